This is an optimization exercise on Yosys and OpenROAD, whose aim is small area, not a production implementation.
At most, simulation tests tie the RTL to the original design; equivalence was not proved.
Runs are listed by start time; runs that overlapped did not see each other's results, and the first one shown may already differ from the original design.
Not every run is shown, and edits may drop behaviour that the tests do not exercise.
For runs 1 to 4, 11, 12, 14 and 25, only the layout was checked, not whether the RTL still works.
Power figures rest on the tool's default switching activity, not on a simulated workload.

## flow/design.v

```verilog
	module NEO (Enable, Load, clk, rst, Full, Data_out, Data_in, write_en);
		input Enable, Load, clk, Full, rst;
		output write_en;
		parameter Data_width = 16;		 
		wire start;
		input  signed [Data_width-1:0] Data_in;			 
		output signed [Data_width*2-1:0] Data_out;		 
		Controller M1 (Enable, Load, rst, clk, Full, start, write_en);
		Datapath	#(.Data_width(Data_width)) M0 (Data_out, Data_in, clk, rst, start);
	endmodule
	module Controller (Enable, Load, rst, clk, Full, start, write_en);
		input	Full, Enable, Load, clk, rst;
		output reg start, write_en;
		parameter Idle = 1'b0;	 
		parameter DSP	= 1'b1;	 
		reg state, next_state;
		always @ (posedge clk or posedge rst)
			if (rst)
				state <= Idle;
			else
				state <= next_state;
		always @ *
			begin
			start = 0;
			write_en =0;
			next_state = state;	 
				case (state)
				Idle: if (Enable)
						next_state = DSP;	 
						else
						next_state = Idle;	 
				DSP:	if (~Full) begin		 
						start = 1;				 
						if (Load)
						write_en = 1; end		 
						else if (Full)
						next_state = Idle;	 
				endcase
			end	
	endmodule
	module Datapath (Data_out, Data_in, clk, rst, start);
		parameter Data_width = 8;						 
		input signed [Data_width-1:0] Data_in;				 
		input clk, rst, start;							 
		output reg signed [Data_width*2-1:0] Data_out;	 
		reg signed [Data_width-1:0] 	Current, Prev, Ahead;	 
		always @ (posedge clk)
			begin
				if (rst) begin
					Data_out <= 0;		 
					Current <= 0;		 
					Prev <= 0;			 
					Ahead <= 0; end	 
			 else if (start) begin
					Prev <= Current;	 
					Current <= Ahead;	 
					Ahead <= Data_in;	 
					Data_out <= (Current * Current) - (Prev * Ahead); end	 
			end
	endmodule
```

## flow/run.sh

```bash
#!/bin/bash
# synth_recipe.tcl (not shown) runs the flow's synth.tcl, then flattens the netlist and writes it again
# the make line also repeats each setting of config.mk as NAME=value (left out here)
make -C /OpenROAD-flow-scripts/flow DESIGN_CONFIG=/design/flow/config.mk WORK_HOME=/design/flow/orfs CLKGATE_MAP_FILE= SYNTH_SCRIPT=/design/flow/synth_recipe.tcl finish
```

## flow/config.mk

```make
export PLATFORM = sky130hd
export DESIGN_NAME = NEO
export DESIGN_NICKNAME = NEO
export VERILOG_FILES = /design/flow/design.v
export SDC_FILE = /design/flow/constraint.sdc
export NUM_CORES = 4
export LEC_CHECK = 0
export CAP_MARGIN = 20
export CORE_MARGIN = 2
export CORE_UTILIZATION = 40
export SLEW_MARGIN = 20
```

## flow/constraint.sdc

```tcl
create_clock -name core_clock -period 9.0 [get_ports {clk}]
set_input_delay 1.8000 -clock core_clock [delete_from_list [all_inputs] [get_ports {clk}]]
set_output_delay 1.8000 -clock core_clock [all_outputs]
set_load 0.01 [all_outputs]
```

==> flow_metrics.env, run 1 <==
export IMPL_startpoint="M0.Prev[15]"
export IMPL_gp_congestion=0.920
export IMPL_synthArstFlopShare=0.0123
export IMPL_drt_wl_total_um=54600
export IMPL_grt_max_degree=93
export IMPL_fin_skew_ps=14.7
export IMPL_fin_area_sq_um=23600
export IMPL_yosys_warnings=2
export IMPL_numCtsBuffers=9
export IMPL_avgSynthCellArea_sq_um=9.16
export IMPL_place_ws_ps=1020
export IMPL_cp_required_ps=9230
export IMPL_syn2layout_area_growth_pct=6.94
export IMPL_insertedDiodeCount=0
export IMPL_synth_area_leaders="fa_1 50%, inv_1 12%, ha_1 9.5%, dfxtp_1 7.3%, nand2_1 5.7%"
export IMPL_hpwl_um=44600
export IMPL_cts_root_buf="clkbuf_16"
export IMPL_start_util=0.403
export IMPL_clk_path_buf_depth=2
export IMPL_cp_end_kind="register"
export IMPL_core_rowCount=86
export IMPL_synth_top_cell_area_share=0.496
export IMPL_cts_setup_buffers=0
export IMPL_swShare=0.449
export IMPL_cts_repair_resized=0
export IMPL_crit_arrival_ps=8190
export IMPL_vias=15300
export IMPL_finalMaxSlewViolations=0
export IMPL_drtIter0Drc=787
export IMPL_rsz0062_at_grt="false"
export IMPL_syn_area_sq_um=22100
export IMPL_core_sq_um=54800
export IMPL_die_area_sq_um=57000
export IMPL_min_from="M0.Data_out[5]"
export IMPL_drive_above_1_share=0.0225
export IMPL_seqPwrFrac=0.227
export IMPL_critPathMaxFanout=17
export IMPL_power_density_nw_per_um2=82.7
export IMPL_die_y_um=239
export IMPL_finalCritPeriodShare=0.885
export IMPL_synth_commonest_cells="691 x inv_1, 547 x fa_1, 336 x nand2_1, 167 x ha_1, 166 x and2_1"
export IMPL_hold_ws_ps=452
export IMPL_yosysMostFrequentCell="inv_1"
export IMPL_ir_worst_vdd_mv=0.0900
export IMPL_clockPowerShare=0.211
export IMPL_finalHoldViolCount=0
export IMPL_period_needed_ps=7960
export IMPL_final_cells=3106
export IMPL_grt_pass1_wl_um=90100
export IMPL_cts_htree_levels=3
export IMPL_synth_seq_cells=81
export IMPL_io_pins=54
export IMPL_synth_top_area_cell="fa_1"
export IMPL_hold_class="reg2reg"
export IMPL_die_w_um=239
export IMPL_grt_pass1_vias=17100
export IMPL_maxCapViolations=0
export IMPL_grt_ovfl_total=0
export IMPL_via_per_inst=4.94
export IMPL_synth_ff_type="dfxtp_1"
export IMPL_ctsHoldBuffers=0
export IMPL_path_clk_slew_ps=80
export IMPL_drc=0
export IMPL_worstSetupPathType="reg2reg"
export IMPL_leakage_nw=11.4
export IMPL_synthCells=2409
export IMPL_ant_nets=0
export IMPL_grt_use_total=0.205
export IMPL_dr_pass1_iters=5
export IMPL_synth_cell_types=58
export IMPL_cts_tree="yes"
export IMPL_final_nets=3132
export IMPL_clock_fmax_ghz=0.126
export IMPL_timing_rr_start="M0.Prev[15]"
export IMPL_worstMarginPinSlew_ps=1040
export IMPL_clkLatencyLatePin_ps=390
export IMPL_fin_setup_tns_ps=0
export IMPL_p_switching_mw=0.875
export IMPL_place_area_sq_um=23300
export IMPL_finalSetupViolCount=0
export IMPL_place_inst=3089
export IMPL_crit_path_start_kind="register"
export IMPL_synth_edf_count=0
export IMPL_p_int_mw=1.08
export IMPL_outcome="timing/DRC/antenna clean"
export IMPL_cts_sinks=81
export IMPL_antenna_found_initial=0
export IMPL_wl_per_cell_um=17.6
export IMPL_io_buffers=53
export IMPL_fin_ws_ps=1040
export IMPL_r2r_setup_slack_ps=1040
export IMPL_slew_headroom=0.307
export IMPL_pwr_share_comb=0.562
export IMPL_ys_seq_area_frac=0.0737
[power by group through the flow]
stage	sequential [mW]	clock [mW]	combinational, mW
after global routing	0.448	0.435	1.21
after global placement	0.449	0	1.06
after detailed placement	0.451	0	1.08
final	0.443	0.412	1.10
after floorplan	0.440	0	0.763
after CTS	0.443	0.423	1.09
[cell type report]
type                    count  area, sq um
fillers                  5370        31200
flip-flops and latches     81         1630
clock buffers              10          229
multi-input cells        1540        17500
well taps                 704          881
inverters                 691         2590
repair buffers             74          703
clock inverters             6         67.6
[placed cells by master, fill, tap and decap left out, types with 3 or more instances in the layout]
cell,netlist,routed
inv_1,691,691
fa_1,547,547
nand2_1,336,336
ha_1,167,167
and2_1,166,166
a21oi_1,83,83
dfxtp_1,80,80
clkdlybuf4s50_1,0,52
nor2_1,30,30
xnor2_1,28,28
nand3_1,21,21
buf_4,0,20
nor2b_1,18,17
a21o_1,14,14
xor2_1,12,12
nand2b_1,12,11
o21ai_0,10,10
nor3_1,10,10
clkbuf_16,0,9
and3_1,8,8
a211oi_1,6,6
a31oi_1,5,5
o31ai_1,5,5
or2_2,4,4
nand4_1,4,4
xnor3_1,4,4
o21bai_1,3,3
or4_1,3,3
[sequential cells by signal, indices dropped and copies added, names as in the netlist]
name and count:
M0.Ahead 16, M0.Prev 16, M1.state 1, M0.Data_out 32
M0.Current 16
[metal layers]
metal	GRT usage	share of wire	wire (um)
met5	0	0	0
met4	0.0867	0.041	2260
met3	0.0204	0.038	2060
met2	0.372	0.53	28900
met1	0.248	0.39	21300
[per-stage QoR]
stage          utilization  power [mW]
2_1_floorplan            -        1.20
3_3_place_gp         0.425        1.51
3_5_place_dp         0.425        1.53
4_1_cts              0.430        1.95
5_1_grt              0.431        2.10
6_report             0.431        1.95
[final timing paths]
check,depth (start not counted),end
hold / removal,2,M0.Data_out[5]
min in group asynchronous,2,M1.state
max in group asynchronous,2,M1.state
setup reg to reg,23,M0.Data_out[21]
hold reg to reg,2,M0.Data_out[5]
setup / recovery,23,M0.Data_out[21]
[worst max-delay path: stages (launching register included)]
cell and delay, ps:
dfxtp_1 680, nand2_1 320, inv_1 650, fa_1 540, inv_1 80, fa_1 410, inv_1 100, fa_1 420
inv_1 90, fa_1 460, fa_1 580, fa_1 430, fa_1 490, inv_1 50, fa_1 470, inv_1 40
ha_1 380, a21o_1 210, a21o_1 190, a2111oi_0 410, a21bo_2 300, a41oi_1 240, xor2_1 170, o31ai_1 70
[kinds of logic (layout without fill, tap and decap cells)]
group                    count (synthesis)  in the layout  share of synthesized area
adder cells (fa/ha/maj)                714            714                      0.591
AO/OA/AOI/OAI                          160            160                     0.0471
flip-flops                              81             81                     0.0737
multiplexers                             2              2                   0.000908
AND/OR/NAND/NOR                        620            620                      0.133
buffers and inverters                  788            781                      0.134
XOR/XNOR                                44             44                     0.0200
==> run 2, diff against run 1 <==
==> flow/design.v (replaced) <==
module NEO (Enable, Load, clk, rst, Full, Data_out, Data_in, write_en);
  input Enable, Load, clk, Full, rst;
  input signed [15:0] Data_in;
  output signed [31:0] Data_out;
  output write_en;
  reg state;
  wire start = state & ~Full;
  assign write_en = start & Load;
  always @(posedge clk or posedge rst)
    if (rst) state <= 1'b0;
    else if (state) state <= ~Full;
    else state <= Enable;
  reg signed [15:0] Prev, Current, Ahead;
  reg signed [31:0] Data_out;
  wire [31:0] psi;
  always @(posedge clk)
    if (rst) begin
      Data_out <= 0; Prev <= 0; Current <= 0; Ahead <= 0;
    end else if (start) begin
      Prev <= Current; Current <= Ahead; Ahead <= Data_in;
      Data_out <= psi;
    end
  wire n0 = Ahead[0] ^ 1'b0;
  wire n1 = (Ahead[1] & ~Ahead[0] & ~1'b0) | (~Ahead[1] & Ahead[0] & 1'b0);
  wire n2 = ~Ahead[1] & (Ahead[0] | 1'b0);
  wire n3 = Ahead[2] ^ Ahead[1];
  wire n4 = (Ahead[3] & ~Ahead[2] & ~Ahead[1]) | (~Ahead[3] & Ahead[2] & Ahead[1]);
  wire n5 = ~Ahead[3] & (Ahead[2] | Ahead[1]);
  wire n6 = Ahead[4] ^ Ahead[3];
  wire n7 = (Ahead[5] & ~Ahead[4] & ~Ahead[3]) | (~Ahead[5] & Ahead[4] & Ahead[3]);
  wire n8 = ~Ahead[5] & (Ahead[4] | Ahead[3]);
  wire n9 = Ahead[6] ^ Ahead[5];
  wire n10 = (Ahead[7] & ~Ahead[6] & ~Ahead[5]) | (~Ahead[7] & Ahead[6] & Ahead[5]);
  wire n11 = ~Ahead[7] & (Ahead[6] | Ahead[5]);
  wire n12 = Ahead[8] ^ Ahead[7];
  wire n13 = (Ahead[9] & ~Ahead[8] & ~Ahead[7]) | (~Ahead[9] & Ahead[8] & Ahead[7]);
  wire n14 = ~Ahead[9] & (Ahead[8] | Ahead[7]);
  wire n15 = Ahead[10] ^ Ahead[9];
  wire n16 = (Ahead[11] & ~Ahead[10] & ~Ahead[9]) | (~Ahead[11] & Ahead[10] & Ahead[9]);
  wire n17 = ~Ahead[11] & (Ahead[10] | Ahead[9]);
  wire n18 = Ahead[12] ^ Ahead[11];
  wire n19 = (Ahead[13] & ~Ahead[12] & ~Ahead[11]) | (~Ahead[13] & Ahead[12] & Ahead[11]);
  wire n20 = ~Ahead[13] & (Ahead[12] | Ahead[11]);
  wire n21 = Ahead[14] ^ Ahead[13];
  wire n22 = (Ahead[15] & ~Ahead[14] & ~Ahead[13]) | (~Ahead[15] & Ahead[14] & Ahead[13]);
  wire n23 = ~Ahead[15] & (Ahead[14] | Ahead[13]);
  wire n24 = Current[0] ^ n2 ^ (((n0 & Prev[0]) | (n1 & 1'b0)) ^ n2);
  wire n25 = (Current[0] & n2) | (Current[0] & (((n0 & Prev[0]) | (n1 & 1'b0)) ^ n2)) | (n2 & (((n0 & Prev[0]) | (n1 & 1'b0)) ^ n2));
  wire n26 = Current[1] ^ (Current[0]&Current[1]) ^ n5;
  wire n27 = (Current[1] & (Current[0]&Current[1])) | (Current[1] & n5) | ((Current[0]&Current[1]) & n5);
  wire n28 = (((n0 & Prev[2]) | (n1 & Prev[1])) ^ n2) ^ (((n3 & Prev[0]) | (n4 & 1'b0)) ^ n5) ^ n26;
  wire n29 = ((((n0 & Prev[2]) | (n1 & Prev[1])) ^ n2) & (((n3 & Prev[0]) | (n4 & 1'b0)) ^ n5)) | ((((n0 & Prev[2]) | (n1 & Prev[1])) ^ n2) & n26) | ((((n3 & Prev[0]) | (n4 & 1'b0)) ^ n5) & n26);
  wire n30 = (Current[0]&Current[2]) ^ (((n0 & Prev[3]) | (n1 & Prev[2])) ^ n2) ^ (((n3 & Prev[1]) | (n4 & Prev[0])) ^ n5);
  wire n31 = ((Current[0]&Current[2]) & (((n0 & Prev[3]) | (n1 & Prev[2])) ^ n2)) | ((Current[0]&Current[2]) & (((n3 & Prev[1]) | (n4 & Prev[0])) ^ n5)) | ((((n0 & Prev[3]) | (n1 & Prev[2])) ^ n2) & (((n3 & Prev[1]) | (n4 & Prev[0])) ^ n5));
  wire n32 = n27 ^ n30 ^ n29;
  wire n33 = (n27 & n30) | (n27 & n29) | (n30 & n29);
  wire n34 = Current[2] ^ (Current[0]&Current[3]) ^ (Current[1]&Current[2]);
  wire n35 = (Current[2] & (Current[0]&Current[3])) | (Current[2] & (Current[1]&Current[2])) | ((Current[0]&Current[3]) & (Current[1]&Current[2]));
  wire n36 = n8 ^ (((n0 & Prev[4]) | (n1 & Prev[3])) ^ n2) ^ (((n3 & Prev[2]) | (n4 & Prev[1])) ^ n5);
  wire n37 = (n8 & (((n0 & Prev[4]) | (n1 & Prev[3])) ^ n2)) | (n8 & (((n3 & Prev[2]) | (n4 & Prev[1])) ^ n5)) | ((((n0 & Prev[4]) | (n1 & Prev[3])) ^ n2) & (((n3 & Prev[2]) | (n4 & Prev[1])) ^ n5));
  wire n38 = (((n6 & Prev[0]) | (n7 & 1'b0)) ^ n8) ^ n34 ^ n31;
  wire n39 = ((((n6 & Prev[0]) | (n7 & 1'b0)) ^ n8) & n34) | ((((n6 & Prev[0]) | (n7 & 1'b0)) ^ n8) & n31) | (n34 & n31);
  wire n40 = n36 ^ n38 ^ n33;
  wire n41 = (n36 & n38) | (n36 & n33) | (n38 & n33);
  wire n42 = (Current[0]&Current[4]) ^ (Current[1]&Current[3]) ^ n35;
  wire n43 = ((Current[0]&Current[4]) & (Current[1]&Current[3])) | ((Current[0]&Current[4]) & n35) | ((Current[1]&Current[3]) & n35);
  wire n44 = (((n0 & Prev[5]) | (n1 & Prev[4])) ^ n2) ^ (((n3 & Prev[3]) | (n4 & Prev[2])) ^ n5) ^ (((n6 & Prev[1]) | (n7 & Prev[0])) ^ n8);
  wire n45 = ((((n0 & Prev[5]) | (n1 & Prev[4])) ^ n2) & (((n3 & Prev[3]) | (n4 & Prev[2])) ^ n5)) | ((((n0 & Prev[5]) | (n1 & Prev[4])) ^ n2) & (((n6 & Prev[1]) | (n7 & Prev[0])) ^ n8)) | ((((n3 & Prev[3]) | (n4 & Prev[2])) ^ n5) & (((n6 & Prev[1]) | (n7 & Prev[0])) ^ n8));
  wire n46 = n37 ^ n42 ^ n44;
  wire n47 = (n37 & n42) | (n37 & n44) | (n42 & n44);
  wire n48 = n39 ^ n46 ^ n41;
  wire n49 = (n39 & n46) | (n39 & n41) | (n46 & n41);
  wire n50 = Current[3] ^ (Current[0]&Current[5]) ^ (Current[1]&Current[4]);
  wire n51 = (Current[3] & (Current[0]&Current[5])) | (Current[3] & (Current[1]&Current[4])) | ((Current[0]&Current[5]) & (Current[1]&Current[4]));
  wire n52 = (Current[2]&Current[3]) ^ n11 ^ (((n0 & Prev[6]) | (n1 & Prev[5])) ^ n2);
  wire n53 = ((Current[2]&Current[3]) & n11) | ((Current[2]&Current[3]) & (((n0 & Prev[6]) | (n1 & Prev[5])) ^ n2)) | (n11 & (((n0 & Prev[6]) | (n1 & Prev[5])) ^ n2));
  wire n54 = (((n3 & Prev[4]) | (n4 & Prev[3])) ^ n5) ^ (((n6 & Prev[2]) | (n7 & Prev[1])) ^ n8) ^ (((n9 & Prev[0]) | (n10 & 1'b0)) ^ n11);
  wire n55 = ((((n3 & Prev[4]) | (n4 & Prev[3])) ^ n5) & (((n6 & Prev[2]) | (n7 & Prev[1])) ^ n8)) | ((((n3 & Prev[4]) | (n4 & Prev[3])) ^ n5) & (((n9 & Prev[0]) | (n10 & 1'b0)) ^ n11)) | ((((n6 & Prev[2]) | (n7 & Prev[1])) ^ n8) & (((n9 & Prev[0]) | (n10 & 1'b0)) ^ n11));
  wire n56 = n50 ^ n43 ^ n45;
  wire n57 = (n50 & n43) | (n50 & n45) | (n43 & n45);
  wire n58 = n52 ^ n54 ^ n56;
  wire n59 = (n52 & n54) | (n52 & n56) | (n54 & n56);
  wire n60 = n47 ^ n58 ^ n49;
  wire n61 = (n47 & n58) | (n47 & n49) | (n58 & n49);
  wire n62 = (Current[0]&Current[6]) ^ (Current[1]&Current[5]) ^ (Current[2]&Current[4]);
  wire n63 = ((Current[0]&Current[6]) & (Current[1]&Current[5])) | ((Current[0]&Current[6]) & (Current[2]&Current[4])) | ((Current[1]&Current[5]) & (Current[2]&Current[4]));
  wire n64 = n51 ^ (((n0 & Prev[7]) | (n1 & Prev[6])) ^ n2) ^ (((n3 & Prev[5]) | (n4 & Prev[4])) ^ n5);
  wire n65 = (n51 & (((n0 & Prev[7]) | (n1 & Prev[6])) ^ n2)) | (n51 & (((n3 & Prev[5]) | (n4 & Prev[4])) ^ n5)) | ((((n0 & Prev[7]) | (n1 & Prev[6])) ^ n2) & (((n3 & Prev[5]) | (n4 & Prev[4])) ^ n5));
  wire n66 = (((n6 & Prev[3]) | (n7 & Prev[2])) ^ n8) ^ (((n9 & Prev[1]) | (n10 & Prev[0])) ^ n11) ^ n62;
  wire n67 = ((((n6 & Prev[3]) | (n7 & Prev[2])) ^ n8) & (((n9 & Prev[1]) | (n10 & Prev[0])) ^ n11)) | ((((n6 & Prev[3]) | (n7 & Prev[2])) ^ n8) & n62) | ((((n9 & Prev[1]) | (n10 & Prev[0])) ^ n11) & n62);
  wire n68 = n53 ^ n55 ^ n64;
  wire n69 = (n53 & n55) | (n53 & n64) | (n55 & n64);
  wire n70 = n66 ^ n57 ^ n68;
  wire n71 = (n66 & n57) | (n66 & n68) | (n57 & n68);
  wire n72 = n59 ^ n70 ^ n61;
  wire n73 = (n59 & n70) | (n59 & n61) | (n70 & n61);
  wire n74 = Current[4] ^ (Current[0]&Current[7]) ^ (Current[1]&Current[6]);
  wire n75 = (Current[4] & (Current[0]&Current[7])) | (Current[4] & (Current[1]&Current[6])) | ((Current[0]&Current[7]) & (Current[1]&Current[6]));
  wire n76 = (Current[2]&Current[5]) ^ (Current[3]&Current[4]) ^ n14;
  wire n77 = ((Current[2]&Current[5]) & (Current[3]&Current[4])) | ((Current[2]&Current[5]) & n14) | ((Current[3]&Current[4]) & n14);
  wire n78 = n63 ^ (((n0 & Prev[8]) | (n1 & Prev[7])) ^ n2) ^ (((n3 & Prev[6]) | (n4 & Prev[5])) ^ n5);
  wire n79 = (n63 & (((n0 & Prev[8]) | (n1 & Prev[7])) ^ n2)) | (n63 & (((n3 & Prev[6]) | (n4 & Prev[5])) ^ n5)) | ((((n0 & Prev[8]) | (n1 & Prev[7])) ^ n2) & (((n3 & Prev[6]) | (n4 & Prev[5])) ^ n5));
  wire n80 = (((n6 & Prev[4]) | (n7 & Prev[3])) ^ n8) ^ (((n9 & Prev[2]) | (n10 & Prev[1])) ^ n11) ^ (((n12 & Prev[0]) | (n13 & 1'b0)) ^ n14);
  wire n81 = ((((n6 & Prev[4]) | (n7 & Prev[3])) ^ n8) & (((n9 & Prev[2]) | (n10 & Prev[1])) ^ n11)) | ((((n6 & Prev[4]) | (n7 & Prev[3])) ^ n8) & (((n12 & Prev[0]) | (n13 & 1'b0)) ^ n14)) | ((((n9 & Prev[2]) | (n10 & Prev[1])) ^ n11) & (((n12 & Prev[0]) | (n13 & 1'b0)) ^ n14));
  wire n82 = n74 ^ n76 ^ n65;
  wire n83 = (n74 & n76) | (n74 & n65) | (n76 & n65);
  wire n84 = n67 ^ n78 ^ n80;
  wire n85 = (n67 & n78) | (n67 & n80) | (n78 & n80);
  wire n86 = n82 ^ n69 ^ n84;
  wire n87 = (n82 & n69) | (n82 & n84) | (n69 & n84);
  wire n88 = n71 ^ n86 ^ n73;
  wire n89 = (n71 & n86) | (n71 & n73) | (n86 & n73);
  wire n90 = (Current[0]&Current[8]) ^ (Current[1]&Current[7]) ^ (Current[2]&Current[6]);
  wire n91 = ((Current[0]&Current[8]) & (Current[1]&Current[7])) | ((Current[0]&Current[8]) & (Current[2]&Current[6])) | ((Current[1]&Current[7]) & (Current[2]&Current[6]));
  wire n92 = (Current[3]&Current[5]) ^ n75 ^ (((n0 & Prev[9]) | (n1 & Prev[8])) ^ n2);
  wire n93 = ((Current[3]&Current[5]) & n75) | ((Current[3]&Current[5]) & (((n0 & Prev[9]) | (n1 & Prev[8])) ^ n2)) | (n75 & (((n0 & Prev[9]) | (n1 & Prev[8])) ^ n2));
  wire n94 = (((n3 & Prev[7]) | (n4 & Prev[6])) ^ n5) ^ (((n6 & Prev[5]) | (n7 & Prev[4])) ^ n8) ^ (((n9 & Prev[3]) | (n10 & Prev[2])) ^ n11);
  wire n95 = ((((n3 & Prev[7]) | (n4 & Prev[6])) ^ n5) & (((n6 & Prev[5]) | (n7 & Prev[4])) ^ n8)) | ((((n3 & Prev[7]) | (n4 & Prev[6])) ^ n5) & (((n9 & Prev[3]) | (n10 & Prev[2])) ^ n11)) | ((((n6 & Prev[5]) | (n7 & Prev[4])) ^ n8) & (((n9 & Prev[3]) | (n10 & Prev[2])) ^ n11));
  wire n96 = (((n12 & Prev[1]) | (n13 & Prev[0])) ^ n14) ^ n90 ^ n77;
  wire n97 = ((((n12 & Prev[1]) | (n13 & Prev[0])) ^ n14) & n90) | ((((n12 & Prev[1]) | (n13 & Prev[0])) ^ n14) & n77) | (n90 & n77);
  wire n98 = n79 ^ n81 ^ n92;
  wire n99 = (n79 & n81) | (n79 & n92) | (n81 & n92);
  wire n100 = n94 ^ n96 ^ n83;
  wire n101 = (n94 & n96) | (n94 & n83) | (n96 & n83);
  wire n102 = n85 ^ n98 ^ n100;
  wire n103 = (n85 & n98) | (n85 & n100) | (n98 & n100);
  wire n104 = n87 ^ n102 ^ n89;
  wire n105 = (n87 & n102) | (n87 & n89) | (n102 & n89);
  wire n106 = Current[5] ^ (Current[0]&Current[9]) ^ (Current[1]&Current[8]);
  wire n107 = (Current[5] & (Current[0]&Current[9])) | (Current[5] & (Current[1]&Current[8])) | ((Current[0]&Current[9]) & (Current[1]&Current[8]));
  wire n108 = (Current[2]&Current[7]) ^ (Current[3]&Current[6]) ^ (Current[4]&Current[5]);
  wire n109 = ((Current[2]&Current[7]) & (Current[3]&Current[6])) | ((Current[2]&Current[7]) & (Current[4]&Current[5])) | ((Current[3]&Current[6]) & (Current[4]&Current[5]));
  wire n110 = n17 ^ n91 ^ (((n0 & Prev[10]) | (n1 & Prev[9])) ^ n2);
  wire n111 = (n17 & n91) | (n17 & (((n0 & Prev[10]) | (n1 & Prev[9])) ^ n2)) | (n91 & (((n0 & Prev[10]) | (n1 & Prev[9])) ^ n2));
  wire n112 = (((n3 & Prev[8]) | (n4 & Prev[7])) ^ n5) ^ (((n6 & Prev[6]) | (n7 & Prev[5])) ^ n8) ^ (((n9 & Prev[4]) | (n10 & Prev[3])) ^ n11);
  wire n113 = ((((n3 & Prev[8]) | (n4 & Prev[7])) ^ n5) & (((n6 & Prev[6]) | (n7 & Prev[5])) ^ n8)) | ((((n3 & Prev[8]) | (n4 & Prev[7])) ^ n5) & (((n9 & Prev[4]) | (n10 & Prev[3])) ^ n11)) | ((((n6 & Prev[6]) | (n7 & Prev[5])) ^ n8) & (((n9 & Prev[4]) | (n10 & Prev[3])) ^ n11));
  wire n114 = (((n12 & Prev[2]) | (n13 & Prev[1])) ^ n14) ^ (((n15 & Prev[0]) | (n16 & 1'b0)) ^ n17) ^ n106;
  wire n115 = ((((n12 & Prev[2]) | (n13 & Prev[1])) ^ n14) & (((n15 & Prev[0]) | (n16 & 1'b0)) ^ n17)) | ((((n12 & Prev[2]) | (n13 & Prev[1])) ^ n14) & n106) | ((((n15 & Prev[0]) | (n16 & 1'b0)) ^ n17) & n106);
  wire n116 = n108 ^ n93 ^ n95;
  wire n117 = (n108 & n93) | (n108 & n95) | (n93 & n95);
  wire n118 = n110 ^ n112 ^ n114;
  wire n119 = (n110 & n112) | (n110 & n114) | (n112 & n114);
  wire n120 = n97 ^ n116 ^ n99;
  wire n121 = (n97 & n116) | (n97 & n99) | (n116 & n99);
  wire n122 = n118 ^ n101 ^ n120;
  wire n123 = (n118 & n101) | (n118 & n120) | (n101 & n120);
  wire n124 = n103 ^ n122 ^ n105;
  wire n125 = (n103 & n122) | (n103 & n105) | (n122 & n105);
  wire n126 = (Current[0]&Current[10]) ^ (Current[1]&Current[9]) ^ (Current[2]&Current[8]);
  wire n127 = ((Current[0]&Current[10]) & (Current[1]&Current[9])) | ((Current[0]&Current[10]) & (Current[2]&Current[8])) | ((Current[1]&Current[9]) & (Current[2]&Current[8]));
  wire n128 = (Current[3]&Current[7]) ^ (Current[4]&Current[6]) ^ n107;
  wire n129 = ((Current[3]&Current[7]) & (Current[4]&Current[6])) | ((Current[3]&Current[7]) & n107) | ((Current[4]&Current[6]) & n107);
  wire n130 = n109 ^ (((n0 & Prev[11]) | (n1 & Prev[10])) ^ n2) ^ (((n3 & Prev[9]) | (n4 & Prev[8])) ^ n5);
  wire n131 = (n109 & (((n0 & Prev[11]) | (n1 & Prev[10])) ^ n2)) | (n109 & (((n3 & Prev[9]) | (n4 & Prev[8])) ^ n5)) | ((((n0 & Prev[11]) | (n1 & Prev[10])) ^ n2) & (((n3 & Prev[9]) | (n4 & Prev[8])) ^ n5));
  wire n132 = (((n6 & Prev[7]) | (n7 & Prev[6])) ^ n8) ^ (((n9 & Prev[5]) | (n10 & Prev[4])) ^ n11) ^ (((n12 & Prev[3]) | (n13 & Prev[2])) ^ n14);
  wire n133 = ((((n6 & Prev[7]) | (n7 & Prev[6])) ^ n8) & (((n9 & Prev[5]) | (n10 & Prev[4])) ^ n11)) | ((((n6 & Prev[7]) | (n7 & Prev[6])) ^ n8) & (((n12 & Prev[3]) | (n13 & Prev[2])) ^ n14)) | ((((n9 & Prev[5]) | (n10 & Prev[4])) ^ n11) & (((n12 & Prev[3]) | (n13 & Prev[2])) ^ n14));
  wire n134 = (((n15 & Prev[1]) | (n16 & Prev[0])) ^ n17) ^ n126 ^ n111;
  wire n135 = ((((n15 & Prev[1]) | (n16 & Prev[0])) ^ n17) & n126) | ((((n15 & Prev[1]) | (n16 & Prev[0])) ^ n17) & n111) | (n126 & n111);
  wire n136 = n113 ^ n115 ^ n128;
  wire n137 = (n113 & n115) | (n113 & n128) | (n115 & n128);
  wire n138 = n130 ^ n132 ^ n117;
  wire n139 = (n130 & n132) | (n130 & n117) | (n132 & n117);
  wire n140 = n134 ^ n136 ^ n119;
  wire n141 = (n134 & n136) | (n134 & n119) | (n136 & n119);
  wire n142 = n138 ^ n121 ^ n140;
  wire n143 = (n138 & n121) | (n138 & n140) | (n121 & n140);
  wire n144 = n123 ^ n142 ^ n125;
  wire n145 = (n123 & n142) | (n123 & n125) | (n142 & n125);
  wire n146 = Current[6] ^ (Current[0]&Current[11]) ^ (Current[1]&Current[10]);
  wire n147 = (Current[6] & (Current[0]&Current[11])) | (Current[6] & (Current[1]&Current[10])) | ((Current[0]&Current[11]) & (Current[1]&Current[10]));
  wire n148 = (Current[2]&Current[9]) ^ (Current[3]&Current[8]) ^ (Current[4]&Current[7]);
  wire n149 = ((Current[2]&Current[9]) & (Current[3]&Current[8])) | ((Current[2]&Current[9]) & (Current[4]&Current[7])) | ((Current[3]&Current[8]) & (Current[4]&Current[7]));
  wire n150 = (Current[5]&Current[6]) ^ n20 ^ n127;
  wire n151 = ((Current[5]&Current[6]) & n20) | ((Current[5]&Current[6]) & n127) | (n20 & n127);
  wire n152 = (((n0 & Prev[12]) | (n1 & Prev[11])) ^ n2) ^ (((n3 & Prev[10]) | (n4 & Prev[9])) ^ n5) ^ (((n6 & Prev[8]) | (n7 & Prev[7])) ^ n8);
  wire n153 = ((((n0 & Prev[12]) | (n1 & Prev[11])) ^ n2) & (((n3 & Prev[10]) | (n4 & Prev[9])) ^ n5)) | ((((n0 & Prev[12]) | (n1 & Prev[11])) ^ n2) & (((n6 & Prev[8]) | (n7 & Prev[7])) ^ n8)) | ((((n3 & Prev[10]) | (n4 & Prev[9])) ^ n5) & (((n6 & Prev[8]) | (n7 & Prev[7])) ^ n8));
  wire n154 = (((n9 & Prev[6]) | (n10 & Prev[5])) ^ n11) ^ (((n12 & Prev[4]) | (n13 & Prev[3])) ^ n14) ^ (((n15 & Prev[2]) | (n16 & Prev[1])) ^ n17);
  wire n155 = ((((n9 & Prev[6]) | (n10 & Prev[5])) ^ n11) & (((n12 & Prev[4]) | (n13 & Prev[3])) ^ n14)) | ((((n9 & Prev[6]) | (n10 & Prev[5])) ^ n11) & (((n15 & Prev[2]) | (n16 & Prev[1])) ^ n17)) | ((((n12 & Prev[4]) | (n13 & Prev[3])) ^ n14) & (((n15 & Prev[2]) | (n16 & Prev[1])) ^ n17));
  wire n156 = (((n18 & Prev[0]) | (n19 & 1'b0)) ^ n20) ^ n146 ^ n148;
  wire n157 = ((((n18 & Prev[0]) | (n19 & 1'b0)) ^ n20) & n146) | ((((n18 & Prev[0]) | (n19 & 1'b0)) ^ n20) & n148) | (n146 & n148);
  wire n158 = n129 ^ n131 ^ n133;
  wire n159 = (n129 & n131) | (n129 & n133) | (n131 & n133);
  wire n160 = n150 ^ n152 ^ n154;
  wire n161 = (n150 & n152) | (n150 & n154) | (n152 & n154);
  wire n162 = n156 ^ n135 ^ n137;
  wire n163 = (n156 & n135) | (n156 & n137) | (n135 & n137);
  wire n164 = n158 ^ n160 ^ n139;
  wire n165 = (n158 & n160) | (n158 & n139) | (n160 & n139);
  wire n166 = n162 ^ n141 ^ n164;
  wire n167 = (n162 & n141) | (n162 & n164) | (n141 & n164);
  wire n168 = n143 ^ n166 ^ n145;
  wire n169 = (n143 & n166) | (n143 & n145) | (n166 & n145);
  wire n170 = (Current[0]&Current[12]) ^ (Current[1]&Current[11]) ^ (Current[2]&Current[10]);
  wire n171 = ((Current[0]&Current[12]) & (Current[1]&Current[11])) | ((Current[0]&Current[12]) & (Current[2]&Current[10])) | ((Current[1]&Current[11]) & (Current[2]&Current[10]));
  wire n172 = (Current[3]&Current[9]) ^ (Current[4]&Current[8]) ^ (Current[5]&Current[7]);
  wire n173 = ((Current[3]&Current[9]) & (Current[4]&Current[8])) | ((Current[3]&Current[9]) & (Current[5]&Current[7])) | ((Current[4]&Current[8]) & (Current[5]&Current[7]));
  wire n174 = n147 ^ n149 ^ (((n0 & Prev[13]) | (n1 & Prev[12])) ^ n2);
  wire n175 = (n147 & n149) | (n147 & (((n0 & Prev[13]) | (n1 & Prev[12])) ^ n2)) | (n149 & (((n0 & Prev[13]) | (n1 & Prev[12])) ^ n2));
  wire n176 = (((n3 & Prev[11]) | (n4 & Prev[10])) ^ n5) ^ (((n6 & Prev[9]) | (n7 & Prev[8])) ^ n8) ^ (((n9 & Prev[7]) | (n10 & Prev[6])) ^ n11);
  wire n177 = ((((n3 & Prev[11]) | (n4 & Prev[10])) ^ n5) & (((n6 & Prev[9]) | (n7 & Prev[8])) ^ n8)) | ((((n3 & Prev[11]) | (n4 & Prev[10])) ^ n5) & (((n9 & Prev[7]) | (n10 & Prev[6])) ^ n11)) | ((((n6 & Prev[9]) | (n7 & Prev[8])) ^ n8) & (((n9 & Prev[7]) | (n10 & Prev[6])) ^ n11));
  wire n178 = (((n12 & Prev[5]) | (n13 & Prev[4])) ^ n14) ^ (((n15 & Prev[3]) | (n16 & Prev[2])) ^ n17) ^ (((n18 & Prev[1]) | (n19 & Prev[0])) ^ n20);
  wire n179 = ((((n12 & Prev[5]) | (n13 & Prev[4])) ^ n14) & (((n15 & Prev[3]) | (n16 & Prev[2])) ^ n17)) | ((((n12 & Prev[5]) | (n13 & Prev[4])) ^ n14) & (((n18 & Prev[1]) | (n19 & Prev[0])) ^ n20)) | ((((n15 & Prev[3]) | (n16 & Prev[2])) ^ n17) & (((n18 & Prev[1]) | (n19 & Prev[0])) ^ n20));
  wire n180 = n170 ^ n172 ^ n151;
  wire n181 = (n170 & n172) | (n170 & n151) | (n172 & n151);
  wire n182 = n153 ^ n155 ^ n157;
  wire n183 = (n153 & n155) | (n153 & n157) | (n155 & n157);
  wire n184 = n174 ^ n176 ^ n178;
  wire n185 = (n174 & n176) | (n174 & n178) | (n176 & n178);
  wire n186 = n159 ^ n180 ^ n182;
  wire n187 = (n159 & n180) | (n159 & n182) | (n180 & n182);
  wire n188 = n161 ^ n184 ^ n163;
  wire n189 = (n161 & n184) | (n161 & n163) | (n184 & n163);
  wire n190 = n186 ^ n165 ^ n188;
  wire n191 = (n186 & n165) | (n186 & n188) | (n165 & n188);
  wire n192 = n167 ^ n190 ^ n169;
  wire n193 = (n167 & n190) | (n167 & n169) | (n190 & n169);
  wire n194 = Current[7] ^ (Current[0]&Current[13]) ^ (Current[1]&Current[12]);
  wire n195 = (Current[7] & (Current[0]&Current[13])) | (Current[7] & (Current[1]&Current[12])) | ((Current[0]&Current[13]) & (Current[1]&Current[12]));
  wire n196 = (Current[2]&Current[11]) ^ (Current[3]&Current[10]) ^ (Current[4]&Current[9]);
  wire n197 = ((Current[2]&Current[11]) & (Current[3]&Current[10])) | ((Current[2]&Current[11]) & (Current[4]&Current[9])) | ((Current[3]&Current[10]) & (Current[4]&Current[9]));
  wire n198 = (Current[5]&Current[8]) ^ (Current[6]&Current[7]) ^ n23;
  wire n199 = ((Current[5]&Current[8]) & (Current[6]&Current[7])) | ((Current[5]&Current[8]) & n23) | ((Current[6]&Current[7]) & n23);
  wire n200 = n171 ^ n173 ^ (((n0 & Prev[14]) | (n1 & Prev[13])) ^ n2);
  wire n201 = (n171 & n173) | (n171 & (((n0 & Prev[14]) | (n1 & Prev[13])) ^ n2)) | (n173 & (((n0 & Prev[14]) | (n1 & Prev[13])) ^ n2));
  wire n202 = (((n3 & Prev[12]) | (n4 & Prev[11])) ^ n5) ^ (((n6 & Prev[10]) | (n7 & Prev[9])) ^ n8) ^ (((n9 & Prev[8]) | (n10 & Prev[7])) ^ n11);
  wire n203 = ((((n3 & Prev[12]) | (n4 & Prev[11])) ^ n5) & (((n6 & Prev[10]) | (n7 & Prev[9])) ^ n8)) | ((((n3 & Prev[12]) | (n4 & Prev[11])) ^ n5) & (((n9 & Prev[8]) | (n10 & Prev[7])) ^ n11)) | ((((n6 & Prev[10]) | (n7 & Prev[9])) ^ n8) & (((n9 & Prev[8]) | (n10 & Prev[7])) ^ n11));
  wire n204 = (((n12 & Prev[6]) | (n13 & Prev[5])) ^ n14) ^ (((n15 & Prev[4]) | (n16 & Prev[3])) ^ n17) ^ (((n18 & Prev[2]) | (n19 & Prev[1])) ^ n20);
  wire n205 = ((((n12 & Prev[6]) | (n13 & Prev[5])) ^ n14) & (((n15 & Prev[4]) | (n16 & Prev[3])) ^ n17)) | ((((n12 & Prev[6]) | (n13 & Prev[5])) ^ n14) & (((n18 & Prev[2]) | (n19 & Prev[1])) ^ n20)) | ((((n15 & Prev[4]) | (n16 & Prev[3])) ^ n17) & (((n18 & Prev[2]) | (n19 & Prev[1])) ^ n20));
  wire n206 = (((n21 & Prev[0]) | (n22 & 1'b0)) ^ n23) ^ n194 ^ n196;
  wire n207 = ((((n21 & Prev[0]) | (n22 & 1'b0)) ^ n23) & n194) | ((((n21 & Prev[0]) | (n22 & 1'b0)) ^ n23) & n196) | (n194 & n196);
  wire n208 = n198 ^ n175 ^ n177;
  wire n209 = (n198 & n175) | (n198 & n177) | (n175 & n177);
  wire n210 = n179 ^ n200 ^ n202;
  wire n211 = (n179 & n200) | (n179 & n202) | (n200 & n202);
  wire n212 = n204 ^ n206 ^ n181;
  wire n213 = (n204 & n206) | (n204 & n181) | (n206 & n181);
  wire n214 = n183 ^ n208 ^ n185;
  wire n215 = (n183 & n208) | (n183 & n185) | (n208 & n185);
  wire n216 = n210 ^ n212 ^ n187;
  wire n217 = (n210 & n212) | (n210 & n187) | (n212 & n187);
  wire n218 = n214 ^ n189 ^ n216;
  wire n219 = (n214 & n189) | (n214 & n216) | (n189 & n216);
  wire n220 = n191 ^ n218 ^ n193;
  wire n221 = (n191 & n218) | (n191 & n193) | (n218 & n193);
  wire n222 = (Current[0]&Current[14]) ^ (Current[1]&Current[13]) ^ (Current[2]&Current[12]);
  wire n223 = ((Current[0]&Current[14]) & (Current[1]&Current[13])) | ((Current[0]&Current[14]) & (Current[2]&Current[12])) | ((Current[1]&Current[13]) & (Current[2]&Current[12]));
  wire n224 = (Current[3]&Current[11]) ^ (Current[4]&Current[10]) ^ (Current[5]&Current[9]);
  wire n225 = ((Current[3]&Current[11]) & (Current[4]&Current[10])) | ((Current[3]&Current[11]) & (Current[5]&Current[9])) | ((Current[4]&Current[10]) & (Current[5]&Current[9]));
  wire n226 = (Current[6]&Current[8]) ^ n195 ^ n197;
  wire n227 = ((Current[6]&Current[8]) & n195) | ((Current[6]&Current[8]) & n197) | (n195 & n197);
  wire n228 = (((n0 & Prev[15]) | (n1 & Prev[14])) ^ n2) ^ (((n3 & Prev[13]) | (n4 & Prev[12])) ^ n5) ^ (((n6 & Prev[11]) | (n7 & Prev[10])) ^ n8);
  wire n229 = ((((n0 & Prev[15]) | (n1 & Prev[14])) ^ n2) & (((n3 & Prev[13]) | (n4 & Prev[12])) ^ n5)) | ((((n0 & Prev[15]) | (n1 & Prev[14])) ^ n2) & (((n6 & Prev[11]) | (n7 & Prev[10])) ^ n8)) | ((((n3 & Prev[13]) | (n4 & Prev[12])) ^ n5) & (((n6 & Prev[11]) | (n7 & Prev[10])) ^ n8));
  wire n230 = (((n9 & Prev[9]) | (n10 & Prev[8])) ^ n11) ^ (((n12 & Prev[7]) | (n13 & Prev[6])) ^ n14) ^ (((n15 & Prev[5]) | (n16 & Prev[4])) ^ n17);
  wire n231 = ((((n9 & Prev[9]) | (n10 & Prev[8])) ^ n11) & (((n12 & Prev[7]) | (n13 & Prev[6])) ^ n14)) | ((((n9 & Prev[9]) | (n10 & Prev[8])) ^ n11) & (((n15 & Prev[5]) | (n16 & Prev[4])) ^ n17)) | ((((n12 & Prev[7]) | (n13 & Prev[6])) ^ n14) & (((n15 & Prev[5]) | (n16 & Prev[4])) ^ n17));
  wire n232 = (((n18 & Prev[3]) | (n19 & Prev[2])) ^ n20) ^ (((n21 & Prev[1]) | (n22 & Prev[0])) ^ n23) ^ n222;
  wire n233 = ((((n18 & Prev[3]) | (n19 & Prev[2])) ^ n20) & (((n21 & Prev[1]) | (n22 & Prev[0])) ^ n23)) | ((((n18 & Prev[3]) | (n19 & Prev[2])) ^ n20) & n222) | ((((n21 & Prev[1]) | (n22 & Prev[0])) ^ n23) & n222);
  wire n234 = n224 ^ n199 ^ n201;
  wire n235 = (n224 & n199) | (n224 & n201) | (n199 & n201);
  wire n236 = n203 ^ n205 ^ n207;
  wire n237 = (n203 & n205) | (n203 & n207) | (n205 & n207);
  wire n238 = n226 ^ n228 ^ n230;
  wire n239 = (n226 & n228) | (n226 & n230) | (n228 & n230);
  wire n240 = n232 ^ n209 ^ n234;
  wire n241 = (n232 & n209) | (n232 & n234) | (n209 & n234);
  wire n242 = n236 ^ n211 ^ n238;
  wire n243 = (n236 & n211) | (n236 & n238) | (n211 & n238);
  wire n244 = n213 ^ n215 ^ n240;
  wire n245 = (n213 & n215) | (n213 & n240) | (n215 & n240);
  wire n246 = n242 ^ n217 ^ n244;
  wire n247 = (n242 & n217) | (n242 & n244) | (n217 & n244);
  wire n248 = n219 ^ n246 ^ n221;
  wire n249 = (n219 & n246) | (n219 & n221) | (n246 & n221);
  wire n250 = Current[8] ^ ~(Current[0]&Current[15]) ^ (Current[1]&Current[14]);
  wire n251 = (Current[8] & ~(Current[0]&Current[15])) | (Current[8] & (Current[1]&Current[14])) | (~(Current[0]&Current[15]) & (Current[1]&Current[14]));
  wire n252 = (Current[2]&Current[13]) ^ (Current[3]&Current[12]) ^ (Current[4]&Current[11]);
  wire n253 = ((Current[2]&Current[13]) & (Current[3]&Current[12])) | ((Current[2]&Current[13]) & (Current[4]&Current[11])) | ((Current[3]&Current[12]) & (Current[4]&Current[11]));
  wire n254 = (Current[5]&Current[10]) ^ (Current[6]&Current[9]) ^ (Current[7]&Current[8]);
  wire n255 = ((Current[5]&Current[10]) & (Current[6]&Current[9])) | ((Current[5]&Current[10]) & (Current[7]&Current[8])) | ((Current[6]&Current[9]) & (Current[7]&Current[8]));
  wire n256 = n223 ^ n225 ^ ~(((n0 & Prev[15]) | (n1 & Prev[15])) ^ n2);
  wire n257 = (n223 & n225) | (n223 & ~(((n0 & Prev[15]) | (n1 & Prev[15])) ^ n2)) | (n225 & ~(((n0 & Prev[15]) | (n1 & Prev[15])) ^ n2));
  wire n258 = (((n3 & Prev[14]) | (n4 & Prev[13])) ^ n5) ^ (((n6 & Prev[12]) | (n7 & Prev[11])) ^ n8) ^ (((n9 & Prev[10]) | (n10 & Prev[9])) ^ n11);
  wire n259 = ((((n3 & Prev[14]) | (n4 & Prev[13])) ^ n5) & (((n6 & Prev[12]) | (n7 & Prev[11])) ^ n8)) | ((((n3 & Prev[14]) | (n4 & Prev[13])) ^ n5) & (((n9 & Prev[10]) | (n10 & Prev[9])) ^ n11)) | ((((n6 & Prev[12]) | (n7 & Prev[11])) ^ n8) & (((n9 & Prev[10]) | (n10 & Prev[9])) ^ n11));
  wire n260 = (((n12 & Prev[8]) | (n13 & Prev[7])) ^ n14) ^ (((n15 & Prev[6]) | (n16 & Prev[5])) ^ n17) ^ (((n18 & Prev[4]) | (n19 & Prev[3])) ^ n20);
  wire n261 = ((((n12 & Prev[8]) | (n13 & Prev[7])) ^ n14) & (((n15 & Prev[6]) | (n16 & Prev[5])) ^ n17)) | ((((n12 & Prev[8]) | (n13 & Prev[7])) ^ n14) & (((n18 & Prev[4]) | (n19 & Prev[3])) ^ n20)) | ((((n15 & Prev[6]) | (n16 & Prev[5])) ^ n17) & (((n18 & Prev[4]) | (n19 & Prev[3])) ^ n20));
  wire n262 = (((n21 & Prev[2]) | (n22 & Prev[1])) ^ n23) ^ n250 ^ n252;
  wire n263 = ((((n21 & Prev[2]) | (n22 & Prev[1])) ^ n23) & n250) | ((((n21 & Prev[2]) | (n22 & Prev[1])) ^ n23) & n252) | (n250 & n252);
  wire n264 = n254 ^ n227 ^ n229;
  wire n265 = (n254 & n227) | (n254 & n229) | (n227 & n229);
  wire n266 = n231 ^ n233 ^ n256;
  wire n267 = (n231 & n233) | (n231 & n256) | (n233 & n256);
  wire n268 = n258 ^ n260 ^ n262;
  wire n269 = (n258 & n260) | (n258 & n262) | (n260 & n262);
  wire n270 = n235 ^ n237 ^ n264;
  wire n271 = (n235 & n237) | (n235 & n264) | (n237 & n264);
  wire n272 = n239 ^ n266 ^ n268;
  wire n273 = (n239 & n266) | (n239 & n268) | (n266 & n268);
  wire n274 = n241 ^ n243 ^ n270;
  wire n275 = (n241 & n243) | (n241 & n270) | (n243 & n270);
  wire n276 = n272 ^ n245 ^ n274;
  wire n277 = (n272 & n245) | (n272 & n274) | (n245 & n274);
  wire n278 = n247 ^ n276 ^ n249;
  wire n279 = (n247 & n276) | (n247 & n249) | (n276 & n249);
  wire n280 = ~(Current[1]&Current[15]) ^ (Current[2]&Current[14]) ^ (Current[3]&Current[13]);
  wire n281 = (~(Current[1]&Current[15]) & (Current[2]&Current[14])) | (~(Current[1]&Current[15]) & (Current[3]&Current[13])) | ((Current[2]&Current[14]) & (Current[3]&Current[13]));
  wire n282 = (Current[4]&Current[12]) ^ (Current[5]&Current[11]) ^ (Current[6]&Current[10]);
  wire n283 = ((Current[4]&Current[12]) & (Current[5]&Current[11])) | ((Current[4]&Current[12]) & (Current[6]&Current[10])) | ((Current[5]&Current[11]) & (Current[6]&Current[10]));
  wire n284 = (Current[7]&Current[9]) ^ n251 ^ n253;
  wire n285 = ((Current[7]&Current[9]) & n251) | ((Current[7]&Current[9]) & n253) | (n251 & n253);
  wire n286 = n255 ^ (((n3 & Prev[15]) | (n4 & Prev[14])) ^ n5) ^ (((n6 & Prev[13]) | (n7 & Prev[12])) ^ n8);
  wire n287 = (n255 & (((n3 & Prev[15]) | (n4 & Prev[14])) ^ n5)) | (n255 & (((n6 & Prev[13]) | (n7 & Prev[12])) ^ n8)) | ((((n3 & Prev[15]) | (n4 & Prev[14])) ^ n5) & (((n6 & Prev[13]) | (n7 & Prev[12])) ^ n8));
  wire n288 = (((n9 & Prev[11]) | (n10 & Prev[10])) ^ n11) ^ (((n12 & Prev[9]) | (n13 & Prev[8])) ^ n14) ^ (((n15 & Prev[7]) | (n16 & Prev[6])) ^ n17);
  wire n289 = ((((n9 & Prev[11]) | (n10 & Prev[10])) ^ n11) & (((n12 & Prev[9]) | (n13 & Prev[8])) ^ n14)) | ((((n9 & Prev[11]) | (n10 & Prev[10])) ^ n11) & (((n15 & Prev[7]) | (n16 & Prev[6])) ^ n17)) | ((((n12 & Prev[9]) | (n13 & Prev[8])) ^ n14) & (((n15 & Prev[7]) | (n16 & Prev[6])) ^ n17));
  wire n290 = (((n18 & Prev[5]) | (n19 & Prev[4])) ^ n20) ^ (((n21 & Prev[3]) | (n22 & Prev[2])) ^ n23) ^ n280;
  wire n291 = ((((n18 & Prev[5]) | (n19 & Prev[4])) ^ n20) & (((n21 & Prev[3]) | (n22 & Prev[2])) ^ n23)) | ((((n18 & Prev[5]) | (n19 & Prev[4])) ^ n20) & n280) | ((((n21 & Prev[3]) | (n22 & Prev[2])) ^ n23) & n280);
  wire n292 = n282 ^ n257 ^ n259;
  wire n293 = (n282 & n257) | (n282 & n259) | (n257 & n259);
  wire n294 = n261 ^ n263 ^ n284;
  wire n295 = (n261 & n263) | (n261 & n284) | (n263 & n284);
  wire n296 = n286 ^ n288 ^ n290;
  wire n297 = (n286 & n288) | (n286 & n290) | (n288 & n290);
  wire n298 = n265 ^ n292 ^ n294;
  wire n299 = (n265 & n292) | (n265 & n294) | (n292 & n294);
  wire n300 = n267 ^ n269 ^ n296;
  wire n301 = (n267 & n269) | (n267 & n296) | (n269 & n296);
  wire n302 = n271 ^ n273 ^ n298;
  wire n303 = (n271 & n273) | (n271 & n298) | (n273 & n298);
  wire n304 = n300 ^ n275 ^ n302;
  wire n305 = (n300 & n275) | (n300 & n302) | (n275 & n302);
  wire n306 = n277 ^ n304 ^ n279;
  wire n307 = (n277 & n304) | (n277 & n279) | (n304 & n279);
  wire n308 = Current[9] ^ 1'b1 ^ ~(Current[2]&Current[15]);
  wire n309 = (Current[9] & 1'b1) | (Current[9] & ~(Current[2]&Current[15])) | (1'b1 & ~(Current[2]&Current[15]));
  wire n310 = (Current[3]&Current[14]) ^ (Current[4]&Current[13]) ^ (Current[5]&Current[12]);
  wire n311 = ((Current[3]&Current[14]) & (Current[4]&Current[13])) | ((Current[3]&Current[14]) & (Current[5]&Current[12])) | ((Current[4]&Current[13]) & (Current[5]&Current[12]));
  wire n312 = (Current[6]&Current[11]) ^ (Current[7]&Current[10]) ^ (Current[8]&Current[9]);
  wire n313 = ((Current[6]&Current[11]) & (Current[7]&Current[10])) | ((Current[6]&Current[11]) & (Current[8]&Current[9])) | ((Current[7]&Current[10]) & (Current[8]&Current[9]));
  wire n314 = n281 ^ n283 ^ ~(((n3 & Prev[15]) | (n4 & Prev[15])) ^ n5);
  wire n315 = (n281 & n283) | (n281 & ~(((n3 & Prev[15]) | (n4 & Prev[15])) ^ n5)) | (n283 & ~(((n3 & Prev[15]) | (n4 & Prev[15])) ^ n5));
  wire n316 = (((n6 & Prev[14]) | (n7 & Prev[13])) ^ n8) ^ (((n9 & Prev[12]) | (n10 & Prev[11])) ^ n11) ^ (((n12 & Prev[10]) | (n13 & Prev[9])) ^ n14);
  wire n317 = ((((n6 & Prev[14]) | (n7 & Prev[13])) ^ n8) & (((n9 & Prev[12]) | (n10 & Prev[11])) ^ n11)) | ((((n6 & Prev[14]) | (n7 & Prev[13])) ^ n8) & (((n12 & Prev[10]) | (n13 & Prev[9])) ^ n14)) | ((((n9 & Prev[12]) | (n10 & Prev[11])) ^ n11) & (((n12 & Prev[10]) | (n13 & Prev[9])) ^ n14));
  wire n318 = (((n15 & Prev[8]) | (n16 & Prev[7])) ^ n17) ^ (((n18 & Prev[6]) | (n19 & Prev[5])) ^ n20) ^ (((n21 & Prev[4]) | (n22 & Prev[3])) ^ n23);
  wire n319 = ((((n15 & Prev[8]) | (n16 & Prev[7])) ^ n17) & (((n18 & Prev[6]) | (n19 & Prev[5])) ^ n20)) | ((((n15 & Prev[8]) | (n16 & Prev[7])) ^ n17) & (((n21 & Prev[4]) | (n22 & Prev[3])) ^ n23)) | ((((n18 & Prev[6]) | (n19 & Prev[5])) ^ n20) & (((n21 & Prev[4]) | (n22 & Prev[3])) ^ n23));
  wire n320 = n308 ^ n310 ^ n312;
  wire n321 = (n308 & n310) | (n308 & n312) | (n310 & n312);
  wire n322 = n285 ^ n287 ^ n289;
  wire n323 = (n285 & n287) | (n285 & n289) | (n287 & n289);
  wire n324 = n291 ^ n314 ^ n316;
  wire n325 = (n291 & n314) | (n291 & n316) | (n314 & n316);
  wire n326 = n318 ^ n320 ^ n293;
  wire n327 = (n318 & n320) | (n318 & n293) | (n320 & n293);
  wire n328 = n295 ^ n322 ^ n297;
  wire n329 = (n295 & n322) | (n295 & n297) | (n322 & n297);
  wire n330 = n324 ^ n326 ^ n299;
  wire n331 = (n324 & n326) | (n324 & n299) | (n326 & n299);
  wire n332 = n301 ^ n328 ^ n303;
  wire n333 = (n301 & n328) | (n301 & n303) | (n328 & n303);
  wire n334 = n330 ^ n305 ^ n332;
  wire n335 = (n330 & n305) | (n330 & n332) | (n305 & n332);
  wire n336 = 1'b1 ^ ~(Current[3]&Current[15]) ^ (Current[4]&Current[14]);
  wire n337 = (1'b1 & ~(Current[3]&Current[15])) | (1'b1 & (Current[4]&Current[14])) | (~(Current[3]&Current[15]) & (Current[4]&Current[14]));
  wire n338 = (Current[5]&Current[13]) ^ (Current[6]&Current[12]) ^ (Current[7]&Current[11]);
  wire n339 = ((Current[5]&Current[13]) & (Current[6]&Current[12])) | ((Current[5]&Current[13]) & (Current[7]&Current[11])) | ((Current[6]&Current[12]) & (Current[7]&Current[11]));
  wire n340 = (Current[8]&Current[10]) ^ n309 ^ n311;
  wire n341 = ((Current[8]&Current[10]) & n309) | ((Current[8]&Current[10]) & n311) | (n309 & n311);
  wire n342 = n313 ^ (((n6 & Prev[15]) | (n7 & Prev[14])) ^ n8) ^ (((n9 & Prev[13]) | (n10 & Prev[12])) ^ n11);
  wire n343 = (n313 & (((n6 & Prev[15]) | (n7 & Prev[14])) ^ n8)) | (n313 & (((n9 & Prev[13]) | (n10 & Prev[12])) ^ n11)) | ((((n6 & Prev[15]) | (n7 & Prev[14])) ^ n8) & (((n9 & Prev[13]) | (n10 & Prev[12])) ^ n11));
  wire n344 = (((n12 & Prev[11]) | (n13 & Prev[10])) ^ n14) ^ (((n15 & Prev[9]) | (n16 & Prev[8])) ^ n17) ^ (((n18 & Prev[7]) | (n19 & Prev[6])) ^ n20);
  wire n345 = ((((n12 & Prev[11]) | (n13 & Prev[10])) ^ n14) & (((n15 & Prev[9]) | (n16 & Prev[8])) ^ n17)) | ((((n12 & Prev[11]) | (n13 & Prev[10])) ^ n14) & (((n18 & Prev[7]) | (n19 & Prev[6])) ^ n20)) | ((((n15 & Prev[9]) | (n16 & Prev[8])) ^ n17) & (((n18 & Prev[7]) | (n19 & Prev[6])) ^ n20));
  wire n346 = (((n21 & Prev[5]) | (n22 & Prev[4])) ^ n23) ^ n336 ^ n338;
  wire n347 = ((((n21 & Prev[5]) | (n22 & Prev[4])) ^ n23) & n336) | ((((n21 & Prev[5]) | (n22 & Prev[4])) ^ n23) & n338) | (n336 & n338);
  wire n348 = n315 ^ n317 ^ n319;
  wire n349 = (n315 & n317) | (n315 & n319) | (n317 & n319);
  wire n350 = n321 ^ n340 ^ n342;
  wire n351 = (n321 & n340) | (n321 & n342) | (n340 & n342);
  wire n352 = n344 ^ n346 ^ n323;
  wire n353 = (n344 & n346) | (n344 & n323) | (n346 & n323);
  wire n354 = n348 ^ n325 ^ n350;
  wire n355 = (n348 & n325) | (n348 & n350) | (n325 & n350);
  wire n356 = n327 ^ n352 ^ n329;
  wire n357 = (n327 & n352) | (n327 & n329) | (n352 & n329);
  wire n358 = n354 ^ n331 ^ n356;
  wire n359 = (n354 & n331) | (n354 & n356) | (n331 & n356);
  wire n360 = n333 ^ n358 ^ n335;
  wire n361 = (n333 & n358) | (n333 & n335) | (n358 & n335);
  wire n362 = Current[10] ^ ~(Current[4]&Current[15]) ^ (Current[5]&Current[14]);
  wire n363 = (Current[10] & ~(Current[4]&Current[15])) | (Current[10] & (Current[5]&Current[14])) | (~(Current[4]&Current[15]) & (Current[5]&Current[14]));
  wire n364 = (Current[6]&Current[13]) ^ (Current[7]&Current[12]) ^ (Current[8]&Current[11]);
  wire n365 = ((Current[6]&Current[13]) & (Current[7]&Current[12])) | ((Current[6]&Current[13]) & (Current[8]&Current[11])) | ((Current[7]&Current[12]) & (Current[8]&Current[11]));
  wire n366 = (Current[9]&Current[10]) ^ n337 ^ n339;
  wire n367 = ((Current[9]&Current[10]) & n337) | ((Current[9]&Current[10]) & n339) | (n337 & n339);
  wire n368 = ~(((n6 & Prev[15]) | (n7 & Prev[15])) ^ n8) ^ (((n9 & Prev[14]) | (n10 & Prev[13])) ^ n11) ^ (((n12 & Prev[12]) | (n13 & Prev[11])) ^ n14);
  wire n369 = (~(((n6 & Prev[15]) | (n7 & Prev[15])) ^ n8) & (((n9 & Prev[14]) | (n10 & Prev[13])) ^ n11)) | (~(((n6 & Prev[15]) | (n7 & Prev[15])) ^ n8) & (((n12 & Prev[12]) | (n13 & Prev[11])) ^ n14)) | ((((n9 & Prev[14]) | (n10 & Prev[13])) ^ n11) & (((n12 & Prev[12]) | (n13 & Prev[11])) ^ n14));
  wire n370 = (((n15 & Prev[10]) | (n16 & Prev[9])) ^ n17) ^ (((n18 & Prev[8]) | (n19 & Prev[7])) ^ n20) ^ (((n21 & Prev[6]) | (n22 & Prev[5])) ^ n23);
  wire n371 = ((((n15 & Prev[10]) | (n16 & Prev[9])) ^ n17) & (((n18 & Prev[8]) | (n19 & Prev[7])) ^ n20)) | ((((n15 & Prev[10]) | (n16 & Prev[9])) ^ n17) & (((n21 & Prev[6]) | (n22 & Prev[5])) ^ n23)) | ((((n18 & Prev[8]) | (n19 & Prev[7])) ^ n20) & (((n21 & Prev[6]) | (n22 & Prev[5])) ^ n23));
  wire n372 = n362 ^ n364 ^ n341;
  wire n373 = (n362 & n364) | (n362 & n341) | (n364 & n341);
  wire n374 = n343 ^ n345 ^ n347;
  wire n375 = (n343 & n345) | (n343 & n347) | (n345 & n347);
  wire n376 = n366 ^ n368 ^ n370;
  wire n377 = (n366 & n368) | (n366 & n370) | (n368 & n370);
  wire n378 = n349 ^ n372 ^ n374;
  wire n379 = (n349 & n372) | (n349 & n374) | (n372 & n374);
  wire n380 = n351 ^ n376 ^ n353;
  wire n381 = (n351 & n376) | (n351 & n353) | (n376 & n353);
  wire n382 = n355 ^ n378 ^ n357;
  wire n383 = (n355 & n378) | (n355 & n357) | (n378 & n357);
  wire n384 = n380 ^ n359 ^ n382;
  wire n385 = (n380 & n359) | (n380 & n382) | (n359 & n382);
  wire n386 = 1'b1 ^ ~(Current[5]&Current[15]) ^ (Current[6]&Current[14]);
  wire n387 = (1'b1 & ~(Current[5]&Current[15])) | (1'b1 & (Current[6]&Current[14])) | (~(Current[5]&Current[15]) & (Current[6]&Current[14]));
  wire n388 = (Current[7]&Current[13]) ^ (Current[8]&Current[12]) ^ (Current[9]&Current[11]);
  wire n389 = ((Current[7]&Current[13]) & (Current[8]&Current[12])) | ((Current[7]&Current[13]) & (Current[9]&Current[11])) | ((Current[8]&Current[12]) & (Current[9]&Current[11]));
  wire n390 = n363 ^ n365 ^ (((n9 & Prev[15]) | (n10 & Prev[14])) ^ n11);
  wire n391 = (n363 & n365) | (n363 & (((n9 & Prev[15]) | (n10 & Prev[14])) ^ n11)) | (n365 & (((n9 & Prev[15]) | (n10 & Prev[14])) ^ n11));
  wire n392 = (((n12 & Prev[13]) | (n13 & Prev[12])) ^ n14) ^ (((n15 & Prev[11]) | (n16 & Prev[10])) ^ n17) ^ (((n18 & Prev[9]) | (n19 & Prev[8])) ^ n20);
  wire n393 = ((((n12 & Prev[13]) | (n13 & Prev[12])) ^ n14) & (((n15 & Prev[11]) | (n16 & Prev[10])) ^ n17)) | ((((n12 & Prev[13]) | (n13 & Prev[12])) ^ n14) & (((n18 & Prev[9]) | (n19 & Prev[8])) ^ n20)) | ((((n15 & Prev[11]) | (n16 & Prev[10])) ^ n17) & (((n18 & Prev[9]) | (n19 & Prev[8])) ^ n20));
  wire n394 = (((n21 & Prev[7]) | (n22 & Prev[6])) ^ n23) ^ n386 ^ n388;
  wire n395 = ((((n21 & Prev[7]) | (n22 & Prev[6])) ^ n23) & n386) | ((((n21 & Prev[7]) | (n22 & Prev[6])) ^ n23) & n388) | (n386 & n388);
  wire n396 = n367 ^ n369 ^ n371;
  wire n397 = (n367 & n369) | (n367 & n371) | (n369 & n371);
  wire n398 = n390 ^ n392 ^ n394;
  wire n399 = (n390 & n392) | (n390 & n394) | (n392 & n394);
  wire n400 = n373 ^ n375 ^ n396;
  wire n401 = (n373 & n375) | (n373 & n396) | (n375 & n396);
  wire n402 = n377 ^ n398 ^ n379;
  wire n403 = (n377 & n398) | (n377 & n379) | (n398 & n379);
  wire n404 = n400 ^ n381 ^ n402;
  wire n405 = (n400 & n381) | (n400 & n402) | (n381 & n402);
  wire n406 = n383 ^ n404 ^ n385;
  wire n407 = (n383 & n404) | (n383 & n385) | (n404 & n385);
  wire n408 = Current[11] ^ ~(Current[6]&Current[15]) ^ (Current[7]&Current[14]);
  wire n409 = (Current[11] & ~(Current[6]&Current[15])) | (Current[11] & (Current[7]&Current[14])) | (~(Current[6]&Current[15]) & (Current[7]&Current[14]));
  wire n410 = (Current[8]&Current[13]) ^ (Current[9]&Current[12]) ^ (Current[10]&Current[11]);
  wire n411 = ((Current[8]&Current[13]) & (Current[9]&Current[12])) | ((Current[8]&Current[13]) & (Current[10]&Current[11])) | ((Current[9]&Current[12]) & (Current[10]&Current[11]));
  wire n412 = n387 ^ n389 ^ ~(((n9 & Prev[15]) | (n10 & Prev[15])) ^ n11);
  wire n413 = (n387 & n389) | (n387 & ~(((n9 & Prev[15]) | (n10 & Prev[15])) ^ n11)) | (n389 & ~(((n9 & Prev[15]) | (n10 & Prev[15])) ^ n11));
  wire n414 = (((n12 & Prev[14]) | (n13 & Prev[13])) ^ n14) ^ (((n15 & Prev[12]) | (n16 & Prev[11])) ^ n17) ^ (((n18 & Prev[10]) | (n19 & Prev[9])) ^ n20);
  wire n415 = ((((n12 & Prev[14]) | (n13 & Prev[13])) ^ n14) & (((n15 & Prev[12]) | (n16 & Prev[11])) ^ n17)) | ((((n12 & Prev[14]) | (n13 & Prev[13])) ^ n14) & (((n18 & Prev[10]) | (n19 & Prev[9])) ^ n20)) | ((((n15 & Prev[12]) | (n16 & Prev[11])) ^ n17) & (((n18 & Prev[10]) | (n19 & Prev[9])) ^ n20));
  wire n416 = (((n21 & Prev[8]) | (n22 & Prev[7])) ^ n23) ^ n408 ^ n410;
  wire n417 = ((((n21 & Prev[8]) | (n22 & Prev[7])) ^ n23) & n408) | ((((n21 & Prev[8]) | (n22 & Prev[7])) ^ n23) & n410) | (n408 & n410);
  wire n418 = n391 ^ n393 ^ n395;
  wire n419 = (n391 & n393) | (n391 & n395) | (n393 & n395);
  wire n420 = n412 ^ n414 ^ n416;
  wire n421 = (n412 & n414) | (n412 & n416) | (n414 & n416);
  wire n422 = n397 ^ n418 ^ n399;
  wire n423 = (n397 & n418) | (n397 & n399) | (n418 & n399);
  wire n424 = n420 ^ n401 ^ n422;
  wire n425 = (n420 & n401) | (n420 & n422) | (n401 & n422);
  wire n426 = n403 ^ n424 ^ n405;
  wire n427 = (n403 & n424) | (n403 & n405) | (n424 & n405);
  wire n428 = 1'b1 ^ ~(Current[7]&Current[15]) ^ (Current[8]&Current[14]);
  wire n429 = (1'b1 & ~(Current[7]&Current[15])) | (1'b1 & (Current[8]&Current[14])) | (~(Current[7]&Current[15]) & (Current[8]&Current[14]));
  wire n430 = (Current[9]&Current[13]) ^ (Current[10]&Current[12]) ^ n409;
  wire n431 = ((Current[9]&Current[13]) & (Current[10]&Current[12])) | ((Current[9]&Current[13]) & n409) | ((Current[10]&Current[12]) & n409);
  wire n432 = n411 ^ (((n12 & Prev[15]) | (n13 & Prev[14])) ^ n14) ^ (((n15 & Prev[13]) | (n16 & Prev[12])) ^ n17);
  wire n433 = (n411 & (((n12 & Prev[15]) | (n13 & Prev[14])) ^ n14)) | (n411 & (((n15 & Prev[13]) | (n16 & Prev[12])) ^ n17)) | ((((n12 & Prev[15]) | (n13 & Prev[14])) ^ n14) & (((n15 & Prev[13]) | (n16 & Prev[12])) ^ n17));
  wire n434 = (((n18 & Prev[11]) | (n19 & Prev[10])) ^ n20) ^ (((n21 & Prev[9]) | (n22 & Prev[8])) ^ n23) ^ n428;
  wire n435 = ((((n18 & Prev[11]) | (n19 & Prev[10])) ^ n20) & (((n21 & Prev[9]) | (n22 & Prev[8])) ^ n23)) | ((((n18 & Prev[11]) | (n19 & Prev[10])) ^ n20) & n428) | ((((n21 & Prev[9]) | (n22 & Prev[8])) ^ n23) & n428);
  wire n436 = n413 ^ n415 ^ n417;
  wire n437 = (n413 & n415) | (n413 & n417) | (n415 & n417);
  wire n438 = n430 ^ n432 ^ n434;
  wire n439 = (n430 & n432) | (n430 & n434) | (n432 & n434);
  wire n440 = n419 ^ n436 ^ n421;
  wire n441 = (n419 & n436) | (n419 & n421) | (n436 & n421);
  wire n442 = n438 ^ n423 ^ n440;
  wire n443 = (n438 & n423) | (n438 & n440) | (n423 & n440);
  wire n444 = n425 ^ n442 ^ n427;
  wire n445 = (n425 & n442) | (n425 & n427) | (n442 & n427);
  wire n446 = Current[12] ^ ~(Current[8]&Current[15]) ^ (Current[9]&Current[14]);
  wire n447 = (Current[12] & ~(Current[8]&Current[15])) | (Current[12] & (Current[9]&Current[14])) | (~(Current[8]&Current[15]) & (Current[9]&Current[14]));
  wire n448 = (Current[10]&Current[13]) ^ (Current[11]&Current[12]) ^ n429;
  wire n449 = ((Current[10]&Current[13]) & (Current[11]&Current[12])) | ((Current[10]&Current[13]) & n429) | ((Current[11]&Current[12]) & n429);
  wire n450 = ~(((n12 & Prev[15]) | (n13 & Prev[15])) ^ n14) ^ (((n15 & Prev[14]) | (n16 & Prev[13])) ^ n17) ^ (((n18 & Prev[12]) | (n19 & Prev[11])) ^ n20);
  wire n451 = (~(((n12 & Prev[15]) | (n13 & Prev[15])) ^ n14) & (((n15 & Prev[14]) | (n16 & Prev[13])) ^ n17)) | (~(((n12 & Prev[15]) | (n13 & Prev[15])) ^ n14) & (((n18 & Prev[12]) | (n19 & Prev[11])) ^ n20)) | ((((n15 & Prev[14]) | (n16 & Prev[13])) ^ n17) & (((n18 & Prev[12]) | (n19 & Prev[11])) ^ n20));
  wire n452 = (((n21 & Prev[10]) | (n22 & Prev[9])) ^ n23) ^ n446 ^ n431;
  wire n453 = ((((n21 & Prev[10]) | (n22 & Prev[9])) ^ n23) & n446) | ((((n21 & Prev[10]) | (n22 & Prev[9])) ^ n23) & n431) | (n446 & n431);
  wire n454 = n433 ^ n435 ^ n448;
  wire n455 = (n433 & n435) | (n433 & n448) | (n435 & n448);
  wire n456 = n450 ^ n437 ^ n452;
  wire n457 = (n450 & n437) | (n450 & n452) | (n437 & n452);
  wire n458 = n454 ^ n439 ^ n441;
  wire n459 = (n454 & n439) | (n454 & n441) | (n439 & n441);
  wire n460 = n456 ^ n443 ^ n458;
  wire n461 = (n456 & n443) | (n456 & n458) | (n443 & n458);
  wire n462 = 1'b1 ^ ~(Current[9]&Current[15]) ^ (Current[10]&Current[14]);
  wire n463 = (1'b1 & ~(Current[9]&Current[15])) | (1'b1 & (Current[10]&Current[14])) | (~(Current[9]&Current[15]) & (Current[10]&Current[14]));
  wire n464 = (Current[11]&Current[13]) ^ n447 ^ (((n15 & Prev[15]) | (n16 & Prev[14])) ^ n17);
  wire n465 = ((Current[11]&Current[13]) & n447) | ((Current[11]&Current[13]) & (((n15 & Prev[15]) | (n16 & Prev[14])) ^ n17)) | (n447 & (((n15 & Prev[15]) | (n16 & Prev[14])) ^ n17));
  wire n466 = (((n18 & Prev[13]) | (n19 & Prev[12])) ^ n20) ^ (((n21 & Prev[11]) | (n22 & Prev[10])) ^ n23) ^ n462;
  wire n467 = ((((n18 & Prev[13]) | (n19 & Prev[12])) ^ n20) & (((n21 & Prev[11]) | (n22 & Prev[10])) ^ n23)) | ((((n18 & Prev[13]) | (n19 & Prev[12])) ^ n20) & n462) | ((((n21 & Prev[11]) | (n22 & Prev[10])) ^ n23) & n462);
  wire n468 = n449 ^ n451 ^ n464;
  wire n469 = (n449 & n451) | (n449 & n464) | (n451 & n464);
  wire n470 = n466 ^ n453 ^ n455;
  wire n471 = (n466 & n453) | (n466 & n455) | (n453 & n455);
  wire n472 = n468 ^ n457 ^ n470;
  wire n473 = (n468 & n457) | (n468 & n470) | (n457 & n470);
  wire n474 = n459 ^ n472 ^ n461;
  wire n475 = (n459 & n472) | (n459 & n461) | (n472 & n461);
  wire n476 = Current[13] ^ ~(Current[10]&Current[15]) ^ (Current[11]&Current[14]);
  wire n477 = (Current[13] & ~(Current[10]&Current[15])) | (Current[13] & (Current[11]&Current[14])) | (~(Current[10]&Current[15]) & (Current[11]&Current[14]));
  wire n478 = (Current[12]&Current[13]) ^ n463 ^ ~(((n15 & Prev[15]) | (n16 & Prev[15])) ^ n17);
  wire n479 = ((Current[12]&Current[13]) & n463) | ((Current[12]&Current[13]) & ~(((n15 & Prev[15]) | (n16 & Prev[15])) ^ n17)) | (n463 & ~(((n15 & Prev[15]) | (n16 & Prev[15])) ^ n17));
  wire n480 = (((n18 & Prev[14]) | (n19 & Prev[13])) ^ n20) ^ (((n21 & Prev[12]) | (n22 & Prev[11])) ^ n23) ^ n476;
  wire n481 = ((((n18 & Prev[14]) | (n19 & Prev[13])) ^ n20) & (((n21 & Prev[12]) | (n22 & Prev[11])) ^ n23)) | ((((n18 & Prev[14]) | (n19 & Prev[13])) ^ n20) & n476) | ((((n21 & Prev[12]) | (n22 & Prev[11])) ^ n23) & n476);
  wire n482 = n465 ^ n467 ^ n478;
  wire n483 = (n465 & n467) | (n465 & n478) | (n467 & n478);
  wire n484 = n480 ^ n469 ^ n482;
  wire n485 = (n480 & n469) | (n480 & n482) | (n469 & n482);
  wire n486 = n471 ^ n484 ^ n473;
  wire n487 = (n471 & n484) | (n471 & n473) | (n484 & n473);
  wire n488 = 1'b1 ^ ~(Current[11]&Current[15]) ^ (Current[12]&Current[14]);
  wire n489 = (1'b1 & ~(Current[11]&Current[15])) | (1'b1 & (Current[12]&Current[14])) | (~(Current[11]&Current[15]) & (Current[12]&Current[14]));
  wire n490 = n477 ^ (((n18 & Prev[15]) | (n19 & Prev[14])) ^ n20) ^ (((n21 & Prev[13]) | (n22 & Prev[12])) ^ n23);
  wire n491 = (n477 & (((n18 & Prev[15]) | (n19 & Prev[14])) ^ n20)) | (n477 & (((n21 & Prev[13]) | (n22 & Prev[12])) ^ n23)) | ((((n18 & Prev[15]) | (n19 & Prev[14])) ^ n20) & (((n21 & Prev[13]) | (n22 & Prev[12])) ^ n23));
  wire n492 = n488 ^ n479 ^ n481;
  wire n493 = (n488 & n479) | (n488 & n481) | (n479 & n481);
  wire n494 = n490 ^ n492 ^ n483;
  wire n495 = (n490 & n492) | (n490 & n483) | (n492 & n483);
  wire n496 = n485 ^ n494 ^ n487;
  wire n497 = (n485 & n494) | (n485 & n487) | (n494 & n487);
  wire n498 = Current[14] ^ ~(Current[12]&Current[15]) ^ (Current[13]&Current[14]);
  wire n499 = (Current[14] & ~(Current[12]&Current[15])) | (Current[14] & (Current[13]&Current[14])) | (~(Current[12]&Current[15]) & (Current[13]&Current[14]));
  wire n500 = n489 ^ ~(((n18 & Prev[15]) | (n19 & Prev[15])) ^ n20) ^ (((n21 & Prev[14]) | (n22 & Prev[13])) ^ n23);
  wire n501 = (n489 & ~(((n18 & Prev[15]) | (n19 & Prev[15])) ^ n20)) | (n489 & (((n21 & Prev[14]) | (n22 & Prev[13])) ^ n23)) | (~(((n18 & Prev[15]) | (n19 & Prev[15])) ^ n20) & (((n21 & Prev[14]) | (n22 & Prev[13])) ^ n23));
  wire n502 = n498 ^ n491 ^ n500;
  wire n503 = (n498 & n491) | (n498 & n500) | (n491 & n500);
  wire n504 = n493 ^ n502 ^ n495;
  wire n505 = (n493 & n502) | (n493 & n495) | (n502 & n495);
  wire n506 = 1'b1 ^ ~(Current[13]&Current[15]) ^ n499;
  wire n507 = (1'b1 & ~(Current[13]&Current[15])) | (1'b1 & n499) | (~(Current[13]&Current[15]) & n499);
  wire n508 = (((n21 & Prev[15]) | (n22 & Prev[14])) ^ n23) ^ n501 ^ n506;
  wire n509 = ((((n21 & Prev[15]) | (n22 & Prev[14])) ^ n23) & n501) | ((((n21 & Prev[15]) | (n22 & Prev[14])) ^ n23) & n506) | (n501 & n506);
  wire n510 = n508 ^ n503 ^ n505;
  wire n511 = (n508 & n503) | (n508 & n505) | (n503 & n505);
  wire n512 = Current[15] ^ ~(Current[14]&Current[15]) ^ ~(((n21 & Prev[15]) | (n22 & Prev[15])) ^ n23);
  wire n513 = (Current[15] & ~(Current[14]&Current[15])) | (Current[15] & ~(((n21 & Prev[15]) | (n22 & Prev[15])) ^ n23)) | (~(Current[14]&Current[15]) & ~(((n21 & Prev[15]) | (n22 & Prev[15])) ^ n23));
  wire n514 = n507 ^ n512 ^ n509;
  wire n515 = (n507 & n512) | (n507 & n509) | (n512 & n509);
  wire n516 = (((n0 & Prev[1]) | (n1 & Prev[0])) ^ n2) ^ n25;
  wire n517 = (((n0 & Prev[1]) | (n1 & Prev[0])) ^ n2) & n25;
  wire n518 = n28 ^ n517;
  wire n519 = n28 & n517;
  wire n520 = n519 ^ n32;
  wire n521 = n519 & n32;
  wire n522 = n521 ^ n40;
  wire n523 = n521 & n40;
  wire n524 = n523 ^ n48;
  wire n525 = n523 & n48;
  wire n526 = n525 ^ n60;
  wire n527 = n525 & n60;
  wire n528 = n527 ^ n72;
  wire n529 = n527 & n72;
  wire n530 = n529 ^ n88;
  wire n531 = n529 & n88;
  wire n532 = n531 ^ n104;
  wire n533 = n531 & n104;
  wire n534 = n533 ^ n124;
  wire n535 = n533 & n124;
  wire n536 = n535 ^ n144;
  wire n537 = n535 & n144;
  wire n538 = n537 ^ n168;
  wire n539 = n537 & n168;
  wire n540 = n539 ^ n192;
  wire n541 = n539 & n192;
  wire n542 = n541 ^ n220;
  wire n543 = n541 & n220;
  wire n544 = n543 ^ n248;
  wire n545 = n543 & n248;
  wire n546 = n545 ^ n278;
  wire n547 = n545 & n278;
  wire n548 = n547 ^ n306;
  wire n549 = n547 & n306;
  wire n550 = n334 ^ n307 ^ n549;
  wire n551 = (n334 & n307) | (n334 & n549) | (n307 & n549);
  wire n552 = n360 ^ n551;
  wire n553 = n360 & n551;
  wire n554 = n384 ^ n361 ^ n553;
  wire n555 = (n384 & n361) | (n384 & n553) | (n361 & n553);
  wire n556 = n406 ^ n555;
  wire n557 = n406 & n555;
  wire n558 = n426 ^ n407 ^ n557;
  wire n559 = (n426 & n407) | (n426 & n557) | (n407 & n557);
  wire n560 = n444 ^ n559;
  wire n561 = n444 & n559;
  wire n562 = n460 ^ n445 ^ n561;
  wire n563 = (n460 & n445) | (n460 & n561) | (n445 & n561);
  wire n564 = n474 ^ n563;
  wire n565 = n474 & n563;
  wire n566 = n486 ^ n475 ^ n565;
  wire n567 = (n486 & n475) | (n486 & n565) | (n475 & n565);
  wire n568 = n496 ^ n567;
  wire n569 = n496 & n567;
  wire n570 = n504 ^ n497 ^ n569;
  wire n571 = (n504 & n497) | (n504 & n569) | (n497 & n569);
  wire n572 = n510 ^ n571;
  wire n573 = n510 & n571;
  wire n574 = n514 ^ n511 ^ n573;
  wire n575 = (n514 & n511) | (n514 & n573) | (n511 & n573);
  wire n576 = n513 ^ n515 ^ n575;
  assign psi = {n576, n574, n572, n570, n568, n566, n564, n562, n560, n558, n556, n554, n552, n550, n548, n546, n544, n542, n540, n538, n536, n534, n532, n530, n528, n526, n524, n522, n520, n518, n516, n24};
endmodule
==> flow_metrics.env, run 2 <==
export IMPL_outcome="complete, but fails checks"
export IMPL_so_violations="negative setup slack"
export IMPL_r2r_setup_slack_ps=-2650
export IMPL_worstSetupPathType="reg2reg"
export IMPL_crit_arrival_ps=11940
export IMPL_clk_path_buf_depth=2
export IMPL_ys_seq_area_frac=0.128
export IMPL_timing_rr_start="Ahead[1]"
export IMPL_drive_above_1_share=0.155
export IMPL_grt_pass1_wl_um=57400
export IMPL_hpwl_um=27100
export IMPL_min_from="Data_out[18]"
export IMPL_hold_ws_ps=455
export IMPL_final_nets=1824
export IMPL_place_area_sq_um=14500
export IMPL_synth_commonest_cells="264 x inv_1, 241 x fa_1, 216 x nand2_1, 114 x a22oi_1, 95 x xnor2_1"
export IMPL_slowest_stage="fa_1"
export IMPL_ctsHoldBuffers=0
export IMPL_clkLatencyLatePin_ps=380
export IMPL_core_sq_um=31400
export IMPL_synth_cell_types=37
export IMPL_hold_class="reg2reg"
export IMPL_leakage_nw=5.92
export IMPL_place_inst=1913
export IMPL_synth_top_area_cell="fa_1"
export IMPL_drtIter0Drc=705
export IMPL_avgSynthCellArea_sq_um=8.85
export IMPL_path_clk_slew_ps=70
export IMPL_r2r_end="Data_out[31]"
export IMPL_yosys_warnings=1
export IMPL_largest_reg_flops=32
export IMPL_numCtsBuffers=9
export IMPL_cp_required_ps=9300
export IMPL_die_w_um=182
export IMPL_synthArstFlopShare=0.0123
export IMPL_cts_root_buf="clkbuf_16"
export IMPL_top_register="Data_out"
export IMPL_rsz0062_at_grt="true"
export IMPL_grt_use_total=0.226
export IMPL_synthCells=1432
export IMPL_utilization=0.474
export IMPL_fin_setup_tns_ps=-11750
export IMPL_cts_htree_levels=3
export IMPL_worst_path_largest_cell_delay_ps=510
export IMPL_clock_fmax_ghz=0.0859
export IMPL_worstRegToRegCells=39
export IMPL_ir_worst_vdd_mv=0.181
export IMPL_start_util=0.404
export IMPL_finalMaxSlewViolations=0
export IMPL_worstMarginPinSlew_ps=994
export IMPL_synth_ff_type="dfxtp_1"
export IMPL_syn_area_sq_um=12700
export IMPL_n_fill_cell=3053
export IMPL_worst_path_most_repeated_cell="fa_2"
export IMPL_slew_headroom=0.337
export IMPL_cp_end_kind="register"
export IMPL_syn2layout_area_growth_pct=17.3
export IMPL_dr_pass1_iters=6
export IMPL_worstHoldEndpoint="Data_out[18]"
export IMPL_wl_per_cell_um=18.2
export IMPL_via_per_inst=5.05
export IMPL_grt_ovfl_total=0
export IMPL_synth_edf_count=0
export IMPL_cts_sinks=81
export IMPL_finalSetupViolCount=10
export IMPL_final_common_cell="inv_1"
export IMPL_die_area_sq_um=33100
export IMPL_grt_pass1_vias=10300
export IMPL_crit_path_start_kind="register"
export IMPL_yosysMostFrequentCell="inv_1"
export IMPL_grt_max_degree=84
export IMPL_fin_area_sq_um=14900
export IMPL_vias=9749
export IMPL_final_cell_mix="260 x inv_1, 218 x fa_1, 210 x nand2_1, 144 x buf_4, 112 x a22oi_1"
export IMPL_power_density_nw_per_um2=185
export IMPL_synth_top_cell_area_share=0.381
export IMPL_drt_wl_total_um=35000
export IMPL_finalCritPeriodShare=1.29
export IMPL_crit_family="adder cells"
export IMPL_synth_area_leaders="fa_1 38%, dfxtp_1 13%, inv_1 7.8%, a22oi_1 6.8%, xnor2_1 6.6%"
export IMPL_critPathMaxFanout=4
export IMPL_synth_seq_cells=81
export IMPL_antenna_found_initial=0
export IMPL_gp_congestion=0.931
export IMPL_maxCapViolations=0
export IMPL_die_y_um=182
export IMPL_fin_ws_ps=-2650
export IMPL_path_buf_inv=2
export IMPL_cp_depth=39
export IMPL_drc=0
export IMPL_io_buffers=53
export IMPL_finalHoldViolCount=0
export IMPL_cts_tree="yes"
export IMPL_fin_skew_ps=17.5
export IMPL_core_rowCount=65
export IMPL_ant_nets=0
export IMPL_min_delay_path_depth=2
export IMPL_io_pins=54
export IMPL_final_cells=1930
export IMPL_period_needed_ps=11650
export IMPL_insertedDiodeCount=0
==> run 2: tightest hold or removal path: stages (launching register included) <==
cell,delay (ps)
dfxtp_1,310
nand2_1,50
a21oi_1,50
==> run 2: stage by stage <==
step	power, mW	worst slack [ps]
2_1_floorplan	1.82	-2350
3_3_place_gp	2.27	-2680
3_5_place_dp	2.32	-2750
4_1_cts	2.77	-2730
5_1_grt	3.13	-3010
6_report	2.76	-2650
==> run 2: power breakdown <==
group / internal (mW) / switching, mW
registers: 0.403 / 0.0249
logic: 0.876 / 1.02
clock network: 0.230 / 0.199
total: 1.51 / 1.25
==> run 2: cell type report <==
type	instances	area [sq um]	share of cell area
clock buffers	10	239	0.0161
clock inverters	6	80.1	0.00539
inverters	267	1010	0.0678
multi-input cells	966	9780	0.658
flip-flops and latches	81	1630	0.110
well taps	402	503	0.0338
repair buffers	198	1630	0.109
==> run 2: cells by family after synthesis <==
kind of cell	after synthesis	share of synthesized area
AO/OA/AOI/OAI	222	0.117
XOR/XNOR	138	0.0954
adder cells (fa/ha/maj)	280	0.419
buffers and inverters	385	0.119
flip-flops	81	0.128
AND/OR/NAND/NOR	326	0.120
==> run 2: worst max path at each step <==
stage / start / to / slack [ps]
detailed placement: Ahead[1] / Data_out[31] / -2750
CTS: Ahead[1] / Data_out[31] / -2730
floorplan: Ahead[1] / Data_out[31] / -2350
global placement: Ahead[1] / Data_out[31] / -2680
global route: Ahead[1] / Data_out[31] / -3010
finish: Ahead[1] / Data_out[31] / -2650
==> run 2: per-layer routing <==
layer  GRT usage  wire, um
met1       0.321     16200
met2       0.355     15800
met3      0.0439      2360
met4      0.0584       686
met5           0         0
==> run 2: timing repair <==
item                       in CTS  in global routing
gates resized for setup         6                 10
setup endpoints to repair      10                 10
buffers inserted                1                  0
pin swaps                       1                  5
--- run 3: outline of the changes from run 2 ---
flow/design.v: 601 -> 600 lines; modules unchanged: 0
  NEO: edited, 601 -> 600 lines, shown in part
==> module NEO as of run 3, first 38 of 600 lines <==
module NEO (Enable, Load, clk, rst, Full, Data_out, Data_in, write_en);
  input Enable, Load, clk, Full, rst;
  input signed [15:0] Data_in;
  output signed [31:0] Data_out;
  output write_en;
  reg state;
  wire start = state & ~Full;
  assign write_en = start & Load;
  always @(posedge clk or posedge rst)
    if (rst) state <= 1'b0;
    else if (state) state <= ~Full;
    else state <= Enable;
  reg signed [15:0] PP, Prev, Current, Ahead;
  wire [31:0] psi;
  always @(posedge clk)
    if (rst) begin
      PP <= 0; Prev <= 0; Current <= 0; Ahead <= 0;
    end else if (start) begin
      PP <= Prev; Prev <= Current; Current <= Ahead; Ahead <= Data_in;
    end
  assign Data_out = psi;
  wire n0 = Current[0] ^ 1'b0;
  wire n1 = (Current[1] & ~Current[0] & ~1'b0) | (~Current[1] & Current[0] & 1'b0);
  wire n2 = ~Current[1] & (Current[0] | 1'b0);
  wire n3 = Current[2] ^ Current[1];
  wire n4 = (Current[3] & ~Current[2] & ~Current[1]) | (~Current[3] & Current[2] & Current[1]);
  wire n5 = ~Current[3] & (Current[2] | Current[1]);
  wire n6 = Current[4] ^ Current[3];
  wire n7 = (Current[5] & ~Current[4] & ~Current[3]) | (~Current[5] & Current[4] & Current[3]);
  wire n8 = ~Current[5] & (Current[4] | Current[3]);
  wire n9 = Current[6] ^ Current[5];
  wire n10 = (Current[7] & ~Current[6] & ~Current[5]) | (~Current[7] & Current[6] & Current[5]);
  wire n11 = ~Current[7] & (Current[6] | Current[5]);
  wire n12 = Current[8] ^ Current[7];
  wire n13 = (Current[9] & ~Current[8] & ~Current[7]) | (~Current[9] & Current[8] & Current[7]);
  wire n14 = ~Current[9] & (Current[8] | Current[7]);
  wire n15 = Current[10] ^ Current[9];
  wire n16 = (Current[11] & ~Current[10] & ~Current[9]) | (~Current[11] & Current[10] & Current[9]);
==> flow_metrics.env, run 3 <==
export IMPL_outcome="complete, but fails checks"
export IMPL_so_violations="negative setup slack"
export IMPL_cts_root_buf="clkbuf_16"
export IMPL_power_mw=1.56
export IMPL_hold_class="reg2reg"
export IMPL_place_area_sq_um=13900
export IMPL_final_cell_mix="261 x inv_1, 218 x fa_1, 185 x nand2_1, 153 x buf_4, 101 x a22oi_1"
export IMPL_crit_arrival_ps=11400
export IMPL_finalMaxSlewViolations=0
export IMPL_fin_area_sq_um=14300
export IMPL_grt_ovfl_total=0
export IMPL_worstMarginPinSlew_ps=667
export IMPL_cp_required_ps=7200
export IMPL_io_buffers=53
export IMPL_synth_ff_type="dfxtp_1"
export IMPL_path_buf_inv=3
export IMPL_synth_top_cell_area_share=0.384
export IMPL_die_w_um=181
export IMPL_ctsHoldBuffers=0
export IMPL_worstRegToRegCells=4
export IMPL_power_density_nw_per_um2=109
export IMPL_utilization=0.465
export IMPL_cts_tree="yes"
export IMPL_critPathMaxFanout=4
export IMPL_synth_edf_count=0
export IMPL_die_area_sq_um=32900
export IMPL_worstSetupPathType="reg2out"
export IMPL_drc=0
export IMPL_yosys_warnings=1
export IMPL_clock_fmax_ghz=0.0758
export IMPL_core_rowCount=64
export IMPL_syn2layout_area_growth_pct=13.8
export IMPL_crit_family="adder cells"
export IMPL_synth_area_leaders="fa_1 38%, dfxtp_1 10%, inv_1 7.9%, xnor2_1 6.8%, a22oi_1 6.2%"
export IMPL_cts_htree_levels=3
export IMPL_io_pins=54
export IMPL_place_inst=1847
export IMPL_gp_congestion=0.904
export IMPL_path_clk_slew_ps=50
export IMPL_worst_path_largest_cell_delay_ps=500
export IMPL_drt_wl_total_um=33400
export IMPL_vias=9307
export IMPL_slowest_stage="fa_1"
export IMPL_final_nets=1764
export IMPL_fin_ws_ps=-4200
export IMPL_slew_headroom=0.556
export IMPL_clk_path_buf_depth=2
export IMPL_yosysMostFrequentCell="inv_1"
export IMPL_clkLatencyLatePin_ps=330
export IMPL_numCtsBuffers=9
export IMPL_cp_end_kind="output port"
export IMPL_drive_above_1_share=0.173
export IMPL_grt_use_total=0.216
export IMPL_start_util=0.409
export IMPL_wl_per_cell_um=18.0
export IMPL_hold_ws_ps=448
export IMPL_synthCells=1390
export IMPL_worst_path_most_repeated_cell="fa_2"
export IMPL_syn_area_sq_um=12600
export IMPL_antenna_found_initial=0
export IMPL_crit_path_start_kind="register"
export IMPL_min_delay_path_depth=2
export IMPL_hpwl_um=26900
export IMPL_grt_pass1_vias=10000
export IMPL_via_per_inst=5.00
export IMPL_ant_nets=0
export IMPL_final_common_cell="inv_1"
export IMPL_drtIter0Drc=676
export IMPL_synth_top_area_cell="fa_1"
export IMPL_rsz0062_at_grt="true"
export IMPL_n_fill_cell=2998
export IMPL_insertedDiodeCount=0
export IMPL_finalSetupViolCount=16
export IMPL_synthArstFlopShare=0.0154
export IMPL_leakage_nw=5.78
export IMPL_maxCapViolations=0
export IMPL_die_y_um=181
export IMPL_avgSynthCellArea_sq_um=9.05
export IMPL_core_sq_um=30700
export IMPL_ir_worst_vdd_mv=0.180
export IMPL_finalHoldViolCount=0
export IMPL_place_ws_ps=-4400
export IMPL_fin_skew_ps=5.37
export IMPL_grt_max_degree=66
export IMPL_finalCritPeriodShare=1.47
export IMPL_cts_sinks=65
export IMPL_synth_commonest_cells="265 x inv_1, 241 x fa_1, 185 x nand2_1, 104 x a22oi_1, 97 x xnor2_1"
export IMPL_synth_cell_types=38
export IMPL_final_cells=1863
export IMPL_dr_pass1_iters=5
export IMPL_fin_setup_tns_ps=-36150
export IMPL_cp_depth=38
export IMPL_ys_seq_area_frac=0.104
export IMPL_synth_seq_cells=65
export IMPL_grt_pass1_wl_um=55100
export IMPL_period_needed_ps=13200
[run 3: cell count changes after synthesis, moves of 10 or more]
cell      change
buf_4        +29
a22oi_1      -10
clkbuf_1     -19
clkbuf_8     +21
nand2_1      -31
dfxtp_1      -16
a21oi_1      -14
[run 3: what timing repair did]
| item | CTS | global route |
|---|---|---|
| setup buffers | 0 | 1 |
| pin swaps | 3 | 3 |
| gates resized for setup | 92 | 6 |
| setup endpoints to repair | 18 | 18 |
[run 3: area by class of cell]
class / count / area, sq um / share of cell area
flip-flops and latches: 65 / 1310 / 0.0918
multi-input cells: 914 / 9530 / 0.666
clock buffers: 10 / 239 / 0.0167
well taps: 396 / 495 / 0.0346
clock inverters: 5 / 32.5 / 0.00227
inverters: 268 / 1010 / 0.0706
repair buffers: 205 / 1690 / 0.118
[run 3: kinds of logic (layout without fill, tap and decap cells)]
family | count (synthesis) | after routing | synth area share
buf+inv | 411 | 488 | 0.156
simple gates | 286 | 286 | 0.104
fa+ha+maj | 280 | 280 | 0.423
compound gates | 208 | 208 | 0.116
xor+xnor | 140 | 140 | 0.0975
flops | 65 | 65 | 0.104
[run 3: routing by layer]
| metal | share of wire | global-route usage | up-vias |
|---|---|---|---|
| met5 | 0 | 0 | - |
| met4 | 0.017 | 0.0433 | 0 |
| met3 | 0.067 | 0.0393 | 29 |
| met2 | 0.47 | 0.355 | 282 |
| met1 | 0.45 | 0.299 | 4698 |
| li1 | - | - | 4298 |
[run 3: worst paths after layout]
kind | startpoint | endpoint | slack (ps)
worst max-delay path | Current[1] | Data_out[31] | -4200
worst min-delay path | Ahead[1] | Current[1] | 450
worst max register to register | state | Prev[3] | 7490
worst min register to register | Ahead[1] | Current[1] | 450
max in group asynchronous | rst | state | 7290
min in group asynchronous | rst | state | 1600
[run 3: worst min-delay path: cells and delay by family, from the launching register on]
family / cells / cell delay [ps]
flip-flops: 1 / 310
AND/OR/NAND/NOR: 1 / 50
AO/OA/AOI/OAI: 1 / 50
[run 3: power by group]
| group | total (mW) | leakage [nW] | switching (mW) | internal, mW |
|---|---|---|---|---|
| Combinational | 0.945 | 5.12 | 0.445 | 0.501 |
| Sequential | 0.300 | 0.531 | 0.00517 | 0.295 |
| Clock | 0.317 | 0.126 | 0.126 | 0.191 |
| Total | 1.56 | 5.78 | 0.576 | 0.987 |
--- run 4: outline of the changes from run 3 ---
flow/design.v: 600 -> 691 lines; modules unchanged: 0
  NEO: edited, 600 -> 691 lines, shown in part
==> module NEO as of run 4, first 38 of 691 lines <==
module NEO (Enable, Load, clk, rst, Full, Data_out, Data_in, write_en);
  input Enable, Load, clk, Full, rst;
  input signed [15:0] Data_in;
  output signed [31:0] Data_out;
  output write_en;
  reg state;
  wire start = state & ~Full;
  assign write_en = start & Load;
  always @(posedge clk or posedge rst)
    if (rst) state <= 1'b0;
    else if (state) state <= ~Full;
    else state <= Enable;
  reg signed [15:0] PP, Prev, Current, Ahead;
  wire [31:0] psi;
  always @(posedge clk)
    if (rst) begin
      PP <= 0; Prev <= 0; Current <= 0; Ahead <= 0;
    end else if (start) begin
      PP <= Prev; Prev <= Current; Current <= Ahead; Ahead <= Data_in;
    end
  assign Data_out = psi;
  wire n0 = Current[0] ^ 1'b0;
  wire n1 = (Current[1] & ~Current[0] & ~1'b0) | (~Current[1] & Current[0] & 1'b0);
  wire n2 = ~Current[1] & (Current[0] | 1'b0);
  wire n3 = Current[2] ^ Current[1];
  wire n4 = (Current[3] & ~Current[2] & ~Current[1]) | (~Current[3] & Current[2] & Current[1]);
  wire n5 = ~Current[3] & (Current[2] | Current[1]);
  wire n6 = Current[4] ^ Current[3];
  wire n7 = (Current[5] & ~Current[4] & ~Current[3]) | (~Current[5] & Current[4] & Current[3]);
  wire n8 = ~Current[5] & (Current[4] | Current[3]);
  wire n9 = Current[6] ^ Current[5];
  wire n10 = (Current[7] & ~Current[6] & ~Current[5]) | (~Current[7] & Current[6] & Current[5]);
  wire n11 = ~Current[7] & (Current[6] | Current[5]);
  wire n12 = Current[8] ^ Current[7];
  wire n13 = (Current[9] & ~Current[8] & ~Current[7]) | (~Current[9] & Current[8] & Current[7]);
  wire n14 = ~Current[9] & (Current[8] | Current[7]);
  wire n15 = Current[10] ^ Current[9];
  wire n16 = (Current[11] & ~Current[10] & ~Current[9]) | (~Current[11] & Current[10] & Current[9]);
==> flow_metrics.env, run 4 <==
export IMPL_outcome="timing/DRC/antenna clean"
export IMPL_slew_headroom=0.541
export IMPL_die_y_um=183
export IMPL_die_area_sq_um=33300
export IMPL_finalCritPeriodShare=0.965
export IMPL_worstMarginPinSlew_ps=689
export IMPL_worstRegToRegCells=4
export IMPL_dr_pass1_iters=6
export IMPL_power_mw=1.58
export IMPL_cts_htree_levels=3
export IMPL_synth_seq_cells=65
export IMPL_synth_top_cell_area_share=0.364
export IMPL_place_ws_ps=249
export IMPL_drc=0
export IMPL_yosys_warnings=1
export IMPL_path_buf_inv=5
export IMPL_startpoint="Current[11]"
export IMPL_path_clk_slew_ps=60
export IMPL_grt_pass1_vias=10200
export IMPL_die_w_um=183
export IMPL_grt_ovfl_total=0
export IMPL_leakage_nw=5.95
export IMPL_core_rowCount=65
export IMPL_core_sq_um=31500
export IMPL_synth_edf_count=0
export IMPL_insertedDiodeCount=0
export IMPL_final_nets=1814
export IMPL_avgSynthCellArea_sq_um=8.54
export IMPL_finalHoldViolCount=0
export IMPL_cp_end_kind="output port"
export IMPL_hpwl_um=26300
export IMPL_period_needed_ps=8690
export IMPL_cp_depth=20
export IMPL_maxCapViolations=0
export IMPL_hold_class="reg2reg"
export IMPL_cts_sinks=65
export IMPL_drive_above_1_share=0.0898
export IMPL_final_cell_mix="288 x inv_1, 231 x fa_1, 207 x nand2_1, 111 x a22oi_1, 91 x xnor2_1"
export IMPL_r2r_end="Prev[2]"
export IMPL_synth_cell_types=44
export IMPL_grt_use_total=0.207
export IMPL_synth_area_leaders="fa_1 36%, dfxtp_1 10%, inv_1 8.5%, a22oi_1 6.6%, xnor2_1 6.4%"
export IMPL_yosysMostFrequentCell="inv_1"
export IMPL_crit_family="adder cells"
export IMPL_n_fill_cell=3085
export IMPL_vias=9717
export IMPL_cp_required_ps=7200
export IMPL_fin_ws_ps=312
export IMPL_slowest_stage="fa_1"
export IMPL_critPathMaxFanout=7
export IMPL_drt_wl_total_um=32500
export IMPL_crit_path_start_kind="register"
export IMPL_synthCells=1494
export IMPL_numCtsBuffers=9
export IMPL_finalMaxSlewViolations=0
export IMPL_timing_rr_start="state"
export IMPL_io_buffers=53
export IMPL_ant_nets=0
export IMPL_ir_worst_vdd_mv=0.113
export IMPL_synth_top_area_cell="fa_1"
export IMPL_io_pins=54
export IMPL_cts_tree="yes"
export IMPL_place_area_sq_um=13700
export IMPL_syn_area_sq_um=12800
export IMPL_synth_commonest_cells="289 x inv_1, 232 x fa_1, 207 x nand2_1, 112 x a22oi_1, 93 x xnor2_1"
export IMPL_cts_root_buf="clkbuf_16"
export IMPL_antenna_found_initial=0
export IMPL_finalSetupViolCount=0
export IMPL_worstPathCellList="inv_1 -> ha_2 -> nor2_2 -> clkinvlp_4 -> buf_12 -> xnor2_2 -> fa_1 -> fa_1 -> fa_1 -> fa_1 -> inv_1 -> fa_1 -> ha_1 -> a21oi_1 -> o22ai_1 -> or2_2 -> o31a_1 -> a31o_1 -> fa_1 -> clkdlybuf4s50_1"
export IMPL_final_common_cell="inv_1"
export IMPL_fin_skew_ps=5.08
export IMPL_wl_per_cell_um=17.1
export IMPL_clk_path_buf_depth=2
export IMPL_crit_arrival_ps=6890
export IMPL_critPathCapture="Data_out[26]"
export IMPL_fin_area_sq_um=14200
export IMPL_gp_congestion=0.914
export IMPL_worst_path_largest_cell_delay_ps=580
export IMPL_ys_seq_area_frac=0.102
export IMPL_syn2layout_area_growth_pct=11.2
export IMPL_power_density_nw_per_um2=112
export IMPL_start_util=0.405
export IMPL_worst_path_most_repeated_cell="fa_1"
export IMPL_synth_ff_type="dfxtp_1"
export IMPL_grt_pass1_wl_um=54300
export IMPL_min_delay_path_depth=2
export IMPL_grt_max_degree=66
export IMPL_worstSetupPathType="reg2out"
export IMPL_clkLatencyLatePin_ps=330
export IMPL_r2r_setup_slack_ps=7400
export IMPL_via_per_inst=5.10
export IMPL_synthArstFlopShare=0.0154
export IMPL_utilization=0.451
export IMPL_drtIter0Drc=732
export IMPL_clock_fmax_ghz=0.115
## run 4: changes by cell type in the layout (fill, tap and decap cells not counted), sizes merged, moves of 7 or more
cell           delta
a21o             +12
fa                -9
o21ai             +9
inv              +25
clkdlybuf4s50    +15
nor2             +20
xor2             +17
buf              -86
nand3             +7
nand2            +22
ha               +23
and2             -32
## run 4: worst min path at each step
stage	startpoint	endpoint	slack (ps)
floorplan	Ahead[14]	Current[14]	430
global placement	Ahead[0]	Current[0]	440
detailed placement	Ahead[7]	Ahead[7]	450
CTS	Ahead[7]	Ahead[7]	450
global route	Ahead[14]	Current[14]	460
finish	Ahead[14]	Current[14]	450
## run 4: cells by family (layout without fill, tap and decap cells)
family,Yosys count,in the layout,synth area share
DFF,65,65,0.102
buffers and inverters,433,443,0.138
AOI/OAI and AO/OA,244,244,0.127
muxes,1,1,0.000785
adders and majority gates,294,294,0.425
and+or+nand+nor,304,304,0.102
xor gates and xnor gates,153,153,0.105
## run 4: routing by layer
layer	GRT usage	share of wire
met5	0	0
met4	0.0600	0.032
met3	0.0226	0.047
met2	0.364	0.50
met1	0.271	0.42
## run 4: per-stage QoR
stage	setup TNS [ps]	hold WS (ps)	instances
after floorplan	0	432	1494
after global placement	0	442	1884
after detailed placement	0	447	1884
after CTS	0	454	1902
after global routing	-6.43	460	1906
final	0	448	1906
## run 4: worst min-delay path: cells and delay by family, from the launching register on
family	cells	cell delay (ps)
simple gates	1	50
flops	1	300
compound gates	1	50
## run 4: power breakdown
| part | total [mW] | switching, mW | internal, mW |
|---|---|---|---|
| Combinational | 0.896 | 0.453 | 0.443 |
| Sequential | 0.302 | 0.00650 | 0.295 |
| Clock | 0.384 | 0.133 | 0.251 |
## run 4: what timing repair did
| item | in CTS | in global routing |
|---|---|---|
| endpoints found under the setup margin | 1 | 13 |
| gates resized for setup | 6 | 22 |
| pin swaps | 0 | 5 |
| hold buffers | 0 | 0 |
| setup buffers | 2 | 4 |
## run 4: cell type report
class	count	area [sq um]	area share
clock buffers	10	239	0.0168
clock inverters	6	90.1	0.00635
inverters	291	1100	0.0773
multi-input cells	996	9770	0.689
flip-flops and latches	65	1310	0.0926
well taps	402	503	0.0355
repair buffers	136	1170	0.0827
==> run 5, diff against run 4 <==
==> flow/design.v (replaced) <==
module NEO (Enable, Load, clk, rst, Full, Data_out, Data_in, write_en);
  input Enable, Load, clk, Full, rst;
  input signed [15:0] Data_in;
  output signed [31:0] Data_out;
  output write_en;
  reg state;
  wire start = state & ~Full;
  assign write_en = start & Load;
  always @(posedge clk or posedge rst)
    if (rst) state <= 1'b0;
    else if (state) state <= ~Full;
    else state <= Enable;
  reg signed [15:0] PP, Prev, Current, Ahead;
  wire [31:0] psi;
  always @(posedge clk)
    if (rst) begin
      PP <= 0; Prev <= 0; Current <= 0; Ahead <= 0;
    end else if (start) begin
      PP <= Prev; Prev <= Current; Current <= Ahead; Ahead <= Data_in;
    end
  assign Data_out = psi;
  wire n0 = Current[0] ^ 1'b0;
  wire n1 = (Current[1] & ~Current[0] & ~1'b0) | (~Current[1] & Current[0] & 1'b0);
  wire n2 = ~Current[1] & (Current[0] | 1'b0);
  wire n3 = Current[2] ^ Current[1];
  wire n4 = (Current[3] & ~Current[2] & ~Current[1]) | (~Current[3] & Current[2] & Current[1]);
  wire n5 = ~Current[3] & (Current[2] | Current[1]);
  wire n6 = Current[4] ^ Current[3];
  wire n7 = (Current[5] & ~Current[4] & ~Current[3]) | (~Current[5] & Current[4] & Current[3]);
  wire n8 = ~Current[5] & (Current[4] | Current[3]);
  wire n9 = Current[6] ^ Current[5];
  wire n10 = (Current[7] & ~Current[6] & ~Current[5]) | (~Current[7] & Current[6] & Current[5]);
  wire n11 = ~Current[7] & (Current[6] | Current[5]);
  wire n12 = Current[8] ^ Current[7];
  wire n13 = (Current[9] & ~Current[8] & ~Current[7]) | (~Current[9] & Current[8] & Current[7]);
  wire n14 = ~Current[9] & (Current[8] | Current[7]);
  wire n15 = Current[10] ^ Current[9];
  wire n16 = (Current[11] & ~Current[10] & ~Current[9]) | (~Current[11] & Current[10] & Current[9]);
  wire n17 = ~Current[11] & (Current[10] | Current[9]);
  wire n18 = Current[12] ^ Current[11];
  wire n19 = (Current[13] & ~Current[12] & ~Current[11]) | (~Current[13] & Current[12] & Current[11]);
  wire n20 = ~Current[13] & (Current[12] | Current[11]);
  wire n21 = Current[14] ^ Current[13];
  wire n22 = (Current[15] & ~Current[14] & ~Current[13]) | (~Current[15] & Current[14] & Current[13]);
  wire n23 = ~Current[15] & (Current[14] | Current[13]);
  wire n24, n25;
  FA un24 (.a(Prev[6]), .b((Prev[0] & Prev[11])), .c((Prev[1] & Prev[10])), .s(n24), .co(n25));
  wire n26 = (Prev[0] & Prev[12]) ^ (Prev[1] & Prev[11]);
  wire n27 = (Prev[0] & Prev[12]) & (Prev[1] & Prev[11]);
  wire n28, n29;
  FA un28 (.a(Prev[7]), .b((Prev[0] & Prev[13])), .c((Prev[1] & Prev[12])), .s(n28), .co(n29));
  wire n30, n31;
  FA un30 (.a((Prev[2] & Prev[11])), .b((Prev[3] & Prev[10])), .c((Prev[4] & Prev[9])), .s(n30), .co(n31));
  wire n32 = (Prev[5] & Prev[8]) ^ (Prev[6] & Prev[7]);
  wire n33 = (Prev[5] & Prev[8]) & (Prev[6] & Prev[7]);
  wire n34, n35;
  FA un34 (.a((Prev[0] & Prev[14])), .b((Prev[1] & Prev[13])), .c((Prev[2] & Prev[12])), .s(n34), .co(n35));
  wire n36, n37;
  FA un36 (.a((Prev[3] & Prev[11])), .b((Prev[4] & Prev[10])), .c((Prev[5] & Prev[9])), .s(n36), .co(n37));
  wire n38 = (Prev[6] & Prev[8]) ^ (((n0 & PP[15]) | (n1 & PP[14])) ^ n2);
  wire n39 = (Prev[6] & Prev[8]) & (((n0 & PP[15]) | (n1 & PP[14])) ^ n2);
  wire n40, n41;
  FA un40 (.a(Prev[8]), .b(~(Prev[0] & Prev[15])), .c((Prev[1] & Prev[14])), .s(n40), .co(n41));
  wire n42, n43;
  FA un42 (.a((Prev[2] & Prev[13])), .b((Prev[3] & Prev[12])), .c((Prev[4] & Prev[11])), .s(n42), .co(n43));
  wire n44, n45;
  FA un44 (.a((Prev[5] & Prev[10])), .b((Prev[6] & Prev[9])), .c((Prev[7] & Prev[8])), .s(n44), .co(n45));
  wire n46 = ~(((n0 & PP[15]) | (n1 & PP[15])) ^ n2) ^ (((n3 & PP[14]) | (n4 & PP[13])) ^ n5);
  wire n47 = ~(((n0 & PP[15]) | (n1 & PP[15])) ^ n2) & (((n3 & PP[14]) | (n4 & PP[13])) ^ n5);
  wire n48, n49;
  FA un48 (.a(~(Prev[1] & Prev[15])), .b((Prev[2] & Prev[14])), .c((Prev[3] & Prev[13])), .s(n48), .co(n49));
  wire n50, n51;
  FA un50 (.a((Prev[4] & Prev[12])), .b((Prev[5] & Prev[11])), .c((Prev[6] & Prev[10])), .s(n50), .co(n51));
  wire n52 = (Prev[7] & Prev[9]) ^ (((n3 & PP[15]) | (n4 & PP[14])) ^ n5);
  wire n53 = (Prev[7] & Prev[9]) & (((n3 & PP[15]) | (n4 & PP[14])) ^ n5);
  wire n54, n55;
  FA un54 (.a(Prev[9]), .b(1'b1), .c(~(Prev[2] & Prev[15])), .s(n54), .co(n55));
  wire n56, n57;
  FA un56 (.a((Prev[3] & Prev[14])), .b((Prev[4] & Prev[13])), .c((Prev[5] & Prev[12])), .s(n56), .co(n57));
  wire n58, n59;
  FA un58 (.a((Prev[6] & Prev[11])), .b((Prev[7] & Prev[10])), .c((Prev[8] & Prev[9])), .s(n58), .co(n59));
  wire n60, n61;
  FA un60 (.a(1'b1), .b(~(Prev[3] & Prev[15])), .c((Prev[4] & Prev[14])), .s(n60), .co(n61));
  wire n62 = (Prev[5] & Prev[13]) ^ (Prev[6] & Prev[12]);
  wire n63 = (Prev[5] & Prev[13]) & (Prev[6] & Prev[12]);
  wire n64, n65;
  FA un64 (.a(Prev[10]), .b(~(Prev[4] & Prev[15])), .c((Prev[5] & Prev[14])), .s(n64), .co(n65));
  wire n66, n67;
  FA un66 (.a(Prev[4]), .b((Prev[0] & Prev[7])), .c((Prev[1] & Prev[6])), .s(n66), .co(n67));
  wire n68 = (Prev[0] & Prev[8]) ^ (Prev[1] & Prev[7]);
  wire n69 = (Prev[0] & Prev[8]) & (Prev[1] & Prev[7]);
  wire n70, n71;
  FA un70 (.a(Prev[5]), .b((Prev[0] & Prev[9])), .c((Prev[1] & Prev[8])), .s(n70), .co(n71));
  wire n72, n73;
  FA un72 (.a((Prev[2] & Prev[7])), .b((Prev[3] & Prev[6])), .c((Prev[4] & Prev[5])), .s(n72), .co(n73));
  wire n74 = n17 ^ (((n0 & PP[10]) | (n1 & PP[9])) ^ n2);
  wire n75 = n17 & (((n0 & PP[10]) | (n1 & PP[9])) ^ n2);
  wire n76, n77;
  FA un76 (.a((Prev[0] & Prev[10])), .b((Prev[1] & Prev[9])), .c((Prev[2] & Prev[8])), .s(n76), .co(n77));
  wire n78, n79;
  FA un78 (.a((Prev[3] & Prev[7])), .b((Prev[4] & Prev[6])), .c((((n0 & PP[11]) | (n1 & PP[10])) ^ n2)), .s(n78), .co(n79));
  wire n80 = (((n3 & PP[9]) | (n4 & PP[8])) ^ n5) ^ (((n6 & PP[7]) | (n7 & PP[6])) ^ n8);
  wire n81 = (((n3 & PP[9]) | (n4 & PP[8])) ^ n5) & (((n6 & PP[7]) | (n7 & PP[6])) ^ n8);
  wire n82, n83;
  FA un82 (.a((Prev[2] & Prev[9])), .b((Prev[3] & Prev[8])), .c((Prev[4] & Prev[7])), .s(n82), .co(n83));
  wire n84, n85;
  FA un84 (.a((Prev[5] & Prev[6])), .b(n20), .c((((n0 & PP[12]) | (n1 & PP[11])) ^ n2)), .s(n84), .co(n85));
  wire n86, n87;
  FA un86 (.a((((n3 & PP[10]) | (n4 & PP[9])) ^ n5)), .b((((n6 & PP[8]) | (n7 & PP[7])) ^ n8)), .c((((n9 & PP[6]) | (n10 & PP[5])) ^ n11)), .s(n86), .co(n87));
  wire n88 = (((n12 & PP[4]) | (n13 & PP[3])) ^ n14) ^ (((n15 & PP[2]) | (n16 & PP[1])) ^ n17);
  wire n89 = (((n12 & PP[4]) | (n13 & PP[3])) ^ n14) & (((n15 & PP[2]) | (n16 & PP[1])) ^ n17);
  wire n90, n91;
  FA un90 (.a((Prev[2] & Prev[10])), .b((Prev[3] & Prev[9])), .c((Prev[4] & Prev[8])), .s(n90), .co(n91));
  wire n92, n93;
  FA un92 (.a((Prev[5] & Prev[7])), .b(n26), .c((((n0 & PP[13]) | (n1 & PP[12])) ^ n2)), .s(n92), .co(n93));
  wire n94, n95;
  FA un94 (.a((((n3 & PP[11]) | (n4 & PP[10])) ^ n5)), .b((((n6 & PP[9]) | (n7 & PP[8])) ^ n8)), .c((((n9 & PP[7]) | (n10 & PP[6])) ^ n11)), .s(n94), .co(n95));
  wire n96, n97;
  FA un96 (.a((((n12 & PP[5]) | (n13 & PP[4])) ^ n14)), .b((((n15 & PP[3]) | (n16 & PP[2])) ^ n17)), .c((((n18 & PP[1]) | (n19 & PP[0])) ^ n20)), .s(n96), .co(n97));
  wire n98, n99;
  FA un98 (.a(n23), .b(n27), .c(n32), .s(n98), .co(n99));
  wire n100, n101;
  FA un100 (.a((((n0 & PP[14]) | (n1 & PP[13])) ^ n2)), .b((((n3 & PP[12]) | (n4 & PP[11])) ^ n5)), .c((((n6 & PP[10]) | (n7 & PP[9])) ^ n8)), .s(n100), .co(n101));
  wire n102, n103;
  FA un102 (.a((((n9 & PP[8]) | (n10 & PP[7])) ^ n11)), .b((((n12 & PP[6]) | (n13 & PP[5])) ^ n14)), .c((((n15 & PP[4]) | (n16 & PP[3])) ^ n17)), .s(n102), .co(n103));
  wire n104, n105;
  FA un104 (.a((((n18 & PP[2]) | (n19 & PP[1])) ^ n20)), .b((((n21 & PP[0]) | (n22 & 1'b0)) ^ n23)), .c(n28), .s(n104), .co(n105));
  wire n106, n107;
  FA un106 (.a(n33), .b((((n3 & PP[13]) | (n4 & PP[12])) ^ n5)), .c((((n6 & PP[11]) | (n7 & PP[10])) ^ n8)), .s(n106), .co(n107));
  wire n108, n109;
  FA un108 (.a((((n9 & PP[9]) | (n10 & PP[8])) ^ n11)), .b((((n12 & PP[7]) | (n13 & PP[6])) ^ n14)), .c((((n15 & PP[5]) | (n16 & PP[4])) ^ n17)), .s(n108), .co(n109));
  wire n110, n111;
  FA un110 (.a((((n18 & PP[3]) | (n19 & PP[2])) ^ n20)), .b((((n21 & PP[1]) | (n22 & PP[0])) ^ n23)), .c(n29), .s(n110), .co(n111));
  wire n112, n113;
  FA un112 (.a(n31), .b(n34), .c(n36), .s(n112), .co(n113));
  wire n114, n115;
  FA un114 (.a((((n6 & PP[12]) | (n7 & PP[11])) ^ n8)), .b((((n9 & PP[10]) | (n10 & PP[9])) ^ n11)), .c((((n12 & PP[8]) | (n13 & PP[7])) ^ n14)), .s(n114), .co(n115));
  wire n116, n117;
  FA un116 (.a((((n15 & PP[6]) | (n16 & PP[5])) ^ n17)), .b((((n18 & PP[4]) | (n19 & PP[3])) ^ n20)), .c((((n21 & PP[2]) | (n22 & PP[1])) ^ n23)), .s(n116), .co(n117));
  wire n118, n119;
  FA un118 (.a(n35), .b(n37), .c(n40), .s(n118), .co(n119));
  wire n120, n121;
  FA un120 (.a(n42), .b(n44), .c(n39), .s(n120), .co(n121));
  wire n122, n123;
  FA un122 (.a((((n6 & PP[13]) | (n7 & PP[12])) ^ n8)), .b((((n9 & PP[11]) | (n10 & PP[10])) ^ n11)), .c((((n12 & PP[9]) | (n13 & PP[8])) ^ n14)), .s(n122), .co(n123));
  wire n124, n125;
  FA un124 (.a((((n15 & PP[7]) | (n16 & PP[6])) ^ n17)), .b((((n18 & PP[5]) | (n19 & PP[4])) ^ n20)), .c((((n21 & PP[3]) | (n22 & PP[2])) ^ n23)), .s(n124), .co(n125));
  wire n126, n127;
  FA un126 (.a(n41), .b(n43), .c(n45), .s(n126), .co(n127));
  wire n128, n129;
  FA un128 (.a(n48), .b(n50), .c(n47), .s(n128), .co(n129));
  wire n130, n131;
  FA un130 (.a(~(((n3 & PP[15]) | (n4 & PP[15])) ^ n5)), .b((((n6 & PP[14]) | (n7 & PP[13])) ^ n8)), .c((((n9 & PP[12]) | (n10 & PP[11])) ^ n11)), .s(n130), .co(n131));
  wire n132, n133;
  FA un132 (.a((((n12 & PP[10]) | (n13 & PP[9])) ^ n14)), .b((((n15 & PP[8]) | (n16 & PP[7])) ^ n17)), .c((((n18 & PP[6]) | (n19 & PP[5])) ^ n20)), .s(n132), .co(n133));
  wire n134, n135;
  FA un134 (.a((((n21 & PP[4]) | (n22 & PP[3])) ^ n23)), .b(n49), .c(n51), .s(n134), .co(n135));
  wire n136, n137;
  FA un136 (.a(n54), .b(n56), .c(n58), .s(n136), .co(n137));
  wire n138, n139;
  FA un138 (.a((Prev[7] & Prev[11])), .b((Prev[8] & Prev[10])), .c(n62), .s(n138), .co(n139));
  wire n140, n141;
  FA un140 (.a((((n6 & PP[15]) | (n7 & PP[14])) ^ n8)), .b((((n9 & PP[13]) | (n10 & PP[12])) ^ n11)), .c((((n12 & PP[11]) | (n13 & PP[10])) ^ n14)), .s(n140), .co(n141));
  wire n142, n143;
  FA un142 (.a((((n15 & PP[9]) | (n16 & PP[8])) ^ n17)), .b((((n18 & PP[7]) | (n19 & PP[6])) ^ n20)), .c((((n21 & PP[5]) | (n22 & PP[4])) ^ n23)), .s(n142), .co(n143));
  wire n144, n145;
  FA un144 (.a(n55), .b(n57), .c(n59), .s(n144), .co(n145));
  wire n146, n147;
  FA un146 (.a((Prev[6] & Prev[13])), .b((Prev[7] & Prev[12])), .c((Prev[8] & Prev[11])), .s(n146), .co(n147));
  wire n148, n149;
  FA un148 (.a((Prev[9] & Prev[10])), .b(n63), .c(~(((n6 & PP[15]) | (n7 & PP[15])) ^ n8)), .s(n148), .co(n149));
  wire n150, n151;
  FA un150 (.a((((n9 & PP[14]) | (n10 & PP[13])) ^ n11)), .b((((n12 & PP[12]) | (n13 & PP[11])) ^ n14)), .c((((n15 & PP[10]) | (n16 & PP[9])) ^ n17)), .s(n150), .co(n151));
  wire n152, n153;
  FA un152 (.a((((n18 & PP[8]) | (n19 & PP[7])) ^ n20)), .b((((n21 & PP[6]) | (n22 & PP[5])) ^ n23)), .c(n61), .s(n152), .co(n153));
  wire n154, n155;
  FA un154 (.a(1'b1), .b(~(Prev[5] & Prev[15])), .c((Prev[6] & Prev[14])), .s(n154), .co(n155));
  wire n156, n157;
  FA un156 (.a((Prev[7] & Prev[13])), .b((Prev[8] & Prev[12])), .c((Prev[9] & Prev[11])), .s(n156), .co(n157));
  wire n158, n159;
  FA un158 (.a((((n9 & PP[15]) | (n10 & PP[14])) ^ n11)), .b((((n12 & PP[13]) | (n13 & PP[12])) ^ n14)), .c((((n15 & PP[11]) | (n16 & PP[10])) ^ n17)), .s(n158), .co(n159));
  wire n160 = (((n18 & PP[9]) | (n19 & PP[8])) ^ n20) ^ (((n21 & PP[7]) | (n22 & PP[6])) ^ n23);
  wire n161 = (((n18 & PP[9]) | (n19 & PP[8])) ^ n20) & (((n21 & PP[7]) | (n22 & PP[6])) ^ n23);
  wire n162, n163;
  FA un162 (.a(Prev[11]), .b(~(Prev[6] & Prev[15])), .c((Prev[7] & Prev[14])), .s(n162), .co(n163));
  wire n164, n165;
  FA un164 (.a((Prev[8] & Prev[13])), .b((Prev[9] & Prev[12])), .c((Prev[10] & Prev[11])), .s(n164), .co(n165));
  wire n166, n167;
  FA un166 (.a(~(((n9 & PP[15]) | (n10 & PP[15])) ^ n11)), .b((((n12 & PP[14]) | (n13 & PP[13])) ^ n14)), .c((((n15 & PP[12]) | (n16 & PP[11])) ^ n17)), .s(n166), .co(n167));
  wire n168, n169;
  FA un168 (.a(1'b1), .b(~(Prev[7] & Prev[15])), .c((Prev[8] & Prev[14])), .s(n168), .co(n169));
  wire n170 = (Prev[9] & Prev[13]) ^ (Prev[10] & Prev[12]);
  wire n171 = (Prev[9] & Prev[13]) & (Prev[10] & Prev[12]);
  wire n172, n173;
  FA un172 (.a(Prev[12]), .b(~(Prev[8] & Prev[15])), .c((Prev[9] & Prev[14])), .s(n172), .co(n173));
  wire n174 = Prev[2] ^ (Prev[0] & Prev[3]);
  wire n175 = Prev[2] & (Prev[0] & Prev[3]);
  wire n176, n177;
  FA un176 (.a(Prev[3]), .b((Prev[0] & Prev[5])), .c((Prev[1] & Prev[4])), .s(n176), .co(n177));
  wire n178 = (Prev[2] & Prev[3]) ^ n11;
  wire n179 = (Prev[2] & Prev[3]) & n11;
  wire n180, n181;
  FA un180 (.a((Prev[0] & Prev[6])), .b((Prev[1] & Prev[5])), .c((Prev[2] & Prev[4])), .s(n180), .co(n181));
  wire n182 = (((n0 & PP[7]) | (n1 & PP[6])) ^ n2) ^ (((n3 & PP[5]) | (n4 & PP[4])) ^ n5);
  wire n183 = (((n0 & PP[7]) | (n1 & PP[6])) ^ n2) & (((n3 & PP[5]) | (n4 & PP[4])) ^ n5);
  wire n184, n185;
  FA un184 (.a((Prev[2] & Prev[5])), .b((Prev[3] & Prev[4])), .c(n14), .s(n184), .co(n185));
  wire n186, n187;
  FA un186 (.a((((n0 & PP[8]) | (n1 & PP[7])) ^ n2)), .b((((n3 & PP[6]) | (n4 & PP[5])) ^ n5)), .c((((n6 & PP[4]) | (n7 & PP[3])) ^ n8)), .s(n186), .co(n187));
  wire n188 = (((n9 & PP[2]) | (n10 & PP[1])) ^ n11) ^ (((n12 & PP[0]) | (n13 & 1'b0)) ^ n14);
  wire n189 = (((n9 & PP[2]) | (n10 & PP[1])) ^ n11) & (((n12 & PP[0]) | (n13 & 1'b0)) ^ n14);
  wire n190, n191;
  FA un190 (.a((Prev[2] & Prev[6])), .b((Prev[3] & Prev[5])), .c(n68), .s(n190), .co(n191));
  wire n192, n193;
  FA un192 (.a((((n0 & PP[9]) | (n1 & PP[8])) ^ n2)), .b((((n3 & PP[7]) | (n4 & PP[6])) ^ n5)), .c((((n6 & PP[5]) | (n7 & PP[4])) ^ n8)), .s(n192), .co(n193));
  wire n194, n195;
  FA un194 (.a((((n9 & PP[3]) | (n10 & PP[2])) ^ n11)), .b((((n12 & PP[1]) | (n13 & PP[0])) ^ n14)), .c(n67), .s(n194), .co(n195));
  wire n196, n197;
  FA un196 (.a(n69), .b((((n3 & PP[8]) | (n4 & PP[7])) ^ n5)), .c((((n6 & PP[6]) | (n7 & PP[5])) ^ n8)), .s(n196), .co(n197));
  wire n198, n199;
  FA un198 (.a((((n9 & PP[4]) | (n10 & PP[3])) ^ n11)), .b((((n12 & PP[2]) | (n13 & PP[1])) ^ n14)), .c((((n15 & PP[0]) | (n16 & 1'b0)) ^ n17)), .s(n198), .co(n199));
  wire n200, n201;
  FA un200 (.a(n70), .b(n72), .c(n74), .s(n200), .co(n201));
  wire n202, n203;
  FA un202 (.a((((n9 & PP[5]) | (n10 & PP[4])) ^ n11)), .b((((n12 & PP[3]) | (n13 & PP[2])) ^ n14)), .c((((n15 & PP[1]) | (n16 & PP[0])) ^ n17)), .s(n202), .co(n203));
  wire n204, n205;
  FA un204 (.a(n71), .b(n73), .c(n76), .s(n204), .co(n205));
  wire n206, n207;
  FA un206 (.a(n75), .b(n80), .c(n78), .s(n206), .co(n207));
  wire n208, n209;
  FA un208 (.a((((n18 & PP[0]) | (n19 & 1'b0)) ^ n20)), .b(n77), .c(n24), .s(n208), .co(n209));
  wire n210, n211;
  FA un210 (.a(n82), .b(n81), .c(n88), .s(n210), .co(n211));
  wire n212, n213;
  FA un212 (.a(n79), .b(n84), .c(n86), .s(n212), .co(n213));
  wire n214, n215;
  FA un214 (.a(n25), .b(n83), .c(n90), .s(n214), .co(n215));
  wire n216, n217;
  FA un216 (.a(n89), .b(n85), .c(n87), .s(n216), .co(n217));
  wire n218, n219;
  FA un218 (.a(n92), .b(n94), .c(n96), .s(n218), .co(n219));
  wire n220, n221;
  FA un220 (.a(n91), .b(n30), .c(n98), .s(n220), .co(n221));
  wire n222, n223;
  FA un222 (.a(n93), .b(n95), .c(n97), .s(n222), .co(n223));
  wire n224, n225;
  FA un224 (.a(n100), .b(n102), .c(n104), .s(n224), .co(n225));
  wire n226, n227;
  FA un226 (.a(n38), .b(n99), .c(n101), .s(n226), .co(n227));
  wire n228, n229;
  FA un228 (.a(n103), .b(n106), .c(n108), .s(n228), .co(n229));
  wire n230, n231;
  FA un230 (.a(n110), .b(n105), .c(n112), .s(n230), .co(n231));
  wire n232, n233;
  FA un232 (.a(n46), .b(n107), .c(n109), .s(n232), .co(n233));
  wire n234, n235;
  FA un234 (.a(n111), .b(n114), .c(n116), .s(n234), .co(n235));
  wire n236, n237;
  FA un236 (.a(n113), .b(n118), .c(n120), .s(n236), .co(n237));
  wire n238, n239;
  FA un238 (.a(n52), .b(n115), .c(n117), .s(n238), .co(n239));
  wire n240, n241;
  FA un240 (.a(n122), .b(n124), .c(n126), .s(n240), .co(n241));
  wire n242, n243;
  FA un242 (.a(n119), .b(n121), .c(n128), .s(n242), .co(n243));
  wire n244, n245;
  FA un244 (.a(n53), .b(n123), .c(n125), .s(n244), .co(n245));
  wire n246, n247;
  FA un246 (.a(n127), .b(n130), .c(n132), .s(n246), .co(n247));
  wire n248, n249;
  FA un248 (.a(n134), .b(n136), .c(n129), .s(n248), .co(n249));
  wire n250, n251;
  FA un250 (.a(n60), .b(n138), .c(n131), .s(n250), .co(n251));
  wire n252, n253;
  FA un252 (.a(n133), .b(n135), .c(n140), .s(n252), .co(n253));
  wire n254, n255;
  FA un254 (.a(n142), .b(n144), .c(n137), .s(n254), .co(n255));
  wire n256, n257;
  FA un256 (.a(n64), .b(n146), .c(n139), .s(n256), .co(n257));
  wire n258, n259;
  FA un258 (.a(n141), .b(n143), .c(n145), .s(n258), .co(n259));
  wire n260, n261;
  FA un260 (.a(n148), .b(n150), .c(n152), .s(n260), .co(n261));
  wire n262, n263;
  FA un262 (.a(n65), .b(n147), .c(n154), .s(n262), .co(n263));
  wire n264, n265;
  FA un264 (.a(n156), .b(n160), .c(n149), .s(n264), .co(n265));
  wire n266, n267;
  FA un266 (.a(n151), .b(n153), .c(n158), .s(n266), .co(n267));
  wire n268, n269;
  FA un268 (.a((((n18 & PP[10]) | (n19 & PP[9])) ^ n20)), .b((((n21 & PP[8]) | (n22 & PP[7])) ^ n23)), .c(n155), .s(n268), .co(n269));
  wire n270, n271;
  FA un270 (.a(n157), .b(n162), .c(n164), .s(n270), .co(n271));
  wire n272, n273;
  FA un272 (.a(n161), .b(n159), .c(n166), .s(n272), .co(n273));
  wire n274, n275;
  FA un274 (.a(n170), .b((((n12 & PP[15]) | (n13 & PP[14])) ^ n14)), .c((((n15 & PP[13]) | (n16 & PP[12])) ^ n17)), .s(n274), .co(n275));
  wire n276, n277;
  FA un276 (.a((((n18 & PP[11]) | (n19 & PP[10])) ^ n20)), .b((((n21 & PP[9]) | (n22 & PP[8])) ^ n23)), .c(n163), .s(n276), .co(n277));
  wire n278, n279;
  FA un278 (.a(n165), .b(n168), .c(n167), .s(n278), .co(n279));
  wire n280, n281;
  FA un280 (.a((Prev[10] & Prev[13])), .b((Prev[11] & Prev[12])), .c(n171), .s(n280), .co(n281));
  wire n282, n283;
  FA un282 (.a(~(((n12 & PP[15]) | (n13 & PP[15])) ^ n14)), .b((((n15 & PP[14]) | (n16 & PP[13])) ^ n17)), .c((((n18 & PP[12]) | (n19 & PP[11])) ^ n20)), .s(n282), .co(n283));
  wire n284, n285;
  FA un284 (.a((((n21 & PP[10]) | (n22 & PP[9])) ^ n23)), .b(n169), .c(n172), .s(n284), .co(n285));
  wire n286, n287;
  FA un286 (.a(1'b1), .b(~(Prev[9] & Prev[15])), .c((Prev[10] & Prev[14])), .s(n286), .co(n287));
  wire n288, n289;
  FA un288 (.a((Prev[11] & Prev[13])), .b((((n15 & PP[15]) | (n16 & PP[14])) ^ n17)), .c((((n18 & PP[13]) | (n19 & PP[12])) ^ n20)), .s(n288), .co(n289));
  wire n290 = (((n21 & PP[11]) | (n22 & PP[10])) ^ n23) ^ n173;
  wire n291 = (((n21 & PP[11]) | (n22 & PP[10])) ^ n23) & n173;
  wire n292, n293;
  FA un292 (.a(Prev[13]), .b(~(Prev[10] & Prev[15])), .c((Prev[11] & Prev[14])), .s(n292), .co(n293));
  wire n294, n295;
  FA un294 (.a((Prev[12] & Prev[13])), .b(~(((n15 & PP[15]) | (n16 & PP[15])) ^ n17)), .c((((n18 & PP[14]) | (n19 & PP[13])) ^ n20)), .s(n294), .co(n295));
  wire n296 = 1'b1 ^ ~(Prev[11] & Prev[15]);
  wire n297 = 1'b1 & ~(Prev[11] & Prev[15]);
  wire n298 = Prev[1] ^ (Prev[0] & Prev[1]);
  wire n299 = Prev[1] & (Prev[0] & Prev[1]);
  wire n300, n301;
  FA un300 (.a((Prev[1] & Prev[2])), .b(n8), .c(n174), .s(n300), .co(n301));
  wire n302, n303;
  FA un302 (.a((Prev[0] & Prev[4])), .b((Prev[1] & Prev[3])), .c(n175), .s(n302), .co(n303));
  wire n304 = (((n0 & PP[5]) | (n1 & PP[4])) ^ n2) ^ (((n3 & PP[3]) | (n4 & PP[2])) ^ n5);
  wire n305 = (((n0 & PP[5]) | (n1 & PP[4])) ^ n2) & (((n3 & PP[3]) | (n4 & PP[2])) ^ n5);
  wire n306, n307;
  FA un306 (.a(n178), .b((((n0 & PP[6]) | (n1 & PP[5])) ^ n2)), .c((((n3 & PP[4]) | (n4 & PP[3])) ^ n5)), .s(n306), .co(n307));
  wire n308, n309;
  FA un308 (.a((((n6 & PP[2]) | (n7 & PP[1])) ^ n8)), .b((((n9 & PP[0]) | (n10 & 1'b0)) ^ n11)), .c(n176), .s(n308), .co(n309));
  wire n310, n311;
  FA un310 (.a(n179), .b((((n6 & PP[3]) | (n7 & PP[2])) ^ n8)), .c((((n9 & PP[1]) | (n10 & PP[0])) ^ n11)), .s(n310), .co(n311));
  wire n312, n313;
  FA un312 (.a(n177), .b(n180), .c(n182), .s(n312), .co(n313));
  wire n314, n315;
  FA un314 (.a(n181), .b(n66), .c(n184), .s(n314), .co(n315));
  wire n316, n317;
  FA un316 (.a(n183), .b(n188), .c(n186), .s(n316), .co(n317));
  wire n318, n319;
  FA un318 (.a(n185), .b(n189), .c(n190), .s(n318), .co(n319));
  wire n320, n321;
  FA un320 (.a(n187), .b(n192), .c(n194), .s(n320), .co(n321));
  wire n322, n323;
  FA un322 (.a(n191), .b(n193), .c(n195), .s(n322), .co(n323));
  wire n324, n325;
  FA un324 (.a(n196), .b(n198), .c(n200), .s(n324), .co(n325));
  wire n326, n327;
  FA un326 (.a(n197), .b(n199), .c(n202), .s(n326), .co(n327));
  wire n328, n329;
  FA un328 (.a(n204), .b(n201), .c(n206), .s(n328), .co(n329));
  wire n330, n331;
  FA un330 (.a(n203), .b(n205), .c(n208), .s(n330), .co(n331));
  wire n332, n333;
  FA un332 (.a(n210), .b(n207), .c(n212), .s(n332), .co(n333));
  wire n334, n335;
  FA un334 (.a(n209), .b(n214), .c(n211), .s(n334), .co(n335));
  wire n336, n337;
  FA un336 (.a(n213), .b(n216), .c(n218), .s(n336), .co(n337));
  wire n338, n339;
  FA un338 (.a(n215), .b(n220), .c(n217), .s(n338), .co(n339));
  wire n340, n341;
  FA un340 (.a(n219), .b(n222), .c(n224), .s(n340), .co(n341));
  wire n342, n343;
  FA un342 (.a(n221), .b(n223), .c(n226), .s(n342), .co(n343));
  wire n344, n345;
  FA un344 (.a(n228), .b(n225), .c(n230), .s(n344), .co(n345));
  wire n346, n347;
  FA un346 (.a(n227), .b(n229), .c(n232), .s(n346), .co(n347));
  wire n348, n349;
  FA un348 (.a(n234), .b(n231), .c(n236), .s(n348), .co(n349));
  wire n350, n351;
  FA un350 (.a(n233), .b(n235), .c(n238), .s(n350), .co(n351));
  wire n352, n353;
  FA un352 (.a(n240), .b(n237), .c(n242), .s(n352), .co(n353));
  wire n354, n355;
  FA un354 (.a(n239), .b(n241), .c(n244), .s(n354), .co(n355));
  wire n356, n357;
  FA un356 (.a(n246), .b(n248), .c(n243), .s(n356), .co(n357));
  wire n358, n359;
  FA un358 (.a(n245), .b(n247), .c(n250), .s(n358), .co(n359));
  wire n360, n361;
  FA un360 (.a(n252), .b(n254), .c(n249), .s(n360), .co(n361));
  wire n362, n363;
  FA un362 (.a(n256), .b(n251), .c(n253), .s(n362), .co(n363));
  wire n364, n365;
  FA un364 (.a(n255), .b(n258), .c(n260), .s(n364), .co(n365));
  wire n366, n367;
  FA un366 (.a(n262), .b(n257), .c(n259), .s(n366), .co(n367));
  wire n368, n369;
  FA un368 (.a(n261), .b(n264), .c(n266), .s(n368), .co(n369));
  wire n370, n371;
  FA un370 (.a(n268), .b(n263), .c(n270), .s(n370), .co(n371));
  wire n372, n373;
  FA un372 (.a(n265), .b(n267), .c(n272), .s(n372), .co(n373));
  wire n374, n375;
  FA un374 (.a(n269), .b(n274), .c(n276), .s(n374), .co(n375));
  wire n376, n377;
  FA un376 (.a(n271), .b(n273), .c(n278), .s(n376), .co(n377));
  wire n378, n379;
  FA un378 (.a(n280), .b(n275), .c(n277), .s(n378), .co(n379));
  wire n380, n381;
  FA un380 (.a(n282), .b(n284), .c(n279), .s(n380), .co(n381));
  wire n382, n383;
  FA un382 (.a(n286), .b(n281), .c(n290), .s(n382), .co(n383));
  wire n384, n385;
  FA un384 (.a(n283), .b(n288), .c(n285), .s(n384), .co(n385));
  wire n386, n387;
  FA un386 (.a((((n21 & PP[12]) | (n22 & PP[11])) ^ n23)), .b(n287), .c(n292), .s(n386), .co(n387));
  wire n388, n389;
  FA un388 (.a(n291), .b(n289), .c(n294), .s(n388), .co(n389));
  wire n390, n391;
  FA un390 (.a((Prev[12] & Prev[14])), .b(n296), .c((((n18 & PP[15]) | (n19 & PP[14])) ^ n20)), .s(n390), .co(n391));
  wire n392, n393;
  FA un392 (.a((((n21 & PP[13]) | (n22 & PP[12])) ^ n23)), .b(n293), .c(n295), .s(n392), .co(n393));
  wire n394, n395;
  FA un394 (.a(Prev[14]), .b(~(Prev[12] & Prev[15])), .c((Prev[13] & Prev[14])), .s(n394), .co(n395));
  wire n396, n397;
  FA un396 (.a(n297), .b(~(((n18 & PP[15]) | (n19 & PP[15])) ^ n20)), .c((((n21 & PP[14]) | (n22 & PP[13])) ^ n23)), .s(n396), .co(n397));
  wire n398 = 1'b1 ^ ~(Prev[13] & Prev[15]);
  wire n399 = 1'b1 & ~(Prev[13] & Prev[15]);
  wire n400 = n5 ^ n298;
  wire n401 = n5 & n298;
  wire n402, n403;
  FA un402 (.a((Prev[0] & Prev[2])), .b(n299), .c((((n0 & PP[3]) | (n1 & PP[2])) ^ n2)), .s(n402), .co(n403));
  wire n404, n405;
  FA un404 (.a((((n0 & PP[4]) | (n1 & PP[3])) ^ n2)), .b((((n3 & PP[2]) | (n4 & PP[1])) ^ n5)), .c((((n6 & PP[0]) | (n7 & 1'b0)) ^ n8)), .s(n404), .co(n405));
  wire n406, n407;
  FA un406 (.a((((n6 & PP[1]) | (n7 & PP[0])) ^ n8)), .b(n302), .c(n304), .s(n406), .co(n407));
  wire n408, n409;
  FA un408 (.a(n305), .b(n303), .c(n306), .s(n408), .co(n409));
  wire n410, n411;
  FA un410 (.a(n307), .b(n310), .c(n309), .s(n410), .co(n411));
  wire n412, n413;
  FA un412 (.a(n311), .b(n314), .c(n313), .s(n412), .co(n413));
  wire n414, n415;
  FA un414 (.a(n315), .b(n318), .c(n317), .s(n414), .co(n415));
  wire n416, n417;
  FA un416 (.a(n319), .b(n321), .c(n322), .s(n416), .co(n417));
  wire n418, n419;
  FA un418 (.a(n323), .b(n326), .c(n325), .s(n418), .co(n419));
  wire n420, n421;
  FA un420 (.a(n327), .b(n330), .c(n329), .s(n420), .co(n421));
  wire n422, n423;
  FA un422 (.a(n331), .b(n334), .c(n333), .s(n422), .co(n423));
  wire n424, n425;
  FA un424 (.a(n335), .b(n338), .c(n337), .s(n424), .co(n425));
  wire n426, n427;
  FA un426 (.a(n339), .b(n342), .c(n341), .s(n426), .co(n427));
  wire n428, n429;
  FA un428 (.a(n343), .b(n346), .c(n345), .s(n428), .co(n429));
  wire n430, n431;
  FA un430 (.a(n347), .b(n350), .c(n349), .s(n430), .co(n431));
  wire n432, n433;
  FA un432 (.a(n351), .b(n354), .c(n353), .s(n432), .co(n433));
  wire n434, n435;
  FA un434 (.a(n355), .b(n358), .c(n360), .s(n434), .co(n435));
  wire n436, n437;
  FA un436 (.a(n359), .b(n362), .c(n364), .s(n436), .co(n437));
  wire n438, n439;
  FA un438 (.a(n363), .b(n366), .c(n365), .s(n438), .co(n439));
  wire n440, n441;
  FA un440 (.a(n370), .b(n367), .c(n369), .s(n440), .co(n441));
  wire n442, n443;
  FA un442 (.a(n374), .b(n371), .c(n376), .s(n442), .co(n443));
  wire n444, n445;
  FA un444 (.a(n375), .b(n378), .c(n380), .s(n444), .co(n445));
  wire n446, n447;
  FA un446 (.a(n382), .b(n379), .c(n384), .s(n446), .co(n447));
  wire n448, n449;
  FA un448 (.a(n386), .b(n383), .c(n385), .s(n448), .co(n449));
  wire n450, n451;
  FA un450 (.a(n390), .b(n387), .c(n389), .s(n450), .co(n451));
  wire n452, n453;
  FA un452 (.a(n394), .b(n391), .c(n396), .s(n452), .co(n453));
  wire n454, n455;
  FA un454 (.a(n398), .b((((n21 & PP[15]) | (n22 & PP[14])) ^ n23)), .c(n395), .s(n454), .co(n455));
  wire n456, n457;
  FA un456 (.a(Prev[15]), .b(~(Prev[14] & Prev[15])), .c(n399), .s(n456), .co(n457));
  wire n458 = Prev[0] ^ n2;
  wire n459 = Prev[0] & n2;
  wire n460 = (((n0 & PP[2]) | (n1 & PP[1])) ^ n2) ^ (((n3 & PP[0]) | (n4 & 1'b0)) ^ n5);
  wire n461 = (((n0 & PP[2]) | (n1 & PP[1])) ^ n2) & (((n3 & PP[0]) | (n4 & 1'b0)) ^ n5);
  wire n462, n463;
  FA un462 (.a((((n3 & PP[1]) | (n4 & PP[0])) ^ n5)), .b(n401), .c(n402), .s(n462), .co(n463));
  wire n464, n465;
  FA un464 (.a(n300), .b(n403), .c(n404), .s(n464), .co(n465));
  wire n466, n467;
  FA un466 (.a(n301), .b(n405), .c(n406), .s(n466), .co(n467));
  wire n468, n469;
  FA un468 (.a(n308), .b(n407), .c(n408), .s(n468), .co(n469));
  wire n470, n471;
  FA un470 (.a(n312), .b(n409), .c(n410), .s(n470), .co(n471));
  wire n472, n473;
  FA un472 (.a(n411), .b(n316), .c(n412), .s(n472), .co(n473));
  wire n474, n475;
  FA un474 (.a(n320), .b(n413), .c(n414), .s(n474), .co(n475));
  wire n476, n477;
  FA un476 (.a(n324), .b(n415), .c(n416), .s(n476), .co(n477));
  wire n478, n479;
  FA un478 (.a(n417), .b(n328), .c(n418), .s(n478), .co(n479));
  wire n480, n481;
  FA un480 (.a(n332), .b(n419), .c(n420), .s(n480), .co(n481));
  wire n482, n483;
  FA un482 (.a(n336), .b(n421), .c(n422), .s(n482), .co(n483));
  wire n484, n485;
  FA un484 (.a(n340), .b(n423), .c(n424), .s(n484), .co(n485));
  wire n486, n487;
  FA un486 (.a(n344), .b(n425), .c(n426), .s(n486), .co(n487));
  wire n488, n489;
  FA un488 (.a(n348), .b(n427), .c(n428), .s(n488), .co(n489));
  wire n490, n491;
  FA un490 (.a(n352), .b(n429), .c(n430), .s(n490), .co(n491));
  wire n492, n493;
  FA un492 (.a(n356), .b(n431), .c(n432), .s(n492), .co(n493));
  wire n494, n495;
  FA un494 (.a(n357), .b(n433), .c(n434), .s(n494), .co(n495));
  wire n496, n497;
  FA un496 (.a(n361), .b(n436), .c(n435), .s(n496), .co(n497));
  wire n498, n499;
  FA un498 (.a(n368), .b(n437), .c(n438), .s(n498), .co(n499));
  wire n500, n501;
  FA un500 (.a(n372), .b(n439), .c(n440), .s(n500), .co(n501));
  wire n502, n503;
  FA un502 (.a(n373), .b(n441), .c(n442), .s(n502), .co(n503));
  wire n504, n505;
  FA un504 (.a(n377), .b(n444), .c(n443), .s(n504), .co(n505));
  wire n506, n507;
  FA un506 (.a(n381), .b(n446), .c(n445), .s(n506), .co(n507));
  wire n508, n509;
  FA un508 (.a(n388), .b(n448), .c(n447), .s(n508), .co(n509));
  wire n510, n511;
  FA un510 (.a(n392), .b(n449), .c(n450), .s(n510), .co(n511));
  wire n512, n513;
  FA un512 (.a(n393), .b(n452), .c(n451), .s(n512), .co(n513));
  wire n514, n515;
  FA un514 (.a(n397), .b(n454), .c(n453), .s(n514), .co(n515));
  wire n516, n517;
  FA un516 (.a(~(((n21 & PP[15]) | (n22 & PP[15])) ^ n23)), .b(n456), .c(n455), .s(n516), .co(n517));
  wire [31:0] fa0 = {n457, n516, n514, n512, n510, n508, n506, n504, n502, n500, n498, n496, n494, n492, n490, n488, n486, n484, n482, n480, n478, n476, n474, n472, n470, n468, n466, n464, n462, n400, (((n0 & PP[1]) | (n1 & PP[0])) ^ n2), (((n0 & PP[0]) | (n1 & 1'b0)) ^ n2)};
  wire [31:0] fa1 = {n517, n515, n513, n511, n509, n507, n505, n503, n501, n499, n497, n495, n493, n491, n489, n487, n485, n483, n481, n479, n477, n475, n473, n471, n469, n467, n465, n463, n461, n460, n459, n458};
  wire [31:0] g0 = fa0 & fa1;
  wire [31:0] p0 = fa0 ^ fa1;
  wire n518 = g0[1] | (p0[1] & g0[0]);
  wire n519 = p0[1] & p0[0];
  wire n520 = g0[3] | (p0[3] & g0[2]);
  wire n521 = p0[3] & p0[2];
  wire n522 = g0[5] | (p0[5] & g0[4]);
  wire n523 = p0[5] & p0[4];
  wire n524 = g0[7] | (p0[7] & g0[6]);
  wire n525 = p0[7] & p0[6];
  wire n526 = g0[9] | (p0[9] & g0[8]);
  wire n527 = p0[9] & p0[8];
  wire n528 = g0[11] | (p0[11] & g0[10]);
  wire n529 = p0[11] & p0[10];
  wire n530 = g0[13] | (p0[13] & g0[12]);
  wire n531 = p0[13] & p0[12];
  wire n532 = g0[15] | (p0[15] & g0[14]);
  wire n533 = p0[15] & p0[14];
  wire n534 = g0[17] | (p0[17] & g0[16]);
  wire n535 = p0[17] & p0[16];
  wire n536 = g0[19] | (p0[19] & g0[18]);
  wire n537 = p0[19] & p0[18];
  wire n538 = g0[21] | (p0[21] & g0[20]);
  wire n539 = p0[21] & p0[20];
  wire n540 = g0[23] | (p0[23] & g0[22]);
  wire n541 = p0[23] & p0[22];
  wire n542 = g0[25] | (p0[25] & g0[24]);
  wire n543 = p0[25] & p0[24];
  wire n544 = g0[27] | (p0[27] & g0[26]);
  wire n545 = p0[27] & p0[26];
  wire n546 = g0[29] | (p0[29] & g0[28]);
  wire n547 = p0[29] & p0[28];
  wire n548 = g0[31] | (p0[31] & g0[30]);
  wire n549 = p0[31] & p0[30];
  wire n550 = n520 | (n521 & n518);
  wire n551 = n521 & n519;
  wire n552 = n524 | (n525 & n522);
  wire n553 = n525 & n523;
  wire n554 = n528 | (n529 & n526);
  wire n555 = n529 & n527;
  wire n556 = n532 | (n533 & n530);
  wire n557 = n533 & n531;
  wire n558 = n536 | (n537 & n534);
  wire n559 = n537 & n535;
  wire n560 = n540 | (n541 & n538);
  wire n561 = n541 & n539;
  wire n562 = n544 | (n545 & n542);
  wire n563 = n545 & n543;
  wire n564 = n548 | (n549 & n546);
  wire n565 = n549 & n547;
  wire n566 = n552 | (n553 & n550);
  wire n567 = n553 & n551;
  wire n568 = n556 | (n557 & n554);
  wire n569 = n557 & n555;
  wire n570 = n560 | (n561 & n558);
  wire n571 = n561 & n559;
  wire n572 = n564 | (n565 & n562);
  wire n573 = n565 & n563;
  wire n574 = n568 | (n569 & n566);
  wire n575 = n569 & n567;
  wire n576 = n572 | (n573 & n570);
  wire n577 = n573 & n571;
  wire n578 = n576 | (n577 & n574);
  wire n579 = n577 & n575;
  wire n580 = n570 | (n571 & n574);
  wire n581 = n571 & n575;
  wire n582 = n554 | (n555 & n566);
  wire n583 = n555 & n567;
  wire n584 = n558 | (n559 & n574);
  wire n585 = n559 & n575;
  wire n586 = n562 | (n563 & n580);
  wire n587 = n563 & n581;
  wire n588 = n522 | (n523 & n550);
  wire n589 = n523 & n551;
  wire n590 = n526 | (n527 & n566);
  wire n591 = n527 & n567;
  wire n592 = n530 | (n531 & n582);
  wire n593 = n531 & n583;
  wire n594 = n534 | (n535 & n574);
  wire n595 = n535 & n575;
  wire n596 = n538 | (n539 & n584);
  wire n597 = n539 & n585;
  wire n598 = n542 | (n543 & n580);
  wire n599 = n543 & n581;
  wire n600 = n546 | (n547 & n586);
  wire n601 = n547 & n587;
  wire n602 = g0[2] | (p0[2] & n518);
  wire n603 = p0[2] & n519;
  wire n604 = g0[4] | (p0[4] & n550);
  wire n605 = p0[4] & n551;
  wire n606 = g0[6] | (p0[6] & n588);
  wire n607 = p0[6] & n589;
  wire n608 = g0[8] | (p0[8] & n566);
  wire n609 = p0[8] & n567;
  wire n610 = g0[10] | (p0[10] & n590);
  wire n611 = p0[10] & n591;
  wire n612 = g0[12] | (p0[12] & n582);
  wire n613 = p0[12] & n583;
  wire n614 = g0[14] | (p0[14] & n592);
  wire n615 = p0[14] & n593;
  wire n616 = g0[16] | (p0[16] & n574);
  wire n617 = p0[16] & n575;
  wire n618 = g0[18] | (p0[18] & n594);
  wire n619 = p0[18] & n595;
  wire n620 = g0[20] | (p0[20] & n584);
  wire n621 = p0[20] & n585;
  wire n622 = g0[22] | (p0[22] & n596);
  wire n623 = p0[22] & n597;
  wire n624 = g0[24] | (p0[24] & n580);
  wire n625 = p0[24] & n581;
  wire n626 = g0[26] | (p0[26] & n598);
  wire n627 = p0[26] & n599;
  wire n628 = g0[28] | (p0[28] & n586);
  wire n629 = p0[28] & n587;
  wire n630 = g0[30] | (p0[30] & n600);
  wire n631 = p0[30] & n601;
  wire n632 = p0[1] ^ g0[0];
  wire n633 = p0[2] ^ n518;
  wire n634 = p0[3] ^ n602;
  wire n635 = p0[4] ^ n550;
  wire n636 = p0[5] ^ n604;
  wire n637 = p0[6] ^ n588;
  wire n638 = p0[7] ^ n606;
  wire n639 = p0[8] ^ n566;
  wire n640 = p0[9] ^ n608;
  wire n641 = p0[10] ^ n590;
  wire n642 = p0[11] ^ n610;
  wire n643 = p0[12] ^ n582;
  wire n644 = p0[13] ^ n612;
  wire n645 = p0[14] ^ n592;
  wire n646 = p0[15] ^ n614;
  wire n647 = p0[16] ^ n574;
  wire n648 = p0[17] ^ n616;
  wire n649 = p0[18] ^ n594;
  wire n650 = p0[19] ^ n618;
  wire n651 = p0[20] ^ n584;
  wire n652 = p0[21] ^ n620;
  wire n653 = p0[22] ^ n596;
  wire n654 = p0[23] ^ n622;
  wire n655 = p0[24] ^ n580;
  wire n656 = p0[25] ^ n624;
  wire n657 = p0[26] ^ n598;
  wire n658 = p0[27] ^ n626;
  wire n659 = p0[28] ^ n586;
  wire n660 = p0[29] ^ n628;
  wire n661 = p0[30] ^ n600;
  wire n662 = p0[31] ^ n630;
  wire [31:0] fsum = {n662, n661, n660, n659, n658, n657, n656, n655, n654, n653, n652, n651, n650, n649, n648, n647, n646, n645, n644, n643, n642, n641, n640, n639, n638, n637, n636, n635, n634, n633, n632, p0[0]};
  assign psi = fsum;
endmodule
module FA (a, b, c, s, co);
  input a, b, c;
  output s, co;
  assign s = a ^ b ^ c;
  assign co = (a & b) | (a & c) | (b & c);
endmodule
--- a/flow/config.mk
+++ b/flow/config.mk
@@ -11 +11,2 @@
 export SLEW_MARGIN = 20
+export SYNTH_HIERARCHICAL = 1
==> flow_metrics.env, run 5 <==
export IMPL_leakage_nw=5.51
export IMPL_power_density_nw_per_um2=120
export IMPL_synth_top_area_cell="fa_1"
export IMPL_clockPowerShare=0.238
export IMPL_highest_layer="met4"
export IMPL_wl_met1_um=13900
export IMPL_worstMarginPinSlew_ps=748
export IMPL_grt_max_degree=66
export IMPL_die_area_sq_um=31600
export IMPL_grt_ovfl_total=0
export IMPL_crit_path_start_kind="register"
export IMPL_start_util=0.407
export IMPL_multiInputGateArea_sq_um=10000
export IMPL_fin_skew_ps=5.81
export IMPL_r2r_setup_slack_ps=7520
export IMPL_clkLatencyLatePin_ps=330
export IMPL_synth_area_leaders="fa_1 40%, dfxtp_1 11%, xnor2_1 9.9%, a22oi_1 6.5%, ha_1 5.8%"
export IMPL_synthArstFlopShare=0.0154
export IMPL_syn_area_sq_um=12100
export IMPL_grt_use_total=0.209
export IMPL_yosys_warnings=7
export IMPL_hold_class="reg2reg"
export IMPL_slew_headroom=0.501
export IMPL_seqPwrFrac=0.191
export IMPL_synth_ff_type="dfxtp_1"
export IMPL_dr_pass1_iters=6
export IMPL_critPathMaxFanout=8
export IMPL_synth_cell_types=43
export IMPL_critPathCapture="Data_out[31]"
export IMPL_cts_htree_levels=3
export IMPL_swShare=0.373
export IMPL_min_delay_path_depth=2
export IMPL_core_sq_um=29600
export IMPL_p_switching_mw=0.591
export IMPL_yosysMostFrequentCell="fa_1"
export IMPL_outcome="timing/DRC/antenna clean"
export IMPL_ir_worst_vdd_mv=0.164
export IMPL_syn2layout_area_growth_pct=9.75
export IMPL_r2r_end="PP[10]"
export IMPL_finalCritPeriodShare=0.965
export IMPL_die_w_um=178
export IMPL_cts_root_buf="clkbuf_16"
export IMPL_path_clk_slew_ps=60
export IMPL_finalHoldViolCount=0
export IMPL_final_cell_mix="239 x fa_1, 167 x nand2_1, 136 x xnor2_1, 107 x and2_1, 105 x a22oi_1"
export IMPL_avgSynthCellArea_sq_um=9.73
export IMPL_drtIter0Drc=745
export IMPL_ctsHoldBuffers=0
export IMPL_cts_setup_buffers=0
export IMPL_antenna_found_initial=0
export IMPL_rsz0062_at_grt="false"
export IMPL_worstSetupPathType="reg2out"
export IMPL_synth_edf_count=0
export IMPL_numCtsBuffers=9
export IMPL_via_per_inst=5.38
export IMPL_power_mw=1.58
export IMPL_cp_required_ps=7200
export IMPL_io_pins=54
export IMPL_io_buffers=53
export IMPL_synth_top_cell_area_share=0.397
export IMPL_cts_repair_resized=0
export IMPL_gp_congestion=0.886
export IMPL_hpwl_um=24000
export IMPL_wl_per_cell_um=19.4
export IMPL_clock_fmax_ghz=0.115
export IMPL_drive_above_1_share=0.0805
export IMPL_die_y_um=178
export IMPL_grt_pass1_vias=9349
export IMPL_startpoint="Current[13]"
export IMPL_final_nets=1541
export IMPL_cts_sinks=65
export IMPL_period_needed_ps=8680
export IMPL_final_common_cell="fa_1"
export IMPL_core_rowCount=63
export IMPL_cts_tree="yes"
export IMPL_finalSetupViolCount=0
export IMPL_n_fill_cell=2860
export IMPL_cp_end_kind="output port"
export IMPL_worstRegToRegCells=4
export IMPL_synth_commonest_cells="239 x fa_1, 167 x nand2_1, 136 x xnor2_1, 107 x and2_1, 105 x a22oi_1"
export IMPL_insertedDiodeCount=0
export IMPL_maxCapViolations=0
export IMPL_seq_area_sq_um=1310
export IMPL_fin_setup_tns_ps=0
export IMPL_drc=0
export IMPL_synthCells=1240
export IMPL_ys_seq_area_frac=0.108
export IMPL_wl_met3_um=1700
export IMPL_timing_rr_start="state"
export IMPL_clk_path_buf_depth=2
export IMPL_finalMaxSlewViolations=0
export IMPL_p_int_mw=0.992
export IMPL_vias=8712
export IMPL_crit_arrival_ps=6880
export IMPL_grt_pass1_wl_um=51000
export IMPL_route_met2_wl_um=15200
export IMPL_drt_wl_total_um=31400
export IMPL_hold_ws_ps=448
export IMPL_pwr_share_comb=0.571
export IMPL_ant_nets=0
export IMPL_synth_seq_cells=65
[run 5: cell count changes after synthesis, moves of 19 or more]
cell,delta
xor2_1,-44
xnor2_1,+43
clkbuf_1,-19
inv_1,-250
nand2_1,-40
and2_1,+68
nor2_1,-26
[run 5: how the worst min path moves through the flow]
stage                     startpoint           to  slack [ps]
after floorplan            Ahead[10]  Current[10]         430
after CTS                  Ahead[13]  Current[13]         460
after detailed placement    Ahead[9]   Current[9]         440
final                       Ahead[9]   Current[9]         450
after global routing        Ahead[9]     Ahead[9]         470
after global placement     Ahead[14]  Current[14]         440
[run 5: per-module statistics from Yosys, one instance, submodules excluded]
module / times used / flip-flops and latches
NEO: 1 / 65
FA: 223 / 0
[run 5: area by class of cell]
class,instances,share of cell area
repair buffers,112,0.0733
multi-input cells,998,0.756
inverters,39,0.0111
clock buffers,11,0.0183
clock inverters,5,0.00595
well taps,390,0.0369
flip-flops and latches,65,0.0989
[run 5: cell families (layout without fill, tap and decap cells)]
kind of cell    Yosys count  count (layout)  share of synthesized area
other cells               1               5                   0.000311
fa+ha+maj               295             295                      0.455
flops                    65              65                      0.108
buf+inv                 181             167                     0.0697
mux                       1               1                   0.000830
compound gates          241             241                      0.135
xor+xnor                152             152                      0.110
simple gates            304             304                      0.121
[run 5: stage by stage]
step	setup WS [ps]	instance area, sq um	util	std cells
global route	1.15	13200	0.447	1620
detailed placement	459	12800	0.434	1604
floorplan	1280	12100	-	1244
CTS	82.8	13200	0.444	1620
global placement	496	12800	0.434	1604
finish	317	13200	0.447	1620
[run 5: layer usage]
| metal | track usage | vias up |
|---|---|---|
| met1 | 0.284 | 4424 |
| met5 | 0 | - |
| met3 | 0.0304 | 40 |
| met4 | 0.0567 | 0 |
| li1 | - | 3976 |
| met2 | 0.349 | 272 |
[run 5: power by group through the flow]
stage	logic, mW	registers (mW)	clock network (mW)
6_report	0.905	0.302	0.377
5_1_grt	1.02	0.303	0.391
4_1_cts	0.920	0.302	0.378
3_5_place_dp	0.916	0.308	0
3_3_place_gp	0.907	0.308	0
2_1_floorplan	0.697	0.305	0
[run 5: worst max-delay path, stage by stage (launching register included)]
cell,delay [ps]
dfxtp_1,490
inv_1,110
ha_1,460
a22oi_1,270
xnor2_1,170
fa_1,480
fa_1,460
fa_1,570
fa_1,440
fa_1,410
ha_1,360
a21oi_1,190
o21ai_0,130
or3_1,360
a21o_1,240
a21boi_2,210
o21ai_1,110
fa_1,380
xnor2_1,160
clkdlybuf4s50_1,550
==> run 6, diff against run 5 <==
--- a/flow/config.mk
+++ b/flow/config.mk
@@ -7,6 +7,6 @@
 export LEC_CHECK = 0
-export CAP_MARGIN = 20
+export CAP_MARGIN = 0
 export CORE_MARGIN = 2
 export CORE_UTILIZATION = 40
-export SLEW_MARGIN = 20
+export SLEW_MARGIN = 0
 export SYNTH_HIERARCHICAL = 1
==> flow_metrics.env, run 6 <==
export IMPL_syn2layout_area_growth_pct=9.73
export IMPL_numCtsBuffers=9
export IMPL_synth_top_cell_area_share=0.397
export IMPL_yosys_area_share_simple=0.121
export IMPL_die_w_um=178
export IMPL_synth_seq_cells=65
export IMPL_io_pins=54
export IMPL_r2r_setup_slack_ps=7500
export IMPL_maxCapViolations=0
export IMPL_final_cell_mix="239 x fa_1, 167 x nand2_1, 136 x xnor2_1, 107 x and2_1, 105 x a22oi_1"
export IMPL_drive_above_1_share=0.0805
export IMPL_ir_worst_vdd_mv=0.164
export IMPL_synth_area_leaders="fa_1 40%, dfxtp_1 11%, xnor2_1 9.9%, a22oi_1 6.5%, ha_1 5.8%"
export IMPL_synth_commonest_cells="239 x fa_1, 167 x nand2_1, 136 x xnor2_1, 107 x and2_1, 105 x a22oi_1"
export IMPL_hpwl_um=24000
export IMPL_yosysMostFrequentCell="fa_1"
export IMPL_drtIter0Drc=745
export IMPL_fin_setup_tns_ps=0
export IMPL_grt_use_total=0.209
export IMPL_clock_fmax_ghz=0.115
export IMPL_place_inst=1604
export IMPL_crit_arrival_ps=6880
export IMPL_period_needed_ps=8680
export IMPL_cp_required_ps=7200
export IMPL_gp_congestion=0.886
export IMPL_worstHoldEndpoint="Current[9]"
export IMPL_hold_ws_ps=448
export IMPL_cts_repair_resized=0
export IMPL_cts_setup_buffers=0
export IMPL_grt_pass1_vias=9349
export IMPL_timing_rr_start="state"
export IMPL_min_delay_path_depth=2
export IMPL_critPathMaxFanout=8
export IMPL_antenna_found_initial=0
export IMPL_synth_top_area_cell="fa_1"
export IMPL_finalHoldViolCount=0
export IMPL_synthCells=1240
export IMPL_finalCritPeriodShare=0.965
export IMPL_fin_area_sq_um=13200
export IMPL_io_buffers=53
export IMPL_worstRegToRegCells=4
export IMPL_synthArstFlopShare=0.0154
export IMPL_yosys_warnings=7
export IMPL_outcome="timing/DRC/antenna clean"
export IMPL_rsz0062_at_grt="false"
export IMPL_finalSetupViolCount=0
export IMPL_ant_nets=0
export IMPL_synthAdderAreaFrac=0.455
export IMPL_final_cells=1620
export IMPL_synth_edf_count=0
export IMPL_hold_class="reg2reg"
export IMPL_n_fill_cell=2861
export IMPL_crit_path_start_kind="register"
export IMPL_clkLatencyLatePin_ps=330
export IMPL_synth_compound_area_frac=0.135
export IMPL_ys_seq_area_frac=0.108
export IMPL_start_util=0.407
export IMPL_cts_sinks=65
export IMPL_ctsHoldBuffers=0
export IMPL_drc=0
export IMPL_synth_top_family_by_area="adder cells"
export IMPL_die_y_um=178
export IMPL_cts_htree_levels=3
export IMPL_final_common_cell="fa_1"
export IMPL_clk_path_buf_depth=2
export IMPL_vias=8718
export IMPL_synth_ff_type="dfxtp_1"
export IMPL_slew_headroom=0.202
export IMPL_cts_tree="yes"
export IMPL_min_from="Ahead[9]"
export IMPL_core_rowCount=63
export IMPL_fin_skew_ps=5.74
export IMPL_worstMarginPinSlew_ps=1200
export IMPL_core_sq_um=29600
export IMPL_grt_max_degree=66
export IMPL_cts_root_buf="clkbuf_16"
export IMPL_leakage_nw=5.51
export IMPL_worstSetupPathType="reg2out"
export IMPL_insertedDiodeCount=0
export IMPL_r2r_end="PP[10]"
export IMPL_grt_pass1_wl_um=51000
export IMPL_cp_end_kind="output port"
export IMPL_path_clk_slew_ps=60
export IMPL_power_density_nw_per_um2=120
export IMPL_finalMaxSlewViolations=0
export IMPL_place_area_sq_um=12800
export IMPL_avgSynthCellArea_sq_um=9.73
export IMPL_synth_xor_area_share=0.110
export IMPL_syn_area_sq_um=12100
export IMPL_die_area_sq_um=31600
export IMPL_synthMuxAreaShare=0.000830
export IMPL_dr_pass1_iters=6
export IMPL_synth_cell_types=43
export IMPL_via_per_inst=5.38
export IMPL_drt_wl_total_um=31500
export IMPL_grt_ovfl_total=0
export IMPL_wl_per_cell_um=19.4
export IMPL_final_nets=1541
[run 6: cell counts after synthesis]
Identical to the previous run, type by type.
[run 6: logic make-up after synthesis]
kind of cell             count (synthesis)
XOR/XNOR                               152
adder cells (fa/ha/maj)                295
AND/OR/NAND/NOR                        304
AO/OA/AOI/OAI                          241
other                                    1
multiplexers                             1
flip-flops                              65
buffers and inverters                  181
[run 6: per-stage QoR]
| step | utilization | power, mW | setup slack, ps |
|---|---|---|---|
| after global routing | 0.447 | 1.71 | 1.15 |
| after CTS | 0.444 | 1.60 | 82.8 |
| final | 0.447 | 1.58 | 317 |
| after floorplan | - | 1.00 | 1280 |
| after global placement | 0.434 | 1.22 | 496 |
| after detailed placement | 0.434 | 1.22 | 459 |
[run 6: modules after synthesis, one instance, submodules excluded]
module,times used,flip-flops and latches,cells inside
NEO,1,65,1017
FA,223,0,1
[run 6: cell type report]
cell class | count | area [sq um] | share of cell area
Multi-Input combinational cell | 998 | 10000 | 0.756
Sequential cell | 65 | 1310 | 0.0989
Timing Repair Buffer | 112 | 968 | 0.0732
Tap cell | 390 | 488 | 0.0369
Clock buffer | 11 | 243 | 0.0183
Inverter | 39 | 146 | 0.0111
Clock inverter | 5 | 78.8 | 0.00596
[run 6: worst max-delay path, cell delays in order, from the launching register on]
cell	delay [ps]
dfxtp_1	490
inv_1	110
ha_1	460
a22oi_1	270
xnor2_1	170
fa_1	480
fa_1	460
fa_1	570
fa_1	440
fa_1	410
ha_1	360
a21oi_1	190
o21ai_0	130
or3_1	360
a21o_1	240
a21boi_2	210
o21ai_1	110
fa_1	380
xnor2_1	160
clkdlybuf4s50_1	550
[run 6: worst max-delay path by stage]
stage                start            to  slack, ps
6_report       Current[13]  Data_out[31]        320
3_3_place_gp    Current[9]  Data_out[31]        500
2_1_floorplan   Current[9]  Data_out[27]       1280
4_1_cts         Current[9]  Data_out[31]         80
3_5_place_dp    Current[7]  Data_out[31]        460
5_1_grt        Current[13]  Data_out[31]          1
[run 6: layer usage]
metal	part of all wire	global-route usage
met3	0.053	0.0304
met4	0.022	0.0567
met2	0.48	0.349
met1	0.44	0.284
met5	0	0
[run 6: power breakdown]
part	switching [mW]	internal [mW]
clock network	0.127	0.249
logic	0.457	0.447
registers	0.00703	0.295
total	0.591	0.992
==> run 7, diff against run 6 <==
==> flow/flow/run.sh (new file) <==
#!/bin/bash
# Own layout flow: the standard ORFS flow, with the port buffers made
# with the smallest buffer cell instead of the default choice.
set -euo pipefail
export BUFFER_PORTS_ARGS="-buffer_cell sky130_fd_sc_hd__buf_1"
bash standard.sh synth > synth.log 2>&1
bash standard.sh finish > layout.log 2>&1
==> flow/standard.sh (new file) <==
#!/bin/bash
# synth_recipe.tcl (not shown) runs the flow's synth.tcl, then flattens the netlist and writes it again
# the make line also repeats each setting of config.mk as NAME=value (left out here)
make -C /OpenROAD-flow-scripts/flow DESIGN_CONFIG=/design/flow/config.mk WORK_HOME=/design/flow/orfs CLKGATE_MAP_FILE= SYNTH_SCRIPT=/design/flow/synth_recipe.tcl "${@:-finish}"
--- a/flow/config.mk
+++ b/flow/config.mk
@@ -7,6 +7,6 @@
 export LEC_CHECK = 0
-export CAP_MARGIN = 0
+export CAP_MARGIN = 20
 export CORE_MARGIN = 2
 export CORE_UTILIZATION = 40
-export SLEW_MARGIN = 0
+export SLEW_MARGIN = 20
 export SYNTH_HIERARCHICAL = 1
removed: flow/run.sh
==> flow_metrics.env, run 7 <==
export IMPL_cts_tree="yes"
export IMPL_die_w_um=178
export IMPL_synthCells=1240
export IMPL_insertedDiodeCount=0
export IMPL_synth_cell_types=43
export IMPL_dr_pass1_iters=5
export IMPL_wl_per_cell_um=19.1
export IMPL_grt_use_total=0.204
export IMPL_grt_ovfl_total=0
export IMPL_worstMarginPinSlew_ps=868
export IMPL_vias=8678
export IMPL_final_cell_mix="239 x fa_1, 167 x nand2_1, 136 x xnor2_1, 107 x and2_1, 105 x a22oi_1"
export IMPL_ys_seq_area_frac=0.108
export IMPL_via_per_inst=5.40
export IMPL_syn2layout_area_growth_pct=5.49
export IMPL_cp_end_kind="output port"
export IMPL_ant_nets=0
export IMPL_power_density_nw_per_um2=109
export IMPL_drc=0
export IMPL_numCtsBuffers=9
export IMPL_cts_htree_levels=3
export IMPL_fin_area_sq_um=12700
export IMPL_slew_headroom=0.421
export IMPL_fin_skew_ps=10.6
export IMPL_worst_path_largest_cell_delay_ps=720
export IMPL_critPathMaxFanout=17
export IMPL_rsz0062_at_grt="false"
export IMPL_grt_pass1_vias=9202
export IMPL_finalSetupViolCount=0
export IMPL_drtIter0Drc=773
export IMPL_core_sq_um=29600
export IMPL_die_area_sq_um=31600
export IMPL_synth_area_leaders="fa_1 40%, dfxtp_1 11%, xnor2_1 9.9%, a22oi_1 6.5%, ha_1 5.8%"
export IMPL_synth_top_area_cell="fa_1"
export IMPL_hold_class="reg2reg"
export IMPL_crit_arrival_ps=6850
export IMPL_final_common_cell="fa_1"
export IMPL_worstPathCellList="inv_1 -> ha_1 -> a22oi_1 -> xnor2_1 -> fa_1 -> fa_1 -> fa_1 -> fa_1 -> fa_1 -> ha_1 -> a21oi_1 -> o21ai_0 -> or3_1 -> a21o_1 -> a21boi_2 -> o21ai_1 -> fa_1 -> xnor2_1 -> buf_1"
export IMPL_seqPwrFrac=0.219
export IMPL_p_int_mw=0.791
export IMPL_yosysMostFrequentCell="fa_1"
export IMPL_gp_congestion=0.920
export IMPL_finalHoldViolCount=0
export IMPL_synth_edf_count=0
export IMPL_place_inst=1591
export IMPL_fin_setup_tns_ps=0
export IMPL_synth_top_cell_area_share=0.397
export IMPL_slowest_stage="ha_1"
export IMPL_leakage_nw=5.26
export IMPL_drt_wl_total_um=30600
export IMPL_path_clk_slew_ps=50
export IMPL_outcome="timing/DRC/antenna clean"
export IMPL_grt_pass1_wl_um=50100
export IMPL_antenna_found_initial=0
export IMPL_core_rowCount=63
export IMPL_yosys_warnings=7
export IMPL_clockPowerShare=0.233
export IMPL_grt_max_degree=66
export IMPL_finalMaxSlewViolations=0
export IMPL_ir_worst_vdd_mv=0.119
export IMPL_hold_ws_ps=448
export IMPL_crit_path_start_kind="register"
export IMPL_synthArstFlopShare=0.0154
export IMPL_place_area_sq_um=12400
export IMPL_synth_seq_cells=65
export IMPL_avgSynthCellArea_sq_um=9.73
export IMPL_crit_family="adder cells"
export IMPL_cts_setup_buffers=0
export IMPL_period_needed_ps=8650
export IMPL_pwr_share_comb=0.548
export IMPL_path_buf_inv=2
export IMPL_synth_ff_type="dfxtp_1"
export IMPL_synth_commonest_cells="239 x fa_1, 167 x nand2_1, 136 x xnor2_1, 107 x and2_1, 105 x a22oi_1"
export IMPL_syn_area_sq_um=12100
export IMPL_clkLatencyLatePin_ps=330
export IMPL_start_util=0.407
export IMPL_hpwl_um=23800
export IMPL_cts_sinks=65
export IMPL_p_switching_mw=0.592
export IMPL_final_nets=1528
export IMPL_swShare=0.428
export IMPL_io_buffers=53
export IMPL_die_y_um=178
export IMPL_drive_above_1_share=0.0682
export IMPL_n_fill_cell=2938
export IMPL_clock_fmax_ghz=0.116
export IMPL_clk_path_buf_depth=2
export IMPL_maxCapViolations=0
export IMPL_cts_root_buf="clkbuf_16"
export IMPL_io_pins=54
export IMPL_utilization=0.429
export IMPL_finalCritPeriodShare=0.961
export IMPL_cp_required_ps=7200
export IMPL_worst_path_most_repeated_cell="fa_1"
export IMPL_worstSetupPathType="reg2out"
export IMPL_final_cells=1607
[run 7: cell counts after synthesis]
Identical to the previous run, type by type.
[run 7: per-stage QoR]
stage	power, mW	setup WS (ps)
6_report	1.38	352
2_1_floorplan	1.00	1280
3_5_place_dp	1.08	606
4_1_cts	1.41	223
3_3_place_gp	1.07	631
5_1_grt	1.52	36.5
[run 7: final cells by class]
cell class              instances  area (sq um)  share of cell area
inverters                      39           146              0.0115
repair buffers                 99           546              0.0429
well taps                     390           488              0.0383
clock buffers                  11           243              0.0191
flip-flops and latches         65          1310               0.103
multi-input cells             998          9960               0.782
clock inverters                 5          40.0             0.00315
[run 7: timing repair]
item | in CTS | in global routing
gates resized for setup | 0 | 5
hold buffers | 0 | 0
endpoints found under the setup margin | 0 | 3
[run 7: logic make-up (layout without fill, tap and decap cells)]
kind of cell | Yosys count | in the layout | synth area share
mux | 1 | 1 | 0.000830
compound gates | 241 | 241 | 0.135
buf+inv | 181 | 154 | 0.0697
other cells | 1 | 5 | 0.000311
xor+xnor | 152 | 152 | 0.110
fa+ha+maj | 295 | 295 | 0.455
flops | 65 | 65 | 0.108
simple gates | 304 | 304 | 0.121
[run 7: worst paths after layout]
check,slack (ps),start,cells after the start,end
min,450,Ahead[14],2,Current[14]
max,350,Current[5],19,Data_out[31]
min reg2reg,450,Ahead[14],2,Current[14]
min in group asynchronous,1660,rst,3,state
max in group asynchronous,7220,rst,3,state
max reg2reg,7530,state,4,Ahead[1]
[run 7: Yosys stat by module, one instance, submodules excluded]
module | area (sq um) | copies in the design
FA | 20.0 | 223
NEO | 7600 | 1
[run 7: power groups by stage]
stage | Sequential [mW] | Combinational (mW) | Clock [mW]
after floorplan | 0.305 | 0.697 | 0
after global placement | 0.308 | 0.763 | 0
after detailed placement | 0.308 | 0.771 | 0
after CTS | 0.302 | 0.774 | 0.329
after global routing | 0.303 | 0.871 | 0.342
final | 0.302 | 0.757 | 0.323
[run 7: layer usage]
| metal | global-route usage | wire length (um) | vias to the layer above | part of all wire |
|---|---|---|---|---|
| met5 | 0 | 0 | - | 0 |
| met4 | 0.0652 | 839 | 0 | 0.027 |
| met3 | 0.0225 | 1660 | 41 | 0.054 |
| met2 | 0.329 | 14600 | 296 | 0.48 |
| met1 | 0.289 | 13600 | 4390 | 0.44 |
| li1 | - | - | 3951 | - |
[run 7: worst min-delay path: cells and delay by family, from the launching register on]
| family | cells | cell delay, ps |
|---|---|---|
| compound gates | 1 | 50 |
| flops | 1 | 300 |
| simple gates | 1 | 50 |
==> run 8, diff against run 7 <==
--- a/flow/flow/run.sh
+++ b/flow/flow/run.sh
@@ -5,2 +5,4 @@
 export BUFFER_PORTS_ARGS="-buffer_cell sky130_fd_sc_hd__buf_1"
+export REMOVE_ABC_BUFFERS=1
+export GPL_TIMING_DRIVEN=0
 bash standard.sh synth > synth.log 2>&1
==> flow_metrics.env, run 8 <==
export IMPL_outcome="timing/DRC/antenna clean"
export IMPL_leakage_nw=5.15
export IMPL_hpwl_um=21100
export IMPL_antenna_found_initial=0
export IMPL_path_clk_slew_ps=60
export IMPL_cp_required_ps=7200
export IMPL_clock_fmax_ghz=0.115
export IMPL_wl_per_cell_um=18.3
export IMPL_synth_seq_cells=65
export IMPL_die_area_sq_um=31600
export IMPL_synthCells=1240
export IMPL_via_per_inst=5.47
export IMPL_cts_root_buf="clkbuf_16"
export IMPL_cp_end_kind="output port"
export IMPL_r2r_setup_slack_ps=7360
export IMPL_synth_compound_area_frac=0.135
export IMPL_clk_path_buf_depth=2
export IMPL_drtIter0Drc=619
export IMPL_gp_congestion=0.851
export IMPL_grt_max_degree=66
export IMPL_syn_area_sq_um=12100
export IMPL_avgSynthCellArea_sq_um=9.73
export IMPL_synth_ff_type="dfxtp_1"
export IMPL_synthArstFlopShare=0.0154
export IMPL_ir_worst_vdd_mv=0.107
export IMPL_cts_htree_levels=3
export IMPL_syn2layout_area_growth_pct=5.30
export IMPL_grt_use_total=0.189
export IMPL_synthAdderAreaFrac=0.455
export IMPL_critPathMaxFanout=18
export IMPL_worstSetupPathType="reg2out"
export IMPL_finalHoldViolCount=0
export IMPL_die_y_um=178
export IMPL_drive_above_1_share=0.0540
export IMPL_maxCapViolations=0
export IMPL_worstMarginPinSlew_ps=944
export IMPL_final_common_cell="fa_1"
export IMPL_power_density_nw_per_um2=113
export IMPL_clkLatencyLatePin_ps=330
export IMPL_period_needed_ps=8720
export IMPL_drc=0
export IMPL_io_pins=54
export IMPL_finalCritPeriodShare=0.969
export IMPL_fin_area_sq_um=12700
export IMPL_insertedDiodeCount=0
export IMPL_hold_ws_ps=445
export IMPL_grt_pass1_vias=8666
export IMPL_cts_sinks=65
export IMPL_crit_path_start_kind="register"
export IMPL_utilization=0.429
export IMPL_cts_tree="yes"
export IMPL_yosys_area_share_simple=0.121
export IMPL_fin_skew_ps=9.20
export IMPL_synth_top_cell_area_share=0.397
export IMPL_synth_top_family_by_area="adder cells"
export IMPL_hold_class="reg2reg"
export IMPL_slowest_stage="nor2_4"
export IMPL_final_cell_mix="239 x fa_1, 167 x nand2_1, 136 x xnor2_1, 107 x and2_1, 105 x a22oi_1"
export IMPL_synth_top_area_cell="fa_1"
export IMPL_core_sq_um=29600
export IMPL_synth_cell_types=43
export IMPL_synth_commonest_cells="239 x fa_1, 167 x nand2_1, 136 x xnor2_1, 107 x and2_1, 105 x a22oi_1"
export IMPL_crit_arrival_ps=6920
export IMPL_final_nets=1496
export IMPL_synth_area_leaders="fa_1 40%, dfxtp_1 11%, xnor2_1 9.9%, a22oi_1 6.5%, ha_1 5.8%"
export IMPL_start_util=0.407
export IMPL_ys_seq_area_frac=0.108
export IMPL_finalMaxSlewViolations=0
export IMPL_grt_pass1_wl_um=47000
export IMPL_rsz0062_at_grt="false"
export IMPL_io_buffers=53
export IMPL_drt_wl_total_um=28900
export IMPL_vias=8617
export IMPL_ant_nets=0
export IMPL_yosys_warnings=7
export IMPL_worst_path_largest_cell_delay_ps=590
export IMPL_grt_ovfl_total=0
export IMPL_n_fill_cell=2980
export IMPL_yosysMostFrequentCell="fa_1"
export IMPL_synthMuxAreaShare=0.000830
export IMPL_synth_edf_count=0
export IMPL_worst_path_most_repeated_cell="fa_1"
export IMPL_slew_headroom=0.370
export IMPL_ctsHoldBuffers=0
export IMPL_core_rowCount=63
export IMPL_place_area_sq_um=12200
export IMPL_numCtsBuffers=9
export IMPL_synth_xor_area_share=0.110
export IMPL_worstPathCellList="inv_1 -> ha_2 -> nor2_4 -> xnor2_1 -> fa_1 -> fa_1 -> fa_1 -> fa_1 -> fa_1 -> ha_1 -> a21oi_1 -> o21ai_0 -> or3_1 -> a21o_1 -> a21boi_2 -> o21ai_1 -> fa_1 -> xnor2_1 -> buf_1"
export IMPL_die_w_um=178
export IMPL_finalSetupViolCount=0
export IMPL_dr_pass1_iters=8
run 8: cell counts after synthesis:
Identical to the previous run, type by type.
run 8: timing repair:
| item | in CTS | in global routing |
|---|---|---|
| buffers inserted | 0 | 12 |
| hold endpoints to repair | 0 | 0 |
| endpoints found under the setup margin | 12 | 6 |
| pin swaps | 0 | 2 |
| resized for setup | 3 | 14 |
run 8: worst max-delay path, delay by kind of cell, from the launching register on:
family | cells | cell delay (ps)
fa+ha+maj | 8 | 3400
compound gates | 5 | 1000
flops | 1 | 550
xor+xnor | 2 | 360
buf+inv | 2 | 290
simple gates | 2 | 970
run 8: power breakdown:
| group | switching, mW | leakage, nW | internal, mW |
|---|---|---|---|
| Sequential | 0.00996 | 0.530 | 0.295 |
| Clock | 0.129 | 0.151 | 0.250 |
| Combinational | 0.449 | 4.47 | 0.303 |
run 8: worst paths after layout:
path,start,to,depth (start not counted)
setup / recovery,Current[7],Data_out[31],19
hold / removal,Ahead[1],Current[1],2
setup reg to reg,state,PP[13],4
hold reg to reg,Ahead[1],Current[1],2
max in group asynchronous,rst,state,3
min in group asynchronous,rst,state,3
run 8: kinds of logic (layout without fill, tap and decap cells):
group / Yosys count / after routing
multiplexers: 1 / 1
AO/OA/AOI/OAI: 241 / 241
flip-flops: 65 / 65
buffers and inverters: 181 / 122
other: 1 / 5
AND/OR/NAND/NOR: 304 / 304
XOR/XNOR: 152 / 152
adder cells (fa/ha/maj): 295 / 295
run 8: layout make-up:
cell class                 count  area, sq um  area share
sequential                    65         1310       0.103
inverter                      39          146      0.0115
timing repair buffer          67          355      0.0280
clock buffer                  10          239      0.0188
multi-input combinational    998        10100       0.793
tap                          390          488      0.0384
clock inverter                 6         91.3     0.00719
run 8: layer usage:
| layer | share of wire | track usage | vias up |
|---|---|---|---|
| met4 | 0.026 | 0.0482 | 0 |
| met2 | 0.50 | 0.314 | 255 |
| met1 | 0.43 | 0.266 | 4438 |
| met5 | 0 | 0 | - |
| li1 | - | - | 3883 |
| met3 | 0.046 | 0.0159 | 41 |
run 8: per-stage QoR:
stage	power (mW)	std cells	setup WS [ps]	setup TNS [ps]
2_1_floorplan	0.857	1102	802	0
3_3_place_gp	1.06	1545	-275	-1220
3_5_place_dp	1.08	1547	-267	-1190
4_1_cts	1.46	1563	11.7	0
5_1_grt	1.56	1575	2.37	0
6_report	1.44	1575	278	0
run 8: modules after synthesis, one instance, submodules excluded:
module | area (sq um) | copies in the design
NEO | 7600 | 1
FA | 20.0 | 223
==> run 9, diff against run 8 <==
--- a/flow/design.v
+++ b/flow/design.v
@@ -539,153 +539,131 @@
   FA un516 (.a(~(((n21 & PP[15]) | (n22 & PP[15])) ^ n23)), .b(n456), .c(n455), .s(n516), .co(n517));
-  wire [31:0] fa0 = {n457, n516, n514, n512, n510, n508, n506, n504, n502, n500, n498, n496, n494, n492, n490, n488, n486, n484, n482, n480, n478, n476, n474, n472, n470, n468, n466, n464, n462, n400, (((n0 & PP[1]) | (n1 & PP[0])) ^ n2), (((n0 & PP[0]) | (n1 & 1'b0)) ^ n2)};
-  wire [31:0] fa1 = {n517, n515, n513, n511, n509, n507, n505, n503, n501, n499, n497, n495, n493, n491, n489, n487, n485, n483, n481, n479, n477, n475, n473, n471, n469, n467, n465, n463, n461, n460, n459, n458};
-  wire [31:0] g0 = fa0 & fa1;
-  wire [31:0] p0 = fa0 ^ fa1;
-  wire n518 = g0[1] | (p0[1] & g0[0]);
-  wire n519 = p0[1] & p0[0];
-  wire n520 = g0[3] | (p0[3] & g0[2]);
-  wire n521 = p0[3] & p0[2];
-  wire n522 = g0[5] | (p0[5] & g0[4]);
-  wire n523 = p0[5] & p0[4];
-  wire n524 = g0[7] | (p0[7] & g0[6]);
-  wire n525 = p0[7] & p0[6];
-  wire n526 = g0[9] | (p0[9] & g0[8]);
-  wire n527 = p0[9] & p0[8];
-  wire n528 = g0[11] | (p0[11] & g0[10]);
-  wire n529 = p0[11] & p0[10];
-  wire n530 = g0[13] | (p0[13] & g0[12]);
-  wire n531 = p0[13] & p0[12];
-  wire n532 = g0[15] | (p0[15] & g0[14]);
-  wire n533 = p0[15] & p0[14];
-  wire n534 = g0[17] | (p0[17] & g0[16]);
-  wire n535 = p0[17] & p0[16];
-  wire n536 = g0[19] | (p0[19] & g0[18]);
-  wire n537 = p0[19] & p0[18];
-  wire n538 = g0[21] | (p0[21] & g0[20]);
-  wire n539 = p0[21] & p0[20];
-  wire n540 = g0[23] | (p0[23] & g0[22]);
-  wire n541 = p0[23] & p0[22];
-  wire n542 = g0[25] | (p0[25] & g0[24]);
-  wire n543 = p0[25] & p0[24];
-  wire n544 = g0[27] | (p0[27] & g0[26]);
-  wire n545 = p0[27] & p0[26];
-  wire n546 = g0[29] | (p0[29] & g0[28]);
-  wire n547 = p0[29] & p0[28];
-  wire n548 = g0[31] | (p0[31] & g0[30]);
-  wire n549 = p0[31] & p0[30];
-  wire n550 = n520 | (n521 & n518);
-  wire n551 = n521 & n519;
-  wire n552 = n524 | (n525 & n522);
-  wire n553 = n525 & n523;
-  wire n554 = n528 | (n529 & n526);
-  wire n555 = n529 & n527;
-  wire n556 = n532 | (n533 & n530);
-  wire n557 = n533 & n531;
-  wire n558 = n536 | (n537 & n534);
-  wire n559 = n537 & n535;
-  wire n560 = n540 | (n541 & n538);
-  wire n561 = n541 & n539;
-  wire n562 = n544 | (n545 & n542);
-  wire n563 = n545 & n543;
-  wire n564 = n548 | (n549 & n546);
-  wire n565 = n549 & n547;
-  wire n566 = n552 | (n553 & n550);
-  wire n567 = n553 & n551;
-  wire n568 = n556 | (n557 & n554);
-  wire n569 = n557 & n555;
-  wire n570 = n560 | (n561 & n558);
-  wire n571 = n561 & n559;
-  wire n572 = n564 | (n565 & n562);
-  wire n573 = n565 & n563;
-  wire n574 = n568 | (n569 & n566);
-  wire n575 = n569 & n567;
-  wire n576 = n572 | (n573 & n570);
-  wire n577 = n573 & n571;
-  wire n578 = n576 | (n577 & n574);
-  wire n579 = n577 & n575;
-  wire n580 = n570 | (n571 & n574);
-  wire n581 = n571 & n575;
-  wire n582 = n554 | (n555 & n566);
-  wire n583 = n555 & n567;
-  wire n584 = n558 | (n559 & n574);
-  wire n585 = n559 & n575;
-  wire n586 = n562 | (n563 & n580);
-  wire n587 = n563 & n581;
-  wire n588 = n522 | (n523 & n550);
-  wire n589 = n523 & n551;
-  wire n590 = n526 | (n527 & n566);
-  wire n591 = n527 & n567;
-  wire n592 = n530 | (n531 & n582);
-  wire n593 = n531 & n583;
-  wire n594 = n534 | (n535 & n574);
-  wire n595 = n535 & n575;
-  wire n596 = n538 | (n539 & n584);
-  wire n597 = n539 & n585;
-  wire n598 = n542 | (n543 & n580);
-  wire n599 = n543 & n581;
-  wire n600 = n546 | (n547 & n586);
-  wire n601 = n547 & n587;
-  wire n602 = g0[2] | (p0[2] & n518);
-  wire n603 = p0[2] & n519;
-  wire n604 = g0[4] | (p0[4] & n550);
-  wire n605 = p0[4] & n551;
-  wire n606 = g0[6] | (p0[6] & n588);
-  wire n607 = p0[6] & n589;
-  wire n608 = g0[8] | (p0[8] & n566);
-  wire n609 = p0[8] & n567;
-  wire n610 = g0[10] | (p0[10] & n590);
-  wire n611 = p0[10] & n591;
-  wire n612 = g0[12] | (p0[12] & n582);
-  wire n613 = p0[12] & n583;
-  wire n614 = g0[14] | (p0[14] & n592);
-  wire n615 = p0[14] & n593;
-  wire n616 = g0[16] | (p0[16] & n574);
-  wire n617 = p0[16] & n575;
-  wire n618 = g0[18] | (p0[18] & n594);
-  wire n619 = p0[18] & n595;
-  wire n620 = g0[20] | (p0[20] & n584);
-  wire n621 = p0[20] & n585;
-  wire n622 = g0[22] | (p0[22] & n596);
-  wire n623 = p0[22] & n597;
-  wire n624 = g0[24] | (p0[24] & n580);
-  wire n625 = p0[24] & n581;
-  wire n626 = g0[26] | (p0[26] & n598);
-  wire n627 = p0[26] & n599;
-  wire n628 = g0[28] | (p0[28] & n586);
-  wire n629 = p0[28] & n587;
-  wire n630 = g0[30] | (p0[30] & n600);
-  wire n631 = p0[30] & n601;
-  wire n632 = p0[1] ^ g0[0];
-  wire n633 = p0[2] ^ n518;
-  wire n634 = p0[3] ^ n602;
-  wire n635 = p0[4] ^ n550;
-  wire n636 = p0[5] ^ n604;
-  wire n637 = p0[6] ^ n588;
-  wire n638 = p0[7] ^ n606;
-  wire n639 = p0[8] ^ n566;
-  wire n640 = p0[9] ^ n608;
-  wire n641 = p0[10] ^ n590;
-  wire n642 = p0[11] ^ n610;
-  wire n643 = p0[12] ^ n582;
-  wire n644 = p0[13] ^ n612;
-  wire n645 = p0[14] ^ n592;
-  wire n646 = p0[15] ^ n614;
-  wire n647 = p0[16] ^ n574;
-  wire n648 = p0[17] ^ n616;
-  wire n649 = p0[18] ^ n594;
-  wire n650 = p0[19] ^ n618;
-  wire n651 = p0[20] ^ n584;
-  wire n652 = p0[21] ^ n620;
-  wire n653 = p0[22] ^ n596;
-  wire n654 = p0[23] ^ n622;
-  wire n655 = p0[24] ^ n580;
-  wire n656 = p0[25] ^ n624;
-  wire n657 = p0[26] ^ n598;
-  wire n658 = p0[27] ^ n626;
-  wire n659 = p0[28] ^ n586;
-  wire n660 = p0[29] ^ n628;
-  wire n661 = p0[30] ^ n600;
-  wire n662 = p0[31] ^ n630;
-  wire [31:0] fsum = {n662, n661, n660, n659, n658, n657, n656, n655, n654, n653, n652, n651, n650, n649, n648, n647, n646, n645, n644, n643, n642, n641, n640, n639, n638, n637, n636, n635, n634, n633, n632, p0[0]};
-  assign psi = fsum;
+  wire n518 = (((n0 & PP[0]) | (n1 & 1'b0)) ^ n2) ^ n458;
+  wire n519 = (((n0 & PP[0]) | (n1 & 1'b0)) ^ n2) & n458;
+  wire n520, n521;
+  FA un520 (.a((((n0 & PP[1]) | (n1 & PP[0])) ^ n2)), .b(n459), .c(n519), .s(n520), .co(n521));
+  wire n522, n523;
+  FA un522 (.a(n400), .b(n460), .c(n521), .s(n522), .co(n523));
+  wire n524, n525;
+  FA un524 (.a(n462), .b(n461), .c(n523), .s(n524), .co(n525));
+  wire n526, n527;
+  FA un526 (.a(n464), .b(n463), .c(n525), .s(n526), .co(n527));
+  wire n528, n529;
+  FA un528 (.a(n466), .b(n465), .c(n527), .s(n528), .co(n529));
+  wire n530, n531;
+  FA un530 (.a(n468), .b(n467), .c(n529), .s(n530), .co(n531));
+  wire n532, n533;
+  FA un532 (.a(n470), .b(n469), .c(n531), .s(n532), .co(n533));
+  wire [23:0] fa0 = {n457, n516, n514, n512, n510, n508, n506, n504, n502, n500, n498, n496, n494, n492, n490, n488, n486, n484, n482, n480, n478, n476, n474, n472};
+  wire [23:0] fa1 = {n517, n515, n513, n511, n509, n507, n505, n503, n501, n499, n497, n495, n493, n491, n489, n487, n485, n483, n481, n479, n477, n475, n473, n471};
+  wire [23:0] g0 = fa0 & fa1;
+  wire [23:0] p0 = fa0 ^ fa1;
+  wire n534 = g0[0] | (p0[0] & n533);
+  wire n535 = g0[1] | (p0[1] & n534);
+  wire n536 = p0[1] & p0[0];
+  wire n537 = g0[3] | (p0[3] & g0[2]);
+  wire n538 = p0[3] & p0[2];
+  wire n539 = g0[5] | (p0[5] & g0[4]);
+  wire n540 = p0[5] & p0[4];
+  wire n541 = g0[7] | (p0[7] & g0[6]);
+  wire n542 = p0[7] & p0[6];
+  wire n543 = g0[9] | (p0[9] & g0[8]);
+  wire n544 = p0[9] & p0[8];
+  wire n545 = g0[11] | (p0[11] & g0[10]);
+  wire n546 = p0[11] & p0[10];
+  wire n547 = g0[13] | (p0[13] & g0[12]);
+  wire n548 = p0[13] & p0[12];
+  wire n549 = g0[15] | (p0[15] & g0[14]);
+  wire n550 = p0[15] & p0[14];
+  wire n551 = g0[17] | (p0[17] & g0[16]);
+  wire n552 = p0[17] & p0[16];
+  wire n553 = g0[19] | (p0[19] & g0[18]);
+  wire n554 = p0[19] & p0[18];
+  wire n555 = g0[21] | (p0[21] & g0[20]);
+  wire n556 = p0[21] & p0[20];
+  wire n557 = g0[23] | (p0[23] & g0[22]);
+  wire n558 = p0[23] & p0[22];
+  wire n559 = n537 | (n538 & n535);
+  wire n560 = n538 & n536;
+  wire n561 = n541 | (n542 & n539);
+  wire n562 = n542 & n540;
+  wire n563 = n545 | (n546 & n543);
+  wire n564 = n546 & n544;
+  wire n565 = n549 | (n550 & n547);
+  wire n566 = n550 & n548;
+  wire n567 = n553 | (n554 & n551);
+  wire n568 = n554 & n552;
+  wire n569 = n557 | (n558 & n555);
+  wire n570 = n558 & n556;
+  wire n571 = n561 | (n562 & n559);
+  wire n572 = n562 & n560;
+  wire n573 = n565 | (n566 & n563);
+  wire n574 = n566 & n564;
+  wire n575 = n569 | (n570 & n567);
+  wire n576 = n570 & n568;
+  wire n577 = n573 | (n574 & n571);
+  wire n578 = n574 & n572;
+  wire n579 = n575 | (n576 & n577);
+  wire n580 = n576 & n578;
+  wire n581 = n563 | (n564 & n571);
+  wire n582 = n564 & n572;
+  wire n583 = n567 | (n568 & n577);
+  wire n584 = n568 & n578;
+  wire n585 = n539 | (n540 & n559);
+  wire n586 = n540 & n560;
+  wire n587 = n543 | (n544 & n571);
+  wire n588 = n544 & n572;
+  wire n589 = n547 | (n548 & n581);
+  wire n590 = n548 & n582;
+  wire n591 = n551 | (n552 & n577);
+  wire n592 = n552 & n578;
+  wire n593 = n555 | (n556 & n583);
+  wire n594 = n556 & n584;
+  wire n595 = g0[2] | (p0[2] & n535);
+  wire n596 = p0[2] & n536;
+  wire n597 = g0[4] | (p0[4] & n559);
+  wire n598 = p0[4] & n560;
+  wire n599 = g0[6] | (p0[6] & n585);
+  wire n600 = p0[6] & n586;
+  wire n601 = g0[8] | (p0[8] & n571);
+  wire n602 = p0[8] & n572;
+  wire n603 = g0[10] | (p0[10] & n587);
+  wire n604 = p0[10] & n588;
+  wire n605 = g0[12] | (p0[12] & n581);
+  wire n606 = p0[12] & n582;
+  wire n607 = g0[14] | (p0[14] & n589);
+  wire n608 = p0[14] & n590;
+  wire n609 = g0[16] | (p0[16] & n577);
+  wire n610 = p0[16] & n578;
+  wire n611 = g0[18] | (p0[18] & n591);
+  wire n612 = p0[18] & n592;
+  wire n613 = g0[20] | (p0[20] & n583);
+  wire n614 = p0[20] & n584;
+  wire n615 = g0[22] | (p0[22] & n593);
+  wire n616 = p0[22] & n594;
+  wire n617 = p0[0] ^ n533;
+  wire n618 = p0[1] ^ n534;
+  wire n619 = p0[2] ^ n535;
+  wire n620 = p0[3] ^ n595;
+  wire n621 = p0[4] ^ n559;
+  wire n622 = p0[5] ^ n597;
+  wire n623 = p0[6] ^ n585;
+  wire n624 = p0[7] ^ n599;
+  wire n625 = p0[8] ^ n571;
+  wire n626 = p0[9] ^ n601;
+  wire n627 = p0[10] ^ n587;
+  wire n628 = p0[11] ^ n603;
+  wire n629 = p0[12] ^ n581;
+  wire n630 = p0[13] ^ n605;
+  wire n631 = p0[14] ^ n589;
+  wire n632 = p0[15] ^ n607;
+  wire n633 = p0[16] ^ n577;
+  wire n634 = p0[17] ^ n609;
+  wire n635 = p0[18] ^ n591;
+  wire n636 = p0[19] ^ n611;
+  wire n637 = p0[20] ^ n583;
+  wire n638 = p0[21] ^ n613;
+  wire n639 = p0[22] ^ n593;
+  wire n640 = p0[23] ^ n615;
+  wire [23:0] fsum = {n640, n639, n638, n637, n636, n635, n634, n633, n632, n631, n630, n629, n628, n627, n626, n625, n624, n623, n622, n621, n620, n619, n618, n617};
+  assign psi = {fsum, n532, n530, n528, n526, n524, n522, n520, n518};
 endmodule
==> flow_metrics.env, run 9 <==
export IMPL_leakage_nw=5.06
export IMPL_drt_wl_total_um=28900
export IMPL_synthCells=1215
export IMPL_hpwl_um=20700
export IMPL_syn2layout_area_growth_pct=5.10
export IMPL_power_mw=1.40
export IMPL_yosys_warnings=7
export IMPL_antenna_found_initial=0
export IMPL_syn_area_sq_um=12000
export IMPL_synth_ff_type="dfxtp_1"
export IMPL_final_cells=1559
export IMPL_place_inst=1522
export IMPL_synth_edf_count=0
export IMPL_via_per_inst=5.42
export IMPL_grt_max_degree=66
export IMPL_rsz0062_at_grt="false"
export IMPL_ant_nets=0
export IMPL_cts_sinks=65
export IMPL_grt_util_met3=0.0148
export IMPL_drive_above_1_share=0.0633
export IMPL_hold_class="reg2reg"
export IMPL_n_fill_cell=2886
export IMPL_grt_pass1_vias=8782
export IMPL_crit_path_start_kind="register"
export IMPL_seq_area_sq_um=1320
export IMPL_fin_setup_tns_ps=0
export IMPL_synth_top_cell_area_share=0.406
export IMPL_drc=0
export IMPL_place_area_sq_um=12000
export IMPL_period_needed_ps=8580
export IMPL_yosysMostFrequentCell="fa_1"
export IMPL_synthArstFlopShare=0.0154
export IMPL_grt_use_met2=0.336
export IMPL_synth_area_leaders="fa_1 41%, dfxtp_1 11%, xnor2_1 9.8%, a22oi_1 6.6%, and2_1 5.6%"
export IMPL_numCtsBuffers=9
export IMPL_finalHoldViolCount=0
export IMPL_grt_use_met1=0.256
export IMPL_io_pins=54
export IMPL_power_density_nw_per_um2=111
export IMPL_core_sq_um=29600
export IMPL_core_rowCount=63
export IMPL_final_common_cell="fa_1"
export IMPL_cp_end_kind="output port"
export IMPL_cp_required_ps=7200
export IMPL_die_area_sq_um=31300
export IMPL_finalMaxSlewViolations=0
export IMPL_drtIter0Drc=542
export IMPL_multiInputGateArea_sq_um=9920
export IMPL_cts_htree_levels=3
export IMPL_clk_path_buf_depth=2
export IMPL_synth_cell_types=41
export IMPL_synth_commonest_cells="243 x fa_1, 163 x nand2_1, 134 x xnor2_1, 107 x and2_1, 105 x a22oi_1"
export IMPL_worstMarginPinSlew_ps=909
export IMPL_die_y_um=177
export IMPL_finalSetupViolCount=0
export IMPL_start_util=0.405
export IMPL_dr_pass1_iters=6
export IMPL_ys_seq_area_frac=0.109
export IMPL_fin_area_sq_um=12600
export IMPL_io_buffers=53
export IMPL_path_clk_slew_ps=60
export IMPL_finalCritPeriodShare=0.953
export IMPL_cts_root_buf="clkbuf_16"
export IMPL_avgSynthCellArea_sq_um=9.85
export IMPL_grt_pass1_wl_um=47200
export IMPL_insertedDiodeCount=0
export IMPL_wl_per_cell_um=18.6
export IMPL_final_cell_mix="243 x fa_1, 163 x nand2_1, 134 x xnor2_1, 107 x and2_1, 105 x a22oi_1"
export IMPL_critPathMaxFanout=17
export IMPL_final_nets=1477
export IMPL_outcome="timing/DRC/antenna clean"
export IMPL_synth_seq_cells=65
export IMPL_clkLatencyLatePin_ps=330
export IMPL_gp_congestion=0.838
export IMPL_slew_headroom=0.393
export IMPL_ir_worst_vdd_mv=0.104
export IMPL_fin_skew_ps=7.56
export IMPL_grt_use_total=0.192
export IMPL_maxCapViolations=0
export IMPL_cts_tree="yes"
export IMPL_grt_busiest_layer="met2"
export IMPL_clock_fmax_ghz=0.117
export IMPL_grt_ovfl_total=0
export IMPL_die_w_um=177
export IMPL_crit_arrival_ps=6780
export IMPL_synth_top_area_cell="fa_1"
export IMPL_vias=8443
export IMPL_worstSetupPathType="reg2out"
[run 9: cell types whose count changed in the layout (fill, tap and decap cells not counted), sizes merged, moves of 2 or more]
cell    before  now
nand2      167  163
ha          56   49
o21a         0    4
fa         239  243
a21o         7    0
xnor2      136  134
inv         39   37
buf         67   76
o21bai       3    0
nor2        11   15
o211ai       3    1
a21oi       80   73
xor2        16   13
[run 9: layout make-up]
type                    instances  area share
clock inverters                 5     0.00438
clock buffers                  11      0.0193
inverters                      37      0.0110
flip-flops and latches         65       0.105
repair buffers                 76      0.0329
multi-input cells             975       0.789
well taps                     390      0.0388
[run 9: layer usage]
| metal | wire (um) | share of wire | vias to the layer above |
|---|---|---|---|
| met2 | 14600 | 0.51 | 266 |
| met3 | 1290 | 0.044 | 37 |
| met5 | 0 | 0 | - |
| li1 | - | - | 3797 |
| met1 | 12500 | 0.43 | 4343 |
| met4 | 567 | 0.020 | 0 |
[run 9: what timing repair did]
| item | in CTS | in global routing |
|---|---|---|
| hold buffers | 0 | 0 |
| buffers inserted | 6 | 15 |
| gates resized for setup | 10 | 13 |
| setup endpoints to repair | 19 | 8 |
| pin swaps | 3 | 1 |
[run 9: worst paths after layout]
| kind | from | endpoint | slack [ps] | depth (start not counted) |
|---|---|---|---|---|
| worst min-delay path | Ahead[0] | Current[0] | 440 | 2 |
| min in group asynchronous | rst | state | 1520 | 2 |
| max in group asynchronous | rst | state | 7380 | 2 |
| worst min register to register | Ahead[0] | Current[0] | 440 | 2 |
| worst max register to register | state | PP[6] | 7370 | 4 |
| worst max-delay path | Current[11] | Data_out[31] | 420 | 18 |
[run 9: kinds of logic (layout without fill, tap and decap cells)]
family	count (synthesis)	count (layout)	synth area share
AO/OA/AOI/OAI	226	226	0.128
XOR/XNOR	147	147	0.108
adder cells (fa/ha/maj)	292	292	0.458
buffers and inverters	179	129	0.0708
flip-flops	65	65	0.109
multiplexers	1	1	0.000836
other	1	5	0.000313
AND/OR/NAND/NOR	304	304	0.126
[run 9: Yosys stat by module (local to each module, per instance)]
module	cells inside	copies in the design	flops+latches	area, sq um
NEO	985	1	65	7360
FA	1	230	0	20.0
[run 9: where the power goes]
| part | switching, mW | internal (mW) | total, mW | leakage [nW] |
|---|---|---|---|---|
| Combinational | 0.439 | 0.309 | 0.748 | 4.39 |
| Clock | 0.127 | 0.221 | 0.348 | 0.142 |
| Sequential | 0.00952 | 0.295 | 0.304 | 0.534 |
[run 9: worst max-delay path, cell delays in order, from the launching register on]
cell	delay, ps
dfxtp_1	530
inv_1	110
ha_1	720
a22oi_1	210
xnor2_1	200
fa_1	480
fa_1	540
fa_1	450
fa_1	510
fa_1	410
ha_1	350
a21oi_1	310
o21a_1	180
o221ai_1	180
a2111oi_2	400
nor3_1	160
fa_1	390
xnor2_1	160
buf_1	160
[run 9: per-stage QoR]
step | hold slack, ps | worst slack [ps] | util
after floorplan | 426 | 560 | -
after global placement | 437 | -674 | 0.405
after detailed placement | 442 | -752 | 0.407
after CTS | 445 | 15.3 | 0.419
after global routing | 465 | 25.2 | 0.426
final | 439 | 423 | 0.426
==> run 10, diff against run 9 <==
==> flow/flow/run.sh (replaced) <==
#!/bin/bash
# Own layout flow: the standard ORFS flow (standard.sh, unchanged
# synthesis), with these changes to the layout steps:
#  - port buffers use the smallest buffer cell (every port still gets one);
#  - ABC's buffers are removed at floorplan and global placement is not
#    timing driven (no gain-based rebuffering; timing repair still runs);
#  - clock tree built from small clock buffers, without dummy loads.
# Each step's output goes to its own log here; ORFS's own logs are under orfs/logs.
set -euo pipefail
export BUFFER_PORTS_ARGS="-buffer_cell sky130_fd_sc_hd__buf_1"
export REMOVE_ABC_BUFFERS=1
export GPL_TIMING_DRIVEN=0
export CTS_ARGS="-sink_clustering_enable -repair_clock_nets -dont_use_dummy_load -buf_list sky130_fd_sc_hd__clkbuf_4 -root_buf sky130_fd_sc_hd__clkbuf_8"
bash standard.sh synth > synth.log 2>&1
bash standard.sh finish > layout.log 2>&1
==> flow_metrics.env, run 10 <==
export IMPL_hold_class="reg2reg"
export IMPL_power_mw=1.24
export IMPL_ys_seq_area_frac=0.109
export IMPL_crit_path_start_kind="register"
export IMPL_via_per_inst=5.40
export IMPL_synth_area_leaders="fa_1 41%, dfxtp_1 11%, xnor2_1 9.8%, a22oi_1 6.6%, and2_1 5.6%"
export IMPL_synthArstFlopShare=0.0154
export IMPL_synth_ff_type="dfxtp_1"
export IMPL_ctsHoldBuffers=0
export IMPL_finalSetupViolCount=0
export IMPL_grt_pass1_wl_um=47000
export IMPL_ir_worst_vdd_mv=0.0831
export IMPL_syn_area_sq_um=12000
export IMPL_worstHoldEndpoint="Current[0]"
export IMPL_maxCapViolations=0
export IMPL_drc=0
export IMPL_io_buffers=53
export IMPL_grt_max_degree=66
export IMPL_grt_pass1_vias=8801
export IMPL_gp_congestion=0.838
export IMPL_synth_edf_count=0
export IMPL_vias=8386
export IMPL_finalMaxSlewViolations=0
export IMPL_r2r_setup_slack_ps=7380
export IMPL_worstPathCellList="a22o_1 -> fa_1 -> fa_1 -> fa_1 -> fa_1 -> fa_1 -> fa_1 -> fa_1 -> inv_1 -> fa_1 -> fa_1 -> nor2b_4 -> o31ai_4 -> a31oi_4 -> a2111oi_2 -> nor3_1 -> fa_1 -> xnor2_1 -> buf_1"
export IMPL_synthCells=1215
export IMPL_period_needed_ps=8590
export IMPL_min_delay_path_depth=2
export IMPL_die_y_um=177
export IMPL_synth_xor_area_share=0.108
export IMPL_critPathMaxFanout=17
export IMPL_worst_path_largest_cell_delay_ps=820
export IMPL_yosys_area_share_simple=0.126
export IMPL_leakage_nw=4.99
export IMPL_finalHoldViolCount=0
export IMPL_core_sq_um=29600
export IMPL_clock_fmax_ghz=0.116
export IMPL_hpwl_um=20700
export IMPL_place_area_sq_um=12000
export IMPL_synth_cell_types=41
export IMPL_cts_htree_levels=3
export IMPL_avgSynthCellArea_sq_um=9.85
export IMPL_drt_wl_total_um=28800
export IMPL_synth_commonest_cells="243 x fa_1, 163 x nand2_1, 134 x xnor2_1, 107 x and2_1, 105 x a22oi_1"
export IMPL_wl_per_cell_um=18.5
export IMPL_worstMarginPinSlew_ps=913
export IMPL_syn2layout_area_growth_pct=3.67
export IMPL_die_w_um=177
export IMPL_die_area_sq_um=31300
export IMPL_drive_above_1_share=0.0585
export IMPL_final_common_cell="fa_1"
export IMPL_slowest_stage="dfxtp_1"
export IMPL_antenna_found_initial=0
export IMPL_io_pins=54
export IMPL_drtIter0Drc=614
export IMPL_n_fill_cell=2916
export IMPL_crit_arrival_ps=6790
export IMPL_power_density_nw_per_um2=99.8
export IMPL_finalCritPeriodShare=0.954
export IMPL_final_nets=1477
export IMPL_slew_headroom=0.390
export IMPL_core_rowCount=63
export IMPL_synth_top_family_by_area="adder cells"
export IMPL_numCtsBuffers=9
export IMPL_synth_seq_cells=65
export IMPL_yosys_warnings=7
export IMPL_start_util=0.405
export IMPL_synthAdderAreaFrac=0.458
export IMPL_dr_pass1_iters=7
export IMPL_grt_use_total=0.191
export IMPL_synth_compound_area_frac=0.128
export IMPL_synth_top_area_cell="fa_1"
export IMPL_worstRegToRegCells=4
export IMPL_min_from="Ahead[0]"
export IMPL_final_cell_mix="243 x fa_1, 163 x nand2_1, 134 x xnor2_1, 107 x and2_1, 105 x a22oi_1"
export IMPL_place_inst=1522
export IMPL_fin_area_sq_um=12400
export IMPL_timing_rr_start="state"
export IMPL_synth_top_cell_area_share=0.406
export IMPL_ant_nets=0
export IMPL_worstSetupPathType="reg2out"
export IMPL_fin_ws_ps=413
export IMPL_worst_path_most_repeated_cell="fa_1"
export IMPL_cts_sinks=65
export IMPL_clkLatencyLatePin_ps=330
export IMPL_rsz0062_at_grt="false"
export IMPL_cp_required_ps=7200
export IMPL_cts_root_buf="clkbuf_8"
export IMPL_grt_ovfl_total=0
export IMPL_yosysMostFrequentCell="fa_1"
export IMPL_cp_end_kind="output port"
export IMPL_fin_skew_ps=17.0
export IMPL_r2r_end="PP[8]"
export IMPL_outcome="timing/DRC/antenna clean"
export IMPL_synthMuxAreaShare=0.000836
export IMPL_place_ws_ps=-752
export IMPL_clk_path_buf_depth=2
export IMPL_path_clk_slew_ps=70
export IMPL_cts_tree="yes"
export IMPL_final_cells=1553
-- run 10: repair_timing --
item	in CTS	in global routing
buffers inserted	6	15
endpoints found under the setup margin	19	8
gates resized for setup	10	13
pin swaps	3	1
cloned	0	0
-- run 10: cells by family after synthesis --
logic type      after synthesis
simple gates                304
fa+ha+maj                   292
compound gates              226
buf+inv                     179
xor+xnor                    147
flops                        65
other cells                   1
mux                           1
-- run 10: how the worst max path moves through the flow --
| stage | startpoint | to |
|---|---|---|
| 6_report | PP[2] | Data_out[31] |
| 5_1_grt | Current[11] | Data_out[31] |
| 4_1_cts | Current[1] | Data_out[31] |
| 3_5_place_dp | Current[1] | Data_out[31] |
| 3_3_place_gp | Current[1] | Data_out[31] |
| 2_1_floorplan | Current[1] | Data_out[31] |
-- run 10: final cells by class --
| cell class | instances | area [sq um] | area share |
|---|---|---|---|
| Antenna cell | 1 | 2.50 | 0.000202 |
| Sequential cell | 65 | 1320 | 0.106 |
| Tap cell | 390 | 488 | 0.0393 |
| Timing Repair Buffer | 76 | 414 | 0.0334 |
| Multi-Input combinational cell | 975 | 9920 | 0.800 |
| Clock buffer | 9 | 124 | 0.00998 |
| Inverter | 37 | 139 | 0.0112 |
-- run 10: routing by layer --
layer / track usage / routed length [um] / vias to the layer above
met1: 0.253 / 12200 / 4318
met5: 0 / 0 / -
met2: 0.335 / 14700 / 249
met4: 0.0475 / 501 / 0
li1: - / - / 3791
met3: 0.0180 / 1360 / 28
-- run 10: worst max-delay path: cells and delay by family, from the launching register on --
| family | cells | cell delay (ps) |
|---|---|---|
| adder cells (fa/ha/maj) | 10 | 3800 |
| AO/OA/AOI/OAI | 4 | 1170 |
| flip-flops | 1 | 820 |
| buffers and inverters | 2 | 250 |
| AND/OR/NAND/NOR | 2 | 230 |
| XOR/XNOR | 1 | 160 |
-- run 10: Yosys stat by module, one instance, submodules excluded --
module,copies in the design,area [sq um]
FA,230,20.0
NEO,1,7360
-- run 10: report_power, final --
group | switching [mW] | total (mW) | leakage [nW] | internal (mW)
Clock | 0.0970 | 0.186 | 0.0647 | 0.0891
Combinational | 0.438 | 0.748 | 4.39 | 0.309
Sequential | 0.00949 | 0.304 | 0.534 | 0.295
-- run 10: per-stage QoR --
step	utilization	hold WS, ps	setup TNS (ps)
detailed placement	0.407	442	-7910
finish	0.420	429	0
global route	0.420	462	0
global placement	0.405	437	-6600
floorplan	-	426	0
CTS	0.414	437	0
## Run 11: large edit since run 10, in outline
flow/design.v: 675 -> 811 lines; modules unchanged: 1
  NEO: edited, 669 -> 805 lines, shown in part
==> module NEO as of run 11, first 53 of 805 lines <==
module NEO (Enable, Load, clk, rst, Full, Data_out, Data_in, write_en);
  input Enable, Load, clk, Full, rst;
  input signed [15:0] Data_in;
  output signed [31:0] Data_out;
  output write_en;
  reg state;
  wire start = state & ~Full;
  assign write_en = start & Load;
  always @(posedge clk or posedge rst)
    if (rst) state <= 1'b0;
    else if (state) state <= ~Full;
    else state <= Enable;
  reg signed [15:0] PP, Prev, Current, Ahead;
  wire [31:0] psi;
  always @(posedge clk)
    if (rst) begin
      PP <= 0; Prev <= 0; Current <= 0; Ahead <= 0;
    end else if (start) begin
      PP <= Prev; Prev <= Current; Current <= Ahead; Ahead <= Data_in;
    end
  assign Data_out = psi;
  wire n0 = Current[0] ^ 1'b0;
  wire n1 = (Current[1] & ~Current[0] & ~1'b0) | (~Current[1] & Current[0] & 1'b0);
  wire n2 = ~(Current[1] & ~(Current[0] & 1'b0));
  wire n3 = ~(PP[0] ^ n2);
  wire n4 = ~(PP[1] ^ n2);
  wire n5 = ~(PP[2] ^ n2);
  wire n6 = ~(PP[3] ^ n2);
  wire n7 = ~(PP[4] ^ n2);
  wire n8 = ~(PP[5] ^ n2);
  wire n9 = ~(PP[6] ^ n2);
  wire n10 = ~(PP[7] ^ n2);
  wire n11 = ~(PP[8] ^ n2);
  wire n12 = ~(PP[9] ^ n2);
  wire n13 = ~(PP[10] ^ n2);
  wire n14 = ~(PP[11] ^ n2);
  wire n15 = ~(PP[12] ^ n2);
  wire n16 = ~(PP[13] ^ n2);
  wire n17 = ~(PP[14] ^ n2);
  wire n18 = ~(PP[15] ^ n2);
  wire n19 = ~n2;
  wire n20 = Current[2] ^ Current[1];
  wire n21 = (Current[3] & ~Current[2] & ~Current[1]) | (~Current[3] & Current[2] & Current[1]);
  wire n22 = ~(Current[3] & ~(Current[2] & Current[1]));
  wire n23 = ~(PP[0] ^ n22);
  wire n24 = ~(PP[1] ^ n22);
  wire n25 = ~(PP[2] ^ n22);
  wire n26 = ~(PP[3] ^ n22);
  wire n27 = ~(PP[4] ^ n22);
  wire n28 = ~(PP[5] ^ n22);
  wire n29 = ~(PP[6] ^ n22);
  wire n30 = ~(PP[7] ^ n22);
  wire n31 = ~(PP[8] ^ n22);
--- a/flow/flow/run.sh
+++ b/flow/flow/run.sh
@@ -12,3 +12,3 @@
 export GPL_TIMING_DRIVEN=0
-export CTS_ARGS="-sink_clustering_enable -repair_clock_nets -dont_use_dummy_load -buf_list sky130_fd_sc_hd__clkbuf_4 -root_buf sky130_fd_sc_hd__clkbuf_8"
+export CTS_ARGS="-sink_clustering_enable -repair_clock_nets -dont_use_dummy_load -buf_list sky130_fd_sc_hd__clkbuf_4 -root_buf sky130_fd_sc_hd__clkbuf_8 -sink_clustering_size 30 -sink_clustering_max_diameter 200"
 bash standard.sh synth > synth.log 2>&1
==> flow_metrics.env, run 11 <==
export IMPL_outcome="timing/DRC/antenna clean"
export IMPL_drc=0
export IMPL_synthAdderAreaFrac=0.458
export IMPL_vias=8153
export IMPL_r2r_setup_slack_ps=7340
export IMPL_finalHoldViolCount=0
export IMPL_drtIter0Drc=578
export IMPL_crit_path_start_kind="register"
export IMPL_synth_cell_types=38
export IMPL_io_pins=54
export IMPL_slew_headroom=0.376
export IMPL_final_nets=1468
export IMPL_maxCapViolations=0
export IMPL_clock_fmax_ghz=0.116
export IMPL_hold_ws_ps=439
export IMPL_synth_xor_area_share=0.102
export IMPL_finalMaxSlewViolations=0
export IMPL_yosys_area_share_simple=0.127
export IMPL_synth_ff_type="dfxtp_1"
export IMPL_ir_worst_vdd_mv=0.0737
export IMPL_worstSetupPathType="reg2out"
export IMPL_via_per_inst=5.28
export IMPL_critPathMaxFanout=19
export IMPL_cts_root_buf="clkbuf_8"
export IMPL_cp_required_ps=7200
export IMPL_clk_path_buf_depth=2
export IMPL_die_area_sq_um=31300
export IMPL_grt_pass1_vias=8710
export IMPL_synth_top_area_cell="fa_1"
export IMPL_period_needed_ps=8610
export IMPL_power_density_nw_per_um2=79.1
export IMPL_place_area_sq_um=12000
export IMPL_io_buffers=53
export IMPL_grt_use_total=0.186
export IMPL_insertedDiodeCount=0
export IMPL_drt_wl_total_um=27200
export IMPL_synthCells=1215
export IMPL_core_sq_um=29600
export IMPL_grt_pass1_wl_um=46200
export IMPL_dr_pass1_iters=5
export IMPL_hold_class="reg2reg"
export IMPL_synthMuxAreaShare=0
export IMPL_wl_per_cell_um=17.6
export IMPL_fin_skew_ps=21.3
export IMPL_worstMarginPinSlew_ps=935
export IMPL_synth_compound_area_frac=0.132
export IMPL_yosys_warnings=7
export IMPL_path_clk_slew_ps=80
export IMPL_hpwl_um=20900
export IMPL_avgSynthCellArea_sq_um=9.85
export IMPL_cts_htree_levels=3
export IMPL_final_common_cell="fa_1"
export IMPL_numCtsBuffers=9
export IMPL_die_w_um=177
export IMPL_synth_area_leaders="fa_1 41%, dfxtp_1 11%, xnor2_1 8.7%, a22oi_1 7.0%, and2_1 5.5%"
export IMPL_synth_edf_count=0
export IMPL_gp_congestion=0.875
export IMPL_synth_top_family_by_area="adder cells"
export IMPL_grt_ovfl_total=0
export IMPL_cts_tree="yes"
export IMPL_cts_sinks=65
export IMPL_rsz0062_at_grt="false"
export IMPL_ant_nets=0
export IMPL_final_cell_mix="243 x fa_1, 164 x nand2_1, 119 x xnor2_1, 112 x a22oi_1, 106 x and2_1"
export IMPL_start_util=0.405
export IMPL_leakage_nw=4.24
export IMPL_finalCritPeriodShare=0.957
export IMPL_synth_seq_cells=65
export IMPL_clkLatencyLatePin_ps=350
export IMPL_ctsHoldBuffers=0
export IMPL_yosysMostFrequentCell="fa_1"
export IMPL_fin_area_sq_um=12200
export IMPL_drive_above_1_share=0.0338
export IMPL_cp_end_kind="output port"
export IMPL_synth_top_cell_area_share=0.406
export IMPL_die_y_um=177
export IMPL_core_rowCount=63
export IMPL_syn2layout_area_growth_pct=1.90
export IMPL_antenna_found_initial=0
export IMPL_grt_max_degree=66
export IMPL_crit_arrival_ps=6810
export IMPL_n_fill_cell=2958
export IMPL_finalSetupViolCount=0
export IMPL_ys_seq_area_frac=0.109
export IMPL_synth_commonest_cells="243 x fa_1, 164 x nand2_1, 119 x xnor2_1, 112 x a22oi_1, 106 x and2_1"
export IMPL_synthArstFlopShare=0.0154
export IMPL_syn_area_sq_um=12000
## run 11: changes by cell type after synthesis, moves of 8 or more
cell | previous run | this run
a22o_1 | 15 | 0
a21oi_1 | 73 | 87
nand2b_1 | 2 | 11
nor3_1 | 1 | 10
xnor2_1 | 134 | 119
clkbuf_1 | 63 | 40
xor2_1 | 13 | 21
o21ai_0 | 14 | 5
nor2_1 | 8 | 20
buf_2 | 16 | 33
## run 11: metal layers
metal	wire length [um]	global-route usage	part of all wire	vias to the layer above
met5	0	0	0	-
met4	357	0.0320	0.013	0
met3	1020	0.0183	0.037	23
met2	14000	0.328	0.51	178
met1	11900	0.251	0.44	4129
li1	-	-	-	3823
## run 11: area by class of cell
cell class                      instances  area, sq um  share of cell area
Clock buffer                            9          124              0.0102
Timing Repair Buffer                   58          267              0.0218
Sequential cell                        65         1310               0.107
Multi-Input combinational cell        990         9890               0.811
Inverter                               31          120             0.00985
Tap cell                              390          488              0.0400
## run 11: final timing paths
| kind | depth (start not counted) | start | end |
|---|---|---|---|
| worst min register to register | 2 | Ahead[13] | Current[13] |
| worst min-delay path | 2 | Ahead[13] | Current[13] |
| min in group asynchronous | 2 | rst | state |
| max in group asynchronous | 2 | rst | state |
| worst max-delay path | 20 | Prev[0] | Data_out[31] |
| worst max register to register | 4 | state | PP[6] |
## run 11: kinds of logic after synthesis
logic type,Yosys count
xor+xnor,140
simple gates,319
other cells,1
compound gates,234
fa+ha+maj,292
flops,65
buf+inv,164
## run 11: where the power goes
group | leakage, nW | internal (mW) | switching, mW
logic | 3.64 | 0.189 | 0.286
registers | 0.531 | 0.295 | 0.00974
clock network | 0.0647 | 0.0889 | 0.0961
## run 11: worst max-delay path, stage by stage, from the launching register on
cell,delay (ps)
dfxtp_1,780
ha_1,350
ha_1,190
fa_1,390
fa_1,400
fa_1,400
fa_1,400
fa_1,430
fa_1,410
fa_1,370
inv_1,80
fa_1,200
fa_1,240
nor2b_1,100
o31ai_4,280
a31oi_4,210
a2111oi_4,380
nor3_1,140
fa_1,390
xnor2_1,160
buf_1,160
## run 11: per-module statistics from Yosys (local to each module, per instance)
module  cells inside  area (sq um)  copies in the design  flip-flops and latches
FA                 1          20.0                   230                       0
NEO              985          7370                     1                      65
## run 11: repair_timing
action                     in CTS  in global routing
gates resized for setup         5                  7
setup buffers                   0                  3
setup endpoints to repair      18                  7
## run 11: through the flow
stage	setup slack, ps	std cells	TNS [ps]	total power [mW]	utilization
2_1_floorplan	622	1086	0	0.657	-
3_3_place_gp	-318	1529	-1710	0.792	0.404
3_5_place_dp	-429	1531	-2940	0.799	0.406
4_1_cts	104	1540	0	0.986	0.410
5_1_grt	0.973	1543	0	1.06	0.413
6_report	390	1543	0	0.965	0.413
==> run 12, diff against run 11 <==
--- a/flow/flow/run.sh
+++ b/flow/flow/run.sh
@@ -12,3 +12,3 @@
 export GPL_TIMING_DRIVEN=0
-export CTS_ARGS="-sink_clustering_enable -repair_clock_nets -dont_use_dummy_load -buf_list sky130_fd_sc_hd__clkbuf_4 -root_buf sky130_fd_sc_hd__clkbuf_8 -sink_clustering_size 30 -sink_clustering_max_diameter 200"
+export CTS_ARGS="-sink_clustering_enable -repair_clock_nets -dont_use_dummy_load -buf_list sky130_fd_sc_hd__clkbuf_4 -root_buf sky130_fd_sc_hd__clkbuf_8"
 bash standard.sh synth > synth.log 2>&1
==> flow_metrics.env, run 12 <==
export IMPL_worstPathCellList="ha_1 -> ha_1 -> fa_1 -> fa_1 -> fa_1 -> fa_1 -> fa_1 -> fa_1 -> fa_1 -> inv_1 -> fa_1 -> fa_1 -> nor2b_1 -> o31ai_4 -> a31oi_4 -> a2111oi_4 -> nor3_1 -> fa_1 -> xnor2_1 -> buf_1"
export IMPL_synthCells=1215
export IMPL_slowest_stage="dfxtp_1"
export IMPL_outcome="timing/DRC/antenna clean"
export IMPL_drt_wl_total_um=27200
export IMPL_drtIter0Drc=578
export IMPL_syn2layout_area_growth_pct=1.90
export IMPL_cp_required_ps=7200
export IMPL_cts_htree_levels=3
export IMPL_via_per_inst=5.28
export IMPL_final_common_cell="fa_1"
export IMPL_fin_area_sq_um=12200
export IMPL_grt_pass1_vias=8710
export IMPL_die_y_um=177
export IMPL_worst_path_largest_cell_delay_ps=780
export IMPL_clk_path_buf_depth=2
export IMPL_ir_worst_vdd_mv=0.0737
export IMPL_slew_headroom=0.376
export IMPL_ctsHoldBuffers=0
export IMPL_core_rowCount=63
export IMPL_power_density_nw_per_um2=79.1
export IMPL_drc=0
export IMPL_grt_util_met3=0.0183
export IMPL_final_nets=1468
export IMPL_crit_family="adder cells"
export IMPL_rsz0062_at_grt="false"
export IMPL_synth_edf_count=0
export IMPL_timing_rr_start="state"
export IMPL_cts_sinks=65
export IMPL_cts_tree="yes"
export IMPL_worstSetupPathType="reg2out"
export IMPL_synth_seq_cells=65
export IMPL_critPathCapture="Data_out[31]"
export IMPL_yosys_warnings=7
export IMPL_syn_area_sq_um=12000
export IMPL_maxCapViolations=0
export IMPL_synth_ff_type="dfxtp_1"
export IMPL_hold_class="reg2reg"
export IMPL_hpwl_um=20900
export IMPL_ys_seq_area_frac=0.109
export IMPL_utilization=0.413
export IMPL_finalHoldViolCount=0
export IMPL_hold_ws_ps=439
export IMPL_grt_pass1_wl_um=46200
export IMPL_min_delay_path_depth=2
export IMPL_grt_max_degree=66
export IMPL_cts_root_buf="clkbuf_8"
export IMPL_crit_arrival_ps=6810
export IMPL_gp_congestion=0.875
export IMPL_worstMarginPinSlew_ps=935
export IMPL_grt_use_met1=0.251
export IMPL_fin_skew_ps=21.3
export IMPL_r2r_setup_slack_ps=7340
export IMPL_numCtsBuffers=9
export IMPL_synthArstFlopShare=0.0154
export IMPL_synthMuxAreaShare=0
export IMPL_dr_pass1_iters=5
export IMPL_die_area_sq_um=31300
export IMPL_place_area_sq_um=12000
export IMPL_final_cells=1543
export IMPL_clock_fmax_ghz=0.116
export IMPL_synth_top_cell_area_share=0.406
export IMPL_finalSetupViolCount=0
export IMPL_place_inst=1531
export IMPL_synth_compound_area_frac=0.132
export IMPL_drive_above_1_share=0.0338
export IMPL_io_pins=54
export IMPL_cp_end_kind="output port"
export IMPL_synthAdderAreaFrac=0.458
export IMPL_grt_use_met2=0.328
export IMPL_ant_nets=0
export IMPL_yosys_area_share_simple=0.127
export IMPL_vias=8153
export IMPL_path_buf_inv=2
export IMPL_synth_top_family_by_area="adder cells"
export IMPL_cp_depth=20
export IMPL_critPathMaxFanout=19
export IMPL_synth_xor_area_share=0.102
export IMPL_yosysMostFrequentCell="fa_1"
export IMPL_synth_area_leaders="fa_1 41%, dfxtp_1 11%, xnor2_1 8.7%, a22oi_1 7.0%, and2_1 5.5%"
export IMPL_antenna_found_initial=0
export IMPL_die_w_um=177
export IMPL_core_sq_um=29600
export IMPL_synth_cell_types=38
export IMPL_worstRegToRegCells=4
export IMPL_io_buffers=53
export IMPL_synth_top_area_cell="fa_1"
export IMPL_r2r_end="PP[6]"
export IMPL_grt_ovfl_total=0
export IMPL_startpoint="Prev[0]"
export IMPL_leakage_nw=4.24
export IMPL_clkLatencyLatePin_ps=350
export IMPL_finalMaxSlewViolations=0
export IMPL_path_clk_slew_ps=80
export IMPL_grt_busiest_layer="met2"
export IMPL_crit_path_start_kind="register"
export IMPL_period_needed_ps=8610
export IMPL_synth_commonest_cells="243 x fa_1, 164 x nand2_1, 119 x xnor2_1, 112 x a22oi_1, 106 x and2_1"
export IMPL_grt_use_total=0.186
export IMPL_insertedDiodeCount=0
export IMPL_start_util=0.405
export IMPL_avgSynthCellArea_sq_um=9.85
export IMPL_final_cell_mix="243 x fa_1, 164 x nand2_1, 119 x xnor2_1, 112 x a22oi_1, 106 x and2_1"
export IMPL_wl_per_cell_um=17.6
export IMPL_power_mw=0.965
export IMPL_worst_path_most_repeated_cell="fa_1"
export IMPL_finalCritPeriodShare=0.957
-- run 12: what timing repair did --
item                                    CTS  global route
endpoints found under the setup margin   18             7
gates resized for setup                   5             7
endpoints found under the hold margin     0             0
buffers inserted                          0             3
-- run 12: Yosys stat by module, one instance, submodules excluded --
module  cells  flops+latches  cell area [sq um]  copies in the design
FA          1              0               20.0                   230
NEO       985             65               7370                     1
-- run 12: logic make-up after synthesis --
kind of cell	Yosys count
compound gates	234
simple gates	319
buf+inv	164
fa+ha+maj	292
xor+xnor	140
flops	65
other cells	1
-- run 12: power by group --
| part | total (mW) | internal (mW) | switching, mW |
|---|---|---|---|
| logic | 0.475 | 0.189 | 0.286 |
| clock network | 0.185 | 0.0889 | 0.0961 |
| registers | 0.305 | 0.295 | 0.00974 |
-- run 12: final cells by class --
| cell class | count | area (sq um) |
|---|---|---|
| Sequential cell | 65 | 1310 |
| Fill cell | 2958 | 17400 |
| Clock buffer | 9 | 124 |
| Multi-Input combinational cell | 990 | 9890 |
| Inverter | 31 | 120 |
| Tap cell | 390 | 488 |
| Timing Repair Buffer | 58 | 267 |
-- run 12: how the worst min path moves through the flow --
stage              start          end  slack, ps
6_report       Ahead[13]  Current[13]        440
4_1_cts         Ahead[9]   Current[9]        440
5_1_grt        Ahead[13]  Current[13]        460
3_3_place_gp    Ahead[9]   Current[9]        440
2_1_floorplan   Ahead[0]   Current[0]        430
3_5_place_dp   Ahead[14]  Current[14]        450
-- run 12: metrics by stage --
step | setup WS (ps) | TNS, ps
after floorplan | 622 | 0
after global placement | -318 | -1710
after detailed placement | -429 | -2940
after CTS | 104 | 0
after global routing | 0.973 | 0
final | 390 | 0
-- run 12: worst reg2reg max path, cell delays in order, from the launching register on --
cell and delay, ps:
dfrtp_1 400, nor2b_4 650, buf_12 290, nand2_1 80
a21oi_1 170
-- run 12: layer usage --
layer / routed length [um] / share of wire
met1: 11900 / 0.44
met2: 14000 / 0.51
met3: 1020 / 0.037
met4: 357 / 0.013
met5: 0 / 0
==> run 13, diff against run 12 <==
==> flow/design.v (replaced) <==
module NEO (Enable, Load, clk, rst, Full, Data_out, Data_in, write_en);
  input Enable, Load, clk, Full, rst;
  input signed [15:0] Data_in;
  output signed [31:0] Data_out;
  output write_en;
  reg state;
  wire start = state & ~Full;
  assign write_en = start & Load;
  always @(posedge clk or posedge rst)
    if (rst) state <= 1'b0;
    else if (state) state <= ~Full;
    else state <= Enable;
  reg signed [15:0] PP, Prev, Current, Ahead;
  wire [31:0] psi;
  always @(posedge clk)
    if (rst) begin
      PP <= 0; Prev <= 0; Current <= 0; Ahead <= 0;
    end else if (start) begin
      PP <= Prev; Prev <= Current; Current <= Ahead; Ahead <= Data_in;
    end
  assign Data_out = psi;
  wire n0 = Prev[1] & ~Prev[0];
  wire n1 = Prev[2] ^ Prev[1];
  wire n2 = (Prev[3] & ~Prev[2] & ~Prev[1]) | (~Prev[3] & Prev[2] & Prev[1]);
  wire n3 = ~(~Prev[3] & (Prev[2] | Prev[1]));
  wire n4 = ~(Prev[0] ^ n3);
  wire n5 = ~(Prev[1] ^ n3);
  wire n6 = ~n3;
  wire n7 = Prev[4] ^ Prev[3];
  wire n8 = (Prev[5] & ~Prev[4] & ~Prev[3]) | (~Prev[5] & Prev[4] & Prev[3]);
  wire n9 = ~(~Prev[5] & (Prev[4] | Prev[3]));
  wire n10 = ~(Prev[0] ^ n9);
  wire n11 = ~(Prev[1] ^ n9);
  wire n12 = ~(Prev[2] ^ n9);
  wire n13 = ~(Prev[3] ^ n9);
  wire n14 = ~n9;
  wire n15 = Prev[6] ^ Prev[5];
  wire n16 = (Prev[7] & ~Prev[6] & ~Prev[5]) | (~Prev[7] & Prev[6] & Prev[5]);
  wire n17 = ~(~Prev[7] & (Prev[6] | Prev[5]));
  wire n18 = ~(Prev[0] ^ n17);
  wire n19 = ~(Prev[1] ^ n17);
  wire n20 = ~(Prev[2] ^ n17);
  wire n21 = ~(Prev[3] ^ n17);
  wire n22 = ~(Prev[4] ^ n17);
  wire n23 = ~(Prev[5] ^ n17);
  wire n24 = ~n17;
  wire n25 = Prev[8] ^ Prev[7];
  wire n26 = (Prev[9] & ~Prev[8] & ~Prev[7]) | (~Prev[9] & Prev[8] & Prev[7]);
  wire n27 = ~(~Prev[9] & (Prev[8] | Prev[7]));
  wire n28 = ~(Prev[0] ^ n27);
  wire n29 = ~(Prev[1] ^ n27);
  wire n30 = ~(Prev[2] ^ n27);
  wire n31 = ~(Prev[3] ^ n27);
  wire n32 = ~(Prev[4] ^ n27);
  wire n33 = ~(Prev[5] ^ n27);
  wire n34 = ~(Prev[6] ^ n27);
  wire n35 = ~(Prev[7] ^ n27);
  wire n36 = ~n27;
  wire n37 = Prev[10] ^ Prev[9];
  wire n38 = (Prev[11] & ~Prev[10] & ~Prev[9]) | (~Prev[11] & Prev[10] & Prev[9]);
  wire n39 = ~(~Prev[11] & (Prev[10] | Prev[9]));
  wire n40 = ~(Prev[0] ^ n39);
  wire n41 = ~(Prev[1] ^ n39);
  wire n42 = ~(Prev[2] ^ n39);
  wire n43 = ~(Prev[3] ^ n39);
  wire n44 = ~(Prev[4] ^ n39);
  wire n45 = ~(Prev[5] ^ n39);
  wire n46 = ~(Prev[6] ^ n39);
  wire n47 = ~(Prev[7] ^ n39);
  wire n48 = ~(Prev[8] ^ n39);
  wire n49 = ~(Prev[9] ^ n39);
  wire n50 = ~n39;
  wire n51 = Prev[12] ^ Prev[11];
  wire n52 = (Prev[13] & ~Prev[12] & ~Prev[11]) | (~Prev[13] & Prev[12] & Prev[11]);
  wire n53 = ~(~Prev[13] & (Prev[12] | Prev[11]));
  wire n54 = ~(Prev[0] ^ n53);
  wire n55 = ~(Prev[1] ^ n53);
  wire n56 = ~(Prev[2] ^ n53);
  wire n57 = ~(Prev[3] ^ n53);
  wire n58 = ~(Prev[4] ^ n53);
  wire n59 = ~(Prev[5] ^ n53);
  wire n60 = ~(Prev[6] ^ n53);
  wire n61 = ~(Prev[7] ^ n53);
  wire n62 = ~(Prev[8] ^ n53);
  wire n63 = ~(Prev[9] ^ n53);
  wire n64 = ~(Prev[10] ^ n53);
  wire n65 = ~(Prev[11] ^ n53);
  wire n66 = ~n53;
  wire n67 = Prev[14] ^ Prev[13];
  wire n68 = (Prev[15] & ~Prev[14] & ~Prev[13]) | (~Prev[15] & Prev[14] & Prev[13]);
  wire n69 = ~(~Prev[15] & (Prev[14] | Prev[13]));
  wire n70 = ~(Prev[0] ^ n69);
  wire n71 = ~(Prev[1] ^ n69);
  wire n72 = ~(Prev[2] ^ n69);
  wire n73 = ~(Prev[3] ^ n69);
  wire n74 = ~(Prev[4] ^ n69);
  wire n75 = ~(Prev[5] ^ n69);
  wire n76 = ~(Prev[6] ^ n69);
  wire n77 = ~(Prev[7] ^ n69);
  wire n78 = ~(Prev[8] ^ n69);
  wire n79 = ~(Prev[9] ^ n69);
  wire n80 = ~(Prev[10] ^ n69);
  wire n81 = ~(Prev[11] ^ n69);
  wire n82 = ~(Prev[12] ^ n69);
  wire n83 = ~(Prev[13] ^ n69);
  wire n84 = ~n69;
  wire n85 = Current[0] ^ 1'b0;
  wire n86 = (Current[1] & ~Current[0] & ~1'b0) | (~Current[1] & Current[0] & 1'b0);
  wire n87 = ~(Current[1] & ~(Current[0] & 1'b0));
  wire n88 = ~(PP[0] ^ n87);
  wire n89 = ~(PP[1] ^ n87);
  wire n90 = ~(PP[2] ^ n87);
  wire n91 = ~(PP[3] ^ n87);
  wire n92 = ~(PP[4] ^ n87);
  wire n93 = ~(PP[5] ^ n87);
  wire n94 = ~(PP[6] ^ n87);
  wire n95 = ~(PP[7] ^ n87);
  wire n96 = ~(PP[8] ^ n87);
  wire n97 = ~(PP[9] ^ n87);
  wire n98 = ~(PP[10] ^ n87);
  wire n99 = ~(PP[11] ^ n87);
  wire n100 = ~(PP[12] ^ n87);
  wire n101 = ~(PP[13] ^ n87);
  wire n102 = ~(PP[14] ^ n87);
  wire n103 = ~(PP[15] ^ n87);
  wire n104 = ~n87;
  wire n105 = Current[2] ^ Current[1];
  wire n106 = (Current[3] & ~Current[2] & ~Current[1]) | (~Current[3] & Current[2] & Current[1]);
  wire n107 = ~(Current[3] & ~(Current[2] & Current[1]));
  wire n108 = ~(PP[0] ^ n107);
  wire n109 = ~(PP[1] ^ n107);
  wire n110 = ~(PP[2] ^ n107);
  wire n111 = ~(PP[3] ^ n107);
  wire n112 = ~(PP[4] ^ n107);
  wire n113 = ~(PP[5] ^ n107);
  wire n114 = ~(PP[6] ^ n107);
  wire n115 = ~(PP[7] ^ n107);
  wire n116 = ~(PP[8] ^ n107);
  wire n117 = ~(PP[9] ^ n107);
  wire n118 = ~(PP[10] ^ n107);
  wire n119 = ~(PP[11] ^ n107);
  wire n120 = ~(PP[12] ^ n107);
  wire n121 = ~(PP[13] ^ n107);
  wire n122 = ~(PP[14] ^ n107);
  wire n123 = ~(PP[15] ^ n107);
  wire n124 = ~n107;
  wire n125 = Current[4] ^ Current[3];
  wire n126 = (Current[5] & ~Current[4] & ~Current[3]) | (~Current[5] & Current[4] & Current[3]);
  wire n127 = ~(Current[5] & ~(Current[4] & Current[3]));
  wire n128 = ~(PP[0] ^ n127);
  wire n129 = ~(PP[1] ^ n127);
  wire n130 = ~(PP[2] ^ n127);
  wire n131 = ~(PP[3] ^ n127);
  wire n132 = ~(PP[4] ^ n127);
  wire n133 = ~(PP[5] ^ n127);
  wire n134 = ~(PP[6] ^ n127);
  wire n135 = ~(PP[7] ^ n127);
  wire n136 = ~(PP[8] ^ n127);
  wire n137 = ~(PP[9] ^ n127);
  wire n138 = ~(PP[10] ^ n127);
  wire n139 = ~(PP[11] ^ n127);
  wire n140 = ~(PP[12] ^ n127);
  wire n141 = ~(PP[13] ^ n127);
  wire n142 = ~(PP[14] ^ n127);
  wire n143 = ~(PP[15] ^ n127);
  wire n144 = ~n127;
  wire n145 = Current[6] ^ Current[5];
  wire n146 = (Current[7] & ~Current[6] & ~Current[5]) | (~Current[7] & Current[6] & Current[5]);
  wire n147 = ~(Current[7] & ~(Current[6] & Current[5]));
  wire n148 = ~(PP[0] ^ n147);
  wire n149 = ~(PP[1] ^ n147);
  wire n150 = ~(PP[2] ^ n147);
  wire n151 = ~(PP[3] ^ n147);
  wire n152 = ~(PP[4] ^ n147);
  wire n153 = ~(PP[5] ^ n147);
  wire n154 = ~(PP[6] ^ n147);
  wire n155 = ~(PP[7] ^ n147);
  wire n156 = ~(PP[8] ^ n147);
  wire n157 = ~(PP[9] ^ n147);
  wire n158 = ~(PP[10] ^ n147);
  wire n159 = ~(PP[11] ^ n147);
  wire n160 = ~(PP[12] ^ n147);
  wire n161 = ~(PP[13] ^ n147);
  wire n162 = ~(PP[14] ^ n147);
  wire n163 = ~(PP[15] ^ n147);
  wire n164 = ~n147;
  wire n165 = Current[8] ^ Current[7];
  wire n166 = (Current[9] & ~Current[8] & ~Current[7]) | (~Current[9] & Current[8] & Current[7]);
  wire n167 = ~(Current[9] & ~(Current[8] & Current[7]));
  wire n168 = ~(PP[0] ^ n167);
  wire n169 = ~(PP[1] ^ n167);
  wire n170 = ~(PP[2] ^ n167);
  wire n171 = ~(PP[3] ^ n167);
  wire n172 = ~(PP[4] ^ n167);
  wire n173 = ~(PP[5] ^ n167);
  wire n174 = ~(PP[6] ^ n167);
  wire n175 = ~(PP[7] ^ n167);
  wire n176 = ~(PP[8] ^ n167);
  wire n177 = ~(PP[9] ^ n167);
  wire n178 = ~(PP[10] ^ n167);
  wire n179 = ~(PP[11] ^ n167);
  wire n180 = ~(PP[12] ^ n167);
  wire n181 = ~(PP[13] ^ n167);
  wire n182 = ~(PP[14] ^ n167);
  wire n183 = ~(PP[15] ^ n167);
  wire n184 = ~n167;
  wire n185 = Current[10] ^ Current[9];
  wire n186 = (Current[11] & ~Current[10] & ~Current[9]) | (~Current[11] & Current[10] & Current[9]);
  wire n187 = ~(Current[11] & ~(Current[10] & Current[9]));
  wire n188 = ~(PP[0] ^ n187);
  wire n189 = ~(PP[1] ^ n187);
  wire n190 = ~(PP[2] ^ n187);
  wire n191 = ~(PP[3] ^ n187);
  wire n192 = ~(PP[4] ^ n187);
  wire n193 = ~(PP[5] ^ n187);
  wire n194 = ~(PP[6] ^ n187);
  wire n195 = ~(PP[7] ^ n187);
  wire n196 = ~(PP[8] ^ n187);
  wire n197 = ~(PP[9] ^ n187);
  wire n198 = ~(PP[10] ^ n187);
  wire n199 = ~(PP[11] ^ n187);
  wire n200 = ~(PP[12] ^ n187);
  wire n201 = ~(PP[13] ^ n187);
  wire n202 = ~(PP[14] ^ n187);
  wire n203 = ~(PP[15] ^ n187);
  wire n204 = ~n187;
  wire n205 = Current[12] ^ Current[11];
  wire n206 = (Current[13] & ~Current[12] & ~Current[11]) | (~Current[13] & Current[12] & Current[11]);
  wire n207 = ~(Current[13] & ~(Current[12] & Current[11]));
  wire n208 = ~(PP[0] ^ n207);
  wire n209 = ~(PP[1] ^ n207);
  wire n210 = ~(PP[2] ^ n207);
  wire n211 = ~(PP[3] ^ n207);
  wire n212 = ~(PP[4] ^ n207);
  wire n213 = ~(PP[5] ^ n207);
  wire n214 = ~(PP[6] ^ n207);
  wire n215 = ~(PP[7] ^ n207);
  wire n216 = ~(PP[8] ^ n207);
  wire n217 = ~(PP[9] ^ n207);
  wire n218 = ~(PP[10] ^ n207);
  wire n219 = ~(PP[11] ^ n207);
  wire n220 = ~(PP[12] ^ n207);
  wire n221 = ~(PP[13] ^ n207);
  wire n222 = ~(PP[14] ^ n207);
  wire n223 = ~(PP[15] ^ n207);
  wire n224 = ~n207;
  wire n225 = Current[14] ^ Current[13];
  wire n226 = (Current[15] & ~Current[14] & ~Current[13]) | (~Current[15] & Current[14] & Current[13]);
  wire n227 = ~(Current[15] & ~(Current[14] & Current[13]));
  wire n228 = ~(PP[0] ^ n227);
  wire n229 = ~(PP[1] ^ n227);
  wire n230 = ~(PP[2] ^ n227);
  wire n231 = ~(PP[3] ^ n227);
  wire n232 = ~(PP[4] ^ n227);
  wire n233 = ~(PP[5] ^ n227);
  wire n234 = ~(PP[6] ^ n227);
  wire n235 = ~(PP[7] ^ n227);
  wire n236 = ~(PP[8] ^ n227);
  wire n237 = ~(PP[9] ^ n227);
  wire n238 = ~(PP[10] ^ n227);
  wire n239 = ~(PP[11] ^ n227);
  wire n240 = ~(PP[12] ^ n227);
  wire n241 = ~(PP[13] ^ n227);
  wire n242 = ~(PP[14] ^ n227);
  wire n243 = ~(PP[15] ^ n227);
  wire n244 = ~n227;
  wire n245 = 1'b1 ^ n16;
  wire n246 = 1'b1 & n16;
  wire n247, n248;
  FA un247 (.a(1'b1), .b(n69), .c(~((n25 & n34) | (n26 & n33))), .s(n247), .co(n248));
  wire n249 = n25 ^ ~((n25 & n35) | (n26 & n34));
  wire n250 = n25 & ~((n25 & n35) | (n26 & n34));
  wire n251 = 1'b1 ^ n7;
  wire n252 = 1'b1 & n7;
  wire n253 = n27 ^ ((n7 | n8) & n13);
  wire n254 = n27 & ((n7 | n8) & n13);
  wire n255, n256;
  FA un255 (.a(1'b1), .b(n8), .c(n187), .s(n255), .co(n256));
  wire n257 = ~((n15 & n21) | (n16 & n20)) ^ ~((n25 & n29) | (n26 & n28));
  wire n258 = ~((n15 & n21) | (n16 & n20)) & ~((n25 & n29) | (n26 & n28));
  wire n259, n260;
  FA un259 (.a(1'b1), .b(n39), .c(~((n15 & n22) | (n16 & n21))), .s(n259), .co(n260));
  wire n261, n262;
  FA un261 (.a(~((n25 & n30) | (n26 & n29))), .b(~((n37 & n40) | (n38 & n50))), .c(~((n85 & n99) | (n86 & n98))), .s(n261), .co(n262));
  wire n263, n264;
  FA un263 (.a(1'b1), .b(n15), .c(n207), .s(n263), .co(n264));
  wire n265, n266;
  FA un265 (.a(~((n15 & n23) | (n16 & n22))), .b(~((n25 & n31) | (n26 & n30))), .c(~((n37 & n41) | (n38 & n40))), .s(n265), .co(n266));
  wire n267, n268;
  FA un267 (.a(~((n85 & n100) | (n86 & n99))), .b(~((n105 & n118) | (n106 & n117))), .c(~((n125 & n136) | (n126 & n135))), .s(n267), .co(n268));
  wire n269, n270;
  FA un269 (.a(n53), .b(((n15 | n16) & n23)), .c(~((n25 & n32) | (n26 & n31))), .s(n269), .co(n270));
  wire n271, n272;
  FA un271 (.a(~((n37 & n42) | (n38 & n41))), .b(~((n51 & n54) | (n52 & n66))), .c(~((n85 & n101) | (n86 & n100))), .s(n271), .co(n272));
  wire n273, n274;
  FA un273 (.a(~((n105 & n119) | (n106 & n118))), .b(~((n125 & n137) | (n126 & n136))), .c(~((n145 & n155) | (n146 & n154))), .s(n273), .co(n274));
  wire n275, n276;
  FA un275 (.a(n227), .b(n245), .c(~((n25 & n33) | (n26 & n32))), .s(n275), .co(n276));
  wire n277, n278;
  FA un277 (.a(~((n37 & n43) | (n38 & n42))), .b(~((n51 & n55) | (n52 & n54))), .c(~((n85 & n102) | (n86 & n101))), .s(n277), .co(n278));
  wire n279, n280;
  FA un279 (.a(~((n105 & n120) | (n106 & n119))), .b(~((n125 & n138) | (n126 & n137))), .c(~((n145 & n156) | (n146 & n155))), .s(n279), .co(n280));
  wire n281 = ~((n165 & n174) | (n166 & n173)) ^ ~((n185 & n192) | (n186 & n191));
  wire n282 = ~((n165 & n174) | (n166 & n173)) & ~((n185 & n192) | (n186 & n191));
  wire n283, n284;
  FA un283 (.a(n246), .b(~((n37 & n44) | (n38 & n43))), .c(~((n51 & n56) | (n52 & n55))), .s(n283), .co(n284));
  wire n285, n286;
  FA un285 (.a(~((n67 & n70) | (n68 & n84))), .b(~((n85 & n103) | (n86 & n102))), .c(~((n105 & n121) | (n106 & n120))), .s(n285), .co(n286));
  wire n287, n288;
  FA un287 (.a(~((n125 & n139) | (n126 & n138))), .b(~((n145 & n157) | (n146 & n156))), .c(~((n165 & n175) | (n166 & n174))), .s(n287), .co(n288));
  wire n289, n290;
  FA un289 (.a(~((n185 & n193) | (n186 & n192))), .b(~((n205 & n211) | (n206 & n210))), .c(~((n225 & n229) | (n226 & n228))), .s(n289), .co(n290));
  wire n291, n292;
  FA un291 (.a(~((n37 & n45) | (n38 & n44))), .b(~((n51 & n57) | (n52 & n56))), .c(~((n67 & n71) | (n68 & n70))), .s(n291), .co(n292));
  wire n293, n294;
  FA un293 (.a(((n85 & n103) | (n86 & n103))), .b(~((n105 & n122) | (n106 & n121))), .c(~((n125 & n140) | (n126 & n139))), .s(n293), .co(n294));
  wire n295, n296;
  FA un295 (.a(~((n145 & n158) | (n146 & n157))), .b(~((n165 & n176) | (n166 & n175))), .c(~((n185 & n194) | (n186 & n193))), .s(n295), .co(n296));
  wire n297, n298;
  FA un297 (.a(~((n205 & n212) | (n206 & n211))), .b(~((n225 & n230) | (n226 & n229))), .c(n249), .s(n297), .co(n298));
  wire n299, n300;
  FA un299 (.a(((n25 | n26) & n35)), .b(~((n37 & n46) | (n38 & n45))), .c(~((n51 & n58) | (n52 & n57))), .s(n299), .co(n300));
  wire n301, n302;
  FA un301 (.a(~((n67 & n72) | (n68 & n71))), .b(~((n105 & n123) | (n106 & n122))), .c(~((n125 & n141) | (n126 & n140))), .s(n301), .co(n302));
  wire n303, n304;
  FA un303 (.a(~((n145 & n159) | (n146 & n158))), .b(~((n165 & n177) | (n166 & n176))), .c(~((n185 & n195) | (n186 & n194))), .s(n303), .co(n304));
  wire n305 = ~((n205 & n213) | (n206 & n212)) ^ ~((n225 & n231) | (n226 & n230));
  wire n306 = ~((n205 & n213) | (n206 & n212)) & ~((n225 & n231) | (n226 & n230));
  wire n307, n308;
  FA un307 (.a(n26), .b(~((n37 & n47) | (n38 & n46))), .c(~((n51 & n59) | (n52 & n58))), .s(n307), .co(n308));
  wire n309, n310;
  FA un309 (.a(~((n67 & n73) | (n68 & n72))), .b(((n105 & n123) | (n106 & n123))), .c(~((n125 & n142) | (n126 & n141))), .s(n309), .co(n310));
  wire n311, n312;
  FA un311 (.a(~((n145 & n160) | (n146 & n159))), .b(~((n165 & n178) | (n166 & n177))), .c(~((n185 & n196) | (n186 & n195))), .s(n311), .co(n312));
  wire n313, n314;
  FA un313 (.a(1'b1), .b(~((n37 & n48) | (n38 & n47))), .c(~((n51 & n60) | (n52 & n59))), .s(n313), .co(n314));
  wire n315, n316;
  FA un315 (.a(~((n67 & n74) | (n68 & n73))), .b(~((n125 & n143) | (n126 & n142))), .c(~((n145 & n161) | (n146 & n160))), .s(n315), .co(n316));
  wire n317, n318;
  FA un317 (.a(n37), .b(~((n37 & n49) | (n38 & n48))), .c(~((n51 & n61) | (n52 & n60))), .s(n317), .co(n318));
  wire n319 = ~((n67 & n75) | (n68 & n74)) ^ ((n125 & n143) | (n126 & n143));
  wire n320 = ~((n67 & n75) | (n68 & n74)) & ((n125 & n143) | (n126 & n143));
  wire n321 = ((n37 | n38) & n49) ^ ~((n51 & n62) | (n52 & n61));
  wire n322 = ((n37 | n38) & n49) & ~((n51 & n62) | (n52 & n61));
  wire n323 = 1'b1 ^ n9;
  wire n324 = 1'b1 & n9;
  wire n325, n326;
  FA un325 (.a(1'b1), .b(n2), .c(n147), .s(n325), .co(n326));
  wire n327 = ~((n7 & n11) | (n8 & n10)) ^ ~((n85 & n94) | (n86 & n93));
  wire n328 = ~((n7 & n11) | (n8 & n10)) & ~((n85 & n94) | (n86 & n93));
  wire n329, n330;
  FA un329 (.a(1'b1), .b(n17), .c(~((n7 & n12) | (n8 & n11))), .s(n329), .co(n330));
  wire n331, n332;
  FA un331 (.a(~((n15 & n18) | (n16 & n24))), .b(~((n85 & n95) | (n86 & n94))), .c(~((n105 & n113) | (n106 & n112))), .s(n331), .co(n332));
  wire n333, n334;
  FA un333 (.a(n167), .b(n251), .c(~((n7 & n13) | (n8 & n12))), .s(n333), .co(n334));
  wire n335, n336;
  FA un335 (.a(~((n15 & n19) | (n16 & n18))), .b(~((n85 & n96) | (n86 & n95))), .c(~((n105 & n114) | (n106 & n113))), .s(n335), .co(n336));
  wire n337 = ~((n125 & n132) | (n126 & n131)) ^ ~((n145 & n150) | (n146 & n149));
  wire n338 = ~((n125 & n132) | (n126 & n131)) & ~((n145 & n150) | (n146 & n149));
  wire n339, n340;
  FA un339 (.a(n252), .b(~((n15 & n20) | (n16 & n19))), .c(~((n25 & n28) | (n26 & n36))), .s(n339), .co(n340));
  wire n341, n342;
  FA un341 (.a(~((n85 & n97) | (n86 & n96))), .b(~((n105 & n115) | (n106 & n114))), .c(~((n125 & n133) | (n126 & n132))), .s(n341), .co(n342));
  wire n343, n344;
  FA un343 (.a(~((n145 & n151) | (n146 & n150))), .b(~((n165 & n169) | (n166 & n168))), .c(n253), .s(n343), .co(n344));
  wire n345, n346;
  FA un345 (.a(~((n85 & n98) | (n86 & n97))), .b(~((n105 & n116) | (n106 & n115))), .c(~((n125 & n134) | (n126 & n133))), .s(n345), .co(n346));
  wire n347, n348;
  FA un347 (.a(~((n145 & n152) | (n146 & n151))), .b(~((n165 & n170) | (n166 & n169))), .c(~((n185 & n188) | (n186 & n204))), .s(n347), .co(n348));
  wire n349, n350;
  FA un349 (.a(n255), .b(n254), .c(n257), .s(n349), .co(n350));
  wire n351, n352;
  FA un351 (.a(~((n105 & n117) | (n106 & n116))), .b(~((n125 & n135) | (n126 & n134))), .c(~((n145 & n153) | (n146 & n152))), .s(n351), .co(n352));
  wire n353, n354;
  FA un353 (.a(~((n165 & n171) | (n166 & n170))), .b(~((n185 & n189) | (n186 & n188))), .c(n256), .s(n353), .co(n354));
  wire n355, n356;
  FA un355 (.a(n258), .b(n259), .c(n261), .s(n355), .co(n356));
  wire n357, n358;
  FA un357 (.a(~((n145 & n154) | (n146 & n153))), .b(~((n165 & n172) | (n166 & n171))), .c(~((n185 & n190) | (n186 & n189))), .s(n357), .co(n358));
  wire n359, n360;
  FA un359 (.a(~((n205 & n208) | (n206 & n224))), .b(n263), .c(n260), .s(n359), .co(n360));
  wire n361, n362;
  FA un361 (.a(n262), .b(n265), .c(n267), .s(n361), .co(n362));
  wire n363, n364;
  FA un363 (.a(~((n165 & n173) | (n166 & n172))), .b(~((n185 & n191) | (n186 & n190))), .c(~((n205 & n209) | (n206 & n208))), .s(n363), .co(n364));
  wire n365, n366;
  FA un365 (.a(n264), .b(n266), .c(n268), .s(n365), .co(n366));
  wire n367, n368;
  FA un367 (.a(n269), .b(n271), .c(n273), .s(n367), .co(n368));
  wire n369, n370;
  FA un369 (.a(~((n205 & n210) | (n206 & n209))), .b(~((n225 & n228) | (n226 & n244))), .c(n281), .s(n369), .co(n370));
  wire n371, n372;
  FA un371 (.a(n270), .b(n272), .c(n274), .s(n371), .co(n372));
  wire n373, n374;
  FA un373 (.a(n275), .b(n277), .c(n279), .s(n373), .co(n374));
  wire n375, n376;
  FA un375 (.a(n282), .b(n276), .c(n278), .s(n375), .co(n376));
  wire n377, n378;
  FA un377 (.a(n280), .b(n247), .c(n283), .s(n377), .co(n378));
  wire n379, n380;
  FA un379 (.a(n285), .b(n287), .c(n289), .s(n379), .co(n380));
  wire n381, n382;
  FA un381 (.a(n248), .b(n284), .c(n286), .s(n381), .co(n382));
  wire n383, n384;
  FA un383 (.a(n288), .b(n290), .c(n291), .s(n383), .co(n384));
  wire n385, n386;
  FA un385 (.a(n293), .b(n295), .c(n297), .s(n385), .co(n386));
  wire n387, n388;
  FA un387 (.a(n250), .b(n305), .c(n292), .s(n387), .co(n388));
  wire n389, n390;
  FA un389 (.a(n294), .b(n296), .c(n299), .s(n389), .co(n390));
  wire n391, n392;
  FA un391 (.a(n301), .b(n303), .c(n298), .s(n391), .co(n392));
  wire n393, n394;
  FA un393 (.a(~((n205 & n214) | (n206 & n213))), .b(~((n225 & n232) | (n226 & n231))), .c(n306), .s(n393), .co(n394));
  wire n395, n396;
  FA un395 (.a(n300), .b(n302), .c(n304), .s(n395), .co(n396));
  wire n397, n398;
  FA un397 (.a(n307), .b(n309), .c(n311), .s(n397), .co(n398));
  wire n399, n400;
  FA un399 (.a(~((n165 & n179) | (n166 & n178))), .b(~((n185 & n197) | (n186 & n196))), .c(~((n205 & n215) | (n206 & n214))), .s(n399), .co(n400));
  wire n401, n402;
  FA un401 (.a(~((n225 & n233) | (n226 & n232))), .b(n308), .c(n310), .s(n401), .co(n402));
  wire n403, n404;
  FA un403 (.a(n312), .b(n313), .c(n315), .s(n403), .co(n404));
  wire n405, n406;
  FA un405 (.a(~((n145 & n162) | (n146 & n161))), .b(~((n165 & n180) | (n166 & n179))), .c(~((n185 & n198) | (n186 & n197))), .s(n405), .co(n406));
  wire n407, n408;
  FA un407 (.a(~((n205 & n216) | (n206 & n215))), .b(~((n225 & n234) | (n226 & n233))), .c(n319), .s(n407), .co(n408));
  wire n409, n410;
  FA un409 (.a(n314), .b(n316), .c(n317), .s(n409), .co(n410));
  wire n411, n412;
  FA un411 (.a(~((n67 & n76) | (n68 & n75))), .b(~((n145 & n163) | (n146 & n162))), .c(~((n165 & n181) | (n166 & n180))), .s(n411), .co(n412));
  wire n413, n414;
  FA un413 (.a(~((n185 & n199) | (n186 & n198))), .b(~((n205 & n217) | (n206 & n216))), .c(~((n225 & n235) | (n226 & n234))), .s(n413), .co(n414));
  wire n415, n416;
  FA un415 (.a(n320), .b(n321), .c(n318), .s(n415), .co(n416));
  wire n417, n418;
  FA un417 (.a(n38), .b(~((n51 & n63) | (n52 & n62))), .c(~((n67 & n77) | (n68 & n76))), .s(n417), .co(n418));
  wire n419, n420;
  FA un419 (.a(((n145 & n163) | (n146 & n163))), .b(~((n165 & n182) | (n166 & n181))), .c(~((n185 & n200) | (n186 & n199))), .s(n419), .co(n420));
  wire n421, n422;
  FA un421 (.a(~((n205 & n218) | (n206 & n217))), .b(~((n225 & n236) | (n226 & n235))), .c(n322), .s(n421), .co(n422));
  wire n423, n424;
  FA un423 (.a(1'b1), .b(~((n51 & n64) | (n52 & n63))), .c(~((n67 & n78) | (n68 & n77))), .s(n423), .co(n424));
  wire n425, n426;
  FA un425 (.a(~((n165 & n183) | (n166 & n182))), .b(~((n185 & n201) | (n186 & n200))), .c(~((n205 & n219) | (n206 & n218))), .s(n425), .co(n426));
  wire n427, n428;
  FA un427 (.a(n51), .b(~((n51 & n65) | (n52 & n64))), .c(~((n67 & n79) | (n68 & n78))), .s(n427), .co(n428));
  wire n429 = ((n165 & n183) | (n166 & n183)) ^ ~((n185 & n202) | (n186 & n201));
  wire n430 = ((n165 & n183) | (n166 & n183)) & ~((n185 & n202) | (n186 & n201));
  wire n431 = ((n51 | n52) & n65) ^ ~((n67 & n80) | (n68 & n79));
  wire n432 = ((n51 | n52) & n65) & ~((n67 & n80) | (n68 & n79));
  wire n433, n434;
  FA un433 (.a(n1), .b(n127), .c(~((n1 & n5) | (n2 & n4))), .s(n433), .co(n434));
  wire n435, n436;
  FA un435 (.a(n323), .b(((n1 | n2) & n5)), .c(~((n7 & n10) | (n8 & n14))), .s(n435), .co(n436));
  wire n437 = ~((n85 & n93) | (n86 & n92)) ^ ~((n105 & n111) | (n106 & n110));
  wire n438 = ~((n85 & n93) | (n86 & n92)) & ~((n105 & n111) | (n106 & n110));
  wire n439, n440;
  FA un439 (.a(n324), .b(~((n105 & n112) | (n106 & n111))), .c(~((n125 & n130) | (n126 & n129))), .s(n439), .co(n440));
  wire n441, n442;
  FA un441 (.a(~((n145 & n148) | (n146 & n164))), .b(n325), .c(n327), .s(n441), .co(n442));
  wire n443, n444;
  FA un443 (.a(~((n125 & n131) | (n126 & n130))), .b(~((n145 & n149) | (n146 & n148))), .c(n326), .s(n443), .co(n444));
  wire n445, n446;
  FA un445 (.a(n328), .b(n329), .c(n331), .s(n445), .co(n446));
  wire n447, n448;
  FA un447 (.a(~((n165 & n168) | (n166 & n184))), .b(n337), .c(n330), .s(n447), .co(n448));
  wire n449, n450;
  FA un449 (.a(n332), .b(n333), .c(n335), .s(n449), .co(n450));
  wire n451, n452;
  FA un451 (.a(n338), .b(n334), .c(n336), .s(n451), .co(n452));
  wire n453, n454;
  FA un453 (.a(n339), .b(n341), .c(n343), .s(n453), .co(n454));
  wire n455, n456;
  FA un455 (.a(n340), .b(n342), .c(n345), .s(n455), .co(n456));
  wire n457, n458;
  FA un457 (.a(n347), .b(n344), .c(n349), .s(n457), .co(n458));
  wire n459, n460;
  FA un459 (.a(n346), .b(n348), .c(n351), .s(n459), .co(n460));
  wire n461, n462;
  FA un461 (.a(n353), .b(n350), .c(n355), .s(n461), .co(n462));
  wire n463, n464;
  FA un463 (.a(n352), .b(n354), .c(n357), .s(n463), .co(n464));
  wire n465, n466;
  FA un465 (.a(n356), .b(n359), .c(n361), .s(n465), .co(n466));
  wire n467, n468;
  FA un467 (.a(n358), .b(n363), .c(n360), .s(n467), .co(n468));
  wire n469, n470;
  FA un469 (.a(n362), .b(n365), .c(n367), .s(n469), .co(n470));
  wire n471, n472;
  FA un471 (.a(n364), .b(n369), .c(n366), .s(n471), .co(n472));
  wire n473, n474;
  FA un473 (.a(n368), .b(n371), .c(n373), .s(n473), .co(n474));
  wire n475, n476;
  FA un475 (.a(n370), .b(n372), .c(n374), .s(n475), .co(n476));
  wire n477, n478;
  FA un477 (.a(n375), .b(n377), .c(n379), .s(n477), .co(n478));
  wire n479, n480;
  FA un479 (.a(n376), .b(n378), .c(n380), .s(n479), .co(n480));
  wire n481, n482;
  FA un481 (.a(n381), .b(n383), .c(n385), .s(n481), .co(n482));
  wire n483, n484;
  FA un483 (.a(n382), .b(n384), .c(n387), .s(n483), .co(n484));
  wire n485, n486;
  FA un485 (.a(n389), .b(n391), .c(n386), .s(n485), .co(n486));
  wire n487, n488;
  FA un487 (.a(n393), .b(n388), .c(n390), .s(n487), .co(n488));
  wire n489, n490;
  FA un489 (.a(n395), .b(n397), .c(n392), .s(n489), .co(n490));
  wire n491, n492;
  FA un491 (.a(n399), .b(n394), .c(n396), .s(n491), .co(n492));
  wire n493, n494;
  FA un493 (.a(n398), .b(n401), .c(n403), .s(n493), .co(n494));
  wire n495, n496;
  FA un495 (.a(n400), .b(n405), .c(n407), .s(n495), .co(n496));
  wire n497, n498;
  FA un497 (.a(n402), .b(n404), .c(n409), .s(n497), .co(n498));
  wire n499, n500;
  FA un499 (.a(n406), .b(n411), .c(n413), .s(n499), .co(n500));
  wire n501, n502;
  FA un501 (.a(n408), .b(n410), .c(n415), .s(n501), .co(n502));
  wire n503, n504;
  FA un503 (.a(n412), .b(n414), .c(n417), .s(n503), .co(n504));
  wire n505, n506;
  FA un505 (.a(n419), .b(n421), .c(n416), .s(n505), .co(n506));
  wire n507, n508;
  FA un507 (.a(~((n225 & n237) | (n226 & n236))), .b(n418), .c(n420), .s(n507), .co(n508));
  wire n509, n510;
  FA un509 (.a(n423), .b(n425), .c(n422), .s(n509), .co(n510));
  wire n511, n512;
  FA un511 (.a(~((n205 & n220) | (n206 & n219))), .b(~((n225 & n238) | (n226 & n237))), .c(n429), .s(n511), .co(n512));
  wire n513, n514;
  FA un513 (.a(n424), .b(n426), .c(n427), .s(n513), .co(n514));
  wire n515, n516;
  FA un515 (.a(~((n185 & n203) | (n186 & n202))), .b(~((n205 & n221) | (n206 & n220))), .c(~((n225 & n239) | (n226 & n238))), .s(n515), .co(n516));
  wire n517, n518;
  FA un517 (.a(n430), .b(n431), .c(n428), .s(n517), .co(n518));
  wire n519, n520;
  FA un519 (.a(n52), .b(~((n67 & n81) | (n68 & n80))), .c(((n185 & n203) | (n186 & n203))), .s(n519), .co(n520));
  wire n521, n522;
  FA un521 (.a(~((n205 & n222) | (n206 & n221))), .b(~((n225 & n240) | (n226 & n239))), .c(n432), .s(n521), .co(n522));
  wire n523, n524;
  FA un523 (.a(1'b1), .b(~((n67 & n82) | (n68 & n81))), .c(~((n205 & n223) | (n206 & n222))), .s(n523), .co(n524));
  wire n525 = n67 ^ ~((n67 & n83) | (n68 & n82));
  wire n526 = n67 & ~((n67 & n83) | (n68 & n82));
  wire n527 = n0 ^ n107;
  wire n528 = n0 & n107;
  wire n529, n530;
  FA un529 (.a(n3), .b(~((n1 & n4) | (n2 & n6))), .c(~((n85 & n91) | (n86 & n90))), .s(n529), .co(n530));
  wire n531, n532;
  FA un531 (.a(~((n85 & n92) | (n86 & n91))), .b(~((n105 & n110) | (n106 & n109))), .c(~((n125 & n128) | (n126 & n144))), .s(n531), .co(n532));
  wire n533, n534;
  FA un533 (.a(~((n125 & n129) | (n126 & n128))), .b(n437), .c(n434), .s(n533), .co(n534));
  wire n535, n536;
  FA un535 (.a(n438), .b(n436), .c(n439), .s(n535), .co(n536));
  wire n537, n538;
  FA un537 (.a(n440), .b(n443), .c(n442), .s(n537), .co(n538));
  wire n539, n540;
  FA un539 (.a(n444), .b(n446), .c(n447), .s(n539), .co(n540));
  wire n541, n542;
  FA un541 (.a(n448), .b(n450), .c(n451), .s(n541), .co(n542));
  wire n543, n544;
  FA un543 (.a(n452), .b(n455), .c(n454), .s(n543), .co(n544));
  wire n545, n546;
  FA un545 (.a(n456), .b(n459), .c(n458), .s(n545), .co(n546));
  wire n547, n548;
  FA un547 (.a(n460), .b(n463), .c(n462), .s(n547), .co(n548));
  wire n549, n550;
  FA un549 (.a(n464), .b(n467), .c(n466), .s(n549), .co(n550));
  wire n551, n552;
  FA un551 (.a(n468), .b(n471), .c(n470), .s(n551), .co(n552));
  wire n553, n554;
  FA un553 (.a(n472), .b(n475), .c(n474), .s(n553), .co(n554));
  wire n555, n556;
  FA un555 (.a(n476), .b(n479), .c(n478), .s(n555), .co(n556));
  wire n557, n558;
  FA un557 (.a(n480), .b(n483), .c(n482), .s(n557), .co(n558));
  wire n559, n560;
  FA un559 (.a(n484), .b(n487), .c(n489), .s(n559), .co(n560));
  wire n561, n562;
  FA un561 (.a(n488), .b(n491), .c(n493), .s(n561), .co(n562));
  wire n563, n564;
  FA un563 (.a(n495), .b(n492), .c(n494), .s(n563), .co(n564));
  wire n565, n566;
  FA un565 (.a(n499), .b(n496), .c(n501), .s(n565), .co(n566));
  wire n567, n568;
  FA un567 (.a(n500), .b(n503), .c(n505), .s(n567), .co(n568));
  wire n569, n570;
  FA un569 (.a(n504), .b(n507), .c(n509), .s(n569), .co(n570));
  wire n571, n572;
  FA un571 (.a(n511), .b(n508), .c(n513), .s(n571), .co(n572));
  wire n573, n574;
  FA un573 (.a(n515), .b(n512), .c(n514), .s(n573), .co(n574));
  wire n575, n576;
  FA un575 (.a(n516), .b(n519), .c(n521), .s(n575), .co(n576));
  wire n577, n578;
  FA un577 (.a(~((n225 & n241) | (n226 & n240))), .b(n520), .c(n523), .s(n577), .co(n578));
  wire n579, n580;
  FA un579 (.a(((n205 & n223) | (n206 & n223))), .b(~((n225 & n242) | (n226 & n241))), .c(n525), .s(n579), .co(n580));
  wire n581 = ((n67 | n68) & n83) ^ ~((n225 & n243) | (n226 & n242));
  wire n582 = ((n67 | n68) & n83) & ~((n225 & n243) | (n226 & n242));
  wire n583 = Prev[0] ^ n87;
  wire n584 = Prev[0] & n87;
  wire n585 = n527 ^ ~((n85 & n90) | (n86 & n89));
  wire n586 = n527 & ~((n85 & n90) | (n86 & n89));
  wire n587, n588;
  FA un587 (.a(n528), .b(~((n105 & n109) | (n106 & n108))), .c(n529), .s(n587), .co(n588));
  wire n589, n590;
  FA un589 (.a(n530), .b(n433), .c(n531), .s(n589), .co(n590));
  wire n591, n592;
  FA un591 (.a(n532), .b(n435), .c(n533), .s(n591), .co(n592));
  wire n593, n594;
  FA un593 (.a(n441), .b(n534), .c(n535), .s(n593), .co(n594));
  wire n595, n596;
  FA un595 (.a(n536), .b(n445), .c(n537), .s(n595), .co(n596));
  wire n597, n598;
  FA un597 (.a(n449), .b(n538), .c(n539), .s(n597), .co(n598));
  wire n599, n600;
  FA un599 (.a(n453), .b(n540), .c(n541), .s(n599), .co(n600));
  wire n601, n602;
  FA un601 (.a(n457), .b(n542), .c(n543), .s(n601), .co(n602));
  wire n603, n604;
  FA un603 (.a(n461), .b(n544), .c(n545), .s(n603), .co(n604));
  wire n605, n606;
  FA un605 (.a(n465), .b(n546), .c(n547), .s(n605), .co(n606));
  wire n607, n608;
  FA un607 (.a(n469), .b(n548), .c(n549), .s(n607), .co(n608));
  wire n609, n610;
  FA un609 (.a(n473), .b(n550), .c(n551), .s(n609), .co(n610));
  wire n611, n612;
  FA un611 (.a(n477), .b(n552), .c(n553), .s(n611), .co(n612));
  wire n613, n614;
  FA un613 (.a(n481), .b(n554), .c(n555), .s(n613), .co(n614));
  wire n615, n616;
  FA un615 (.a(n485), .b(n556), .c(n557), .s(n615), .co(n616));
  wire n617, n618;
  FA un617 (.a(n486), .b(n558), .c(n559), .s(n617), .co(n618));
  wire n619, n620;
  FA un619 (.a(n490), .b(n561), .c(n560), .s(n619), .co(n620));
  wire n621, n622;
  FA un621 (.a(n497), .b(n562), .c(n563), .s(n621), .co(n622));
  wire n623, n624;
  FA un623 (.a(n498), .b(n564), .c(n565), .s(n623), .co(n624));
  wire n625, n626;
  FA un625 (.a(n502), .b(n567), .c(n566), .s(n625), .co(n626));
  wire n627, n628;
  FA un627 (.a(n506), .b(n569), .c(n568), .s(n627), .co(n628));
  wire n629, n630;
  FA un629 (.a(n510), .b(n571), .c(n570), .s(n629), .co(n630));
  wire n631, n632;
  FA un631 (.a(n517), .b(n573), .c(n572), .s(n631), .co(n632));
  wire n633, n634;
  FA un633 (.a(n518), .b(n575), .c(n574), .s(n633), .co(n634));
  wire n635, n636;
  FA un635 (.a(n522), .b(n577), .c(n576), .s(n635), .co(n636));
  wire n637, n638;
  FA un637 (.a(n524), .b(n579), .c(n578), .s(n637), .co(n638));
  wire n639, n640;
  FA un639 (.a(n526), .b(n581), .c(n580), .s(n639), .co(n640));
  wire n641, n642;
  FA un641 (.a(n68), .b(((n225 & n243) | (n226 & n243))), .c(n582), .s(n641), .co(n642));
  wire n643 = ~((n85 & n88) | (n86 & n104)) ^ n583;
  wire n644 = ~((n85 & n88) | (n86 & n104)) & n583;
  wire n645, n646;
  FA un645 (.a(~((n85 & n89) | (n86 & n88))), .b(n584), .c(n644), .s(n645), .co(n646));
  wire n647, n648;
  FA un647 (.a(~((n105 & n108) | (n106 & n124))), .b(n585), .c(n646), .s(n647), .co(n648));
  wire n649, n650;
  FA un649 (.a(n587), .b(n586), .c(n648), .s(n649), .co(n650));
  wire n651, n652;
  FA un651 (.a(n589), .b(n588), .c(n650), .s(n651), .co(n652));
  wire n653, n654;
  FA un653 (.a(n591), .b(n590), .c(n652), .s(n653), .co(n654));
  wire n655, n656;
  FA un655 (.a(n593), .b(n592), .c(n654), .s(n655), .co(n656));
  wire n657, n658;
  FA un657 (.a(n595), .b(n594), .c(n656), .s(n657), .co(n658));
  wire [23:0] fa0 = {1'b1, n641, n639, n637, n635, n633, n631, n629, n627, n625, n623, n621, n619, n617, n615, n613, n611, n609, n607, n605, n603, n601, n599, n597};
  wire [23:0] fa1 = {n642, n640, n638, n636, n634, n632, n630, n628, n626, n624, n622, n620, n618, n616, n614, n612, n610, n608, n606, n604, n602, n600, n598, n596};
  wire [23:0] g0 = fa0 & fa1;
  wire [23:0] p0 = fa0 ^ fa1;
  wire n659 = g0[0] | (p0[0] & n658);
  wire n660 = g0[1] | (p0[1] & n659);
  wire n661 = p0[1] & p0[0];
  wire n662 = g0[3] | (p0[3] & g0[2]);
  wire n663 = p0[3] & p0[2];
  wire n664 = g0[5] | (p0[5] & g0[4]);
  wire n665 = p0[5] & p0[4];
  wire n666 = g0[7] | (p0[7] & g0[6]);
  wire n667 = p0[7] & p0[6];
  wire n668 = g0[9] | (p0[9] & g0[8]);
  wire n669 = p0[9] & p0[8];
  wire n670 = g0[11] | (p0[11] & g0[10]);
  wire n671 = p0[11] & p0[10];
  wire n672 = g0[13] | (p0[13] & g0[12]);
  wire n673 = p0[13] & p0[12];
  wire n674 = g0[15] | (p0[15] & g0[14]);
  wire n675 = p0[15] & p0[14];
  wire n676 = g0[17] | (p0[17] & g0[16]);
  wire n677 = p0[17] & p0[16];
  wire n678 = g0[19] | (p0[19] & g0[18]);
  wire n679 = p0[19] & p0[18];
  wire n680 = g0[21] | (p0[21] & g0[20]);
  wire n681 = p0[21] & p0[20];
  wire n682 = g0[23] | (p0[23] & g0[22]);
  wire n683 = p0[23] & p0[22];
  wire n684 = n662 | (n663 & n660);
  wire n685 = n663 & n661;
  wire n686 = n666 | (n667 & n664);
  wire n687 = n667 & n665;
  wire n688 = n670 | (n671 & n668);
  wire n689 = n671 & n669;
  wire n690 = n674 | (n675 & n672);
  wire n691 = n675 & n673;
  wire n692 = n678 | (n679 & n676);
  wire n693 = n679 & n677;
  wire n694 = n682 | (n683 & n680);
  wire n695 = n683 & n681;
  wire n696 = n686 | (n687 & n684);
  wire n697 = n687 & n685;
  wire n698 = n690 | (n691 & n688);
  wire n699 = n691 & n689;
  wire n700 = n694 | (n695 & n692);
  wire n701 = n695 & n693;
  wire n702 = n698 | (n699 & n696);
  wire n703 = n699 & n697;
  wire n704 = n700 | (n701 & n702);
  wire n705 = n701 & n703;
  wire n706 = n688 | (n689 & n696);
  wire n707 = n689 & n697;
  wire n708 = n692 | (n693 & n702);
  wire n709 = n693 & n703;
  wire n710 = n664 | (n665 & n684);
  wire n711 = n665 & n685;
  wire n712 = n668 | (n669 & n696);
  wire n713 = n669 & n697;
  wire n714 = n672 | (n673 & n706);
  wire n715 = n673 & n707;
  wire n716 = n676 | (n677 & n702);
  wire n717 = n677 & n703;
  wire n718 = n680 | (n681 & n708);
  wire n719 = n681 & n709;
  wire n720 = g0[2] | (p0[2] & n660);
  wire n721 = p0[2] & n661;
  wire n722 = g0[4] | (p0[4] & n684);
  wire n723 = p0[4] & n685;
  wire n724 = g0[6] | (p0[6] & n710);
  wire n725 = p0[6] & n711;
  wire n726 = g0[8] | (p0[8] & n696);
  wire n727 = p0[8] & n697;
  wire n728 = g0[10] | (p0[10] & n712);
  wire n729 = p0[10] & n713;
  wire n730 = g0[12] | (p0[12] & n706);
  wire n731 = p0[12] & n707;
  wire n732 = g0[14] | (p0[14] & n714);
  wire n733 = p0[14] & n715;
  wire n734 = g0[16] | (p0[16] & n702);
  wire n735 = p0[16] & n703;
  wire n736 = g0[18] | (p0[18] & n716);
  wire n737 = p0[18] & n717;
  wire n738 = g0[20] | (p0[20] & n708);
  wire n739 = p0[20] & n709;
  wire n740 = g0[22] | (p0[22] & n718);
  wire n741 = p0[22] & n719;
  wire n742 = p0[0] ^ n658;
  wire n743 = p0[1] ^ n659;
  wire n744 = p0[2] ^ n660;
  wire n745 = p0[3] ^ n720;
  wire n746 = p0[4] ^ n684;
  wire n747 = p0[5] ^ n722;
  wire n748 = p0[6] ^ n710;
  wire n749 = p0[7] ^ n724;
  wire n750 = p0[8] ^ n696;
  wire n751 = p0[9] ^ n726;
  wire n752 = p0[10] ^ n712;
  wire n753 = p0[11] ^ n728;
  wire n754 = p0[12] ^ n706;
  wire n755 = p0[13] ^ n730;
  wire n756 = p0[14] ^ n714;
  wire n757 = p0[15] ^ n732;
  wire n758 = p0[16] ^ n702;
  wire n759 = p0[17] ^ n734;
  wire n760 = p0[18] ^ n716;
  wire n761 = p0[19] ^ n736;
  wire n762 = p0[20] ^ n708;
  wire n763 = p0[21] ^ n738;
  wire n764 = p0[22] ^ n718;
  wire n765 = p0[23] ^ n740;
  wire [23:0] fsum = {n765, n764, n763, n762, n761, n760, n759, n758, n757, n756, n755, n754, n753, n752, n751, n750, n749, n748, n747, n746, n745, n744, n743, n742};
  assign psi = {fsum, n657, n655, n653, n651, n649, n647, n645, n643};
endmodule
module FA (a, b, c, s, co);
  input a, b, c;
  output s, co;
  assign s = a ^ b ^ c;
  assign co = (a & b) | (a & c) | (b & c);
endmodule
==> flow_metrics.env, run 13 <==
export IMPL_multiInputGateArea_sq_um=9550
export IMPL_die_w_um=175
export IMPL_maxCapViolations=0
export IMPL_syn_area_sq_um=11700
export IMPL_die_y_um=175
export IMPL_min_delay_path_depth=2
export IMPL_synth_cell_types=50
export IMPL_power_density_nw_per_um2=66.5
export IMPL_grt_busiest_layer="met2"
export IMPL_grt_pass1_vias=8731
export IMPL_period_needed_ps=8690
export IMPL_yosys_warnings=7
export IMPL_finalSetupViolCount=0
export IMPL_outcome="timing/DRC/antenna clean"
export IMPL_grt_use_met1=0.259
export IMPL_ctsHoldBuffers=0
export IMPL_via_per_inst=5.40
export IMPL_synth_top_cell_area_share=0.340
export IMPL_worstPathCellList="clkinvlp_4 -> ha_1 -> nor2_4 -> inv_1 -> and3_1 -> a21oi_1 -> fa_1 -> fa_1 -> fa_1 -> fa_1 -> inv_1 -> fa_1 -> fa_1 -> nand2b_1 -> a21o_4 -> a211oi_4 -> a211oi_2 -> buf_4 -> o211ai_2 -> fa_1 -> buf_1"
export IMPL_synthArstFlopShare=0.0154
export IMPL_worstSetupPathType="reg2out"
export IMPL_drt_wl_total_um=28500
export IMPL_path_clk_slew_ps=60
export IMPL_startpoint="Prev[5]"
export IMPL_avgSynthCellArea_sq_um=9.35
export IMPL_r2r_end="Prev[0]"
export IMPL_hold_class="reg2reg"
export IMPL_core_sq_um=28800
export IMPL_grt_use_total=0.191
export IMPL_worstHoldEndpoint="Current[1]"
export IMPL_antenna_found_initial=0
export IMPL_r2r_setup_slack_ps=7430
export IMPL_drc=0
export IMPL_crit_path_start_kind="register"
export IMPL_die_area_sq_um=30700
export IMPL_worstMarginPinSlew_ps=969
export IMPL_gp_congestion=0.921
export IMPL_final_cells=1580
export IMPL_grt_max_degree=66
export IMPL_cp_required_ps=7200
export IMPL_place_inst=1566
export IMPL_vias=8537
export IMPL_synth_ff_type="dfxtp_1"
export IMPL_finalMaxSlewViolations=0
export IMPL_grt_pass1_wl_um=46600
export IMPL_insertedDiodeCount=0
export IMPL_synthCells=1255
export IMPL_cts_htree_levels=3
export IMPL_numCtsBuffers=9
export IMPL_slowest_stage="dfxtp_1"
export IMPL_drtIter0Drc=506
export IMPL_grt_ovfl_total=0
export IMPL_grt_util_met3=0.0207
export IMPL_crit_arrival_ps=6890
export IMPL_syn2layout_area_growth_pct=2.44
export IMPL_fin_skew_ps=18.6
export IMPL_ys_seq_area_frac=0.111
export IMPL_hold_ws_ps=438
export IMPL_leakage_nw=3.38
export IMPL_io_buffers=53
export IMPL_seq_area_sq_um=1310
export IMPL_start_util=0.408
export IMPL_fin_setup_tns_ps=0
export IMPL_ir_worst_vdd_mv=0.0847
export IMPL_final_cell_mix="199 x fa_1, 172 x xnor2_1, 155 x nand2_1, 152 x a22oi_1, 87 x a21oi_1"
export IMPL_finalCritPeriodShare=0.966
export IMPL_worst_path_largest_cell_delay_ps=560
export IMPL_final_common_cell="fa_1"
export IMPL_cts_sinks=65
export IMPL_cts_tree="yes"
export IMPL_cp_end_kind="output port"
export IMPL_yosysMostFrequentCell="fa_1"
export IMPL_hpwl_um=22900
export IMPL_synth_area_leaders="fa_1 34%, xnor2_1 13%, dfxtp_1 11%, a22oi_1 9.7%, ha_1 5.5%"
export IMPL_ant_nets=0
export IMPL_clock_fmax_ghz=0.115
export IMPL_worstRegToRegCells=5
export IMPL_rsz0062_at_grt="false"
export IMPL_clk_path_buf_depth=2
export IMPL_synth_seq_cells=65
export IMPL_timing_rr_start="state"
export IMPL_n_fill_cell=2828
export IMPL_final_nets=1470
export IMPL_place_ws_ps=92.1
export IMPL_critPathMaxFanout=9
export IMPL_core_rowCount=62
export IMPL_grt_use_met2=0.325
export IMPL_synth_edf_count=0
export IMPL_min_from="Ahead[1]"
export IMPL_drive_above_1_share=0.0535
export IMPL_synth_commonest_cells="199 x fa_1, 172 x xnor2_1, 155 x nand2_1, 152 x a22oi_1, 88 x a21oi_1"
export IMPL_cts_root_buf="clkbuf_8"
export IMPL_io_pins=54
export IMPL_dr_pass1_iters=5
export IMPL_clkLatencyLatePin_ps=350
export IMPL_synth_top_area_cell="fa_1"
export IMPL_fin_ws_ps=306
export IMPL_wl_per_cell_um=18.0
export IMPL_finalHoldViolCount=0
export IMPL_slew_headroom=0.354
export IMPL_worst_path_most_repeated_cell="fa_1"
## run 13: layer usage
| metal | part of all wire | up-vias |
|---|---|---|
| li1 | - | 4070 |
| met1 | 0.46 | 4221 |
| met2 | 0.48 | 201 |
| met3 | 0.034 | 45 |
| met4 | 0.025 | 0 |
| met5 | 0 | - |
## run 13: repair_timing
item,in CTS,in global routing
cloned,0,1
endpoints found under the setup margin,7,12
gates resized for setup,6,18
setup buffers,1,3
pin swaps,1,1
## run 13: logic make-up (layout without fill, tap and decap cells)
kind of cell	count (synthesis)	in the layout	share of synthesized area
other	1	9	0.000320
adder cells (fa/ha/maj)	251	251	0.395
buffers and inverters	200	133	0.0864
AND/OR/NAND/NOR	235	235	0.0862
AO/OA/AOI/OAI	322	322	0.185
flip-flops	65	65	0.111
XOR/XNOR	180	180	0.134
multiplexers	1	1	0.000853
## run 13: per-module statistics from Yosys (local to each module, per instance)
module,cell area [sq um],copies in the design,cells
FA,20.0,186,1
NEO,8010,1,1069
## run 13: worst max-delay path: cells and delay by family (launching register included)
family                   cells  cell delay, ps
buffers and inverters        5             790
AO/OA/AOI/OAI                5            1150
flip-flops                   1             560
adder cells (fa/ha/maj)      8            3420
AND/OR/NAND/NOR              3             610
## run 13: area by class of cell
type	count	area share
well taps	384	0.0400
inverters	62	0.0201
repair buffers	61	0.0250
flip-flops and latches	65	0.109
multi-input cells	998	0.795
repair inverters	1	0.000417
clock buffers	9	0.0103
## run 13: metrics by stage
stage	instance area (sq um)	total power [mW]	utilization
2_1_floorplan	11000	0.526	-
3_3_place_gp	11700	0.610	0.405
3_5_place_dp	11800	0.620	0.409
4_1_cts	11900	0.810	0.414
5_1_grt	12000	0.866	0.417
6_report	12000	0.799	0.417
## run 13: how the worst max path moves through the flow
stage | cells past startpoint | to | slack (ps)
after global routing | 25 | Data_out[31] | 10
final | 21 | Data_out[30] | 310
after global placement | 21 | Data_out[29] | 30
after CTS | 24 | Data_out[29] | 4
after floorplan | 20 | Data_out[29] | 1000
after detailed placement | 20 | Data_out[29] | 90
## run 13: where the power goes
part	internal (mW)	switching, mW
Clock	0.0888	0.0971
Combinational	0.121	0.189
Sequential	0.295	0.00833
==> run 14, diff against run 13 <==
--- a/flow/design.v
+++ b/flow/design.v
@@ -680,35 +680,35 @@
   FA un657 (.a(n595), .b(n594), .c(n656), .s(n657), .co(n658));
-  wire [23:0] fa0 = {1'b1, n641, n639, n637, n635, n633, n631, n629, n627, n625, n623, n621, n619, n617, n615, n613, n611, n609, n607, n605, n603, n601, n599, n597};
-  wire [23:0] fa1 = {n642, n640, n638, n636, n634, n632, n630, n628, n626, n624, n622, n620, n618, n616, n614, n612, n610, n608, n606, n604, n602, n600, n598, n596};
-  wire [23:0] g0 = fa0 & fa1;
-  wire [23:0] p0 = fa0 ^ fa1;
-  wire n659 = g0[0] | (p0[0] & n658);
-  wire n660 = g0[1] | (p0[1] & n659);
-  wire n661 = p0[1] & p0[0];
-  wire n662 = g0[3] | (p0[3] & g0[2]);
-  wire n663 = p0[3] & p0[2];
-  wire n664 = g0[5] | (p0[5] & g0[4]);
-  wire n665 = p0[5] & p0[4];
-  wire n666 = g0[7] | (p0[7] & g0[6]);
-  wire n667 = p0[7] & p0[6];
-  wire n668 = g0[9] | (p0[9] & g0[8]);
-  wire n669 = p0[9] & p0[8];
-  wire n670 = g0[11] | (p0[11] & g0[10]);
-  wire n671 = p0[11] & p0[10];
-  wire n672 = g0[13] | (p0[13] & g0[12]);
-  wire n673 = p0[13] & p0[12];
-  wire n674 = g0[15] | (p0[15] & g0[14]);
-  wire n675 = p0[15] & p0[14];
-  wire n676 = g0[17] | (p0[17] & g0[16]);
-  wire n677 = p0[17] & p0[16];
-  wire n678 = g0[19] | (p0[19] & g0[18]);
-  wire n679 = p0[19] & p0[18];
-  wire n680 = g0[21] | (p0[21] & g0[20]);
-  wire n681 = p0[21] & p0[20];
-  wire n682 = g0[23] | (p0[23] & g0[22]);
-  wire n683 = p0[23] & p0[22];
-  wire n684 = n662 | (n663 & n660);
-  wire n685 = n663 & n661;
-  wire n686 = n666 | (n667 & n664);
-  wire n687 = n667 & n665;
+  wire n659, n660;
+  FA un659 (.a(n597), .b(n596), .c(n658), .s(n659), .co(n660));
+  wire n661, n662;
+  FA un661 (.a(n599), .b(n598), .c(n660), .s(n661), .co(n662));
+  wire n663, n664;
+  FA un663 (.a(n601), .b(n600), .c(n662), .s(n663), .co(n664));
+  wire n665, n666;
+  FA un665 (.a(n603), .b(n602), .c(n664), .s(n665), .co(n666));
+  wire [19:0] fa0 = {1'b1, n641, n639, n637, n635, n633, n631, n629, n627, n625, n623, n621, n619, n617, n615, n613, n611, n609, n607, n605};
+  wire [19:0] fa1 = {n642, n640, n638, n636, n634, n632, n630, n628, n626, n624, n622, n620, n618, n616, n614, n612, n610, n608, n606, n604};
+  wire [19:0] g0 = fa0 & fa1;
+  wire [19:0] p0 = fa0 ^ fa1;
+  wire n667 = g0[0] | (p0[0] & n666);
+  wire n668 = g0[1] | (p0[1] & n667);
+  wire n669 = p0[1] & p0[0];
+  wire n670 = g0[3] | (p0[3] & g0[2]);
+  wire n671 = p0[3] & p0[2];
+  wire n672 = g0[5] | (p0[5] & g0[4]);
+  wire n673 = p0[5] & p0[4];
+  wire n674 = g0[7] | (p0[7] & g0[6]);
+  wire n675 = p0[7] & p0[6];
+  wire n676 = g0[9] | (p0[9] & g0[8]);
+  wire n677 = p0[9] & p0[8];
+  wire n678 = g0[11] | (p0[11] & g0[10]);
+  wire n679 = p0[11] & p0[10];
+  wire n680 = g0[13] | (p0[13] & g0[12]);
+  wire n681 = p0[13] & p0[12];
+  wire n682 = g0[15] | (p0[15] & g0[14]);
+  wire n683 = p0[15] & p0[14];
+  wire n684 = g0[17] | (p0[17] & g0[16]);
+  wire n685 = p0[17] & p0[16];
+  wire n686 = g0[19] | (p0[19] & g0[18]);
+  wire n687 = p0[19] & p0[18];
   wire n688 = n670 | (n671 & n668);
@@ -727,68 +727,56 @@
   wire n701 = n695 & n693;
-  wire n702 = n698 | (n699 & n696);
-  wire n703 = n699 & n697;
-  wire n704 = n700 | (n701 & n702);
-  wire n705 = n701 & n703;
-  wire n706 = n688 | (n689 & n696);
-  wire n707 = n689 & n697;
-  wire n708 = n692 | (n693 & n702);
-  wire n709 = n693 & n703;
-  wire n710 = n664 | (n665 & n684);
-  wire n711 = n665 & n685;
-  wire n712 = n668 | (n669 & n696);
-  wire n713 = n669 & n697;
-  wire n714 = n672 | (n673 & n706);
-  wire n715 = n673 & n707;
-  wire n716 = n676 | (n677 & n702);
-  wire n717 = n677 & n703;
-  wire n718 = n680 | (n681 & n708);
-  wire n719 = n681 & n709;
-  wire n720 = g0[2] | (p0[2] & n660);
-  wire n721 = p0[2] & n661;
-  wire n722 = g0[4] | (p0[4] & n684);
-  wire n723 = p0[4] & n685;
-  wire n724 = g0[6] | (p0[6] & n710);
-  wire n725 = p0[6] & n711;
-  wire n726 = g0[8] | (p0[8] & n696);
-  wire n727 = p0[8] & n697;
-  wire n728 = g0[10] | (p0[10] & n712);
-  wire n729 = p0[10] & n713;
-  wire n730 = g0[12] | (p0[12] & n706);
-  wire n731 = p0[12] & n707;
-  wire n732 = g0[14] | (p0[14] & n714);
-  wire n733 = p0[14] & n715;
-  wire n734 = g0[16] | (p0[16] & n702);
-  wire n735 = p0[16] & n703;
-  wire n736 = g0[18] | (p0[18] & n716);
-  wire n737 = p0[18] & n717;
-  wire n738 = g0[20] | (p0[20] & n708);
-  wire n739 = p0[20] & n709;
-  wire n740 = g0[22] | (p0[22] & n718);
-  wire n741 = p0[22] & n719;
-  wire n742 = p0[0] ^ n658;
-  wire n743 = p0[1] ^ n659;
-  wire n744 = p0[2] ^ n660;
-  wire n745 = p0[3] ^ n720;
-  wire n746 = p0[4] ^ n684;
-  wire n747 = p0[5] ^ n722;
-  wire n748 = p0[6] ^ n710;
-  wire n749 = p0[7] ^ n724;
-  wire n750 = p0[8] ^ n696;
-  wire n751 = p0[9] ^ n726;
-  wire n752 = p0[10] ^ n712;
-  wire n753 = p0[11] ^ n728;
-  wire n754 = p0[12] ^ n706;
-  wire n755 = p0[13] ^ n730;
-  wire n756 = p0[14] ^ n714;
-  wire n757 = p0[15] ^ n732;
-  wire n758 = p0[16] ^ n702;
-  wire n759 = p0[17] ^ n734;
-  wire n760 = p0[18] ^ n716;
-  wire n761 = p0[19] ^ n736;
-  wire n762 = p0[20] ^ n708;
-  wire n763 = p0[21] ^ n738;
-  wire n764 = p0[22] ^ n718;
-  wire n765 = p0[23] ^ n740;
-  wire [23:0] fsum = {n765, n764, n763, n762, n761, n760, n759, n758, n757, n756, n755, n754, n753, n752, n751, n750, n749, n748, n747, n746, n745, n744, n743, n742};
-  assign psi = {fsum, n657, n655, n653, n651, n649, n647, n645, n643};
+  wire n702 = n700 | (n701 & n698);
+  wire n703 = n701 & n699;
+  wire n704 = n692 | (n693 & n698);
+  wire n705 = n693 & n699;
+  wire n706 = n696 | (n697 & n702);
+  wire n707 = n697 & n703;
+  wire n708 = n672 | (n673 & n688);
+  wire n709 = n673 & n689;
+  wire n710 = n676 | (n677 & n698);
+  wire n711 = n677 & n699;
+  wire n712 = n680 | (n681 & n704);
+  wire n713 = n681 & n705;
+  wire n714 = n684 | (n685 & n702);
+  wire n715 = n685 & n703;
+  wire n716 = g0[2] | (p0[2] & n668);
+  wire n717 = p0[2] & n669;
+  wire n718 = g0[4] | (p0[4] & n688);
+  wire n719 = p0[4] & n689;
+  wire n720 = g0[6] | (p0[6] & n708);
+  wire n721 = p0[6] & n709;
+  wire n722 = g0[8] | (p0[8] & n698);
+  wire n723 = p0[8] & n699;
+  wire n724 = g0[10] | (p0[10] & n710);
+  wire n725 = p0[10] & n711;
+  wire n726 = g0[12] | (p0[12] & n704);
+  wire n727 = p0[12] & n705;
+  wire n728 = g0[14] | (p0[14] & n712);
+  wire n729 = p0[14] & n713;
+  wire n730 = g0[16] | (p0[16] & n702);
+  wire n731 = p0[16] & n703;
+  wire n732 = g0[18] | (p0[18] & n714);
+  wire n733 = p0[18] & n715;
+  wire n734 = p0[0] ^ n666;
+  wire n735 = p0[1] ^ n667;
+  wire n736 = p0[2] ^ n668;
+  wire n737 = p0[3] ^ n716;
+  wire n738 = p0[4] ^ n688;
+  wire n739 = p0[5] ^ n718;
+  wire n740 = p0[6] ^ n708;
+  wire n741 = p0[7] ^ n720;
+  wire n742 = p0[8] ^ n698;
+  wire n743 = p0[9] ^ n722;
+  wire n744 = p0[10] ^ n710;
+  wire n745 = p0[11] ^ n724;
+  wire n746 = p0[12] ^ n704;
+  wire n747 = p0[13] ^ n726;
+  wire n748 = p0[14] ^ n712;
+  wire n749 = p0[15] ^ n728;
+  wire n750 = p0[16] ^ n702;
+  wire n751 = p0[17] ^ n730;
+  wire n752 = p0[18] ^ n714;
+  wire n753 = p0[19] ^ n732;
+  wire [19:0] fsum = {n753, n752, n751, n750, n749, n748, n747, n746, n745, n744, n743, n742, n741, n740, n739, n738, n737, n736, n735, n734};
+  assign psi = {fsum, n665, n663, n661, n659, n657, n655, n653, n651, n649, n647, n645, n643};
 endmodule
==> flow_metrics.env, run 14 <==
export IMPL_synthArstFlopShare=0.0154
export IMPL_grt_use_total=0.192
export IMPL_synth_xor_area_share=0.145
export IMPL_so_violations="negative setup slack"
export IMPL_critPathMaxFanout=3
export IMPL_cts_root_buf="clkbuf_8"
export IMPL_ir_worst_vdd_mv=0.0708
export IMPL_finalCritPeriodShare=1.02
export IMPL_cts_tree="yes"
export IMPL_final_cell_mix="183 x fa_1, 170 x xnor2_1, 153 x nand2_1, 152 x a22oi_1, 98 x a21oi_1"
export IMPL_rsz0062_at_grt="true"
export IMPL_grt_pass1_vias=8729
export IMPL_final_cells=1583
export IMPL_syn_area_sq_um=11600
export IMPL_dr_pass1_iters=5
export IMPL_die_area_sq_um=30500
export IMPL_yosys_area_share_simple=0.0855
export IMPL_synthMuxAreaShare=0
export IMPL_grt_util_met3=0.0220
export IMPL_vias=8515
export IMPL_via_per_inst=5.38
export IMPL_die_y_um=175
export IMPL_insertedDiodeCount=0
export IMPL_hold_class="reg2reg"
export IMPL_outcome="complete, but fails checks"
export IMPL_numCtsBuffers=9
export IMPL_place_inst=1546
export IMPL_worstSetupPathType="reg2out"
export IMPL_synth_top_family_by_area="adder cells"
export IMPL_yosys_warnings=7
export IMPL_synth_cell_types=43
export IMPL_cts_sinks=65
export IMPL_synthCells=1233
export IMPL_clock_fmax_ghz=0.109
export IMPL_cp_required_ps=7200
export IMPL_maxCapViolations=0
export IMPL_antenna_found_initial=0
export IMPL_synthAdderAreaFrac=0.397
export IMPL_power_density_nw_per_um2=65.6
export IMPL_path_clk_slew_ps=70
export IMPL_grt_use_met1=0.254
export IMPL_grt_max_degree=66
export IMPL_synth_compound_area_frac=0.171
export IMPL_final_common_cell="fa_1"
export IMPL_worst_path_most_repeated_cell="fa_2"
export IMPL_yosysMostFrequentCell="fa_1"
export IMPL_synth_edf_count=0
export IMPL_grt_use_met2=0.333
export IMPL_synth_commonest_cells="201 x fa_1, 171 x xnor2_1, 154 x nand2_1, 152 x a22oi_1, 101 x a21oi_1"
export IMPL_crit_arrival_ps=7400
export IMPL_place_area_sq_um=11600
export IMPL_finalSetupViolCount=12
export IMPL_slew_headroom=0.335
export IMPL_avgSynthCellArea_sq_um=9.45
export IMPL_period_needed_ps=9200
export IMPL_n_fill_cell=2906
export IMPL_leakage_nw=3.60
export IMPL_synth_seq_cells=65
export IMPL_finalMaxSlewViolations=0
export IMPL_synth_top_area_cell="fa_1"
export IMPL_ant_nets=0
export IMPL_finalHoldViolCount=0
export IMPL_hold_ws_ps=443
export IMPL_synth_area_leaders="fa_1 35%, xnor2_1 13%, dfxtp_1 11%, a22oi_1 9.8%, ha_1 5.2%"
export IMPL_worst_path_largest_cell_delay_ps=540
export IMPL_die_w_um=175
export IMPL_core_rowCount=62
export IMPL_fin_area_sq_um=12300
export IMPL_grt_busiest_layer="met2"
export IMPL_drive_above_1_share=0.120
export IMPL_synth_ff_type="dfxtp_1"
export IMPL_ys_seq_area_frac=0.112
export IMPL_worstMarginPinSlew_ps=991
export IMPL_core_sq_um=28700
export IMPL_grt_pass1_wl_um=46400
export IMPL_fin_skew_ps=17.2
export IMPL_cp_end_kind="output port"
export IMPL_hpwl_um=22300
export IMPL_fin_setup_tns_ps=-1670
export IMPL_drc=0
export IMPL_slowest_stage="fa_2"
export IMPL_final_nets=1471
export IMPL_crit_path_start_kind="register"
export IMPL_synth_top_cell_area_share=0.346
export IMPL_io_buffers=53
export IMPL_io_pins=54
export IMPL_cts_htree_levels=3
export IMPL_drtIter0Drc=619
export IMPL_gp_congestion=0.896
export IMPL_syn2layout_area_growth_pct=5.26
export IMPL_clkLatencyLatePin_ps=350
export IMPL_fin_ws_ps=-203
export IMPL_drt_wl_total_um=28200
export IMPL_start_util=0.406
export IMPL_clk_path_buf_depth=2
export IMPL_grt_ovfl_total=0
export IMPL_wl_per_cell_um=17.8
[run 14: cell count changes after synthesis, moves of 7 or more]
cell	before	now
a211oi_1	15	0
buf_1	20	8
nand2b_1	13	6
a21oi_1	88	101
buf_4	42	35
nor2b_1	18	5
buf_6	7	17
buf_2	35	46
xor2_1	8	22
inv_1	53	43
nor2_1	30	45
a31oi_1	16	2
[run 14: per-stage QoR]
stage	utilization	setup slack, ps	power [mW]
final	0.427	-203	0.804
after global routing	0.427	-521	0.867
after CTS	0.421	-297	0.806
after detailed placement	0.405	-1760	0.594
after global placement	0.402	-1720	0.584
after floorplan	-	-403	0.509
[run 14: layout make-up]
| type | count | area, sq um | share of cell area |
|---|---|---|---|
| Tap cell | 384 | 480 | 0.0392 |
| Clock buffer | 9 | 124 | 0.0101 |
| Timing Repair Buffer | 84 | 543 | 0.0443 |
| Multi-Input combinational cell | 986 | 9540 | 0.779 |
| Sequential cell | 65 | 1330 | 0.109 |
| Inverter | 55 | 234 | 0.0191 |
[run 14: logic make-up after synthesis]
kind of cell,count (synthesis)
compound gates,301
xor+xnor,193
fa+ha+maj,249
buf+inv,190
flops,65
other cells,1
simple gates,234
[run 14: power by group]
group          switching, mW  leakage [nW]  internal, mW
clock                 0.0974        0.0647        0.0890
sequential           0.00761         0.537         0.294
combinational          0.181          3.00         0.135
total                  0.286          3.60         0.517
[run 14: routing by layer]
metal	vias up	share of wire
met5	-	0
met4	0	0.024
met3	47	0.045
met2	231	0.49
met1	4233	0.44
li1	4004	-
[run 14: per-module statistics from Yosys, one instance, submodules excluded]
module,area (sq um),cells
FA,20.0,1
NEO,7840,1043
[run 14: final timing paths]
check / startpoint / to / slack [ps] / cells past startpoint
min: Ahead[0] / Current[0] / 440 / 2
min in group asynchronous: rst / state / 1580 / 2
max reg2reg: state / Current[4] / 7490 / 4
max in group asynchronous: rst / state / 7310 / 2
max: Prev[1] / Data_out[26] / -200 / 28
min reg2reg: Ahead[0] / Current[0] / 440 / 2
[run 14: timing repair]
action | 4_1_cts | 5_1_grt
resized for setup | 84 | 17
buffers inserted | 16 | 12
pin swaps | 9 | 7
endpoints found under the hold margin | 0 | 0
gates cloned | 0 | 0
hold buffers | 0 | 0
endpoints found under the setup margin | 20 | 16
[run 14: worst max-delay path: cells and delay by family, from the launching register on]
kind / cells / cell delay (ps)
fa+ha+maj: 15 / 5350
compound gates: 5 / 570
buf+inv: 6 / 550
flops: 1 / 380
simple gates: 2 / 170
==> run 15, diff against run 14 <==
==> flow/design.v: back to that of run 13 <==
--- a/flow/flow/run.sh
+++ b/flow/flow/run.sh
@@ -12,3 +12,3 @@
 export GPL_TIMING_DRIVEN=0
-export CTS_ARGS="-sink_clustering_enable -repair_clock_nets -dont_use_dummy_load -buf_list sky130_fd_sc_hd__clkbuf_4 -root_buf sky130_fd_sc_hd__clkbuf_8"
+export CTS_ARGS="-sink_clustering_enable -repair_clock_nets -dont_use_dummy_load -buf_list sky130_fd_sc_hd__clkbuf_2 -root_buf sky130_fd_sc_hd__clkbuf_4"
 bash standard.sh synth > synth.log 2>&1
==> flow_metrics.env, run 15 <==
export IMPL_leakage_nw=3.41
export IMPL_wl_per_cell_um=18.0
export IMPL_place_area_sq_um=11800
export IMPL_vias=8552
export IMPL_maxCapViolations=0
export IMPL_fin_area_sq_um=12100
export IMPL_cts_htree_levels=3
export IMPL_r2r_end="Prev[0]"
export IMPL_startpoint="Prev[3]"
export IMPL_hpwl_um=22900
export IMPL_io_pins=54
export IMPL_final_cell_mix="198 x fa_1, 172 x xnor2_1, 155 x nand2_1, 152 x a22oi_1, 87 x a21oi_1"
export IMPL_yosys_area_share_simple=0.0862
export IMPL_finalCritPeriodShare=0.958
export IMPL_synth_top_cell_area_share=0.340
export IMPL_cp_end_kind="output port"
export IMPL_crit_arrival_ps=6820
export IMPL_drtIter0Drc=552
export IMPL_start_util=0.408
export IMPL_synthMuxAreaShare=0.000853
export IMPL_finalMaxSlewViolations=0
export IMPL_gp_congestion=0.921
export IMPL_die_w_um=175
export IMPL_critPathMaxFanout=9
export IMPL_antenna_found_initial=0
export IMPL_grt_use_total=0.193
export IMPL_numCtsBuffers=9
export IMPL_grt_pass1_vias=8779
export IMPL_synth_commonest_cells="199 x fa_1, 172 x xnor2_1, 155 x nand2_1, 152 x a22oi_1, 88 x a21oi_1"
export IMPL_r2r_setup_slack_ps=7430
export IMPL_seqPwrFrac=0.401
export IMPL_yosys_warnings=7
export IMPL_slew_headroom=0.357
export IMPL_swShare=0.384
export IMPL_fin_setup_tns_ps=0
export IMPL_grt_ovfl_total=0
export IMPL_power_mw=0.754
export IMPL_synth_seq_cells=65
export IMPL_synth_top_area_cell="fa_1"
export IMPL_synth_area_leaders="fa_1 34%, xnor2_1 13%, dfxtp_1 11%, a22oi_1 9.7%, ha_1 5.5%"
export IMPL_synth_cell_types=50
export IMPL_ir_worst_vdd_mv=0.0798
export IMPL_fin_ws_ps=379
export IMPL_ctsHoldBuffers=0
export IMPL_hold_class="reg2reg"
export IMPL_dr_pass1_iters=5
export IMPL_cp_required_ps=7200
export IMPL_power_density_nw_per_um2=62.5
export IMPL_die_y_um=175
export IMPL_synth_compound_area_frac=0.185
export IMPL_clock_fmax_ghz=0.116
export IMPL_p_switching_mw=0.289
export IMPL_synth_xor_area_share=0.134
export IMPL_core_sq_um=28800
export IMPL_yosysMostFrequentCell="fa_1"
export IMPL_synthAdderAreaFrac=0.395
export IMPL_synthArstFlopShare=0.0154
export IMPL_cts_sinks=65
export IMPL_p_int_mw=0.464
export IMPL_path_clk_slew_ps=100
export IMPL_final_common_cell="fa_1"
export IMPL_synth_ff_type="dfxtp_1"
export IMPL_die_area_sq_um=30700
export IMPL_drc=0
export IMPL_worstMarginPinSlew_ps=965
export IMPL_syn_area_sq_um=11700
export IMPL_core_rowCount=62
export IMPL_clockPowerShare=0.182
export IMPL_synthCells=1255
export IMPL_outcome="timing/DRC/antenna clean"
export IMPL_synth_edf_count=0
export IMPL_cts_root_buf="clkbuf_4"
export IMPL_pwr_share_comb=0.417
export IMPL_ant_nets=0
export IMPL_period_needed_ps=8620
export IMPL_insertedDiodeCount=0
export IMPL_ys_seq_area_frac=0.111
export IMPL_worstRegToRegCells=5
export IMPL_synth_top_family_by_area="adder cells"
export IMPL_drive_above_1_share=0.0664
export IMPL_critPathCapture="Data_out[30]"
export IMPL_cts_tree="yes"
export IMPL_fin_skew_ps=30.4
export IMPL_io_buffers=53
export IMPL_finalSetupViolCount=0
export IMPL_clk_path_buf_depth=2
export IMPL_final_nets=1478
export IMPL_via_per_inst=5.39
export IMPL_timing_rr_start="state"
export IMPL_grt_pass1_wl_um=46900
export IMPL_crit_path_start_kind="register"
export IMPL_grt_max_degree=66
export IMPL_worstSetupPathType="reg2out"
export IMPL_drt_wl_total_um=28600
export IMPL_place_ws_ps=92.1
export IMPL_clkLatencyLatePin_ps=420
export IMPL_syn2layout_area_growth_pct=2.84
export IMPL_avgSynthCellArea_sq_um=9.35
export IMPL_finalHoldViolCount=0
## run 15: changes by cell type after synthesis, sizes merged, moves of 4 or more
cell	change
nor2b	+14
nor2	-16
xor2	-14
a21oi	-14
ha	+4
a211oi	+17
clkbuf	+5
a31oi	+14
inv	+5
## run 15: what timing repair did
action                     CTS  global route
gates cloned                 1             0
pin swaps                    2             2
setup endpoints to repair   11            15
gates resized for setup     12            25
setup buffers                5             7
## run 15: worst min-delay path by stage
| stage | slack [ps] | endpoint | cells past startpoint | start |
|---|---|---|---|---|
| 2_1_floorplan | 430 | Current[0] | 2 | Ahead[0] |
| 3_3_place_gp | 440 | Current[0] | 2 | Ahead[0] |
| 3_5_place_dp | 440 | Current[0] | 2 | Ahead[0] |
| 4_1_cts | 440 | Current[1] | 2 | Ahead[1] |
| 5_1_grt | 450 | Current[1] | 2 | Ahead[1] |
| 6_report | 430 | Current[1] | 2 | Ahead[1] |
## run 15: metal layers
metal / part of all wire / up-vias / wire [um] / track usage
met5: 0 / - / 0 / 0
li1: - / 4104 / - / -
met4: 0.026 / 0 / 736 / 0.0556
met2: 0.49 / 220 / 13900 / 0.327
met1: 0.45 / 4183 / 12800 / 0.260
met3: 0.040 / 45 / 1130 / 0.0218
## run 15: kinds of logic after synthesis
| kind of cell | count (synthesis) |
|---|---|
| DFF | 65 |
| AOI/OAI and AO/OA | 322 |
| muxes | 1 |
| and+or+nand+nor | 235 |
| other | 1 |
| xor gates and xnor gates | 180 |
| buffers and inverters | 200 |
| adders and majority gates | 251 |
## run 15: area by class of cell
class / instances / area (sq um)
clock buffers: 9 / 67.6
fillers: 2833 / 16700
inverters: 62 / 251
multi-input cells: 998 / 9570
flip-flops and latches: 65 / 1320
well taps: 384 / 480
repair buffers: 69 / 360
repair inverters: 1 / 5.00
## run 15: through the flow
step	utilization	hold WS [ps]	cells
CTS	0.414	444	1581
global placement	0.405	437	1562
global route	0.419	446	1588
floorplan	-	426	1125
detailed placement	0.409	438	1566
finish	0.419	434	1588
## run 15: power by group through the flow
stage,clock (mW),sequential (mW),combinational [mW]
floorplan,0,0.307,0.220
global placement,0,0.309,0.302
detailed placement,0,0.310,0.311
CTS,0.145,0.303,0.318
global route,0.158,0.304,0.361
finish,0.137,0.302,0.314
## run 15: critical path, stage by stage, from the launching register on
cell and delay, ps:
dfxtp_1 580, inv_2 180, ha_1 240, or2_1 300, clkinv_2 140, xnor2_1 100, a22oi_1 230, fa_1 470
fa_1 460, fa_1 490, fa_1 490, inv_1 50, fa_1 410, fa_2 370, nand2b_1 190, a21o_4 250
a211oi_4 380, a211oi_2 120, buf_4 170, o211ai_2 200, fa_1 440, buf_1 140
## run 15: Yosys stat by module, one instance, submodules excluded
module  area, sq um  cells inside  times used
NEO            8010          1069           1
FA             20.0             1         186
==> run 16, diff against run 15 <==
--- a/flow/flow/run.sh
+++ b/flow/flow/run.sh
@@ -12,3 +12,4 @@
 export GPL_TIMING_DRIVEN=0
-export CTS_ARGS="-sink_clustering_enable -repair_clock_nets -dont_use_dummy_load -buf_list sky130_fd_sc_hd__clkbuf_2 -root_buf sky130_fd_sc_hd__clkbuf_4"
+export RECOVER_POWER=100
+export CTS_ARGS="-sink_clustering_enable -repair_clock_nets -dont_use_dummy_load -buf_list sky130_fd_sc_hd__clkbuf_4 -root_buf sky130_fd_sc_hd__clkbuf_8"
 bash standard.sh synth > synth.log 2>&1
==> flow_metrics.env, run 16 <==
export IMPL_outcome="complete, but fails checks"
export IMPL_so_violations="max-capacitance violations, max-slew violations"
export IMPL_worstRegToRegCells=2
export IMPL_clkLatencyLatePin_ps=350
export IMPL_numCtsBuffers=9
export IMPL_critPathMaxFanout=9
export IMPL_grt_ovfl_total=0
export IMPL_cts_tree="yes"
export IMPL_antenna_found_initial=0
export IMPL_drtIter0Drc=512
export IMPL_grt_pass1_wl_um=46600
export IMPL_yosysMostFrequentCell="fa_1"
export IMPL_grt_pass1_vias=8731
export IMPL_finalMaxSlewViolations=66
export IMPL_vias=8526
export IMPL_drive_above_1_share=0.0502
export IMPL_die_y_um=175
export IMPL_final_common_cell="fa_1"
export IMPL_die_area_sq_um=30700
export IMPL_synth_seq_cells=65
export IMPL_clk_path_buf_depth=2
export IMPL_final_cell_mix="199 x fa_1, 172 x xnor2_1, 155 x nand2_1, 152 x a22oi_1, 87 x a21oi_1"
export IMPL_synth_edf_count=0
export IMPL_hpwl_um=22900
export IMPL_io_buffers=53
export IMPL_critPathCapture="Data_out[30]"
export IMPL_hold_class="reg2reg"
export IMPL_cp_end_kind="output port"
export IMPL_worstPathCellList="clkinvlp_4 -> ha_1 -> nor2_4 -> inv_1 -> and3_1 -> a21oi_1 -> fa_1 -> fa_1 -> fa_1 -> fa_1 -> inv_1 -> fa_1 -> fa_1 -> nand2b_1 -> a21o_4 -> a211oi_4 -> a211oi_2 -> buf_4 -> o211ai_2 -> fa_1 -> buf_1"
export IMPL_r2r_end="state"
export IMPL_rsz0062_at_grt="false"
export IMPL_p_switching_mw=0.293
export IMPL_gp_congestion=0.921
export IMPL_syn_area_sq_um=11700
export IMPL_cts_root_buf="clkbuf_8"
export IMPL_finalCritPeriodShare=0.966
export IMPL_crit_arrival_ps=6900
export IMPL_leakage_nw=3.37
export IMPL_grt_max_degree=66
export IMPL_synth_cell_types=50
export IMPL_seqPwrFrac=0.380
export IMPL_worst_path_most_repeated_cell="fa_1"
export IMPL_die_w_um=175
export IMPL_slew_headroom=-0.585
export IMPL_yosys_warnings=7
export IMPL_cp_depth=21
export IMPL_worstMarginPinSlew_ps=2380
export IMPL_finalHoldViolCount=0
export IMPL_io_pins=54
export IMPL_n_fill_cell=2830
export IMPL_pwr_share_comb=0.388
export IMPL_path_buf_inv=5
export IMPL_fin_skew_ps=18.4
export IMPL_crit_path_start_kind="register"
export IMPL_drc=0
export IMPL_finalSetupViolCount=0
export IMPL_path_clk_slew_ps=60
export IMPL_cts_sinks=65
export IMPL_power_density_nw_per_um2=66.5
export IMPL_ctsHoldBuffers=0
export IMPL_swShare=0.368
export IMPL_synthArstFlopShare=0.0154
export IMPL_core_rowCount=62
export IMPL_start_util=0.408
export IMPL_maxCapViolations=1
export IMPL_crit_family="adder cells"
export IMPL_worstSetupPathType="reg2out"
export IMPL_drt_wl_total_um=28500
export IMPL_dr_pass1_iters=5
export IMPL_synth_top_cell_area_share=0.340
export IMPL_ys_seq_area_frac=0.111
export IMPL_core_sq_um=28800
export IMPL_synth_ff_type="dfxtp_1"
export IMPL_timing_rr_start="state"
export IMPL_worst_path_largest_cell_delay_ps=560
export IMPL_wl_per_cell_um=18.1
export IMPL_avgSynthCellArea_sq_um=9.35
export IMPL_cts_htree_levels=3
export IMPL_grt_use_total=0.191
export IMPL_fin_setup_tns_ps=0
export IMPL_via_per_inst=5.40
export IMPL_startpoint="Prev[5]"
export IMPL_clockPowerShare=0.232
export IMPL_synth_commonest_cells="199 x fa_1, 172 x xnor2_1, 155 x nand2_1, 152 x a22oi_1, 88 x a21oi_1"
export IMPL_insertedDiodeCount=0
export IMPL_synthCells=1255
export IMPL_slowest_stage="dfxtp_1"
export IMPL_synth_top_area_cell="fa_1"
export IMPL_hold_ws_ps=441
export IMPL_syn2layout_area_growth_pct=2.25
export IMPL_ant_nets=0
export IMPL_ir_worst_vdd_mv=0.0847
export IMPL_synth_area_leaders="fa_1 34%, xnor2_1 13%, dfxtp_1 11%, a22oi_1 9.7%, ha_1 5.5%"
export IMPL_p_int_mw=0.504
export IMPL_clock_fmax_ghz=0.115
export IMPL_period_needed_ps=8700
export IMPL_final_nets=1470
export IMPL_cp_required_ps=7200
export IMPL_r2r_setup_slack_ps=6480
-- run 16: cell count changes in the layout (fill, tap and decap cells not counted), moves of 2 or more --
cell	delta
dfxtp_1	+4
dfxtp_4	-2
nand2b_4	-2
clkbuf_4	-9
clkbuf_1	+2
clkbuf_8	+9
clkinv_1	+2
clkinvlp_4	-3
dfxtp_2	-2
buf_4	-9
-- run 16: routing by layer --
layer  up-vias  track usage  wire length (um)
met3        46       0.0207              1050
met4         0       0.0545               731
met1      4200        0.259             12900
li1       4073            -                 -
met2       207        0.325             13800
met5         -            0                 0
-- run 16: repair_timing --
item / 4_1_cts / 5_1_grt
hold endpoints to repair: 0 / 0
cloned: 0 / 1
setup endpoints to repair: 7 / 12
pin swaps: 1 / 1
resized for setup: 6 / 18
buffers inserted: 1 / 3
-- run 16: through the flow --
stage               setup WS (ps)  power [mW]  area, sq um  utilization  std cells
floorplan                     998       0.526        11000            -       1125
global placement             27.2       0.610        11700        0.405       1562
detailed placement           92.1       0.620        11800        0.409       1566
CTS                          3.96       0.810        11900        0.414       1576
global route                 10.8       0.865        12000        0.417       1580
finish                        305       0.797        12000        0.417       1580
-- run 16: worst min-delay path, cell delays in order, from the launching register on --
cell and delay (ps):
dfxtp_1 310, nand2_1 50, a21oi_1 50
-- run 16: per-module statistics from Yosys, one instance, submodules excluded --
module  cells inside  flip-flops and latches  copies in the design
FA                 1                       0                   186
NEO             1069                      65                     1
-- run 16: layout make-up --
type / instances / area (sq um) / area share
Inverter: 62 / 239 / 0.0199
Timing Repair Buffer: 61 / 295 / 0.0246
Multi-Input combinational cell: 998 / 9540 / 0.795
Sequential cell: 65 / 1310 / 0.110
Clock buffer: 9 / 124 / 0.0103
Timing Repair inverter: 1 / 5.00 / 0.000417
Tap cell: 384 / 480 / 0.0401
-- run 16: cell families (layout without fill, tap and decap cells) --
| kind of cell | after synthesis | in the layout | share of synthesized area |
|---|---|---|---|
| simple gates | 235 | 235 | 0.0862 |
| other cells | 1 | 9 | 0.000320 |
| mux | 1 | 1 | 0.000853 |
| fa+ha+maj | 251 | 251 | 0.395 |
| buf+inv | 200 | 133 | 0.0864 |
| xor+xnor | 180 | 180 | 0.134 |
| compound gates | 322 | 322 | 0.185 |
| flops | 65 | 65 | 0.111 |
-- run 16: power by group through the flow --
stage / clock network [mW] / registers (mW) / logic [mW]
after CTS: 0.194 / 0.303 / 0.313
after global placement: 0 / 0.309 / 0.302
after global routing: 0.205 / 0.304 / 0.356
after floorplan: 0 / 0.307 / 0.220
final: 0.185 / 0.303 / 0.309
after detailed placement: 0 / 0.310 / 0.311
-- run 16: worst min path at each step --
stage                 endpoint  cells past startpoint      from  slack [ps]
floorplan           Current[0]                      2  Ahead[0]         430
global placement    Current[0]                      2  Ahead[0]         440
detailed placement  Current[0]                      2  Ahead[0]         440
CTS                 Current[0]                      2  Ahead[0]         450
global route        Current[1]                      2  Ahead[1]         450
finish              Current[1]                      2  Ahead[1]         440
--- run 17: outline of the changes from run 16 ---
flow/design.v: 800 -> 811 lines; modules unchanged: 1
  NEO: edited, 794 -> 800 lines, shown in part
  XNOR2: new, 5 lines
==> module NEO, changes in run 17, first 37 of 1038 lines <==
@@ -266,529 +266,535 @@
   wire n244 = ~n227;
-  wire n245 = 1'b1 ^ n16;
-  wire n246 = 1'b1 & n16;
-  wire n247, n248;
-  FA un247 (.a(1'b1), .b(n69), .c(~((n25 & n34) | (n26 & n33))), .s(n247), .co(n248));
-  wire n249 = n25 ^ ~((n25 & n35) | (n26 & n34));
-  wire n250 = n25 & ~((n25 & n35) | (n26 & n34));
-  wire n251 = 1'b1 ^ n7;
-  wire n252 = 1'b1 & n7;
-  wire n253 = n27 ^ ((n7 | n8) & n13);
-  wire n254 = n27 & ((n7 | n8) & n13);
-  wire n255, n256;
-  FA un255 (.a(1'b1), .b(n8), .c(n187), .s(n255), .co(n256));
-  wire n257 = ~((n15 & n21) | (n16 & n20)) ^ ~((n25 & n29) | (n26 & n28));
-  wire n258 = ~((n15 & n21) | (n16 & n20)) & ~((n25 & n29) | (n26 & n28));
+  wire n245 = ~n16;
+  wire n246;
+  XNOR2 un246 (.a(n69), .b(~((n25 & n34) | (n26 & n33))), .y(n246));
+  wire n247 = n69 | ~((n25 & n34) | (n26 & n33));
+  wire n248 = n25 ^ ~((n25 & n35) | (n26 & n34));
+  wire n249 = n25 & ~((n25 & n35) | (n26 & n34));
+  wire n250 = ~n7;
+  wire n251 = n27 ^ ((n7 | n8) & n13);
+  wire n252 = n27 & ((n7 | n8) & n13);
+  wire n253;
+  XNOR2 un253 (.a(n8), .b(n187), .y(n253));
+  wire n254 = n8 | n187;
+  wire n255 = ~((n15 & n21) | (n16 & n20)) ^ ~((n25 & n29) | (n26 & n28));
+  wire n256 = ~((n15 & n21) | (n16 & n20)) & ~((n25 & n29) | (n26 & n28));
+  wire n257;
+  XNOR2 un257 (.a(n39), .b(~((n15 & n22) | (n16 & n21))), .y(n257));
+  wire n258 = n39 | ~((n15 & n22) | (n16 & n21));
   wire n259, n260;
-  FA un259 (.a(1'b1), .b(n39), .c(~((n15 & n22) | (n16 & n21))), .s(n259), .co(n260));
-  wire n261, n262;
-  FA un261 (.a(~((n25 & n30) | (n26 & n29))), .b(~((n37 & n40) | (n38 & n50))), .c(~((n85 & n99) | (n86 & n98))), .s(n261), .co(n262));
==> module XNOR2 as of run 17 <==
module XNOR2 (a, b, y);
  input a, b;
  output y;
  assign y = ~(a ^ b);
endmodule
--- a/flow/flow/run.sh
+++ b/flow/flow/run.sh
@@ -12,3 +12,4 @@
 export GPL_TIMING_DRIVEN=0
-export RECOVER_POWER=100
+export SKIP_INCREMENTAL_REPAIR=1
+export SKIP_CTS_REPAIR_TIMING=1
 export CTS_ARGS="-sink_clustering_enable -repair_clock_nets -dont_use_dummy_load -buf_list sky130_fd_sc_hd__clkbuf_4 -root_buf sky130_fd_sc_hd__clkbuf_8"
==> flow_metrics.env, run 17 <==
export IMPL_cts_tree="yes"
export IMPL_period_needed_ps=9720
export IMPL_drive_above_1_share=0.0265
export IMPL_final_nets=1474
export IMPL_die_area_sq_um=30700
export IMPL_so_violations="negative setup slack"
export IMPL_synth_top_area_cell="fa_1"
export IMPL_drtIter0Drc=470
export IMPL_clkLatencyLatePin_ps=340
export IMPL_cts_sinks=65
export IMPL_fin_skew_ps=19.9
export IMPL_slowest_stage="dfxtp_1"
export IMPL_hold_class="reg2reg"
export IMPL_start_util=0.408
export IMPL_die_y_um=175
export IMPL_die_w_um=175
export IMPL_cp_end_kind="output port"
export IMPL_synthCells=1280
export IMPL_via_per_inst=5.41
export IMPL_hpwl_um=22800
export IMPL_crit_path_start_kind="register"
export IMPL_final_cells=1593
export IMPL_drt_wl_total_um=28400
export IMPL_worstMarginPinSlew_ps=1210
export IMPL_worst_path_largest_cell_delay_ps=1010
export IMPL_ir_worst_vdd_mv=0.108
export IMPL_synth_top_cell_area_share=0.324
export IMPL_clk_path_buf_depth=2
export IMPL_n_fill_cell=2874
export IMPL_cts_root_buf="clkbuf_8"
export IMPL_leakage_nw=3.73
export IMPL_synth_cell_types=49
export IMPL_path_clk_slew_ps=70
export IMPL_finalHoldViolCount=0
export IMPL_insertedDiodeCount=0
export IMPL_hold_ws_ps=454
export IMPL_crit_arrival_ps=7920
export IMPL_critPathMaxFanout=22
export IMPL_ant_nets=0
export IMPL_place_inst=1584
export IMPL_synth_edf_count=0
export IMPL_yosys_warnings=7
export IMPL_synth_ff_type="dfxtp_1"
export IMPL_maxCapViolations=0
export IMPL_dr_pass1_iters=5
export IMPL_fin_area_sq_um=11800
export IMPL_synth_area_leaders="fa_1 32%, dfxtp_1 11%, xnor2_1 10%, a22oi_1 8.6%, ha_1 5.5%"
export IMPL_fin_ws_ps=-719
export IMPL_finalCritPeriodShare=1.08
export IMPL_slew_headroom=0.191
export IMPL_drc=0
export IMPL_vias=8624
export IMPL_final_common_cell="fa_1"
export IMPL_synthArstFlopShare=0.0154
export IMPL_clock_fmax_ghz=0.103
export IMPL_place_area_sq_um=11700
export IMPL_grt_pass1_vias=8805
export IMPL_syn2layout_area_growth_pct=0.715
export IMPL_ys_seq_area_frac=0.111
export IMPL_grt_use_total=0.192
export IMPL_final_cell_mix="190 x fa_1, 158 x nand2_1, 135 x xnor2_1, 135 x a22oi_1, 109 x a21oi_1"
export IMPL_core_sq_um=28800
export IMPL_cts_htree_levels=3
export IMPL_power_density_nw_per_um2=78.5
export IMPL_grt_ovfl_total=0
export IMPL_worstPathCellList="ha_1 -> nand2b_1 -> ha_1 -> ha_1 -> fa_1 -> fa_1 -> fa_1 -> fa_1 -> fa_1 -> fa_1 -> inv_1 -> fa_1 -> fa_1 -> nand2b_1 -> a21o_1 -> a31oi_2 -> a311oi_2 -> a21boi_0 -> fa_1 -> xor2_1 -> buf_1"
export IMPL_yosysMostFrequentCell="fa_1"
export IMPL_outcome="complete, but fails checks"
export IMPL_finalSetupViolCount=16
export IMPL_worst_path_most_repeated_cell="fa_1"
export IMPL_numCtsBuffers=9
export IMPL_io_pins=54
export IMPL_wl_per_cell_um=17.8
export IMPL_antenna_found_initial=0
export IMPL_gp_congestion=0.923
export IMPL_synth_seq_cells=65
export IMPL_io_buffers=53
export IMPL_worstSetupPathType="reg2out"
export IMPL_grt_pass1_wl_um=46800
export IMPL_finalMaxSlewViolations=0
export IMPL_synth_commonest_cells="190 x fa_1, 158 x nand2_1, 135 x a22oi_1, 135 x xnor2_1, 109 x a21oi_1"
export IMPL_core_rowCount=62
export IMPL_syn_area_sq_um=11700
export IMPL_avgSynthCellArea_sq_um=9.17
export IMPL_grt_max_degree=66
export IMPL_cp_required_ps=7200
run 17: per-module statistics from Yosys (local to each module, per instance):
| module | flops+latches | area [sq um] | cells inside |
|---|---|---|---|
| XNOR2 | 0 | 8.76 | 1 |
| FA | 0 | 20.0 | 1 |
| NEO | 65 | 8110 | 1094 |
run 17: worst paths after layout:
check	start	end	slack, ps	cells past startpoint
setup / recovery	Current[1]	Data_out[27]	-720	21
hold / removal	Ahead[7]	Current[7]	450	2
setup reg to reg	state	Prev[1]	7350	4
hold reg to reg	Ahead[7]	Current[7]	450	2
max in group asynchronous	rst	state	7370	2
min in group asynchronous	rst	state	1520	2
run 17: where the power goes:
group	switching [mW]	internal, mW
sequential	0.00849	0.295
clock	0.0953	0.0888
combinational	0.266	0.173
total	0.370	0.557
run 17: worst max-delay path, delay by kind of cell (launching register included):
family | cells | cell delay (ps)
flip-flops | 1 | 1010
buffers and inverters | 2 | 250
XOR/XNOR | 1 | 180
AND/OR/NAND/NOR | 2 | 960
adder cells (fa/ha/maj) | 12 | 4170
AO/OA/AOI/OAI | 4 | 980
run 17: cells by family after synthesis:
logic type               after synthesis  synth area share
AO/OA/AOI/OAI                        311             0.175
AND/OR/NAND/NOR                      250            0.0919
adder cells (fa/ha/maj)              242             0.380
buffers and inverters                208            0.0898
XOR/XNOR                             204             0.152
flip-flops                            65             0.111
run 17: metrics by stage:
stage | TNS, ps | total power [mW] | setup WS [ps] | utilization
floorplan | 0 | 0.623 | 658 | -
global placement | -3020 | 0.758 | -476 | 0.404
detailed placement | -3130 | 0.763 | -479 | 0.406
CTS | -9610 | 0.953 | -893 | 0.411
global route | -17750 | 1.01 | -1350 | 0.411
finish | -6970 | 0.927 | -719 | 0.411
run 17: metal layers:
metal	vias to the layer above	GRT usage	routed length, um
met2	207	0.328	13500
met4	0	0.0535	723
met3	48	0.0247	1290
met5	-	0	0
met1	4275	0.255	12800
li1	4094	-	-
run 17: layout make-up:
cell class | count | area [sq um] | area share
multi-input combinational | 1007 | 9390 | 0.795
sequential | 65 | 1310 | 0.111
tap | 384 | 480 | 0.0407
inverter | 73 | 275 | 0.0233
timing repair buffer | 55 | 240 | 0.0203
clock buffer | 9 | 124 | 0.0105
==> run 18, diff against run 17 <==
--- a/flow/flow/run.sh
+++ b/flow/flow/run.sh
@@ -13,3 +13,3 @@
 export SKIP_INCREMENTAL_REPAIR=1
-export SKIP_CTS_REPAIR_TIMING=1
+export SETUP_SLACK_MARGIN=0.1
 export CTS_ARGS="-sink_clustering_enable -repair_clock_nets -dont_use_dummy_load -buf_list sky130_fd_sc_hd__clkbuf_4 -root_buf sky130_fd_sc_hd__clkbuf_8"
==> flow_metrics.env, run 18 <==
export IMPL_die_area_sq_um=30700
export IMPL_leakage_nw=3.74
export IMPL_finalHoldViolCount=0
export IMPL_synth_commonest_cells="190 x fa_1, 158 x nand2_1, 135 x a22oi_1, 135 x xnor2_1, 109 x a21oi_1"
export IMPL_synth_cell_types=49
export IMPL_cp_required_ps=7200
export IMPL_grt_pass1_wl_um=46900
export IMPL_clk_path_buf_depth=2
export IMPL_die_w_um=175
export IMPL_cts_repair_resized=14
export IMPL_grt_pass1_vias=8812
export IMPL_gp_congestion=0.923
export IMPL_drc=0
export IMPL_drt_wl_total_um=28400
export IMPL_finalMaxSlewViolations=0
export IMPL_path_clk_slew_ps=60
export IMPL_critPathMaxFanout=7
export IMPL_hold_ws_ps=451
export IMPL_seq_area_sq_um=1310
export IMPL_slew_headroom=0.173
export IMPL_cts_tree="yes"
export IMPL_drtIter0Drc=511
export IMPL_cts_sinks=65
export IMPL_crit_path_start_kind="register"
export IMPL_core_rowCount=62
export IMPL_clock_fmax_ghz=0.114
export IMPL_n_fill_cell=2867
export IMPL_crit_arrival_ps=6990
export IMPL_synth_seq_cells=65
export IMPL_power_density_nw_per_um2=79.2
export IMPL_dr_pass1_iters=5
export IMPL_fin_skew_ps=20.1
export IMPL_finalCritPeriodShare=0.977
export IMPL_synthCells=1280
export IMPL_clkLatencyLatePin_ps=340
export IMPL_synth_top_area_cell="fa_1"
export IMPL_hpwl_um=22800
export IMPL_via_per_inst=5.42
export IMPL_syn_area_sq_um=11700
export IMPL_synth_area_leaders="fa_1 32%, dfxtp_1 11%, xnor2_1 10%, a22oi_1 8.6%, ha_1 5.5%"
export IMPL_vias=8652
export IMPL_io_buffers=53
export IMPL_fin_area_sq_um=11900
export IMPL_r2r_setup_slack_ps=7370
export IMPL_wl_met3_um=1240
export IMPL_cp_end_kind="output port"
export IMPL_ys_seq_area_frac=0.111
export IMPL_final_cell_mix="190 x fa_1, 158 x nand2_1, 135 x xnor2_1, 135 x a22oi_1, 109 x a21oi_1"
export IMPL_worstMarginPinSlew_ps=1230
export IMPL_maxCapViolations=0
export IMPL_die_y_um=175
export IMPL_place_inst=1584
export IMPL_synth_top_cell_area_share=0.324
export IMPL_grt_max_degree=66
export IMPL_synth_ff_type="dfxtp_1"
export IMPL_yosys_warnings=7
export IMPL_final_nets=1475
export IMPL_synthArstFlopShare=0.0154
export IMPL_utilization=0.412
export IMPL_ant_nets=0
export IMPL_yosysMostFrequentCell="fa_1"
export IMPL_highest_layer="met4"
export IMPL_final_cells=1595
export IMPL_fin_setup_tns_ps=0
export IMPL_start_util=0.408
export IMPL_drive_above_1_share=0.0347
export IMPL_wl_per_cell_um=17.8
export IMPL_ctsHoldBuffers=0
export IMPL_fin_ws_ps=211
export IMPL_core_sq_um=28800
export IMPL_cts_htree_levels=3
export IMPL_finalSetupViolCount=0
export IMPL_final_common_cell="fa_1"
export IMPL_cts_root_buf="clkbuf_8"
export IMPL_worstSetupPathType="reg2out"
export IMPL_multiInputGateArea_sq_um=9420
export IMPL_wl_met1_um=12900
export IMPL_numCtsBuffers=9
export IMPL_grt_ovfl_total=0
export IMPL_io_pins=54
export IMPL_synth_edf_count=0
export IMPL_syn2layout_area_growth_pct=1.15
export IMPL_cts_setup_buffers=1
export IMPL_avgSynthCellArea_sq_um=9.17
export IMPL_place_area_sq_um=11700
export IMPL_route_met2_wl_um=13700
export IMPL_place_ws_ps=-479
export IMPL_antenna_found_initial=0
export IMPL_ir_worst_vdd_mv=0.107
export IMPL_grt_use_total=0.192
export IMPL_hold_class="reg2reg"
export IMPL_outcome="timing/DRC/antenna clean"
export IMPL_power_mw=0.940
export IMPL_period_needed_ps=8790
## run 18: cell counts after synthesis
Identical to the previous run, type by type.
## run 18: Yosys stat by module, one instance, submodules excluded
module  flops+latches  cell area [sq um]  copies in the design
XNOR2               0               8.76                     9
FA                  0               20.0                   177
NEO                65               8110                     1
## run 18: final timing paths
path	start	end	depth (start not counted)
setup / recovery	Prev[1]	Data_out[31]	25
hold / removal	Ahead[1]	Current[1]	2
setup reg to reg	state	Prev[2]	4
hold reg to reg	Ahead[1]	Current[1]	2
max in group asynchronous	rst	state	2
min in group asynchronous	rst	state	2
## run 18: cells by family (layout without fill, tap and decap cells)
family / after synthesis / in the layout / synth area share
xor gates and xnor gates: 204 / 204 / 0.152
buffers and inverters: 208 / 138 / 0.0898
other: 0 / 1 / 0
and+or+nand+nor: 250 / 250 / 0.0919
AOI/OAI and AO/OA: 311 / 311 / 0.175
DFF: 65 / 65 / 0.111
adders and majority gates: 242 / 242 / 0.380
## run 18: area by class of cell
cell class / instances / share of cell area
multi-input combinational: 1007 / 0.794
inverter: 73 / 0.0236
tap: 384 / 0.0405
timing repair buffer: 56 / 0.0209
antenna: 1 / 0.000211
sequential: 65 / 0.111
clock buffer: 9 / 0.0104
## run 18: routing by layer
metal | vias up | GRT usage
met5 | - | 0
met4 | 0 | 0.0535
met3 | 42 | 0.0247
met2 | 213 | 0.328
met1 | 4310 | 0.256
li1 | 4087 | -
## run 18: worst max-delay path, stage by stage (launching register included)
cell	delay (ps)
dfxtp_2	400
inv_2	140
ha_1	250
nor2_4	140
inv_1	90
and3_1	180
a21oi_1	170
fa_1	470
fa_1	470
fa_1	450
fa_1	410
fa_1	410
fa_1	400
fa_1	370
inv_1	70
fa_1	180
fa_1	210
nand2b_1	150
a21o_1	220
a31oi_4	160
a311oi_2	290
buf_4	170
o211ai_1	130
fa_1	400
xnor2_1	160
buf_1	160
## run 18: power by group
group	leakage [nW]	internal, mW	total, mW	switching (mW)
Combinational	3.15	0.181	0.452	0.271
Sequential	0.532	0.295	0.303	0.00854
Clock	0.0647	0.0888	0.185	0.0957
==> run 19, diff against run 18 <==
--- a/flow/flow/run.sh
+++ b/flow/flow/run.sh
@@ -13,3 +13,3 @@
 export SKIP_INCREMENTAL_REPAIR=1
-export SETUP_SLACK_MARGIN=0.1
+export SETUP_SLACK_MARGIN=0.2
 export CTS_ARGS="-sink_clustering_enable -repair_clock_nets -dont_use_dummy_load -buf_list sky130_fd_sc_hd__clkbuf_4 -root_buf sky130_fd_sc_hd__clkbuf_8"
==> flow_metrics.env, run 19 <==
export IMPL_outcome="timing/DRC/antenna clean"
export IMPL_dr_pass1_iters=5
export IMPL_gp_congestion=0.923
export IMPL_critPathMaxFanout=7
export IMPL_final_cells=1595
export IMPL_clockPowerShare=0.197
export IMPL_finalSetupViolCount=0
export IMPL_period_needed_ps=8760
export IMPL_grt_use_total=0.192
export IMPL_core_rowCount=62
export IMPL_maxCapViolations=0
export IMPL_finalCritPeriodShare=0.973
export IMPL_clkLatencyLatePin_ps=340
export IMPL_yosysMostFrequentCell="fa_1"
export IMPL_avgSynthCellArea_sq_um=9.17
export IMPL_syn2layout_area_growth_pct=1.28
export IMPL_io_buffers=53
export IMPL_power_density_nw_per_um2=79.3
export IMPL_drive_above_1_share=0.0372
export IMPL_syn_area_sq_um=11700
export IMPL_start_util=0.408
export IMPL_worstMarginPinSlew_ps=1230
export IMPL_fin_setup_tns_ps=0
export IMPL_grt_pass1_wl_um=46900
export IMPL_grt_pass1_vias=8818
export IMPL_synth_seq_cells=65
export IMPL_synth_ff_type="dfxtp_1"
export IMPL_drc=0
export IMPL_finalMaxSlewViolations=0
export IMPL_clock_fmax_ghz=0.114
export IMPL_worstRegToRegCells=4
export IMPL_final_cell_mix="189 x fa_1, 158 x nand2_1, 135 x xnor2_1, 135 x a22oi_1, 109 x a21oi_1"
export IMPL_cts_htree_levels=3
export IMPL_die_y_um=175
export IMPL_final_common_cell="fa_1"
export IMPL_drt_wl_total_um=28500
export IMPL_utilization=0.413
export IMPL_core_sq_um=28800
export IMPL_synth_edf_count=0
export IMPL_slew_headroom=0.172
export IMPL_synth_commonest_cells="190 x fa_1, 158 x nand2_1, 135 x a22oi_1, 135 x xnor2_1, 109 x a21oi_1"
export IMPL_wl_per_cell_um=17.9
export IMPL_antenna_found_initial=0
export IMPL_crit_path_start_kind="register"
export IMPL_via_per_inst=5.41
export IMPL_seqPwrFrac=0.321
export IMPL_synthArstFlopShare=0.0154
export IMPL_leakage_nw=3.75
export IMPL_cp_required_ps=7200
export IMPL_crit_arrival_ps=6960
export IMPL_path_clk_slew_ps=60
export IMPL_swShare=0.400
export IMPL_die_area_sq_um=30700
export IMPL_vias=8632
export IMPL_finalHoldViolCount=0
export IMPL_pwr_share_comb=0.481
export IMPL_hpwl_um=22800
export IMPL_synth_top_area_cell="fa_1"
export IMPL_cts_setup_buffers=1
export IMPL_ant_nets=0
export IMPL_cts_tree="yes"
export IMPL_p_switching_mw=0.376
export IMPL_p_int_mw=0.566
export IMPL_ir_worst_vdd_mv=0.111
export IMPL_synth_top_cell_area_share=0.324
export IMPL_place_inst=1584
export IMPL_grt_ovfl_total=0
export IMPL_die_w_um=175
export IMPL_clk_path_buf_depth=2
export IMPL_min_delay_path_depth=2
export IMPL_hold_class="reg2reg"
export IMPL_place_area_sq_um=11700
export IMPL_cts_repair_resized=20
export IMPL_synth_area_leaders="fa_1 32%, dfxtp_1 11%, xnor2_1 10%, a22oi_1 8.6%, ha_1 5.5%"
export IMPL_synth_cell_types=49
export IMPL_drtIter0Drc=483
export IMPL_cts_sinks=65
export IMPL_ctsHoldBuffers=0
export IMPL_worstSetupPathType="reg2out"
export IMPL_grt_max_degree=66
export IMPL_yosys_warnings=7
export IMPL_final_nets=1475
export IMPL_fin_skew_ps=16.6
export IMPL_numCtsBuffers=9
export IMPL_io_pins=54
export IMPL_power_mw=0.942
export IMPL_synthCells=1280
export IMPL_cp_end_kind="output port"
export IMPL_ys_seq_area_frac=0.111
export IMPL_fin_area_sq_um=11900
export IMPL_cts_root_buf="clkbuf_8"
==> run 19: path summary, 6_finish.rpt <==
check	startpoint	end	slack, ps
worst max register to register	state	Prev[1]	7370
worst max-delay path	Prev[1]	Data_out[31]	240
worst min register to register	Ahead[1]	Current[1]	450
min in group asynchronous	rst	state	1520
worst min-delay path	Ahead[1]	Current[1]	450
max in group asynchronous	rst	state	7370
==> run 19: logic make-up (layout without fill, tap and decap cells) <==
group / Yosys count / count (layout) / synth area share
xor gates and xnor gates: 204 / 204 / 0.152
DFF: 65 / 65 / 0.111
other: 0 / 1 / 0
AOI/OAI and AO/OA: 311 / 311 / 0.175
buffers and inverters: 208 / 138 / 0.0898
adders and majority gates: 242 / 242 / 0.380
and+or+nand+nor: 250 / 250 / 0.0919
==> run 19: per-layer routing <==
metal	part of all wire	vias to the layer above	global-route usage
li1	-	4090	-
met1	0.45	4290	0.256
met2	0.48	206	0.329
met3	0.043	46	0.0247
met4	0.025	0	0.0535
met5	0	-	0
==> run 19: stage by stage <==
| step | setup slack (ps) | hold WS, ps |
|---|---|---|
| after floorplan | 658 | 426 |
| after global placement | -476 | 437 |
| after detailed placement | -479 | 447 |
| after CTS | 147 | 454 |
| after global routing | -228 | 473 |
| final | 244 | 449 |
==> run 19: worst max-delay path: stages, from the launching register on <==
cell	delay, ps
dfxtp_4	390
inv_2	110
ha_1	250
nor2_4	140
inv_1	90
and3_1	180
a21oi_1	170
fa_1	470
fa_1	470
fa_1	450
fa_1	410
fa_1	410
fa_1	400
fa_1	370
inv_1	70
fa_1	190
fa_2	220
nand2b_1	140
a21o_1	220
a31oi_4	160
a311oi_2	290
buf_4	170
o211ai_1	130
fa_1	400
xnor2_1	160
buf_1	160
==> run 19: area by class of cell <==
type | instances | area [sq um]
Tap cell | 384 | 480
Antenna cell | 1 | 2.50
Fill cell | 2865 | 16900
Timing Repair Buffer | 56 | 249
Clock buffer | 9 | 124
Inverter | 73 | 282
Sequential cell | 65 | 1320
Multi-Input combinational cell | 1007 | 9430
==> run 19: per-module statistics from Yosys (local to each module, per instance) <==
module | cell area [sq um] | cells
XNOR2 | 8.76 | 1
FA | 20.0 | 1
NEO | 8110 | 1094
==> run 19: power by group through the flow <==
stage	Sequential [mW]	Clock [mW]	Combinational, mW
2_1_floorplan	0.307	0	0.316
3_3_place_gp	0.309	0	0.449
3_5_place_dp	0.310	0	0.453
4_1_cts	0.303	0.194	0.468
5_1_grt	0.304	0.205	0.519
6_report	0.303	0.186	0.453
==> run 20, diff against run 19 <==
--- a/flow/flow/run.sh
+++ b/flow/flow/run.sh
@@ -6,3 +6,5 @@
 #    timing driven (no gain-based rebuffering; timing repair still runs);
-#  - clock tree built from small clock buffers, without dummy loads.
+#  - clock tree built from small clock buffers, without dummy loads;
+#  - no repair after global routing (its parasitic estimate is pessimistic);
+#    instead the post-CTS timing repair aims 0.1 ns above zero slack.
 # Each step's output goes to its own log here; ORFS's own logs are under orfs/logs.
@@ -13,3 +15,3 @@
 export SKIP_INCREMENTAL_REPAIR=1
-export SETUP_SLACK_MARGIN=0.2
+export SETUP_SLACK_MARGIN=0.1
 export CTS_ARGS="-sink_clustering_enable -repair_clock_nets -dont_use_dummy_load -buf_list sky130_fd_sc_hd__clkbuf_4 -root_buf sky130_fd_sc_hd__clkbuf_8"
==> flow_metrics.env, run 20 <==
export IMPL_hold_ws_ps=451
export IMPL_ctsHoldBuffers=0
export IMPL_cp_end_kind="output port"
export IMPL_dr_pass1_iters=5
export IMPL_path_buf_inv=5
export IMPL_n_fill_cell=2867
export IMPL_r2r_setup_slack_ps=7370
export IMPL_final_cell_mix="190 x fa_1, 158 x nand2_1, 135 x xnor2_1, 135 x a22oi_1, 109 x a21oi_1"
export IMPL_power_density_nw_per_um2=79.2
export IMPL_grt_max_degree=66
export IMPL_finalSetupViolCount=0
export IMPL_drt_wl_total_um=28400
export IMPL_die_area_sq_um=30700
export IMPL_min_delay_path_depth=2
export IMPL_ant_nets=0
export IMPL_worst_path_most_repeated_cell="fa_1"
export IMPL_synth_ff_type="dfxtp_1"
export IMPL_synth_edf_count=0
export IMPL_maxCapViolations=0
export IMPL_min_from="Ahead[1]"
export IMPL_yosys_warnings=7
export IMPL_fin_skew_ps=20.1
export IMPL_cts_repair_resized=14
export IMPL_worstHoldEndpoint="Current[1]"
export IMPL_vias=8652
export IMPL_period_needed_ps=8790
export IMPL_synth_top_cell_area_share=0.324
export IMPL_path_clk_slew_ps=60
export IMPL_start_util=0.408
export IMPL_die_w_um=175
export IMPL_io_buffers=53
export IMPL_place_area_sq_um=11700
export IMPL_clock_fmax_ghz=0.114
export IMPL_outcome="timing/DRC/antenna clean"
export IMPL_wl_per_cell_um=17.8
export IMPL_fin_ws_ps=211
export IMPL_core_rowCount=62
export IMPL_power_mw=0.940
export IMPL_r2r_end="Prev[2]"
export IMPL_synth_commonest_cells="190 x fa_1, 158 x nand2_1, 135 x a22oi_1, 135 x xnor2_1, 109 x a21oi_1"
export IMPL_syn_area_sq_um=11700
export IMPL_hold_class="reg2reg"
export IMPL_avgSynthCellArea_sq_um=9.17
export IMPL_syn2layout_area_growth_pct=1.15
export IMPL_gp_congestion=0.923
export IMPL_timing_rr_start="state"
export IMPL_slew_headroom=0.173
export IMPL_cp_required_ps=7200
export IMPL_synth_cell_types=49
export IMPL_cts_root_buf="clkbuf_8"
export IMPL_ir_worst_vdd_mv=0.107
export IMPL_cts_setup_buffers=1
export IMPL_critPathMaxFanout=7
export IMPL_final_nets=1475
export IMPL_cts_tree="yes"
export IMPL_grt_use_total=0.192
export IMPL_antenna_found_initial=0
export IMPL_finalMaxSlewViolations=0
export IMPL_final_common_cell="fa_1"
export IMPL_io_pins=54
export IMPL_synth_top_area_cell="fa_1"
export IMPL_grt_pass1_vias=8812
export IMPL_synth_area_leaders="fa_1 32%, dfxtp_1 11%, xnor2_1 10%, a22oi_1 8.6%, ha_1 5.5%"
export IMPL_drive_above_1_share=0.0347
export IMPL_worstMarginPinSlew_ps=1230
export IMPL_cp_depth=25
export IMPL_via_per_inst=5.42
export IMPL_place_ws_ps=-479
export IMPL_crit_path_start_kind="register"
export IMPL_drc=0
export IMPL_finalCritPeriodShare=0.977
export IMPL_worstSetupPathType="reg2out"
export IMPL_worst_path_largest_cell_delay_ps=470
export IMPL_hpwl_um=22800
export IMPL_crit_family="adder cells"
export IMPL_ys_seq_area_frac=0.111
export IMPL_clkLatencyLatePin_ps=340
export IMPL_crit_arrival_ps=6990
export IMPL_core_sq_um=28800
export IMPL_slowest_stage="fa_1"
export IMPL_clk_path_buf_depth=2
export IMPL_synth_seq_cells=65
export IMPL_numCtsBuffers=9
export IMPL_cts_htree_levels=3
export IMPL_worstRegToRegCells=4
export IMPL_fin_area_sq_um=11900
export IMPL_synthArstFlopShare=0.0154
export IMPL_leakage_nw=3.74
export IMPL_grt_ovfl_total=0
export IMPL_synthCells=1280
export IMPL_die_y_um=175
export IMPL_drtIter0Drc=511
export IMPL_cts_sinks=65
export IMPL_finalHoldViolCount=0
export IMPL_grt_pass1_wl_um=46900
export IMPL_yosysMostFrequentCell="fa_1"
run 20: cell counts after synthesis:
No cell type changed its count.
run 20: metrics by stage:
stage / util / cells / setup TNS [ps]
detailed placement: 0.406 / 1584 / -3130
CTS: 0.412 / 1594 / 0
floorplan: - / 1145 / 0
finish: 0.412 / 1595 / 0
global placement: 0.404 / 1582 / -3020
global route: 0.412 / 1594 / -936
run 20: logic make-up (layout without fill, tap and decap cells):
group                    after synthesis  after routing  synth area share
AO/OA/AOI/OAI                        311            311             0.175
XOR/XNOR                             204            204             0.152
adder cells (fa/ha/maj)              242            242             0.380
buffers and inverters                208            138            0.0898
flip-flops                            65             65             0.111
other                                  0              1                 0
AND/OR/NAND/NOR                      250            250            0.0919
run 20: area by class of cell:
class | count | area, sq um | share of cell area
multi-input combinational | 1007 | 9420 | 0.794
sequential | 65 | 1310 | 0.111
tap | 384 | 480 | 0.0405
inverter | 73 | 280 | 0.0236
timing repair buffer | 56 | 248 | 0.0209
clock buffer | 9 | 124 | 0.0104
antenna | 1 | 2.50 | 0.000211
run 20: modules after synthesis (local to each module, per instance):
module  flops+latches  cells
FA                  0      1
NEO                65   1094
XNOR2               0      1
run 20: routing by layer:
layer	global-route usage	up-vias	wire length, um
met5	0	-	0
met4	0.0535	0	685
met3	0.0247	42	1240
met2	0.328	213	13700
met1	0.256	4310	12900
li1	-	4087	-
run 20: worst max-delay path by stage:
stage / slack [ps] / startpoint / endpoint
detailed placement: -480 / Current[1] / Data_out[31]
finish: 210 / Prev[1] / Data_out[31]
CTS: 110 / Prev[1] / Data_out[31]
global route: -260 / Prev[1] / Data_out[31]
global placement: -480 / Current[1] / Data_out[27]
floorplan: 660 / Current[1] / Data_out[31]
run 20: worst min-delay path, delay by kind of cell (launching register included):
kind               cells  cell delay (ps)
DFF                    1              310
and+or+nand+nor        1               50
AOI/OAI and AO/OA      1               50
run 20: power breakdown:
part / internal (mW) / switching (mW)
sequential: 0.295 / 0.00854
combinational: 0.181 / 0.271
clock: 0.0888 / 0.0957
total: 0.564 / 0.375
==> run 21, diff against run 20 <==
--- a/flow/config.mk
+++ b/flow/config.mk
@@ -9,3 +9,4 @@
 export CORE_MARGIN = 2
-export CORE_UTILIZATION = 40
+export CORE_UTILIZATION = 60
+export PLACE_DENSITY = 0.75
 export SLEW_MARGIN = 20
==> flow_metrics.env, run 21 <==
export IMPL_worstPathCellList="inv_2 -> ha_1 -> nor2_4 -> inv_1 -> and3_1 -> a21oi_1 -> fa_1 -> fa_1 -> fa_1 -> fa_1 -> fa_1 -> fa_1 -> fa_1 -> inv_1 -> fa_1 -> fa_1 -> nand2b_1 -> a21o_1 -> a31oi_4 -> a311oi_4 -> o211ai_1 -> fa_1 -> xnor2_1 -> buf_1"
export IMPL_via_per_inst=5.92
export IMPL_final_cells=1475
export IMPL_insertedDiodeCount=0
export IMPL_clock_fmax_ghz=0.113
export IMPL_slowest_stage="fa_1"
export IMPL_vias=8732
export IMPL_clockPowerShare=0.197
export IMPL_synthArstFlopShare=0.0154
export IMPL_worst_path_most_repeated_cell="fa_1"
export IMPL_drc=0
export IMPL_gp_congestion=1.02
export IMPL_syn2layout_area_growth_pct=-0.0431
export IMPL_final_nets=1475
export IMPL_cp_end_kind="output port"
export IMPL_synth_seq_cells=65
export IMPL_clkLatencyLatePin_ps=360
export IMPL_synth_area_leaders="fa_1 32%, dfxtp_1 11%, xnor2_1 10%, a22oi_1 8.6%, ha_1 5.5%"
export IMPL_syn_area_sq_um=11700
export IMPL_path_clk_slew_ps=80
export IMPL_ctsHoldBuffers=0
export IMPL_synth_ff_type="dfxtp_1"
export IMPL_finalMaxSlewViolations=0
export IMPL_final_common_cell="fa_1"
export IMPL_worstSetupPathType="reg2out"
export IMPL_drive_above_1_share=0.0347
export IMPL_outcome="timing/DRC/antenna clean"
export IMPL_synth_cell_types=49
export IMPL_core_rowCount=51
export IMPL_avgSynthCellArea_sq_um=9.17
export IMPL_maxCapViolations=0
export IMPL_slew_headroom=0.179
export IMPL_critPathMaxFanout=7
export IMPL_die_y_um=144
export IMPL_place_inst=1465
export IMPL_ir_worst_vdd_mv=0.136
export IMPL_utilization=0.607
export IMPL_finalCritPeriodShare=0.983
export IMPL_path_buf_inv=4
export IMPL_synth_top_area_cell="fa_1"
export IMPL_crit_path_start_kind="register"
export IMPL_fin_skew_ps=24.0
export IMPL_hpwl_um=21700
export IMPL_cts_sinks=65
export IMPL_r2r_setup_slack_ps=7410
export IMPL_cts_setup_buffers=1
export IMPL_p_int_mw=0.567
export IMPL_swShare=0.397
export IMPL_final_cell_mix="190 x fa_1, 158 x nand2_1, 135 x xnor2_1, 135 x a22oi_1, 109 x a21oi_1"
export IMPL_numCtsBuffers=9
export IMPL_cts_htree_levels=3
export IMPL_wl_per_cell_um=18.8
export IMPL_core_sq_um=19300
export IMPL_finalHoldViolCount=0
export IMPL_hold_class="reg2reg"
export IMPL_clk_path_buf_depth=2
export IMPL_finalSetupViolCount=0
export IMPL_grt_max_degree=66
export IMPL_worstMarginPinSlew_ps=1220
export IMPL_synth_top_cell_area_share=0.324
export IMPL_dr_pass1_iters=5
export IMPL_drtIter0Drc=870
export IMPL_drt_wl_total_um=27700
export IMPL_pwr_share_comb=0.480
export IMPL_grt_use_total=0.283
export IMPL_synth_edf_count=0
export IMPL_cp_required_ps=7200
export IMPL_cts_tree="yes"
export IMPL_seqPwrFrac=0.323
export IMPL_grt_ovfl_total=0
export IMPL_die_w_um=144
export IMPL_start_util=0.607
export IMPL_grt_pass1_vias=8824
export IMPL_grt_pass1_wl_um=45200
export IMPL_io_buffers=53
export IMPL_cts_root_buf="clkbuf_8"
export IMPL_yosysMostFrequentCell="fa_1"
export IMPL_ant_nets=0
export IMPL_fin_setup_tns_ps=0
export IMPL_crit_family="adder cells"
export IMPL_power_mw=0.940
export IMPL_power_density_nw_per_um2=80.1
export IMPL_period_needed_ps=8840
export IMPL_crit_arrival_ps=7040
export IMPL_worst_path_largest_cell_delay_ps=470
export IMPL_cts_repair_resized=15
export IMPL_yosys_warnings=7
export IMPL_p_switching_mw=0.373
export IMPL_synthCells=1280
export IMPL_io_pins=54
export IMPL_die_area_sq_um=20700
export IMPL_synth_commonest_cells="190 x fa_1, 158 x nand2_1, 135 x a22oi_1, 135 x xnor2_1, 109 x a21oi_1"
export IMPL_ys_seq_area_frac=0.111
export IMPL_leakage_nw=3.74
export IMPL_antenna_found_initial=0
## run 21: worst reg2reg max path: stages, from the launching register on
cell,delay [ps]
dfrtp_1,400
nor2b_4,630
buf_12,280
nand2_1,80
a21oi_1,130
## run 21: path summary, 6_finish.rpt
| path | from | to | depth (start not counted) |
|---|---|---|---|
| max | Prev[1] | Data_out[31] | 24 |
| min | Ahead[3] | Current[3] | 2 |
| max reg2reg | state | Prev[2] | 4 |
| min reg2reg | Ahead[3] | Current[3] | 2 |
| max in group asynchronous | rst | state | 2 |
| min in group asynchronous | rst | state | 2 |
## run 21: area by class of cell
type                    instances  area, sq um
inverters                      73          280
clock buffers                   9          124
repair buffers                 56          248
fillers                      1756         7610
flip-flops and latches         65         1310
multi-input cells            1007         9430
well taps                     265          332
## run 21: power by group through the flow
| stage | clock network (mW) | registers, mW | logic, mW |
|---|---|---|---|
| finish | 0.186 | 0.303 | 0.451 |
| global route | 0.202 | 0.305 | 0.521 |
| CTS | 0.189 | 0.303 | 0.458 |
| detailed placement | 0 | 0.310 | 0.439 |
| global placement | 0 | 0.309 | 0.428 |
| floorplan | 0 | 0.307 | 0.316 |
## run 21: logic make-up (layout without fill, tap and decap cells)
kind of cell,count (synthesis),count (layout),synth area share
AOI/OAI and AO/OA,311,311,0.175
xor gates and xnor gates,204,204,0.152
and+or+nand+nor,250,250,0.0919
adders and majority gates,242,242,0.380
buffers and inverters,208,138,0.0898
DFF,65,65,0.111
## run 21: layer usage
layer | vias up | global-route usage | wire length (um)
li1 | 4086 | - | -
met1 | 4255 | 0.378 | 11900
met2 | 315 | 0.466 | 13200
met3 | 76 | 0.0353 | 1450
met4 | 0 | 0.118 | 1160
met5 | - | 0 | 0
## run 21: stage by stage
step | instance area [sq um] | hold WS [ps] | setup slack (ps)
final | 11700 | 427 | 155
after global routing | 11700 | 445 | -292
after CTS | 11700 | 434 | 109
after detailed placement | 11500 | 445 | -492
after global placement | 11500 | 437 | -405
after floorplan | 11000 | 426 | 658
## run 21: per-module statistics from Yosys (local to each module, per instance)
module | times used | flops+latches | cell area, sq um | cells inside
FA | 177 | 0 | 20.0 | 1
NEO | 1 | 65 | 8110 | 1094
XNOR2 | 9 | 0 | 8.76 | 1
==> run 22, diff against run 21 <==
--- a/flow/design.v
+++ b/flow/design.v
@@ -14,8 +14,12 @@
   wire [31:0] psi;
-  always @(posedge clk)
-    if (rst) begin
-      PP <= 0; Prev <= 0; Current <= 0; Ahead <= 0;
-    end else if (start) begin
-      PP <= Prev; Prev <= Current; Current <= Ahead; Ahead <= Data_in;
-    end
+  wire ld = start & ~rst;
+  wire hold = ~start & ~rst;
+  wire [15:0] ldv = {16{ld}};
+  wire [15:0] holdv = {16{hold}};
+  always @(posedge clk) begin
+    PP <= (ldv & Prev) | (holdv & PP);
+    Prev <= (ldv & Current) | (holdv & Prev);
+    Current <= (ldv & Ahead) | (holdv & Current);
+    Ahead <= (ldv & Data_in) | (holdv & Ahead);
+  end
   assign Data_out = psi;
--- a/flow/config.mk
+++ b/flow/config.mk
@@ -9,4 +9,3 @@
 export CORE_MARGIN = 2
-export CORE_UTILIZATION = 60
-export PLACE_DENSITY = 0.75
+export CORE_UTILIZATION = 40
 export SLEW_MARGIN = 20
==> flow_metrics.env, run 22 <==
export IMPL_yosysMostFrequentCell="fa_1"
export IMPL_grt_pass1_wl_um=46800
export IMPL_min_delay_path_depth=1
export IMPL_synth_cell_types=54
export IMPL_cts_setup_buffers=0
export IMPL_drive_above_1_share=0.0450
export IMPL_critPathMaxFanout=15
export IMPL_final_common_cell="fa_1"
export IMPL_cts_root_buf="clkbuf_8"
export IMPL_final_nets=1376
export IMPL_multiInputGateArea_sq_um=9340
export IMPL_vias=8417
export IMPL_worst_path_largest_cell_delay_ps=600
export IMPL_worst_path_most_repeated_cell="fa_1"
export IMPL_grt_ovfl_total=0
export IMPL_fin_skew_ps=25.6
export IMPL_power_mw=0.940
export IMPL_swShare=0.397
export IMPL_clock_fmax_ghz=0.114
export IMPL_gp_congestion=0.920
export IMPL_finalCritPeriodShare=0.971
export IMPL_place_area_sq_um=11700
export IMPL_min_from="Ahead[2]"
export IMPL_syn_area_sq_um=11500
export IMPL_syn2layout_area_growth_pct=2.69
export IMPL_crit_path_start_kind="register"
export IMPL_cp_required_ps=7200
export IMPL_antenna_found_initial=0
export IMPL_finalMaxSlewViolations=0
export IMPL_period_needed_ps=8740
export IMPL_n_fill_cell=2858
export IMPL_numCtsBuffers=9
export IMPL_grt_max_degree=48
export IMPL_drt_wl_total_um=28900
export IMPL_ctsHoldBuffers=0
export IMPL_seqPwrFrac=0.325
export IMPL_via_per_inst=5.63
export IMPL_yosys_warnings=7
export IMPL_worstPathCellList="inv_1 -> ha_1 -> nor2_4 -> inv_1 -> and3_1 -> a21oi_1 -> fa_1 -> fa_1 -> fa_1 -> fa_1 -> fa_1 -> ha_1 -> and4_1 -> o21ai_0 -> a21oi_2 -> a21oi_4 -> o31ai_1 -> fa_1 -> buf_1"
export IMPL_leakage_nw=3.81
export IMPL_core_sq_um=28500
export IMPL_timing_rr_start="state"
export IMPL_finalHoldViolCount=0
export IMPL_seq_area_sq_um=1310
export IMPL_utilization=0.415
export IMPL_r2r_end="Prev[1]"
export IMPL_die_w_um=174
export IMPL_drc=0
export IMPL_synth_area_leaders="fa_1 33%, dfxtp_1 11%, xnor2_1 10%, a22oi_1 9.0%, ha_1 5.6%"
export IMPL_cts_repair_resized=16
export IMPL_finalSetupViolCount=0
export IMPL_cts_tree="yes"
export IMPL_worstSetupPathType="reg2out"
export IMPL_avgSynthCellArea_sq_um=9.82
export IMPL_synth_commonest_cells="190 x fa_1, 139 x a22oi_1, 133 x xnor2_1, 67 x inv_1"
export IMPL_io_buffers=53
export IMPL_power_density_nw_per_um2=79.4
export IMPL_crit_arrival_ps=6940
export IMPL_ir_worst_vdd_mv=0.100
export IMPL_insertedDiodeCount=0
export IMPL_synthCells=1175
export IMPL_hpwl_um=22900
export IMPL_synth_top_cell_area_share=0.330
export IMPL_p_int_mw=0.567
export IMPL_start_util=0.404
export IMPL_wl_per_cell_um=19.3
export IMPL_worstHoldEndpoint="Current[2]"
export IMPL_die_y_um=174
export IMPL_synth_edf_count=0
export IMPL_p_switching_mw=0.373
export IMPL_worstRegToRegCells=5
export IMPL_r2r_setup_slack_ps=7480
export IMPL_slowest_stage="dfxtp_1"
export IMPL_io_pins=54
export IMPL_core_rowCount=62
export IMPL_path_clk_slew_ps=80
export IMPL_grt_use_total=0.194
export IMPL_grt_pass1_vias=8473
export IMPL_drtIter0Drc=573
export IMPL_fin_area_sq_um=11800
export IMPL_cts_htree_levels=3
export IMPL_synth_seq_cells=65
export IMPL_final_cell_mix="190 x fa_1, 139 x a22oi_1, 133 x xnor2_1, 66 x inv_1, 64 x a22o_1"
export IMPL_fin_setup_tns_ps=0
export IMPL_slew_headroom=0.263
export IMPL_dr_pass1_iters=5
export IMPL_cts_sinks=65
export IMPL_maxCapViolations=0
export IMPL_clk_path_buf_depth=2
export IMPL_hold_class="reg2reg"
export IMPL_clkLatencyLatePin_ps=330
export IMPL_ys_seq_area_frac=0.113
export IMPL_clockPowerShare=0.191
export IMPL_outcome="timing/DRC/antenna clean"
export IMPL_worstMarginPinSlew_ps=1100
export IMPL_cp_end_kind="output port"
export IMPL_ant_nets=0
export IMPL_die_area_sq_um=30200
export IMPL_synth_ff_type="dfxtp_1"
export IMPL_synth_top_area_cell="fa_1"
export IMPL_synthArstFlopShare=0.0154
export IMPL_pwr_share_comb=0.484
## run 22: final cells by class
class / count / share of cell area
Inverter: 76 / 0.0245
Timing Repair Buffer: 57 / 0.0250
Tap cell: 384 / 0.0406
Timing Repair inverter: 1 / 0.000422
Multi-Input combinational cell: 903 / 0.788
Clock buffer: 9 / 0.0105
Sequential cell: 65 / 0.111
## run 22: per-layer routing
metal,GRT usage,up-vias,wire length [um]
li1,-,3921,-
met1,0.262,4213,12800
met2,0.336,245,14100
met3,0.0215,38,1420
met4,0.0434,0,565
met5,0,-,0
## run 22: per-stage QoR
step           std cells  hold WS (ps)  worst slack [ps]
2_1_floorplan       1044           443              1010
3_3_place_gp        1481           450              -402
3_5_place_dp        1485           459              -395
4_1_cts             1495           460               149
5_1_grt             1495           481              -177
6_report            1495           451               262
## run 22: logic make-up (layout without fill, tap and decap cells)
family	Yosys count	after routing	share of synthesized area
compound gates	333	333	0.212
fa+ha+maj	242	242	0.386
buf+inv	207	143	0.0861
xor+xnor	189	189	0.143
simple gates	138	138	0.0582
flops	65	65	0.113
mux	1	1	0.000868
## run 22: critical path: cells and delay by family (launching register included)
kind                     cells  cell delay (ps)
adder cells (fa/ha/maj)      8             3500
flip-flops                   1              600
buffers and inverters        3              510
AO/OA/AOI/OAI                5             1140
AND/OR/NAND/NOR              3              840
## run 22: worst max-delay path by stage
stage | start | end | slack [ps] | depth (start not counted)
after floorplan | Current[0] | Data_out[31] | 1010 | 20
after global placement | Prev[2] | Data_out[27] | -400 | 24
after detailed placement | Prev[2] | Data_out[27] | -400 | 24
after CTS | Prev[2] | Data_out[31] | 150 | 24
after global routing | Prev[0] | Data_out[29] | -180 | 21
final | Prev[13] | Data_out[30] | 260 | 19
## run 22: power by group through the flow
stage / registers, mW / logic (mW) / clock network, mW
2_1_floorplan: 0.308 / 0.314 / 0
3_3_place_gp: 0.310 / 0.445 / 0
3_5_place_dp: 0.311 / 0.456 / 0
4_1_cts: 0.305 / 0.473 / 0.186
5_1_grt: 0.307 / 0.523 / 0.198
6_report: 0.305 / 0.455 / 0.180
## run 22: per-module statistics from Yosys (local to each module, per instance)
module / times used / cell area [sq um] / flip-flops and latches
FA: 177 / 20.0 / 0
XNOR2: 9 / 8.76 / 0
NEO: 1 / 7910 / 65
==> run 23, diff against run 22 <==
==> flow/design.v (replaced) <==
module NEO (Enable, Load, clk, rst, Full, Data_out, Data_in, write_en);
  input Enable, Load, clk, Full, rst;
  input signed [15:0] Data_in;
  output signed [31:0] Data_out;
  output write_en;
  reg state;
  wire start = state & ~Full;
  assign write_en = start & Load;
  always @(posedge clk or posedge rst)
    if (rst) state <= 1'b0;
    else if (state) state <= ~Full;
    else state <= Enable;
  reg signed [15:0] PP, Prev, Current, Ahead;
  wire [31:0] psi;
  wire ld = start & ~rst;
  wire hold = ~start & ~rst;
  wire [15:0] ldv = {16{ld}};
  wire [15:0] holdv = {16{hold}};
  always @(posedge clk) begin
    PP <= (ldv & Prev) | (holdv & PP);
    Prev <= (ldv & Current) | (holdv & Prev);
    Current <= (ldv & Ahead) | (holdv & Current);
    Ahead <= (ldv & Data_in) | (holdv & Ahead);
  end
  assign Data_out = psi;
  wire n0 = Prev[1] & ~Prev[0];
  wire n1 = Prev[2] ^ Prev[1];
  wire n2 = (Prev[3] & ~Prev[2] & ~Prev[1]) | (~Prev[3] & Prev[2] & Prev[1]);
  wire n3 = ~(~Prev[3] & (Prev[2] | Prev[1]));
  wire n4 = ~(Prev[0] ^ n3);
  wire n5 = ~(Prev[2] ^ n3);
  wire n6 = ~(Prev[3] ^ n3);
  wire n7 = ~n3;
  wire n8 = Prev[4] ^ Prev[3];
  wire n9 = (Prev[5] & ~Prev[4] & ~Prev[3]) | (~Prev[5] & Prev[4] & Prev[3]);
  wire n10 = ~(~Prev[5] & (Prev[4] | Prev[3]));
  wire n11 = ~(Prev[0] ^ n10);
  wire n12 = ~(Prev[1] ^ n10);
  wire n13 = ~(Prev[2] ^ n10);
  wire n14 = ~(Prev[4] ^ n10);
  wire n15 = ~(Prev[5] ^ n10);
  wire n16 = ~n10;
  wire n17 = Prev[6] ^ Prev[5];
  wire n18 = (Prev[7] & ~Prev[6] & ~Prev[5]) | (~Prev[7] & Prev[6] & Prev[5]);
  wire n19 = ~(~Prev[7] & (Prev[6] | Prev[5]));
  wire n20 = ~(Prev[0] ^ n19);
  wire n21 = ~(Prev[1] ^ n19);
  wire n22 = ~(Prev[2] ^ n19);
  wire n23 = ~(Prev[3] ^ n19);
  wire n24 = ~(Prev[4] ^ n19);
  wire n25 = ~(Prev[6] ^ n19);
  wire n26 = ~(Prev[7] ^ n19);
  wire n27 = ~n19;
  wire n28 = Prev[8] ^ Prev[7];
  wire n29 = (Prev[9] & ~Prev[8] & ~Prev[7]) | (~Prev[9] & Prev[8] & Prev[7]);
  wire n30 = ~(~Prev[9] & (Prev[8] | Prev[7]));
  wire n31 = ~(Prev[0] ^ n30);
  wire n32 = ~(Prev[1] ^ n30);
  wire n33 = ~(Prev[2] ^ n30);
  wire n34 = ~(Prev[3] ^ n30);
  wire n35 = ~(Prev[4] ^ n30);
  wire n36 = ~(Prev[5] ^ n30);
  wire n37 = ~(Prev[6] ^ n30);
  wire n38 = ~(Prev[8] ^ n30);
  wire n39 = ~(Prev[9] ^ n30);
  wire n40 = ~n30;
  wire n41 = Prev[10] ^ Prev[9];
  wire n42 = (Prev[11] & ~Prev[10] & ~Prev[9]) | (~Prev[11] & Prev[10] & Prev[9]);
  wire n43 = ~(~Prev[11] & (Prev[10] | Prev[9]));
  wire n44 = ~(Prev[0] ^ n43);
  wire n45 = ~(Prev[1] ^ n43);
  wire n46 = ~(Prev[2] ^ n43);
  wire n47 = ~(Prev[3] ^ n43);
  wire n48 = ~(Prev[4] ^ n43);
  wire n49 = ~(Prev[5] ^ n43);
  wire n50 = ~(Prev[6] ^ n43);
  wire n51 = ~(Prev[7] ^ n43);
  wire n52 = ~(Prev[8] ^ n43);
  wire n53 = ~(Prev[10] ^ n43);
  wire n54 = ~(Prev[11] ^ n43);
  wire n55 = ~n43;
  wire n56 = Prev[12] ^ Prev[11];
  wire n57 = (Prev[13] & ~Prev[12] & ~Prev[11]) | (~Prev[13] & Prev[12] & Prev[11]);
  wire n58 = ~(~Prev[13] & (Prev[12] | Prev[11]));
  wire n59 = ~(Prev[0] ^ n58);
  wire n60 = ~(Prev[1] ^ n58);
  wire n61 = ~(Prev[2] ^ n58);
  wire n62 = ~(Prev[3] ^ n58);
  wire n63 = ~(Prev[4] ^ n58);
  wire n64 = ~(Prev[5] ^ n58);
  wire n65 = ~(Prev[6] ^ n58);
  wire n66 = ~(Prev[7] ^ n58);
  wire n67 = ~(Prev[8] ^ n58);
  wire n68 = ~(Prev[9] ^ n58);
  wire n69 = ~(Prev[10] ^ n58);
  wire n70 = ~(Prev[12] ^ n58);
  wire n71 = ~(Prev[13] ^ n58);
  wire n72 = ~n58;
  wire n73 = Prev[14] ^ Prev[13];
  wire n74 = (Prev[15] & ~Prev[14] & ~Prev[13]) | (~Prev[15] & Prev[14] & Prev[13]);
  wire n75 = ~(~Prev[15] & (Prev[14] | Prev[13]));
  wire n76 = ~(Prev[0] ^ n75);
  wire n77 = ~(Prev[1] ^ n75);
  wire n78 = ~(Prev[2] ^ n75);
  wire n79 = ~(Prev[3] ^ n75);
  wire n80 = ~(Prev[4] ^ n75);
  wire n81 = ~(Prev[5] ^ n75);
  wire n82 = ~(Prev[6] ^ n75);
  wire n83 = ~(Prev[7] ^ n75);
  wire n84 = ~(Prev[8] ^ n75);
  wire n85 = ~(Prev[9] ^ n75);
  wire n86 = ~(Prev[10] ^ n75);
  wire n87 = ~(Prev[11] ^ n75);
  wire n88 = ~(Prev[12] ^ n75);
  wire n89 = ~(Prev[14] ^ n75);
  wire n90 = ~(Prev[15] ^ n75);
  wire n91 = ~n75;
  wire n92 = Current[0] ^ 1'b0;
  wire n93 = (Current[1] & ~Current[0] & ~1'b0) | (~Current[1] & Current[0] & 1'b0);
  wire n94 = ~(Current[1] & ~(Current[0] & 1'b0));
  wire n95 = ~(PP[0] ^ n94);
  wire n96 = ~(PP[1] ^ n94);
  wire n97 = ~(PP[2] ^ n94);
  wire n98 = ~(PP[3] ^ n94);
  wire n99 = ~(PP[4] ^ n94);
  wire n100 = ~(PP[5] ^ n94);
  wire n101 = ~(PP[6] ^ n94);
  wire n102 = ~(PP[7] ^ n94);
  wire n103 = ~(PP[8] ^ n94);
  wire n104 = ~(PP[9] ^ n94);
  wire n105 = ~(PP[10] ^ n94);
  wire n106 = ~(PP[11] ^ n94);
  wire n107 = ~(PP[12] ^ n94);
  wire n108 = ~(PP[13] ^ n94);
  wire n109 = ~(PP[14] ^ n94);
  wire n110 = ~(PP[15] ^ n94);
  wire n111 = ~n94;
  wire n112 = Current[2] ^ Current[1];
  wire n113 = (Current[3] & ~Current[2] & ~Current[1]) | (~Current[3] & Current[2] & Current[1]);
  wire n114 = ~(Current[3] & ~(Current[2] & Current[1]));
  wire n115 = ~(PP[0] ^ n114);
  wire n116 = ~(PP[1] ^ n114);
  wire n117 = ~(PP[2] ^ n114);
  wire n118 = ~(PP[3] ^ n114);
  wire n119 = ~(PP[4] ^ n114);
  wire n120 = ~(PP[5] ^ n114);
  wire n121 = ~(PP[6] ^ n114);
  wire n122 = ~(PP[7] ^ n114);
  wire n123 = ~(PP[8] ^ n114);
  wire n124 = ~(PP[9] ^ n114);
  wire n125 = ~(PP[10] ^ n114);
  wire n126 = ~(PP[11] ^ n114);
  wire n127 = ~(PP[12] ^ n114);
  wire n128 = ~(PP[13] ^ n114);
  wire n129 = ~(PP[14] ^ n114);
  wire n130 = ~(PP[15] ^ n114);
  wire n131 = ~n114;
  wire n132 = Current[4] ^ Current[3];
  wire n133 = (Current[5] & ~Current[4] & ~Current[3]) | (~Current[5] & Current[4] & Current[3]);
  wire n134 = ~(Current[5] & ~(Current[4] & Current[3]));
  wire n135 = ~(PP[0] ^ n134);
  wire n136 = ~(PP[1] ^ n134);
  wire n137 = ~(PP[2] ^ n134);
  wire n138 = ~(PP[3] ^ n134);
  wire n139 = ~(PP[4] ^ n134);
  wire n140 = ~(PP[5] ^ n134);
  wire n141 = ~(PP[6] ^ n134);
  wire n142 = ~(PP[7] ^ n134);
  wire n143 = ~(PP[8] ^ n134);
  wire n144 = ~(PP[9] ^ n134);
  wire n145 = ~(PP[10] ^ n134);
  wire n146 = ~(PP[11] ^ n134);
  wire n147 = ~(PP[12] ^ n134);
  wire n148 = ~(PP[13] ^ n134);
  wire n149 = ~(PP[14] ^ n134);
  wire n150 = ~(PP[15] ^ n134);
  wire n151 = ~n134;
  wire n152 = Current[6] ^ Current[5];
  wire n153 = (Current[7] & ~Current[6] & ~Current[5]) | (~Current[7] & Current[6] & Current[5]);
  wire n154 = ~(Current[7] & ~(Current[6] & Current[5]));
  wire n155 = ~(PP[0] ^ n154);
  wire n156 = ~(PP[1] ^ n154);
  wire n157 = ~(PP[2] ^ n154);
  wire n158 = ~(PP[3] ^ n154);
  wire n159 = ~(PP[4] ^ n154);
  wire n160 = ~(PP[5] ^ n154);
  wire n161 = ~(PP[6] ^ n154);
  wire n162 = ~(PP[7] ^ n154);
  wire n163 = ~(PP[8] ^ n154);
  wire n164 = ~(PP[9] ^ n154);
  wire n165 = ~(PP[10] ^ n154);
  wire n166 = ~(PP[11] ^ n154);
  wire n167 = ~(PP[12] ^ n154);
  wire n168 = ~(PP[13] ^ n154);
  wire n169 = ~(PP[14] ^ n154);
  wire n170 = ~(PP[15] ^ n154);
  wire n171 = ~n154;
  wire n172 = Current[8] ^ Current[7];
  wire n173 = (Current[9] & ~Current[8] & ~Current[7]) | (~Current[9] & Current[8] & Current[7]);
  wire n174 = ~(Current[9] & ~(Current[8] & Current[7]));
  wire n175 = ~(PP[0] ^ n174);
  wire n176 = ~(PP[1] ^ n174);
  wire n177 = ~(PP[2] ^ n174);
  wire n178 = ~(PP[3] ^ n174);
  wire n179 = ~(PP[4] ^ n174);
  wire n180 = ~(PP[5] ^ n174);
  wire n181 = ~(PP[6] ^ n174);
  wire n182 = ~(PP[7] ^ n174);
  wire n183 = ~(PP[8] ^ n174);
  wire n184 = ~(PP[9] ^ n174);
  wire n185 = ~(PP[10] ^ n174);
  wire n186 = ~(PP[11] ^ n174);
  wire n187 = ~(PP[12] ^ n174);
  wire n188 = ~(PP[13] ^ n174);
  wire n189 = ~(PP[14] ^ n174);
  wire n190 = ~(PP[15] ^ n174);
  wire n191 = ~n174;
  wire n192 = Current[10] ^ Current[9];
  wire n193 = (Current[11] & ~Current[10] & ~Current[9]) | (~Current[11] & Current[10] & Current[9]);
  wire n194 = ~(Current[11] & ~(Current[10] & Current[9]));
  wire n195 = ~(PP[0] ^ n194);
  wire n196 = ~(PP[1] ^ n194);
  wire n197 = ~(PP[2] ^ n194);
  wire n198 = ~(PP[3] ^ n194);
  wire n199 = ~(PP[4] ^ n194);
  wire n200 = ~(PP[5] ^ n194);
  wire n201 = ~(PP[6] ^ n194);
  wire n202 = ~(PP[7] ^ n194);
  wire n203 = ~(PP[8] ^ n194);
  wire n204 = ~(PP[9] ^ n194);
  wire n205 = ~(PP[10] ^ n194);
  wire n206 = ~(PP[11] ^ n194);
  wire n207 = ~(PP[12] ^ n194);
  wire n208 = ~(PP[13] ^ n194);
  wire n209 = ~(PP[14] ^ n194);
  wire n210 = ~(PP[15] ^ n194);
  wire n211 = ~n194;
  wire n212 = Current[12] ^ Current[11];
  wire n213 = (Current[13] & ~Current[12] & ~Current[11]) | (~Current[13] & Current[12] & Current[11]);
  wire n214 = ~(Current[13] & ~(Current[12] & Current[11]));
  wire n215 = ~(PP[0] ^ n214);
  wire n216 = ~(PP[1] ^ n214);
  wire n217 = ~(PP[2] ^ n214);
  wire n218 = ~(PP[3] ^ n214);
  wire n219 = ~(PP[4] ^ n214);
  wire n220 = ~(PP[5] ^ n214);
  wire n221 = ~(PP[6] ^ n214);
  wire n222 = ~(PP[7] ^ n214);
  wire n223 = ~(PP[8] ^ n214);
  wire n224 = ~(PP[9] ^ n214);
  wire n225 = ~(PP[10] ^ n214);
  wire n226 = ~(PP[11] ^ n214);
  wire n227 = ~(PP[12] ^ n214);
  wire n228 = ~(PP[13] ^ n214);
  wire n229 = ~(PP[14] ^ n214);
  wire n230 = ~(PP[15] ^ n214);
  wire n231 = ~n214;
  wire n232 = Current[14] ^ Current[13];
  wire n233 = (Current[15] & ~Current[14] & ~Current[13]) | (~Current[15] & Current[14] & Current[13]);
  wire n234 = ~(Current[15] & ~(Current[14] & Current[13]));
  wire n235 = ~(PP[0] ^ n234);
  wire n236 = ~(PP[1] ^ n234);
  wire n237 = ~(PP[2] ^ n234);
  wire n238 = ~(PP[3] ^ n234);
  wire n239 = ~(PP[4] ^ n234);
  wire n240 = ~(PP[5] ^ n234);
  wire n241 = ~(PP[6] ^ n234);
  wire n242 = ~(PP[7] ^ n234);
  wire n243 = ~(PP[8] ^ n234);
  wire n244 = ~(PP[9] ^ n234);
  wire n245 = ~(PP[10] ^ n234);
  wire n246 = ~(PP[11] ^ n234);
  wire n247 = ~(PP[12] ^ n234);
  wire n248 = ~(PP[13] ^ n234);
  wire n249 = ~(PP[14] ^ n234);
  wire n250 = ~(PP[15] ^ n234);
  wire n251 = ~n234;
  wire n252 = ~n75;
  wire n253 = ~n30;
  wire n254, n255;
  FA un254 (.a(n194), .b(((n8 | n9) & n15)), .c(~((n17 & n23) | (n18 & n22))), .s(n254), .co(n255));
  wire n256;
  XNOR2 un256 (.a(n43), .b(~((n17 & n24) | (n18 & n23))), .y(n256));
  wire n257 = n43 | ~((n17 & n24) | (n18 & n23));
  wire n258 = ~((n28 & n33) | (n29 & n32)) ^ ~((n41 & n44) | (n42 & n55));
  wire n259 = ~((n28 & n33) | (n29 & n32)) & ~((n41 & n44) | (n42 & n55));
  wire n260;
  XNOR2 un260 (.a(n214), .b(~((n17 & n25) | (n18 & n24))), .y(n260));
  wire n261 = n214 | ~((n17 & n25) | (n18 & n24));
  wire n262, n263;
  FA un262 (.a(~((n28 & n34) | (n29 & n33))), .b(~((n41 & n45) | (n42 & n44))), .c(~((n92 & n107) | (n93 & n106))), .s(n262), .co(n263));
  wire n264 = ~((n112 & n125) | (n113 & n124)) ^ ~((n132 & n143) | (n133 & n142));
  wire n265 = ~((n112 & n125) | (n113 & n124)) & ~((n132 & n143) | (n133 & n142));
  wire n266;
  XNOR2 un266 (.a(n58), .b(~((n17 & n26) | (n18 & n25))), .y(n266));
  wire n267 = n58 | ~((n17 & n26) | (n18 & n25));
  wire n268, n269;
  FA un268 (.a(~((n28 & n35) | (n29 & n34))), .b(~((n41 & n46) | (n42 & n45))), .c(~((n56 & n59) | (n57 & n72))), .s(n268), .co(n269));
  wire n270, n271;
  FA un270 (.a(~((n92 & n108) | (n93 & n107))), .b(~((n112 & n126) | (n113 & n125))), .c(~((n132 & n144) | (n133 & n143))), .s(n270), .co(n271));
  wire n272 = ~((n152 & n162) | (n153 & n161)) ^ ~((n172 & n180) | (n173 & n179));
  wire n273 = ~((n152 & n162) | (n153 & n161)) & ~((n172 & n180) | (n173 & n179));
  wire n274, n275;
  FA un274 (.a(n234), .b(((n17 | n18) & n26)), .c(~((n28 & n36) | (n29 & n35))), .s(n274), .co(n275));
  wire n276, n277;
  FA un276 (.a(~((n41 & n47) | (n42 & n46))), .b(~((n56 & n60) | (n57 & n59))), .c(~((n92 & n109) | (n93 & n108))), .s(n276), .co(n277));
  wire n278, n279;
  FA un278 (.a(~((n112 & n127) | (n113 & n126))), .b(~((n132 & n145) | (n133 & n144))), .c(~((n152 & n163) | (n153 & n162))), .s(n278), .co(n279));
  wire n280, n281;
  FA un280 (.a(~((n172 & n181) | (n173 & n180))), .b(~((n192 & n199) | (n193 & n198))), .c(~((n212 & n217) | (n213 & n216))), .s(n280), .co(n281));
  wire n282, n283;
  FA un282 (.a(n252), .b(~((n28 & n37) | (n29 & n36))), .c(~((n41 & n48) | (n42 & n47))), .s(n282), .co(n283));
  wire n284, n285;
  FA un284 (.a(~((n56 & n61) | (n57 & n60))), .b(~((n73 & n76) | (n74 & n91))), .c(~((n92 & n110) | (n93 & n109))), .s(n284), .co(n285));
  wire n286, n287;
  FA un286 (.a(~((n112 & n128) | (n113 & n127))), .b(~((n132 & n146) | (n133 & n145))), .c(~((n152 & n164) | (n153 & n163))), .s(n286), .co(n287));
  wire n288, n289;
  FA un288 (.a(~((n172 & n182) | (n173 & n181))), .b(~((n192 & n200) | (n193 & n199))), .c(~((n212 & n218) | (n213 & n217))), .s(n288), .co(n289));
  wire n290, n291;
  FA un290 (.a(n75), .b(~((n28 & n38) | (n29 & n37))), .c(~((n41 & n49) | (n42 & n48))), .s(n290), .co(n291));
  wire n292, n293;
  FA un292 (.a(~((n56 & n62) | (n57 & n61))), .b(~((n73 & n77) | (n74 & n76))), .c(((n92 & n110) | (n93 & n110))), .s(n292), .co(n293));
  wire n294, n295;
  FA un294 (.a(~((n112 & n129) | (n113 & n128))), .b(~((n132 & n147) | (n133 & n146))), .c(~((n152 & n165) | (n153 & n164))), .s(n294), .co(n295));
  wire n296, n297;
  FA un296 (.a(~((n172 & n183) | (n173 & n182))), .b(~((n192 & n201) | (n193 & n200))), .c(~((n212 & n219) | (n213 & n218))), .s(n296), .co(n297));
  wire n298;
  XNOR2 un298 (.a(~((n28 & n39) | (n29 & n38))), .b(~((n41 & n50) | (n42 & n49))), .y(n298));
  wire n299 = ~((n28 & n39) | (n29 & n38)) | ~((n41 & n50) | (n42 & n49));
  wire n300, n301;
  FA un300 (.a(~((n56 & n63) | (n57 & n62))), .b(~((n73 & n78) | (n74 & n77))), .c(~((n112 & n130) | (n113 & n129))), .s(n300), .co(n301));
  wire n302, n303;
  FA un302 (.a(~((n132 & n148) | (n133 & n147))), .b(~((n152 & n166) | (n153 & n165))), .c(~((n172 & n184) | (n173 & n183))), .s(n302), .co(n303));
  wire n304 = ~((n192 & n202) | (n193 & n201)) ^ ~((n212 & n220) | (n213 & n219));
  wire n305 = ~((n192 & n202) | (n193 & n201)) & ~((n212 & n220) | (n213 & n219));
  wire n306;
  XNOR2 un306 (.a(((n28 | n29) & n39)), .b(~((n41 & n51) | (n42 & n50))), .y(n306));
  wire n307 = ((n28 | n29) & n39) | ~((n41 & n51) | (n42 & n50));
  wire n308, n309;
  FA un308 (.a(~((n56 & n64) | (n57 & n63))), .b(~((n73 & n79) | (n74 & n78))), .c(((n112 & n130) | (n113 & n130))), .s(n308), .co(n309));
  wire n310, n311;
  FA un310 (.a(~((n132 & n149) | (n133 & n148))), .b(~((n152 & n167) | (n153 & n166))), .c(~((n172 & n185) | (n173 & n184))), .s(n310), .co(n311));
  wire n312 = ~((n192 & n203) | (n193 & n202)) ^ ~((n212 & n221) | (n213 & n220));
  wire n313 = ~((n192 & n203) | (n193 & n202)) & ~((n212 & n221) | (n213 & n220));
  wire n314, n315;
  FA un314 (.a(~((n41 & n52) | (n42 & n51))), .b(~((n56 & n65) | (n57 & n64))), .c(~((n73 & n80) | (n74 & n79))), .s(n314), .co(n315));
  wire n316, n317;
  FA un316 (.a(~((n132 & n150) | (n133 & n149))), .b(~((n152 & n168) | (n153 & n167))), .c(~((n172 & n186) | (n173 & n185))), .s(n316), .co(n317));
  wire n318, n319;
  FA un318 (.a(~((n41 & n53) | (n42 & n52))), .b(~((n56 & n66) | (n57 & n65))), .c(~((n73 & n81) | (n74 & n80))), .s(n318), .co(n319));
  wire n320 = ~(~((n41 & n54) | (n42 & n53)));
  wire n321 = ~(((n41 | n42) & n54));
  wire n322;
  XNOR2 un322 (.a(n154), .b(((n1 | n2) & n6)), .y(n322));
  wire n323 = n154 | ((n1 | n2) & n6);
  wire n324;
  XNOR2 un324 (.a(n19), .b(~((n8 & n13) | (n9 & n12))), .y(n324));
  wire n325 = n19 | ~((n8 & n13) | (n9 & n12));
  wire n326 = ~((n17 & n20) | (n18 & n27)) ^ ~((n92 & n102) | (n93 & n101));
  wire n327 = ~((n17 & n20) | (n18 & n27)) & ~((n92 & n102) | (n93 & n101));
  wire n328;
  XNOR2 un328 (.a(n174), .b(~((n8 & n14) | (n9 & n13))), .y(n328));
  wire n329 = n174 | ~((n8 & n14) | (n9 & n13));
  wire n330, n331;
  FA un330 (.a(~((n17 & n21) | (n18 & n20))), .b(~((n92 & n103) | (n93 & n102))), .c(~((n112 & n121) | (n113 & n120))), .s(n330), .co(n331));
  wire n332 = ~((n132 & n139) | (n133 & n138)) ^ ~((n152 & n157) | (n153 & n156));
  wire n333 = ~((n132 & n139) | (n133 & n138)) & ~((n152 & n157) | (n153 & n156));
  wire n334, n335;
  FA un334 (.a(n253), .b(~((n8 & n15) | (n9 & n14))), .c(~((n17 & n22) | (n18 & n21))), .s(n334), .co(n335));
  wire n336, n337;
  FA un336 (.a(~((n28 & n31) | (n29 & n40))), .b(~((n92 & n104) | (n93 & n103))), .c(~((n112 & n122) | (n113 & n121))), .s(n336), .co(n337));
  wire n338, n339;
  FA un338 (.a(~((n132 & n140) | (n133 & n139))), .b(~((n152 & n158) | (n153 & n157))), .c(~((n172 & n176) | (n173 & n175))), .s(n338), .co(n339));
  wire n340, n341;
  FA un340 (.a(n30), .b(~((n28 & n32) | (n29 & n31))), .c(~((n92 & n105) | (n93 & n104))), .s(n340), .co(n341));
  wire n342, n343;
  FA un342 (.a(~((n112 & n123) | (n113 & n122))), .b(~((n132 & n141) | (n133 & n140))), .c(~((n152 & n159) | (n153 & n158))), .s(n342), .co(n343));
  wire n344, n345;
  FA un344 (.a(~((n172 & n177) | (n173 & n176))), .b(~((n192 & n195) | (n193 & n211))), .c(n254), .s(n344), .co(n345));
  wire n346, n347;
  FA un346 (.a(~((n92 & n106) | (n93 & n105))), .b(~((n112 & n124) | (n113 & n123))), .c(~((n132 & n142) | (n133 & n141))), .s(n346), .co(n347));
  wire n348, n349;
  FA un348 (.a(~((n152 & n160) | (n153 & n159))), .b(~((n172 & n178) | (n173 & n177))), .c(~((n192 & n196) | (n193 & n195))), .s(n348), .co(n349));
  wire n350, n351;
  FA un350 (.a(n258), .b(n255), .c(n256), .s(n350), .co(n351));
  wire n352, n353;
  FA un352 (.a(~((n152 & n161) | (n153 & n160))), .b(~((n172 & n179) | (n173 & n178))), .c(~((n192 & n197) | (n193 & n196))), .s(n352), .co(n353));
  wire n354, n355;
  FA un354 (.a(~((n212 & n215) | (n213 & n231))), .b(n259), .c(n264), .s(n354), .co(n355));
  wire n356, n357;
  FA un356 (.a(n257), .b(n260), .c(n262), .s(n356), .co(n357));
  wire n358, n359;
  FA un358 (.a(~((n192 & n198) | (n193 & n197))), .b(~((n212 & n216) | (n213 & n215))), .c(n265), .s(n358), .co(n359));
  wire n360, n361;
  FA un360 (.a(n272), .b(n261), .c(n263), .s(n360), .co(n361));
  wire n362, n363;
  FA un362 (.a(n266), .b(n268), .c(n270), .s(n362), .co(n363));
  wire n364, n365;
  FA un364 (.a(~((n232 & n235) | (n233 & n251))), .b(n273), .c(n267), .s(n364), .co(n365));
  wire n366, n367;
  FA un366 (.a(n269), .b(n271), .c(n274), .s(n366), .co(n367));
  wire n368, n369;
  FA un368 (.a(n276), .b(n278), .c(n280), .s(n368), .co(n369));
  wire n370, n371;
  FA un370 (.a(~((n232 & n236) | (n233 & n235))), .b(n275), .c(n277), .s(n370), .co(n371));
  wire n372, n373;
  FA un372 (.a(n279), .b(n281), .c(n282), .s(n372), .co(n373));
  wire n374, n375;
  FA un374 (.a(n284), .b(n286), .c(n288), .s(n374), .co(n375));
  wire n376, n377;
  FA un376 (.a(~((n232 & n237) | (n233 & n236))), .b(n283), .c(n285), .s(n376), .co(n377));
  wire n378, n379;
  FA un378 (.a(n287), .b(n289), .c(n290), .s(n378), .co(n379));
  wire n380, n381;
  FA un380 (.a(n292), .b(n294), .c(n296), .s(n380), .co(n381));
  wire n382, n383;
  FA un382 (.a(~((n232 & n238) | (n233 & n237))), .b(n304), .c(n291), .s(n382), .co(n383));
  wire n384, n385;
  FA un384 (.a(n293), .b(n295), .c(n297), .s(n384), .co(n385));
  wire n386, n387;
  FA un386 (.a(n298), .b(n300), .c(n302), .s(n386), .co(n387));
  wire n388, n389;
  FA un388 (.a(~((n232 & n239) | (n233 & n238))), .b(n305), .c(n312), .s(n388), .co(n389));
  wire n390, n391;
  FA un390 (.a(n299), .b(n301), .c(n303), .s(n390), .co(n391));
  wire n392, n393;
  FA un392 (.a(n306), .b(n308), .c(n310), .s(n392), .co(n393));
  wire n394, n395;
  FA un394 (.a(~((n192 & n204) | (n193 & n203))), .b(~((n212 & n222) | (n213 & n221))), .c(~((n232 & n240) | (n233 & n239))), .s(n394), .co(n395));
  wire n396, n397;
  FA un396 (.a(n313), .b(n307), .c(n309), .s(n396), .co(n397));
  wire n398, n399;
  FA un398 (.a(n311), .b(n314), .c(n316), .s(n398), .co(n399));
  wire n400, n401;
  FA un400 (.a(((n132 & n150) | (n133 & n150))), .b(~((n152 & n169) | (n153 & n168))), .c(~((n172 & n187) | (n173 & n186))), .s(n400), .co(n401));
  wire n402, n403;
  FA un402 (.a(~((n192 & n205) | (n193 & n204))), .b(~((n212 & n223) | (n213 & n222))), .c(~((n232 & n241) | (n233 & n240))), .s(n402), .co(n403));
  wire n404, n405;
  FA un404 (.a(n315), .b(n317), .c(n318), .s(n404), .co(n405));
  wire n406, n407;
  FA un406 (.a(~((n56 & n67) | (n57 & n66))), .b(~((n73 & n82) | (n74 & n81))), .c(~((n152 & n170) | (n153 & n169))), .s(n406), .co(n407));
  wire n408, n409;
  FA un408 (.a(~((n172 & n188) | (n173 & n187))), .b(~((n192 & n206) | (n193 & n205))), .c(~((n212 & n224) | (n213 & n223))), .s(n408), .co(n409));
  wire n410, n411;
  FA un410 (.a(~((n232 & n242) | (n233 & n241))), .b(n320), .c(n319), .s(n410), .co(n411));
  wire n412, n413;
  FA un412 (.a(~((n56 & n68) | (n57 & n67))), .b(~((n73 & n83) | (n74 & n82))), .c(((n152 & n170) | (n153 & n170))), .s(n412), .co(n413));
  wire n414, n415;
  FA un414 (.a(~((n172 & n189) | (n173 & n188))), .b(~((n192 & n207) | (n193 & n206))), .c(~((n212 & n225) | (n213 & n224))), .s(n414), .co(n415));
  wire n416, n417;
  FA un416 (.a(~((n232 & n243) | (n233 & n242))), .b(~((n41 & n54) | (n42 & n53))), .c(n321), .s(n416), .co(n417));
  wire n418, n419;
  FA un418 (.a(~((n56 & n69) | (n57 & n68))), .b(~((n73 & n84) | (n74 & n83))), .c(~((n172 & n190) | (n173 & n189))), .s(n418), .co(n419));
  wire n420, n421;
  FA un420 (.a(~((n192 & n208) | (n193 & n207))), .b(~((n212 & n226) | (n213 & n225))), .c(~((n232 & n244) | (n233 & n243))), .s(n420), .co(n421));
  wire n422, n423;
  FA un422 (.a(~((n56 & n70) | (n57 & n69))), .b(~((n73 & n85) | (n74 & n84))), .c(((n172 & n190) | (n173 & n190))), .s(n422), .co(n423));
  wire n424 = ~(~((n56 & n71) | (n57 & n70)));
  wire n425 = ~(((n56 | n57) & n71));
  wire n426 = n134 ^ ~((n1 & n5) | (n2 & n4));
  wire n427 = n134 & ~((n1 & n5) | (n2 & n4));
  wire n428, n429;
  FA un428 (.a(n10), .b(~((n1 & n6) | (n2 & n5))), .c(~((n8 & n11) | (n9 & n16))), .s(n428), .co(n429));
  wire n430 = ~((n92 & n100) | (n93 & n99)) ^ ~((n112 & n118) | (n113 & n117));
  wire n431 = ~((n92 & n100) | (n93 & n99)) & ~((n112 & n118) | (n113 & n117));
  wire n432, n433;
  FA un432 (.a(~((n8 & n12) | (n9 & n11))), .b(~((n92 & n101) | (n93 & n100))), .c(~((n112 & n119) | (n113 & n118))), .s(n432), .co(n433));
  wire n434, n435;
  FA un434 (.a(~((n132 & n137) | (n133 & n136))), .b(~((n152 & n155) | (n153 & n171))), .c(n322), .s(n434), .co(n435));
  wire n436, n437;
  FA un436 (.a(~((n112 & n120) | (n113 & n119))), .b(~((n132 & n138) | (n133 & n137))), .c(~((n152 & n156) | (n153 & n155))), .s(n436), .co(n437));
  wire n438, n439;
  FA un438 (.a(n326), .b(n323), .c(n324), .s(n438), .co(n439));
  wire n440, n441;
  FA un440 (.a(~((n172 & n175) | (n173 & n191))), .b(n327), .c(n332), .s(n440), .co(n441));
  wire n442, n443;
  FA un442 (.a(n325), .b(n328), .c(n330), .s(n442), .co(n443));
  wire n444, n445;
  FA un444 (.a(n333), .b(n329), .c(n331), .s(n444), .co(n445));
  wire n446, n447;
  FA un446 (.a(n334), .b(n336), .c(n338), .s(n446), .co(n447));
  wire n448, n449;
  FA un448 (.a(n335), .b(n337), .c(n339), .s(n448), .co(n449));
  wire n450, n451;
  FA un450 (.a(n340), .b(n342), .c(n344), .s(n450), .co(n451));
  wire n452, n453;
  FA un452 (.a(n341), .b(n343), .c(n346), .s(n452), .co(n453));
  wire n454, n455;
  FA un454 (.a(n348), .b(n345), .c(n350), .s(n454), .co(n455));
  wire n456, n457;
  FA un456 (.a(n347), .b(n349), .c(n352), .s(n456), .co(n457));
  wire n458, n459;
  FA un458 (.a(n354), .b(n351), .c(n356), .s(n458), .co(n459));
  wire n460, n461;
  FA un460 (.a(n353), .b(n358), .c(n355), .s(n460), .co(n461));
  wire n462, n463;
  FA un462 (.a(n357), .b(n360), .c(n362), .s(n462), .co(n463));
  wire n464, n465;
  FA un464 (.a(n359), .b(n361), .c(n363), .s(n464), .co(n465));
  wire n466, n467;
  FA un466 (.a(n364), .b(n366), .c(n368), .s(n466), .co(n467));
  wire n468, n469;
  FA un468 (.a(n365), .b(n367), .c(n369), .s(n468), .co(n469));
  wire n470, n471;
  FA un470 (.a(n370), .b(n372), .c(n374), .s(n470), .co(n471));
  wire n472, n473;
  FA un472 (.a(n371), .b(n373), .c(n375), .s(n472), .co(n473));
  wire n474, n475;
  FA un474 (.a(n376), .b(n378), .c(n380), .s(n474), .co(n475));
  wire n476, n477;
  FA un476 (.a(n377), .b(n379), .c(n381), .s(n476), .co(n477));
  wire n478, n479;
  FA un478 (.a(n382), .b(n384), .c(n386), .s(n478), .co(n479));
  wire n480, n481;
  FA un480 (.a(n388), .b(n383), .c(n385), .s(n480), .co(n481));
  wire n482, n483;
  FA un482 (.a(n387), .b(n390), .c(n392), .s(n482), .co(n483));
  wire n484, n485;
  FA un484 (.a(n394), .b(n389), .c(n391), .s(n484), .co(n485));
  wire n486, n487;
  FA un486 (.a(n393), .b(n396), .c(n398), .s(n486), .co(n487));
  wire n488, n489;
  FA un488 (.a(n395), .b(n400), .c(n402), .s(n488), .co(n489));
  wire n490, n491;
  FA un490 (.a(n397), .b(n399), .c(n404), .s(n490), .co(n491));
  wire n492, n493;
  FA un492 (.a(n401), .b(n403), .c(n406), .s(n492), .co(n493));
  wire n494, n495;
  FA un494 (.a(n408), .b(n405), .c(n410), .s(n494), .co(n495));
  wire n496, n497;
  FA un496 (.a(n407), .b(n409), .c(n412), .s(n496), .co(n497));
  wire n498, n499;
  FA un498 (.a(n414), .b(n416), .c(n411), .s(n498), .co(n499));
  wire n500, n501;
  FA un500 (.a(((n41 | n42) & n54)), .b(n413), .c(n415), .s(n500), .co(n501));
  wire n502, n503;
  FA un502 (.a(n418), .b(n420), .c(n417), .s(n502), .co(n503));
  wire n504, n505;
  FA un504 (.a(~((n192 & n209) | (n193 & n208))), .b(~((n212 & n227) | (n213 & n226))), .c(~((n232 & n245) | (n233 & n244))), .s(n504), .co(n505));
  wire n506, n507;
  FA un506 (.a(n419), .b(n421), .c(n422), .s(n506), .co(n507));
  wire n508, n509;
  FA un508 (.a(~((n73 & n86) | (n74 & n85))), .b(~((n192 & n210) | (n193 & n209))), .c(~((n212 & n228) | (n213 & n227))), .s(n508), .co(n509));
  wire n510, n511;
  FA un510 (.a(~((n232 & n246) | (n233 & n245))), .b(n424), .c(n423), .s(n510), .co(n511));
  wire n512, n513;
  FA un512 (.a(~((n73 & n87) | (n74 & n86))), .b(((n192 & n210) | (n193 & n210))), .c(~((n212 & n229) | (n213 & n228))), .s(n512), .co(n513));
  wire n514, n515;
  FA un514 (.a(~((n232 & n247) | (n233 & n246))), .b(~((n56 & n71) | (n57 & n70))), .c(n425), .s(n514), .co(n515));
  wire n516, n517;
  FA un516 (.a(~((n73 & n88) | (n74 & n87))), .b(~((n212 & n230) | (n213 & n229))), .c(~((n232 & n248) | (n233 & n247))), .s(n516), .co(n517));
  wire n518 = n0 ^ n114;
  wire n519 = n0 & n114;
  wire n520, n521;
  FA un520 (.a(n3), .b(~((n1 & n4) | (n2 & n7))), .c(~((n92 & n98) | (n93 & n97))), .s(n520), .co(n521));
  wire n522, n523;
  FA un522 (.a(~((n92 & n99) | (n93 & n98))), .b(~((n112 & n117) | (n113 & n116))), .c(~((n132 & n135) | (n133 & n151))), .s(n522), .co(n523));
  wire n524, n525;
  FA un524 (.a(~((n132 & n136) | (n133 & n135))), .b(n427), .c(n430), .s(n524), .co(n525));
  wire n526, n527;
  FA un526 (.a(n431), .b(n429), .c(n432), .s(n526), .co(n527));
  wire n528, n529;
  FA un528 (.a(n433), .b(n436), .c(n435), .s(n528), .co(n529));
  wire n530, n531;
  FA un530 (.a(n437), .b(n440), .c(n439), .s(n530), .co(n531));
  wire n532, n533;
  FA un532 (.a(n441), .b(n443), .c(n444), .s(n532), .co(n533));
  wire n534, n535;
  FA un534 (.a(n445), .b(n447), .c(n448), .s(n534), .co(n535));
  wire n536, n537;
  FA un536 (.a(n449), .b(n452), .c(n451), .s(n536), .co(n537));
  wire n538, n539;
  FA un538 (.a(n453), .b(n456), .c(n455), .s(n538), .co(n539));
  wire n540, n541;
  FA un540 (.a(n457), .b(n460), .c(n459), .s(n540), .co(n541));
  wire n542, n543;
  FA un542 (.a(n461), .b(n464), .c(n463), .s(n542), .co(n543));
  wire n544, n545;
  FA un544 (.a(n465), .b(n468), .c(n467), .s(n544), .co(n545));
  wire n546, n547;
  FA un546 (.a(n469), .b(n472), .c(n471), .s(n546), .co(n547));
  wire n548, n549;
  FA un548 (.a(n473), .b(n476), .c(n475), .s(n548), .co(n549));
  wire n550, n551;
  FA un550 (.a(n477), .b(n480), .c(n479), .s(n550), .co(n551));
  wire n552, n553;
  FA un552 (.a(n481), .b(n484), .c(n483), .s(n552), .co(n553));
  wire n554, n555;
  FA un554 (.a(n488), .b(n485), .c(n487), .s(n554), .co(n555));
  wire n556, n557;
  FA un556 (.a(n489), .b(n492), .c(n494), .s(n556), .co(n557));
  wire n558, n559;
  FA un558 (.a(n493), .b(n496), .c(n498), .s(n558), .co(n559));
  wire n560, n561;
  FA un560 (.a(n497), .b(n500), .c(n502), .s(n560), .co(n561));
  wire n562, n563;
  FA un562 (.a(n504), .b(n501), .c(n506), .s(n562), .co(n563));
  wire n564, n565;
  FA un564 (.a(n505), .b(n508), .c(n507), .s(n564), .co(n565));
  wire n566, n567;
  FA un566 (.a(n509), .b(n512), .c(n514), .s(n566), .co(n567));
  wire n568, n569;
  FA un568 (.a(((n56 | n57) & n71)), .b(n513), .c(n516), .s(n568), .co(n569));
  wire n570, n571;
  FA un570 (.a(~((n73 & n89) | (n74 & n88))), .b(((n212 & n230) | (n213 & n230))), .c(~((n232 & n249) | (n233 & n248))), .s(n570), .co(n571));
  wire n572 = ~(~((n73 & n90) | (n74 & n89)));
  wire n573 = ~(((n73 | n74) & n90));
  wire n574 = Prev[0] ^ n94;
  wire n575 = Prev[0] & n94;
  wire n576 = n518 ^ ~((n92 & n97) | (n93 & n96));
  wire n577 = n518 & ~((n92 & n97) | (n93 & n96));
  wire n578, n579;
  FA un578 (.a(n519), .b(~((n112 & n116) | (n113 & n115))), .c(n520), .s(n578), .co(n579));
  wire n580, n581;
  FA un580 (.a(n426), .b(n521), .c(n522), .s(n580), .co(n581));
  wire n582, n583;
  FA un582 (.a(n523), .b(n428), .c(n524), .s(n582), .co(n583));
  wire n584, n585;
  FA un584 (.a(n525), .b(n434), .c(n526), .s(n584), .co(n585));
  wire n586, n587;
  FA un586 (.a(n527), .b(n438), .c(n528), .s(n586), .co(n587));
  wire n588, n589;
  FA un588 (.a(n442), .b(n529), .c(n530), .s(n588), .co(n589));
  wire n590, n591;
  FA un590 (.a(n446), .b(n531), .c(n532), .s(n590), .co(n591));
  wire n592, n593;
  FA un592 (.a(n533), .b(n534), .c(n450), .s(n592), .co(n593));
  wire n594, n595;
  FA un594 (.a(n535), .b(n454), .c(n536), .s(n594), .co(n595));
  wire n596, n597;
  FA un596 (.a(n458), .b(n537), .c(n538), .s(n596), .co(n597));
  wire n598, n599;
  FA un598 (.a(n462), .b(n539), .c(n540), .s(n598), .co(n599));
  wire n600, n601;
  FA un600 (.a(n466), .b(n541), .c(n542), .s(n600), .co(n601));
  wire n602, n603;
  FA un602 (.a(n470), .b(n543), .c(n544), .s(n602), .co(n603));
  wire n604, n605;
  FA un604 (.a(n474), .b(n545), .c(n546), .s(n604), .co(n605));
  wire n606, n607;
  FA un606 (.a(n478), .b(n547), .c(n548), .s(n606), .co(n607));
  wire n608, n609;
  FA un608 (.a(n482), .b(n549), .c(n550), .s(n608), .co(n609));
  wire n610, n611;
  FA un610 (.a(n486), .b(n551), .c(n552), .s(n610), .co(n611));
  wire n612, n613;
  FA un612 (.a(n490), .b(n553), .c(n554), .s(n612), .co(n613));
  wire n614, n615;
  FA un614 (.a(n491), .b(n555), .c(n556), .s(n614), .co(n615));
  wire n616, n617;
  FA un616 (.a(n495), .b(n558), .c(n557), .s(n616), .co(n617));
  wire n618, n619;
  FA un618 (.a(n499), .b(n560), .c(n559), .s(n618), .co(n619));
  wire n620, n621;
  FA un620 (.a(n503), .b(n562), .c(n561), .s(n620), .co(n621));
  wire n622, n623;
  FA un622 (.a(n510), .b(n564), .c(n563), .s(n622), .co(n623));
  wire n624, n625;
  FA un624 (.a(n511), .b(n566), .c(n565), .s(n624), .co(n625));
  wire n626, n627;
  FA un626 (.a(n515), .b(n568), .c(n567), .s(n626), .co(n627));
  wire n628, n629;
  FA un628 (.a(n517), .b(n570), .c(n569), .s(n628), .co(n629));
  wire n630, n631;
  FA un630 (.a(~((n232 & n250) | (n233 & n249))), .b(n572), .c(n571), .s(n630), .co(n631));
  wire n632, n633;
  FA un632 (.a(((n232 & n250) | (n233 & n250))), .b(~((n73 & n90) | (n74 & n89))), .c(n573), .s(n632), .co(n633));
  wire n634 = ~((n92 & n95) | (n93 & n111)) ^ n574;
  wire n635 = ~((n92 & n95) | (n93 & n111)) & n574;
  wire n636, n637;
  FA un636 (.a(~((n92 & n96) | (n93 & n95))), .b(n575), .c(n635), .s(n636), .co(n637));
  wire n638, n639;
  FA un638 (.a(~((n112 & n115) | (n113 & n131))), .b(n576), .c(n637), .s(n638), .co(n639));
  wire n640, n641;
  FA un640 (.a(n578), .b(n577), .c(n639), .s(n640), .co(n641));
  wire n642, n643;
  FA un642 (.a(n580), .b(n579), .c(n641), .s(n642), .co(n643));
  wire n644, n645;
  FA un644 (.a(n582), .b(n581), .c(n643), .s(n644), .co(n645));
  wire n646, n647;
  FA un646 (.a(n584), .b(n583), .c(n645), .s(n646), .co(n647));
  wire n648, n649;
  FA un648 (.a(n586), .b(n585), .c(n647), .s(n648), .co(n649));
  wire [23:0] fa0 = {((n73 | n74) & n90), n632, n630, n628, n626, n624, n622, n620, n618, n616, n614, n612, n610, n608, n606, n604, n602, n600, n598, n596, n594, n592, n590, n588};
  wire [23:0] fa1 = {n633, n631, n629, n627, n625, n623, n621, n619, n617, n615, n613, n611, n609, n607, n605, n603, n601, n599, n597, n595, n593, n591, n589, n587};
  wire [23:0] g0 = fa0 & fa1;
  wire [23:0] p0 = fa0 ^ fa1;
  wire n650 = g0[0] | (p0[0] & n649);
  wire n651 = g0[1] | (p0[1] & n650);
  wire n652 = p0[1] & p0[0];
  wire n653 = g0[3] | (p0[3] & g0[2]);
  wire n654 = p0[3] & p0[2];
  wire n655 = g0[5] | (p0[5] & g0[4]);
  wire n656 = p0[5] & p0[4];
  wire n657 = g0[7] | (p0[7] & g0[6]);
  wire n658 = p0[7] & p0[6];
  wire n659 = g0[9] | (p0[9] & g0[8]);
  wire n660 = p0[9] & p0[8];
  wire n661 = g0[11] | (p0[11] & g0[10]);
  wire n662 = p0[11] & p0[10];
  wire n663 = g0[13] | (p0[13] & g0[12]);
  wire n664 = p0[13] & p0[12];
  wire n665 = g0[15] | (p0[15] & g0[14]);
  wire n666 = p0[15] & p0[14];
  wire n667 = g0[17] | (p0[17] & g0[16]);
  wire n668 = p0[17] & p0[16];
  wire n669 = g0[19] | (p0[19] & g0[18]);
  wire n670 = p0[19] & p0[18];
  wire n671 = g0[21] | (p0[21] & g0[20]);
  wire n672 = p0[21] & p0[20];
  wire n673 = g0[23] | (p0[23] & g0[22]);
  wire n674 = p0[23] & p0[22];
  wire n675 = n653 | (n654 & n651);
  wire n676 = n654 & n652;
  wire n677 = n657 | (n658 & n655);
  wire n678 = n658 & n656;
  wire n679 = n661 | (n662 & n659);
  wire n680 = n662 & n660;
  wire n681 = n665 | (n666 & n663);
  wire n682 = n666 & n664;
  wire n683 = n669 | (n670 & n667);
  wire n684 = n670 & n668;
  wire n685 = n673 | (n674 & n671);
  wire n686 = n674 & n672;
  wire n687 = n677 | (n678 & n675);
  wire n688 = n678 & n676;
  wire n689 = n681 | (n682 & n679);
  wire n690 = n682 & n680;
  wire n691 = n685 | (n686 & n683);
  wire n692 = n686 & n684;
  wire n693 = n689 | (n690 & n687);
  wire n694 = n690 & n688;
  wire n695 = n691 | (n692 & n693);
  wire n696 = n692 & n694;
  wire n697 = n679 | (n680 & n687);
  wire n698 = n680 & n688;
  wire n699 = n683 | (n684 & n693);
  wire n700 = n684 & n694;
  wire n701 = n655 | (n656 & n675);
  wire n702 = n656 & n676;
  wire n703 = n659 | (n660 & n687);
  wire n704 = n660 & n688;
  wire n705 = n663 | (n664 & n697);
  wire n706 = n664 & n698;
  wire n707 = n667 | (n668 & n693);
  wire n708 = n668 & n694;
  wire n709 = n671 | (n672 & n699);
  wire n710 = n672 & n700;
  wire n711 = g0[2] | (p0[2] & n651);
  wire n712 = p0[2] & n652;
  wire n713 = g0[4] | (p0[4] & n675);
  wire n714 = p0[4] & n676;
  wire n715 = g0[6] | (p0[6] & n701);
  wire n716 = p0[6] & n702;
  wire n717 = g0[8] | (p0[8] & n687);
  wire n718 = p0[8] & n688;
  wire n719 = g0[10] | (p0[10] & n703);
  wire n720 = p0[10] & n704;
  wire n721 = g0[12] | (p0[12] & n697);
  wire n722 = p0[12] & n698;
  wire n723 = g0[14] | (p0[14] & n705);
  wire n724 = p0[14] & n706;
  wire n725 = g0[16] | (p0[16] & n693);
  wire n726 = p0[16] & n694;
  wire n727 = g0[18] | (p0[18] & n707);
  wire n728 = p0[18] & n708;
  wire n729 = g0[20] | (p0[20] & n699);
  wire n730 = p0[20] & n700;
  wire n731 = g0[22] | (p0[22] & n709);
  wire n732 = p0[22] & n710;
  wire n733 = p0[0] ^ n649;
  wire n734 = p0[1] ^ n650;
  wire n735 = p0[2] ^ n651;
  wire n736 = p0[3] ^ n711;
  wire n737 = p0[4] ^ n675;
  wire n738 = p0[5] ^ n713;
  wire n739 = p0[6] ^ n701;
  wire n740 = p0[7] ^ n715;
  wire n741 = p0[8] ^ n687;
  wire n742 = p0[9] ^ n717;
  wire n743 = p0[10] ^ n703;
  wire n744 = p0[11] ^ n719;
  wire n745 = p0[12] ^ n697;
  wire n746 = p0[13] ^ n721;
  wire n747 = p0[14] ^ n705;
  wire n748 = p0[15] ^ n723;
  wire n749 = p0[16] ^ n693;
  wire n750 = p0[17] ^ n725;
  wire n751 = p0[18] ^ n707;
  wire n752 = p0[19] ^ n727;
  wire n753 = p0[20] ^ n699;
  wire n754 = p0[21] ^ n729;
  wire n755 = p0[22] ^ n709;
  wire n756 = p0[23] ^ n731;
  wire [23:0] fsum = {n756, n755, n754, n753, n752, n751, n750, n749, n748, n747, n746, n745, n744, n743, n742, n741, n740, n739, n738, n737, n736, n735, n734, n733};
  assign psi = {fsum, n648, n646, n644, n642, n640, n638, n636, n634};
endmodule
module FA (a, b, c, s, co);
  input a, b, c;
  output s, co;
  assign s = a ^ b ^ c;
  assign co = (a & b) | (a & c) | (b & c);
endmodule
module XNOR2 (a, b, y);
  input a, b;
  output y;
  assign y = ~(a ^ b);
endmodule
==> flow_metrics.env, run 23 <==
export IMPL_r2r_setup_slack_ps=7350
export IMPL_core_sq_um=27900
export IMPL_maxCapViolations=0
export IMPL_drtIter0Drc=610
export IMPL_clkLatencyLatePin_ps=340
export IMPL_cp_end_kind="output port"
export IMPL_die_w_um=173
export IMPL_path_clk_slew_ps=50
export IMPL_via_per_inst=5.66
export IMPL_io_pins=54
export IMPL_fin_ws_ps=133
export IMPL_synthAdderAreaFrac=0.379
export IMPL_cts_htree_levels=3
export IMPL_finalCritPeriodShare=0.985
export IMPL_gp_congestion=0.915
export IMPL_synth_edf_count=0
export IMPL_timing_rr_start="state"
export IMPL_crit_arrival_ps=7070
export IMPL_synth_compound_area_frac=0.220
export IMPL_cp_required_ps=7200
export IMPL_cts_sinks=65
export IMPL_slowest_stage="dfxtp_1"
export IMPL_grt_ovfl_total=0
export IMPL_outcome="timing/DRC/antenna clean"
export IMPL_fin_skew_ps=18.4
export IMPL_fin_area_sq_um=11700
export IMPL_die_y_um=173
export IMPL_numCtsBuffers=9
export IMPL_dr_pass1_iters=5
export IMPL_drt_wl_total_um=27900
export IMPL_yosys_warnings=7
export IMPL_synth_ff_type="dfxtp_1"
export IMPL_period_needed_ps=8870
export IMPL_synth_cell_types=54
export IMPL_io_buffers=53
export IMPL_finalSetupViolCount=0
export IMPL_core_rowCount=61
export IMPL_grt_pass1_wl_um=45500
export IMPL_syn_area_sq_um=11400
export IMPL_synthCells=1140
export IMPL_leakage_nw=3.71
export IMPL_final_common_cell="fa_1"
export IMPL_final_cell_mix="187 x fa_1, 150 x a22oi_1, 132 x xnor2_1, 64 x a22o_1, 60 x dfxtp_1"
export IMPL_clock_fmax_ghz=0.113
export IMPL_synth_top_cell_area_share=0.328
export IMPL_critPathMaxFanout=8
export IMPL_yosys_area_share_simple=0.0523
export IMPL_grt_busiest_layer="met2"
export IMPL_synthMuxAreaShare=0.000876
export IMPL_n_fill_cell=2815
export IMPL_vias=8240
export IMPL_hpwl_um=22100
export IMPL_ant_nets=0
export IMPL_place_ws_ps=-35.3
export IMPL_crit_family="adder cells"
export IMPL_cp_depth=21
export IMPL_grt_use_met2=0.306
export IMPL_clk_path_buf_depth=2
export IMPL_avgSynthCellArea_sq_um=10.0
export IMPL_ys_seq_area_frac=0.114
export IMPL_hold_class="reg2reg"
export IMPL_worstSetupPathType="reg2out"
export IMPL_place_area_sq_um=11500
export IMPL_cts_setup_buffers=1
export IMPL_grt_use_met1=0.272
export IMPL_cts_root_buf="clkbuf_8"
export IMPL_utilization=0.417
export IMPL_critPathCapture="Data_out[31]"
export IMPL_grt_pass1_vias=8284
export IMPL_slew_headroom=0.205
export IMPL_power_density_nw_per_um2=80.5
export IMPL_antenna_found_initial=0
export IMPL_r2r_end="Ahead[3]"
export IMPL_synth_commonest_cells="187 x fa_1, 150 x a22oi_1, 132 x xnor2_1, 64 x a22o_1, 64 x dfxtp_1"
export IMPL_synth_top_area_cell="fa_1"
export IMPL_cts_tree="yes"
export IMPL_finalMaxSlewViolations=0
export IMPL_wl_per_cell_um=19.2
export IMPL_crit_path_start_kind="register"
export IMPL_grt_util_met3=0.0237
export IMPL_drc=0
export IMPL_syn2layout_area_growth_pct=2.00
export IMPL_yosysMostFrequentCell="fa_1"
export IMPL_path_buf_inv=3
export IMPL_synth_area_leaders="fa_1 33%, dfxtp_1 11%, xnor2_1 10%, a22oi_1 9.9%, ha_1 5.1%"
export IMPL_worst_path_largest_cell_delay_ps=600
export IMPL_ir_worst_vdd_mv=0.106
export IMPL_synth_seq_cells=65
export IMPL_worstPathCellList="inv_1 -> ha_1 -> or2_1 -> inv_4 -> xnor2_1 -> a22oi_1 -> fa_1 -> fa_1 -> fa_1 -> fa_1 -> fa_1 -> ha_1 -> o21a_1 -> o211ai_1 -> a311oi_4 -> a21oi_2 -> o31ai_2 -> fa_1 -> xor2_1 -> xnor2_1 -> buf_1"
export IMPL_ctsHoldBuffers=0
export IMPL_start_util=0.409
export IMPL_synthArstFlopShare=0.0154
export IMPL_synth_top_family_by_area="adder cells"
export IMPL_drive_above_1_share=0.0483
export IMPL_cts_repair_resized=12
export IMPL_final_nets=1334
export IMPL_place_inst=1444
export IMPL_grt_max_degree=48
export IMPL_finalHoldViolCount=0
export IMPL_final_cells=1455
export IMPL_worst_path_most_repeated_cell="fa_1"
export IMPL_worstMarginPinSlew_ps=1190
export IMPL_worstRegToRegCells=4
export IMPL_insertedDiodeCount=0
export IMPL_grt_use_total=0.190
export IMPL_startpoint="Prev[7]"
export IMPL_synth_xor_area_share=0.144
export IMPL_die_area_sq_um=29900
run 23: cell types whose count changed after synthesis, sizes merged, moves of 6 or more:
cell    before  now
clkbuf      50   26
buf         81  104
inv         72   60
nor2        43   25
a22oi      139  150
o22ai        8    2
nand2b      10   16
run 23: per-layer routing:
layer | up-vias | share of wire | wire length [um]
met5 | - | 0 | 0
li1 | 3826 | - | -
met3 | 40 | 0.061 | 1690
met4 | 0 | 0.022 | 603
met1 | 4117 | 0.46 | 12800
met2 | 257 | 0.46 | 12800
run 23: worst min path at each step:
stage | end | depth (start not counted) | from | slack (ps)
after floorplan | Current[0] | 1 | Ahead[0] | 440
after global placement | Current[14] | 1 | Ahead[14] | 450
after detailed placement | Current[5] | 1 | Ahead[5] | 450
after CTS | Current[5] | 1 | Ahead[5] | 470
after global routing | Current[3] | 1 | Ahead[3] | 480
final | Current[5] | 1 | Ahead[5] | 460
run 23: worst register-to-register path: stages, from the launching register on:
cell and delay [ps]:
dfrtp_1 430, nand2_1 130, nor2_4 610, buf_16 260, a22o_1 150
run 23: per-module statistics from Yosys, one instance, submodules excluded:
module,area [sq um],cells
XNOR2,8.76,1
FA,20.0,1
NEO,7870,958
run 23: power breakdown:
part | switching (mW) | internal, mW
Clock | 0.0940 | 0.0888
Combinational | 0.268 | 0.183
Sequential | 0.00924 | 0.296
run 23: through the flow:
step                      hold slack (ps)  TNS [ps]  power, mW
final                                 458         0      0.938
after global routing                  480     -1040       1.02
after CTS                             465         0      0.957
after detailed placement              453     -35.3      0.758
after global placement                449     -1250      0.748
after floorplan                       443         0      0.620
run 23: cells by family after synthesis:
family | after synthesis
AO/OA/AOI/OAI | 338
adder cells (fa/ha/maj) | 234
buffers and inverters | 196
XOR/XNOR | 188
AND/OR/NAND/NOR | 118
flip-flops | 65
multiplexers | 1
run 23: cell type report:
type	instances	area, sq um	share of cell area
flip-flops and latches	65	1310	0.113
repair inverters	1	5.00	0.000429
inverters	66	269	0.0231
clock buffers	9	124	0.0106
repair buffers	57	289	0.0248
well taps	378	473	0.0406
multi-input cells	879	9180	0.788
==> run 24, diff against run 23 <==
--- a/flow/flow/run.sh
+++ b/flow/flow/run.sh
@@ -8,3 +8,3 @@
 #  - no repair after global routing (its parasitic estimate is pessimistic);
-#    instead the post-CTS timing repair aims 0.1 ns above zero slack.
+#    instead the post-CTS timing repair aims 0.25 ns above zero slack.
 # Each step's output goes to its own log here; ORFS's own logs are under orfs/logs.
@@ -15,3 +15,3 @@
 export SKIP_INCREMENTAL_REPAIR=1
-export SETUP_SLACK_MARGIN=0.1
+export SETUP_SLACK_MARGIN=0.25
 export CTS_ARGS="-sink_clustering_enable -repair_clock_nets -dont_use_dummy_load -buf_list sky130_fd_sc_hd__clkbuf_4 -root_buf sky130_fd_sc_hd__clkbuf_8"
==> flow_metrics.env, run 24 <==
export IMPL_place_ws_ps=-35.3
export IMPL_wl_per_cell_um=19.2
export IMPL_path_buf_inv=3
export IMPL_grt_pass1_vias=8298
export IMPL_synthMuxAreaShare=0.000876
export IMPL_dr_pass1_iters=5
export IMPL_worstPathCellList="inv_1 -> ha_1 -> nor2_2 -> inv_1 -> xnor2_1 -> a22oi_1 -> fa_1 -> fa_1 -> fa_1 -> fa_1 -> fa_1 -> ha_1 -> o211ai_1 -> a21o_1 -> a311oi_4 -> a21oi_2 -> o31ai_2 -> fa_1 -> xor2_1 -> xnor2_1 -> buf_2"
export IMPL_cts_tree="yes"
export IMPL_critPathMaxFanout=12
export IMPL_ant_nets=0
export IMPL_syn_area_sq_um=11400
export IMPL_hold_class="reg2reg"
export IMPL_drc=0
export IMPL_timing_rr_start="state"
export IMPL_min_from="Ahead[5]"
export IMPL_gp_congestion=0.915
export IMPL_grt_max_degree=48
export IMPL_yosys_area_share_simple=0.0523
export IMPL_utilization=0.418
export IMPL_start_util=0.409
export IMPL_final_nets=1337
export IMPL_path_clk_slew_ps=50
export IMPL_die_area_sq_um=29900
export IMPL_avgSynthCellArea_sq_um=10.0
export IMPL_io_buffers=53
export IMPL_worstMarginPinSlew_ps=1200
export IMPL_worst_path_most_repeated_cell="fa_1"
export IMPL_cts_root_buf="clkbuf_8"
export IMPL_synth_edf_count=0
export IMPL_synth_cell_types=54
export IMPL_io_pins=54
export IMPL_cp_required_ps=7200
export IMPL_fin_ws_ps=252
export IMPL_finalSetupViolCount=0
export IMPL_insertedDiodeCount=0
export IMPL_period_needed_ps=8750
export IMPL_synth_top_area_cell="fa_1"
export IMPL_final_common_cell="fa_1"
export IMPL_hpwl_um=22100
export IMPL_ctsHoldBuffers=0
export IMPL_synth_compound_area_frac=0.220
export IMPL_slew_headroom=0.203
export IMPL_grt_use_total=0.190
export IMPL_clock_fmax_ghz=0.114
export IMPL_worst_path_largest_cell_delay_ps=510
export IMPL_power_density_nw_per_um2=80.9
export IMPL_synthCells=1140
export IMPL_place_inst=1444
export IMPL_worstRegToRegCells=4
export IMPL_drive_above_1_share=0.0537
export IMPL_worstSetupPathType="reg2out"
export IMPL_leakage_nw=3.73
export IMPL_ys_seq_area_frac=0.114
export IMPL_r2r_end="Ahead[3]"
export IMPL_vias=8233
export IMPL_min_delay_path_depth=1
export IMPL_synth_top_family_by_area="adder cells"
export IMPL_die_y_um=173
export IMPL_core_sq_um=27900
export IMPL_power_mw=0.946
export IMPL_core_rowCount=61
export IMPL_slowest_stage="nor2_2"
export IMPL_synthAdderAreaFrac=0.379
export IMPL_ir_worst_vdd_mv=0.106
export IMPL_grt_ovfl_total=0
export IMPL_synthArstFlopShare=0.0154
export IMPL_grt_pass1_wl_um=45600
export IMPL_crit_path_start_kind="register"
export IMPL_via_per_inst=5.65
export IMPL_outcome="timing/DRC/antenna clean"
export IMPL_finalCritPeriodShare=0.972
export IMPL_cts_repair_resized=17
export IMPL_cts_htree_levels=3
export IMPL_crit_arrival_ps=6950
export IMPL_drt_wl_total_um=27900
export IMPL_crit_family="adder cells"
export IMPL_yosys_warnings=7
export IMPL_synth_ff_type="dfxtp_1"
export IMPL_syn2layout_area_growth_pct=2.31
export IMPL_antenna_found_initial=0
export IMPL_fin_skew_ps=19.2
export IMPL_final_cells=1458
export IMPL_synth_area_leaders="fa_1 33%, dfxtp_1 11%, xnor2_1 10%, a22oi_1 9.9%, ha_1 5.1%"
export IMPL_clkLatencyLatePin_ps=340
export IMPL_yosysMostFrequentCell="fa_1"
export IMPL_r2r_setup_slack_ps=7350
export IMPL_synth_xor_area_share=0.144
export IMPL_worstHoldEndpoint="Current[5]"
export IMPL_numCtsBuffers=9
export IMPL_finalMaxSlewViolations=0
export IMPL_cts_sinks=65
export IMPL_drtIter0Drc=575
export IMPL_synth_top_cell_area_share=0.328
export IMPL_finalHoldViolCount=0
export IMPL_cp_end_kind="output port"
export IMPL_die_w_um=173
export IMPL_synth_seq_cells=65
export IMPL_synth_commonest_cells="187 x fa_1, 150 x a22oi_1, 132 x xnor2_1, 64 x a22o_1, 64 x dfxtp_1"
export IMPL_final_cell_mix="187 x fa_1, 150 x a22oi_1, 132 x xnor2_1, 64 x a22o_1, 59 x dfxtp_1"
export IMPL_cts_setup_buffers=4
export IMPL_clk_path_buf_depth=2
export IMPL_maxCapViolations=0
## run 24: cell counts after synthesis
Identical to the previous run, type by type.
## run 24: per-stage QoR
step,hold slack (ps),setup TNS [ps],instance area (sq um)
floorplan,443,0,10700
finish,461,0,11700
detailed placement,453,-35.3,11500
global route,480,-334,11700
global placement,449,-1250,11300
CTS,465,0,11700
## run 24: report_power, final
part	internal (mW)	total [mW]	switching [mW]
Clock	0.0888	0.183	0.0938
Sequential	0.295	0.304	0.00924
Combinational	0.189	0.459	0.270
Total	0.573	0.946	0.373
## run 24: per-module statistics from Yosys, one instance, submodules excluded
module	flip-flops and latches	cells	cell area, sq um	copies in the design
XNOR2	0	1	8.76	8
NEO	65	958	7870	1
FA	0	1	20.0	174
## run 24: how the worst max path moves through the flow
stage               cells past startpoint      endpoint         from
floorplan                              21  Data_out[31]   Current[0]
global placement                       19  Data_out[31]  Current[11]
detailed placement                     25  Data_out[31]      Prev[1]
CTS                                    25  Data_out[31]      Prev[1]
global route                           21  Data_out[31]      Prev[9]
finish                                 21  Data_out[31]      Prev[9]
## run 24: kinds of logic after synthesis
family	count (synthesis)
AO/OA/AOI/OAI	338
adder cells (fa/ha/maj)	234
buffers and inverters	196
XOR/XNOR	188
AND/OR/NAND/NOR	118
flip-flops	65
multiplexers	1
## run 24: routing by layer
metal | wire (um) | GRT usage | vias up
met5 | 0 | 0 | -
met4 | 606 | 0.0463 | 0
met3 | 1660 | 0.0237 | 37
met2 | 12800 | 0.306 | 253
met1 | 12900 | 0.272 | 4113
li1 | - | - | 3830
## run 24: worst register-to-register path: stages, from the launching register on
cell,delay (ps)
dfrtp_1,430
nand2_1,130
nor2_4,610
buf_16,260
a22o_1,160
## run 24: cell type report
| class | instances | area [sq um] |
|---|---|---|
| inverter | 66 | 269 |
| fill | 2809 | 16200 |
| timing repair inverter | 1 | 5.00 |
| tap | 378 | 473 |
| timing repair buffer | 60 | 313 |
| clock buffer | 9 | 124 |
| multi-input combinational | 879 | 9190 |
| sequential | 65 | 1320 |
==> run 25, diff against run 24 <==
--- a/flow/design.v
+++ b/flow/design.v
@@ -683,33 +683,33 @@
   FA un648 (.a(n586), .b(n585), .c(n647), .s(n648), .co(n649));
-  wire [23:0] fa0 = {((n73 | n74) & n90), n632, n630, n628, n626, n624, n622, n620, n618, n616, n614, n612, n610, n608, n606, n604, n602, n600, n598, n596, n594, n592, n590, n588};
-  wire [23:0] fa1 = {n633, n631, n629, n627, n625, n623, n621, n619, n617, n615, n613, n611, n609, n607, n605, n603, n601, n599, n597, n595, n593, n591, n589, n587};
-  wire [23:0] g0 = fa0 & fa1;
-  wire [23:0] p0 = fa0 ^ fa1;
-  wire n650 = g0[0] | (p0[0] & n649);
-  wire n651 = g0[1] | (p0[1] & n650);
-  wire n652 = p0[1] & p0[0];
-  wire n653 = g0[3] | (p0[3] & g0[2]);
-  wire n654 = p0[3] & p0[2];
-  wire n655 = g0[5] | (p0[5] & g0[4]);
-  wire n656 = p0[5] & p0[4];
-  wire n657 = g0[7] | (p0[7] & g0[6]);
-  wire n658 = p0[7] & p0[6];
-  wire n659 = g0[9] | (p0[9] & g0[8]);
-  wire n660 = p0[9] & p0[8];
-  wire n661 = g0[11] | (p0[11] & g0[10]);
-  wire n662 = p0[11] & p0[10];
-  wire n663 = g0[13] | (p0[13] & g0[12]);
-  wire n664 = p0[13] & p0[12];
-  wire n665 = g0[15] | (p0[15] & g0[14]);
-  wire n666 = p0[15] & p0[14];
-  wire n667 = g0[17] | (p0[17] & g0[16]);
-  wire n668 = p0[17] & p0[16];
-  wire n669 = g0[19] | (p0[19] & g0[18]);
-  wire n670 = p0[19] & p0[18];
-  wire n671 = g0[21] | (p0[21] & g0[20]);
-  wire n672 = p0[21] & p0[20];
-  wire n673 = g0[23] | (p0[23] & g0[22]);
-  wire n674 = p0[23] & p0[22];
-  wire n675 = n653 | (n654 & n651);
-  wire n676 = n654 & n652;
+  wire n650, n651;
+  FA un650 (.a(n588), .b(n587), .c(n649), .s(n650), .co(n651));
+  wire n652, n653;
+  FA un652 (.a(n590), .b(n589), .c(n651), .s(n652), .co(n653));
+  wire [21:0] fa0 = {((n73 | n74) & n90), n632, n630, n628, n626, n624, n622, n620, n618, n616, n614, n612, n610, n608, n606, n604, n602, n600, n598, n596, n594, n592};
+  wire [21:0] fa1 = {n633, n631, n629, n627, n625, n623, n621, n619, n617, n615, n613, n611, n609, n607, n605, n603, n601, n599, n597, n595, n593, n591};
+  wire [21:0] g0 = fa0 & fa1;
+  wire [21:0] p0 = fa0 ^ fa1;
+  wire n654 = g0[0] | (p0[0] & n653);
+  wire n655 = g0[1] | (p0[1] & n654);
+  wire n656 = p0[1] & p0[0];
+  wire n657 = g0[3] | (p0[3] & g0[2]);
+  wire n658 = p0[3] & p0[2];
+  wire n659 = g0[5] | (p0[5] & g0[4]);
+  wire n660 = p0[5] & p0[4];
+  wire n661 = g0[7] | (p0[7] & g0[6]);
+  wire n662 = p0[7] & p0[6];
+  wire n663 = g0[9] | (p0[9] & g0[8]);
+  wire n664 = p0[9] & p0[8];
+  wire n665 = g0[11] | (p0[11] & g0[10]);
+  wire n666 = p0[11] & p0[10];
+  wire n667 = g0[13] | (p0[13] & g0[12]);
+  wire n668 = p0[13] & p0[12];
+  wire n669 = g0[15] | (p0[15] & g0[14]);
+  wire n670 = p0[15] & p0[14];
+  wire n671 = g0[17] | (p0[17] & g0[16]);
+  wire n672 = p0[17] & p0[16];
+  wire n673 = g0[19] | (p0[19] & g0[18]);
+  wire n674 = p0[19] & p0[18];
+  wire n675 = g0[21] | (p0[21] & g0[20]);
+  wire n676 = p0[21] & p0[20];
   wire n677 = n657 | (n658 & n655);
@@ -724,74 +724,66 @@
   wire n686 = n674 & n672;
-  wire n687 = n677 | (n678 & n675);
-  wire n688 = n678 & n676;
-  wire n689 = n681 | (n682 & n679);
-  wire n690 = n682 & n680;
-  wire n691 = n685 | (n686 & n683);
-  wire n692 = n686 & n684;
-  wire n693 = n689 | (n690 & n687);
-  wire n694 = n690 & n688;
-  wire n695 = n691 | (n692 & n693);
-  wire n696 = n692 & n694;
-  wire n697 = n679 | (n680 & n687);
-  wire n698 = n680 & n688;
-  wire n699 = n683 | (n684 & n693);
-  wire n700 = n684 & n694;
-  wire n701 = n655 | (n656 & n675);
-  wire n702 = n656 & n676;
-  wire n703 = n659 | (n660 & n687);
-  wire n704 = n660 & n688;
-  wire n705 = n663 | (n664 & n697);
-  wire n706 = n664 & n698;
-  wire n707 = n667 | (n668 & n693);
-  wire n708 = n668 & n694;
-  wire n709 = n671 | (n672 & n699);
-  wire n710 = n672 & n700;
-  wire n711 = g0[2] | (p0[2] & n651);
-  wire n712 = p0[2] & n652;
-  wire n713 = g0[4] | (p0[4] & n675);
-  wire n714 = p0[4] & n676;
-  wire n715 = g0[6] | (p0[6] & n701);
-  wire n716 = p0[6] & n702;
-  wire n717 = g0[8] | (p0[8] & n687);
-  wire n718 = p0[8] & n688;
-  wire n719 = g0[10] | (p0[10] & n703);
-  wire n720 = p0[10] & n704;
-  wire n721 = g0[12] | (p0[12] & n697);
-  wire n722 = p0[12] & n698;
-  wire n723 = g0[14] | (p0[14] & n705);
-  wire n724 = p0[14] & n706;
-  wire n725 = g0[16] | (p0[16] & n693);
-  wire n726 = p0[16] & n694;
-  wire n727 = g0[18] | (p0[18] & n707);
-  wire n728 = p0[18] & n708;
-  wire n729 = g0[20] | (p0[20] & n699);
-  wire n730 = p0[20] & n700;
-  wire n731 = g0[22] | (p0[22] & n709);
-  wire n732 = p0[22] & n710;
-  wire n733 = p0[0] ^ n649;
-  wire n734 = p0[1] ^ n650;
-  wire n735 = p0[2] ^ n651;
-  wire n736 = p0[3] ^ n711;
-  wire n737 = p0[4] ^ n675;
-  wire n738 = p0[5] ^ n713;
-  wire n739 = p0[6] ^ n701;
-  wire n740 = p0[7] ^ n715;
-  wire n741 = p0[8] ^ n687;
-  wire n742 = p0[9] ^ n717;
-  wire n743 = p0[10] ^ n703;
-  wire n744 = p0[11] ^ n719;
-  wire n745 = p0[12] ^ n697;
-  wire n746 = p0[13] ^ n721;
-  wire n747 = p0[14] ^ n705;
-  wire n748 = p0[15] ^ n723;
-  wire n749 = p0[16] ^ n693;
-  wire n750 = p0[17] ^ n725;
-  wire n751 = p0[18] ^ n707;
-  wire n752 = p0[19] ^ n727;
-  wire n753 = p0[20] ^ n699;
-  wire n754 = p0[21] ^ n729;
-  wire n755 = p0[22] ^ n709;
-  wire n756 = p0[23] ^ n731;
-  wire [23:0] fsum = {n756, n755, n754, n753, n752, n751, n750, n749, n748, n747, n746, n745, n744, n743, n742, n741, n740, n739, n738, n737, n736, n735, n734, n733};
-  assign psi = {fsum, n648, n646, n644, n642, n640, n638, n636, n634};
+  wire n687 = n679 | (n680 & n677);
+  wire n688 = n680 & n678;
+  wire n689 = n683 | (n684 & n681);
+  wire n690 = n684 & n682;
+  wire n691 = n689 | (n690 & n687);
+  wire n692 = n690 & n688;
+  wire n693 = n681 | (n682 & n687);
+  wire n694 = n682 & n688;
+  wire n695 = n685 | (n686 & n691);
+  wire n696 = n686 & n692;
+  wire n697 = n659 | (n660 & n677);
+  wire n698 = n660 & n678;
+  wire n699 = n663 | (n664 & n687);
+  wire n700 = n664 & n688;
+  wire n701 = n667 | (n668 & n693);
+  wire n702 = n668 & n694;
+  wire n703 = n671 | (n672 & n691);
+  wire n704 = n672 & n692;
+  wire n705 = n675 | (n676 & n695);
+  wire n706 = n676 & n696;
+  wire n707 = g0[2] | (p0[2] & n655);
+  wire n708 = p0[2] & n656;
+  wire n709 = g0[4] | (p0[4] & n677);
+  wire n710 = p0[4] & n678;
+  wire n711 = g0[6] | (p0[6] & n697);
+  wire n712 = p0[6] & n698;
+  wire n713 = g0[8] | (p0[8] & n687);
+  wire n714 = p0[8] & n688;
+  wire n715 = g0[10] | (p0[10] & n699);
+  wire n716 = p0[10] & n700;
+  wire n717 = g0[12] | (p0[12] & n693);
+  wire n718 = p0[12] & n694;
+  wire n719 = g0[14] | (p0[14] & n701);
+  wire n720 = p0[14] & n702;
+  wire n721 = g0[16] | (p0[16] & n691);
+  wire n722 = p0[16] & n692;
+  wire n723 = g0[18] | (p0[18] & n703);
+  wire n724 = p0[18] & n704;
+  wire n725 = g0[20] | (p0[20] & n695);
+  wire n726 = p0[20] & n696;
+  wire n727 = p0[0] ^ n653;
+  wire n728 = p0[1] ^ n654;
+  wire n729 = p0[2] ^ n655;
+  wire n730 = p0[3] ^ n707;
+  wire n731 = p0[4] ^ n677;
+  wire n732 = p0[5] ^ n709;
+  wire n733 = p0[6] ^ n697;
+  wire n734 = p0[7] ^ n711;
+  wire n735 = p0[8] ^ n687;
+  wire n736 = p0[9] ^ n713;
+  wire n737 = p0[10] ^ n699;
+  wire n738 = p0[11] ^ n715;
+  wire n739 = p0[12] ^ n693;
+  wire n740 = p0[13] ^ n717;
+  wire n741 = p0[14] ^ n701;
+  wire n742 = p0[15] ^ n719;
+  wire n743 = p0[16] ^ n691;
+  wire n744 = p0[17] ^ n721;
+  wire n745 = p0[18] ^ n703;
+  wire n746 = p0[19] ^ n723;
+  wire n747 = p0[20] ^ n695;
+  wire n748 = p0[21] ^ n725;
+  wire [21:0] fsum = {n748, n747, n746, n745, n744, n743, n742, n741, n740, n739, n738, n737, n736, n735, n734, n733, n732, n731, n730, n729, n728, n727};
+  assign psi = {fsum, n652, n650, n648, n646, n644, n642, n640, n638, n636, n634};
 endmodule
==> flow_metrics.env, run 25 <==
export IMPL_startpoint="Current[11]"
export IMPL_cts_sinks=65
export IMPL_synth_cell_types=55
export IMPL_yosys_warnings=7
export IMPL_die_y_um=173
export IMPL_yosys_area_share_simple=0.0530
export IMPL_cts_repair_resized=57
export IMPL_synth_top_cell_area_share=0.330
export IMPL_finalCritPeriodShare=0.969
export IMPL_grt_pass1_wl_um=46200
export IMPL_yosysMostFrequentCell="fa_1"
export IMPL_timing_rr_start="state"
export IMPL_worstMarginPinSlew_ps=1210
export IMPL_finalHoldViolCount=0
export IMPL_cts_setup_buffers=12
export IMPL_min_from="Ahead[0]"
export IMPL_synth_compound_area_frac=0.219
export IMPL_final_common_cell="fa_1"
export IMPL_numCtsBuffers=9
export IMPL_hold_ws_ps=470
export IMPL_synthAdderAreaFrac=0.379
export IMPL_fin_skew_ps=21.3
export IMPL_maxCapViolations=0
export IMPL_clockPowerShare=0.197
export IMPL_grt_use_total=0.192
export IMPL_drtIter0Drc=506
export IMPL_syn_area_sq_um=11400
export IMPL_ant_nets=0
export IMPL_synth_seq_cells=65
export IMPL_finalSetupViolCount=0
export IMPL_finalMaxSlewViolations=0
export IMPL_crit_path_start_kind="register"
export IMPL_p_int_mw=0.577
export IMPL_dr_pass1_iters=5
export IMPL_cp_end_kind="output port"
export IMPL_drive_above_1_share=0.0852
export IMPL_seqPwrFrac=0.324
export IMPL_die_w_um=173
export IMPL_place_ws_ps=-893
export IMPL_ir_worst_vdd_mv=0.0998
export IMPL_grt_max_degree=48
export IMPL_clock_fmax_ghz=0.115
export IMPL_hpwl_um=22100
export IMPL_fin_setup_tns_ps=0
export IMPL_swShare=0.385
export IMPL_synth_area_leaders="fa_1 33%, dfxtp_1 11%, xnor2_1 10%, a22oi_1 9.9%, ha_1 4.9%"
export IMPL_synth_ff_type="dfxtp_1"
export IMPL_synthMuxAreaShare=0.000877
export IMPL_fin_ws_ps=275
export IMPL_path_clk_slew_ps=60
export IMPL_insertedDiodeCount=0
export IMPL_worstSetupPathType="reg2out"
export IMPL_synthCells=1131
export IMPL_grt_pass1_vias=8454
export IMPL_via_per_inst=5.62
export IMPL_cts_htree_levels=3
export IMPL_slew_headroom=0.192
export IMPL_crit_arrival_ps=6930
export IMPL_path_buf_inv=1
export IMPL_synthArstFlopShare=0.0154
export IMPL_start_util=0.408
export IMPL_slowest_stage="and2b_1"
export IMPL_drc=0
export IMPL_hold_class="reg2reg"
export IMPL_clk_path_buf_depth=2
export IMPL_cts_root_buf="clkbuf_8"
export IMPL_io_buffers=53
export IMPL_final_nets=1336
export IMPL_synth_xor_area_share=0.144
export IMPL_syn2layout_area_growth_pct=3.58
export IMPL_synth_top_family_by_area="adder cells"
export IMPL_antenna_found_initial=0
export IMPL_die_area_sq_um=29900
export IMPL_period_needed_ps=8730
export IMPL_worst_path_most_repeated_cell="fa_1"
export IMPL_crit_family="adder cells"
export IMPL_worstPathCellList="ha_1 -> and2b_1 -> xor2_1 -> a22oi_1 -> fa_1 -> fa_1 -> fa_1 -> fa_1 -> fa_1 -> ha_1 -> o21a_1 -> o21ai_0 -> a311oi_4 -> a21oi_4 -> a21oi_2 -> fa_2 -> xor2_1 -> xnor2_1 -> buf_2"
export IMPL_gp_congestion=0.901
export IMPL_leakage_nw=3.74
export IMPL_p_switching_mw=0.361
export IMPL_cp_required_ps=7200
export IMPL_synth_edf_count=0
export IMPL_utilization=0.423
export IMPL_final_cell_mix="177 x fa_1, 150 x a22oi_1, 132 x xnor2_1, 64 x a22o_1, 55 x xor2_1"
export IMPL_synth_top_area_cell="fa_1"
export IMPL_vias=8196
export IMPL_r2r_setup_slack_ps=7390
export IMPL_power_density_nw_per_um2=79.4
export IMPL_wl_per_cell_um=19.4
export IMPL_cts_tree="yes"
export IMPL_avgSynthCellArea_sq_um=10.1
export IMPL_io_pins=54
export IMPL_power_mw=0.938
export IMPL_drt_wl_total_um=28200
export IMPL_critPathMaxFanout=19
export IMPL_worst_path_largest_cell_delay_ps=990
export IMPL_clkLatencyLatePin_ps=330
export IMPL_core_rowCount=61
export IMPL_grt_ovfl_total=0
export IMPL_outcome="timing/DRC/antenna clean"
export IMPL_pwr_share_comb=0.480
export IMPL_synth_commonest_cells="188 x fa_1, 150 x a22oi_1, 132 x xnor2_1, 64 x a22o_1, 64 x dfxtp_1"
export IMPL_ctsHoldBuffers=0
export IMPL_ys_seq_area_frac=0.114
export IMPL_core_sq_um=27900
==> run 25: metrics by stage <==
stage	area [sq um]	instances
2_1_floorplan	10600	1001
3_3_place_gp	11300	1432
3_5_place_dp	11400	1436
4_1_cts	11800	1458
5_1_grt	11800	1458
6_report	11800	1458
==> run 25: cell type report <==
cell class,instances,area (sq um)
multi-input cells,873,9230
well taps,378,473
repair inverters,1,5.00
repair buffers,69,383
clock buffers,9,124
inverters,63,275
flip-flops and latches,65,1330
fillers,2814,16100
==> run 25: worst paths after layout <==
kind | endpoint | cells after the start
setup / recovery | Data_out[31] | 19
hold / removal | Current[0] | 1
setup reg to reg | Ahead[3] | 4
hold reg to reg | Current[0] | 1
max in group asynchronous | state | 2
min in group asynchronous | state | 2
==> run 25: Yosys stat by module (local to each module, per instance) <==
module | times used | cell area, sq um
XNOR2 | 8 | 8.76
FA | 176 | 20.0
NEO | 1 | 7820
==> run 25: logic make-up after synthesis <==
| logic type | after synthesis |
|---|---|
| and+or+nand+nor | 117 |
| DFF | 65 |
| xor gates and xnor gates | 187 |
| AOI/OAI and AO/OA | 335 |
| muxes | 1 |
| adders and majority gates | 233 |
| buffers and inverters | 193 |
==> run 25: power groups by stage <==
| stage | registers, mW | clock network [mW] | logic (mW) |
|---|---|---|---|
| 6_report | 0.304 | 0.184 | 0.450 |
| 2_1_floorplan | 0.308 | 0 | 0.292 |
| 3_5_place_dp | 0.311 | 0 | 0.417 |
| 3_3_place_gp | 0.310 | 0 | 0.409 |
| 5_1_grt | 0.305 | 0.204 | 0.510 |
| 4_1_cts | 0.304 | 0.193 | 0.462 |
==> run 25: per-layer routing <==
metal | vias up | track usage | part of all wire
li1 | 3810 | - | -
met1 | 4107 | 0.270 | 0.46
met2 | 241 | 0.320 | 0.47
met3 | 38 | 0.0200 | 0.050
met4 | 0 | 0.0456 | 0.022
met5 | - | 0 | 0
==> run 26, diff against run 25 <==
--- a/flow/design.v
+++ b/flow/design.v
@@ -679,37 +679,37 @@
   FA un644 (.a(n582), .b(n581), .c(n643), .s(n644), .co(n645));
-  wire n646, n647;
-  FA un646 (.a(n584), .b(n583), .c(n645), .s(n646), .co(n647));
-  wire n648, n649;
-  FA un648 (.a(n586), .b(n585), .c(n647), .s(n648), .co(n649));
-  wire n650, n651;
-  FA un650 (.a(n588), .b(n587), .c(n649), .s(n650), .co(n651));
-  wire n652, n653;
-  FA un652 (.a(n590), .b(n589), .c(n651), .s(n652), .co(n653));
-  wire [21:0] fa0 = {((n73 | n74) & n90), n632, n630, n628, n626, n624, n622, n620, n618, n616, n614, n612, n610, n608, n606, n604, n602, n600, n598, n596, n594, n592};
-  wire [21:0] fa1 = {n633, n631, n629, n627, n625, n623, n621, n619, n617, n615, n613, n611, n609, n607, n605, n603, n601, n599, n597, n595, n593, n591};
-  wire [21:0] g0 = fa0 & fa1;
-  wire [21:0] p0 = fa0 ^ fa1;
-  wire n654 = g0[0] | (p0[0] & n653);
-  wire n655 = g0[1] | (p0[1] & n654);
-  wire n656 = p0[1] & p0[0];
-  wire n657 = g0[3] | (p0[3] & g0[2]);
-  wire n658 = p0[3] & p0[2];
-  wire n659 = g0[5] | (p0[5] & g0[4]);
-  wire n660 = p0[5] & p0[4];
-  wire n661 = g0[7] | (p0[7] & g0[6]);
-  wire n662 = p0[7] & p0[6];
-  wire n663 = g0[9] | (p0[9] & g0[8]);
-  wire n664 = p0[9] & p0[8];
-  wire n665 = g0[11] | (p0[11] & g0[10]);
-  wire n666 = p0[11] & p0[10];
-  wire n667 = g0[13] | (p0[13] & g0[12]);
-  wire n668 = p0[13] & p0[12];
-  wire n669 = g0[15] | (p0[15] & g0[14]);
-  wire n670 = p0[15] & p0[14];
-  wire n671 = g0[17] | (p0[17] & g0[16]);
-  wire n672 = p0[17] & p0[16];
-  wire n673 = g0[19] | (p0[19] & g0[18]);
-  wire n674 = p0[19] & p0[18];
-  wire n675 = g0[21] | (p0[21] & g0[20]);
-  wire n676 = p0[21] & p0[20];
+  wire [25:0] fa0 = {((n73 | n74) & n90), n632, n630, n628, n626, n624, n622, n620, n618, n616, n614, n612, n610, n608, n606, n604, n602, n600, n598, n596, n594, n592, n590, n588, n586, n584};
+  wire [25:0] fa1 = {n633, n631, n629, n627, n625, n623, n621, n619, n617, n615, n613, n611, n609, n607, n605, n603, n601, n599, n597, n595, n593, n591, n589, n587, n585, n583};
+  wire [25:0] g0 = fa0 & fa1;
+  wire [25:0] p0 = fa0 ^ fa1;
+  wire n646 = g0[0] | (p0[0] & n645);
+  wire n647 = g0[1] | (p0[1] & n646);
+  wire n648 = p0[1] & p0[0];
+  wire n649 = g0[3] | (p0[3] & g0[2]);
+  wire n650 = p0[3] & p0[2];
+  wire n651 = g0[5] | (p0[5] & g0[4]);
+  wire n652 = p0[5] & p0[4];
+  wire n653 = g0[7] | (p0[7] & g0[6]);
+  wire n654 = p0[7] & p0[6];
+  wire n655 = g0[9] | (p0[9] & g0[8]);
+  wire n656 = p0[9] & p0[8];
+  wire n657 = g0[11] | (p0[11] & g0[10]);
+  wire n658 = p0[11] & p0[10];
+  wire n659 = g0[13] | (p0[13] & g0[12]);
+  wire n660 = p0[13] & p0[12];
+  wire n661 = g0[15] | (p0[15] & g0[14]);
+  wire n662 = p0[15] & p0[14];
+  wire n663 = g0[17] | (p0[17] & g0[16]);
+  wire n664 = p0[17] & p0[16];
+  wire n665 = g0[19] | (p0[19] & g0[18]);
+  wire n666 = p0[19] & p0[18];
+  wire n667 = g0[21] | (p0[21] & g0[20]);
+  wire n668 = p0[21] & p0[20];
+  wire n669 = g0[23] | (p0[23] & g0[22]);
+  wire n670 = p0[23] & p0[22];
+  wire n671 = g0[25] | (p0[25] & g0[24]);
+  wire n672 = p0[25] & p0[24];
+  wire n673 = n649 | (n650 & n647);
+  wire n674 = n650 & n648;
+  wire n675 = n653 | (n654 & n651);
+  wire n676 = n654 & n652;
   wire n677 = n657 | (n658 & n655);
@@ -722,4 +722,4 @@
   wire n684 = n670 & n668;
-  wire n685 = n673 | (n674 & n671);
-  wire n686 = n674 & n672;
+  wire n685 = n675 | (n676 & n673);
+  wire n686 = n676 & n674;
   wire n687 = n679 | (n680 & n677);
@@ -728,62 +728,74 @@
   wire n690 = n684 & n682;
-  wire n691 = n689 | (n690 & n687);
-  wire n692 = n690 & n688;
-  wire n693 = n681 | (n682 & n687);
-  wire n694 = n682 & n688;
-  wire n695 = n685 | (n686 & n691);
-  wire n696 = n686 & n692;
-  wire n697 = n659 | (n660 & n677);
-  wire n698 = n660 & n678;
-  wire n699 = n663 | (n664 & n687);
-  wire n700 = n664 & n688;
-  wire n701 = n667 | (n668 & n693);
-  wire n702 = n668 & n694;
-  wire n703 = n671 | (n672 & n691);
-  wire n704 = n672 & n692;
-  wire n705 = n675 | (n676 & n695);
-  wire n706 = n676 & n696;
-  wire n707 = g0[2] | (p0[2] & n655);
-  wire n708 = p0[2] & n656;
-  wire n709 = g0[4] | (p0[4] & n677);
-  wire n710 = p0[4] & n678;
-  wire n711 = g0[6] | (p0[6] & n697);
-  wire n712 = p0[6] & n698;
-  wire n713 = g0[8] | (p0[8] & n687);
-  wire n714 = p0[8] & n688;
-  wire n715 = g0[10] | (p0[10] & n699);
-  wire n716 = p0[10] & n700;
-  wire n717 = g0[12] | (p0[12] & n693);
-  wire n718 = p0[12] & n694;
-  wire n719 = g0[14] | (p0[14] & n701);
-  wire n720 = p0[14] & n702;
-  wire n721 = g0[16] | (p0[16] & n691);
-  wire n722 = p0[16] & n692;
-  wire n723 = g0[18] | (p0[18] & n703);
-  wire n724 = p0[18] & n704;
-  wire n725 = g0[20] | (p0[20] & n695);
-  wire n726 = p0[20] & n696;
-  wire n727 = p0[0] ^ n653;
-  wire n728 = p0[1] ^ n654;
-  wire n729 = p0[2] ^ n655;
-  wire n730 = p0[3] ^ n707;
-  wire n731 = p0[4] ^ n677;
-  wire n732 = p0[5] ^ n709;
-  wire n733 = p0[6] ^ n697;
-  wire n734 = p0[7] ^ n711;
-  wire n735 = p0[8] ^ n687;
-  wire n736 = p0[9] ^ n713;
-  wire n737 = p0[10] ^ n699;
-  wire n738 = p0[11] ^ n715;
-  wire n739 = p0[12] ^ n693;
-  wire n740 = p0[13] ^ n717;
-  wire n741 = p0[14] ^ n701;
-  wire n742 = p0[15] ^ n719;
-  wire n743 = p0[16] ^ n691;
-  wire n744 = p0[17] ^ n721;
-  wire n745 = p0[18] ^ n703;
-  wire n746 = p0[19] ^ n723;
-  wire n747 = p0[20] ^ n695;
-  wire n748 = p0[21] ^ n725;
-  wire [21:0] fsum = {n748, n747, n746, n745, n744, n743, n742, n741, n740, n739, n738, n737, n736, n735, n734, n733, n732, n731, n730, n729, n728, n727};
-  assign psi = {fsum, n652, n650, n648, n646, n644, n642, n640, n638, n636, n634};
+  wire n691 = n687 | (n688 & n685);
+  wire n692 = n688 & n686;
+  wire n693 = n689 | (n690 & n691);
+  wire n694 = n690 & n692;
+  wire n695 = n677 | (n678 & n685);
+  wire n696 = n678 & n686;
+  wire n697 = n681 | (n682 & n691);
+  wire n698 = n682 & n692;
+  wire n699 = n651 | (n652 & n673);
+  wire n700 = n652 & n674;
+  wire n701 = n655 | (n656 & n685);
+  wire n702 = n656 & n686;
+  wire n703 = n659 | (n660 & n695);
+  wire n704 = n660 & n696;
+  wire n705 = n663 | (n664 & n691);
+  wire n706 = n664 & n692;
+  wire n707 = n667 | (n668 & n697);
+  wire n708 = n668 & n698;
+  wire n709 = n671 | (n672 & n693);
+  wire n710 = n672 & n694;
+  wire n711 = g0[2] | (p0[2] & n647);
+  wire n712 = p0[2] & n648;
+  wire n713 = g0[4] | (p0[4] & n673);
+  wire n714 = p0[4] & n674;
+  wire n715 = g0[6] | (p0[6] & n699);
+  wire n716 = p0[6] & n700;
+  wire n717 = g0[8] | (p0[8] & n685);
+  wire n718 = p0[8] & n686;
+  wire n719 = g0[10] | (p0[10] & n701);
+  wire n720 = p0[10] & n702;
+  wire n721 = g0[12] | (p0[12] & n695);
+  wire n722 = p0[12] & n696;
+  wire n723 = g0[14] | (p0[14] & n703);
+  wire n724 = p0[14] & n704;
+  wire n725 = g0[16] | (p0[16] & n691);
+  wire n726 = p0[16] & n692;
+  wire n727 = g0[18] | (p0[18] & n705);
+  wire n728 = p0[18] & n706;
+  wire n729 = g0[20] | (p0[20] & n697);
+  wire n730 = p0[20] & n698;
+  wire n731 = g0[22] | (p0[22] & n707);
+  wire n732 = p0[22] & n708;
+  wire n733 = g0[24] | (p0[24] & n693);
+  wire n734 = p0[24] & n694;
+  wire n735 = p0[0] ^ n645;
+  wire n736 = p0[1] ^ n646;
+  wire n737 = p0[2] ^ n647;
+  wire n738 = p0[3] ^ n711;
+  wire n739 = p0[4] ^ n673;
+  wire n740 = p0[5] ^ n713;
+  wire n741 = p0[6] ^ n699;
+  wire n742 = p0[7] ^ n715;
+  wire n743 = p0[8] ^ n685;
+  wire n744 = p0[9] ^ n717;
+  wire n745 = p0[10] ^ n701;
+  wire n746 = p0[11] ^ n719;
+  wire n747 = p0[12] ^ n695;
+  wire n748 = p0[13] ^ n721;
+  wire n749 = p0[14] ^ n703;
+  wire n750 = p0[15] ^ n723;
+  wire n751 = p0[16] ^ n691;
+  wire n752 = p0[17] ^ n725;
+  wire n753 = p0[18] ^ n705;
+  wire n754 = p0[19] ^ n727;
+  wire n755 = p0[20] ^ n697;
+  wire n756 = p0[21] ^ n729;
+  wire n757 = p0[22] ^ n707;
+  wire n758 = p0[23] ^ n731;
+  wire n759 = p0[24] ^ n693;
+  wire n760 = p0[25] ^ n733;
+  wire [25:0] fsum = {n760, n759, n758, n757, n756, n755, n754, n753, n752, n751, n750, n749, n748, n747, n746, n745, n744, n743, n742, n741, n740, n739, n738, n737, n736, n735};
+  assign psi = {fsum, n644, n642, n640, n638, n636, n634};
 endmodule
==> flow_metrics.env, run 26 <==
export IMPL_r2r_setup_slack_ps=7380
export IMPL_power_density_nw_per_um2=81.9
export IMPL_fin_skew_ps=20.7
export IMPL_maxCapViolations=0
export IMPL_utilization=0.416
export IMPL_cts_root_buf="clkbuf_8"
export IMPL_cp_end_kind="output port"
export IMPL_die_w_um=173
export IMPL_worstSetupPathType="reg2out"
export IMPL_ir_worst_vdd_mv=0.0948
export IMPL_final_common_cell="fa_1"
export IMPL_fin_area_sq_um=11600
export IMPL_drtIter0Drc=630
export IMPL_synth_commonest_cells="186 x fa_1, 148 x a22oi_1, 132 x xnor2_1, 64 x a22o_1, 64 x dfxtp_1"
export IMPL_synth_seq_cells=65
export IMPL_vias=8227
export IMPL_cts_htree_levels=3
export IMPL_drc=0
export IMPL_dr_pass1_iters=5
export IMPL_avgSynthCellArea_sq_um=9.99
export IMPL_min_from="Ahead[1]"
export IMPL_die_area_sq_um=29900
export IMPL_finalSetupViolCount=0
export IMPL_yosys_warnings=7
export IMPL_syn_area_sq_um=11400
export IMPL_io_pins=54
export IMPL_clk_path_buf_depth=2
export IMPL_leakage_nw=3.66
export IMPL_die_y_um=173
export IMPL_synth_top_area_cell="fa_1"
export IMPL_start_util=0.408
export IMPL_grt_ovfl_total=0
export IMPL_finalMaxSlewViolations=0
export IMPL_clock_fmax_ghz=0.115
export IMPL_cts_sinks=65
export IMPL_ant_nets=0
export IMPL_slew_headroom=0.236
export IMPL_wl_per_cell_um=19.4
export IMPL_synthCells=1142
export IMPL_numCtsBuffers=9
export IMPL_cts_repair_resized=15
export IMPL_r2r_end="PP[0]"
export IMPL_synth_ff_type="dfxtp_1"
export IMPL_core_sq_um=27900
export IMPL_grt_use_total=0.191
export IMPL_drt_wl_total_um=28200
export IMPL_synth_top_cell_area_share=0.326
export IMPL_path_clk_slew_ps=70
export IMPL_cp_required_ps=7200
export IMPL_critPathMaxFanout=8
export IMPL_worstMarginPinSlew_ps=1150
export IMPL_via_per_inst=5.64
export IMPL_synthArstFlopShare=0.0154
export IMPL_timing_rr_start="state"
export IMPL_clkLatencyLatePin_ps=330
export IMPL_cts_tree="yes"
export IMPL_antenna_found_initial=0
export IMPL_core_rowCount=61
export IMPL_crit_arrival_ps=6920
export IMPL_period_needed_ps=8720
export IMPL_insertedDiodeCount=0
export IMPL_hpwl_um=22300
export IMPL_worstHoldEndpoint="Current[1]"
export IMPL_hold_class="reg2reg"
export IMPL_drive_above_1_share=0.0519
export IMPL_gp_congestion=0.915
export IMPL_fin_setup_tns_ps=0
export IMPL_cts_setup_buffers=1
export IMPL_final_nets=1338
export IMPL_worstRegToRegCells=4
export IMPL_grt_pass1_wl_um=46200
export IMPL_io_buffers=53
export IMPL_grt_max_degree=48
export IMPL_final_cell_mix="186 x fa_1, 148 x a22oi_1, 132 x xnor2_1, 64 x a22o_1, 60 x dfxtp_1"
export IMPL_yosysMostFrequentCell="fa_1"
export IMPL_synth_cell_types=51
export IMPL_ctsHoldBuffers=0
export IMPL_syn2layout_area_growth_pct=1.89
export IMPL_synth_area_leaders="fa_1 33%, dfxtp_1 11%, xnor2_1 10%, a22oi_1 9.7%, ha_1 5.4%"
export IMPL_finalHoldViolCount=0
export IMPL_outcome="timing/DRC/antenna clean"
export IMPL_min_delay_path_depth=1
export IMPL_finalCritPeriodShare=0.968
export IMPL_place_area_sq_um=11500
export IMPL_synth_edf_count=0
export IMPL_crit_path_start_kind="register"
export IMPL_ys_seq_area_frac=0.114
export IMPL_grt_pass1_vias=8359
## run 26: cell types whose count changed in the layout (fill, tap and decap cells not counted), moves of 7 or more
cell and delta:
dfxtp_1 +7, fa_2 -11, a21oi_1 +10, fa_1 +9
buf_4 -11
## run 26: logic make-up after synthesis
kind of cell,synth area share
xor gates and xnor gates,0.145
DFF,0.114
buffers and inverters,0.0877
AOI/OAI and AO/OA,0.212
and+or+nand+nor,0.0593
muxes,0.000877
adders and majority gates,0.380
## run 26: stage by stage
step | cells | total power, mW | setup WS, ps | hold slack, ps
after floorplan | 1012 | 0.633 | 786 | 443
after global placement | 1443 | 0.768 | -550 | 449
after detailed placement | 1448 | 0.779 | 179 | 457
after CTS | 1458 | 0.972 | 260 | 462
after global routing | 1458 | 1.04 | -143 | 477
final | 1458 | 0.952 | 284 | 454
## run 26: worst max path at each step
stage	cells past startpoint	end	slack [ps]	start
after floorplan	21	Data_out[31]	790	Prev[11]
after global placement	20	Data_out[31]	-550	Current[11]
after CTS	25	Data_out[31]	260	Prev[2]
after global routing	25	Data_out[31]	-140	Prev[2]
final	22	Data_out[31]	280	Prev[7]
after detailed placement	23	Data_out[31]	180	Prev[11]
## run 26: metal layers
| layer | routed length, um | global-route usage | vias to the layer above |
|---|---|---|---|
| met4 | 311 | 0.0307 | 0 |
| met5 | 0 | 0 | - |
| li1 | - | - | 3830 |
| met2 | 13200 | 0.316 | 253 |
| met3 | 1520 | 0.0242 | 27 |
| met1 | 13200 | 0.273 | 4117 |
## run 26: final cells by class
cell class                      count  area [sq um]
Timing Repair Buffer               59           300
Tap cell                          378           473
Multi-Input combinational cell    889          9180
Clock buffer                        9           124
Fill cell                        2797         16300
Sequential cell                    65          1310
Inverter                           58           230
## run 26: per-module statistics from Yosys, one instance, submodules excluded
| module | times used | cells | cell area [sq um] | flops+latches |
|---|---|---|---|---|
| FA | 172 | 1 | 20.0 | 0 |
| NEO | 1 | 962 | 7900 | 65 |
| XNOR2 | 8 | 1 | 8.76 | 0 |
## run 26: worst max-delay path, cell delays in order (launching register included)
cell and delay, ps:
dfxtp_4 420, inv_1 160, ha_1 250, or2_2 380, inv_6 140, xnor2_1 90
a22oi_1 290, fa_1 560, fa_1 420, fa_1 490, fa_1 570, fa_1 440
ha_1 330, a21oi_1 170, o21ai_0 190, a21oi_2 280, a21oi_2 110, o211ai_1 250
a31oi_1 160, fa_1 400, xor2_1 190, xnor2_1 140, buf_1 160
## run 26: where the power goes
part | internal (mW) | total, mW | switching (mW) | leakage [nW]
clock network | 0.0889 | 0.183 | 0.0941 | 0.0647
registers | 0.295 | 0.304 | 0.00911 | 0.532
logic | 0.186 | 0.465 | 0.279 | 3.06
total | 0.570 | 0.952 | 0.382 | 3.66

-- separate check: timing with driven ports --
No port has a modelled driver above. Below, the same layouts with a new extraction and two added sets of constraints. Step 1 (the two cells are an assumption about what drives the block):
set clk [get_ports {clk}]
set_driving_cell -lib_cell sky130_fd_sc_hd__clkbuf_16 $clk
set_driving_cell -lib_cell sky130_fd_sc_hd__buf_2 [delete_from_list [all_inputs] $clk]
Step 2 times the ports against the registers' clock, not the clock port: input delays grow and output delays shrink by t, the midpoint of the rising clock arrivals with the driver on. Three values: ideal, step 1, step 2; two values: the first two.
run | t, ns | slack for setup (ns) | clock arrival spread, ns
run 1 | 0.431 | 1.035 / 1.035 / 1.035 | 0.015 / 0.015
run 2 | 0.420 | -2.645 / -2.645 / -2.645 | 0.018 / 0.018
run 3 | 0.367 | -4.197 / -4.235 / -3.868 | 0.007 / 0.007
run 4 | 0.359 | 0.312 / 0.277 / 0.636 | 0.007 / 0.008
run 5 | 0.357 | 0.317 / 0.283 / 0.640 | 0.006 / 0.007
run 6 | 0.357 | 0.317 / 0.283 / 0.640 | 0.006 / 0.007
run 7 | 0.354 | 0.352 / 0.322 / 0.676 | 0.010 / 0.011
run 8 | 0.352 | 0.278 / 0.246 / 0.598 | 0.012 / 0.012
run 9 | 0.360 | 0.423 / 0.386 / 0.746 | 0.008 / 0.008
run 10 | 0.353 | 0.413 / 0.381 / 0.734 | 0.024 / 0.024
run 11 | 0.372 | 0.390 / 0.356 / 0.728 | 0.022 / 0.022
run 12 | 0.372 | 0.390 / 0.356 / 0.728 | 0.022 / 0.022
run 13 | 0.378 | 0.306 / 0.271 / 0.649 | 0.021 / 0.021
run 14 | 0.372 | -0.203 / -0.238 / 0.135 | 0.023 / 0.023
run 15 | 0.442 | 0.379 / 0.346 / 0.788 | 0.032 / 0.032
run 16 | 0.377 | 0.305 / 0.271 / 0.647 | 0.021 / 0.021
run 17 | 0.367 | -0.719 / -0.753 / -0.385 | 0.023 / 0.023
run 18 | 0.369 | 0.211 / 0.178 / 0.547 | 0.025 / 0.026
run 19 | 0.370 | 0.244 / 0.211 / 0.582 | 0.021 / 0.021
run 20 | 0.369 | 0.211 / 0.178 / 0.547 | 0.025 / 0.026
run 21 | 0.374 | 0.155 / 0.124 / 0.498 | 0.027 / 0.028
run 22 | 0.359 | 0.262 / 0.225 / 0.584 | 0.026 / 0.026
run 23 | 0.359 | 0.133 / 0.101 / 0.460 | 0.031 / 0.031
run 24 | 0.360 | 0.252 / 0.220 / 0.580 | 0.029 / 0.030
run 25 | 0.354 | 0.275 / 0.242 / 0.595 | 0.024 / 0.025
run 26 | 0.358 | 0.284 / 0.252 / 0.610 | 0.027 / 0.026
